What follows belongs to an exercise in optimizing a design on an open flow for small area; a production flow would make more cautious choices.
RTL that was checked went through simulation tests only; none was proved equivalent to the original.
Order is by start time. A run may have started before the one above it ended, and the first run may already hold edits.
The series may have gaps, and a smaller design here may also do less where the tests do not look.
Only the layout flow was run in runs 1, 3, 8 and 9; the RTL was not checked for function there.
No activity file was given, so power comes from the tool's default toggle rates.

===== design/flow/config.mk =====
export PLATFORM = sky130hd
export DESIGN_NAME = Motor_Controller
export DESIGN_NICKNAME = Motor_Controller
export VERILOG_FILES = /design/flow/design.v
export SDC_FILE = /design/flow/constraint.sdc
export NUM_CORES = 4
export LEC_CHECK = 0
export CAP_MARGIN = 20
export CORE_MARGIN = 2
export CORE_UTILIZATION = 40
export SLEW_MARGIN = 20

===== design/flow/constraint.sdc =====
create_clock -name core_clock -period 10.0 [get_ports {in_clk}]
set_input_delay 2.0000 -clock core_clock [delete_from_list [all_inputs] [get_ports {in_clk}]]
set_output_delay 2.0000 -clock core_clock [all_outputs]
set_load 0.01 [all_outputs]

===== design/flow/design.v =====
`timescale 1ns / 1ps
module PWM_Generator
#(parameter 
      CLK_FREQUENCY = 8'd100,     
      PWM_PERIOD			 = 16'd20000      
)
(
    input in_rst,              
    input in_clk,				 
    input [15:0] pwm_thres,	 
    output reg pwm_out,			 
    output reg out_reg_period_start    
    );
localparam
      TIMER_1US_CONTER = CLK_FREQUENCY / 2 - 1,
      PWM_PERIOD_CONTER = PWM_PERIOD - 1;
reg [8 - 1 : 0]  timer_cnter;
reg                  timer_1us;
reg [15:0] count;   
always@(posedge in_clk) begin
   if(in_rst == 1) begin
      timer_cnter <= 0;
      timer_1us <= 0;
      out_reg_period_start <= 0;
      count <= 0;
   end
   else begin
      if(timer_cnter >= TIMER_1US_CONTER) begin
         timer_1us <= ~timer_1us;
         timer_cnter <= 0;
         if(timer_1us == 0) begin
            if(count >= PWM_PERIOD_CONTER) begin
               count <= 0;
            end
            else begin
               count <= count + 1;
            end
         end
      end
      else begin
         timer_cnter <= timer_cnter + 1;
         if((count == 0) && (timer_cnter == 0) && (timer_1us == 1)) begin
            out_reg_period_start <= 1;
         end
         else begin
            out_reg_period_start <= 0;
         end
      end
   end
end
always@(*) begin
	if(count < pwm_thres)  
		pwm_out <=1;
	else
		pwm_out <=0;
end
endmodule
`timescale 1ns / 1ps
module encoder
   #(
   DUAL_CH_EN = 1'b1
   )
   (
	clk,
	rst_n,
	clr,	 
	phA,
	phB,
	dir,
	cnter,  
	upOf,
   downOf
	);
   localparam
      State0 = 2'b00,
      State1 = 2'b01,
      State2 = 2'b11,
      State3 = 2'b10;
	input clk, rst_n, clr;   
	input phA, phB;	 
	output reg dir;			 
	output  reg [15:0] cnter;			 
	reg [1:0] phADelayed, phBDelayed;	 
	output upOf;
   output downOf;
   reg [1 : 0] state;
	wire cntEn;	
	always@(posedge clk)
		begin
		phADelayed <= {phADelayed[0], phA}; 
		phBDelayed <= {phBDelayed[0], phB}; 
		end
	assign cntEn = (phADelayed[1] ^ phADelayed[0] ^
	                phBDelayed[1] ^ phBDelayed[0]);
   always@(posedge clk or negedge rst_n) begin
		if(~rst_n)
			cnter <= 16'h00000;
      else begin
         case({clr,cntEn})
            2'b00: begin
               cnter <= 0;
            end
            2'b01: begin
               if(dir == 0) begin
                  cnter <= 1;
               end
               else begin
                  cnter <= 16'hFFFF;
               end
            end
            2'b10: begin
               cnter <= cnter;
            end
            2'b11: begin
               if(dir == 0) begin
                  if(upOf == 1)
                     cnter <= cnter;
                  else
                     cnter <= cnter + 1;
               end
               else begin
                  if(downOf == 1)            
                     cnter <= cnter;            
                  else            
                     cnter <= cnter - 1;            
               end
            end
         endcase
      end
   end
   assign upOf = (cnter == 16'h7fff) ? 1 : 0;
   assign downOf = (cnter == 16'h8001) ? 1 : 0;
   always@(posedge clk or negedge rst_n) begin
      if(rst_n == 0) begin
         state <= State0;
         dir <= 0;
      end
      else if(rst_n == 1)begin
         if(1 == DUAL_CH_EN) begin
            case(state)
               State0: begin
                  if((phA == 1) && (phB == 0)) begin
                     state <= State1;
                     dir   <= 1;
                  end
                  else if((phA == 0) && (phB == 1)) begin
                     state <= State3;
                     dir   <= 0;
                  end
                  else begin
                     state <= state;
                     dir   <= dir;
                  end
               end
               State1: begin
                  if((phA == 1) && (phB == 1)) begin
                     state <= State2;
                     dir   <= 1;
                  end
                  else if((phA == 0) && (phB == 0)) begin
                     state <= State0;
                     dir   <= 0;
                  end
                  else begin
                     state <= state;
                     dir   <= dir;
                  end
               end
               State2: begin
                  if((phA == 0) && (phB == 1)) begin
                     state <= State3;
                     dir   <= 1;
                  end
                  else if((phA == 1) && (phB == 0)) begin
                     state <= State1;
                     dir   <= 0;
                  end
                  else begin
                     state <= state;
                     dir   <= dir;
                  end
               end
               State3: begin
                  if((phA == 0) && (phB == 0)) begin
                     state <= State0;
                     dir   <= 1;
                  end
                  else if((phA == 1) && (phB == 1)) begin
                     state <= State2;
                     dir   <= 0;
                  end
                  else begin
                     state <= state;
                     dir   <= dir;
                  end
               end
            endcase
         end
         else begin
            dir <= dir;
         end
      end
      else begin
         state <= state;
         dir <= dir;
      end
   end
endmodule
`timescale 1 ns / 1 ps 
(* CORE_GENERATION_INFO="pid_ctrl,hls_ip_2014_2,{HLS_INPUT_TYPE=c,HLS_INPUT_FLOAT=0,HLS_INPUT_FIXED=0,HLS_INPUT_PART=xc7z020clg484-1,HLS_INPUT_CLOCK=10.000000,HLS_INPUT_ARCH=others,HLS_SYN_CLOCK=8.354000,HLS_SYN_LAT=3,HLS_SYN_TPT=none,HLS_SYN_MEM=0,HLS_SYN_DSP=0,HLS_SYN_FF=0,HLS_SYN_LUT=0}" *)
module pid_ctrl (
        ap_clk,
        ap_rst,
        ap_start,
        ap_done,
        ap_idle,
        ap_ready,
        io_port_err_in,
        io_port_kp_parameter,
        io_port_ki_parameter,
        io_port_out_max,
        io_port_out_min,
        io_port_ui_limit,
        io_port_set_ui_temp_en,
        io_port_set_ui_temp,
        io_port_out,
        io_port_out_ap_vld,
        io_port_out_sign,
        io_port_out_sign_ap_vld,
        io_port_usign_out,
        io_port_usign_out_ap_vld
);
parameter    ap_const_logic_1 = 1'b1;
parameter    ap_const_logic_0 = 1'b0;
parameter    ap_ST_st1_fsm_0 = 2'b00;
parameter    ap_ST_st2_fsm_1 = 2'b1;
parameter    ap_ST_st3_fsm_2 = 2'b10;
parameter    ap_ST_st4_fsm_3 = 2'b11;
parameter    ap_const_lv32_0 = 32'b00000000000000000000000000000000;
parameter    ap_const_lv8_1 = 8'b1;
parameter    ap_const_lv32_8 = 32'b1000;
parameter    ap_const_lv32_1F = 32'b11111;
parameter    ap_const_lv32_17 = 32'b10111;
parameter    ap_const_lv1_1 = 1'b1;
parameter    ap_const_lv32_F = 32'b1111;
parameter    ap_const_lv16_0 = 16'b0000000000000000;
parameter    ap_true = 1'b1;
input   ap_clk;
input   ap_rst;
input   ap_start;
output   ap_done;
output   ap_idle;
output   ap_ready;
input  [15:0] io_port_err_in;
input  [15:0] io_port_kp_parameter;
input  [15:0] io_port_ki_parameter;
input  [15:0] io_port_out_max;
input  [15:0] io_port_out_min;
input  [31:0] io_port_ui_limit;
input  [7:0] io_port_set_ui_temp_en;
input  [31:0] io_port_set_ui_temp;
output  [15:0] io_port_out;
output   io_port_out_ap_vld;
output  [7:0] io_port_out_sign;
output   io_port_out_sign_ap_vld;
output  [15:0] io_port_usign_out;
output   io_port_usign_out_ap_vld;
reg ap_done;
reg ap_idle;
reg ap_ready;
reg io_port_out_ap_vld;
reg io_port_out_sign_ap_vld;
reg io_port_usign_out_ap_vld;
reg   [1:0] ap_CS_fsm;
reg   [31:0] ui_temp;
wire   [31:0] tmp_1_fu_150_p1;
reg   [31:0] tmp_1_reg_396;
wire   [31:0] tmp_6_fu_164_p2;
reg   [31:0] tmp_6_reg_401;
reg   [23:0] tmp_8_reg_410;
reg   [15:0] out_2_reg_416;
wire   [31:0] ui_temp_new_fu_222_p3;
reg   [31:0] ui_temp_new_reg_421;
reg   [15:0] tmp_11_reg_427;
wire   [0:0] sel_tmp7_fu_319_p2;
reg   [0:0] sel_tmp7_reg_437;
wire   [15:0] out_5_fu_340_p3;
reg   [15:0] out_5_reg_442;
wire   [31:0] ui_temp_new_1_fu_325_p3;
wire   [15:0] out_6_fu_354_p3;
wire   [0:0] tmp_fu_132_p2;
wire   [15:0] tmp_5_fu_158_p0;
wire   [15:0] tmp_5_fu_158_p1;
wire   [31:0] ui_temp_loc_fu_142_p3;
wire   [31:0] tmp_5_fu_158_p2;
wire   [15:0] up_temp_fu_174_p0;
wire   [15:0] up_temp_fu_174_p1;
wire   [31:0] up_temp_fu_174_p2;
wire   [31:0] tmp_s_fu_204_p2;
wire   [0:0] tmp_10_fu_210_p2;
wire   [0:0] tmp_7_fu_199_p2;
wire   [31:0] tmp_10_tmp_6_fu_215_p3;
wire   [23:0] tmp_9_fu_244_p1;
wire   [23:0] tmp_3_fu_253_p1;
wire   [15:0] out_3_fu_258_p2;
wire   [0:0] tmp_13_fu_268_p2;
wire   [0:0] tmp_9_fu_244_p2;
wire   [0:0] tmp_3_fu_253_p2;
wire   [0:0] sel_tmp1_fu_288_p2;
wire   [0:0] sel_tmp2_fu_294_p2;
wire   [31:0] sel_tmp_fu_282_p3;
wire   [0:0] sel_tmp6_demorgan_fu_307_p2;
wire   [0:0] tmp_12_fu_262_p2;
wire   [0:0] sel_tmp6_fu_313_p2;
wire   [31:0] sel_tmp3_fu_300_p3;
wire   [15:0] out_5_out_3_fu_274_p3;
wire   [15:0] out_4_fu_332_p3;
wire   [0:0] tmp_14_fu_360_p3;
wire   [15:0] tmp_15_fu_368_p2;
wire   [0:0] tmp_16_fu_383_p3;
reg   [1:0] ap_NS_fsm;
always @ (posedge ap_clk)
begin : ap_ret_ap_CS_fsm
    if (ap_rst == 1'b1) begin
        ap_CS_fsm <= ap_ST_st1_fsm_0;
    end else begin
        ap_CS_fsm <= ap_NS_fsm;
    end
end
always @(posedge ap_clk)
begin
    if ((ap_ST_st2_fsm_1 == ap_CS_fsm)) begin
        out_2_reg_416 <= {{up_temp_fu_174_p2[ap_const_lv32_17 : ap_const_lv32_8]}};
        tmp_11_reg_427 <= {{ui_temp_new_fu_222_p3[ap_const_lv32_17 : ap_const_lv32_8]}};
        tmp_8_reg_410 <= {{up_temp_fu_174_p2[ap_const_lv32_1F : ap_const_lv32_8]}};
        ui_temp_new_reg_421 <= ui_temp_new_fu_222_p3;
    end
end
always @(posedge ap_clk)
begin
    if ((ap_ST_st3_fsm_2 == ap_CS_fsm)) begin
        out_5_reg_442 <= out_5_fu_340_p3;
        sel_tmp7_reg_437 <= sel_tmp7_fu_319_p2;
    end
end
always @(posedge ap_clk)
begin
    if (ap_rst == 1'b1) begin
        ui_temp <= ap_const_lv32_0;
    end else if ((ap_ST_st3_fsm_2 == ap_CS_fsm)) begin
        ui_temp <= ui_temp_new_1_fu_325_p3;
    end
end
always @(posedge ap_clk)
begin
    if (((ap_ST_st1_fsm_0 == ap_CS_fsm) & ~(ap_start == ap_const_logic_0))) begin
        tmp_1_reg_396 <= tmp_1_fu_150_p1;
        tmp_6_reg_401 <= tmp_6_fu_164_p2;
    end
end
always @ (ap_CS_fsm)
begin
    if ((ap_ST_st4_fsm_3 == ap_CS_fsm)) begin
        ap_done = ap_const_logic_1;
    end else begin
        ap_done = ap_const_logic_0;
    end
end
always @ (ap_start or ap_CS_fsm)
begin
    if ((~(ap_const_logic_1 == ap_start) & (ap_ST_st1_fsm_0 == ap_CS_fsm))) begin
        ap_idle = ap_const_logic_1;
    end else begin
        ap_idle = ap_const_logic_0;
    end
end
always @ (ap_CS_fsm)
begin
    if ((ap_ST_st4_fsm_3 == ap_CS_fsm)) begin
        ap_ready = ap_const_logic_1;
    end else begin
        ap_ready = ap_const_logic_0;
    end
end
always @ (ap_CS_fsm)
begin
    if ((ap_ST_st4_fsm_3 == ap_CS_fsm)) begin
        io_port_out_ap_vld = ap_const_logic_1;
    end else begin
        io_port_out_ap_vld = ap_const_logic_0;
    end
end
always @ (ap_CS_fsm)
begin
    if ((ap_ST_st4_fsm_3 == ap_CS_fsm)) begin
        io_port_out_sign_ap_vld = ap_const_logic_1;
    end else begin
        io_port_out_sign_ap_vld = ap_const_logic_0;
    end
end
always @ (ap_CS_fsm)
begin
    if ((ap_ST_st4_fsm_3 == ap_CS_fsm)) begin
        io_port_usign_out_ap_vld = ap_const_logic_1;
    end else begin
        io_port_usign_out_ap_vld = ap_const_logic_0;
    end
end
always @ (ap_start or ap_CS_fsm)
begin
    case (ap_CS_fsm)
        ap_ST_st1_fsm_0 : 
        begin
            if (~(ap_start == ap_const_logic_0)) begin
                ap_NS_fsm = ap_ST_st2_fsm_1;
            end else begin
                ap_NS_fsm = ap_ST_st1_fsm_0;
            end
        end
        ap_ST_st2_fsm_1 : 
        begin
            ap_NS_fsm = ap_ST_st3_fsm_2;
        end
        ap_ST_st3_fsm_2 : 
        begin
            ap_NS_fsm = ap_ST_st4_fsm_3;
        end
        ap_ST_st4_fsm_3 : 
        begin
            ap_NS_fsm = ap_ST_st1_fsm_0;
        end
        default : 
        begin
            ap_NS_fsm = 'bx;
        end
    endcase
end
assign io_port_out = out_6_fu_354_p3;
assign io_port_out_sign = $unsigned(tmp_16_fu_383_p3);
assign io_port_usign_out = ((tmp_14_fu_360_p3)? tmp_15_fu_368_p2: out_6_fu_354_p3);
assign out_3_fu_258_p2 = (tmp_11_reg_427 + out_2_reg_416);
assign out_4_fu_332_p3 = ((tmp_9_fu_244_p2)? io_port_out_max: out_5_out_3_fu_274_p3);
assign out_5_fu_340_p3 = ((sel_tmp2_fu_294_p2)? io_port_out_min: out_4_fu_332_p3);
assign out_5_out_3_fu_274_p3 = ((tmp_13_fu_268_p2)? io_port_out_min: out_3_fu_258_p2);
assign out_6_fu_354_p3 = ((sel_tmp7_reg_437)? io_port_out_max: out_5_reg_442);
assign sel_tmp1_fu_288_p2 = (tmp_9_fu_244_p2 ^ ap_const_lv1_1);
assign sel_tmp2_fu_294_p2 = (tmp_3_fu_253_p2 & sel_tmp1_fu_288_p2);
assign sel_tmp3_fu_300_p3 = ((sel_tmp2_fu_294_p2)? tmp_6_reg_401: sel_tmp_fu_282_p3);
assign sel_tmp6_demorgan_fu_307_p2 = (tmp_9_fu_244_p2 | tmp_3_fu_253_p2);
assign sel_tmp6_fu_313_p2 = (sel_tmp6_demorgan_fu_307_p2 ^ ap_const_lv1_1);
assign sel_tmp7_fu_319_p2 = (tmp_12_fu_262_p2 & sel_tmp6_fu_313_p2);
assign sel_tmp_fu_282_p3 = ((tmp_9_fu_244_p2)? tmp_6_reg_401: ui_temp_new_reg_421);
assign tmp_10_fu_210_p2 = ($signed(tmp_6_reg_401) < $signed(tmp_s_fu_204_p2)? 1'b1: 1'b0);
assign tmp_10_tmp_6_fu_215_p3 = ((tmp_10_fu_210_p2)? tmp_s_fu_204_p2: tmp_6_reg_401);
assign tmp_12_fu_262_p2 = ($signed(out_3_fu_258_p2) > $signed(io_port_out_max)? 1'b1: 1'b0);
assign tmp_13_fu_268_p2 = ($signed(out_3_fu_258_p2) < $signed(io_port_out_min)? 1'b1: 1'b0);
assign tmp_14_fu_360_p3 = out_6_fu_354_p3[ap_const_lv32_F];
assign tmp_15_fu_368_p2 = (ap_const_lv16_0 - out_6_fu_354_p3);
assign tmp_16_fu_383_p3 = out_6_fu_354_p3[ap_const_lv32_F];
assign tmp_1_fu_150_p1 = $signed(io_port_err_in);
assign tmp_3_fu_253_p1 = $signed(io_port_out_min);
assign tmp_3_fu_253_p2 = ($signed(tmp_8_reg_410) < $signed(tmp_3_fu_253_p1)? 1'b1: 1'b0);
assign tmp_5_fu_158_p0 = io_port_ki_parameter;
assign tmp_5_fu_158_p1 = io_port_err_in;
assign tmp_5_fu_158_p2 = ($signed(tmp_5_fu_158_p0) * $signed(tmp_5_fu_158_p1));
assign tmp_6_fu_164_p2 = (ui_temp_loc_fu_142_p3 + tmp_5_fu_158_p2);
assign tmp_7_fu_199_p2 = ($signed(tmp_6_reg_401) > $signed(io_port_ui_limit)? 1'b1: 1'b0);
assign tmp_9_fu_244_p1 = $signed(io_port_out_max);
assign tmp_9_fu_244_p2 = ($signed(tmp_8_reg_410) > $signed(tmp_9_fu_244_p1)? 1'b1: 1'b0);
assign tmp_fu_132_p2 = (io_port_set_ui_temp_en == ap_const_lv8_1? 1'b1: 1'b0);
assign tmp_s_fu_204_p2 = (ap_const_lv32_0 - io_port_ui_limit);
assign ui_temp_loc_fu_142_p3 = ((tmp_fu_132_p2)? io_port_set_ui_temp: ui_temp);
assign ui_temp_new_1_fu_325_p3 = ((sel_tmp7_fu_319_p2)? ui_temp_new_reg_421: sel_tmp3_fu_300_p3);
assign ui_temp_new_fu_222_p3 = ((tmp_7_fu_199_p2)? io_port_ui_limit: tmp_10_tmp_6_fu_215_p3);
assign up_temp_fu_174_p0 = io_port_kp_parameter;
assign up_temp_fu_174_p1 = tmp_1_reg_396;
assign up_temp_fu_174_p2 = ($signed(up_temp_fu_174_p0) * $signed(up_temp_fu_174_p1));
endmodule  
`timescale 1ns / 1ps
module Motor_Controller
#(
parameter
      CLK_FREQUENCY = 8'd4,            
      PWM_PERIOD			 = 16'd2016,       
		SPEED_CTRL_PERIOD = 16'd2,     
localparam
		WIDTH = 8'd16,
	   INT_WIDTH = 8'd32
)
(
    input in_rst_n,          
    input in_clk,				 
	 input in_module_en,  
	 input in_fwd_dir,   
	 input in_PID_passby,
	 input in_phA,          
	 input in_phB,          
	 input [WIDTH - 1 : 0] in_speed_set,
	 output reg [WIDTH - 1 : 0] out_cur_speed,
	 input [WIDTH - 1 : 0] in_kp_param,
	 input [WIDTH - 1 : 0] in_ki_param,
	 input [WIDTH - 1 : 0] in_pid_out_max,
	 input [WIDTH - 1 : 0] in_pid_out_min,
	 input [31 : 0] in_pid_ui_limit,
	 output reg out_reg_PWMdir,
	 output out_w_PWM     
    );
localparam
    STATE0 = 2'd0,
    STATE1 = 2'd1,
    STATE2 = 2'd2,
    STATE3 = 2'd3
	 ;
reg [1 : 0] reg_calc_state;
reg reg_encoder_clr_n;
reg reg_pid_start;
wire w_pid_done;
reg [WIDTH - 1 : 0] reg_err;
wire [WIDTH - 1 : 0] w_pid_out;
wire [7 : 0] w_pid_out_sign;
reg [WIDTH - 1 : 0] reg_pwm_thres;
wire w_pwm_period_start;
wire [WIDTH - 1 : 0] w_encoder_cnter;
reg reg_speed_period_end;
reg [15 : 0] reg_speed_ctrl_period_cnter;
wire dir;
wire upOf;
wire downOf;
always@(posedge in_clk) begin
    if(in_rst_n == 0) begin
	     reg_calc_state         <= STATE0;
		  reg_encoder_clr_n  <= 0;
		  reg_pid_start <= 0;
		  out_reg_PWMdir <= 0;
		  out_cur_speed <= 0;
		  reg_pwm_thres <= 0;
	 end
	 else begin
	     case(reg_calc_state)
		      STATE0: begin
				    if(in_module_en == 1) begin
					     reg_calc_state  <= STATE1;
						  reg_encoder_clr_n <= 1;
				    end
					 else begin
					     reg_pwm_thres <= 0;
					 end
				end
				STATE1: begin
				    reg_calc_state  <= STATE2;
				    reg_encoder_clr_n <= 0;
					 out_cur_speed <= w_encoder_cnter;
					 reg_err <= in_speed_set - ((in_PID_passby == 0) ? w_encoder_cnter : 16'd0);
					 reg_pid_start <= 1;
				end
				STATE2: begin
				    reg_encoder_clr_n <= 1;
					 if(w_pid_done == 1) begin
				        reg_calc_state  <= STATE3;
						  reg_pid_start <= 0;
						  if(in_fwd_dir == 1) begin
						      out_reg_PWMdir <= w_pid_out_sign[0];
						  end
						  else begin
						      out_reg_PWMdir <= ~w_pid_out_sign[0];
						  end
						  reg_pwm_thres <= ((in_PID_passby == 0) ? {w_pid_out[10 : 0], 5'd0} : w_pid_out[15 : 0]);
					 end 
				end
				STATE3: begin
				    if(reg_speed_period_end == 1) begin
				        reg_calc_state  <= STATE0;
					 end
				end
		  endcase
	 end
end
always@(posedge in_clk) begin
    if(in_rst_n == 0) begin
		  reg_speed_ctrl_period_cnter <= 1;
    end
	 else begin
	     if(w_pwm_period_start == 1) begin
		      if( reg_speed_ctrl_period_cnter >= SPEED_CTRL_PERIOD) begin
					 reg_speed_ctrl_period_cnter <= 1;
				end
		      else begin
				    reg_speed_ctrl_period_cnter <= reg_speed_ctrl_period_cnter + 1;
			    end
		  end
	 end
end
always@(posedge in_clk) begin
    if(in_rst_n == 0) begin
	     reg_speed_period_end <= 0;
    end
	 else begin
	     if((w_pwm_period_start == 1)  && ( reg_speed_ctrl_period_cnter >= SPEED_CTRL_PERIOD)) begin
		      reg_speed_period_end <= 1;
		  end
		  else begin
		      reg_speed_period_end <= 0;
		  end
	 end
end
PWM_Generator
#(
    .CLK_FREQUENCY   (CLK_FREQUENCY),
    .PWM_PERIOD           (PWM_PERIOD)
)
 PWM_Generator_inst0
 (
    .in_rst			                     (~ in_rst_n), 
    .in_clk			                  (in_clk), 
    .pwm_thres		               (reg_pwm_thres), 
    .pwm_out			               (out_w_PWM), 
    .out_reg_period_start    (w_pwm_period_start)
    );
encoder
#(
    .DUAL_CH_EN(1'b1)
) encoder_inst0 (
    .clk       (in_clk), 
    .rst_n    (in_rst_n), 
    .clr        (reg_encoder_clr_n), 
    .phA     (in_phA), 
    .phB     (in_phB), 
    .dir       (dir), 
    .cnter   (w_encoder_cnter), 
    .upOf   (upOf), 
    .downOf(downOf)
    );
pid_ctrl pid_ctrl_inst0 (
    .ap_clk		(in_clk), 
    .ap_rst		(~in_rst_n), 
    .ap_start   (reg_pid_start), 
    .ap_done  (w_pid_done), 
    .ap_idle    (), 
    .ap_ready (), 
    .io_port_err_in                        (reg_err), 
    .io_port_kp_parameter           ((in_PID_passby == 0) ? in_kp_param : 16'd256), 
    .io_port_ki_parameter            ((in_PID_passby == 0) ? in_ki_param : 16'd0), 
    .io_port_out_max                   ((in_PID_passby == 0) ? in_pid_out_max : PWM_PERIOD), 
    .io_port_out_min                    ((in_PID_passby == 0) ? in_pid_out_min : (0 - PWM_PERIOD)), 
    .io_port_ui_limit                     ((in_PID_passby == 0) ? in_pid_ui_limit : 16'd0), 
    .io_port_set_ui_temp_en        (8'd0), 
    .io_port_set_ui_temp              (32'd0), 
    .io_port_out                                (), 
    .io_port_out_ap_vld(), 
    .io_port_out_sign                         (w_pid_out_sign),     
    .io_port_out_sign_ap_vld(), 
    .io_port_usign_out                     (w_pid_out), 
    .io_port_usign_out_ap_vld()
    );
endmodule

===== design/flow/run.sh =====
#!/bin/bash
# synth_recipe.tcl (not shown) runs the flow's synth.tcl, then flattens the netlist and writes it again
# the make line also repeats each setting of config.mk as NAME=value (left out here)
make -C /OpenROAD-flow-scripts/flow DESIGN_CONFIG=/design/flow/config.mk WORK_HOME=/design/flow/orfs CLKGATE_MAP_FILE= SYNTH_SCRIPT=/design/flow/synth_recipe.tcl finish

==> out/metrics.cfg, run 1 <==
[routing]
wl_per_cell_um = 17.99
vias = 28500
viasPerCell = 5.145
drcViolationCount = 0
drt-pass1-iter-count = 5
wirelength_mm = 99.68
initialDrtViolationCount = 1734
ant_nets = 0

[yosys]
ys_async_sr_fraction_pct = 6.934
avgSynthCellArea_um2 = 9.283
ys_ff_latch = 274
syn_area_um2 = 38640
ys_seq_area_share_pct = 17.99
ys_warn_count = 5
ys.flop_type = edfxtp_1
netlist_instances = 4162
synth_cell_types = 84
synth_edf_count = 137

[setup_path]
reg2reg_to = pid_ctrl_inst0.tmp_6_reg_401[29]$_DFFE_PP_
cp_num_cells = 23
cp_top_family = adder cells
critPathSlowestCell = fa_1
critPathLaunchType = input pin
rr_startpoint = reg_err[1]$_DFFE_PP_
ff2ff_setup_slack_ns = 2.77
path_class = in -> reg
cpPeakStageDelay_ns = 0.64
path_buf_inv = 5
path_max_fanout = 12
reg2regPathDepth = 22
end_kind = flop
worstSetupStartpoint = in_ki_param[15]
cp.arrival_ns = 8.90
crit_chain = clkdlybuf4s50_1, nor2b_1, buf_4, nand2_1, fa_1, fa_1, inv_1, fa_1, fa_1, fa_1, inv_1, fa_1, inv_1, ha_1, nand2_1, nor3_1, nand3_1, a211oi_1, nor4_1, nor3_1, and2_1, o21ai_0, a221oi_1
worstPathRequired_ns = 10.34
cp_common_cell = fa_1
critPathCapture = pid_ctrl_inst0.tmp_6_reg_401[29]$_DFFE_PP_

[job]
maxCapViolations = 0

[grt]
grt_max_degree = 82
grtUsageTotal_pct = 20.51
grt_overflow_total = 0
grt_pass1_wl_mm = 160.2
grt_pass1_vias = 29070
antenna_found_initial = 6

[floorplanning]
die_h_um = 314.8
die_w_um = 314.8
coreArea_um2 = 95290
rows = 113
design.die.area_um2 = 99100
io_pins = 137
start_util_pct = 40.55

[clock_network]
numCtsBuffers = 34
htreeDepth = 2
cts_root_buf = clkbuf_16
post_cts_buffers = 0
clk_latency_ns = 0.58
clk_pin_slew_ns = 0.05
ctsResizeCount = 0
cts_tree = built
cts.sinks = 274
ctsHoldBuffers = 0
clock_path_buffers = 3

[worst_hold_path]
holdPathStages = 0
hold_path.class = reg -> reg

[placed_design]
port_buffers = 136
dp_slack_ns = 0.8021
gp_congestion = 0.8942
dp_hpwl_mm = 80.81
dp.cells = 5476
place_area_um2 = 41430

[timing]
setup_ws_ns = 1.444
fmax_mhz = 116.9
grt_setup_unrepaired = no
worst_slew_pin_slew_ns = 1.159
finalClockSkew_ns = 0.03205
fin_setup_tns_ns = 0
finalMaxSlewViolations = 0
slew-limit-headroom_pct = 22.72
finalSetupViolCount = 0
fin_crit_sh_pct = 85.56
layout_min_cycle_time_ns = 8.556
final-hold-violation-count = 0

[cells_and_area]
area_delta_synth_final_pct = 10.36
fillCellCount = 9299
multi_input_area_um2 = 28520
final_cell_mix = inv_1, fa_1, nand2_1
seq_area_um2 = 6952
insertedDiodeCount = 0
final_nets = 5321
layoutNonFillerInstCount = 5540
drive_gt1_share_pct = 3.532
final_common_cell = inv_1
final_area_um2 = 42640

[run_status]
status = finished clean

-- how the worst min path moves through the flow --
stage	start	endpoint	slack, ns
6_report	encoder_inst0.phADelayed[0]$_DFF_P_	encoder_inst0.phADelayed[1]$_DFF_P_	0.36
5_1_grt	encoder_inst0.phADelayed[0]$_DFF_P_	encoder_inst0.phADelayed[1]$_DFF_P_	0.37
4_1_cts	encoder_inst0.phADelayed[0]$_DFF_P_	encoder_inst0.phADelayed[1]$_DFF_P_	0.36
3_5_place_dp	encoder_inst0.phADelayed[0]$_DFF_P_	encoder_inst0.phADelayed[1]$_DFF_P_	0.35
3_3_place_gp	encoder_inst0.phADelayed[0]$_DFF_P_	encoder_inst0.phADelayed[1]$_DFF_P_	0.35
2_1_floorplan	encoder_inst0.phBDelayed[0]$_DFF_P_	encoder_inst0.phBDelayed[1]$_DFF_P_	0.35
-- worst register-to-register path, cell delays in order, from the launching register on --
cell	delay [ns]
edfxtp_1	0.77
nand2_1	0.32
inv_1	0.09
fa_1	0.73
inv_1	0.11
fa_1	0.53
inv_1	0.28
fa_1	0.50
fa_1	0.50
fa_1	0.50
inv_1	0.05
fa_1	0.48
inv_1	0.05
ha_1	0.38
nand2_1	0.08
nor3_1	0.15
nand3_1	0.10
a211oi_1	0.31
nor4_1	0.09
nor3_1	0.38
and2_1	0.20
o21ai_0	0.08
a221oi_1	0.33
-- registers in the layout, summed over array words and instances, names as in the netlist, 8 cells and up --
name	count
pid_ctrl_inst0.tmp_1_reg_396	16
pid_ctrl_inst0.ui_temp	32
pid_ctrl_inst0.tmp_8_reg_410	9
out_cur_speed	16
reg_pwm_thres	16
pid_ctrl_inst0.out_5_reg_442	16
pid_ctrl_inst0.out_2_reg_416	15
reg_speed_ctrl_period_cnter	16
pid_ctrl_inst0.tmp_6_reg_401	32
PWM_Generator_inst0.count	16
PWM_Generator_inst0.timer_cnter	8
reg_err	16
pid_ctrl_inst0.ui_temp_new_reg_421	32
encoder_inst0.cnter	16
-- cell type report --
type,count,area share (%)
sequential,274,16.30
timing repair buffer,193,4.237
inverter,696,6.127
tap,1265,3.712
multi-input combinational,3051,66.88
clock inverter,14,0.3873
clock buffer,47,2.353
-- metal layers --
metal  global-route usage [%]  wire, µm  vias up
met4                    5.325      2508        4
met2                    32.58     45100      665
met5                        0        25        -
met3                    3.611      6085      121
met1                    28.90     45970    14050
li1                         -         -    13670
-- per-stage QoR --
stage	hold WS (ns)	util, %
after floorplan	0.3487	-
after global placement	0.3536	43.47
after detailed placement	0.3549	43.47
after CTS	0.3629	44.70
after global routing	0.3673	44.75
final	0.3606	44.75
-- synthesized netlist by cell type (19+ instances only) --
| cell | instances | share of area (%) |
|---|---|---|
| xnor2_1 | 118 | 2.7 |
| o21ai_0 | 144 | 1.9 |
| nor4_1 | 22 | 0.36 |
| and3_1 | 24 | 0.39 |
| xor2_1 | 46 | 1.0 |
| nand2b_1 | 27 | 0.44 |
| dfrtp_1 | 19 | 1.2 |
| nand4_1 | 31 | 0.50 |
| a21o_1 | 58 | 1.1 |
| inv_1 | 696 | 6.8 |
| a31oi_1 | 24 | 0.39 |
| ha_1 | 395 | 13 |
| a21oi_1 | 180 | 2.3 |
| dfxtp_1 | 118 | 6.1 |
| nand2_1 | 397 | 3.9 |
| and2_1 | 273 | 4.4 |
| nor3_1 | 41 | 0.53 |
| nor2_1 | 203 | 2.0 |
| clkbuf_1 | 121 | 1.2 |
| a211oi_1 | 25 | 0.49 |
| mux2i_1 | 84 | 2.2 |
| edfxtp_1 | 137 | 11 |
| o21a_1 | 36 | 0.70 |
| nor2b_1 | 97 | 1.6 |
| fa_1 | 557 | 29 |
| nand3_1 | 67 | 0.87 |
-- cell families after synthesis --
kind of cell	Yosys count	share of synthesized area, %
simple gates	1233	15.92
xor+xnor	164	3.718
buf+inv	841	8.300
other cells	1	0.009706
flops	274	17.99
fa+ha+maj	952	41.65
compound gates	608	10.08
mux	89	2.322
Power of run 1 is left out: the tool's default activity adds up to more than one toggle a clock period on the data nets, which glitch-free logic cannot reach.
==> run 2, diff against run 1 <==
==> design/flow/design.v (replaced) <==
`timescale 1ns / 1ps
module Motor_Controller
#(
parameter
      CLK_FREQUENCY     = 8'd4,       
      PWM_PERIOD        = 16'd2016,   
      SPEED_CTRL_PERIOD = 16'd2       
)
(
    input in_rst_n,
    input in_clk,
    input in_module_en,
    input in_fwd_dir,
    input in_PID_passby,
    input in_phA,
    input in_phB,
    input [15:0] in_speed_set,
    output reg [15:0] out_cur_speed,
    input [15:0] in_kp_param,
    input [15:0] in_ki_param,
    input [15:0] in_pid_out_max,
    input [15:0] in_pid_out_min,
    input [31:0] in_pid_ui_limit,
    output reg out_reg_PWMdir,
    output out_w_PWM
);
localparam CW = (PWM_PERIOD > 16'd8192) ? 15 : (PWM_PERIOD > 16'd4096) ? 14 :
                (PWM_PERIOD > 16'd2048) ? 12 : (PWM_PERIOD > 16'd1024) ? 11 :
                (PWM_PERIOD > 16'd512) ? 10 : (PWM_PERIOD > 16'd256) ? 9 :
                (PWM_PERIOD > 16'd128) ? 8 : (PWM_PERIOD > 16'd64) ? 7 :
                (PWM_PERIOD > 16'd32) ? 6 : 5;
localparam [2:0] P0F = 3'b000, P1 = 3'b001, P2 = 3'b011, P3 = 3'b010,
                 P4 = 3'b110, P5 = 3'b111, P6 = 3'b101, P0 = 3'b100;
reg [2:0] st;
wire idle = (st == P0F) | (st == P0);
wire s_p1 = (st == P1);
wire s_p2 = (st == P2);
wire s_p4 = (st == P4);
wire s_p5 = (st == P5);
wire spe;
always @(posedge in_clk) begin
    if (!in_rst_n) st <= P0F;
    else case (st)
        P0F, P0: if (in_module_en) st <= P1;
        P1: st <= P2;
        P2: st <= P3;
        P3: st <= P4;
        P4: st <= P5;
        P5: st <= P6;
        P6: if (spe) st <= P0;
        default: st <= P0F;
    endcase
end
reg [1:0] ph;             
reg [CW-1:0] count;       
reg started;              
always @(posedge in_clk) begin
    if (!in_rst_n) begin
        ph <= 2'd0;
        count <= {CW{1'b0}};
        started <= 1'b0;
    end else begin
        ph <= ph + 2'd1;
        if (ph == 2'd1) begin
            started <= 1'b1;
            if ((count & (PWM_PERIOD - 1)) == (PWM_PERIOD - 1)) count <= {CW{1'b0}};
            else count <= count + 1'b1;
        end
    end
end
assign spe = started & (ph == 2'd1) & (count == {CW{1'b0}});
reg [15:0] pwm_thres;
assign out_w_PWM = (count < pwm_thres);
reg a0, a1, b0, b1;
always @(posedge in_clk) begin
    a0 <= in_phA; a1 <= a0;
    b0 <= in_phB; b1 <= b0;
end
wire cnt_en = a0 ^ a1 ^ b0 ^ b1;
reg sA, sB, dir;
always @(posedge in_clk or negedge in_rst_n) begin
    if (!in_rst_n) begin
        sA <= 1'b0; sB <= 1'b0; dir <= 1'b0;
    end else if ((in_phA ^ sA) ^ (in_phB ^ sB)) begin
        sA <= in_phA; sB <= in_phB;
        dir <= sA ^ sB ^ in_phA ^ sA;
    end
end
reg [15:0] cnter;
wire enc_clr = (st == P0F) | s_p2;
wire [15:0] cbase = enc_clr ? 16'd0 : cnter;
wire csat = dir ? (cbase == 16'h8001) : (cbase == 16'h7fff);
always @(posedge in_clk) begin
    if (cnt_en & ~csat) cnter <= cbase + (dir ? 16'hffff : 16'h0001);
    else cnter <= cbase;
end
reg [15:0] err;
reg [31:0] ui;           
reg [31:0] x;            
reg [15:0] t16;          
reg tovh, tovl;          
reg [15:0] o5;           
reg sel7;
wire signed [15:0] ki_e = in_PID_passby ? 16'sd0 : in_ki_param;
wire signed [15:0] kp_e = in_PID_passby ? 16'sd256 : in_kp_param;
wire signed [15:0] max_e = in_PID_passby ? PWM_PERIOD : in_pid_out_max;
wire signed [15:0] min_e = in_PID_passby ? (16'd0 - PWM_PERIOD) : in_pid_out_min;
wire signed [31:0] lim = in_PID_passby ? 32'd0 : in_pid_ui_limit;
wire signed [15:0] m_a = st[0] ? ki_e : kp_e;
wire signed [31:0] prod = m_a * $signed(err);
wire signed [31:0] nlim = 32'd0 - lim;
wire gt = $signed(ui) > lim;
wire lt = $signed(ui) < nlim;
wire [31:0] clamp = gt ? lim : (lt ? nlim : ui);
wire signed [15:0] o3 = x[23:8] + t16;
wire t9 = tovh | (~tovl & ($signed(t16) > max_e));
wire t3 = tovl | (~tovh & ($signed(t16) < min_e));
wire t12 = o3 > max_e;
wire t13 = o3 < min_e;
wire cl = t9 | t3;
wire [15:0] o6 = sel7 ? max_e : o5;
wire [15:0] mag = o6[15] ? (16'd0 - o6) : o6;
always @(posedge in_clk) begin
    if (s_p1) err <= in_speed_set - (in_PID_passby ? 16'd0 : cnter);
    x <= clamp;
    t16 <= prod[23:8];
    tovh <= ~prod[31] & (prod[30:23] != 8'h00);
    tovl <= prod[31] & (prod[30:23] != 8'hff);
    o5 <= t9 ? max_e : ((t3 | t13) ? min_e : o3);
    sel7 <= t12 & ~cl;
end
always @(posedge in_clk) begin
    if (!in_rst_n) ui <= 32'd0;
    else if (s_p2) ui <= ui + prod;
    else if (s_p4 & ~cl) ui <= x;
end
always @(posedge in_clk) begin
    if (!in_rst_n) begin
        out_cur_speed <= 16'd0;
        out_reg_PWMdir <= 1'b0;
        pwm_thres <= 16'd0;
    end else begin
        if (s_p1) out_cur_speed <= cnter;
        if (s_p5) begin
            out_reg_PWMdir <= o6[15] ^ ~in_fwd_dir;
            pwm_thres <= in_PID_passby ? mag : {mag[10:0], 5'd0};
        end else if (idle & ~in_module_en) pwm_thres <= 16'd0;
    end
end
endmodule
==> run 2 against run 1 <==
  * First-iteration DRC count shrank 29%
  * Core utilization grew 3.1 points
  * Maximum frequency shrank 12%
  * Routed wire length shrank 28%
  * Global-route usage grew 1.7 points
  * Critical path depth grew 10
  * Highest routed layer is now met4
  * Clock skew shrank 0.017 ns
  * Sequential share of layout area shrank 3.2 points
  * Synthesized area shrank 34%
  * Non-clock buffer count grew 194
  * Die area shrank 34%
==> out/metrics.cfg, run 2 <==
[clock_network]
cts.sinks = 188  ; -31%
numCtsBuffers = 17  ; -50%
cts_root_buf = clkbuf_16
htreeDepth = 4  ; +2
clk_latency_ns = 0.46  ; -0.12 ns
cts_tree = built
clock_path_buffers = 2  ; -1
clk_pin_slew_ns = 0.07  ; +0.02 ns
ctsHoldBuffers = 0  ; unchanged

[yosys]
yosysTopAreaCell = fa_1
ys_async_sr_fraction_pct = 1.596  ; -5.3 points
ys.flop_type = dfxtp_1
synth_area_leaders = fa_1, ha_1, dfxtp_1, inv_1, nand2_1
synth.top_cell.area_share_pct = 21.04  ; -7.8 points
yosys-top-cells-count = inv_1, nand2_1, ha_1
syn_area_um2 = 25310  ; -34%
synth_most_common_cell = inv_1
ys_ff_latch = 188  ; -31%
synth_edf_count = 16  ; -88%
ys_warn_count = 1  ; -4
avgSynthCellArea_um2 = 8.346  ; -10%
synth_cell_types = 79  ; -6.0%
ys_seq_area_share_pct = 15.56  ; -2.4 points
netlist_instances = 3033  ; -27%

[timing]
slew-limit-headroom_pct = 34.76  ; +12 points
finalSetupViolCount = 0  ; unchanged
worst_slew_pin_slew_ns = 0.9786  ; -0.1806 ns
fin_crit_sh_pct = 97.36  ; +12 points
layout_min_cycle_time_ns = 9.736  ; +1.180 ns
fmax_mhz = 102.7  ; -12%
final-hold-violation-count = 0  ; unchanged
finalClockSkew_ns = 0.01482  ; -0.01723 ns
finalMaxSlewViolations = 0  ; unchanged

[routing]
wl_per_cell_um = 17.23  ; -4.2%
drt-pass1-iter-count = 5  ; unchanged
vias = 21680  ; -24%
drcViolationCount = 0  ; unchanged
viasPerCell = 5.178  ; +0.65%
wirelength_mm = 72.14  ; -28%
ant_nets = 0  ; unchanged
initialDrtViolationCount = 1223  ; -29%

[cells_and_area]
final_common_cell = inv_1
drive_gt1_share_pct = 10.30  ; +6.8 points
insertedDiodeCount = 0  ; unchanged
final_nets = 4014  ; -25%
final_cell_mix = inv_1, nand2_1, ha_1
layoutNonFillerInstCount = 4187  ; -24%
top_regs = ui (32), x (32)
area_delta_synth_final_pct = 18.75

[floorplanning]
io_pins = 137  ; unchanged
start_util_pct = 40.28  ; -0.27 points
design.die.area_um2 = 65310  ; -34%
die_w_um = 255.6  ; -19%
coreArea_um2 = 62850  ; -34%
rows = 92  ; -19%
die_h_um = 255.6  ; -19%

[setup_path]
path_max_fanout = 8  ; -4
path_class = in -> reg
worstPathRequired_ns = 10.39  ; +0.05 ns
cp.arrival_ns = 10.12  ; +1.22 ns
critPathSlowestCell = fa_1
critPathLaunchType = input pin
cpPeakStageDelay_ns = 0.59  ; -0.05 ns
cp_common_cell = fa_1
end_kind = flop

[grt]
grtUsageTotal_pct = 22.26  ; +1.7 points
grt_max_degree = 53  ; -35%
grt_pass1_vias = 21580  ; -26%
antenna_found_initial = 0  ; -6
grt_pass1_wl_mm = 117.2  ; -27%
grt_overflow_total = 0  ; unchanged

[job]
maxCapViolations = 0  ; unchanged

[placed_design]
gp_congestion = 0.8937  ; about the same
dp_hpwl_mm = 59.53  ; -26%
dp.cells = 4149  ; -24%
port_buffers = 136  ; unchanged

[run_status]
status = finished clean

[worst_hold_path]
hold_path.class = reg -> reg

run 2: changes by cell type after synthesis, sizes merged, moves of 51 or more:
cell | before | now
nor2b | 97 | 41
inv | 696 | 391
ha | 395 | 301
edfxtp | 137 | 16
nand2 | 397 | 329
and2 | 273 | 143
dfxtp | 118 | 169
fa | 557 | 266
run 2: repair_timing:
action / in CTS / in global routing
resized for setup: 4 / 45
buffers inserted: 0 / 5
pin swaps: 0 / 40
endpoints found under the setup margin: 1 / 6
cloned: 0 / 1
run 2: final cells by class:
type                            instances  area, µm²
Multi-Input combinational cell       2343      19720
Sequential cell                       188       3940
Clock inverter                         15      155.1
Tap cell                              846       1059
Timing Repair Buffer                  387       3296
Inverter                              391       1468
Fill cell                            6226      32790
Clock buffer                           17      425.4
run 2: kinds of logic (layout without fill, tap and decap cells):
| logic type | Yosys count | count (layout) | synth area share, % |
|---|---|---|---|
| AO/OA/AOI/OAI | 602 | 602 | 15.19 |
| flip-flops | 188 | 188 | 15.56 |
| XOR/XNOR | 148 | 148 | 5.175 |
| AND/OR/NAND/NOR | 962 | 962 | 18.13 |
| adder cells (fa/ha/maj) | 568 | 568 | 35.95 |
| multiplexers | 63 | 63 | 2.531 |
| buffers and inverters | 502 | 810 | 7.459 |
run 2: path summary, 6_finish.rpt:
path | from | cells past startpoint | slack, ns | end
setup / recovery | in_ki_param[4] | 33 | 0.26 | ui[31]$_SDFFE_PN0P_
hold / removal | b0$_DFF_P_ | 0 | 0.36 | b1$_DFF_P_
min in group asynchronous | in_rst_n | 2 | 1.92 | dir$_DFFE_PN0P_
hold reg to reg | b0$_DFF_P_ | 0 | 0.36 | b1$_DFF_P_
max in group asynchronous | in_rst_n | 2 | 7.81 | sA$_DFFE_PN0P_
setup reg to reg | st[0]$_SDFFE_PN0P_ | 33 | 1.06 | ui[30]$_SDFFE_PN0P_
run 2: metrics by stage:
stage | hold slack, ns | util (%) | TNS [ns] | setup WS, ns | cell area (µm²)
5_1_grt | 0.3767 | 47.83 | -0.04789 | -0.04789 | 30060
3_5_place_dp | 0.3574 | 46.46 | -1.336 | -0.5449 | 29200
2_1_floorplan | 0.3489 | - | 0 | 0.002825 | 25350
3_3_place_gp | 0.3572 | 46.46 | -1.139 | -0.4842 | 29200
6_report | 0.3632 | 47.83 | 0 | 0.2635 | 30060
4_1_cts | 0.3662 | 47.41 | 0 | 0.006149 | 29790
run 2: metal layers:
| layer | routed length (µm) | GRT usage, % | share of wire [%] |
|---|---|---|---|
| met5 | 0 | 0 | 0 |
| met4 | 1416 | 5.214 | 2.0 |
| met3 | 2702 | 1.862 | 3.7 |
| met2 | 33940 | 37.04 | 47 |
| met1 | 34080 | 31.38 | 47 |
run 2: critical path: cells and delay by family:
family	cells	cell delay (ns)
AOI/OAI and AO/OA	9	1.45
and+or+nand+nor	6	1.15
adders and majority gates	8	3.65
muxes	1	0.22
buffers and inverters	7	1.07
xor gates and xnor gates	2	0.56
Power of run 2 is left out for the same reason.
==> run 3, diff against run 2 <==
--- a/design/flow/design.v
+++ b/design/flow/design.v
@@ -108,4 +108,6 @@
 wire signed [31:0] lim = in_PID_passby ? 32'd0 : in_pid_ui_limit;
-wire signed [15:0] m_a = st[0] ? ki_e : kp_e;
-wire signed [31:0] prod = m_a * $signed(err);
+wire [15:0] m_a = st[0] ? ki_e : kp_e;
+wire [31:0] m_c = st[0] ? ui : 32'd0;
+wire [31:0] prod;
+mac16 u_mac (.a(m_a), .b(err), .c(m_c), .s(prod));
 wire signed [31:0] nlim = 32'd0 - lim;
@@ -133,3 +135,3 @@
     if (!in_rst_n) ui <= 32'd0;
-    else if (s_p2) ui <= ui + prod;
+    else if (s_p2) ui <= prod;
     else if (s_p4 & ~cl) ui <= x;
@@ -150 +152,861 @@
 endmodule
+module mac16(input [15:0] a, input [15:0] b, input [31:0] c, output [31:0] s);
+wire pp1, pp2, pp3, pp4, pp5, pp6, pp7, pp8, pp9, pp10, pp11, pp12, pp13, pp14, pp15, pp16;
+wire pp17, pp18, pp19, pp20, pp21, pp22, pp23, pp24, pp25, pp26, pp27, pp28, pp29, pp30, pp31, pp32;
+wire pp33, pp34, pp35, pp36, pp37, pp38, pp39, pp40, pp41, pp42, pp43, pp44, pp45, pp46, pp47, pp48;
+wire pp49, pp50, pp51, pp52, pp53, pp54, pp55, pp56, pp57, pp58, pp59, pp60, pp61, pp62, pp63, pp64;
+wire pp65, pp66, pp67, pp68, pp69, pp70, pp71, pp72, pp73, pp74, pp75, pp76, pp77, pp78, pp79, pp80;
+wire pp81, pp82, pp83, pp84, pp85, pp86, pp87, pp88, pp89, pp90, pp91, pp92, pp93, pp94, pp95, pp96;
+wire pp97, pp98, pp99, pp100, pp101, pp102, pp103, pp104, pp105, pp106, pp107, pp108, pp109, pp110, pp111, pp112;
+wire pp113, pp114, pp115, pp116, pp117, pp118, pp119, pp120, pp121, pp122, pp123, pp124, pp125, pp126, pp127, pp128;
+wire pp129, pp130, pp131, pp132, pp133, pp134, pp135, pp136, pp137, pp138, pp139, pp140, pp141, pp142, pp143, pp144;
+wire pp145, pp146, pp147, pp148, pp149, pp150, pp151, pp152, pp153, pp154, pp155, pp156, pp157, pp158, pp159, pp160;
+wire pp161, pp162, pp163, pp164, pp165, pp166, pp167, pp168, pp169, pp170, pp171, pp172, pp173, pp174, pp175, pp176;
+wire pp177, pp178, pp179, pp180, pp181, pp182, pp183, pp184, pp185, pp186, pp187, pp188, pp189, pp190, pp191, pp192;
+wire pp193, pp194, pp195, pp196, pp197, pp198, pp199, pp200, pp201, pp202, pp203, pp204, pp205, pp206, pp207, pp208;
+wire pp209, pp210, pp211, pp212, pp213, pp214, pp215, pp216, pp217, pp218, pp219, pp220, pp221, pp222, pp223, pp224;
+wire pp225, pp226, pp227, pp228, pp229, pp230, pp231, pp232, pp233, pp234, pp235, pp236, pp237, pp238, pp239, pp240;
+wire pp241, pp242, pp243, pp244, pp245, pp246, pp247, pp248, pp249, pp250, pp251, pp252, pp253, pp254, pp255, pp256;
+wire s257, c258, s259, c260, s261, c262, s263, c264, s265, c266, s267, c268, s269, c270, s271, c272;
+wire s273, c274, s275, c276, s277, c278, s279, c280, s281, c282, s283, c284, s285, c286, s287, c288;
+wire s289, c290, s291, c292, s293, c294, s295, c296, s297, c298, s299, c300, s301, c302, s303, c304;
+wire s305, c306, s307, c308, s309, c310, s311, c312, s313, c314, s315, c316, s317, c318, s319, c320;
+wire s321, c322, s323, c324, s325, c326, s327, c328, s329, c330, s331, c332, s333, c334, s335, c336;
+wire s337, c338, s339, c340, s341, c342, s343, c344, s345, c346, s347, c348, s349, c350, s351, c352;
+wire s353, c354, s355, c356, s357, c358, s359, c360, s361, c362, s363, c364, s365, c366, s367, c368;
+wire s369, c370, s371, c372, s373, c374, s375, c376, s377, c378, s379, c380, s381, c382, s383, c384;
+wire s385, c386, s387, c388, s389, c390, s391, c392, s393, c394, s395, c396, s397, c398, s399, c400;
+wire s401, c402, s403, c404, s405, c406, s407, c408, s409, c410, s411, c412, s413, c414, s415, c416;
+wire s417, c418, s419, c420, s421, c422, s423, c424, s425, c426, s427, c428, s429, c430, s431, c432;
+wire s433, c434, s435, c436, s437, c438, s439, c440, s441, c442, s443, c444, s445, c446, s447, c448;
+wire s449, c450, s451, c452, s453, c454, s455, c456, s457, c458, s459, c460, s461, c462, s463, c464;
+wire s465, c466, s467, c468, s469, c470, s471, c472, s473, c474, s475, c476, s477, c478, s479, c480;
+wire s481, c482, s483, c484, s485, c486, s487, c488, s489, c490, s491, c492, s493, c494, s495, c496;
+wire s497, c498, s499, c500, s501, c502, s503, c504, s505, c506, s507, c508, s509, c510, s511, c512;
+wire s513, c514, s515, c516, s517, c518, s519, c520, s521, c522, s523, c524, s525, c526, s527, c528;
+wire s529, c530, s531, c532, s533, c534, s535, c536, s537, c538, s539, c540, s541, c542, s543, c544;
+wire s545, c546, s547, c548, s549, c550, s551, c552, s553, c554, s555, c556, s557, c558, s559, c560;
+wire s561, c562, s563, c564, s565, c566, s567, c568, s569, c570, s571, c572, s573, c574, s575, c576;
+wire s577, c578, s579, c580, s581, c582, s583, c584, s585, c586, s587, c588, s589, c590, s591, c592;
+wire s593, c594, s595, c596, s597, c598, s599, c600, s601, c602, s603, c604, s605, c606, s607, c608;
+wire s609, c610, s611, c612, s613, c614, s615, c616, s617, c618, s619, c620, s621, c622, s623, c624;
+wire s625, c626, s627, c628, s629, c630, s631, c632, s633, c634, s635, c636, s637, c638, s639, c640;
+wire s641, c642, s643, c644, s645, c646, s647, c648, s649, c650, s651, c652, s653, c654, s655, c656;
+wire s657, c658, s659, c660, s661, c662, s663, c664, s665, c666, s667, c668, s669, c670, s671, c672;
+wire s673, c674, s675, c676, s677, c678, s679, c680, s681, c682, s683, c684, s685, c686, s687, c688;
+wire s689, c690, s691, c692, s693, c694, s695, c696, s697, c698, s699, c700, s701, c702, s703, c704;
+wire s705, c706, s707, c708, s709, c710, s711, c712, s713, c714, s715, c716, s717, c718, s719, c720;
+wire s721, c722, s723, c724, s725, c726, s727, c728, s729, c730, s731, c732, s733, c734, s735, c736;
+wire s737, c738, s739, c740, s741, c742, s743, c744, s745, c746, s747, c748, s749, c750, s751, c752;
+wire s753, c754, s755, c756, s757, c758, s759, c760, s761, c762, s763, c764, s765, c766, s767, c768;
+wire s769, c770, s771, c772, s773, c774, s775, c776, s777, c778, s779, c780, s781, c782, s783, c784;
+wire s785, c786, s787, c788, s789, c790, s791, c792, s793, c794, s795, c796, s797, c798, s799, c800;
+wire s801, c802, s803, c804, s805, c806;
+assign pp1 = a[0] & b[0];
+assign pp2 = a[0] & b[1];
+assign pp3 = a[0] & b[2];
+assign pp4 = a[0] & b[3];
+assign pp5 = a[0] & b[4];
+assign pp6 = a[0] & b[5];
+assign pp7 = a[0] & b[6];
+assign pp8 = a[0] & b[7];
+assign pp9 = a[0] & b[8];
+assign pp10 = a[0] & b[9];
+assign pp11 = a[0] & b[10];
+assign pp12 = a[0] & b[11];
+assign pp13 = a[0] & b[12];
+assign pp14 = a[0] & b[13];
+assign pp15 = a[0] & b[14];
+assign pp16 = a[1] & b[0];
+assign pp17 = a[1] & b[1];
+assign pp18 = a[1] & b[2];
+assign pp19 = a[1] & b[3];
+assign pp20 = a[1] & b[4];
+assign pp21 = a[1] & b[5];
+assign pp22 = a[1] & b[6];
+assign pp23 = a[1] & b[7];
+assign pp24 = a[1] & b[8];
+assign pp25 = a[1] & b[9];
+assign pp26 = a[1] & b[10];
+assign pp27 = a[1] & b[11];
+assign pp28 = a[1] & b[12];
+assign pp29 = a[1] & b[13];
+assign pp30 = a[1] & b[14];
+assign pp31 = a[2] & b[0];
+assign pp32 = a[2] & b[1];
+assign pp33 = a[2] & b[2];
+assign pp34 = a[2] & b[3];
+assign pp35 = a[2] & b[4];
+assign pp36 = a[2] & b[5];
+assign pp37 = a[2] & b[6];
+assign pp38 = a[2] & b[7];
+assign pp39 = a[2] & b[8];
+assign pp40 = a[2] & b[9];
+assign pp41 = a[2] & b[10];
+assign pp42 = a[2] & b[11];
+assign pp43 = a[2] & b[12];
+assign pp44 = a[2] & b[13];
+assign pp45 = a[2] & b[14];
+assign pp46 = a[3] & b[0];
+assign pp47 = a[3] & b[1];
+assign pp48 = a[3] & b[2];
+assign pp49 = a[3] & b[3];
+assign pp50 = a[3] & b[4];
+assign pp51 = a[3] & b[5];
+assign pp52 = a[3] & b[6];
+assign pp53 = a[3] & b[7];
+assign pp54 = a[3] & b[8];
+assign pp55 = a[3] & b[9];
+assign pp56 = a[3] & b[10];
+assign pp57 = a[3] & b[11];
+assign pp58 = a[3] & b[12];
+assign pp59 = a[3] & b[13];
+assign pp60 = a[3] & b[14];
+assign pp61 = a[4] & b[0];
+assign pp62 = a[4] & b[1];
+assign pp63 = a[4] & b[2];
+assign pp64 = a[4] & b[3];
+assign pp65 = a[4] & b[4];
+assign pp66 = a[4] & b[5];
+assign pp67 = a[4] & b[6];
+assign pp68 = a[4] & b[7];
+assign pp69 = a[4] & b[8];
+assign pp70 = a[4] & b[9];
+assign pp71 = a[4] & b[10];
+assign pp72 = a[4] & b[11];
+assign pp73 = a[4] & b[12];
+assign pp74 = a[4] & b[13];
+assign pp75 = a[4] & b[14];
+assign pp76 = a[5] & b[0];
+assign pp77 = a[5] & b[1];
+assign pp78 = a[5] & b[2];
+assign pp79 = a[5] & b[3];
+assign pp80 = a[5] & b[4];
+assign pp81 = a[5] & b[5];
+assign pp82 = a[5] & b[6];
+assign pp83 = a[5] & b[7];
+assign pp84 = a[5] & b[8];
+assign pp85 = a[5] & b[9];
+assign pp86 = a[5] & b[10];
+assign pp87 = a[5] & b[11];
+assign pp88 = a[5] & b[12];
+assign pp89 = a[5] & b[13];
+assign pp90 = a[5] & b[14];
+assign pp91 = a[6] & b[0];
+assign pp92 = a[6] & b[1];
+assign pp93 = a[6] & b[2];
+assign pp94 = a[6] & b[3];
+assign pp95 = a[6] & b[4];
+assign pp96 = a[6] & b[5];
+assign pp97 = a[6] & b[6];
+assign pp98 = a[6] & b[7];
+assign pp99 = a[6] & b[8];
+assign pp100 = a[6] & b[9];
+assign pp101 = a[6] & b[10];
+assign pp102 = a[6] & b[11];
+assign pp103 = a[6] & b[12];
+assign pp104 = a[6] & b[13];
+assign pp105 = a[6] & b[14];
+assign pp106 = a[7] & b[0];
+assign pp107 = a[7] & b[1];
+assign pp108 = a[7] & b[2];
+assign pp109 = a[7] & b[3];
+assign pp110 = a[7] & b[4];
+assign pp111 = a[7] & b[5];
+assign pp112 = a[7] & b[6];
+assign pp113 = a[7] & b[7];
+assign pp114 = a[7] & b[8];
+assign pp115 = a[7] & b[9];
+assign pp116 = a[7] & b[10];
+assign pp117 = a[7] & b[11];
+assign pp118 = a[7] & b[12];
+assign pp119 = a[7] & b[13];
+assign pp120 = a[7] & b[14];
+assign pp121 = a[8] & b[0];
+assign pp122 = a[8] & b[1];
+assign pp123 = a[8] & b[2];
+assign pp124 = a[8] & b[3];
+assign pp125 = a[8] & b[4];
+assign pp126 = a[8] & b[5];
+assign pp127 = a[8] & b[6];
+assign pp128 = a[8] & b[7];
+assign pp129 = a[8] & b[8];
+assign pp130 = a[8] & b[9];
+assign pp131 = a[8] & b[10];
+assign pp132 = a[8] & b[11];
+assign pp133 = a[8] & b[12];
+assign pp134 = a[8] & b[13];
+assign pp135 = a[8] & b[14];
+assign pp136 = a[9] & b[0];
+assign pp137 = a[9] & b[1];
+assign pp138 = a[9] & b[2];
+assign pp139 = a[9] & b[3];
+assign pp140 = a[9] & b[4];
+assign pp141 = a[9] & b[5];
+assign pp142 = a[9] & b[6];
+assign pp143 = a[9] & b[7];
+assign pp144 = a[9] & b[8];
+assign pp145 = a[9] & b[9];
+assign pp146 = a[9] & b[10];
+assign pp147 = a[9] & b[11];
+assign pp148 = a[9] & b[12];
+assign pp149 = a[9] & b[13];
+assign pp150 = a[9] & b[14];
+assign pp151 = a[10] & b[0];
+assign pp152 = a[10] & b[1];
+assign pp153 = a[10] & b[2];
+assign pp154 = a[10] & b[3];
+assign pp155 = a[10] & b[4];
+assign pp156 = a[10] & b[5];
+assign pp157 = a[10] & b[6];
+assign pp158 = a[10] & b[7];
+assign pp159 = a[10] & b[8];
+assign pp160 = a[10] & b[9];
+assign pp161 = a[10] & b[10];
+assign pp162 = a[10] & b[11];
+assign pp163 = a[10] & b[12];
+assign pp164 = a[10] & b[13];
+assign pp165 = a[10] & b[14];
+assign pp166 = a[11] & b[0];
+assign pp167 = a[11] & b[1];
+assign pp168 = a[11] & b[2];
+assign pp169 = a[11] & b[3];
+assign pp170 = a[11] & b[4];
+assign pp171 = a[11] & b[5];
+assign pp172 = a[11] & b[6];
+assign pp173 = a[11] & b[7];
+assign pp174 = a[11] & b[8];
+assign pp175 = a[11] & b[9];
+assign pp176 = a[11] & b[10];
+assign pp177 = a[11] & b[11];
+assign pp178 = a[11] & b[12];
+assign pp179 = a[11] & b[13];
+assign pp180 = a[11] & b[14];
+assign pp181 = a[12] & b[0];
+assign pp182 = a[12] & b[1];
+assign pp183 = a[12] & b[2];
+assign pp184 = a[12] & b[3];
+assign pp185 = a[12] & b[4];
+assign pp186 = a[12] & b[5];
+assign pp187 = a[12] & b[6];
+assign pp188 = a[12] & b[7];
+assign pp189 = a[12] & b[8];
+assign pp190 = a[12] & b[9];
+assign pp191 = a[12] & b[10];
+assign pp192 = a[12] & b[11];
+assign pp193 = a[12] & b[12];
+assign pp194 = a[12] & b[13];
+assign pp195 = a[12] & b[14];
+assign pp196 = a[13] & b[0];
+assign pp197 = a[13] & b[1];
+assign pp198 = a[13] & b[2];
+assign pp199 = a[13] & b[3];
+assign pp200 = a[13] & b[4];
+assign pp201 = a[13] & b[5];
+assign pp202 = a[13] & b[6];
+assign pp203 = a[13] & b[7];
+assign pp204 = a[13] & b[8];
+assign pp205 = a[13] & b[9];
+assign pp206 = a[13] & b[10];
+assign pp207 = a[13] & b[11];
+assign pp208 = a[13] & b[12];
+assign pp209 = a[13] & b[13];
+assign pp210 = a[13] & b[14];
+assign pp211 = a[14] & b[0];
+assign pp212 = a[14] & b[1];
+assign pp213 = a[14] & b[2];
+assign pp214 = a[14] & b[3];
+assign pp215 = a[14] & b[4];
+assign pp216 = a[14] & b[5];
+assign pp217 = a[14] & b[6];
+assign pp218 = a[14] & b[7];
+assign pp219 = a[14] & b[8];
+assign pp220 = a[14] & b[9];
+assign pp221 = a[14] & b[10];
+assign pp222 = a[14] & b[11];
+assign pp223 = a[14] & b[12];
+assign pp224 = a[14] & b[13];
+assign pp225 = a[14] & b[14];
+assign pp226 = a[15] & ~b[0];
+assign pp227 = b[15] & ~a[0];
+assign pp228 = a[15] & ~b[1];
+assign pp229 = b[15] & ~a[1];
+assign pp230 = a[15] & ~b[2];
+assign pp231 = b[15] & ~a[2];
+assign pp232 = a[15] & ~b[3];
+assign pp233 = b[15] & ~a[3];
+assign pp234 = a[15] & ~b[4];
+assign pp235 = b[15] & ~a[4];
+assign pp236 = a[15] & ~b[5];
+assign pp237 = b[15] & ~a[5];
+assign pp238 = a[15] & ~b[6];
+assign pp239 = b[15] & ~a[6];
+assign pp240 = a[15] & ~b[7];
+assign pp241 = b[15] & ~a[7];
+assign pp242 = a[15] & ~b[8];
+assign pp243 = b[15] & ~a[8];
+assign pp244 = a[15] & ~b[9];
+assign pp245 = b[15] & ~a[9];
+assign pp246 = a[15] & ~b[10];
+assign pp247 = b[15] & ~a[10];
+assign pp248 = a[15] & ~b[11];
+assign pp249 = b[15] & ~a[11];
+assign pp250 = a[15] & ~b[12];
+assign pp251 = b[15] & ~a[12];
+assign pp252 = a[15] & ~b[13];
+assign pp253 = b[15] & ~a[13];
+assign pp254 = a[15] & ~b[14];
+assign pp255 = b[15] & ~a[14];
+assign pp256 = ~(a[15] | b[15]);
+assign s257 = c[0] ^ pp1;
+assign c258 = c[0] & pp1;
+assign s259 = c[1] ^ pp2 ^ pp16;
+assign c260 = (c[1] & pp2) | (pp16 & (c[1] ^ pp2));
+assign s261 = c258 ^ s259;
+assign c262 = c258 & s259;
+assign s263 = c[2] ^ pp3 ^ pp17;
+assign c264 = (c[2] & pp3) | (pp17 & (c[2] ^ pp3));
+assign s265 = pp31 ^ c260 ^ s263;
+assign c266 = (pp31 & c260) | (s263 & (pp31 ^ c260));
+assign s267 = c262 ^ s265;
+assign c268 = c262 & s265;
+assign s269 = c[3] ^ pp4 ^ pp18;
+assign c270 = (c[3] & pp4) | (pp18 & (c[3] ^ pp4));
+assign s271 = pp32 ^ pp46 ^ c264;
+assign c272 = (pp32 & pp46) | (c264 & (pp32 ^ pp46));
+assign s273 = s269 ^ c266 ^ s271;
+assign c274 = (s269 & c266) | (s271 & (s269 ^ c266));
+assign s275 = c268 ^ s273;
+assign c276 = c268 & s273;
+assign s277 = c[4] ^ pp5 ^ pp19;
+assign c278 = (c[4] & pp5) | (pp19 & (c[4] ^ pp5));
+assign s279 = pp33 ^ pp47 ^ pp61;
+assign c280 = (pp33 & pp47) | (pp61 & (pp33 ^ pp47));
+assign s281 = c270 ^ s277 ^ s279;
+assign c282 = (c270 & s277) | (s279 & (c270 ^ s277));
+assign s283 = c272 ^ s281 ^ c274;
+assign c284 = (c272 & s281) | (c274 & (c272 ^ s281));
+assign s285 = c276 ^ s283;
+assign c286 = c276 & s283;
+assign s287 = c[5] ^ pp6 ^ pp20;
+assign c288 = (c[5] & pp6) | (pp20 & (c[5] ^ pp6));
+assign s289 = pp34 ^ pp48 ^ pp62;
+assign c290 = (pp34 & pp48) | (pp62 & (pp34 ^ pp48));
+assign s291 = pp76 ^ c278 ^ c280;
+assign c292 = (pp76 & c278) | (c280 & (pp76 ^ c278));
+assign s293 = s287 ^ s289 ^ c282;
+assign c294 = (s287 & s289) | (c282 & (s287 ^ s289));
+assign s295 = s291 ^ s293 ^ c284;
+assign c296 = (s291 & s293) | (c284 & (s291 ^ s293));
+assign s297 = c286 ^ s295;
+assign c298 = c286 & s295;
+assign s299 = c[6] ^ pp7 ^ pp21;
+assign c300 = (c[6] & pp7) | (pp21 & (c[6] ^ pp7));
+assign s301 = pp35 ^ pp49 ^ pp63;
+assign c302 = (pp35 & pp49) | (pp63 & (pp35 ^ pp49));
+assign s303 = pp77 ^ pp91 ^ c288;
+assign c304 = (pp77 & pp91) | (c288 & (pp77 ^ pp91));
+assign s305 = c290 ^ s299 ^ s301;
+assign c306 = (c290 & s299) | (s301 & (c290 ^ s299));
+assign s307 = c292 ^ s303 ^ s305;
+assign c308 = (c292 & s303) | (s305 & (c292 ^ s303));
+assign s309 = c294 ^ s307 ^ c296;
+assign c310 = (c294 & s307) | (c296 & (c294 ^ s307));
+assign s311 = c298 ^ s309;
+assign c312 = c298 & s309;
+assign s313 = c[7] ^ pp8 ^ pp22;
+assign c314 = (c[7] & pp8) | (pp22 & (c[7] ^ pp8));
+assign s315 = pp36 ^ pp50 ^ pp64;
+assign c316 = (pp36 & pp50) | (pp64 & (pp36 ^ pp50));
+assign s317 = pp78 ^ pp92 ^ pp106;
+assign c318 = (pp78 & pp92) | (pp106 & (pp78 ^ pp92));
+assign s319 = c300 ^ c302 ^ s313;
+assign c320 = (c300 & c302) | (s313 & (c300 ^ c302));
+assign s321 = s315 ^ s317 ^ c304;
+assign c322 = (s315 & s317) | (c304 & (s315 ^ s317));
+assign s323 = c306 ^ s319 ^ s321;
+assign c324 = (c306 & s319) | (s321 & (c306 ^ s319));
+assign s325 = c308 ^ s323 ^ c310;
+assign c326 = (c308 & s323) | (c310 & (c308 ^ s323));
+assign s327 = c312 ^ s325;
+assign c328 = c312 & s325;
+assign s329 = c[8] ^ pp9 ^ pp23;
+assign c330 = (c[8] & pp9) | (pp23 & (c[8] ^ pp9));
+assign s331 = pp37 ^ pp51 ^ pp65;
+assign c332 = (pp37 & pp51) | (pp65 & (pp37 ^ pp51));
+assign s333 = pp79 ^ pp93 ^ pp107;
+assign c334 = (pp79 & pp93) | (pp107 & (pp79 ^ pp93));
+assign s335 = pp121 ^ c314 ^ c316;
+assign c336 = (pp121 & c314) | (c316 & (pp121 ^ c314));
+assign s337 = c318 ^ s329 ^ s331;
+assign c338 = (c318 & s329) | (s331 & (c318 ^ s329));
+assign s339 = s333 ^ c320 ^ s335;
+assign c340 = (s333 & c320) | (s335 & (s333 ^ c320));
+assign s341 = s337 ^ c322 ^ s339;
+assign c342 = (s337 & c322) | (s339 & (s337 ^ c322));
+assign s343 = c324 ^ s341 ^ c326;
+assign c344 = (c324 & s341) | (c326 & (c324 ^ s341));
+assign s345 = c328 ^ s343;
+assign c346 = c328 & s343;
+assign s347 = c[9] ^ pp10 ^ pp24;
+assign c348 = (c[9] & pp10) | (pp24 & (c[9] ^ pp10));
+assign s349 = pp38 ^ pp52 ^ pp66;
+assign c350 = (pp38 & pp52) | (pp66 & (pp38 ^ pp52));
+assign s351 = pp80 ^ pp94 ^ pp108;
+assign c352 = (pp80 & pp94) | (pp108 & (pp80 ^ pp94));
+assign s353 = pp122 ^ pp136 ^ c330;
+assign c354 = (pp122 & pp136) | (c330 & (pp122 ^ pp136));
+assign s355 = c332 ^ c334 ^ s347;
+assign c356 = (c332 & c334) | (s347 & (c332 ^ c334));
+assign s357 = s349 ^ s351 ^ c336;
+assign c358 = (s349 & s351) | (c336 & (s349 ^ s351));
+assign s359 = c338 ^ s353 ^ s355;
+assign c360 = (c338 & s353) | (s355 & (c338 ^ s353));
+assign s361 = c340 ^ s357 ^ s359;
+assign c362 = (c340 & s357) | (s359 & (c340 ^ s357));
+assign s363 = c342 ^ s361 ^ c344;
+assign c364 = (c342 & s361) | (c344 & (c342 ^ s361));
+assign s365 = c346 ^ s363;
+assign c366 = c346 & s363;
+assign s367 = c[10] ^ pp11 ^ pp25;
+assign c368 = (c[10] & pp11) | (pp25 & (c[10] ^ pp11));
+assign s369 = pp39 ^ pp53 ^ pp67;
+assign c370 = (pp39 & pp53) | (pp67 & (pp39 ^ pp53));
+assign s371 = pp81 ^ pp95 ^ pp109;
+assign c372 = (pp81 & pp95) | (pp109 & (pp81 ^ pp95));
+assign s373 = pp123 ^ pp137 ^ pp151;
+assign c374 = (pp123 & pp137) | (pp151 & (pp123 ^ pp137));
+assign s375 = c348 ^ c350 ^ c352;
+assign c376 = (c348 & c350) | (c352 & (c348 ^ c350));
+assign s377 = s367 ^ s369 ^ s371;
+assign c378 = (s367 & s369) | (s371 & (s367 ^ s369));
+assign s379 = s373 ^ c354 ^ c356;
+assign c380 = (s373 & c354) | (c356 & (s373 ^ c354));
+assign s381 = s375 ^ s377 ^ c358;
+assign c382 = (s375 & s377) | (c358 & (s375 ^ s377));
+assign s383 = c360 ^ s379 ^ s381;
+assign c384 = (c360 & s379) | (s381 & (c360 ^ s379));
+assign s385 = c362 ^ s383 ^ c364;
+assign c386 = (c362 & s383) | (c364 & (c362 ^ s383));
+assign s387 = c366 ^ s385;
+assign c388 = c366 & s385;
+assign s389 = c[11] ^ pp12 ^ pp26;
+assign c390 = (c[11] & pp12) | (pp26 & (c[11] ^ pp12));
+assign s391 = pp40 ^ pp54 ^ pp68;
+assign c392 = (pp40 & pp54) | (pp68 & (pp40 ^ pp54));
+assign s393 = pp82 ^ pp96 ^ pp110;
+assign c394 = (pp82 & pp96) | (pp110 & (pp82 ^ pp96));
+assign s395 = pp124 ^ pp138 ^ pp152;
+assign c396 = (pp124 & pp138) | (pp152 & (pp124 ^ pp138));
+assign s397 = pp166 ^ c368 ^ c370;
+assign c398 = (pp166 & c368) | (c370 & (pp166 ^ c368));
+assign s399 = c372 ^ c374 ^ s389;
+assign c400 = (c372 & c374) | (s389 & (c372 ^ c374));
+assign s401 = s391 ^ s393 ^ s395;
+assign c402 = (s391 & s393) | (s395 & (s391 ^ s393));
+assign s403 = c376 ^ c378 ^ s397;
+assign c404 = (c376 & c378) | (s397 & (c376 ^ c378));
+assign s405 = s399 ^ s401 ^ c380;
+assign c406 = (s399 & s401) | (c380 & (s399 ^ s401));
+assign s407 = s403 ^ c382 ^ s405;
+assign c408 = (s403 & c382) | (s405 & (s403 ^ c382));
+assign s409 = c384 ^ s407 ^ c386;
+assign c410 = (c384 & s407) | (c386 & (c384 ^ s407));
+assign s411 = c388 ^ s409;
+assign c412 = c388 & s409;
+assign s413 = c[12] ^ pp13 ^ pp27;
+assign c414 = (c[12] & pp13) | (pp27 & (c[12] ^ pp13));
+assign s415 = pp41 ^ pp55 ^ pp69;
+assign c416 = (pp41 & pp55) | (pp69 & (pp41 ^ pp55));
+assign s417 = pp83 ^ pp97 ^ pp111;
+assign c418 = (pp83 & pp97) | (pp111 & (pp83 ^ pp97));
+assign s419 = pp125 ^ pp139 ^ pp153;
+assign c420 = (pp125 & pp139) | (pp153 & (pp125 ^ pp139));
+assign s421 = pp167 ^ pp181 ^ c390;
+assign c422 = (pp167 & pp181) | (c390 & (pp167 ^ pp181));
+assign s423 = c392 ^ c394 ^ c396;
+assign c424 = (c392 & c394) | (c396 & (c392 ^ c394));
+assign s425 = s413 ^ s415 ^ s417;
+assign c426 = (s413 & s415) | (s417 & (s413 ^ s415));
+assign s427 = s419 ^ c398 ^ c400;
+assign c428 = (s419 & c398) | (c400 & (s419 ^ c398));
+assign s429 = c402 ^ s421 ^ s423;
+assign c430 = (c402 & s421) | (s423 & (c402 ^ s421));
+assign s431 = s425 ^ c404 ^ s427;
+assign c432 = (s425 & c404) | (s427 & (s425 ^ c404));
+assign s433 = s429 ^ c406 ^ s431;
+assign c434 = (s429 & c406) | (s431 & (s429 ^ c406));
+assign s435 = c408 ^ s433 ^ c410;
+assign c436 = (c408 & s433) | (c410 & (c408 ^ s433));
+assign s437 = c412 ^ s435;
+assign c438 = c412 & s435;
+assign s439 = c[13] ^ pp14 ^ pp28;
+assign c440 = (c[13] & pp14) | (pp28 & (c[13] ^ pp14));
+assign s441 = pp42 ^ pp56 ^ pp70;
+assign c442 = (pp42 & pp56) | (pp70 & (pp42 ^ pp56));
+assign s443 = pp84 ^ pp98 ^ pp112;
+assign c444 = (pp84 & pp98) | (pp112 & (pp84 ^ pp98));
+assign s445 = pp126 ^ pp140 ^ pp154;
+assign c446 = (pp126 & pp140) | (pp154 & (pp126 ^ pp140));
+assign s447 = pp168 ^ pp182 ^ pp196;
+assign c448 = (pp168 & pp182) | (pp196 & (pp168 ^ pp182));
+assign s449 = c414 ^ c416 ^ c418;
+assign c450 = (c414 & c416) | (c418 & (c414 ^ c416));
+assign s451 = c420 ^ s439 ^ s441;
+assign c452 = (c420 & s439) | (s441 & (c420 ^ s439));
+assign s453 = s443 ^ s445 ^ s447;
+assign c454 = (s443 & s445) | (s447 & (s443 ^ s445));
+assign s455 = c422 ^ c424 ^ c426;
+assign c456 = (c422 & c424) | (c426 & (c422 ^ c424));
+assign s457 = s449 ^ s451 ^ s453;
+assign c458 = (s449 & s451) | (s453 & (s449 ^ s451));
+assign s459 = c428 ^ c430 ^ s455;
+assign c460 = (c428 & c430) | (s455 & (c428 ^ c430));
+assign s461 = s457 ^ c432 ^ s459;
+assign c462 = (s457 & c432) | (s459 & (s457 ^ c432));
+assign s463 = c434 ^ s461 ^ c436;
+assign c464 = (c434 & s461) | (c436 & (c434 ^ s461));
+assign s465 = c438 ^ s463;
+assign c466 = c438 & s463;
+assign s467 = c[14] ^ pp15 ^ pp29;
+assign c468 = (c[14] & pp15) | (pp29 & (c[14] ^ pp15));
+assign s469 = pp43 ^ pp57 ^ pp71;
+assign c470 = (pp43 & pp57) | (pp71 & (pp43 ^ pp57));
+assign s471 = pp85 ^ pp99 ^ pp113;
+assign c472 = (pp85 & pp99) | (pp113 & (pp85 ^ pp99));
+assign s473 = pp127 ^ pp141 ^ pp155;
+assign c474 = (pp127 & pp141) | (pp155 & (pp127 ^ pp141));
+assign s475 = pp169 ^ pp183 ^ pp197;
+assign c476 = (pp169 & pp183) | (pp197 & (pp169 ^ pp183));
+assign s477 = pp211 ^ c440 ^ c442;
+assign c478 = (pp211 & c440) | (c442 & (pp211 ^ c440));
+assign s479 = c444 ^ c446 ^ c448;
+assign c480 = (c444 & c446) | (c448 & (c444 ^ c446));
+assign s481 = s467 ^ s469 ^ s471;
+assign c482 = (s467 & s469) | (s471 & (s467 ^ s469));
+assign s483 = s473 ^ s475 ^ c450;
+assign c484 = (s473 & s475) | (c450 & (s473 ^ s475));
+assign s485 = c452 ^ c454 ^ s477;
+assign c486 = (c452 & c454) | (s477 & (c452 ^ c454));
+assign s487 = s479 ^ s481 ^ c456;
+assign c488 = (s479 & s481) | (c456 & (s479 ^ s481));
+assign s489 = s483 ^ c458 ^ s485;
+assign c490 = (s483 & c458) | (s485 & (s483 ^ c458));
+assign s491 = s487 ^ c460 ^ s489;
+assign c492 = (s487 & c460) | (s489 & (s487 ^ c460));
+assign s493 = c462 ^ s491 ^ c464;
+assign c494 = (c462 & s491) | (c464 & (c462 ^ s491));
+assign s495 = c466 ^ s493;
+assign c496 = c466 & s493;
+assign s497 = b[15] ^ c[15] ^ a[15];
+assign c498 = (b[15] & c[15]) | (a[15] & (b[15] ^ c[15]));
+assign s499 = pp30 ^ pp44 ^ pp58;
+assign c500 = (pp30 & pp44) | (pp58 & (pp30 ^ pp44));
+assign s501 = pp72 ^ pp86 ^ pp100;
+assign c502 = (pp72 & pp86) | (pp100 & (pp72 ^ pp86));
+assign s503 = pp114 ^ pp128 ^ pp142;
+assign c504 = (pp114 & pp128) | (pp142 & (pp114 ^ pp128));
+assign s505 = pp156 ^ pp170 ^ pp184;
+assign c506 = (pp156 & pp170) | (pp184 & (pp156 ^ pp170));
+assign s507 = pp198 ^ pp212 ^ pp226;
+assign c508 = (pp198 & pp212) | (pp226 & (pp198 ^ pp212));
+assign s509 = pp227 ^ s497 ^ c468;
+assign c510 = (pp227 & s497) | (c468 & (pp227 ^ s497));
+assign s511 = c470 ^ c472 ^ c474;
+assign c512 = (c470 & c472) | (c474 & (c470 ^ c472));
+assign s513 = c476 ^ s499 ^ s501;
+assign c514 = (c476 & s499) | (s501 & (c476 ^ s499));
+assign s515 = s503 ^ s505 ^ s507;
+assign c516 = (s503 & s505) | (s507 & (s503 ^ s505));
+assign s517 = c478 ^ c480 ^ c482;
+assign c518 = (c478 & c480) | (c482 & (c478 ^ c480));
+assign s519 = s509 ^ s511 ^ s513;
+assign c520 = (s509 & s511) | (s513 & (s509 ^ s511));
+assign s521 = s515 ^ c484 ^ c486;
+assign c522 = (s515 & c484) | (c486 & (s515 ^ c484));
+assign s523 = s517 ^ s519 ^ c488;
+assign c524 = (s517 & s519) | (c488 & (s517 ^ s519));
+assign s525 = s521 ^ c490 ^ s523;
+assign c526 = (s521 & c490) | (s523 & (s521 ^ c490));
+assign s527 = c492 ^ s525 ^ c494;
+assign c528 = (c492 & s525) | (c494 & (c492 ^ s525));
+assign s529 = c496 ^ s527;
+assign c530 = c496 & s527;
+assign s531 = c[16] ^ pp45 ^ pp59;
+assign c532 = (c[16] & pp45) | (pp59 & (c[16] ^ pp45));
+assign s533 = pp73 ^ pp87 ^ pp101;
+assign c534 = (pp73 & pp87) | (pp101 & (pp73 ^ pp87));
+assign s535 = pp115 ^ pp129 ^ pp143;
+assign c536 = (pp115 & pp129) | (pp143 & (pp115 ^ pp129));
+assign s537 = pp157 ^ pp171 ^ pp185;
+assign c538 = (pp157 & pp171) | (pp185 & (pp157 ^ pp171));
+assign s539 = pp199 ^ pp213 ^ pp228;
+assign c540 = (pp199 & pp213) | (pp228 & (pp199 ^ pp213));
+assign s541 = pp229 ^ c498 ^ c500;
+assign c542 = (pp229 & c498) | (c500 & (pp229 ^ c498));
+assign s543 = c502 ^ c504 ^ c506;
+assign c544 = (c502 & c504) | (c506 & (c502 ^ c504));
+assign s545 = c508 ^ s531 ^ s533;
+assign c546 = (c508 & s531) | (s533 & (c508 ^ s531));
+assign s547 = s535 ^ s537 ^ s539;
+assign c548 = (s535 & s537) | (s539 & (s535 ^ s537));
+assign s549 = c510 ^ c512 ^ c514;
+assign c550 = (c510 & c512) | (c514 & (c510 ^ c512));
+assign s551 = c516 ^ s541 ^ s543;
+assign c552 = (c516 & s541) | (s543 & (c516 ^ s541));
+assign s553 = s545 ^ s547 ^ c518;
+assign c554 = (s545 & s547) | (c518 & (s545 ^ s547));
+assign s555 = c520 ^ s549 ^ s551;
+assign c556 = (c520 & s549) | (s551 & (c520 ^ s549));
+assign s557 = c522 ^ s553 ^ s555;
+assign c558 = (c522 & s553) | (s555 & (c522 ^ s553));
+assign s559 = c524 ^ s557 ^ c526;
+assign c560 = (c524 & s557) | (c526 & (c524 ^ s557));
+assign s561 = s559 ^ c528 ^ c530;
+assign c562 = (s559 & c528) | (c530 & (s559 ^ c528));
+assign s563 = c[17] ^ pp60 ^ pp74;
+assign c564 = (c[17] & pp60) | (pp74 & (c[17] ^ pp60));
+assign s565 = pp88 ^ pp102 ^ pp116;
+assign c566 = (pp88 & pp102) | (pp116 & (pp88 ^ pp102));
+assign s567 = pp130 ^ pp144 ^ pp158;
+assign c568 = (pp130 & pp144) | (pp158 & (pp130 ^ pp144));
+assign s569 = pp172 ^ pp186 ^ pp200;
+assign c570 = (pp172 & pp186) | (pp200 & (pp172 ^ pp186));
+assign s571 = pp214 ^ pp230 ^ pp231;
+assign c572 = (pp214 & pp230) | (pp231 & (pp214 ^ pp230));
+assign s573 = c532 ^ c534 ^ c536;
+assign c574 = (c532 & c534) | (c536 & (c532 ^ c534));
+assign s575 = c538 ^ c540 ^ s563;
+assign c576 = (c538 & c540) | (s563 & (c538 ^ c540));
+assign s577 = s565 ^ s567 ^ s569;
+assign c578 = (s565 & s567) | (s569 & (s565 ^ s567));
+assign s579 = s571 ^ c542 ^ c544;
+assign c580 = (s571 & c542) | (c544 & (s571 ^ c542));
+assign s581 = c546 ^ c548 ^ s573;
+assign c582 = (c546 & c548) | (s573 & (c546 ^ c548));
+assign s583 = s575 ^ s577 ^ c550;
+assign c584 = (s575 & s577) | (c550 & (s575 ^ s577));
+assign s585 = c552 ^ s579 ^ s581;
+assign c586 = (c552 & s579) | (s581 & (c552 ^ s579));
+assign s587 = c554 ^ s583 ^ c556;
+assign c588 = (c554 & s583) | (c556 & (c554 ^ s583));
+assign s589 = s585 ^ c558 ^ s587;
+assign c590 = (s585 & c558) | (s587 & (s585 ^ c558));
+assign s591 = s589 ^ c560 ^ c562;
+assign c592 = (s589 & c560) | (c562 & (s589 ^ c560));
+assign s593 = c[18] ^ pp75 ^ pp89;
+assign c594 = (c[18] & pp75) | (pp89 & (c[18] ^ pp75));
+assign s595 = pp103 ^ pp117 ^ pp131;
+assign c596 = (pp103 & pp117) | (pp131 & (pp103 ^ pp117));
+assign s597 = pp145 ^ pp159 ^ pp173;
+assign c598 = (pp145 & pp159) | (pp173 & (pp145 ^ pp159));
+assign s599 = pp187 ^ pp201 ^ pp215;
+assign c600 = (pp187 & pp201) | (pp215 & (pp187 ^ pp201));
+assign s601 = pp232 ^ pp233 ^ c564;
+assign c602 = (pp232 & pp233) | (c564 & (pp232 ^ pp233));
+assign s603 = c566 ^ c568 ^ c570;
+assign c604 = (c566 & c568) | (c570 & (c566 ^ c568));
+assign s605 = c572 ^ s593 ^ s595;
+assign c606 = (c572 & s593) | (s595 & (c572 ^ s593));
+assign s607 = s597 ^ s599 ^ c574;
+assign c608 = (s597 & s599) | (c574 & (s597 ^ s599));
+assign s609 = c576 ^ c578 ^ s601;
+assign c610 = (c576 & c578) | (s601 & (c576 ^ c578));
+assign s611 = s603 ^ s605 ^ c580;
+assign c612 = (s603 & s605) | (c580 & (s603 ^ s605));
+assign s613 = c582 ^ s607 ^ s609;
+assign c614 = (c582 & s607) | (s609 & (c582 ^ s607));
+assign s615 = c584 ^ s611 ^ c586;
+assign c616 = (c584 & s611) | (c586 & (c584 ^ s611));
+assign s617 = s613 ^ c588 ^ s615;
+assign c618 = (s613 & c588) | (s615 & (s613 ^ c588));
+assign s619 = c590 ^ s617 ^ c592;
+assign c620 = (c590 & s617) | (c592 & (c590 ^ s617));
+assign s621 = c[19] ^ pp90 ^ pp104;
+assign c622 = (c[19] & pp90) | (pp104 & (c[19] ^ pp90));
+assign s623 = pp118 ^ pp132 ^ pp146;
+assign c624 = (pp118 & pp132) | (pp146 & (pp118 ^ pp132));
+assign s625 = pp160 ^ pp174 ^ pp188;
+assign c626 = (pp160 & pp174) | (pp188 & (pp160 ^ pp174));
+assign s627 = pp202 ^ pp216 ^ pp234;
+assign c628 = (pp202 & pp216) | (pp234 & (pp202 ^ pp216));
+assign s629 = pp235 ^ c594 ^ c596;
+assign c630 = (pp235 & c594) | (c596 & (pp235 ^ c594));
+assign s631 = c598 ^ c600 ^ s621;
+assign c632 = (c598 & c600) | (s621 & (c598 ^ c600));
+assign s633 = s623 ^ s625 ^ s627;
+assign c634 = (s623 & s625) | (s627 & (s623 ^ s625));
+assign s635 = c602 ^ c604 ^ c606;
+assign c636 = (c602 & c604) | (c606 & (c602 ^ c604));
+assign s637 = s629 ^ s631 ^ s633;
+assign c638 = (s629 & s631) | (s633 & (s629 ^ s631));
+assign s639 = c608 ^ c610 ^ s635;
+assign c640 = (c608 & c610) | (s635 & (c608 ^ c610));
+assign s641 = s637 ^ c612 ^ c614;
+assign c642 = (s637 & c612) | (c614 & (s637 ^ c612));
+assign s643 = s639 ^ c616 ^ s641;
+assign c644 = (s639 & c616) | (s641 & (s639 ^ c616));
+assign s645 = c618 ^ s643 ^ c620;
+assign c646 = (c618 & s643) | (c620 & (c618 ^ s643));
+assign s647 = c[20] ^ pp105 ^ pp119;
+assign c648 = (c[20] & pp105) | (pp119 & (c[20] ^ pp105));
+assign s649 = pp133 ^ pp147 ^ pp161;
+assign c650 = (pp133 & pp147) | (pp161 & (pp133 ^ pp147));
+assign s651 = pp175 ^ pp189 ^ pp203;
+assign c652 = (pp175 & pp189) | (pp203 & (pp175 ^ pp189));
+assign s653 = pp217 ^ pp236 ^ pp237;
+assign c654 = (pp217 & pp236) | (pp237 & (pp217 ^ pp236));
+assign s655 = c622 ^ c624 ^ c626;
+assign c656 = (c622 & c624) | (c626 & (c622 ^ c624));
+assign s657 = c628 ^ s647 ^ s649;
+assign c658 = (c628 & s647) | (s649 & (c628 ^ s647));
+assign s659 = s651 ^ s653 ^ c630;
+assign c660 = (s651 & s653) | (c630 & (s651 ^ s653));
+assign s661 = c632 ^ c634 ^ s655;
+assign c662 = (c632 & c634) | (s655 & (c632 ^ c634));
+assign s663 = s657 ^ c636 ^ s659;
+assign c664 = (s657 & c636) | (s659 & (s657 ^ c636));
+assign s665 = c638 ^ s661 ^ s663;
+assign c666 = (c638 & s661) | (s663 & (c638 ^ s661));
+assign s667 = c640 ^ c642 ^ s665;
+assign c668 = (c640 & c642) | (s665 & (c640 ^ c642));
+assign s669 = c644 ^ s667 ^ c646;
+assign c670 = (c644 & s667) | (c646 & (c644 ^ s667));
+assign s671 = c[21] ^ pp120 ^ pp134;
+assign c672 = (c[21] & pp120) | (pp134 & (c[21] ^ pp120));
+assign s673 = pp148 ^ pp162 ^ pp176;
+assign c674 = (pp148 & pp162) | (pp176 & (pp148 ^ pp162));
+assign s675 = pp190 ^ pp204 ^ pp218;
+assign c676 = (pp190 & pp204) | (pp218 & (pp190 ^ pp204));
+assign s677 = pp238 ^ pp239 ^ c648;
+assign c678 = (pp238 & pp239) | (c648 & (pp238 ^ pp239));
+assign s679 = c650 ^ c652 ^ c654;
+assign c680 = (c650 & c652) | (c654 & (c650 ^ c652));
+assign s681 = s671 ^ s673 ^ s675;
+assign c682 = (s671 & s673) | (s675 & (s671 ^ s673));
+assign s683 = c656 ^ c658 ^ s677;
+assign c684 = (c656 & c658) | (s677 & (c656 ^ c658));
+assign s685 = s679 ^ s681 ^ c660;
+assign c686 = (s679 & s681) | (c660 & (s679 ^ s681));
+assign s687 = c662 ^ s683 ^ c664;
+assign c688 = (c662 & s683) | (c664 & (c662 ^ s683));
+assign s689 = s685 ^ c666 ^ s687;
+assign c690 = (s685 & c666) | (s687 & (s685 ^ c666));
+assign s691 = c668 ^ s689 ^ c670;
+assign c692 = (c668 & s689) | (c670 & (c668 ^ s689));
+assign s693 = c[22] ^ pp135 ^ pp149;
+assign c694 = (c[22] & pp135) | (pp149 & (c[22] ^ pp135));
+assign s695 = pp163 ^ pp177 ^ pp191;
+assign c696 = (pp163 & pp177) | (pp191 & (pp163 ^ pp177));
+assign s697 = pp205 ^ pp219 ^ pp240;
+assign c698 = (pp205 & pp219) | (pp240 & (pp205 ^ pp219));
+assign s699 = pp241 ^ c672 ^ c674;
+assign c700 = (pp241 & c672) | (c674 & (pp241 ^ c672));
+assign s701 = c676 ^ s693 ^ s695;
+assign c702 = (c676 & s693) | (s695 & (c676 ^ s693));
+assign s703 = s697 ^ c678 ^ c680;
+assign c704 = (s697 & c678) | (c680 & (s697 ^ c678));
+assign s705 = c682 ^ s699 ^ s701;
+assign c706 = (c682 & s699) | (s701 & (c682 ^ s699));
+assign s707 = c684 ^ s703 ^ s705;
+assign c708 = (c684 & s703) | (s705 & (c684 ^ s703));
+assign s709 = c686 ^ s707 ^ c688;
+assign c710 = (c686 & s707) | (c688 & (c686 ^ s707));
+assign s711 = c690 ^ s709 ^ c692;
+assign c712 = (c690 & s709) | (c692 & (c690 ^ s709));
+assign s713 = c[23] ^ pp150 ^ pp164;
+assign c714 = (c[23] & pp150) | (pp164 & (c[23] ^ pp150));
+assign s715 = pp178 ^ pp192 ^ pp206;
+assign c716 = (pp178 & pp192) | (pp206 & (pp178 ^ pp192));
+assign s717 = pp220 ^ pp242 ^ pp243;
+assign c718 = (pp220 & pp242) | (pp243 & (pp220 ^ pp242));
+assign s719 = c694 ^ c696 ^ c698;
+assign c720 = (c694 & c696) | (c698 & (c694 ^ c696));
+assign s721 = s713 ^ s715 ^ s717;
+assign c722 = (s713 & s715) | (s717 & (s713 ^ s715));
+assign s723 = c700 ^ c702 ^ s719;
+assign c724 = (c700 & c702) | (s719 & (c700 ^ c702));
+assign s725 = s721 ^ c704 ^ c706;
+assign c726 = (s721 & c704) | (c706 & (s721 ^ c704));
+assign s727 = s723 ^ c708 ^ s725;
+assign c728 = (s723 & c708) | (s725 & (s723 ^ c708));
+assign s729 = s727 ^ c710 ^ c712;
+assign c730 = (s727 & c710) | (c712 & (s727 ^ c710));
+assign s731 = c[24] ^ pp165 ^ pp179;
+assign c732 = (c[24] & pp165) | (pp179 & (c[24] ^ pp165));
+assign s733 = pp193 ^ pp207 ^ pp221;
+assign c734 = (pp193 & pp207) | (pp221 & (pp193 ^ pp207));
+assign s735 = pp244 ^ pp245 ^ c714;
+assign c736 = (pp244 & pp245) | (c714 & (pp244 ^ pp245));
+assign s737 = c716 ^ c718 ^ s731;
+assign c738 = (c716 & c718) | (s731 & (c716 ^ c718));
+assign s739 = s733 ^ c720 ^ c722;
+assign c740 = (s733 & c720) | (c722 & (s733 ^ c720));
+assign s741 = s735 ^ s737 ^ c724;
+assign c742 = (s735 & s737) | (c724 & (s735 ^ s737));
+assign s743 = s739 ^ s741 ^ c726;
+assign c744 = (s739 & s741) | (c726 & (s739 ^ s741));
+assign s745 = c728 ^ s743 ^ c730;
+assign c746 = (c728 & s743) | (c730 & (c728 ^ s743));
+assign s747 = c[25] ^ pp180 ^ pp194;
+assign c748 = (c[25] & pp180) | (pp194 & (c[25] ^ pp180));
+assign s749 = pp208 ^ pp222 ^ pp246;
+assign c750 = (pp208 & pp222) | (pp246 & (pp208 ^ pp222));
+assign s751 = pp247 ^ c732 ^ c734;
+assign c752 = (pp247 & c732) | (c734 & (pp247 ^ c732));
+assign s753 = s747 ^ s749 ^ c736;
+assign c754 = (s747 & s749) | (c736 & (s747 ^ s749));
+assign s755 = c738 ^ s751 ^ c740;
+assign c756 = (c738 & s751) | (c740 & (c738 ^ s751));
+assign s757 = s753 ^ c742 ^ s755;
+assign c758 = (s753 & c742) | (s755 & (s753 ^ c742));
+assign s759 = c744 ^ s757 ^ c746;
+assign c760 = (c744 & s757) | (c746 & (c744 ^ s757));
+assign s761 = c[26] ^ pp195 ^ pp209;
+assign c762 = (c[26] & pp195) | (pp209 & (c[26] ^ pp195));
+assign s763 = pp223 ^ pp248 ^ pp249;
+assign c764 = (pp223 & pp248) | (pp249 & (pp223 ^ pp248));
+assign s765 = c748 ^ c750 ^ s761;
+assign c766 = (c748 & c750) | (s761 & (c748 ^ c750));
+assign s767 = s763 ^ c752 ^ s765;
+assign c768 = (s763 & c752) | (s765 & (s763 ^ c752));
+assign s769 = c754 ^ s767 ^ c756;
+assign c770 = (c754 & s767) | (c756 & (c754 ^ s767));
+assign s771 = c758 ^ s769 ^ c760;
+assign c772 = (c758 & s769) | (c760 & (c758 ^ s769));
+assign s773 = c[27] ^ pp210 ^ pp224;
+assign c774 = (c[27] & pp210) | (pp224 & (c[27] ^ pp210));
+assign s775 = pp250 ^ pp251 ^ c762;
+assign c776 = (pp250 & pp251) | (c762 & (pp250 ^ pp251));
+assign s777 = c764 ^ s773 ^ c766;
+assign c778 = (c764 & s773) | (c766 & (c764 ^ s773));
+assign s779 = s775 ^ c768 ^ s777;
+assign c780 = (s775 & c768) | (s777 & (s775 ^ c768));
+assign s781 = s779 ^ c770 ^ c772;
+assign c782 = (s779 & c770) | (c772 & (s779 ^ c770));
+assign s783 = c[28] ^ pp225 ^ pp252;
+assign c784 = (c[28] & pp225) | (pp252 & (c[28] ^ pp225));
+assign s785 = pp253 ^ c774 ^ s783;
+assign c786 = (pp253 & c774) | (s783 & (pp253 ^ c774));
+assign s787 = c776 ^ s785 ^ c778;
+assign c788 = (c776 & s785) | (c778 & (c776 ^ s785));
+assign s789 = s787 ^ c780 ^ c782;
+assign c790 = (s787 & c780) | (c782 & (s787 ^ c780));
+assign s791 = c[29] ^ pp254 ^ pp255;
+assign c792 = (c[29] & pp254) | (pp255 & (c[29] ^ pp254));
+assign s793 = c784 ^ s791 ^ c786;
+assign c794 = (c784 & s791) | (c786 & (c784 ^ s791));
+assign s795 = s793 ^ c788 ^ c790;
+assign c796 = (s793 & c788) | (c790 & (s793 ^ c788));
+assign s797 = 1'b1 ^ c[30] ^ pp256;
+assign c798 = (1'b1 & c[30]) | (pp256 & (1'b1 ^ c[30]));
+assign s799 = c792 ^ s797 ^ c794;
+assign c800 = (c792 & s797) | (c794 & (c792 ^ s797));
+assign s801 = s799 ^ c796;
+assign c802 = s799 & c796;
+assign s803 = 1'b1 ^ c[31] ^ c798;
+assign c804 = (1'b1 & c[31]) | (c798 & (1'b1 ^ c[31]));
+assign s805 = s803 ^ c800 ^ c802;
+assign c806 = (s803 & c800) | (c802 & (s803 ^ c800));
+assign s = {s805, s801, s795, s789, s781, s771, s759, s745, s729, s711, s691, s669, s645, s619, s591, s561, s529, s495, s465, s437, s411, s387, s365, s345, s327, s311, s297, s285, s275, s267, s261, s257};
+endmodule
==> run 3 against run 2 <==
  * Now fails the layout checks on setup timing
  * Worst hold slack better by 0.0010 ns
  * Design area is 14% lower
  * Routed wire length is 2.6% lower
  * Flip-flop and latch count stayed put
  * Synthesized cell count is 16% lower
  * Non-clock buffer count is 114 lower
  * Setup slack worse by 3.6 ns
  * Synthesized area is 12% lower
  * Count of clock-buffer cells in the layout is 2 higher
  * Critical path depth is 15 higher
  * Via count is 13% lower
  * Highest routed layer unchanged
==> out/metrics.cfg, run 3 <==
[run_status]
status = failed layout checks
failed_checks = setup timing

[yosys]
synth.top_cell.area_share_pct = 23.30  ; +2.3 points
yosysTopAreaCell = fa_1
synth_cell_types = 79  ; unchanged
syn_area_um2 = 22170  ; -12%
netlist_instances = 2534  ; -16%
yosys-top-cells-count = nand2_1, inv_1, fa_1
synth_edf_count = 16  ; unchanged
synth_area_leaders = fa_1, dfxtp_1, ha_1, nand2_1, inv_1
synth_most_common_cell = nand2_1
avgSynthCellArea_um2 = 8.749  ; +4.8%
ys_warn_count = 1  ; unchanged
ys.flop_type = dfxtp_1
ys_ff_latch = 188  ; unchanged
ys_seq_area_share_pct = 17.77  ; +2.2 points
ys_async_sr_fraction_pct = 1.596  ; unchanged

[timing]
fmax_mhz = 75.04  ; -27%
grt_setup_unrepaired = yes
slew-limit-headroom_pct = 29.74  ; -5.0 points
worst_slew_pin_slew_ns = 1.050  ; +0.07145 ns
fin_crit_sh_pct = 133.3  ; +36 points
holdWs_ns = 0.3642  ; +0.001025 ns
finalClockSkew_ns = 0.01712  ; +0.002306 ns
layout_min_cycle_time_ns = 13.33  ; +3.590 ns
finalMaxSlewViolations = 0  ; unchanged
setup_ws_ns = -3.326  ; -3.590 ns
finalSetupViolCount = 19  ; +19
final-hold-violation-count = 0  ; unchanged

[setup_path]
cp_top_family = adder cells
cp.arrival_ns = 13.70  ; +3.58 ns
cpPeakStageDelay_ns = 0.49  ; -0.10 ns
critPathSlowestCell = fa_1
path_max_fanout = 4  ; -4
critPathLaunchType = input pin
worstPathRequired_ns = 10.38  ; about the same
cp_common_cell = fa_2
path_buf_inv = 9  ; +2
path_class = in -> reg
end_kind = flop

[cells_and_area]
seq_area_um2 = 3944  ; about the same
final_cell_mix = nand2_1, inv_1, fa_1
top_regs = ui (32), x (32)
final_common_cell = nand2_1
area_delta_synth_final_pct = 16.77
drive_gt1_share_pct = 10.81  ; +0.52 points
fillCellCount = 5262  ; -15%
insertedDiodeCount = 0  ; unchanged
layoutNonFillerInstCount = 3476  ; -17%
final_nets = 3295  ; -18%
fin_util_pct = 47.08  ; -0.75 points
multi_input_area_um2 = 17000  ; -14%

[grt]
antenna_found_initial = 0  ; unchanged
grt_pass1_vias = 19710  ; -8.7%
grt_pass1_wl_mm = 109.9  ; -6.2%
grtUsageTotal_pct = 24.98  ; +2.7 points
grt_overflow_total = 0  ; unchanged
grt_max_degree = 53  ; unchanged

[power]
worst_ir_drop_vdd_mv = 0.3925
powerDensity_nw_per_um2 = 319.3
power_leakage_nw = 11.26
finalPower_w = 0.008265

[floorplanning]
io_pins = 137  ; unchanged
die_w_um = 239.4  ; -6.3%
start_util_pct = 40.32  ; +0.043 points
design.die.area_um2 = 57320  ; -12%
coreArea_um2 = 54990  ; -13%
rows = 86  ; -6.5%
die_h_um = 239.4  ; -6.3%

[routing]
met2_length_mm = 34.62  ; +2.0%
maxUsedRoutingLayer = met4
wl_met1_mm = 29.31  ; -14%
drcViolationCount = 0  ; unchanged
drt-pass1-iter-count = 5  ; unchanged
ant_nets = 0  ; unchanged
viasPerCell = 5.442  ; +5.1%
wirelength_mm = 70.26  ; -2.6%
wl_per_cell_um = 20.21  ; +17%
met3_wirelength_mm = 3.862  ; +43%
initialDrtViolationCount = 1166  ; -4.7%
vias = 18920  ; -13%

[placed_design]
dp_hpwl_mm = 56.77  ; -4.6%
gp_congestion = 0.9763  ; +9.2%
port_buffers = 136  ; unchanged
dp.cells = 3434  ; -17%
dp_slack_ns = -4.286  ; -3.742 ns

[clock_network]
numCtsBuffers = 17  ; unchanged
cts.sinks = 188  ; unchanged
ctsHoldBuffers = 0  ; unchanged
clk_pin_slew_ns = 0.08  ; about the same
clock_path_buffers = 2  ; unchanged
cts_root_buf = clkbuf_16
htreeDepth = 4  ; unchanged
clk_latency_ns = 0.48  ; +0.02 ns
cts_tree = built

[worst_hold_path]
hold_path.class = reg -> reg

[job]
maxCapViolations = 0  ; unchanged

==> run 3: cell count changes in the layout (fill, tap and decap cells not counted), moves of 26 or more <==
cell | before | now
nor3_1 | 66 | 38
a21o_1 | 75 | 24
xor2_1 | 49 | 15
buf_4 | 245 | 133
mux2i_1 | 53 | 79
fa_2 | 3 | 29
o21ai_1 | 59 | 4
ha_1 | 299 | 201
nor2_1 | 210 | 140
inv_1 | 387 | 261
o21ai_0 | 52 | 88
fa_1 | 263 | 229
a21oi_1 | 179 | 131
==> run 3: worst register-to-register path, delay by kind of cell, from the launching register on <==
kind | cells | cell delay [ns]
AOI/OAI and AO/OA | 2 | 0.23
xor gates and xnor gates | 3 | 0.49
adders and majority gates | 31 | 10.10
buffers and inverters | 8 | 0.52
DFF | 1 | 0.52
muxes | 1 | 0.13
and+or+nand+nor | 2 | 0.26
==> run 3: logic make-up after synthesis <==
group / Yosys count / synth area share [%]
adders and majority gates: 462 / 34.80
AOI/OAI and AO/OA: 472 / 13.94
muxes: 110 / 5.113
and+or+nand+nor: 824 / 17.99
xor gates and xnor gates: 95 / 3.753
DFF: 188 / 17.77
buffers and inverters: 383 / 6.632
==> run 3: power by group <==
| group | switching, W | internal, W |
|---|---|---|
| sequential | 0.000236 | 0.00102 |
| combinational | 0.00349 | 0.00283 |
| clock | 0.000340 | 0.000351 |
==> run 3: worst paths after layout <==
path,startpoint,slack [ns],depth (start not counted),endpoint
worst max-delay path,in_ki_param[0],-3.33,48,ui[31]$_SDFFE_PN0P_
worst min-delay path,a0$_DFF_P_,0.36,0,a1$_DFF_P_
worst max register to register,st[0]$_SDFFE_PN0P_,-2.32,47,ui[31]$_SDFFE_PN0P_
worst min register to register,a0$_DFF_P_,0.36,0,a1$_DFF_P_
max in group asynchronous,in_rst_n,7.47,2,dir$_DFFE_PN0P_
min in group asynchronous,in_rst_n,2.21,2,sA$_DFFE_PN0P_
==> run 3: layer usage <==
layer / vias to the layer above / global-route usage [%]
met2: 596 / 44.10
met5: - / 0
met4: 0 / 8.977
met3: 107 / 3.884
met1: 9315 / 30.77
li1: 8900 / -
==> run 3: area by class of cell <==
class	count	share of cell area, %
multi-input combinational	1963	65.65
sequential	188	15.24
timing repair buffer	273	9.300
inverter	272	3.944
tap	748	3.615
clock buffer	19	1.793
clock inverter	13	0.4592
==> run 3: through the flow <==
stage	instance area, µm²	TNS (ns)
finish	25890	-32.73
global route	25890	-36.92
CTS	25840	-31.87
detailed placement	25130	-51.62
global placement	25130	-50.42
floorplan	22380	-43.46
==> run 3: timing repair <==
item	CTS	global route
gates resized for setup	40	8
endpoints found under the hold margin	0	0
endpoints found under the setup margin	21	19
pin swaps	16	6
setup buffers	9	3
==> run 4, diff against run 3 <==
==> design/flow/design.v (replaced) <==
`timescale 1ns / 1ps
module Motor_Controller
#(
parameter
      CLK_FREQUENCY     = 8'd4,       
      PWM_PERIOD        = 16'd2016,   
      SPEED_CTRL_PERIOD = 16'd2       
)
(
    input in_rst_n,
    input in_clk,
    input in_module_en,
    input in_fwd_dir,
    input in_PID_passby,
    input in_phA,
    input in_phB,
    input [15:0] in_speed_set,
    output reg [15:0] out_cur_speed,
    input [15:0] in_kp_param,
    input [15:0] in_ki_param,
    input [15:0] in_pid_out_max,
    input [15:0] in_pid_out_min,
    input [31:0] in_pid_ui_limit,
    output reg out_reg_PWMdir,
    output out_w_PWM
);
localparam CW = (PWM_PERIOD > 16'd8192) ? 15 : (PWM_PERIOD > 16'd4096) ? 13 :
                (PWM_PERIOD > 16'd2048) ? 12 : (PWM_PERIOD > 16'd1024) ? 11 :
                (PWM_PERIOD > 16'd512) ? 10 : (PWM_PERIOD > 16'd256) ? 9 :
                (PWM_PERIOD > 16'd128) ? 8 : (PWM_PERIOD > 16'd64) ? 7 :
                (PWM_PERIOD > 16'd32) ? 6 : 5;
localparam [CW-1:0] LAST = PWM_PERIOD - 1;
localparam [2:0] P0F = 3'b000, P1 = 3'b001, P2 = 3'b011, P3 = 3'b010,
                 P4 = 3'b110, P5 = 3'b111, P6 = 3'b101, P0 = 3'b100;
reg [2:0] st;
wire idle = (st == P0F) | (st == P0);
wire s_p1 = (st == P1);
wire s_p2 = (st == P2);
wire s_p4 = (st == P4);
wire s_p5 = (st == P5);
wire spe;
always @(posedge in_clk) begin
    if (!in_rst_n) st <= P0F;
    else case (st)
        P0F, P0: if (in_module_en) st <= P1;
        P1: st <= P2;
        P2: st <= P3;
        P3: st <= P4;
        P4: st <= P5;
        P5: st <= P6;
        P6: if (spe) st <= P0;
        default: st <= P0F;
    endcase
end
reg [1:0] ph;             
reg [CW-1:0] count;       
reg started;              
wire tick = (ph == 2'd1);
wire [CW:0] cc;           
wire [CW-1:0] cnext;
assign cc[0] = tick;
genvar i;
generate for (i = 0; i < CW; i = i + 1) begin : g_cnt
    assign cnext[i] = count[i] ^ cc[i];
    assign cc[i+1] = count[i] & cc[i];
end endgenerate
wire czero = ~in_rst_n | (tick & ((count & LAST) == LAST));
always @(posedge in_clk) begin
    if (!in_rst_n) begin
        ph <= 2'd0;
        started <= 1'b0;
    end else begin
        ph <= ph + 2'd1;
        if (tick) started <= 1'b1;
    end
    count <= czero ? {CW{1'b0}} : cnext;
end
assign spe = started & tick & (count == {CW{1'b0}});
reg [15:0] pwm_thres;
wire [CW:0] pc;
assign pc[0] = 1'b0;
generate for (i = 0; i < CW; i = i + 1) begin : g_pwm
    assign pc[i+1] = (pwm_thres[i] & ~count[i]) | (pwm_thres[i] & pc[i]) | (~count[i] & pc[i]);
end endgenerate
assign out_w_PWM = pc[CW] | (|pwm_thres[15:CW]);
reg a0, a1, b0, b1;
always @(posedge in_clk) begin
    a0 <= in_phA; a1 <= a0;
    b0 <= in_phB; b1 <= b0;
end
wire cnt_en = a0 ^ a1 ^ b0 ^ b1;
reg sA, sB, dir;
always @(posedge in_clk or negedge in_rst_n) begin
    if (!in_rst_n) begin
        sA <= 1'b0; sB <= 1'b0; dir <= 1'b0;
    end else if ((in_phA ^ sA) ^ (in_phB ^ sB)) begin
        sA <= in_phA; sB <= in_phB;
        dir <= sB ^ in_phA;
    end
end
reg [15:0] cnter;
wire enc_clr = (st == P0F) | s_p2;
wire [15:0] cbase = enc_clr ? 16'd0 : cnter;
wire [16:0] ec;
wire [15:0] enext;
assign ec[0] = 1'b0;
generate for (i = 0; i < 16; i = i + 1) begin : g_enc
    wire bi = (i == 0) ? cnt_en : (cnt_en & dir);
    assign enext[i] = cbase[i] ^ bi ^ ec[i];
    assign ec[i+1] = (cbase[i] & bi) | (cbase[i] & ec[i]) | (bi & ec[i]);
end endgenerate
wire csat = enext[15] & ~(|enext[14:0]);
wire csat_up = csat & ~dir;
always @(posedge in_clk) begin
    cnter <= {enext[15] & ~csat_up, enext[14:1] | {14{csat_up}}, enext[0] | csat};
end
reg [15:0] err;
reg [31:0] ui;           
reg [31:0] x;            
reg [15:0] t16;          
reg tovh, tovl;          
reg [15:0] o5;           
reg sel7;
wire [16:0] rc;
wire [15:0] err_d;
assign rc[0] = 1'b1;
generate for (i = 0; i < 16; i = i + 1) begin : g_err
    wire bi = ~cnter[i] | in_PID_passby;
    assign err_d[i] = in_speed_set[i] ^ bi ^ rc[i];
    assign rc[i+1] = (in_speed_set[i] & bi) | (in_speed_set[i] & rc[i]) | (bi & rc[i]);
end endgenerate
wire [15:0] ki_e = in_PID_passby ? 16'd0 : in_ki_param;
wire [15:0] kp_e = in_PID_passby ? 16'd256 : in_kp_param;
wire [15:0] max_e = in_PID_passby ? PWM_PERIOD : in_pid_out_max;
wire [15:0] min_e = in_PID_passby ? (16'd0 - PWM_PERIOD) : in_pid_out_min;
wire [15:0] m_a = st[0] ? ki_e : kp_e;
wire [31:0] m_c = st[0] ? ui : 32'd0;
wire [31:0] prod;
mac16 u_mac (.a(m_a), .b(err), .c(m_c), .s(prod));
wire [31:0] lim = in_pid_ui_limit;
wire [31:0] nlim;
inc32 u_neg (.a(~lim), .y(nlim));
wire gt, lt;
slt #(32) u_gt (.a(lim), .b(ui), .y(gt));
wire [31:0] clamp = gt ? lim : (lt ? nlim : ui);
slt #(32) u_lt (.a(ui), .b(nlim), .y(lt));
wire [16:0] oc;
wire [15:0] o3;
assign oc[0] = 1'b0;
generate for (i = 0; i < 16; i = i + 1) begin : g_o3
    assign o3[i] = x[i+8] ^ t16[i] ^ oc[i];
    assign oc[i+1] = (x[i+8] & t16[i]) | (x[i+8] & oc[i]) | (t16[i] & oc[i]);
end endgenerate
wire c9, c3, t12, t13;
slt #(16) u_c9 (.a(max_e), .b(t16), .y(c9));
slt #(16) u_c3 (.a(t16), .b(min_e), .y(c3));
slt #(16) u_12 (.a(max_e), .b(o3), .y(t12));
slt #(16) u_13 (.a(o3), .b(min_e), .y(t13));
wire t9 = tovh | (~tovl & c9);
wire t3 = tovl | (~tovh & c3);
wire cl = t9 | t3;
wire [15:0] o6 = sel7 ? max_e : o5;
wire [16:0] mc;
wire [15:0] mag;
assign mc[0] = o6[15];
generate for (i = 0; i < 16; i = i + 1) begin : g_mag
    wire v = o6[i] ^ o6[15];
    assign mag[i] = v ^ mc[i];
    assign mc[i+1] = v & mc[i];
end endgenerate
always @(posedge in_clk) begin
    if (s_p1) err <= err_d;
    x <= in_PID_passby ? 32'd0 : clamp;
    t16 <= prod[23:8];
    tovh <= ~prod[31] & (prod[30:23] != 8'h00);
    tovl <= prod[31] & (prod[30:23] != 8'hff);
    o5 <= t9 ? max_e : ((t3 | t13) ? min_e : o3);
    sel7 <= t12 & ~cl;
end
always @(posedge in_clk) begin
    if (!in_rst_n) ui <= 32'd0;
    else if (s_p2) ui <= prod;
    else if (s_p4 & ~cl) ui <= x;
end
always @(posedge in_clk) begin
    if (!in_rst_n) begin
        out_cur_speed <= 16'd0;
        out_reg_PWMdir <= 1'b0;
        pwm_thres <= 16'd0;
    end else begin
        if (s_p1) out_cur_speed <= cnter;
        if (s_p5) begin
            out_reg_PWMdir <= o6[15] ^ ~in_fwd_dir;
            pwm_thres <= in_PID_passby ? mag : {mag[10:0], 5'd0};
        end else if (idle & ~in_module_en) pwm_thres <= 16'd0;
    end
end
endmodule
module slt #(parameter N = 16) (input [N-1:0] a, input [N-1:0] b, output y);
wire [N:0] c;
assign c[0] = 1'b0;
genvar i;
generate for (i = 0; i < N; i = i + 1) begin : g
    wire ai = (i == N-1) ? ~a[i] : a[i];
    wire bi = (i == N-1) ? ~b[i] : b[i];
    assign c[i+1] = (bi & ~ai) | (bi & c[i]) | (~ai & c[i]);
end endgenerate
assign y = c[N];
endmodule
module inc32 (input [31:0] a, output [31:0] y);
wire [32:0] c;
assign c[0] = 1'b1;
genvar i;
generate for (i = 0; i < 32; i = i + 1) begin : g
    assign y[i] = a[i] ^ c[i];
    assign c[i+1] = a[i] & c[i];
end endgenerate
endmodule
module mac16(input [15:0] a, input [15:0] b, input [31:0] c, output [31:0] s);
wire pp1, pp2, pp3, pp4, pp5, pp6, pp7, pp8, pp9, pp10, pp11, pp12, pp13, pp14, pp15, pp16;
wire pp17, pp18, pp19, pp20, pp21, pp22, pp23, pp24, pp25, pp26, pp27, pp28, pp29, pp30, pp31, pp32;
wire pp33, pp34, pp35, pp36, pp37, pp38, pp39, pp40, pp41, pp42, pp43, pp44, pp45, pp46, pp47, pp48;
wire pp49, pp50, pp51, pp52, pp53, pp54, pp55, pp56, pp57, pp58, pp59, pp60, pp61, pp62, pp63, pp64;
wire pp65, pp66, pp67, pp68, pp69, pp70, pp71, pp72, pp73, pp74, pp75, pp76, pp77, pp78, pp79, pp80;
wire pp81, pp82, pp83, pp84, pp85, pp86, pp87, pp88, pp89, pp90, pp91, pp92, pp93, pp94, pp95, pp96;
wire pp97, pp98, pp99, pp100, pp101, pp102, pp103, pp104, pp105, pp106, pp107, pp108, pp109, pp110, pp111, pp112;
wire pp113, pp114, pp115, pp116, pp117, pp118, pp119, pp120, pp121, pp122, pp123, pp124, pp125, pp126, pp127, pp128;
wire pp129, pp130, pp131, pp132, pp133, pp134, pp135, pp136, pp137, pp138, pp139, pp140, pp141, pp142, pp143, pp144;
wire pp145, pp146, pp147, pp148, pp149, pp150, pp151, pp152, pp153, pp154, pp155, pp156, pp157, pp158, pp159, pp160;
wire pp161, pp162, pp163, pp164, pp165, pp166, pp167, pp168, pp169, pp170, pp171, pp172, pp173, pp174, pp175, pp176;
wire pp177, pp178, pp179, pp180, pp181, pp182, pp183, pp184, pp185, pp186, pp187, pp188, pp189, pp190, pp191, pp192;
wire pp193, pp194, pp195, pp196, pp197, pp198, pp199, pp200, pp201, pp202, pp203, pp204, pp205, pp206, pp207, pp208;
wire pp209, pp210, pp211, pp212, pp213, pp214, pp215, pp216, pp217, pp218, pp219, pp220, pp221, pp222, pp223, pp224;
wire pp225, pp226, pp227, pp228, pp229, pp230, pp231, pp232, pp233, pp234, pp235, pp236, pp237, pp238, pp239, pp240;
wire pp241, pp242, pp243, pp244, pp245, pp246, pp247, pp248, pp249, pp250, pp251, pp252, pp253, pp254, pp255, pp256;
wire s257, c258, s259, c260, s261, c262, s263, c264, s265, c266, s267, c268, s269, c270, s271, c272;
wire s273, c274, s275, c276, s277, c278, s279, c280, s281, c282, s283, c284, s285, c286, s287, c288;
wire s289, c290, s291, c292, s293, c294, s295, c296, s297, c298, s299, c300, s301, c302, s303, c304;
wire s305, c306, s307, c308, s309, c310, s311, c312, s313, c314, s315, c316, s317, c318, s319, c320;
wire s321, c322, s323, c324, s325, c326, s327, c328, s329, c330, s331, c332, s333, c334, s335, c336;
wire s337, c338, s339, c340, s341, c342, s343, c344, s345, c346, s347, c348, s349, c350, s351, c352;
wire s353, c354, s355, c356, s357, c358, s359, c360, s361, c362, s363, c364, s365, c366, s367, c368;
wire s369, c370, s371, c372, s373, c374, s375, c376, s377, c378, s379, c380, s381, c382, s383, c384;
wire s385, c386, s387, c388, s389, c390, s391, c392, s393, c394, s395, c396, s397, c398, s399, c400;
wire s401, c402, s403, c404, s405, c406, s407, c408, s409, c410, s411, c412, s413, c414, s415, c416;
wire s417, c418, s419, c420, s421, c422, s423, c424, s425, c426, s427, c428, s429, c430, s431, c432;
wire s433, c434, s435, c436, s437, c438, s439, c440, s441, c442, s443, c444, s445, c446, s447, c448;
wire s449, c450, s451, c452, s453, c454, s455, c456, s457, c458, s459, c460, s461, c462, s463, c464;
wire s465, c466, s467, c468, s469, c470, s471, c472, s473, c474, s475, c476, s477, c478, s479, c480;
wire s481, c482, s483, c484, s485, c486, s487, c488, s489, c490, s491, c492, s493, c494, s495, c496;
wire s497, c498, s499, c500, s501, c502, s503, c504, s505, c506, s507, c508, s509, c510, s511, c512;
wire s513, c514, s515, c516, s517, c518, s519, c520, s521, c522, s523, c524, s525, c526, s527, c528;
wire s529, c530, s531, c532, s533, c534, s535, c536, s537, c538, s539, c540, s541, c542, s543, c544;
wire s545, c546, s547, c548, s549, c550, s551, c552, s553, c554, s555, c556, s557, c558, s559, c560;
wire s561, c562, s563, c564, s565, c566, s567, c568, s569, c570, s571, c572, s573, c574, s575, c576;
wire s577, c578, s579, c580, s581, c582, s583, c584, s585, c586, s587, c588, s589, c590, s591, c592;
wire s593, c594, s595, c596, s597, c598, s599, c600, s601, c602, s603, c604, s605, c606, s607, c608;
wire s609, c610, s611, c612, s613, c614, s615, c616, s617, c618, s619, c620, s621, c622, s623, c624;
wire s625, c626, s627, c628, s629, c630, s631, c632, s633, c634, s635, c636, s637, c638, s639, c640;
wire s641, c642, s643, c644, s645, c646, s647, c648, s649, c650, s651, c652, s653, c654, s655, c656;
wire s657, c658, s659, c660, s661, c662, s663, c664, s665, c666, s667, c668, s669, c670, s671, c672;
wire s673, c674, s675, c676, s677, c678, s679, c680, s681, c682, s683, c684, s685, c686, s687, c688;
wire s689, c690, s691, c692, s693, c694, s695, c696, s697, c698, s699, c700, s701, c702, s703, c704;
wire s705, c706, s707, c708, s709, c710, s711, c712, s713, c714, s715, c716, s717, c718, s719, c720;
wire s721, c722, s723, c724, s725, c726, s727, c728, s729, c730, s731, c732, s733, c734, s735, c736;
wire s737, c738, s739, c740, s741, c742, s743, c744, s745, c746, s747, c748, s749, c750, s751, c752;
wire s753, c754, s755, c756, s757, c758, s759, c760, s761, c762, s763, c764, s765, c766, s767, h768;
wire s769, h770, s771, h772, s773, p774, c775, s776, c777, s778, c779, s780, c781, s782, c783, s784;
wire h785, s786, h787, s788, h789, s790, p791, c792, s793, c794, s795, c796, s797, c798, s799, c800;
wire s801, h802, s803, h804, s805, h806, s807, p808, c809, s810, c811, s812, c813, s814, c815, s816;
wire c817, s818, h819, s820, h821, s822, h823, s824, p825, c826, s827, c828, s829, c830, s831, c832;
wire s833, c834, s835, h836, s837, h838, s839, h840, s841, p842, c843, s844, c845, s846, c847, s848;
wire c849, s850, c851, s852, h853, s854, h855, s856, h857, s858;
assign pp1 = a[0] & b[0];
assign pp2 = a[0] & b[1];
assign pp3 = a[0] & b[2];
assign pp4 = a[0] & b[3];
assign pp5 = a[0] & b[4];
assign pp6 = a[0] & b[5];
assign pp7 = a[0] & b[6];
assign pp8 = a[0] & b[7];
assign pp9 = a[0] & b[8];
assign pp10 = a[0] & b[9];
assign pp11 = a[0] & b[10];
assign pp12 = a[0] & b[11];
assign pp13 = a[0] & b[12];
assign pp14 = a[0] & b[13];
assign pp15 = a[0] & b[14];
assign pp16 = a[1] & b[0];
assign pp17 = a[1] & b[1];
assign pp18 = a[1] & b[2];
assign pp19 = a[1] & b[3];
assign pp20 = a[1] & b[4];
assign pp21 = a[1] & b[5];
assign pp22 = a[1] & b[6];
assign pp23 = a[1] & b[7];
assign pp24 = a[1] & b[8];
assign pp25 = a[1] & b[9];
assign pp26 = a[1] & b[10];
assign pp27 = a[1] & b[11];
assign pp28 = a[1] & b[12];
assign pp29 = a[1] & b[13];
assign pp30 = a[1] & b[14];
assign pp31 = a[2] & b[0];
assign pp32 = a[2] & b[1];
assign pp33 = a[2] & b[2];
assign pp34 = a[2] & b[3];
assign pp35 = a[2] & b[4];
assign pp36 = a[2] & b[5];
assign pp37 = a[2] & b[6];
assign pp38 = a[2] & b[7];
assign pp39 = a[2] & b[8];
assign pp40 = a[2] & b[9];
assign pp41 = a[2] & b[10];
assign pp42 = a[2] & b[11];
assign pp43 = a[2] & b[12];
assign pp44 = a[2] & b[13];
assign pp45 = a[2] & b[14];
assign pp46 = a[3] & b[0];
assign pp47 = a[3] & b[1];
assign pp48 = a[3] & b[2];
assign pp49 = a[3] & b[3];
assign pp50 = a[3] & b[4];
assign pp51 = a[3] & b[5];
assign pp52 = a[3] & b[6];
assign pp53 = a[3] & b[7];
assign pp54 = a[3] & b[8];
assign pp55 = a[3] & b[9];
assign pp56 = a[3] & b[10];
assign pp57 = a[3] & b[11];
assign pp58 = a[3] & b[12];
assign pp59 = a[3] & b[13];
assign pp60 = a[3] & b[14];
assign pp61 = a[4] & b[0];
assign pp62 = a[4] & b[1];
assign pp63 = a[4] & b[2];
assign pp64 = a[4] & b[3];
assign pp65 = a[4] & b[4];
assign pp66 = a[4] & b[5];
assign pp67 = a[4] & b[6];
assign pp68 = a[4] & b[7];
assign pp69 = a[4] & b[8];
assign pp70 = a[4] & b[9];
assign pp71 = a[4] & b[10];
assign pp72 = a[4] & b[11];
assign pp73 = a[4] & b[12];
assign pp74 = a[4] & b[13];
assign pp75 = a[4] & b[14];
assign pp76 = a[5] & b[0];
assign pp77 = a[5] & b[1];
assign pp78 = a[5] & b[2];
assign pp79 = a[5] & b[3];
assign pp80 = a[5] & b[4];
assign pp81 = a[5] & b[5];
assign pp82 = a[5] & b[6];
assign pp83 = a[5] & b[7];
assign pp84 = a[5] & b[8];
assign pp85 = a[5] & b[9];
assign pp86 = a[5] & b[10];
assign pp87 = a[5] & b[11];
assign pp88 = a[5] & b[12];
assign pp89 = a[5] & b[13];
assign pp90 = a[5] & b[14];
assign pp91 = a[6] & b[0];
assign pp92 = a[6] & b[1];
assign pp93 = a[6] & b[2];
assign pp94 = a[6] & b[3];
assign pp95 = a[6] & b[4];
assign pp96 = a[6] & b[5];
assign pp97 = a[6] & b[6];
assign pp98 = a[6] & b[7];
assign pp99 = a[6] & b[8];
assign pp100 = a[6] & b[9];
assign pp101 = a[6] & b[10];
assign pp102 = a[6] & b[11];
assign pp103 = a[6] & b[12];
assign pp104 = a[6] & b[13];
assign pp105 = a[6] & b[14];
assign pp106 = a[7] & b[0];
assign pp107 = a[7] & b[1];
assign pp108 = a[7] & b[2];
assign pp109 = a[7] & b[3];
assign pp110 = a[7] & b[4];
assign pp111 = a[7] & b[5];
assign pp112 = a[7] & b[6];
assign pp113 = a[7] & b[7];
assign pp114 = a[7] & b[8];
assign pp115 = a[7] & b[9];
assign pp116 = a[7] & b[10];
assign pp117 = a[7] & b[11];
assign pp118 = a[7] & b[12];
assign pp119 = a[7] & b[13];
assign pp120 = a[7] & b[14];
assign pp121 = a[8] & b[0];
assign pp122 = a[8] & b[1];
assign pp123 = a[8] & b[2];
assign pp124 = a[8] & b[3];
assign pp125 = a[8] & b[4];
assign pp126 = a[8] & b[5];
assign pp127 = a[8] & b[6];
assign pp128 = a[8] & b[7];
assign pp129 = a[8] & b[8];
assign pp130 = a[8] & b[9];
assign pp131 = a[8] & b[10];
assign pp132 = a[8] & b[11];
assign pp133 = a[8] & b[12];
assign pp134 = a[8] & b[13];
assign pp135 = a[8] & b[14];
assign pp136 = a[9] & b[0];
assign pp137 = a[9] & b[1];
assign pp138 = a[9] & b[2];
assign pp139 = a[9] & b[3];
assign pp140 = a[9] & b[4];
assign pp141 = a[9] & b[5];
assign pp142 = a[9] & b[6];
assign pp143 = a[9] & b[7];
assign pp144 = a[9] & b[8];
assign pp145 = a[9] & b[9];
assign pp146 = a[9] & b[10];
assign pp147 = a[9] & b[11];
assign pp148 = a[9] & b[12];
assign pp149 = a[9] & b[13];
assign pp150 = a[9] & b[14];
assign pp151 = a[10] & b[0];
assign pp152 = a[10] & b[1];
assign pp153 = a[10] & b[2];
assign pp154 = a[10] & b[3];
assign pp155 = a[10] & b[4];
assign pp156 = a[10] & b[5];
assign pp157 = a[10] & b[6];
assign pp158 = a[10] & b[7];
assign pp159 = a[10] & b[8];
assign pp160 = a[10] & b[9];
assign pp161 = a[10] & b[10];
assign pp162 = a[10] & b[11];
assign pp163 = a[10] & b[12];
assign pp164 = a[10] & b[13];
assign pp165 = a[10] & b[14];
assign pp166 = a[11] & b[0];
assign pp167 = a[11] & b[1];
assign pp168 = a[11] & b[2];
assign pp169 = a[11] & b[3];
assign pp170 = a[11] & b[4];
assign pp171 = a[11] & b[5];
assign pp172 = a[11] & b[6];
assign pp173 = a[11] & b[7];
assign pp174 = a[11] & b[8];
assign pp175 = a[11] & b[9];
assign pp176 = a[11] & b[10];
assign pp177 = a[11] & b[11];
assign pp178 = a[11] & b[12];
assign pp179 = a[11] & b[13];
assign pp180 = a[11] & b[14];
assign pp181 = a[12] & b[0];
assign pp182 = a[12] & b[1];
assign pp183 = a[12] & b[2];
assign pp184 = a[12] & b[3];
assign pp185 = a[12] & b[4];
assign pp186 = a[12] & b[5];
assign pp187 = a[12] & b[6];
assign pp188 = a[12] & b[7];
assign pp189 = a[12] & b[8];
assign pp190 = a[12] & b[9];
assign pp191 = a[12] & b[10];
assign pp192 = a[12] & b[11];
assign pp193 = a[12] & b[12];
assign pp194 = a[12] & b[13];
assign pp195 = a[12] & b[14];
assign pp196 = a[13] & b[0];
assign pp197 = a[13] & b[1];
assign pp198 = a[13] & b[2];
assign pp199 = a[13] & b[3];
assign pp200 = a[13] & b[4];
assign pp201 = a[13] & b[5];
assign pp202 = a[13] & b[6];
assign pp203 = a[13] & b[7];
assign pp204 = a[13] & b[8];
assign pp205 = a[13] & b[9];
assign pp206 = a[13] & b[10];
assign pp207 = a[13] & b[11];
assign pp208 = a[13] & b[12];
assign pp209 = a[13] & b[13];
assign pp210 = a[13] & b[14];
assign pp211 = a[14] & b[0];
assign pp212 = a[14] & b[1];
assign pp213 = a[14] & b[2];
assign pp214 = a[14] & b[3];
assign pp215 = a[14] & b[4];
assign pp216 = a[14] & b[5];
assign pp217 = a[14] & b[6];
assign pp218 = a[14] & b[7];
assign pp219 = a[14] & b[8];
assign pp220 = a[14] & b[9];
assign pp221 = a[14] & b[10];
assign pp222 = a[14] & b[11];
assign pp223 = a[14] & b[12];
assign pp224 = a[14] & b[13];
assign pp225 = a[14] & b[14];
assign pp226 = a[15] & ~b[0];
assign pp227 = b[15] & ~a[0];
assign pp228 = a[15] & ~b[1];
assign pp229 = b[15] & ~a[1];
assign pp230 = a[15] & ~b[2];
assign pp231 = b[15] & ~a[2];
assign pp232 = a[15] & ~b[3];
assign pp233 = b[15] & ~a[3];
assign pp234 = a[15] & ~b[4];
assign pp235 = b[15] & ~a[4];
assign pp236 = a[15] & ~b[5];
assign pp237 = b[15] & ~a[5];
assign pp238 = a[15] & ~b[6];
assign pp239 = b[15] & ~a[6];
assign pp240 = a[15] & ~b[7];
assign pp241 = b[15] & ~a[7];
assign pp242 = a[15] & ~b[8];
assign pp243 = b[15] & ~a[8];
assign pp244 = a[15] & ~b[9];
assign pp245 = b[15] & ~a[9];
assign pp246 = a[15] & ~b[10];
assign pp247 = b[15] & ~a[10];
assign pp248 = a[15] & ~b[11];
assign pp249 = b[15] & ~a[11];
assign pp250 = a[15] & ~b[12];
assign pp251 = b[15] & ~a[12];
assign pp252 = a[15] & ~b[13];
assign pp253 = b[15] & ~a[13];
assign pp254 = a[15] & ~b[14];
assign pp255 = b[15] & ~a[14];
assign pp256 = ~(a[15] | b[15]);
assign s257 = c[12] ^ pp13;
assign c258 = c[12] & pp13;
assign s259 = c[13] ^ pp14 ^ pp28;
assign c260 = (c[13] & pp14) | (pp28 & (c[13] ^ pp14));
assign s261 = pp42 ^ pp56;
assign c262 = pp42 & pp56;
assign s263 = c[14] ^ pp15 ^ pp29;
assign c264 = (c[14] & pp15) | (pp29 & (c[14] ^ pp15));
assign s265 = pp43 ^ pp57 ^ pp71;
assign c266 = (pp43 & pp57) | (pp71 & (pp43 ^ pp57));
assign s267 = pp85 ^ pp99;
assign c268 = pp85 & pp99;
assign s269 = b[15] ^ c[15] ^ a[15];
assign c270 = (b[15] & c[15]) | (a[15] & (b[15] ^ c[15]));
assign s271 = pp30 ^ pp44 ^ pp58;
assign c272 = (pp30 & pp44) | (pp58 & (pp30 ^ pp44));
assign s273 = pp72 ^ pp86 ^ pp100;
assign c274 = (pp72 & pp86) | (pp100 & (pp72 ^ pp86));
assign s275 = pp114 ^ pp128 ^ pp142;
assign c276 = (pp114 & pp128) | (pp142 & (pp114 ^ pp128));
assign s277 = pp156 ^ pp170;
assign c278 = pp156 & pp170;
assign s279 = c[16] ^ pp45 ^ pp59;
assign c280 = (c[16] & pp45) | (pp59 & (c[16] ^ pp45));
assign s281 = pp73 ^ pp87 ^ pp101;
assign c282 = (pp73 & pp87) | (pp101 & (pp73 ^ pp87));
assign s283 = pp115 ^ pp129 ^ pp143;
assign c284 = (pp115 & pp129) | (pp143 & (pp115 ^ pp129));
assign s285 = pp157 ^ pp171 ^ pp185;
assign c286 = (pp157 & pp171) | (pp185 & (pp157 ^ pp171));
assign s287 = c[17] ^ pp60 ^ pp74;
assign c288 = (c[17] & pp60) | (pp74 & (c[17] ^ pp60));
assign s289 = pp88 ^ pp102 ^ pp116;
assign c290 = (pp88 & pp102) | (pp116 & (pp88 ^ pp102));
assign s291 = pp130 ^ pp144 ^ pp158;
assign c292 = (pp130 & pp144) | (pp158 & (pp130 ^ pp144));
assign s293 = c[18] ^ pp75 ^ pp89;
assign c294 = (c[18] & pp75) | (pp89 & (c[18] ^ pp75));
assign s295 = pp103 ^ pp117 ^ pp131;
assign c296 = (pp103 & pp117) | (pp131 & (pp103 ^ pp117));
assign s297 = c[19] ^ pp90 ^ pp104;
assign c298 = (c[19] & pp90) | (pp104 & (c[19] ^ pp90));
assign s299 = c[8] ^ pp9;
assign c300 = c[8] & pp9;
assign s301 = c[9] ^ pp10 ^ pp24;
assign c302 = (c[9] & pp10) | (pp24 & (c[9] ^ pp10));
assign s303 = pp38 ^ pp52;
assign c304 = pp38 & pp52;
assign s305 = c[10] ^ pp11 ^ pp25;
assign c306 = (c[10] & pp11) | (pp25 & (c[10] ^ pp11));
assign s307 = pp39 ^ pp53 ^ pp67;
assign c308 = (pp39 & pp53) | (pp67 & (pp39 ^ pp53));
assign s309 = pp81 ^ pp95;
assign c310 = pp81 & pp95;
assign s311 = c[11] ^ pp12 ^ pp26;
assign c312 = (c[11] & pp12) | (pp26 & (c[11] ^ pp12));
assign s313 = pp40 ^ pp54 ^ pp68;
assign c314 = (pp40 & pp54) | (pp68 & (pp40 ^ pp54));
assign s315 = pp82 ^ pp96 ^ pp110;
assign c316 = (pp82 & pp96) | (pp110 & (pp82 ^ pp96));
assign s317 = pp124 ^ pp138;
assign c318 = pp124 & pp138;
assign s319 = pp27 ^ pp41 ^ pp55;
assign c320 = (pp27 & pp41) | (pp55 & (pp27 ^ pp41));
assign s321 = pp69 ^ pp83 ^ pp97;
assign c322 = (pp69 & pp83) | (pp97 & (pp69 ^ pp83));
assign s323 = pp111 ^ pp125 ^ pp139;
assign c324 = (pp111 & pp125) | (pp139 & (pp111 ^ pp125));
assign s325 = pp153 ^ pp167 ^ pp181;
assign c326 = (pp153 & pp167) | (pp181 & (pp153 ^ pp167));
assign s327 = pp70 ^ pp84 ^ pp98;
assign c328 = (pp70 & pp84) | (pp98 & (pp70 ^ pp84));
assign s329 = pp112 ^ pp126 ^ pp140;
assign c330 = (pp112 & pp126) | (pp140 & (pp112 ^ pp126));
assign s331 = pp154 ^ pp168 ^ pp182;
assign c332 = (pp154 & pp168) | (pp182 & (pp154 ^ pp168));
assign s333 = pp196 ^ c258 ^ s261;
assign c334 = (pp196 & c258) | (s261 & (pp196 ^ c258));
assign s335 = pp113 ^ pp127 ^ pp141;
assign c336 = (pp113 & pp127) | (pp141 & (pp113 ^ pp127));
assign s337 = pp155 ^ pp169 ^ pp183;
assign c338 = (pp155 & pp169) | (pp183 & (pp155 ^ pp169));
assign s339 = pp197 ^ pp211 ^ c262;
assign c340 = (pp197 & pp211) | (c262 & (pp197 ^ pp211));
assign s341 = s267 ^ c260 ^ s263;
assign c342 = (s267 & c260) | (s263 & (s267 ^ c260));
assign s343 = pp184 ^ pp198 ^ pp212;
assign c344 = (pp184 & pp198) | (pp212 & (pp184 ^ pp198));
assign s345 = pp226 ^ pp227 ^ c268;
assign c346 = (pp226 & pp227) | (c268 & (pp226 ^ pp227));
assign s347 = s277 ^ s269 ^ c264;
assign c348 = (s277 & s269) | (c264 & (s277 ^ s269));
assign s349 = c266 ^ s271 ^ s273;
assign c350 = (c266 & s271) | (s273 & (c266 ^ s271));
assign s351 = pp199 ^ pp213 ^ pp228;
assign c352 = (pp199 & pp213) | (pp228 & (pp199 ^ pp213));
assign s353 = pp229 ^ c278 ^ c270;
assign c354 = (pp229 & c278) | (c270 & (pp229 ^ c278));
assign s355 = c272 ^ c274 ^ c276;
assign c356 = (c272 & c274) | (c276 & (c272 ^ c274));
assign s357 = s279 ^ s281 ^ s283;
assign c358 = (s279 & s281) | (s283 & (s279 ^ s281));
assign s359 = pp172 ^ pp186 ^ pp200;
assign c360 = (pp172 & pp186) | (pp200 & (pp172 ^ pp186));
assign s361 = pp214 ^ pp230 ^ pp231;
assign c362 = (pp214 & pp230) | (pp231 & (pp214 ^ pp230));
assign s363 = c280 ^ c282 ^ c284;
assign c364 = (c280 & c282) | (c284 & (c280 ^ c282));
assign s365 = c286 ^ s287 ^ s289;
assign c366 = (c286 & s287) | (s289 & (c286 ^ s287));
assign s367 = pp145 ^ pp159 ^ pp173;
assign c368 = (pp145 & pp159) | (pp173 & (pp145 ^ pp159));
assign s369 = pp187 ^ pp201 ^ pp215;
assign c370 = (pp187 & pp201) | (pp215 & (pp187 ^ pp201));
assign s371 = pp232 ^ pp233 ^ c288;
assign c372 = (pp232 & pp233) | (c288 & (pp232 ^ pp233));
assign s373 = c290 ^ c292 ^ s293;
assign c374 = (c290 & c292) | (s293 & (c290 ^ c292));
assign s375 = pp118 ^ pp132 ^ pp146;
assign c376 = (pp118 & pp132) | (pp146 & (pp118 ^ pp132));
assign s377 = pp160 ^ pp174 ^ pp188;
assign c378 = (pp160 & pp174) | (pp188 & (pp160 ^ pp174));
assign s379 = pp202 ^ pp216 ^ pp234;
assign c380 = (pp202 & pp216) | (pp234 & (pp202 ^ pp216));
assign s381 = pp235 ^ c294 ^ c296;
assign c382 = (pp235 & c294) | (c296 & (pp235 ^ c294));
assign s383 = c[20] ^ pp105 ^ pp119;
assign c384 = (c[20] & pp105) | (pp119 & (c[20] ^ pp105));
assign s385 = pp133 ^ pp147 ^ pp161;
assign c386 = (pp133 & pp147) | (pp161 & (pp133 ^ pp147));
assign s387 = pp175 ^ pp189 ^ pp203;
assign c388 = (pp175 & pp189) | (pp203 & (pp175 ^ pp189));
assign s389 = pp217 ^ pp236 ^ pp237;
assign c390 = (pp217 & pp236) | (pp237 & (pp217 ^ pp236));
assign s391 = c[21] ^ pp120 ^ pp134;
assign c392 = (c[21] & pp120) | (pp134 & (c[21] ^ pp120));
assign s393 = pp148 ^ pp162 ^ pp176;
assign c394 = (pp148 & pp162) | (pp176 & (pp148 ^ pp162));
assign s395 = pp190 ^ pp204 ^ pp218;
assign c396 = (pp190 & pp204) | (pp218 & (pp190 ^ pp204));
assign s397 = c[22] ^ pp135 ^ pp149;
assign c398 = (c[22] & pp135) | (pp149 & (c[22] ^ pp135));
assign s399 = pp163 ^ pp177 ^ pp191;
assign c400 = (pp163 & pp177) | (pp191 & (pp163 ^ pp177));
assign s401 = c[23] ^ pp150 ^ pp164;
assign c402 = (c[23] & pp150) | (pp164 & (c[23] ^ pp150));
assign s403 = c[5] ^ pp6;
assign c404 = c[5] & pp6;
assign s405 = c[6] ^ pp7 ^ pp21;
assign c406 = (c[6] & pp7) | (pp21 & (c[6] ^ pp7));
assign s407 = pp35 ^ pp49;
assign c408 = pp35 & pp49;
assign s409 = c[7] ^ pp8 ^ pp22;
assign c410 = (c[7] & pp8) | (pp22 & (c[7] ^ pp8));
assign s411 = pp36 ^ pp50 ^ pp64;
assign c412 = (pp36 & pp50) | (pp64 & (pp36 ^ pp50));
assign s413 = pp78 ^ pp92;
assign c414 = pp78 & pp92;
assign s415 = pp23 ^ pp37 ^ pp51;
assign c416 = (pp23 & pp37) | (pp51 & (pp23 ^ pp37));
assign s417 = pp65 ^ pp79 ^ pp93;
assign c418 = (pp65 & pp79) | (pp93 & (pp65 ^ pp79));
assign s419 = pp107 ^ pp121 ^ s299;
assign c420 = (pp107 & pp121) | (s299 & (pp107 ^ pp121));
assign s421 = pp66 ^ pp80 ^ pp94;
assign c422 = (pp66 & pp80) | (pp94 & (pp66 ^ pp80));
assign s423 = pp108 ^ pp122 ^ pp136;
assign c424 = (pp108 & pp122) | (pp136 & (pp108 ^ pp122));
assign s425 = c300 ^ s303 ^ s301;
assign c426 = (c300 & s303) | (s301 & (c300 ^ s303));
assign s427 = pp109 ^ pp123 ^ pp137;
assign c428 = (pp109 & pp123) | (pp137 & (pp109 ^ pp123));
assign s429 = pp151 ^ c304 ^ s309;
assign c430 = (pp151 & c304) | (s309 & (pp151 ^ c304));
assign s431 = c302 ^ s305 ^ s307;
assign c432 = (c302 & s305) | (s307 & (c302 ^ s305));
assign s433 = pp152 ^ pp166 ^ c310;
assign c434 = (pp152 & pp166) | (c310 & (pp152 ^ pp166));
assign s435 = s317 ^ c306 ^ c308;
assign c436 = (s317 & c306) | (c308 & (s317 ^ c306));
assign s437 = s311 ^ s313 ^ s315;
assign c438 = (s311 & s313) | (s315 & (s311 ^ s313));
assign s439 = c318 ^ s257 ^ c312;
assign c440 = (c318 & s257) | (c312 & (c318 ^ s257));
assign s441 = c314 ^ c316 ^ s319;
assign c442 = (c314 & c316) | (s319 & (c314 ^ c316));
assign s443 = s321 ^ s323 ^ s325;
assign c444 = (s321 & s323) | (s325 & (s321 ^ s323));
assign s445 = c320 ^ c322 ^ c324;
assign c446 = (c320 & c322) | (c324 & (c320 ^ c322));
assign s447 = c326 ^ s327 ^ s329;
assign c448 = (c326 & s327) | (s329 & (c326 ^ s327));
assign s449 = s331 ^ s259 ^ s333;
assign c450 = (s331 & s259) | (s333 & (s331 ^ s259));
assign s451 = c328 ^ c330 ^ c332;
assign c452 = (c328 & c330) | (c332 & (c328 ^ c330));
assign s453 = s335 ^ s337 ^ s265;
assign c454 = (s335 & s337) | (s265 & (s335 ^ s337));
assign s455 = c334 ^ s339 ^ s341;
assign c456 = (c334 & s339) | (s341 & (c334 ^ s339));
assign s457 = c336 ^ c338 ^ s343;
assign c458 = (c336 & c338) | (s343 & (c336 ^ c338));
assign s459 = s275 ^ c340 ^ s345;
assign c460 = (s275 & c340) | (s345 & (s275 ^ c340));
assign s461 = c342 ^ s347 ^ s349;
assign c462 = (c342 & s347) | (s349 & (c342 ^ s347));
assign s463 = c344 ^ s351 ^ s285;
assign c464 = (c344 & s351) | (s285 & (c344 ^ s351));
assign s465 = c346 ^ s353 ^ c348;
assign c466 = (c346 & s353) | (c348 & (c346 ^ s353));
assign s467 = c350 ^ s355 ^ s357;
assign c468 = (c350 & s355) | (s357 & (c350 ^ s355));
assign s469 = c352 ^ s359 ^ s361;
assign c470 = (c352 & s359) | (s361 & (c352 ^ s359));
assign s471 = s291 ^ c354 ^ c356;
assign c472 = (s291 & c354) | (c356 & (s291 ^ c354));
assign s473 = c358 ^ s363 ^ s365;
assign c474 = (c358 & s363) | (s365 & (c358 ^ s363));
assign s475 = c360 ^ c362 ^ s367;
assign c476 = (c360 & c362) | (s367 & (c360 ^ c362));
assign s477 = s369 ^ s295 ^ c364;
assign c478 = (s369 & s295) | (c364 & (s369 ^ s295));
assign s479 = c366 ^ s371 ^ s373;
assign c480 = (c366 & s371) | (s373 & (c366 ^ s371));
assign s481 = c368 ^ c370 ^ s375;
assign c482 = (c368 & c370) | (s375 & (c368 ^ c370));
assign s483 = s377 ^ s379 ^ s297;
assign c484 = (s377 & s379) | (s297 & (s377 ^ s379));
assign s485 = c372 ^ c374 ^ s381;
assign c486 = (c372 & c374) | (s381 & (c372 ^ c374));
assign s487 = c376 ^ c378 ^ c380;
assign c488 = (c376 & c378) | (c380 & (c376 ^ c378));
assign s489 = c298 ^ s383 ^ s385;
assign c490 = (c298 & s383) | (s385 & (c298 ^ s383));
assign s491 = s387 ^ s389 ^ c382;
assign c492 = (s387 & s389) | (c382 & (s387 ^ s389));
assign s493 = pp238 ^ pp239 ^ c384;
assign c494 = (pp238 & pp239) | (c384 & (pp238 ^ pp239));
assign s495 = c386 ^ c388 ^ c390;
assign c496 = (c386 & c388) | (c390 & (c386 ^ c388));
assign s497 = s391 ^ s393 ^ s395;
assign c498 = (s391 & s393) | (s395 & (s391 ^ s393));
assign s499 = pp205 ^ pp219 ^ pp240;
assign c500 = (pp205 & pp219) | (pp240 & (pp205 ^ pp219));
assign s501 = pp241 ^ c392 ^ c394;
assign c502 = (pp241 & c392) | (c394 & (pp241 ^ c392));
assign s503 = c396 ^ s397 ^ s399;
assign c504 = (c396 & s397) | (s399 & (c396 ^ s397));
assign s505 = pp178 ^ pp192 ^ pp206;
assign c506 = (pp178 & pp192) | (pp206 & (pp178 ^ pp192));
assign s507 = pp220 ^ pp242 ^ pp243;
assign c508 = (pp220 & pp242) | (pp243 & (pp220 ^ pp242));
assign s509 = c398 ^ c400 ^ s401;
assign c510 = (c398 & c400) | (s401 & (c398 ^ c400));
assign s511 = c[24] ^ pp165 ^ pp179;
assign c512 = (c[24] & pp165) | (pp179 & (c[24] ^ pp165));
assign s513 = pp193 ^ pp207 ^ pp221;
assign c514 = (pp193 & pp207) | (pp221 & (pp193 ^ pp207));
assign s515 = pp244 ^ pp245 ^ c402;
assign c516 = (pp244 & pp245) | (c402 & (pp244 ^ pp245));
assign s517 = c[25] ^ pp180 ^ pp194;
assign c518 = (c[25] & pp180) | (pp194 & (c[25] ^ pp180));
assign s519 = pp208 ^ pp222 ^ pp246;
assign c520 = (pp208 & pp222) | (pp246 & (pp208 ^ pp222));
assign s521 = c[26] ^ pp195 ^ pp209;
assign c522 = (c[26] & pp195) | (pp209 & (c[26] ^ pp195));
assign s523 = c[3] ^ pp4;
assign c524 = c[3] & pp4;
assign s525 = c[4] ^ pp5 ^ pp19;
assign c526 = (c[4] & pp5) | (pp19 & (c[4] ^ pp5));
assign s527 = pp33 ^ pp47;
assign c528 = pp33 & pp47;
assign s529 = pp20 ^ pp34 ^ pp48;
assign c530 = (pp20 & pp34) | (pp48 & (pp20 ^ pp34));
assign s531 = pp62 ^ pp76 ^ s403;
assign c532 = (pp62 & pp76) | (s403 & (pp62 ^ pp76));
assign s533 = pp63 ^ pp77 ^ pp91;
assign c534 = (pp63 & pp77) | (pp91 & (pp63 ^ pp77));
assign s535 = c404 ^ s407 ^ s405;
assign c536 = (c404 & s407) | (s405 & (c404 ^ s407));
assign s537 = pp106 ^ c408 ^ s413;
assign c538 = (pp106 & c408) | (s413 & (pp106 ^ c408));
assign s539 = c406 ^ s409 ^ s411;
assign c540 = (c406 & s409) | (s411 & (c406 ^ s409));
assign s541 = c414 ^ c410 ^ c412;
assign c542 = (c414 & c410) | (c412 & (c414 ^ c410));
assign s543 = s415 ^ s417 ^ s419;
assign c544 = (s415 & s417) | (s419 & (s415 ^ s417));
assign s545 = c416 ^ c418 ^ s421;
assign c546 = (c416 & c418) | (s421 & (c416 ^ c418));
assign s547 = s423 ^ c420 ^ s425;
assign c548 = (s423 & c420) | (s425 & (s423 ^ c420));
assign s549 = c422 ^ c424 ^ s427;
assign c550 = (c422 & c424) | (s427 & (c422 ^ c424));
assign s551 = s429 ^ c426 ^ s431;
assign c552 = (s429 & c426) | (s431 & (s429 ^ c426));
assign s553 = c428 ^ c430 ^ s433;
assign c554 = (c428 & c430) | (s433 & (c428 ^ c430));
assign s555 = c432 ^ s435 ^ s437;
assign c556 = (c432 & s435) | (s437 & (c432 ^ s435));
assign s557 = c434 ^ c436 ^ c438;
assign c558 = (c434 & c436) | (c438 & (c434 ^ c436));
assign s559 = s439 ^ s441 ^ s443;
assign c560 = (s439 & s441) | (s443 & (s439 ^ s441));
assign s561 = c440 ^ c442 ^ c444;
assign c562 = (c440 & c442) | (c444 & (c440 ^ c442));
assign s563 = s445 ^ s447 ^ s449;
assign c564 = (s445 & s447) | (s449 & (s445 ^ s447));
assign s565 = c446 ^ c448 ^ s451;
assign c566 = (c446 & c448) | (s451 & (c446 ^ c448));
assign s567 = s453 ^ c450 ^ s455;
assign c568 = (s453 & c450) | (s455 & (s453 ^ c450));
assign s569 = c452 ^ c454 ^ s457;
assign c570 = (c452 & c454) | (s457 & (c452 ^ c454));
assign s571 = s459 ^ c456 ^ s461;
assign c572 = (s459 & c456) | (s461 & (s459 ^ c456));
assign s573 = c458 ^ s463 ^ c460;
assign c574 = (c458 & s463) | (c460 & (c458 ^ s463));
assign s575 = s465 ^ c462 ^ s467;
assign c576 = (s465 & c462) | (s467 & (s465 ^ c462));
assign s577 = c464 ^ s469 ^ c466;
assign c578 = (c464 & s469) | (c466 & (c464 ^ s469));
assign s579 = s471 ^ c468 ^ s473;
assign c580 = (s471 & c468) | (s473 & (s471 ^ c468));
assign s581 = c470 ^ s475 ^ c472;
assign c582 = (c470 & s475) | (c472 & (c470 ^ s475));
assign s583 = s477 ^ c474 ^ s479;
assign c584 = (s477 & c474) | (s479 & (s477 ^ c474));
assign s585 = c476 ^ s481 ^ s483;
assign c586 = (c476 & s481) | (s483 & (c476 ^ s481));
assign s587 = c478 ^ c480 ^ s485;
assign c588 = (c478 & c480) | (s485 & (c478 ^ c480));
assign s589 = c482 ^ c484 ^ s487;
assign c590 = (c482 & c484) | (s487 & (c482 ^ c484));
assign s591 = s489 ^ c486 ^ s491;
assign c592 = (s489 & c486) | (s491 & (s489 ^ c486));
assign s593 = c488 ^ c490 ^ s493;
assign c594 = (c488 & c490) | (s493 & (c488 ^ c490));
assign s595 = s495 ^ s497 ^ c492;
assign c596 = (s495 & s497) | (c492 & (s495 ^ s497));
assign s597 = s499 ^ c494 ^ c496;
assign c598 = (s499 & c494) | (c496 & (s499 ^ c494));
assign s599 = c498 ^ s501 ^ s503;
assign c600 = (c498 & s501) | (s503 & (c498 ^ s501));
assign s601 = c500 ^ s505 ^ s507;
assign c602 = (c500 & s505) | (s507 & (c500 ^ s505));
assign s603 = c502 ^ c504 ^ s509;
assign c604 = (c502 & c504) | (s509 & (c502 ^ c504));
assign s605 = c506 ^ c508 ^ s511;
assign c606 = (c506 & c508) | (s511 & (c506 ^ c508));
assign s607 = s513 ^ c510 ^ s515;
assign c608 = (s513 & c510) | (s515 & (s513 ^ c510));
assign s609 = pp247 ^ c512 ^ c514;
assign c610 = (pp247 & c512) | (c514 & (pp247 ^ c512));
assign s611 = s517 ^ s519 ^ c516;
assign c612 = (s517 & s519) | (c516 & (s517 ^ s519));
assign s613 = pp223 ^ pp248 ^ pp249;
assign c614 = (pp223 & pp248) | (pp249 & (pp223 ^ pp248));
assign s615 = c518 ^ c520 ^ s521;
assign c616 = (c518 & c520) | (s521 & (c518 ^ c520));
assign s617 = c[27] ^ pp210 ^ pp224;
assign c618 = (c[27] & pp210) | (pp224 & (c[27] ^ pp210));
assign s619 = pp250 ^ pp251 ^ c522;
assign c620 = (pp250 & pp251) | (c522 & (pp250 ^ pp251));
assign s621 = c[28] ^ pp225 ^ pp252;
assign c622 = (c[28] & pp225) | (pp252 & (c[28] ^ pp225));
assign s623 = c[2] ^ pp3;
assign c624 = c[2] & pp3;
assign s625 = pp18 ^ pp32 ^ pp46;
assign c626 = (pp18 & pp32) | (pp46 & (pp18 ^ pp32));
assign s627 = pp61 ^ c524 ^ s527;
assign c628 = (pp61 & c524) | (s527 & (pp61 ^ c524));
assign s629 = c528 ^ c526 ^ s529;
assign c630 = (c528 & c526) | (s529 & (c528 ^ c526));
assign s631 = c530 ^ s533 ^ c532;
assign c632 = (c530 & s533) | (c532 & (c530 ^ s533));
assign s633 = c534 ^ s537 ^ c536;
assign c634 = (c534 & s537) | (c536 & (c534 ^ s537));
assign s635 = c538 ^ c540 ^ s541;
assign c636 = (c538 & c540) | (s541 & (c538 ^ c540));
assign s637 = c542 ^ s545 ^ c544;
assign c638 = (c542 & s545) | (c544 & (c542 ^ s545));
assign s639 = c546 ^ s549 ^ c548;
assign c640 = (c546 & s549) | (c548 & (c546 ^ s549));
assign s641 = c550 ^ s553 ^ c552;
assign c642 = (c550 & s553) | (c552 & (c550 ^ s553));
assign s643 = c554 ^ c556 ^ s557;
assign c644 = (c554 & c556) | (s557 & (c554 ^ c556));
assign s645 = c558 ^ c560 ^ s561;
assign c646 = (c558 & c560) | (s561 & (c558 ^ c560));
assign s647 = c562 ^ s565 ^ c564;
assign c648 = (c562 & s565) | (c564 & (c562 ^ s565));
assign s649 = c566 ^ s569 ^ c568;
assign c650 = (c566 & s569) | (c568 & (c566 ^ s569));
assign s651 = c570 ^ s573 ^ c572;
assign c652 = (c570 & s573) | (c572 & (c570 ^ s573));
assign s653 = c574 ^ s577 ^ c576;
assign c654 = (c574 & s577) | (c576 & (c574 ^ s577));
assign s655 = c578 ^ s581 ^ c580;
assign c656 = (c578 & s581) | (c580 & (c578 ^ s581));
assign s657 = s585 ^ c582 ^ c584;
assign c658 = (s585 & c582) | (c584 & (s585 ^ c582));
assign s659 = c586 ^ s589 ^ s591;
assign c660 = (c586 & s589) | (s591 & (c586 ^ s589));
assign s661 = c590 ^ s593 ^ c592;
assign c662 = (c590 & s593) | (c592 & (c590 ^ s593));
assign s663 = c594 ^ s597 ^ s599;
assign c664 = (c594 & s597) | (s599 & (c594 ^ s597));
assign s665 = s601 ^ c598 ^ c600;
assign c666 = (s601 & c598) | (c600 & (s601 ^ c598));
assign s667 = c602 ^ s605 ^ c604;
assign c668 = (c602 & s605) | (c604 & (c602 ^ s605));
assign s669 = c606 ^ s609 ^ c608;
assign c670 = (c606 & s609) | (c608 & (c606 ^ s609));
assign s671 = s613 ^ c610 ^ s615;
assign c672 = (s613 & c610) | (s615 & (s613 ^ c610));
assign s673 = c614 ^ s617 ^ c616;
assign c674 = (c614 & s617) | (c616 & (c614 ^ s617));
assign s675 = pp253 ^ c618 ^ s621;
assign c676 = (pp253 & c618) | (s621 & (pp253 ^ c618));
assign s677 = c[29] ^ pp254 ^ pp255;
assign c678 = (c[29] & pp254) | (pp255 & (c[29] ^ pp254));
assign s679 = 1'b1 ^ c[30];
assign c680 = 1'b1 & c[30];
assign s681 = c[1] ^ pp2;
assign c682 = c[1] & pp2;
assign s683 = pp17 ^ pp31 ^ s623;
assign c684 = (pp17 & pp31) | (s623 & (pp17 ^ pp31));
assign s685 = c624 ^ s523 ^ s625;
assign c686 = (c624 & s523) | (s625 & (c624 ^ s523));
assign s687 = c626 ^ s525 ^ s627;
assign c688 = (c626 & s525) | (s627 & (c626 ^ s525));
assign s689 = c628 ^ s531 ^ s629;
assign c690 = (c628 & s531) | (s629 & (c628 ^ s531));
assign s691 = c630 ^ s535 ^ s631;
assign c692 = (c630 & s535) | (s631 & (c630 ^ s535));
assign s693 = s539 ^ c632 ^ s633;
assign c694 = (s539 & c632) | (s633 & (s539 ^ c632));
assign s695 = s543 ^ c634 ^ s635;
assign c696 = (s543 & c634) | (s635 & (s543 ^ c634));
assign s697 = c636 ^ s547 ^ s637;
assign c698 = (c636 & s547) | (s637 & (c636 ^ s547));
assign s699 = s551 ^ c638 ^ s639;
assign c700 = (s551 & c638) | (s639 & (s551 ^ c638));
assign s701 = s555 ^ c640 ^ s641;
assign c702 = (s555 & c640) | (s641 & (s555 ^ c640));
assign s703 = s559 ^ c642 ^ s643;
assign c704 = (s559 & c642) | (s643 & (s559 ^ c642));
assign s705 = s563 ^ c644 ^ s645;
assign c706 = (s563 & c644) | (s645 & (s563 ^ c644));
assign s707 = c646 ^ s567 ^ s647;
assign c708 = (c646 & s567) | (s647 & (c646 ^ s567));
assign s709 = s571 ^ c648 ^ s649;
assign c710 = (s571 & c648) | (s649 & (s571 ^ c648));
assign s711 = s575 ^ c650 ^ s651;
assign c712 = (s575 & c650) | (s651 & (s575 ^ c650));
assign s713 = s579 ^ c652 ^ s653;
assign c714 = (s579 & c652) | (s653 & (s579 ^ c652));
assign s715 = s583 ^ c654 ^ s655;
assign c716 = (s583 & c654) | (s655 & (s583 ^ c654));
assign s717 = s587 ^ c656 ^ s657;
assign c718 = (s587 & c656) | (s657 & (s587 ^ c656));
assign s719 = c588 ^ s659 ^ c658;
assign c720 = (c588 & s659) | (c658 & (c588 ^ s659));
assign s721 = s595 ^ c660 ^ s661;
assign c722 = (s595 & c660) | (s661 & (s595 ^ c660));
assign s723 = c596 ^ s663 ^ c662;
assign c724 = (c596 & s663) | (c662 & (c596 ^ s663));
assign s725 = s603 ^ c664 ^ s665;
assign c726 = (s603 & c664) | (s665 & (s603 ^ c664));
assign s727 = s607 ^ c666 ^ s667;
assign c728 = (s607 & c666) | (s667 & (s607 ^ c666));
assign s729 = s611 ^ s669 ^ c668;
assign c730 = (s611 & s669) | (c668 & (s611 ^ s669));
assign s731 = c612 ^ s671 ^ c670;
assign c732 = (c612 & s671) | (c670 & (c612 ^ s671));
assign s733 = s619 ^ c672 ^ s673;
assign c734 = (s619 & c672) | (s673 & (s619 ^ c672));
assign s735 = c620 ^ s675 ^ c674;
assign c736 = (c620 & s675) | (c674 & (c620 ^ s675));
assign s737 = c622 ^ s677 ^ c676;
assign c738 = (c622 & s677) | (c676 & (c622 ^ s677));
assign s739 = s679 ^ pp256 ^ c678;
assign c740 = (s679 & pp256) | (c678 & (s679 ^ pp256));
assign s741 = 1'b1 ^ c[31] ^ c680;
assign c742 = (1'b1 & c[31]) | (c680 & (1'b1 ^ c[31]));
assign s743 = c[0] ^ pp1;
assign c744 = c[0] & pp1;
assign s745 = s681 ^ pp16 ^ c744;
assign c746 = (s681 & pp16) | (c744 & (s681 ^ pp16));
assign s747 = c682 ^ s683 ^ c746;
assign c748 = (c682 & s683) | (c746 & (c682 ^ s683));
assign s749 = c684 ^ s685 ^ c748;
assign c750 = (c684 & s685) | (c748 & (c684 ^ s685));
assign s751 = c686 ^ s687 ^ c750;
assign c752 = (c686 & s687) | (c750 & (c686 ^ s687));
assign s753 = c688 ^ s689 ^ c752;
assign c754 = (c688 & s689) | (c752 & (c688 ^ s689));
assign s755 = c690 ^ s691 ^ c754;
assign c756 = (c690 & s691) | (c754 & (c690 ^ s691));
assign s757 = c692 ^ s693 ^ c756;
assign c758 = (c692 & s693) | (c756 & (c692 ^ s693));
assign s759 = c694 ^ s695;
assign c760 = c694 & s695;
assign s761 = c696 ^ s697 ^ c760;
assign c762 = (c696 & s697) | (c760 & (c696 ^ s697));
assign s763 = c698 ^ s699 ^ c762;
assign c764 = (c698 & s699) | (c762 & (c698 ^ s699));
assign s765 = c700 ^ s701 ^ c764;
assign c766 = (c700 & s701) | (c764 & (c700 ^ s701));
assign s767 = s759 ^ c758;
assign h768 = s759 & c758;
assign s769 = s761 ^ h768;
assign h770 = s761 & h768;
assign s771 = s763 ^ h770;
assign h772 = s763 & h770;
assign s773 = s765 ^ h772;
assign p774 = s759 & s761 & s763 & s765;
assign c775 = c766 | (c758 & p774);
assign s776 = c702 ^ s703;
assign c777 = c702 & s703;
assign s778 = c704 ^ s705 ^ c777;
assign c779 = (c704 & s705) | (c777 & (c704 ^ s705));
assign s780 = c706 ^ s707 ^ c779;
assign c781 = (c706 & s707) | (c779 & (c706 ^ s707));
assign s782 = c708 ^ s709 ^ c781;
assign c783 = (c708 & s709) | (c781 & (c708 ^ s709));
assign s784 = s776 ^ c775;
assign h785 = s776 & c775;
assign s786 = s778 ^ h785;
assign h787 = s778 & h785;
assign s788 = s780 ^ h787;
assign h789 = s780 & h787;
assign s790 = s782 ^ h789;
assign p791 = s776 & s778 & s780 & s782;
assign c792 = c783 | (c775 & p791);
assign s793 = c710 ^ s711;
assign c794 = c710 & s711;
assign s795 = c712 ^ s713 ^ c794;
assign c796 = (c712 & s713) | (c794 & (c712 ^ s713));
assign s797 = c714 ^ s715 ^ c796;
assign c798 = (c714 & s715) | (c796 & (c714 ^ s715));
assign s799 = c716 ^ s717 ^ c798;
assign c800 = (c716 & s717) | (c798 & (c716 ^ s717));
assign s801 = s793 ^ c792;
assign h802 = s793 & c792;
assign s803 = s795 ^ h802;
assign h804 = s795 & h802;
assign s805 = s797 ^ h804;
assign h806 = s797 & h804;
assign s807 = s799 ^ h806;
assign p808 = s793 & s795 & s797 & s799;
assign c809 = c800 | (c792 & p808);
assign s810 = c718 ^ s719;
assign c811 = c718 & s719;
assign s812 = c720 ^ s721 ^ c811;
assign c813 = (c720 & s721) | (c811 & (c720 ^ s721));
assign s814 = c722 ^ s723 ^ c813;
assign c815 = (c722 & s723) | (c813 & (c722 ^ s723));
assign s816 = c724 ^ s725 ^ c815;
assign c817 = (c724 & s725) | (c815 & (c724 ^ s725));
assign s818 = s810 ^ c809;
assign h819 = s810 & c809;
assign s820 = s812 ^ h819;
assign h821 = s812 & h819;
assign s822 = s814 ^ h821;
assign h823 = s814 & h821;
assign s824 = s816 ^ h823;
assign p825 = s810 & s812 & s814 & s816;
assign c826 = c817 | (c809 & p825);
assign s827 = c726 ^ s727;
assign c828 = c726 & s727;
assign s829 = c728 ^ s729 ^ c828;
assign c830 = (c728 & s729) | (c828 & (c728 ^ s729));
assign s831 = c730 ^ s731 ^ c830;
assign c832 = (c730 & s731) | (c830 & (c730 ^ s731));
assign s833 = c732 ^ s733 ^ c832;
assign c834 = (c732 & s733) | (c832 & (c732 ^ s733));
assign s835 = s827 ^ c826;
assign h836 = s827 & c826;
assign s837 = s829 ^ h836;
assign h838 = s829 & h836;
assign s839 = s831 ^ h838;
assign h840 = s831 & h838;
assign s841 = s833 ^ h840;
assign p842 = s827 & s829 & s831 & s833;
assign c843 = c834 | (c826 & p842);
assign s844 = c734 ^ s735;
assign c845 = c734 & s735;
assign s846 = c736 ^ s737 ^ c845;
assign c847 = (c736 & s737) | (c845 & (c736 ^ s737));
assign s848 = c738 ^ s739 ^ c847;
assign c849 = (c738 & s739) | (c847 & (c738 ^ s739));
assign s850 = c740 ^ s741 ^ c849;
assign c851 = (c740 & s741) | (c849 & (c740 ^ s741));
assign s852 = s844 ^ c843;
assign h853 = s844 & c843;
assign s854 = s846 ^ h853;
assign h855 = s846 & h853;
assign s856 = s848 ^ h855;
assign h857 = s848 & h855;
assign s858 = s850 ^ h857;
assign s = {s858, s856, s854, s852, s841, s839, s837, s835, s824, s822, s820, s818, s807, s805, s803, s801, s790, s788, s786, s784, s773, s771, s769, s767, s757, s755, s753, s751, s749, s747, s745, s743};
endmodule
==> run 4 against run 3 <==
  * Worst hold slack better by 0.0052 ns
  * Combinational power down 18%
  * Global-route usage down 0.99 points
  * Sequential share of layout area up 1.5 points
  * Clock power up 6.1%
  * Final cell count down 11%
  * Now clean on timing, DRC and antenna
  * Sequential power about the same
==> out/metrics.cfg, run 4 <==
[clock_network]
numCtsBuffers = 17  ; unchanged
cts_root_buf = clkbuf_16
cts_tree = built
clk_latency_ns = 0.48  ; about the same
htreeDepth = 4  ; unchanged
cts.sinks = 188  ; unchanged
clock_path_buffers = 2  ; unchanged
clk_pin_slew_ns = 0.08  ; about the same

[routing]
initialDrtViolationCount = 1217  ; +4.4%
vias = 16910  ; -11%
drcViolationCount = 0  ; unchanged
drt-pass1-iter-count = 5  ; unchanged
ant_nets = 0  ; unchanged
wl_per_cell_um = 20.12  ; -0.47%
viasPerCell = 5.471  ; +0.53%
wirelength_mm = 62.18  ; -11%

[timing]
finalClockSkew_ns = 0.02026  ; +0.003132 ns
finalMaxSlewViolations = 0  ; unchanged
slew-limit-headroom_pct = 29.47  ; -0.26 points
holdWs_ns = 0.3694  ; +0.005192 ns
worst_slew_pin_slew_ns = 1.054  ; +0.003950 ns
fmax_mhz = 103.3  ; +38%
fin_crit_sh_pct = 96.85  ; -36 points
finalSetupViolCount = 0  ; -19
layout_min_cycle_time_ns = 9.685  ; -3.641 ns
final-hold-violation-count = 0  ; unchanged
fin_setup_tns_ns = 0  ; +32.73 ns

[cells_and_area]
top_regs = ui (32), x (32)
area_delta_synth_final_pct = 13.57
insertedDiodeCount = 0  ; unchanged
final_cell_mix = inv_1, fa_1, nand2_1
final_common_cell = inv_1
seq_area_um2 = 3940  ; about the same
multi_input_area_um2 = 14970  ; -12%
final_nets = 2908  ; -12%
layoutNonFillerInstCount = 3091  ; -11%
fin_util_pct = 45.90  ; -1.2 points
fillCellCount = 4892  ; -7.0%
drive_gt1_share_pct = 5.682  ; -5.1 points

[power]
powerDensity_nw_per_um2 = 305.3  ; -4.4%
finalPower_w = 0.007174  ; -13%
worst_ir_drop_vdd_mv = 0.3830  ; -2.4%
power_leakage_nw = 10.21  ; -9.3%

[yosys]
netlist_instances = 2311  ; -8.8%
ys_async_sr_fraction_pct = 1.596  ; unchanged
syn_area_um2 = 20690  ; -6.7%
avgSynthCellArea_um2 = 8.953  ; +2.3%
synth_most_common_cell = inv_1
synth_cell_types = 88  ; +11%
synth_edf_count = 16  ; unchanged
ys_seq_area_share_pct = 19.04  ; +1.3 points
synth_area_leaders = fa_1, dfxtp_1, inv_1, ha_1, and2_1
ys_warn_count = 1  ; unchanged
synth.top_cell.area_share_pct = 28.25  ; +5.0 points
yosysTopAreaCell = fa_1
ys_ff_latch = 188  ; unchanged
yosys-top-cells-count = inv_1, fa_1, nand2_1
ys.flop_type = dfxtp_1

[grt]
antenna_found_initial = 0  ; unchanged
grtUsageTotal_pct = 23.99  ; -0.99 points
grt_max_degree = 98  ; +85%
grt_overflow_total = 0  ; unchanged
grt_pass1_wl_mm = 99.83  ; -9.2%
grt_pass1_vias = 17980  ; -8.8%

[placed_design]
dp_hpwl_mm = 48.03  ; -15%
gp_congestion = 0.9542  ; -2.3%
dp.cells = 3059  ; -11%
port_buffers = 136  ; unchanged

[floorplanning]
io_pins = 137  ; unchanged
rows = 83  ; -3.5%
coreArea_um2 = 51200  ; -6.9%
start_util_pct = 40.41  ; +0.094 points
die_h_um = 231.4  ; -3.3%
design.die.area_um2 = 53560  ; -6.6%
die_w_um = 231.4  ; -3.3%

[setup_path]
path_class = in -> reg
critPathLaunchType = input pin
end_kind = flop
cp.arrival_ns = 10.07  ; -3.63 ns
cpPeakStageDelay_ns = 0.49  ; about the same
critPathSlowestCell = clkdlybuf4s50_1
cp_common_cell = ha_1
path_max_fanout = 15  ; +11
worstPathRequired_ns = 10.39  ; about the same

[worst_hold_path]
hold_path.class = reg -> reg

[job]
maxCapViolations = 0  ; unchanged

[run_status]
status = finished clean

==> run 4: cell types whose count changed after synthesis, moves of 20 or more <==
cell,before,now
a211oi_1,17,37
a21oi_1,133,46
fa_1,258,292
ha_1,203,99
inv_1,270,352
mux2i_1,84,55
nand2_1,316,237
nor2_1,146,102
nor2b_1,50,89
nor3_1,40,18
o2111ai_1,2,26
o211ai_1,4,37
o21ai_0,88,65
xnor2_1,80,25
==> run 4: area by class of cell <==
cell class	instances	share of cell area, %
Inverter	355	5.671
Clock buffer	17	1.810
Timing Repair Buffer	184	7.519
Multi-Input combinational cell	1652	63.69
Clock inverter	15	0.9212
Tap cell	680	3.621
Sequential cell	188	16.77
==> run 4: cells by family after synthesis <==
family          count (synthesis)  synth area share, %
simple gates                  740                18.27
buf+inv                       471                8.781
fa+ha+maj                     403                34.82
compound gates                394                13.65
flops                         188                19.04
mux                            75                3.749
xor+xnor                       40                1.693
==> run 4: report_power, final <==
group	switching, W	total [W]	leakage [nW]	internal [W]
sequential	0.000244	0.00124	1.58	0.00100
combinational	0.00303	0.00520	8.33	0.00217
clock	0.000365	0.000732	0.305	0.000367
total	0.00364	0.00717	10.2	0.00354
==> run 4: critical path, delay by kind of cell <==
kind / cells / cell delay (ns)
AOI/OAI and AO/OA: 6 / 1.32
adders and majority gates: 28 / 5.73
buffers and inverters: 4 / 0.83
muxes: 1 / 0.15
and+or+nand+nor: 1 / 0.05
==> run 4: routing by layer <==
metal / vias up / GRT usage, % / part of all wire (%)
li1: 7795 / - / -
met1: 8433 / 31.66 / 44
met2: 559 / 39.39 / 47
met3: 124 / 3.925 / 5.8
met4: 0 / 9.315 / 3.4
met5: - / 0 / 0
==> run 4: metrics by stage <==
step	setup slack (ns)	instance area (µm²)
after global placement	0.01463	22840
after detailed placement	-0.1520	22840
after global routing	-0.03191	23500
after CTS	0.3512	23480
final	0.3148	23500
after floorplan	0.05286	20690
==> run 4: path summary, 6_finish.rpt <==
check,endpoint,startpoint,slack (ns),depth (start not counted)
setup / recovery,x[13]$_SDFF_PP0_,in_pid_ui_limit[1],0.31,40
hold / removal,a1$_DFF_P_,a0$_DFF_P_,0.37,0
setup reg to reg,o5[11]$_DFF_P_,t16[0]$_DFF_P_,0.71,26
hold reg to reg,a1$_DFF_P_,a0$_DFF_P_,0.37,0
max in group asynchronous,sB$_DFFE_PN0P_,in_rst_n,7.53,2
min in group asynchronous,dir$_DFFE_PN0P_,in_rst_n,1.88,2
==> run 4: timing repair <==
action	CTS	global route
hold buffers	0	0
setup endpoints to repair	0	9
setup buffers	0	0
resized for setup	0	2
==> run 5, diff against run 4 <==
==> design/flow/flow/run.sh (new file) <==
#!/bin/bash
# Own layout flow: the standard synthesis, then a signal-polarity clean-up of
# the mapped netlist (flow/polopt.py: removes inverters around full adders and
# picks inverted/non-inverted gate twins), then the standard layout of that
# netlist, with the smallest buffer on the ports.
set -euo pipefail
W=$(pwd)
R=$W/orfs/results/$FLOW_PLATFORM/Motor_Controller/base
LIB=$FLOW_HOME/platforms/$FLOW_PLATFORM/lib/sky130_fd_sc_hd__tt_025C_1v80.lib
bash standard.sh synth > $W/synth.log 2>&1
cp $R/1_2_yosys.v $W/1_2_yosys.std.v
python3 $W/flow/polopt.py $W/1_2_yosys.std.v $R/1_2_yosys.v $LIB > $W/polopt.log 2>&1
rm -f $R/1_synth.odb
bash standard.sh 'BUFFER_PORTS_ARGS=-buffer_cell sky130_fd_sc_hd__buf_1' finish > $W/layout.log 2>&1
==> design/flow/flow/polopt.py (new file) <==
#!/usr/bin/env python3
"""Signal-polarity optimisation of a mapped sky130hd netlist (after synthesis).

Every internal inverter is dissolved; then each full adder may be used in
inverted polarity (a full adder is self-dual: FA(~a,~b,~c) = (~sum, ~cout)),
and each simple gate may be swapped for its output-inverted twin (and2 <->
nand2, a21o <-> a21oi, ...).  A local search picks the choice with the least
cell area (inverters added where a consumer needs the other polarity plus the
area change of swapped gates).  Flip-flops, ports and the logic function are
left unchanged.

usage: polopt.py in.v out.v liberty.lib"""
import re, sys, random, math

src, dst, lib = sys.argv[1], sys.argv[2], sys.argv[3]
text = open(src).read()
libtxt = open(lib).read()
AREA = {}
for m in re.finditer(r'cell \("(sky130_fd_sc_hd__\w+)"\)\s*\{(.*?)\n\s*area\s*:\s*([\d.]+)', libtxt, re.S):
    AREA[m.group(1)] = float(m.group(3))
INV_AREA = AREA['sky130_fd_sc_hd__inv_1']

PAIRS = [('and2', 'nand2'), ('and3', 'nand3'), ('and4', 'nand4'), ('or2', 'nor2'), ('or3', 'nor3'),
         ('or4', 'nor4'), ('xor2', 'xnor2'), ('xor3', 'xnor3'), ('a21o', 'a21oi'), ('o21a', 'o21ai'),
         ('a22o', 'a22oi'), ('o22a', 'o22ai'), ('a211o', 'a211oi'), ('o211a', 'o211ai'),
         ('a31o', 'a31oi'), ('o31a', 'o31ai'), ('a2bb2o', 'a2bb2oi'), ('o2bb2a', 'o2bb2ai'),
         ('a32o', 'a32oi'), ('o32a', 'o32ai'), ('a221o', 'a221oi'), ('o221a', 'o221ai'),
         ('a311o', 'a311oi'), ('o311a', 'o311ai'), ('a2111o', 'a2111oi'), ('o2111a', 'o2111ai'),
         ('and2b', 'nand2b'), ('or2b', 'nor2b'), ('and3b', 'nand3b'), ('or3b', 'nor3b'),
         ('and4b', 'nand4b'), ('or4b', 'nor4b'), ('a21bo', 'a21boi'), ('o21ba', 'o21bai'),
         ('mux2', 'mux2i'), ('and4bb', 'nand4bb'), ('or4bb', 'nor4bb'), ('a41o', 'a41oi'),
         ('o41a', 'o41ai'), ('buf', 'inv'), ('clkbuf', 'clkinv')]
TWIN = {}
for a, b in PAIRS:
    TWIN[a] = b
    TWIN[b] = a
def twin_type(typ):
    m = re.match(r'sky130_fd_sc_hd__(\w+?)_(\d+)$', typ)
    if not m or m.group(1) not in TWIN:
        return None
    t = TWIN[m.group(1)]
    for d in (m.group(2), '1', '2'):
        cand = 'sky130_fd_sc_hd__%s_%s' % (t, d)
        if cand in AREA:
            return cand
    return None

OUTPINS = {'X', 'Y', 'Q', 'Q_N', 'SUM', 'COUT', 'HI', 'LO'}
cell_re = re.compile(r'^(\s*)(sky130_fd_sc_hd__\w+)\s+(\\\S+\s|\S+)\s*\((.*?)\);\n', re.M | re.S)
pin_re = re.compile(r'\.(\w+)\(\s*(.*?)\s*\)\s*(?:,|$)', re.S)
cells = []
for m in cell_re.finditer(text):
    typ, name, body = m.group(2), m.group(3), m.group(4)
    pins = [(p, n.strip()) for p, n in pin_re.findall(body)]
    cells.append({'typ': typ, 'name': name, 'pins': pins, 'span': m.span()})

ports = set()
for m in re.finditer(r'^\s*(input|output|inout)\s+(\[[^\]]*\]\s*)?(\S+?)\s*;', text, re.M):
    ports.add(m.group(3))
fixed = set()
for m in re.finditer(r'^\s*assign\s+(.*?);', text, re.M | re.S):
    for tok in re.findall(r'\\\S+|[A-Za-z_][\w$]*(?:\[\d+\])?', m.group(1)):
        fixed.add(tok.strip())
def base(n):
    return n.lstrip('\\').strip().split('[')[0]
def is_fixed(n):
    return n in fixed or base(n) in ports or "'" in n
def is_inv(c):
    return re.match(r'sky130_fd_sc_hd__(clk)?inv_\d+$', c['typ']) is not None
def is_fa(c):
    return re.match(r'sky130_fd_sc_hd__fa_\d+$', c['typ']) is not None

drv = {}
for i, c in enumerate(cells):
    for p, n in c['pins']:
        if p in OUTPINS:
            drv[n] = (i, p)
coll = set()
for i, c in enumerate(cells):
    if is_inv(c):
        d = dict(c['pins'])
        if not is_fixed(d['A']) and not is_fixed(d['Y']):
            coll.add(i)
memo = {}
def root(n):
    if n in memo:
        return memo[n]
    if n in drv and drv[n][0] in coll:
        r, par = root(dict(cells[drv[n][0]]['pins'])['A'])
        res = (r, par ^ 1)
    else:
        res = (n, 0)
    memo[n] = res
    return res

cons = []
for i, c in enumerate(cells):
    if i in coll:
        continue
    for k, (p, n) in enumerate(c['pins']):
        if p in OUTPINS or p == 'CLK':
            continue
        r, par = root(n)
        cons.append((i, k, r, par))

# flippable cells: kind 'fa' (inputs and outputs flip) or 'gate' (output flips, type swaps)
flip = {}
kind = {}
delta = {}
for i, c in enumerate(cells):
    if i in coll:
        continue
    outs_fixed = any(is_fixed(n) for p, n in c['pins'] if p in OUTPINS)
    if outs_fixed:
        continue
    if is_fa(c):
        flip[i] = 0; kind[i] = 'fa'; delta[i] = 0.0
    else:
        t = twin_type(c['typ'])
        if t and sum(1 for p, n in c['pins'] if p in OUTPINS) == 1:
            flip[i] = 0; kind[i] = 'gate'; delta[i] = AREA[t] - AREA[c['typ']]

def q(r):
    if r in drv and drv[r][0] in flip:
        return flip[drv[r][0]]
    return 0
cnt = {}
by_cell = {}
for (i, k, r, par) in cons:
    need = par ^ (flip[i] if kind.get(i) == 'fa' else 0)
    cnt.setdefault(r, [0, 0])[need] += 1
    if kind.get(i) == 'fa':
        by_cell.setdefault(i, []).append((r, par))
outs = {i: [n for p, n in cells[i]['pins'] if p in OUTPINS] for i in flip}
def rcost(r):
    c = cnt.get(r)
    if c is None:
        return 0.0
    return INV_AREA if c[1 - q(r)] > 0 else 0.0
def ccost(i):
    return delta[i] if flip[i] else 0.0
def toggle(i):
    for (r, par) in by_cell.get(i, []):
        need = par ^ flip[i]
        cnt[r][need] -= 1
        cnt[r][need ^ 1] += 1
    flip[i] ^= 1
def total():
    return sum(rcost(r) for r in cnt) + sum(ccost(i) for i in flip)
start = total()
random.seed(7)
keys = list(flip)
aff_of = {i: set(r for r, _ in by_cell.get(i, [])) | set(outs[i]) for i in keys}
cur = start
best = start
best_flip = dict(flip)
T = 3.0
steps = 400 * len(keys)
for s in range(steps):
    i = random.choice(keys)
    aff = aff_of[i]
    before = sum(rcost(r) for r in aff) + ccost(i)
    toggle(i)
    after = sum(rcost(r) for r in aff) + ccost(i)
    d = after - before
    if d <= 0 or random.random() < math.exp(-d / T):
        cur += d
        if cur < best - 1e-9:
            best = cur
            best_flip = dict(flip)
    else:
        toggle(i)
    T = max(0.05, 3.0 * (1 - s / steps))
# restore best
for i in keys:
    if flip[i] != best_flip[i]:
        toggle(i)
final = total()

newinv = {}
extra_wires = []
extra_cells = []
def esc(n):
    return n + ' ' if n.startswith('\\') else n
def net_for(r, need):
    if need == q(r):
        return r
    if r not in newinv:
        k = len(newinv)
        w = 'pinv_%d_n' % k
        newinv[r] = w
        extra_wires.append('  wire %s;\n' % w)
        extra_cells.append('  sky130_fd_sc_hd__inv_1 pinv_%d (\n    .A(%s),\n    .Y(%s)\n  );\n' % (k, esc(r), w))
    return newinv[r]
newpins = {}
for (i, k, r, par) in cons:
    need = par ^ (flip[i] if kind.get(i) == 'fa' else 0)
    newpins[(i, k)] = net_for(r, need)

out = []
pos = 0
nswap = 0
for i, c in enumerate(cells):
    s, e = c['span']
    out.append(text[pos:s])
    pos = e
    if i in coll:
        continue
    typ = c['typ']
    swap = kind.get(i) == 'gate' and flip[i]
    if swap:
        typ = twin_type(typ)
        nswap += 1
    pins = []
    for k, (p, n) in enumerate(c['pins']):
        if swap and p in ('X', 'Y'):
            p = 'Y' if p == 'X' else 'X'
        pins.append('    .%s(%s)' % (p, esc(newpins.get((i, k), n))))
    name = c['name'] if c['name'].endswith(' ') or not c['name'].startswith('\\') else c['name'] + ' '
    out.append('  %s %s(\n%s\n  );\n' % (typ, name if name.endswith(' ') else name + ' ', ',\n'.join(pins)))
tail = text[pos:]
body = ''.join(out)
idx = body.find('  sky130_fd_sc_hd__')
body = body[:idx] + ''.join(extra_wires) + body[idx:]
tail = tail.replace('endmodule', ''.join(extra_cells) + 'endmodule', 1)
open(dst, 'w').write(body + tail)
print('polopt: %d cells, %d inverters dissolved, %d added, %d FAs inverted, %d gates swapped; '
      'polarity cost %.1f -> %.1f um2' % (len(cells), len(coll), len(newinv),
      sum(1 for i in flip if kind[i] == 'fa' and flip[i]), nswap, start, final))
==> design/flow/standard.sh (new file) <==
#!/bin/bash
# synth_recipe.tcl (not shown) runs the flow's synth.tcl, then flattens the netlist and writes it again
# the make line also repeats each setting of config.mk as NAME=value (left out here)
make -C /OpenROAD-flow-scripts/flow DESIGN_CONFIG=/design/flow/config.mk WORK_HOME=/design/flow/orfs CLKGATE_MAP_FILE= SYNTH_SCRIPT=/design/flow/synth_recipe.tcl "${@:-finish}"
removed: design/flow/run.sh
==> run 5 against run 4 <==
  * Routed wire length decreased by 4.5%
  * Non-clock buffer count shrank 11
  * Flip-flop and latch count unchanged
  * Die area shrank 2.8%
  * Sequential share of layout area up 1.2 points
  * Global-route usage decreased by 0.67 points
  * Setup slack gained 0.30 ns
  * Register-to-register slack improved by 0.22 ns
  * Power down 5.1%
  * Combinational power fell by 6.7%
  * Critical endpoint is now x[12]$_SDFF_PP0_
  * Largest cell class unchanged
==> out/metrics.cfg, run 5 <==
[setup_path]
path_class = in -> reg
cp_common_cell = ha_1
critPathLaunchType = input pin
reg2regPathDepth = 26  ; unchanged
ff2ff_setup_slack_ns = 0.93  ; +0.22 ns
critPathSlowestCell = o31a_1
reg2reg_to = o5[0]$_DFF_P_
end_kind = flop
rr_startpoint = t16[0]$_DFF_P_
cp.arrival_ns = 9.77  ; -0.30 ns
path_max_fanout = 16  ; +1
worstPathRequired_ns = 10.38  ; about the same
cpPeakStageDelay_ns = 0.34  ; -0.15 ns

[clock_network]
clock_path_buffers = 2  ; unchanged
cts.sinks = 188  ; unchanged
htreeDepth = 4  ; unchanged
post_cts_buffers = 0  ; unchanged
ctsHoldBuffers = 0  ; unchanged
clk_pin_slew_ns = 0.08  ; about the same
cts_root_buf = clkbuf_16
numCtsBuffers = 17  ; unchanged
clk_latency_ns = 0.47  ; about the same
ctsResizeCount = 0  ; unchanged
cts_tree = built

[cells_and_area]
final_nets = 2726  ; -6.3%
drive_gt1_share_pct = 5.473  ; -0.21 points
area_delta_synth_final_pct = 8.926
top_regs = ui (32), x (32)
fin_util_pct = 43.91  ; -2.0 points
insertedDiodeCount = 0  ; unchanged
final_cell_mix = fa_1, nand2_1, inv_1
seq_area_um2 = 3940  ; unchanged
fillCellCount = 4909  ; +0.35%
multi_input_area_um2 = 14960  ; about the same
final_common_cell = fa_1

[routing]
ant_nets = 0  ; unchanged
drt-pass1-iter-count = 6  ; +1
wirelength_mm = 59.38  ; -4.5%
vias = 16260  ; -3.8%
drcViolationCount = 0  ; unchanged
wl_per_cell_um = 20.47  ; +1.8%
viasPerCell = 5.606  ; +2.5%
initialDrtViolationCount = 1112  ; -8.6%

[timing]
worst_slew_pin_slew_ns = 1.063  ; +0.009054 ns
fin_setup_tns_ns = 0  ; unchanged
finalMaxSlewViolations = 0  ; unchanged
finalSetupViolCount = 0  ; unchanged
layout_min_cycle_time_ns = 9.389  ; -0.2965 ns
grt_setup_unrepaired = no
fmax_mhz = 106.5  ; +3.2%
finalClockSkew_ns = 0.01340  ; -0.006852 ns
slew-limit-headroom_pct = 28.87  ; -0.61 points
final-hold-violation-count = 0  ; unchanged
fin_crit_sh_pct = 93.89  ; -3.0 points
setup_ws_ns = 0.6113  ; +0.2965 ns

[floorplanning]
design.die.area_um2 = 52060  ; -2.8%
coreArea_um2 = 49860  ; -2.6%
die_h_um = 228.2  ; -1.4%
io_pins = 137  ; unchanged
rows = 82  ; -1.2%
die_w_um = 228.2  ; -1.4%
start_util_pct = 40.31  ; -0.097 points

[worst_hold_path]
min_from = a0$_DFF_P_
hold_path.class = reg -> reg
holdPathStages = 0  ; unchanged
min_delay_worst_endpoint = a1$_DFF_P_

[grt]
grt_pass1_wl_mm = 95.51  ; -4.3%
grt_use_met3_pct = 2.938  ; -0.99 points
grtUsageTotal_pct = 23.32  ; -0.67 points
use_met1_pct = 31.14  ; -0.52 points
met2_usage_pct = 39.25  ; -0.14 points
antenna_found_initial = 0  ; unchanged
gr-max-usage-layer = met2
grt_max_degree = 116  ; +18%
grt_pass1_vias = 17080  ; -5.0%
grt_overflow_total = 0  ; unchanged

[yosys]
syn_area_um2 = 20100  ; -2.8%
ys_warn_count = 1  ; unchanged
avgSynthCellArea_um2 = 9.345  ; +4.4%
netlist_instances = 2151  ; -6.9%

[power]
worst_ir_drop_vdd_mv = 0.3893  ; +1.6%
power_leakage_nw = 8.924  ; -13%
powerDensity_nw_per_um2 = 310.9  ; +1.8%

[job]
maxCapViolations = 0  ; unchanged

[placed_design]
dp_slack_ns = 0.2052  ; +0.3571 ns
port_buffers = 136  ; unchanged
dp_hpwl_mm = 45.99  ; -4.2%
gp_congestion = 0.9470  ; -0.75%

[run_status]
status = finished clean

run 5: layout make-up:
| cell class | instances | share of cell area [%] |
|---|---|---|
| timing repair buffer | 173 | 3.857 |
| tap | 672 | 3.840 |
| clock buffer | 17 | 1.943 |
| inverter | 184 | 3.154 |
| clock inverter | 15 | 0.8686 |
| multi-input combinational | 1652 | 68.34 |
| sequential | 188 | 17.99 |
run 5: critical path: cells and delay by family:
family                     cells  cell delay, ns
AOI/OAI and AO/OA              6            1.29
adders and majority gates     28            5.72
and+or+nand+nor                1            0.07
muxes                          1            0.17
buffers and inverters          4            0.52
run 5: how the worst max path moves through the flow:
stage                       startpoint               end  depth (start not counted)
floorplan                in_PID_passby      tovh$_DFF_P_                         30
CTS                 in_pid_ui_limit[1]  x[12]$_SDFF_PP0_                         40
finish              in_pid_ui_limit[1]  x[12]$_SDFF_PP0_                         40
global placement    in_pid_ui_limit[1]  x[12]$_SDFF_PP0_                         40
detailed placement  in_pid_ui_limit[1]  x[12]$_SDFF_PP0_                         38
global route        in_pid_ui_limit[0]  x[10]$_SDFF_PP0_                         38
run 5: power by group:
group	switching (W)	internal (W)
logic	0.00284	0.00201
clock network	0.000354	0.000362
registers	0.000245	0.000999
total	0.00344	0.00337
run 5: per-stage QoR:
step                      std cells  instance area (µm²)  power [W]  hold WS (ns)
after floorplan                2151                20100   0.004390        0.3489
after global placement         2868                21240   0.005952        0.3530
after detailed placement       2868                21250   0.006015        0.3575
after CTS                      2900                21860   0.006782        0.3692
after global routing           2901                21900   0.007405        0.3752
final                          2901                21900   0.006807        0.3660
run 5: metal layers:
metal  part of all wire [%]  vias up
met2                     48      552
li1                       -     7426
met3                    5.5       98
met4                    2.8        0
met5                      0        -
met1                     44     8186
==> run 6, diff against run 5 <==
==> design/flow/run.sh (new file) <==
#!/bin/bash
# synth_recipe.tcl (not shown) runs the flow's synth.tcl, then flattens the netlist and writes it again
# the make line also repeats each setting of config.mk as NAME=value (left out here)
make -C /OpenROAD-flow-scripts/flow DESIGN_CONFIG=/design/flow/config.mk WORK_HOME=/design/flow/orfs CLKGATE_MAP_FILE= SYNTH_SCRIPT=/design/flow/synth_recipe.tcl finish
--- a/design/flow/config.mk
+++ b/design/flow/config.mk
@@ -7,2 +7,3 @@
 export LEC_CHECK = 0
+export ABC_AREA = 1
 export CAP_MARGIN = 20
removed: design/flow/flow/run.sh
removed: design/flow/flow/polopt.py
removed: design/flow/standard.sh
==> run 6 against run 5 <==
  * Routed wire length decreased by 0.29%
  * Final cell count grew 17%
  * Critical path type unchanged
  * Largest cell class unchanged
  * Synthesized area down 1.0%
  * Register-to-register slack better by 0.02 ns
  * Flip-flop and latch count did not move
  * Critical path depth did not move
  * Highest routed layer unchanged
  * Global-route usage rose by 0.92 points
  * Clock skew fell by 0.0029 ns
  * Die area fell by 1.0%
  * Via count rose by 5.3%
  * First-iteration DRC count up 5.9%
==> out/metrics.cfg, run 6 <==
[floorplanning]
start_util_pct = 40.56  ; +0.24 points
design.die.area_um2 = 51540  ; -1.0%
coreArea_um2 = 49050  ; -1.6%
die_w_um = 227.0  ; -0.51%
rows = 81  ; -1.2%
die_h_um = 227.0  ; -0.51%
io_pins = 137  ; unchanged

[timing]
fin_setup_tns_ns = 0  ; unchanged
worst_slew_pin_slew_ns = 1.008  ; -0.05470 ns
layout_min_cycle_time_ns = 9.356  ; -0.03250 ns
finalSetupViolCount = 0  ; unchanged
grt_setup_unrepaired = no
slew-limit-headroom_pct = 32.77  ; +3.9 points
fmax_mhz = 106.9  ; +0.35%
finalMaxSlewViolations = 0  ; unchanged
final-hold-violation-count = 0  ; unchanged
fin_crit_sh_pct = 93.56  ; -0.33 points
finalClockSkew_ns = 0.01046  ; -0.002945 ns

[run_status]
status = finished clean

[yosys]
syn_area_um2 = 19890  ; -1.0%
synth.top_cell.area_share_pct = 29.38
synth_edf_count = 16
ys_ff_latch = 188
synth_area_leaders = fa_1, dfxtp_1, nand2_1, inv_1, ha_1
ys_seq_area_share_pct = 19.80
yosysTopAreaCell = fa_1
avgSynthCellArea_um2 = 7.611  ; -19%
netlist_instances = 2614  ; +22%
ys_warn_count = 1  ; unchanged
ys.flop_type = dfxtp_1
ys_async_sr_fraction_pct = 1.596
synth_most_common_cell = nand2_1
synth_cell_types = 46
yosys-top-cells-count = nand2_1, inv_1, fa_1

[placed_design]
dp_hpwl_mm = 47.95  ; +4.2%
port_buffers = 136  ; unchanged
gp_congestion = 0.9526  ; +0.59%
dp.cells = 3367  ; +17%
place_area_um2 = 22060  ; +3.8%

[routing]
drcViolationCount = 0  ; unchanged
viasPerCell = 5.034  ; -10%
drt-pass1-iter-count = 5  ; -1
vias = 17120  ; +5.3%
initialDrtViolationCount = 1178  ; +5.9%
wirelength_mm = 59.21  ; -0.29%
ant_nets = 0  ; unchanged
wl_per_cell_um = 17.41  ; -15%

[setup_path]
path_max_fanout = 59  ; +43
critPathLaunchType = input pin
critPathSlowestCell = clkdlybuf4s50_1
cpPeakStageDelay_ns = 0.50  ; +0.16 ns
cp.arrival_ns = 9.74  ; -0.03 ns
worstPathRequired_ns = 10.38  ; about the same
path_class = in -> reg
cp_common_cell = ha_1
end_kind = flop

[cells_and_area]
final_nets = 3233  ; +19%
insertedDiodeCount = 0  ; unchanged
top_regs = ui (32), x (32)
final_common_cell = nand2_1
fin_util_pct = 46.20  ; +2.3 points
layoutNonFillerInstCount = 3400  ; +17%
final_cell_mix = nand2_1, inv_1, fa_1
drive_gt1_share_pct = 4.020  ; -1.5 points
fillCellCount = 5036  ; +2.6%
final_area_um2 = 22660  ; +3.5%
area_delta_synth_final_pct = 13.91

[clock_network]
clk_latency_ns = 0.49  ; +0.02 ns
ctsResizeCount = 0  ; unchanged
cts.sinks = 188  ; unchanged
post_cts_buffers = 0  ; unchanged
htreeDepth = 4  ; unchanged
ctsHoldBuffers = 0  ; unchanged
numCtsBuffers = 17  ; unchanged
cts_root_buf = clkbuf_16
cts_tree = built
clk_pin_slew_ns = 0.07  ; about the same
clock_path_buffers = 2  ; unchanged

[worst_hold_path]
hold_path.class = reg -> reg

[grt]
grt_max_degree = 63  ; -46%
grt_pass1_wl_mm = 94.84  ; -0.70%
antenna_found_initial = 1  ; +1
grt_overflow_total = 0  ; unchanged
grt_pass1_vias = 17800  ; +4.2%
grtUsageTotal_pct = 24.24  ; +0.92 points

[job]
maxCapViolations = 0  ; unchanged

[run 6: through the flow]
stage / hold WS, ns / setup slack (ns)
final: 0.3709 / 0.6438
after global placement: 0.3540 / 0.2552
after global routing: 0.3771 / 0.1436
after CTS: 0.3692 / 0.6768
after detailed placement: 0.3639 / 0.1674
after floorplan: 0.3489 / 0.8464
[run 6: per-layer routing]
layer / global-route usage (%) / vias up / share of wire [%]
met3: 4.324 / 124 / 6.0
met4: 11.98 / 0 / 4.5
li1: - / 8211 / -
met2: 41.75 / 543 / 49
met1: 29.27 / 8238 / 40
met5: 0 / - / 0
[run 6: cell type report]
cell class / count / area, µm² / share of cell area [%]
well taps: 664 / 830.8 / 3.666
clock inverters: 8 / 80.08 / 0.3534
flip-flops and latches: 188 / 3940 / 17.39
clock buffers: 24 / 501.7 / 2.214
inverters: 565 / 2121 / 9.358
multi-input cells: 1766 / 13430 / 59.25
repair buffers: 185 / 1762 / 7.774
[run 6: path summary, 6_finish.rpt]
path | cells past startpoint | to | slack (ns) | startpoint
setup / recovery | 40 | x[0]$_SDFF_PP0_ | 0.64 | in_pid_ui_limit[0]
hold / removal | 0 | b1$_DFF_P_ | 0.37 | b0$_DFF_P_
setup reg to reg | 27 | cnter[13]$_DFF_P_ | 0.95 | st[0]$_SDFFE_PN0P_
hold reg to reg | 0 | b1$_DFF_P_ | 0.37 | b0$_DFF_P_
max in group asynchronous | 2 | sB$_DFFE_PN0P_ | 7.89 | in_rst_n
min in group asynchronous | 2 | dir$_DFFE_PN0P_ | 1.87 | in_rst_n
[run 6: cells by family after synthesis]
kind of cell	count (synthesis)	synth area share [%]
buf+inv	660	12.75
fa+ha+maj	391	35.61
compound gates	334	9.943
flops	188	19.80
mux	2	0.1132
simple gates	1001	20.11
xor+xnor	38	1.673
[run 6: critical path, delay by kind of cell]
family	cells	cell delay, ns
AO/OA/AOI/OAI	2	0.31
XOR/XNOR	1	0.23
adder cells (fa/ha/maj)	30	5.99
buffers and inverters	4	0.86
AND/OR/NAND/NOR	3	0.30
Power of run 6 is not shown: the default activity estimate is doubtful for this run.
==> run 7, diff against run 6 <==
--- a/design/flow/design.v
+++ b/design/flow/design.v
@@ -116,3 +116,2 @@
 end
-reg [15:0] err;
 reg [31:0] ui;           
@@ -121,4 +120,5 @@
 reg tovh, tovl;          
-reg [15:0] o5;           
-reg sel7;
+wire [15:0] err = t16;
+wire [15:0] o5 = t16;
+wire sel7 = tovh;
 wire [16:0] rc;
@@ -171,9 +171,7 @@
 always @(posedge in_clk) begin
-    if (s_p1) err <= err_d;
     x <= in_PID_passby ? 32'd0 : clamp;
-    t16 <= prod[23:8];
-    tovh <= ~prod[31] & (prod[30:23] != 8'h00);
+    if (~st[1]) t16 <= err_d;
+    else if (~st[0]) t16 <= st[2] ? (t9 ? max_e : ((t3 | t13) ? min_e : o3)) : prod[23:8];
+    tovh <= st[2] ? (t12 & ~cl) : (~prod[31] & (prod[30:23] != 8'h00));
     tovl <= prod[31] & (prod[30:23] != 8'hff);
-    o5 <= t9 ? max_e : ((t3 | t13) ? min_e : o3);
-    sel7 <= t12 & ~cl;
 end
==> design/flow/flow/run.sh (new file) <==
#!/bin/bash
# Own layout flow: the standard synthesis, then a signal-polarity clean-up of
# the mapped netlist (flow/polopt.py: removes inverters around full adders and
# picks inverted/non-inverted gate twins), then the standard layout of that
# netlist, with the smallest buffer on the ports.
set -euo pipefail
W=$(pwd)
R=$W/orfs/results/$FLOW_PLATFORM/Motor_Controller/base
LIB=$FLOW_HOME/platforms/$FLOW_PLATFORM/lib/sky130_fd_sc_hd__tt_025C_1v80.lib
bash standard.sh synth > $W/synth.log 2>&1
cp $R/1_2_yosys.v $W/1_2_yosys.std.v
python3 $W/flow/polopt.py $W/1_2_yosys.std.v $R/1_2_yosys.v $LIB > $W/polopt.log 2>&1
rm -f $R/1_synth.odb
bash standard.sh 'BUFFER_PORTS_ARGS=-buffer_cell sky130_fd_sc_hd__buf_1' finish > $W/layout.log 2>&1
==> design/flow/flow/polopt.py: back to that of run 5 <==
==> design/flow/standard.sh (new file) <==
#!/bin/bash
# synth_recipe.tcl (not shown) runs the flow's synth.tcl, then flattens the netlist and writes it again
# the make line also repeats each setting of config.mk as NAME=value (left out here)
make -C /OpenROAD-flow-scripts/flow DESIGN_CONFIG=/design/flow/config.mk WORK_HOME=/design/flow/orfs CLKGATE_MAP_FILE= SYNTH_SCRIPT=/design/flow/synth_recipe.tcl "${@:-finish}"
--- a/design/flow/config.mk
+++ b/design/flow/config.mk
@@ -7,3 +7,2 @@
 export LEC_CHECK = 0
-export ABC_AREA = 1
 export CAP_MARGIN = 20
removed: design/flow/run.sh
==> run 7 against run 6 <==
  * Still clean on timing, DRC and antenna
  * Maximum frequency shrank 1.4%
  * Synthesized cell count shrank 19%
  * Non-clock buffer count grew 22
  * Final cell count shrank 16%
  * Register-to-register slack gained 0.18 ns
  * Critical path type unchanged
  * Global-route usage grew 2.5 points
  * Count of clock-buffer cells in the layout shrank 7
  * Sequential share of layout area shrank 2.0 points
  * Critical path depth shrank 11
  * Routed wire length grew 11%
  * Die area shrank 2.8%
==> out/metrics.cfg, run 7 <==
[timing]
fin_setup_tns_ns = 0  ; unchanged
setup_ws_ns = 0.5107  ; -0.1331 ns
holdWs_ns = 0.3695  ; -0.001388 ns
final-hold-violation-count = 0  ; unchanged
fmax_mhz = 105.4  ; -1.4%
grt_setup_unrepaired = no
fin_crit_sh_pct = 94.89  ; +1.3 points
finalSetupViolCount = 0  ; unchanged
worst_slew_pin_slew_ns = 1.088  ; +0.07969 ns
finalClockSkew_ns = 0.01577  ; +0.005312 ns
slew-limit-headroom_pct = 27.19  ; -5.6 points
layout_min_cycle_time_ns = 9.489  ; +0.1331 ns
finalMaxSlewViolations = 0  ; unchanged

[setup_path]
cp_common_cell = fa_1
reg2regPathDepth = 29  ; +7.4%
critPathSlowestCell = fa_1
cp.arrival_ns = 9.84  ; +0.10 ns
path_max_fanout = 21  ; -64%
rr_startpoint = st[0]$_SDFFE_PN0P_
end_kind = flop
reg2reg_to = tovh$_DFF_P_
worstPathRequired_ns = 10.35  ; -0.03 ns
ff2ff_setup_slack_ns = 1.13  ; +0.18 ns
critPathLaunchType = input pin
cpPeakStageDelay_ns = 0.56  ; +0.06 ns
path_class = in -> reg

[clock_network]
htreeDepth = 4  ; unchanged
numCtsBuffers = 17  ; unchanged
post_cts_buffers = 0  ; unchanged
ctsHoldBuffers = 0  ; unchanged
cts_tree = built
clock_path_buffers = 2  ; unchanged
clk_latency_ns = 0.46  ; -0.03 ns
ctsResizeCount = 0  ; unchanged
cts_root_buf = clkbuf_16
clk_pin_slew_ns = 0.07  ; about the same
cts.sinks = 155  ; -18%

[placed_design]
dp_hpwl_mm = 52.07  ; +8.6%
gp_congestion = 0.9491  ; -0.37%
port_buffers = 136  ; unchanged
dp_slack_ns = 0.06180  ; -0.1056 ns

[worst_hold_path]
min_from = b0$_DFF_P_
hold_path.class = reg -> reg
holdPathStages = 0  ; unchanged
min_delay_worst_endpoint = b1$_DFF_P_

[floorplanning]
die_h_um = 223.8  ; -1.4%
coreArea_um2 = 47750  ; -2.7%
die_w_um = 223.8  ; -1.4%
io_pins = 137  ; unchanged
design.die.area_um2 = 50070  ; -2.8%
rows = 80  ; -1.2%
start_util_pct = 40.46  ; -0.096 points

[cells_and_area]
fin_util_pct = 44.60  ; -1.6 points
drive_gt1_share_pct = 7.265  ; +3.2 points
area_delta_synth_final_pct = 10.22
top_regs = ui (32), x (32)
final_cell_mix = fa_1, inv_1, nand2_1
final_nets = 2727  ; -16%
final_common_cell = fa_1
fillCellCount = 4626  ; -8.1%

[yosys]
ys_warn_count = 1  ; unchanged
syn_area_um2 = 19320  ; -2.9%
avgSynthCellArea_um2 = 9.130  ; +20%
netlist_instances = 2116  ; -19%

[routing]
wirelength_mm = 65.71  ; +11%
vias = 16590  ; -3.1%
drt-pass1-iter-count = 6  ; +1
drcViolationCount = 0  ; unchanged
initialDrtViolationCount = 1753  ; +49%
wl_per_cell_um = 23.07  ; +32%
viasPerCell = 5.825  ; +16%
ant_nets = 0  ; unchanged

[run_status]
status = finished clean

[grt]
antenna_found_initial = 4  ; +3
grt_pass1_wl_mm = 101.0  ; +6.5%
grt_overflow_total = 0  ; unchanged
grtUsageTotal_pct = 26.70  ; +2.5 points
grt_max_degree = 98  ; +56%
grt_pass1_vias = 16940  ; -4.8%

[job]
maxCapViolations = 0  ; unchanged

-- run 7: stage by stage --
step,instances,cell area (µm²)
detailed placement,2813,20690
global placement,2813,20680
finish,2848,21290
global route,2848,21290
floorplan,2116,19320
CTS,2845,21280
-- run 7: area by class of cell --
class	count	area, µm²	share of cell area, %
multi-input combinational	1647	14860	69.80
sequential	155	3279	15.40
timing repair buffer	207	1074	5.042
tap	615	769.5	3.614
inverter	189	709.4	3.332
clock buffer	17	425.4	1.998
clock inverter	15	165.2	0.7756
antenna	3	7.507	0.03526
-- run 7: worst max-delay path by stage --
stage / startpoint / end / slack, ns / cells past startpoint
2_1_floorplan: in_PID_passby / ui[31]$_SDFFE_PN0P_ / 0.04 / 32
3_3_place_gp: in_pid_ui_limit[0] / x[18]$_SDFF_PP0_ / 0.20 / 41
3_5_place_dp: in_PID_passby / tovh$_DFF_P_ / 0.06 / 29
4_1_cts: in_PID_passby / tovh$_DFF_P_ / 0.55 / 29
5_1_grt: in_pid_ui_limit[0] / x[18]$_SDFF_PP0_ / 0.05 / 41
6_report: in_PID_passby / tovh$_DFF_P_ / 0.51 / 29
-- run 7: worst max-delay path: cells and delay by family --
family / cells / cell delay (ns)
xor+xnor: 3 / 0.49
buf+inv: 5 / 0.75
compound gates: 3 / 0.74
simple gates: 5 / 0.97
fa+ha+maj: 13 / 4.86
-- run 7: routing by layer --
layer | track usage [%] | part of all wire [%] | wire length, µm
met5 | 0 | 0.017 | 11
met3 | 5.614 | 9.6 | 6314
met4 | 11.10 | 4.5 | 2969
met2 | 40.66 | 43 | 28530
met1 | 36.94 | 42 | 27880
Power of run 7 is not shown: default switching activity piles up to over one toggle a cycle in this logic, so the estimate is an artifact.
==> run 8, diff against run 7 <==
--- a/design/flow/design.v
+++ b/design/flow/design.v
@@ -78,3 +78,4 @@
 assign spe = started & tick & (count == {CW{1'b0}});
-reg [15:0] pwm_thres;
+reg [CW-1:0] pwm_thres;
+reg thres_big;
 wire [CW:0] pc;
@@ -84,3 +85,3 @@
 end endgenerate
-assign out_w_PWM = pc[CW] | (|pwm_thres[15:CW]);
+assign out_w_PWM = pc[CW] | thres_big;
 reg a0, a1, b0, b1;
@@ -170,2 +171,3 @@
 end endgenerate
+wire [15:0] thr16 = in_PID_passby ? mag : {mag[10:0], 5'd0};
 always @(posedge in_clk) begin
@@ -186,3 +188,4 @@
         out_reg_PWMdir <= 1'b0;
-        pwm_thres <= 16'd0;
+        pwm_thres <= {CW{1'b0}};
+        thres_big <= 1'b0;
     end else begin
@@ -191,4 +194,8 @@
             out_reg_PWMdir <= o6[15] ^ ~in_fwd_dir;
-            pwm_thres <= in_PID_passby ? mag : {mag[10:0], 5'd0};
-        end else if (idle & ~in_module_en) pwm_thres <= 16'd0;
+            pwm_thres <= thr16[CW-1:0];
+            thres_big <= |thr16[15:CW];
+        end else if (idle & ~in_module_en) begin
+            pwm_thres <= {CW{1'b0}};
+            thres_big <= 1'b0;
+        end
     end
--- a/design/flow/config.mk
+++ b/design/flow/config.mk
@@ -10,2 +10,3 @@
 export CORE_UTILIZATION = 40
+export CTS_BUF_LIST = sky130_fd_sc_hd__clkbuf_4 sky130_fd_sc_hd__clkbuf_8
 export SLEW_MARGIN = 20
==> run 8 against run 7 <==
  * Still clean
  * Core utilization fell by 0.43 points
  * Final cell count down 0.49%
  * Register-to-register slack improved by 0.04 ns
  * Routed wire length up 6.3%
  * Highest routed layer unchanged
  * Sequential share of layout area fell by 0.17 points
  * Worst hold slack improved by 0.0019 ns
==> out/metrics.cfg, run 8 <==
[run_status]
status = finished clean

[floorplanning]
io_pins = 137  ; unchanged
die_h_um = 222.9  ; -0.37%
design.die.area_um2 = 49700  ; -0.74%
rows = 80  ; unchanged
start_util_pct = 40.32  ; -0.14 points
die_w_um = 222.9  ; -0.37%
coreArea_um2 = 47550  ; -0.42%

[clock_network]
htreeDepth = 4  ; unchanged
cts_root_buf = clkbuf_8
ctsResizeCount = 0  ; unchanged
post_cts_buffers = 0  ; unchanged
clock_path_buffers = 2  ; unchanged
cts.sinks = 151  ; -2.6%
ctsHoldBuffers = 0  ; unchanged
clk_latency_ns = 0.50  ; +0.04 ns
cts_tree = built
numCtsBuffers = 17  ; unchanged
clk_pin_slew_ns = 0.08  ; about the same

[timing]
layout_min_cycle_time_ns = 9.557  ; +0.06785 ns
finalSetupViolCount = 0  ; unchanged
finalMaxSlewViolations = 0  ; unchanged
fmax_mhz = 104.6  ; -0.71%
fin_crit_sh_pct = 95.57  ; +0.68 points
setup_ws_ns = 0.4428  ; -0.06785 ns
holdWs_ns = 0.3714  ; +0.001890 ns
worst_slew_pin_slew_ns = 1.135  ; +0.04668 ns
finalClockSkew_ns = 0.01110  ; -0.004676 ns
grt_setup_unrepaired = no
slew-limit-headroom_pct = 24.35  ; -2.8 points
final-hold-violation-count = 0  ; unchanged
fin_setup_tns_ns = 0  ; unchanged

[setup_path]
cp_num_cells = 31  ; +6.9%
end_kind = flop
cp_top_family = adder cells
critPathSlowestCell = fa_1
ff2ff_setup_slack_ns = 1.17  ; +0.04 ns
path_class = in -> reg
reg2regPathDepth = 29  ; unchanged
cp_common_cell = fa_1
cp.arrival_ns = 10.00  ; +0.16 ns
reg2reg_to = tovh$_DFF_P_
path_max_fanout = 30  ; +43%
rr_startpoint = st[0]$_SDFFE_PN0P_
cpPeakStageDelay_ns = 0.52  ; -0.04 ns
critPathLaunchType = input pin
path_buf_inv = 6  ; +1
worstPathRequired_ns = 10.44  ; +0.09 ns

[cells_and_area]
top_regs = ui (32), x (32)
final_common_cell = fa_1
fillCellCount = 4697  ; +1.5%
final_nets = 2715  ; -0.44%
area_delta_synth_final_pct = 9.541
drive_gt1_share_pct = 6.904  ; -0.36 points
final_cell_mix = fa_1, inv_1, nand2_1
final_area_um2 = 21000  ; -1.4%

[worst_hold_path]
min_from = a0$_DFF_P_
hold_path.class = reg -> reg
min_delay_worst_endpoint = a1$_DFF_P_
holdPathStages = 0  ; unchanged

[routing]
wl_per_cell_um = 24.66  ; +6.9%
vias = 17050  ; +2.8%
wirelength_mm = 69.88  ; +6.3%
initialDrtViolationCount = 1377  ; -21%
drt-pass1-iter-count = 5  ; -1
drcViolationCount = 0  ; unchanged
ant_nets = 0  ; unchanged
viasPerCell = 6.018  ; +3.3%

[yosys]
avgSynthCellArea_um2 = 9.138  ; about the same
netlist_instances = 2098  ; -0.85%
syn_area_um2 = 19170  ; -0.76%
ys_warn_count = 1  ; unchanged

[grt]
grt_overflow_total = 0  ; unchanged
grt_max_degree = 60  ; -39%
grtUsageTotal_pct = 28.69  ; +2.0 points
grt_pass1_vias = 17700  ; +4.5%
grt_pass1_wl_mm = 107.4  ; +6.3%
antenna_found_initial = 5  ; +1

[placed_design]
place_area_um2 = 20600  ; -0.39%
dp_hpwl_mm = 54.85  ; +5.3%
port_buffers = 136  ; unchanged
dp_slack_ns = 0.03091  ; -0.03089 ns
gp_congestion = 0.9614  ; +1.3%

[job]
maxCapViolations = 0  ; unchanged

==> run 8: routing by layer <==
metal	GRT usage [%]	vias to the layer above	share of wire, %
met1	36.40	8497	40
met3	5.927	188	8.2
li1	-	7475	-
met4	14.27	10	5.4
met5	1.173	-	0.21
met2	46.50	884	46
==> run 8: through the flow <==
stage	std cells	util, %
final	2834	44.17
after global routing	2832	44.16
after CTS	2831	44.15
after detailed placement	2801	43.34
after global placement	2801	43.34
after floorplan	2098	-
==> run 8: final cells by class <==
cell class | count | area, µm² | share of cell area [%]
sequential | 151 | 3199 | 15.23
antenna | 3 | 7.507 | 0.03575
clock buffer | 23 | 291.5 | 1.388
tap | 615 | 769.5 | 3.664
clock inverter | 7 | 95.09 | 0.4528
timing repair buffer | 211 | 1112 | 5.296
multi-input combinational | 1640 | 14830 | 70.59
inverter | 184 | 700.7 | 3.336
==> run 8: how the worst max path moves through the flow <==
stage | to | slack [ns] | start
2_1_floorplan | tovh$_DFF_P_ | 0.03 | in_PID_passby
3_3_place_gp | x[16]$_SDFF_PP0_ | 0.12 | in_pid_ui_limit[0]
3_5_place_dp | x[16]$_SDFF_PP0_ | 0.03 | in_pid_ui_limit[1]
4_1_cts | x[16]$_SDFF_PP0_ | 0.56 | in_pid_ui_limit[1]
5_1_grt | x[4]$_SDFF_PP0_ | 0.13 | in_pid_ui_limit[1]
6_report | tovh$_DFF_P_ | 0.44 | in_PID_passby
==> run 8: worst reg2reg max path: cells and delay by family (launching register included) <==
kind	cells	cell delay (ns)
adders and majority gates	13	4.76
xor gates and xnor gates	3	0.56
buffers and inverters	3	0.33
AOI/OAI and AO/OA	5	1.14
and+or+nand+nor	4	0.70
DFF	1	0.92
muxes	1	0.37
Power of run 8 is left out for the same reason.
==> run 9, diff against run 8 <==
--- a/design/flow/flow/polopt.py
+++ b/design/flow/flow/polopt.py
@@ -150,25 +150,30 @@
 start = total()
-random.seed(7)
 keys = list(flip)
 aff_of = {i: set(r for r, _ in by_cell.get(i, [])) | set(outs[i]) for i in keys}
-cur = start
 best = start
 best_flip = dict(flip)
-T = 3.0
-steps = 400 * len(keys)
-for s in range(steps):
-    i = random.choice(keys)
-    aff = aff_of[i]
-    before = sum(rcost(r) for r in aff) + ccost(i)
-    toggle(i)
-    after = sum(rcost(r) for r in aff) + ccost(i)
-    d = after - before
-    if d <= 0 or random.random() < math.exp(-d / T):
-        cur += d
-        if cur < best - 1e-9:
-            best = cur
-            best_flip = dict(flip)
-    else:
+for seed in range(8):
+    random.seed(seed)
+    # restart from the all-zero assignment
+    for i in keys:
+        if flip[i]:
+            toggle(i)
+    cur = start
+    T0 = 4.0
+    steps = 300 * len(keys)
+    for s_ in range(steps):
+        T = max(0.02, T0 * (1 - s_ / steps))
+        i = random.choice(keys)
+        aff = aff_of[i]
+        before = sum(rcost(r) for r in aff) + ccost(i)
         toggle(i)
-    T = max(0.05, 3.0 * (1 - s / steps))
+        after = sum(rcost(r) for r in aff) + ccost(i)
+        d = after - before
+        if d <= 0 or random.random() < math.exp(-d / T):
+            cur += d
+            if cur < best - 1e-9:
+                best = cur
+                best_flip = dict(flip)
+        else:
+            toggle(i)
 # restore best
@@ -229 +234,14 @@
       sum(1 for i in flip if kind[i] == 'fa' and flip[i]), nswap, start, final))
+if len(sys.argv) > 4:
+    from collections import Counter
+    dk = Counter(); ck = Counter()
+    for r in cnt:
+        if rcost(r):
+            d = cells[drv[r][0]]['typ'].replace('sky130_fd_sc_hd__', '') + '.' + drv[r][1] if r in drv else 'port'
+            dk[d] += 1
+    for (i, k, r, par) in cons:
+        need = par ^ (flip[i] if kind.get(i) == 'fa' else 0)
+        if need != q(r):
+            ck[cells[i]['typ'].replace('sky130_fd_sc_hd__', '') + '.' + cells[i]['pins'][k][0]] += 1
+    print('drivers', dk.most_common(12))
+    print('consumers', ck.most_common(16))
--- a/design/flow/config.mk
+++ b/design/flow/config.mk
@@ -11,2 +11,3 @@
 export CTS_BUF_LIST = sky130_fd_sc_hd__clkbuf_4 sky130_fd_sc_hd__clkbuf_8
+export GPL_TIMING_DRIVEN = 0
 export SLEW_MARGIN = 20
==> run 9 against run 8 <==
  * Synthesized area shrank 0.18%
  * Highest routed layer is now met4
  * Flip-flop and latch count is the same
  * Worst hold slack lost 0.0041 ns
  * Largest cell class unchanged
  * Sequential share of layout area shrank 0.22 points
  * Setup slack lost 0.22 ns
  * Count of clock-buffer cells in the layout shrank 5
  * Non-clock buffer count grew 56
  * Clock skew grew 0.012 ns
  * Still clean
  * First-iteration DRC count grew 43%
  * Global-route usage grew 1.3 points
==> out/metrics.cfg, run 9 <==
[run_status]
status = finished clean

[setup_path]
reg2reg_to = cnter[10]$_DFF_P_
end_kind = flop
cp.arrival_ns = 10.16  ; +0.16 ns
cp_common_cell = fa_1
cpPeakStageDelay_ns = 0.60  ; +0.08 ns
reg2regPathDepth = 24  ; -17%
worstSetupStartpoint = in_PID_passby
critPathSlowestCell = fa_2
path_max_fanout = 19  ; -37%
ff2ff_setup_slack_ns = 0.38  ; -0.79 ns
worstPathRequired_ns = 10.38  ; -0.06 ns
critPathLaunchType = input pin
path_class = in -> reg
critPathCapture = tovh$_DFF_P_

[grt]
grt_max_degree = 20  ; -67%
grt_overflow_total = 0  ; unchanged
antenna_found_initial = 4  ; -1
grt_pass1_vias = 18260  ; +3.2%
grt_pass1_wl_mm = 111.4  ; +3.7%
grtUsageTotal_pct = 29.99  ; +1.3 points

[cells_and_area]
final_nets = 2772  ; +2.1%
final_cell_mix = fa_1, nand2_1, inv_1
final_common_cell = fa_1
layoutNonFillerInstCount = 2892  ; +2.0%
final_area_um2 = 21290  ; +1.4%
top_regs = ui (32), x (32)
area_delta_synth_final_pct = 11.26
drive_gt1_share_pct = 7.209  ; +0.30 points
fin_util_pct = 44.88  ; +0.71 points

[clock_network]
clk_pin_slew_ns = 0.10  ; +0.02 ns
htreeDepth = 4  ; unchanged
clock_path_buffers = 2  ; unchanged
cts_root_buf = clkbuf_8
ctsHoldBuffers = 0  ; unchanged
cts.sinks = 151  ; unchanged
numCtsBuffers = 17  ; unchanged
clk_latency_ns = 0.49  ; about the same
cts_tree = built

[job]
maxCapViolations = 0  ; unchanged

[timing]
layout_min_cycle_time_ns = 9.777  ; +0.2198 ns
fin_crit_sh_pct = 97.77  ; +2.2 points
finalMaxSlewViolations = 0  ; unchanged
setup_ws_ns = 0.2230  ; -0.2198 ns
slew-limit-headroom_pct = 16.95  ; -7.4 points
finalClockSkew_ns = 0.02332  ; +0.01222 ns
final-hold-violation-count = 0  ; unchanged
fmax_mhz = 102.3  ; -2.2%
finalSetupViolCount = 0  ; unchanged
worst_slew_pin_slew_ns = 1.211  ; +0.07637 ns

[placed_design]
dp_slack_ns = -2.502  ; -2.533 ns
dp.cells = 2847  ; +1.6%
port_buffers = 131  ; -3.7%
dp_hpwl_mm = 59.88  ; +9.2%
place_area_um2 = 20400  ; -0.98%
gp_congestion = 0.9932  ; +3.3%

[floorplanning]
io_pins = 137  ; unchanged
start_util_pct = 40.34  ; about the same
die_w_um = 222.7  ; about the same
coreArea_um2 = 47450  ; -0.21%
rows = 80  ; unchanged
die_h_um = 222.7  ; about the same
design.die.area_um2 = 49610  ; -0.17%

[routing]
wirelength_mm = 73.65  ; +5.4%
drcViolationCount = 0  ; unchanged
drt-pass1-iter-count = 6  ; +1
viasPerCell = 6.056  ; +0.63%
initialDrtViolationCount = 1972  ; +43%
ant_nets = 0  ; unchanged
wl_per_cell_um = 25.47  ; +3.3%
vias = 17510  ; +2.7%

[yosys]
syn_area_um2 = 19140  ; -0.18%
netlist_instances = 2101  ; +0.14%
avgSynthCellArea_um2 = 9.109  ; -0.32%
ys_warn_count = 1  ; unchanged

[worst_hold_path]
hold_path.class = reg -> reg

run 9: critical path: cells and delay by family:
| kind | cells | cell delay [ns] |
|---|---|---|
| AOI/OAI and AO/OA | 4 | 0.85 |
| and+or+nand+nor | 4 | 0.96 |
| adders and majority gates | 13 | 4.92 |
| buffers and inverters | 10 | 1.41 |
run 9: cell type report:
type                       count  area (µm²)
antenna                        2       5.005
buffer                       122       595.6
clock buffer                  18       241.5
clock inverter                14       206.4
fill                        4722       26150
inverter                     185       703.2
multi-input combinational   1640       14980
sequential                   151        3198
tap                          615       769.5
timing repair buffer         145       596.8
run 9: worst min-delay path by stage:
stage          slack (ns)  startpoint  depth (start not counted)          to
2_1_floorplan        0.35  b0$_DFF_P_                          0  b1$_DFF_P_
4_1_cts              0.37  b0$_DFF_P_                          0  b1$_DFF_P_
3_5_place_dp         0.36  b0$_DFF_P_                          0  b1$_DFF_P_
3_3_place_gp         0.35  b0$_DFF_P_                          0  b1$_DFF_P_
5_1_grt              0.38  b0$_DFF_P_                          0  b1$_DFF_P_
6_report             0.37  b0$_DFF_P_                          0  b1$_DFF_P_
run 9: per-stage QoR:
stage / setup TNS (ns) / hold slack [ns]
floorplan: 0 / 0.3489
global placement: -54.78 / 0.3536
detailed placement: -58.80 / 0.3600
CTS: 0 / 0.3704
global route: -0.008130 / 0.3767
finish: 0 / 0.3673
run 9: layer usage:
metal / share of wire [%] / GRT usage, % / vias to the layer above
li1: - / - / 7585
met1: 40 / 39.11 / 8677
met2: 45 / 47.05 / 1034
met3: 9.9 / 6.599 / 217
met4: 5.6 / 14.98 / 0
met5: 0 / 0 / -
run 9: what timing repair did:
action,in CTS,in global routing
pin swaps,6,13
endpoints found under the setup margin,29,34
buffers inserted,7,7
gates resized for setup,59,55
Power of run 9 is left out for the same reason.
==> run 10, diff against run 9 <==
--- a/design/flow/design.v
+++ b/design/flow/design.v
@@ -118,3 +118,5 @@
 reg [31:0] ui;           
+reg incf;                
 reg [31:0] x;            
+reg lt3;                 
 reg [15:0] t16;          
@@ -139,13 +141,11 @@
 wire [31:0] prod;
-mac16 u_mac (.a(m_a), .b(err), .c(m_c), .s(prod));
+mac16 u_mac (.a(m_a), .b(err), .c(m_c), .ci(st[0] & incf), .s(prod));
 wire [31:0] lim = in_pid_ui_limit;
-wire [31:0] nlim;
-inc32 u_neg (.a(~lim), .y(nlim));
 wire gt, lt;
 slt #(32) u_gt (.a(lim), .b(ui), .y(gt));
-wire [31:0] clamp = gt ? lim : (lt ? nlim : ui);
-slt #(32) u_lt (.a(ui), .b(nlim), .y(lt));
+sneg #(32) u_lt (.a(ui), .b(lim), .y(lt));
+wire [31:0] clamp = gt ? lim : (lt ? ~lim : ui);
 wire [16:0] oc;
 wire [15:0] o3;
-assign oc[0] = 1'b0;
+assign oc[0] = lt3 & (&x[7:0]);
 generate for (i = 0; i < 16; i = i + 1) begin : g_o3
@@ -174,2 +174,3 @@
     x <= in_PID_passby ? 32'd0 : clamp;
+    lt3 <= ~in_PID_passby & ~gt & lt;
     if (~st[1]) t16 <= err_d;
@@ -180,5 +181,12 @@
 always @(posedge in_clk) begin
-    if (!in_rst_n) ui <= 32'd0;
-    else if (s_p2) ui <= prod;
-    else if (s_p4 & ~cl) ui <= x;
+    if (!in_rst_n) begin
+        ui <= 32'd0;
+        incf <= 1'b0;
+    end else if (s_p2) begin
+        ui <= prod;
+        incf <= 1'b0;
+    end else if (s_p4 & ~cl) begin
+        ui <= x;
+        incf <= lt3;
+    end
 end
@@ -214,12 +222,12 @@
 endmodule
-module inc32 (input [31:0] a, output [31:0] y);
-wire [32:0] c;
-assign c[0] = 1'b1;
+module sneg #(parameter N = 32) (input [N-1:0] a, input [N-1:0] b, output y);
+wire [N:0] c;
+assign c[0] = 1'b0;
 genvar i;
-generate for (i = 0; i < 32; i = i + 1) begin : g
-    assign y[i] = a[i] ^ c[i];
-    assign c[i+1] = a[i] & c[i];
+generate for (i = 0; i < N; i = i + 1) begin : g
+    assign c[i+1] = (a[i] & b[i]) | (a[i] & c[i]) | (b[i] & c[i]);
 end endgenerate
+assign y = a[N-1] ^ b[N-1] ^ c[N];
 endmodule
-module mac16(input [15:0] a, input [15:0] b, input [31:0] c, output [31:0] s);
+module mac16(input [15:0] a, input [15:0] b, input [31:0] c, input ci, output [31:0] s);
 wire pp1, pp2, pp3, pp4, pp5, pp6, pp7, pp8, pp9, pp10, pp11, pp12, pp13, pp14, pp15, pp16;
@@ -271,9 +279,9 @@
 wire s737, c738, s739, c740, s741, c742, s743, c744, s745, c746, s747, c748, s749, c750, s751, c752;
-wire s753, c754, s755, c756, s757, c758, s759, c760, s761, c762, s763, c764, s765, c766, s767, h768;
-wire s769, h770, s771, h772, s773, p774, c775, s776, c777, s778, c779, s780, c781, s782, c783, s784;
-wire h785, s786, h787, s788, h789, s790, p791, c792, s793, c794, s795, c796, s797, c798, s799, c800;
-wire s801, h802, s803, h804, s805, h806, s807, p808, c809, s810, c811, s812, c813, s814, c815, s816;
-wire c817, s818, h819, s820, h821, s822, h823, s824, p825, c826, s827, c828, s829, c830, s831, c832;
-wire s833, c834, s835, h836, s837, h838, s839, h840, s841, p842, c843, s844, c845, s846, c847, s848;
-wire c849, s850, c851, s852, h853, s854, h855, s856, h857, s858;
+wire s753, c754, s755, c756, s757, c758, s759, c760, s761, c762, s763, c764, s765, c766, s767, c768;
+wire s769, h770, s771, h772, s773, h774, s775, p776, c777, s778, c779, s780, c781, s782, c783, s784;
+wire c785, s786, h787, s788, h789, s790, h791, s792, p793, c794, s795, c796, s797, c798, s799, c800;
+wire s801, c802, s803, h804, s805, h806, s807, h808, s809, p810, c811, s812, c813, s814, c815, s816;
+wire c817, s818, c819, s820, h821, s822, h823, s824, h825, s826, p827, c828, s829, c830, s831, c832;
+wire s833, c834, s835, c836, s837, h838, s839, h840, s841, h842, s843, p844, c845, s846, c847, s848;
+wire c849, s850, c851, s852, c853, s854, h855, s856, h857, s858, h859, s860;
 assign pp1 = a[0] & b[0];
@@ -958,68 +966,68 @@
 assign c680 = 1'b1 & c[30];
-assign s681 = c[1] ^ pp2;
-assign c682 = c[1] & pp2;
-assign s683 = pp17 ^ pp31 ^ s623;
-assign c684 = (pp17 & pp31) | (s623 & (pp17 ^ pp31));
-assign s685 = c624 ^ s523 ^ s625;
-assign c686 = (c624 & s523) | (s625 & (c624 ^ s523));
-assign s687 = c626 ^ s525 ^ s627;
-assign c688 = (c626 & s525) | (s627 & (c626 ^ s525));
-assign s689 = c628 ^ s531 ^ s629;
-assign c690 = (c628 & s531) | (s629 & (c628 ^ s531));
-assign s691 = c630 ^ s535 ^ s631;
-assign c692 = (c630 & s535) | (s631 & (c630 ^ s535));
-assign s693 = s539 ^ c632 ^ s633;
-assign c694 = (s539 & c632) | (s633 & (s539 ^ c632));
-assign s695 = s543 ^ c634 ^ s635;
-assign c696 = (s543 & c634) | (s635 & (s543 ^ c634));
-assign s697 = c636 ^ s547 ^ s637;
-assign c698 = (c636 & s547) | (s637 & (c636 ^ s547));
-assign s699 = s551 ^ c638 ^ s639;
-assign c700 = (s551 & c638) | (s639 & (s551 ^ c638));
-assign s701 = s555 ^ c640 ^ s641;
-assign c702 = (s555 & c640) | (s641 & (s555 ^ c640));
-assign s703 = s559 ^ c642 ^ s643;
-assign c704 = (s559 & c642) | (s643 & (s559 ^ c642));
-assign s705 = s563 ^ c644 ^ s645;
-assign c706 = (s563 & c644) | (s645 & (s563 ^ c644));
-assign s707 = c646 ^ s567 ^ s647;
-assign c708 = (c646 & s567) | (s647 & (c646 ^ s567));
-assign s709 = s571 ^ c648 ^ s649;
-assign c710 = (s571 & c648) | (s649 & (s571 ^ c648));
-assign s711 = s575 ^ c650 ^ s651;
-assign c712 = (s575 & c650) | (s651 & (s575 ^ c650));
-assign s713 = s579 ^ c652 ^ s653;
-assign c714 = (s579 & c652) | (s653 & (s579 ^ c652));
-assign s715 = s583 ^ c654 ^ s655;
-assign c716 = (s583 & c654) | (s655 & (s583 ^ c654));
-assign s717 = s587 ^ c656 ^ s657;
-assign c718 = (s587 & c656) | (s657 & (s587 ^ c656));
-assign s719 = c588 ^ s659 ^ c658;
-assign c720 = (c588 & s659) | (c658 & (c588 ^ s659));
-assign s721 = s595 ^ c660 ^ s661;
-assign c722 = (s595 & c660) | (s661 & (s595 ^ c660));
-assign s723 = c596 ^ s663 ^ c662;
-assign c724 = (c596 & s663) | (c662 & (c596 ^ s663));
-assign s725 = s603 ^ c664 ^ s665;
-assign c726 = (s603 & c664) | (s665 & (s603 ^ c664));
-assign s727 = s607 ^ c666 ^ s667;
-assign c728 = (s607 & c666) | (s667 & (s607 ^ c666));
-assign s729 = s611 ^ s669 ^ c668;
-assign c730 = (s611 & s669) | (c668 & (s611 ^ s669));
-assign s731 = c612 ^ s671 ^ c670;
-assign c732 = (c612 & s671) | (c670 & (c612 ^ s671));
-assign s733 = s619 ^ c672 ^ s673;
-assign c734 = (s619 & c672) | (s673 & (s619 ^ c672));
-assign s735 = c620 ^ s675 ^ c674;
-assign c736 = (c620 & s675) | (c674 & (c620 ^ s675));
-assign s737 = c622 ^ s677 ^ c676;
-assign c738 = (c622 & s677) | (c676 & (c622 ^ s677));
-assign s739 = s679 ^ pp256 ^ c678;
-assign c740 = (s679 & pp256) | (c678 & (s679 ^ pp256));
-assign s741 = 1'b1 ^ c[31] ^ c680;
-assign c742 = (1'b1 & c[31]) | (c680 & (1'b1 ^ c[31]));
-assign s743 = c[0] ^ pp1;
-assign c744 = c[0] & pp1;
-assign s745 = s681 ^ pp16 ^ c744;
-assign c746 = (s681 & pp16) | (c744 & (s681 ^ pp16));
+assign s681 = c[0] ^ ci;
+assign c682 = c[0] & ci;
+assign s683 = c[1] ^ pp2 ^ pp16;
+assign c684 = (c[1] & pp2) | (pp16 & (c[1] ^ pp2));
+assign s685 = pp17 ^ pp31 ^ s623;
+assign c686 = (pp17 & pp31) | (s623 & (pp17 ^ pp31));
+assign s687 = c624 ^ s523 ^ s625;
+assign c688 = (c624 & s523) | (s625 & (c624 ^ s523));
+assign s689 = c626 ^ s525 ^ s627;
+assign c690 = (c626 & s525) | (s627 & (c626 ^ s525));
+assign s691 = c628 ^ s531 ^ s629;
+assign c692 = (c628 & s531) | (s629 & (c628 ^ s531));
+assign s693 = c630 ^ s535 ^ s631;
+assign c694 = (c630 & s535) | (s631 & (c630 ^ s535));
+assign s695 = s539 ^ c632 ^ s633;
+assign c696 = (s539 & c632) | (s633 & (s539 ^ c632));
+assign s697 = s543 ^ c634 ^ s635;
+assign c698 = (s543 & c634) | (s635 & (s543 ^ c634));
+assign s699 = c636 ^ s547 ^ s637;
+assign c700 = (c636 & s547) | (s637 & (c636 ^ s547));
+assign s701 = s551 ^ c638 ^ s639;
+assign c702 = (s551 & c638) | (s639 & (s551 ^ c638));
+assign s703 = s555 ^ c640 ^ s641;
+assign c704 = (s555 & c640) | (s641 & (s555 ^ c640));
+assign s705 = s559 ^ c642 ^ s643;
+assign c706 = (s559 & c642) | (s643 & (s559 ^ c642));
+assign s707 = s563 ^ c644 ^ s645;
+assign c708 = (s563 & c644) | (s645 & (s563 ^ c644));
+assign s709 = c646 ^ s567 ^ s647;
+assign c710 = (c646 & s567) | (s647 & (c646 ^ s567));
+assign s711 = s571 ^ c648 ^ s649;
+assign c712 = (s571 & c648) | (s649 & (s571 ^ c648));
+assign s713 = s575 ^ c650 ^ s651;
+assign c714 = (s575 & c650) | (s651 & (s575 ^ c650));
+assign s715 = s579 ^ c652 ^ s653;
+assign c716 = (s579 & c652) | (s653 & (s579 ^ c652));
+assign s717 = s583 ^ c654 ^ s655;
+assign c718 = (s583 & c654) | (s655 & (s583 ^ c654));
+assign s719 = s587 ^ c656 ^ s657;
+assign c720 = (s587 & c656) | (s657 & (s587 ^ c656));
+assign s721 = c588 ^ s659 ^ c658;
+assign c722 = (c588 & s659) | (c658 & (c588 ^ s659));
+assign s723 = s595 ^ c660 ^ s661;
+assign c724 = (s595 & c660) | (s661 & (s595 ^ c660));
+assign s725 = c596 ^ s663 ^ c662;
+assign c726 = (c596 & s663) | (c662 & (c596 ^ s663));
+assign s727 = s603 ^ c664 ^ s665;
+assign c728 = (s603 & c664) | (s665 & (s603 ^ c664));
+assign s729 = s607 ^ c666 ^ s667;
+assign c730 = (s607 & c666) | (s667 & (s607 ^ c666));
+assign s731 = s611 ^ s669 ^ c668;
+assign c732 = (s611 & s669) | (c668 & (s611 ^ s669));
+assign s733 = c612 ^ s671 ^ c670;
+assign c734 = (c612 & s671) | (c670 & (c612 ^ s671));
+assign s735 = s619 ^ c672 ^ s673;
+assign c736 = (s619 & c672) | (s673 & (s619 ^ c672));
+assign s737 = c620 ^ s675 ^ c674;
+assign c738 = (c620 & s675) | (c674 & (c620 ^ s675));
+assign s739 = c622 ^ s677 ^ c676;
+assign c740 = (c622 & s677) | (c676 & (c622 ^ s677));
+assign s741 = s679 ^ pp256 ^ c678;
+assign c742 = (s679 & pp256) | (c678 & (s679 ^ pp256));
+assign s743 = 1'b1 ^ c[31] ^ c680;
+assign c744 = (1'b1 & c[31]) | (c680 & (1'b1 ^ c[31]));
+assign s745 = s681 ^ pp1;
+assign c746 = s681 & pp1;
 assign s747 = c682 ^ s683 ^ c746;
@@ -1036,6 +1044,6 @@
 assign c758 = (c692 & s693) | (c756 & (c692 ^ s693));
-assign s759 = c694 ^ s695;
-assign c760 = c694 & s695;
-assign s761 = c696 ^ s697 ^ c760;
-assign c762 = (c696 & s697) | (c760 & (c696 ^ s697));
+assign s759 = c694 ^ s695 ^ c758;
+assign c760 = (c694 & s695) | (c758 & (c694 ^ s695));
+assign s761 = c696 ^ s697;
+assign c762 = c696 & s697;
 assign s763 = c698 ^ s699 ^ c762;
@@ -1044,6 +1052,6 @@
 assign c766 = (c700 & s701) | (c764 & (c700 ^ s701));
-assign s767 = s759 ^ c758;
-assign h768 = s759 & c758;
-assign s769 = s761 ^ h768;
-assign h770 = s761 & h768;
+assign s767 = c702 ^ s703 ^ c766;
+assign c768 = (c702 & s703) | (c766 & (c702 ^ s703));
+assign s769 = s761 ^ c760;
+assign h770 = s761 & c760;
 assign s771 = s763 ^ h770;
@@ -1051,8 +1059,8 @@
 assign s773 = s765 ^ h772;
-assign p774 = s759 & s761 & s763 & s765;
-assign c775 = c766 | (c758 & p774);
-assign s776 = c702 ^ s703;
-assign c777 = c702 & s703;
-assign s778 = c704 ^ s705 ^ c777;
-assign c779 = (c704 & s705) | (c777 & (c704 ^ s705));
+assign h774 = s765 & h772;
+assign s775 = s767 ^ h774;
+assign p776 = s761 & s763 & s765 & s767;
+assign c777 = c768 | (c760 & p776);
+assign s778 = c704 ^ s705;
+assign c779 = c704 & s705;
 assign s780 = c706 ^ s707 ^ c779;
@@ -1061,6 +1069,6 @@
 assign c783 = (c708 & s709) | (c781 & (c708 ^ s709));
-assign s784 = s776 ^ c775;
-assign h785 = s776 & c775;
-assign s786 = s778 ^ h785;
-assign h787 = s778 & h785;
+assign s784 = c710 ^ s711 ^ c783;
+assign c785 = (c710 & s711) | (c783 & (c710 ^ s711));
+assign s786 = s778 ^ c777;
+assign h787 = s778 & c777;
 assign s788 = s780 ^ h787;
@@ -1068,8 +1076,8 @@
 assign s790 = s782 ^ h789;
-assign p791 = s776 & s778 & s780 & s782;
-assign c792 = c783 | (c775 & p791);
-assign s793 = c710 ^ s711;
-assign c794 = c710 & s711;
-assign s795 = c712 ^ s713 ^ c794;
-assign c796 = (c712 & s713) | (c794 & (c712 ^ s713));
+assign h791 = s782 & h789;
+assign s792 = s784 ^ h791;
+assign p793 = s778 & s780 & s782 & s784;
+assign c794 = c785 | (c777 & p793);
+assign s795 = c712 ^ s713;
+assign c796 = c712 & s713;
 assign s797 = c714 ^ s715 ^ c796;
@@ -1078,6 +1086,6 @@
 assign c800 = (c716 & s717) | (c798 & (c716 ^ s717));
-assign s801 = s793 ^ c792;
-assign h802 = s793 & c792;
-assign s803 = s795 ^ h802;
-assign h804 = s795 & h802;
+assign s801 = c718 ^ s719 ^ c800;
+assign c802 = (c718 & s719) | (c800 & (c718 ^ s719));
+assign s803 = s795 ^ c794;
+assign h804 = s795 & c794;
 assign s805 = s797 ^ h804;
@@ -1085,8 +1093,8 @@
 assign s807 = s799 ^ h806;
-assign p808 = s793 & s795 & s797 & s799;
-assign c809 = c800 | (c792 & p808);
-assign s810 = c718 ^ s719;
-assign c811 = c718 & s719;
-assign s812 = c720 ^ s721 ^ c811;
-assign c813 = (c720 & s721) | (c811 & (c720 ^ s721));
+assign h808 = s799 & h806;
+assign s809 = s801 ^ h808;
+assign p810 = s795 & s797 & s799 & s801;
+assign c811 = c802 | (c794 & p810);
+assign s812 = c720 ^ s721;
+assign c813 = c720 & s721;
 assign s814 = c722 ^ s723 ^ c813;
@@ -1095,6 +1103,6 @@
 assign c817 = (c724 & s725) | (c815 & (c724 ^ s725));
-assign s818 = s810 ^ c809;
-assign h819 = s810 & c809;
-assign s820 = s812 ^ h819;
-assign h821 = s812 & h819;
+assign s818 = c726 ^ s727 ^ c817;
+assign c819 = (c726 & s727) | (c817 & (c726 ^ s727));
+assign s820 = s812 ^ c811;
+assign h821 = s812 & c811;
 assign s822 = s814 ^ h821;
@@ -1102,8 +1110,8 @@
 assign s824 = s816 ^ h823;
-assign p825 = s810 & s812 & s814 & s816;
-assign c826 = c817 | (c809 & p825);
-assign s827 = c726 ^ s727;
-assign c828 = c726 & s727;
-assign s829 = c728 ^ s729 ^ c828;
-assign c830 = (c728 & s729) | (c828 & (c728 ^ s729));
+assign h825 = s816 & h823;
+assign s826 = s818 ^ h825;
+assign p827 = s812 & s814 & s816 & s818;
+assign c828 = c819 | (c811 & p827);
+assign s829 = c728 ^ s729;
+assign c830 = c728 & s729;
 assign s831 = c730 ^ s731 ^ c830;
@@ -1112,6 +1120,6 @@
 assign c834 = (c732 & s733) | (c832 & (c732 ^ s733));
-assign s835 = s827 ^ c826;
-assign h836 = s827 & c826;
-assign s837 = s829 ^ h836;
-assign h838 = s829 & h836;
+assign s835 = c734 ^ s735 ^ c834;
+assign c836 = (c734 & s735) | (c834 & (c734 ^ s735));
+assign s837 = s829 ^ c828;
+assign h838 = s829 & c828;
 assign s839 = s831 ^ h838;
@@ -1119,8 +1127,8 @@
 assign s841 = s833 ^ h840;
-assign p842 = s827 & s829 & s831 & s833;
-assign c843 = c834 | (c826 & p842);
-assign s844 = c734 ^ s735;
-assign c845 = c734 & s735;
-assign s846 = c736 ^ s737 ^ c845;
-assign c847 = (c736 & s737) | (c845 & (c736 ^ s737));
+assign h842 = s833 & h840;
+assign s843 = s835 ^ h842;
+assign p844 = s829 & s831 & s833 & s835;
+assign c845 = c836 | (c828 & p844);
+assign s846 = c736 ^ s737;
+assign c847 = c736 & s737;
 assign s848 = c738 ^ s739 ^ c847;
@@ -1129,6 +1137,6 @@
 assign c851 = (c740 & s741) | (c849 & (c740 ^ s741));
-assign s852 = s844 ^ c843;
-assign h853 = s844 & c843;
-assign s854 = s846 ^ h853;
-assign h855 = s846 & h853;
+assign s852 = c742 ^ s743 ^ c851;
+assign c853 = (c742 & s743) | (c851 & (c742 ^ s743));
+assign s854 = s846 ^ c845;
+assign h855 = s846 & c845;
 assign s856 = s848 ^ h855;
@@ -1136,3 +1144,5 @@
 assign s858 = s850 ^ h857;
-assign s = {s858, s856, s854, s852, s841, s839, s837, s835, s824, s822, s820, s818, s807, s805, s803, s801, s790, s788, s786, s784, s773, s771, s769, s767, s757, s755, s753, s751, s749, s747, s745, s743};
+assign h859 = s850 & h857;
+assign s860 = s852 ^ h859;
+assign s = {s860, s858, s856, s854, s843, s841, s839, s837, s826, s824, s822, s820, s809, s807, s805, s803, s792, s790, s788, s786, s775, s773, s771, s769, s759, s757, s755, s753, s751, s749, s747, s745};
 endmodule
==> design/flow/flow/run.sh (replaced) <==
#!/bin/bash
# Own layout flow:
#  1. the standard synthesis (standard.sh synth);
#  2. three more syntheses of the same RTL that differ only in ABC's script or
#     in SYNTH_HIERARCHICAL, each in its own folder;
#  3. flow/choose.py keeps a netlist only if its flip-flops are exactly the
#     standard synthesis's (same cells, renamed to the standard names), puts
#     each through flow/polopt.py (inverter clean-up around full adders, gate
#     polarity twins) and takes the smallest;
#  4. the standard layout of that netlist, with the smallest port buffer.
set -euo pipefail
W=$(pwd)
R=$W/orfs/results/$FLOW_PLATFORM/Motor_Controller/base
LIB=$FLOW_HOME/platforms/$FLOW_PLATFORM/lib/sky130_fd_sc_hd__tt_025C_1v80.lib
bash standard.sh synth > $W/synth.log 2>&1
cp $R/1_2_yosys.v $W/1_2_yosys.std.v
alts=()
i=0
for v in "ABC_AREA=1" "SYNTH_HIERARCHICAL=0" "SYNTH_HIERARCHICAL=0 ABC_AREA=1"; do
  i=$((i+1))
  sed "s#$W/orfs#$W/alt$i#g" standard.sh > $W/alt$i.sh
  ( bash $W/alt$i.sh $v synth > $W/alt$i.log 2>&1 || true ) &
  alts+=("$W/alt$i/results/$FLOW_PLATFORM/Motor_Controller/base/1_2_yosys.v")
done
wait
python3 $W/flow/choose.py $LIB $R/1_2_yosys.v $W/1_2_yosys.std.v "${alts[@]}" > $W/choose.log 2>&1
rm -f $R/1_synth.odb
bash standard.sh 'BUFFER_PORTS_ARGS=-buffer_cell sky130_fd_sc_hd__buf_1' finish > $W/layout.log 2>&1
==> design/flow/flow/choose.py (new file) <==
#!/usr/bin/env python3
"""Pick the smallest of several synthesis netlists of the same RTL.

usage: choose.py liberty out.v ref.v [alt.v ...]
ref.v is bench's standard synthesis. An alternative is used only if it has
exactly the same flip-flops (output net, cell type); its flip-flop instances
are renamed to the names the standard synthesis gave them. Each netlist is
first put through polopt.py; the one with the least cell area is written."""
import re, sys, subprocess, os

lib, out, ref = sys.argv[1], sys.argv[2], sys.argv[3]
alts = sys.argv[4:]
here = os.path.dirname(os.path.abspath(__file__))
libtxt = open(lib).read()
AREA = {m.group(1): float(m.group(3)) for m in re.finditer(
    r'cell \("(sky130_fd_sc_hd__\w+)"\)\s*\{(.*?)\n\s*area\s*:\s*([\d.]+)', libtxt, re.S)}
cell_re = re.compile(r'^(\s*)(sky130_fd_sc_hd__\w+)\s+(\\\S+\s|\S+)\s*\((.*?)\);\n', re.M | re.S)
FF = re.compile(r'sky130_fd_sc_hd__(df|edf|sdf|dl)\w*$')

def parse(text):
    cells = []
    for m in cell_re.finditer(text):
        pins = dict((p, n.strip()) for p, n in re.findall(r'\.(\w+)\(\s*(.*?)\s*\)\s*(?:,|$)', m.group(4), re.S))
        cells.append((m.group(2), m.group(3).strip(), pins, m.span(3)))
    return cells

def area(text):
    return sum(AREA.get(t, 0.0) for t, n, p, s in parse(text))

def flops(cells):
    # instance name -> (type, output net)
    return {n: (t, p.get('Q', p.get('Q_N'))) for t, n, p, s in cells if FF.match(t)}

reft = open(ref).read()
refff = flops(parse(reft))
refq = {q: n for n, (t, q) in refff.items()}
cands = [('standard', ref, reft)]
for a in alts:
    if not os.path.exists(a):
        print('%s: missing' % a)
        continue
    t = open(a).read()
    cells = parse(t)
    ff = flops(cells)
    ren = {}
    ok = len(ff) == len(refff)
    for n, (typ, q) in ff.items():
        want = n if n in refff else refq.get(q)
        if want is None or refff[want][0] != typ:
            ok = False
            break
        if want != n:
            ren[n] = want
    if not ok or len(set(ren.values()) | (set(ff) - set(ren))) != len(refff):
        print('%s: flip-flops differ from the standard synthesis, not used' % a)
        continue
    names = set(n for _, n, _, _ in cells)
    spans = []
    for typ, n, pins, span in cells:
        if n in ren:
            spans.append((span, ren[n]))
        elif n in set(ren.values()):
            k = 0
            while '%s_c%d' % (n.lstrip('\\'), k) in names:
                k += 1
            spans.append((span, '%s_c%d' % (n.lstrip('\\'), k)))
    for (s, e), new in sorted(spans, reverse=True):
        if new.startswith('\\') or re.search(r'[^\w]', new):
            new = '\\' + new.lstrip('\\')
        t = t[:s] + new + ' ' + t[e:]
    chk = flops(parse(t))
    assert set(chk) == set(refff) and all(chk[n][0] == refff[n][0] for n in refff), 'rename failed'
    fn = a + '.ren.v'
    open(fn, 'w').write(t)
    cands.append((os.path.basename(os.path.dirname(a)) or a, fn, t))
best = None
for name, fn, t in cands:
    pfn = fn + '.pol.v'
    r = subprocess.run([sys.executable, os.path.join(here, 'polopt.py'), fn, pfn, lib], capture_output=True, text=True)
    if r.returncode != 0:
        print('%s: polopt failed: %s' % (name, r.stderr[-500:]))
        continue
    a0 = area(t)
    a1 = area(open(pfn).read())
    print('%s (%s): area %.1f, after polopt %.1f; %s' % (name, fn, a0, a1, r.stdout.strip()))
    if best is None or a1 < best[0] - 1e-6:
        best = (a1, name, pfn)
print('chosen: %s, %.1f' % (best[1], best[0]))
open(out, 'w').write(open(best[2]).read())
--- a/design/flow/config.mk
+++ b/design/flow/config.mk
@@ -11,3 +11,3 @@
 export CTS_BUF_LIST = sky130_fd_sc_hd__clkbuf_4 sky130_fd_sc_hd__clkbuf_8
-export GPL_TIMING_DRIVEN = 0
 export SLEW_MARGIN = 20
+export SYNTH_HIERARCHICAL = 1
==> run 10 against run 9 <==
  * Still clean
  * Routed wire length is 20% lower
  * Maximum frequency increased by 0.99%
  * Setup slack gained 0.096 ns
  * Via count fell by 13%
  * Critical path depth down 2
  * Sequential share of layout area grew 0.67 points
  * Global-route usage is 5.3 points lower
  * First-iteration DRC count down 46%
  * Non-clock buffer count down 49
  * Synthesized area decreased by 1.4%
==> out/metrics.cfg, run 10 <==
[routing]
drt-pass1-iter-count = 6  ; unchanged
initialDrtViolationCount = 1074  ; -46%
wirelength_mm = 59.10  ; -20%
viasPerCell = 5.534  ; -8.6%
vias = 15290  ; -13%
drcViolationCount = 0  ; unchanged
wl_per_cell_um = 21.40  ; -16%
ant_nets = 0  ; unchanged

[placed_design]
dp_hpwl_mm = 47.21  ; -21%
port_buffers = 136  ; +3.8%
dp.cells = 2730  ; -4.1%
gp_congestion = 0.9605  ; -3.3%

[floorplanning]
coreArea_um2 = 46560  ; -1.9%
design.die.area_um2 = 48940  ; -1.3%
die_w_um = 221.2  ; -0.67%
start_util_pct = 40.55  ; +0.21 points
rows = 79  ; -1.3%
die_h_um = 221.2  ; -0.67%
io_pins = 137  ; unchanged

[cells_and_area]
drive_gt1_share_pct = 10.77  ; +3.6 points
top_regs = ui (32), x (32)
final_nets = 2624  ; -5.3%
area_delta_synth_final_pct = 9.399
fillCellCount = 4487  ; -5.0%
layoutNonFillerInstCount = 2762  ; -4.5%
insertedDiodeCount = 0  ; -2
final_cell_mix = nand2_1, fa_1, inv_1
final_common_cell = nand2_1

[setup_path]
end_kind = flop
worstPathRequired_ns = 10.20  ; -0.18 ns
path_class = reg -> reg
critPathLaunchType = flop
reg2reg_to = t16[4]$_DFFE_PP_
rr_startpoint = x[0]$_SDFF_PP0_
critPathCapture = t16[4]$_DFFE_PP_
path_max_fanout = 13  ; -6
cp.arrival_ns = 9.88  ; -0.28 ns
ff2ff_setup_slack_ns = 0.32  ; -0.06 ns
critPathSlowestCell = fa_1
cp_top_family = adder cells
path_buf_inv = 3  ; -7
cpPeakStageDelay_ns = 0.59  ; about the same
cp_num_cells = 29  ; -6.5%
cp_common_cell = fa_1
reg2regPathDepth = 29  ; +21%
worstSetupStartpoint = x[0]$_SDFF_PP0_

[grt]
grt_pass1_vias = 16240  ; -11%
grtUsageTotal_pct = 24.72  ; -5.3 points
antenna_found_initial = 0  ; -4
grt_pass1_wl_mm = 93.97  ; -16%
grt_max_degree = 55  ; +180%
grt_overflow_total = 0  ; unchanged

[worst_hold_path]
hold_path.class = reg -> reg

[yosys]
netlist_instances = 2036  ; -3.1%
avgSynthCellArea_um2 = 9.272  ; +1.8%
syn_area_um2 = 18880  ; -1.4%
ys_warn_count = 7  ; +6

[clock_network]
numCtsBuffers = 17  ; unchanged
clk_latency_ns = 0.49  ; about the same
clock_path_buffers = 2  ; unchanged
cts_root_buf = clkbuf_8
htreeDepth = 4  ; unchanged
cts.sinks = 153  ; +1.3%
cts_tree = built
clk_pin_slew_ns = 0.09  ; about the same

[timing]
slew-limit-headroom_pct = 27.36  ; +10 points
worst_slew_pin_slew_ns = 1.090  ; -0.1216 ns
fmax_mhz = 103.3  ; +0.99%
grt_setup_unrepaired = no
finalMaxSlewViolations = 0  ; unchanged
finalSetupViolCount = 0  ; unchanged
finalClockSkew_ns = 0.02075  ; -0.002571 ns
final-hold-violation-count = 0  ; unchanged
fin_crit_sh_pct = 96.81  ; -0.96 points
layout_min_cycle_time_ns = 9.681  ; -0.09556 ns

[run_status]
status = finished clean

[job]
maxCapViolations = 0  ; unchanged

[run 10: layout make-up]
class | instances | area [µm²] | share of cell area, %
Inverter | 172 | 655.6 | 3.175
Multi-Input combinational cell | 1581 | 14460 | 70.03
Clock buffer | 18 | 247.7 | 1.200
Timing Repair Buffer | 218 | 1180 | 5.713
Sequential cell | 153 | 3239 | 15.69
Clock inverter | 13 | 107.6 | 0.5211
Tap cell | 607 | 759.5 | 3.678
[run 10: what timing repair did]
action,4_1_cts,5_1_grt
resized for setup,0,6
hold buffers,0,0
buffers inserted,0,0
setup endpoints to repair,0,18
[run 10: how the worst min path moves through the flow]
stage	startpoint	end	slack [ns]	cells after the start
after detailed placement	b0$_DFF_P_	b1$_DFF_P_	0.36	0
after floorplan	b0$_DFF_P_	b1$_DFF_P_	0.35	0
after CTS	b0$_DFF_P_	b1$_DFF_P_	0.37	0
after global routing	b0$_DFF_P_	b1$_DFF_P_	0.38	0
final	b0$_DFF_P_	b1$_DFF_P_	0.37	0
after global placement	b0$_DFF_P_	b1$_DFF_P_	0.35	0
[run 10: metrics by stage]
step	hold WS, ns	utilization [%]	cell area, µm²	setup TNS, ns	setup slack (ns)
finish	0.3690	44.36	20650	0	0.3186
floorplan	0.3489	-	19020	0	0.003022
CTS	0.3692	44.24	20600	0	0.02839
global route	0.3792	44.36	20650	0	0.002077
global placement	0.3541	43.46	20230	-0.07309	-0.05400
detailed placement	0.3565	43.48	20240	-0.2854	-0.1450
[run 10: worst reg2reg max path: cells and delay by family (launching register included)]
kind                     cells  cell delay (ns)
AO/OA/AOI/OAI                5             0.66
adder cells (fa/ha/maj)     16             7.11
buffers and inverters        3             0.47
flip-flops                   1             0.32
multiplexers                 1             0.36
AND/OR/NAND/NOR              4             0.49
[run 10: metal layers]
metal | vias to the layer above | global-route usage (%) | part of all wire (%)
li1 | 6926 | - | -
met1 | 7614 | 31.85 | 41
met2 | 598 | 41.19 | 48
met3 | 148 | 4.023 | 6.4
met4 | 0 | 10.46 | 4.5
met5 | - | 0 | 0
Power of run 10 is left out for the same reason.
==> run 11, diff against run 10 <==
==> design/flow/flow/run.sh (replaced) <==
#!/bin/bash
# Own layout flow:
#  1. the standard synthesis (standard.sh synth);
#  2. flow/remap.py maps the combinational logic again with an area-oriented
#     ABC script (flip-flops, full/half adders and their names are kept);
#  3. flow/polopt.py removes inverters around full adders and picks gate
#     polarity twins;
#  4. the standard layout of that netlist, with the smallest port buffer.
set -euo pipefail
W=$(pwd)
R=$W/orfs/results/$FLOW_PLATFORM/Motor_Controller/base
LIB=$FLOW_HOME/platforms/$FLOW_PLATFORM/lib/sky130_fd_sc_hd__tt_025C_1v80.lib
YS=$(command -v yosys || echo $FLOW_HOME/../tools/install/yosys/bin/yosys)
bash standard.sh synth > $W/synth.log 2>&1
cp $R/1_2_yosys.v $W/1_2_yosys.std.v
python3 $W/flow/remap.py $YS $LIB $W/1_2_yosys.std.v $W/1_2_yosys.remap.v > $W/remap.log 2>&1
python3 $W/flow/polopt.py $W/1_2_yosys.remap.v $R/1_2_yosys.v $LIB > $W/polopt.log 2>&1
rm -f $R/1_synth.odb
bash standard.sh 'BUFFER_PORTS_ARGS=-buffer_cell sky130_fd_sc_hd__buf_1' finish > $W/layout.log 2>&1
==> design/flow/flow/remap.py (new file) <==
#!/usr/bin/env python3
"""Re-map the combinational logic of a mapped netlist with an area-oriented
ABC script. Flip-flops, full and half adders and tie cells stay as they are
(same instances and names); every other cell is read as its liberty function
and mapped again.

usage: remap.py yosys liberty in.v out.v"""
import sys, subprocess, os, re, tempfile
ys, lib, src, dst = sys.argv[1:5]
keep = set(re.findall(r'^\s*(sky130_fd_sc_hd__(?:fa|ha|df|edf|sdf|dl|conb)\w*)\s', open(src).read(), re.M))
d = tempfile.mkdtemp(prefix='remap')
abc = os.path.join(d, 'area.abc')
open(abc, 'w').write('strash\ndc2\ndch -f\nmap -a\nmfs2\nstrash\ndch -f\nmap -a\ntopo\ndnsize\n')
script = os.path.join(d, 'remap.ys')
open(script, 'w').write('''read_liberty -ignore_miss_func %s
read_verilog %s
hierarchy -top Motor_Controller
setattr -mod -set keep_hierarchy 1 %s
flatten
opt_clean
abc -liberty %s -script %s Motor_Controller
opt_clean -purge
select Motor_Controller
write_verilog -noattr -noexpr -nohex -nodec -selected %s
''' % (lib, src, ' '.join(sorted(keep)), lib, abc, dst))
r = subprocess.run([ys, '-q', '-l', dst + '.log', script], capture_output=True, text=True)
sys.exit(r.returncode)
removed: design/flow/flow/choose.py
==> run 11 against run 10 <==
  * Still clean
  * Synthesized area shrank 11%
  * Global-route usage increased by 3.9 points
  * Final cell count is 1.3% lower
  * Synthesized cell count shrank 4.7%
  * First-iteration DRC count up 70%
  * Register-to-register slack improved by 0.30 ns
  * Maximum frequency up 1.3%
  * Critical path depth rose by 7
  * Non-clock buffer count is 3 lower
  * Sequential share of layout area is 1.3 points higher
  * Count of clock-buffer cells in the layout grew 1
  * Die area down 10%
  * Largest cell class unchanged
==> out/metrics.cfg, run 11 <==
[run_status]
status = finished clean

[cells_and_area]
drive_gt1_share_pct = 6.310  ; -4.5 points
area_delta_synth_final_pct = 13.28
final_nets = 2655  ; +1.2%
final_area_um2 = 19110  ; -7.5%
final_common_cell = nand2_1
final_cell_mix = nand2_1, fa_1, nor2_1
insertedDiodeCount = 0  ; unchanged
top_regs = ui (32), x (32)

[floorplanning]
io_pins = 137  ; unchanged
design.die.area_um2 = 43830  ; -10%
die_w_um = 209.4  ; -5.4%
rows = 75  ; -5.1%
coreArea_um2 = 41760  ; -10%
start_util_pct = 40.39  ; -0.15 points
die_h_um = 209.4  ; -5.4%

[routing]
initialDrtViolationCount = 1828  ; +70%
viasPerCell = 5.793  ; +4.7%
drcViolationCount = 0  ; unchanged
maxUsedRoutingLayer = met4
wl_per_cell_um = 22.52  ; +5.3%
wl_met1_mm = 25.38  ; +4.6%
ant_nets = 0  ; unchanged
met3_wirelength_mm = 5.647  ; +48%
met2_length_mm = 27.87  ; -1.7%
vias = 15790  ; +3.3%
wirelength_mm = 61.40  ; +3.9%
drt-pass1-iter-count = 8  ; +2

[setup_path]
worstPathRequired_ns = 10.40  ; +0.20 ns
reg2regPathDepth = 27  ; -6.9%
path_max_fanout = 25  ; +12
critPathSlowestCell = fa_1
end_kind = flop
path_class = in -> reg
rr_startpoint = x[0]$_SDFF_PP0_
reg2reg_to = t16[13]$_DFFE_PP_
ff2ff_setup_slack_ns = 0.62  ; +0.30 ns
cp_top_family = adder cells
cp_common_cell = fa_1
cpPeakStageDelay_ns = 0.53  ; -0.06 ns
path_buf_inv = 8  ; +5
cp.arrival_ns = 9.95  ; +0.07 ns
critPathLaunchType = input pin

[clock_network]
cts_root_buf = clkbuf_8
post_cts_buffers = 0  ; unchanged
clk_pin_slew_ns = 0.10  ; about the same
ctsHoldBuffers = 0  ; unchanged
cts.sinks = 153  ; unchanged
htreeDepth = 4  ; unchanged
clock_path_buffers = 2  ; unchanged
cts_tree = built
numCtsBuffers = 17  ; unchanged
ctsResizeCount = 0  ; unchanged
clk_latency_ns = 0.47  ; -0.02 ns

[yosys]
avgSynthCellArea_um2 = 8.695  ; -6.2%
netlist_instances = 1940  ; -4.7%
syn_area_um2 = 16870  ; -11%
ys_warn_count = 7  ; unchanged

[timing]
slew-limit-headroom_pct = 30.24  ; +2.9 points
finalClockSkew_ns = 0.01541  ; -0.005336 ns
final-hold-violation-count = 0  ; unchanged
fmax_mhz = 104.7  ; +1.3%
worst_slew_pin_slew_ns = 1.045  ; -0.04433 ns
finalMaxSlewViolations = 0  ; unchanged
grt_setup_unrepaired = no
finalSetupViolCount = 0  ; unchanged
layout_min_cycle_time_ns = 9.553  ; -0.1280 ns
fin_crit_sh_pct = 95.53  ; -1.3 points

[worst_hold_path]
holdPathStages = 0  ; unchanged
min_delay_worst_endpoint = b1$_DFF_P_
min_from = b0$_DFF_P_
hold_path.class = reg -> reg

[placed_design]
dp_hpwl_mm = 49.93  ; +5.8%
port_buffers = 136  ; unchanged
gp_congestion = 0.9784  ; +1.9%
place_area_um2 = 18670  ; -7.8%

[grt]
grt_overflow_total = 0  ; unchanged
antenna_found_initial = 0  ; unchanged
grt_max_degree = 39  ; -29%
grt_pass1_vias = 15940  ; -1.8%
grtUsageTotal_pct = 28.57  ; +3.9 points
grt_pass1_wl_mm = 94.74  ; +0.82%

[job]
maxCapViolations = 0  ; unchanged

run 11: how the worst max path moves through the flow:
stage | startpoint | slack (ns) | to | depth (start not counted)
detailed placement | in_PID_passby | -0.02 | ui[31]$_SDFFE_PN0P_ | 36
global placement | in_PID_passby | 0.006 | tovh$_DFF_P_ | 37
floorplan | in_PID_passby | 0.18 | ui[31]$_SDFFE_PN0P_ | 29
finish | in_PID_passby | 0.45 | ui[31]$_SDFFE_PN0P_ | 36
CTS | in_PID_passby | 0.44 | ui[31]$_SDFFE_PN0P_ | 36
global route | in_PID_passby | 0.02 | tovh$_DFF_P_ | 37
run 11: worst register-to-register path, delay by kind of cell (launching register included):
family	cells	cell delay, ns
AOI/OAI and AO/OA	5	0.76
DFF	1	0.33
xor gates and xnor gates	2	0.43
buffers and inverters	2	0.33
and+or+nand+nor	3	0.33
adders and majority gates	15	6.93
run 11: metrics by stage:
| stage | TNS [ns] | instances | setup slack (ns) | hold slack [ns] | utilization, % |
|---|---|---|---|---|---|
| 3_3_place_gp | 0 | 2692 | 0.005737 | 0.3550 | 44.71 |
| 6_report | 0 | 2726 | 0.4466 | 0.3779 | 45.76 |
| 4_1_cts | 0 | 2724 | 0.4443 | 0.3811 | 45.64 |
| 5_1_grt | 0 | 2726 | 0.02007 | 0.3921 | 45.76 |
| 3_5_place_dp | -0.04280 | 2692 | -0.02317 | 0.3586 | 44.71 |
| 2_1_floorplan | 0 | 1940 | 0.1842 | 0.3489 | - |
run 11: layout make-up:
class                   instances  area, µm²
fillers                      4127      22650
multi-input cells            1516      12630
repair buffers                215       1157
flip-flops and latches        153       3238
well taps                     539      674.4
clock buffers                  19      255.2
inverters                     271       1017
clock inverters                13      133.9
run 11: routing by layer:
metal	global-route usage, %	vias to the layer above
li1	-	6974
met1	38.82	7872
met2	45.22	795
met5	0	-
met4	10.10	0
met3	6.210	151
Power of run 11 is left out for the same reason.
==> run 12, diff against run 11 <==
==> design/flow/flow/run.sh (replaced) <==
#!/bin/bash
# Own layout flow: the standard synthesis, then a signal-polarity clean-up of
# the mapped netlist (flow/polopt.py: removes inverters around full adders and
# picks inverted/non-inverted gate twins), then the standard layout of that
# netlist, with the smallest buffer on the ports.
set -euo pipefail
W=$(pwd)
R=$W/orfs/results/$FLOW_PLATFORM/Motor_Controller/base
LIB=$FLOW_HOME/platforms/$FLOW_PLATFORM/lib/sky130_fd_sc_hd__tt_025C_1v80.lib
bash standard.sh synth > $W/synth.log 2>&1
cp $R/1_2_yosys.v $W/1_2_yosys.std.v
python3 $W/flow/polopt.py $W/1_2_yosys.std.v $R/1_2_yosys.v $LIB > $W/polopt.log 2>&1
rm -f $R/1_synth.odb
bash standard.sh 'BUFFER_PORTS_ARGS=-buffer_cell sky130_fd_sc_hd__buf_1' finish > $W/layout.log 2>&1
removed: design/flow/flow/remap.py
==> run 12 against run 11 <==
  * Worst hold slack lost 0.0089 ns
  * Die area grew 12%
  * Still clean
  * Flip-flop and latch count is the same
  * Setup slack lost 0.13 ns
  * Core utilization shrank 1.4 points
  * Via count shrank 3.2%
  * Global-route usage shrank 3.9 points
  * Clock skew grew 0.0053 ns
  * Critical endpoint is now t16[4]$_DFFE_PP_
  * Count of clock-buffer cells in the layout shrank 1
  * Design area grew 8.1%
  * Non-clock buffer count grew 3
==> out/metrics.cfg, run 12 <==
[clock_network]
post_cts_buffers = 0  ; unchanged
clk_latency_ns = 0.49  ; +0.02 ns
htreeDepth = 4  ; unchanged
cts_tree = built
clock_path_buffers = 2  ; unchanged
cts_root_buf = clkbuf_8
cts.sinks = 153  ; unchanged
numCtsBuffers = 17  ; unchanged
ctsHoldBuffers = 0  ; unchanged
clk_pin_slew_ns = 0.09  ; about the same

[grt]
antenna_found_initial = 0  ; unchanged
grt_overflow_total = 0  ; unchanged
met2_usage_pct = 41.19  ; -4.0 points
grt_pass1_vias = 16240  ; +1.9%
grt_pass1_wl_mm = 93.97  ; -0.81%
use_met1_pct = 31.85  ; -7.0 points
gr-max-usage-layer = met2
grt_max_degree = 55  ; +41%
grtUsageTotal_pct = 24.72  ; -3.9 points
grt_use_met3_pct = 4.023  ; -2.2 points

[timing]
finalSetupViolCount = 0  ; unchanged
worst_slew_pin_slew_ns = 1.090  ; +0.04433 ns
grt_setup_unrepaired = no
slew-limit-headroom_pct = 27.36  ; -2.9 points
fin_crit_sh_pct = 96.81  ; +1.3 points
layout_min_cycle_time_ns = 9.681  ; +0.1280 ns
finalMaxSlewViolations = 0  ; unchanged
fmax_mhz = 103.3  ; -1.3%
finalClockSkew_ns = 0.02075  ; +0.005336 ns
final-hold-violation-count = 0  ; unchanged

[routing]
wirelength_mm = 59.10  ; -3.7%
wl_per_cell_um = 21.40  ; -5.0%
vias = 15290  ; -3.2%
viasPerCell = 5.534  ; -4.5%
ant_nets = 0  ; unchanged
initialDrtViolationCount = 1074  ; -41%
drcViolationCount = 0  ; unchanged
drt-pass1-iter-count = 6  ; -2

[placed_design]
port_buffers = 136  ; unchanged
dp_hpwl_mm = 47.21  ; -5.4%
gp_congestion = 0.9605  ; -1.8%
place_area_um2 = 20240  ; +8.4%

[yosys]
syn_area_um2 = 18880  ; +12%
netlist_instances = 2036  ; +4.9%
ys_warn_count = 7  ; unchanged
avgSynthCellArea_um2 = 9.272  ; +6.6%

[setup_path]
ff2ff_setup_slack_ns = 0.32  ; -0.30 ns
cp.arrival_ns = 9.88  ; -0.07 ns
critPathLaunchType = flop
critPathSlowestCell = fa_1
cpPeakStageDelay_ns = 0.59  ; +0.06 ns
rr_startpoint = x[0]$_SDFF_PP0_
path_class = reg -> reg
worstPathRequired_ns = 10.20  ; -0.20 ns
cp_top_family = adder cells
path_buf_inv = 3  ; -5
cp_common_cell = fa_1
end_kind = flop
reg2regPathDepth = 29  ; +7.4%
reg2reg_to = t16[4]$_DFFE_PP_
path_max_fanout = 13  ; -48%

[worst_hold_path]
min_delay_worst_endpoint = b1$_DFF_P_
hold_path.class = reg -> reg
min_from = b0$_DFF_P_
holdPathStages = 0  ; unchanged

[floorplanning]
die_w_um = 221.2  ; +5.7%
design.die.area_um2 = 48940  ; +12%
start_util_pct = 40.55  ; +0.15 points
coreArea_um2 = 46560  ; +11%
io_pins = 137  ; unchanged
rows = 79  ; +5.3%
die_h_um = 221.2  ; +5.7%

[cells_and_area]
insertedDiodeCount = 0  ; unchanged
top_regs = ui (32), x (32)
seq_area_um2 = 3239  ; about the same
area_delta_synth_final_pct = 9.399
final_area_um2 = 20650  ; +8.1%
final_common_cell = nand2_1
multi_input_area_um2 = 14460  ; +14%
final_nets = 2624  ; -1.2%
drive_gt1_share_pct = 10.77  ; +4.5 points
fillCellCount = 4487  ; +8.7%
final_cell_mix = nand2_1, fa_1, inv_1

[job]
maxCapViolations = 0  ; unchanged

[run_status]
status = finished clean

## run 12: worst max-delay path by stage
stage,depth (start not counted),endpoint,startpoint
floorplan,32,ui[31]$_SDFFE_PN0P_,in_PID_passby
global placement,29,ui[31]$_SDFFE_PN0P_,in_PID_passby
detailed placement,26,tovh$_DFF_P_,in_PID_passby
CTS,29,t16[10]$_DFFE_PP_,x[0]$_SDFF_PP0_
global route,27,ui[31]$_SDFFE_PN0P_,in_PID_passby
finish,29,t16[4]$_DFFE_PP_,x[0]$_SDFF_PP0_
## run 12: final cells by class
type / count / area share [%]
Multi-Input combinational cell: 1581 / 70.03
Inverter: 172 / 3.175
Clock buffer: 18 / 1.200
Sequential cell: 153 / 15.69
Tap cell: 607 / 3.678
Timing Repair Buffer: 218 / 5.713
Clock inverter: 13 / 0.5211
## run 12: per-layer routing
| layer | wire length, µm | part of all wire, % |
|---|---|---|
| met1 | 24270 | 41 |
| met2 | 28360 | 48 |
| met5 | 0 | 0 |
| met4 | 2661 | 4.5 |
| met3 | 3811 | 6.4 |
## run 12: timing repair
item / CTS / global route
endpoints found under the hold margin: 0 / 0
setup endpoints to repair: 0 / 18
resized for setup: 0 / 6
## run 12: worst register-to-register path: cells and delay by family (launching register included)
family | cells | cell delay, ns
compound gates | 5 | 0.66
simple gates | 4 | 0.49
buf+inv | 3 | 0.47
fa+ha+maj | 16 | 7.11
mux | 1 | 0.36
flops | 1 | 0.32
## run 12: through the flow
step	cells	TNS [ns]	hold slack (ns)	util, %	setup slack [ns]
after floorplan	2036	0	0.3489	-	0.003022
after global placement	2730	-0.07309	0.3541	43.46	-0.05400
final	2762	0	0.3690	44.36	0.3186
after global routing	2762	0	0.3792	44.36	0.002077
after detailed placement	2730	-0.2854	0.3565	43.48	-0.1450
after CTS	2761	0	0.3692	44.24	0.02839
Power of run 12 is left out for the same reason.
==> run 13, diff against run 12 <==
==> design/flow/flow/run.sh (replaced) <==
#!/bin/bash
# Own layout flow:
#  1. the standard synthesis (standard.sh synth);
#  2. flow/remap.py maps the combinational logic again with an area-oriented
#     ABC script (flip-flops, full/half adders and their names are kept);
#  3. flow/polopt.py removes inverters around full adders and picks gate
#     polarity twins;
#  4. the standard layout of that netlist, with the smallest port buffer.
set -euo pipefail
W=$(pwd)
R=$W/orfs/results/$FLOW_PLATFORM/Motor_Controller/base
LIB=$FLOW_HOME/platforms/$FLOW_PLATFORM/lib/sky130_fd_sc_hd__tt_025C_1v80.lib
YS=$(command -v yosys || echo $FLOW_HOME/../tools/install/yosys/bin/yosys)
bash standard.sh synth > $W/synth.log 2>&1
cp $R/1_2_yosys.v $W/1_2_yosys.std.v
python3 $W/flow/remap.py $YS $LIB $W/1_2_yosys.std.v $W/1_2_yosys.remap.v > $W/remap.log 2>&1
python3 $W/flow/polopt.py $W/1_2_yosys.remap.v $R/1_2_yosys.v $LIB > $W/polopt.log 2>&1
rm -f $R/1_synth.odb
bash standard.sh 'BUFFER_PORTS_ARGS=-buffer_cell sky130_fd_sc_hd__buf_1' finish > $W/layout.log 2>&1
==> design/flow/flow/remap.py (new file) <==
#!/usr/bin/env python3
"""Re-map the combinational logic of a mapped netlist with an area-oriented
ABC script. Flip-flops, full and half adders and tie cells stay as they are
(same instances and names); every other cell is read as its liberty function
and mapped again.

usage: remap.py yosys liberty in.v out.v"""
import sys, subprocess, os, re, tempfile
ys, lib, src, dst = sys.argv[1:5]
keep = set(re.findall(r'^\s*(sky130_fd_sc_hd__(?:fa|ha|df|edf|sdf|dl|conb)\w*)\s', open(src).read(), re.M))
libcells = re.findall(r'cell \("(sky130_fd_sc_hd__\w+)"\)', open(lib).read())
dont = ' '.join('-dont_use ' + c for c in libcells if 'lpflow' in c or 'probe' in c)
d = tempfile.mkdtemp(prefix='remap')
abc = os.path.join(d, 'area.abc')
open(abc, 'w').write('strash\ndc2\ndch -f\nmap -a\nmfs2\nstrash\ndch -f\nmap -a\ntopo\ndnsize\n')
script = os.path.join(d, 'remap.ys')
open(script, 'w').write('''read_liberty -ignore_miss_func %s
read_verilog %s
hierarchy -top Motor_Controller
setattr -mod -set keep_hierarchy 1 %s
flatten
opt_clean
abc -liberty %s %s -script %s Motor_Controller
opt_clean -purge
select Motor_Controller
write_verilog -noattr -noexpr -nohex -nodec -selected %s
''' % (lib, src, ' '.join(sorted(keep)), lib, dont, abc, dst))
r = subprocess.run([ys, '-q', '-l', dst + '.log', script], capture_output=True, text=True)
sys.exit(r.returncode)
--- a/design/flow/config.mk
+++ b/design/flow/config.mk
@@ -11,2 +11,3 @@
 export CTS_BUF_LIST = sky130_fd_sc_hd__clkbuf_4 sky130_fd_sc_hd__clkbuf_8
+export GPL_TIMING_DRIVEN = 0
 export SLEW_MARGIN = 20
==> run 13 against run 12 <==
  * Die area is 10% lower
  * Setup slack better by 0.053 ns
  * Largest cell class unchanged
  * Synthesized cell count is 5.0% lower
==> out/metrics.cfg, run 13 <==
[timing]
worst_slew_pin_slew_ns = 1.080  ; -0.009955 ns
setup_ws_ns = 0.3712  ; +0.05259 ns
final-hold-violation-count = 0  ; unchanged
finalClockSkew_ns = 0.01840  ; -0.002351 ns
fin_setup_tns_ns = 0  ; unchanged
fin_crit_sh_pct = 96.29  ; -0.53 points
slew-limit-headroom_pct = 27.95  ; +0.58 points
finalSetupViolCount = 0  ; unchanged
fmax_mhz = 103.9  ; +0.55%
layout_min_cycle_time_ns = 9.629  ; -0.05259 ns
finalMaxSlewViolations = 0  ; unchanged

[setup_path]
cp.arrival_ns = 9.87  ; about the same
end_kind = flop
path_class = reg -> reg
critPathLaunchType = flop
worstPathRequired_ns = 10.24  ; +0.04 ns
ff2ff_setup_slack_ns = 0.37  ; +0.05 ns
path_max_fanout = 20  ; +7

[grt]
antenna_found_initial = 0  ; unchanged
grt_pass1_vias = 15810  ; -2.7%
grt_overflow_total = 0  ; unchanged
use_met1_pct = 37.89  ; +6.0 points
gr-max-usage-layer = met2
grt_max_degree = 44  ; -20%
grt_use_met3_pct = 5.521  ; +1.5 points
grtUsageTotal_pct = 27.90  ; +3.2 points
met2_usage_pct = 44.77  ; +3.6 points
grt_pass1_wl_mm = 92.38  ; -1.7%

[cells_and_area]
multi_input_area_um2 = 12740  ; -12%
fin_util_pct = 46.46  ; +2.1 points
seq_area_um2 = 3239  ; unchanged
final_nets = 2644  ; +0.76%
area_delta_synth_final_pct = 15.14
final_cell_mix = nand2_1, fa_1, nor2_1
drive_gt1_share_pct = 7.399  ; -3.4 points
top_regs = ui (32), x (32)
fillCellCount = 4176  ; -6.9%
final_common_cell = nand2_1
insertedDiodeCount = 0  ; unchanged

[routing]
vias = 15750  ; +3.0%
ant_nets = 0  ; unchanged
viasPerCell = 5.800  ; +4.8%
initialDrtViolationCount = 2072  ; +93%
drt-pass1-iter-count = 8  ; +2
drcViolationCount = 0  ; unchanged
wirelength_mm = 61.18  ; +3.5%
wl_per_cell_um = 22.53  ; +5.3%

[clock_network]
cts.sinks = 153  ; unchanged
numCtsBuffers = 17  ; unchanged
clk_pin_slew_ns = 0.11  ; +0.02 ns
htreeDepth = 4  ; unchanged
cts_tree = built
clk_latency_ns = 0.51  ; +0.02 ns
ctsHoldBuffers = 0  ; unchanged
clock_path_buffers = 2  ; unchanged
cts_root_buf = clkbuf_8

[floorplanning]
design.die.area_um2 = 43880  ; -10%
start_util_pct = 40.35  ; -0.19 points
rows = 75  ; -5.1%
die_w_um = 209.5  ; -5.3%
io_pins = 137  ; unchanged
coreArea_um2 = 41850  ; -10%
die_h_um = 209.5  ; -5.3%

[yosys]
netlist_instances = 1934  ; -5.0%
syn_area_um2 = 16890  ; -11%
ys_warn_count = 7  ; unchanged
avgSynthCellArea_um2 = 8.733  ; -5.8%

[placed_design]
dp_hpwl_mm = 47.38  ; +0.36%
gp_congestion = 0.9505  ; -1.0%
port_buffers = 136  ; unchanged
dp_slack_ns = -2.261  ; -2.116 ns

[job]
maxCapViolations = 0  ; unchanged

[worst_hold_path]
hold_path.class = reg -> reg

[run_status]
status = finished clean

run 13: metrics by stage:
stage / instances / cell area [µm²] / hold slack [ns]
after floorplan: 1934 / 16890 / 0.3489
after global routing: 2715 / 19440 / 0.3884
after detailed placement: 2628 / 18370 / 0.3592
after global placement: 2609 / 18070 / 0.3547
final: 2715 / 19440 / 0.3763
after CTS: 2677 / 18980 / 0.3803
run 13: path summary, 6_finish.rpt:
kind | startpoint | to | depth (start not counted)
max in group asynchronous | in_rst_n | dir$_DFFE_PN0P_ | 2
setup / recovery | x[7]$_SDFF_PP0_ | t16[15]$_DFFE_PP_ | 27
hold / removal | a0$_DFF_P_ | a1$_DFF_P_ | 0
min in group asynchronous | in_rst_n | sB$_DFFE_PN0P_ | 2
setup reg to reg | x[7]$_SDFF_PP0_ | t16[15]$_DFFE_PP_ | 27
hold reg to reg | a0$_DFF_P_ | a1$_DFF_P_ | 0
run 13: final cells by class:
class	instances	area share, %
tap	539	3.468
multi-input combinational	1518	65.54
timing repair buffer	209	6.711
sequential	153	16.66
timing repair inverter	1	0.05791
clock buffer	17	1.203
clock inverter	15	1.030
inverter	263	5.334
run 13: what timing repair did:
action / CTS / global route
resized for setup: 16 / 19
buffers inserted: 17 / 31
gates cloned: 0 / 4
pin swaps: 9 / 15
setup endpoints to repair: 31 / 7
run 13: critical path, stage by stage (launching register included):
cell,delay (ns)
dfxtp_1,0.32
nand4_1,0.09
nor3_1,0.10
fa_1,0.46
fa_1,0.48
fa_1,0.47
fa_1,0.47
fa_1,0.47
fa_1,0.46
fa_1,0.46
fa_1,0.47
fa_1,0.46
fa_1,0.47
fa_1,0.46
fa_1,0.48
fa_1,0.46
fa_1,0.46
fa_1,0.44
xnor2_1,0.19
xor2_1,0.13
inv_1,0.12
o22ai_1,0.07
o22ai_1,0.26
nand3_4,0.26
inv_2,0.28
a21oi_1,0.13
o21ai_1,0.28
o221ai_1,0.18
run 13: metal layers:
layer	vias to the layer above	share of wire [%]
met5	-	0
met4	0	3.3
met3	134	9.5
met2	809	46
met1	7843	41
li1	6961	-
Power of run 13 is left out for the same reason.
==> run 14, diff against run 13 <==
--- a/design/flow/config.mk
+++ b/design/flow/config.mk
@@ -7,3 +7,3 @@
 export LEC_CHECK = 0
-export CAP_MARGIN = 20
+export CAP_MARGIN = 0
 export CORE_MARGIN = 2
@@ -11,4 +11,3 @@
 export CTS_BUF_LIST = sky130_fd_sc_hd__clkbuf_4 sky130_fd_sc_hd__clkbuf_8
-export GPL_TIMING_DRIVEN = 0
-export SLEW_MARGIN = 20
+export SLEW_MARGIN = 0
 export SYNTH_HIERARCHICAL = 1
==> run 14 against run 13 <==
  * Still clean on timing, DRC and antenna
  * Design area is 1.5% lower
  * Synthesized cell count did not move
  * Non-clock buffer count grew 2
  * Core utilization shrank 0.70 points
  * Register-to-register slack gained 0.07 ns
==> out/metrics.cfg, run 14 <==
[setup_path]
path_buf_inv = 2  ; unchanged
cp_common_cell = fa_1
path_max_fanout = 12  ; -40%
cpPeakStageDelay_ns = 0.47  ; about the same
ff2ff_setup_slack_ns = 0.44  ; +0.07 ns
cp.arrival_ns = 9.74  ; -0.13 ns
worstPathRequired_ns = 10.18  ; -0.06 ns
end_kind = flop
path_class = reg -> reg
critPathLaunchType = flop
critPathSlowestCell = fa_1
cp_top_family = adder cells

[grt]
grtUsageTotal_pct = 28.84  ; +0.94 points
grt_overflow_total = 0  ; unchanged
grt_pass1_vias = 15980  ; +1.1%
grt_pass1_wl_mm = 95.25  ; +3.1%
antenna_found_initial = 0  ; unchanged
grt_max_degree = 40  ; -9.1%

[timing]
fmax_mhz = 104.6  ; +0.76%
slew-limit-headroom_pct = 17.73  ; -10 points
finalSetupViolCount = 0  ; unchanged
grt_setup_unrepaired = no
fin_crit_sh_pct = 95.56  ; -0.73 points
worst_slew_pin_slew_ns = 1.233  ; +0.1530 ns
finalMaxSlewViolations = 0  ; unchanged
fin_setup_tns_ns = 0  ; unchanged
finalClockSkew_ns = 0.01581  ; -0.002589 ns
layout_min_cycle_time_ns = 9.556  ; -0.07269 ns
final-hold-violation-count = 0  ; unchanged

[floorplanning]
design.die.area_um2 = 43880  ; unchanged
coreArea_um2 = 41850  ; unchanged
rows = 75  ; unchanged
die_w_um = 209.5  ; unchanged
die_h_um = 209.5  ; unchanged
start_util_pct = 40.35  ; unchanged
io_pins = 137  ; unchanged

[yosys]
syn_area_um2 = 16890  ; unchanged
netlist_instances = 1934  ; unchanged
avgSynthCellArea_um2 = 8.733  ; unchanged
ys_warn_count = 7  ; unchanged

[clock_network]
clock_path_buffers = 2  ; unchanged
clk_latency_ns = 0.47  ; -0.04 ns
cts_tree = built
clk_pin_slew_ns = 0.08  ; -0.03 ns
htreeDepth = 4  ; unchanged
cts_root_buf = clkbuf_8
cts.sinks = 153  ; unchanged
numCtsBuffers = 17  ; unchanged

[cells_and_area]
final_nets = 2645  ; +0.038%
final_common_cell = nand2_1
fillCellCount = 4170  ; -0.14%
drive_gt1_share_pct = 6.293  ; -1.1 points
final_cell_mix = nand2_1, fa_1, nor2_1
multi_input_area_um2 = 12680  ; -0.53%
area_delta_synth_final_pct = 13.39
top_regs = ui (32), x (32)
seq_area_um2 = 3238  ; about the same
insertedDiodeCount = 0  ; unchanged

[routing]
wirelength_mm = 62.30  ; +1.8%
drcViolationCount = 0  ; unchanged
viasPerCell = 5.805  ; about the same
vias = 15770  ; +0.13%
drt-pass1-iter-count = 6  ; -2
wl_per_cell_um = 22.94  ; +1.8%
ant_nets = 0  ; unchanged
initialDrtViolationCount = 1524  ; -26%

[job]
maxCapViolations = 0  ; unchanged

[worst_hold_path]
hold_path.class = reg -> reg

[placed_design]
dp_hpwl_mm = 50.80  ; +7.2%
gp_congestion = 0.9993  ; +5.1%
port_buffers = 136  ; unchanged

[run_status]
status = finished clean

==> run 14: cell types whose count changed in the layout (fill, tap and decap cells not counted), sizes merged <==
cell | before | now
buf | 205 | 209
bufinv | 1 | 6
clkinvlp | 5 | 2
clkinv | 53 | 50
clkbuf | 21 | 20
inv | 220 | 219
==> run 14: area by class of cell <==
class                           count  share of cell area (%)
Clock inverter                     14                   1.281
Multi-Input combinational cell   1518                   66.19
Timing Repair Buffer              211                   5.684
Tap cell                          539                   3.521
Inverter                          263                   5.155
Sequential cell                   153                   16.91
Clock buffer                       18                   1.261
==> run 14: timing repair <==
| item | CTS | global route |
|---|---|---|
| gates resized for setup | 0 | 2 |
| hold buffers | 0 | 0 |
| setup buffers | 0 | 0 |
| setup endpoints to repair | 0 | 3 |
==> run 14: metrics by stage <==
stage                     cells  utilization (%)  instance area [µm²]  setup slack, ns  hold WS [ns]
after floorplan            1934                -                16890           0.1846        0.3489
after global placement     2684            44.59                18660           0.2636        0.3541
after detailed placement   2684            44.59                18660          0.05066        0.3581
after CTS                  2716            45.75                19150           0.3753        0.3704
after global routing       2716            45.76                19150          0.06233        0.3781
final                      2716            45.76                19150           0.4438        0.3671
==> run 14: per-layer routing <==
metal | wire, µm | global-route usage, % | vias to the layer above | share of wire, %
met5 | 0 | 0 | - | 0
met3 | 4764 | 3.457 | 131 | 7.6
li1 | - | - | 6953 | -
met1 | 26220 | 40.26 | 7946 | 42
met4 | 2428 | 10.81 | 0 | 3.9
met2 | 28890 | 46.32 | 737 | 46
==> run 14: worst paths after layout <==
check | start | to | cells after the start
min in group asynchronous | in_rst_n | sA$_DFFE_PN0P_ | 2
max | x[7]$_SDFF_PP0_ | t16[15]$_DFFE_PP_ | 27
max reg2reg | x[7]$_SDFF_PP0_ | t16[15]$_DFFE_PP_ | 27
min | b0$_DFF_P_ | b1$_DFF_P_ | 0
max in group asynchronous | in_rst_n | dir$_DFFE_PN0P_ | 2
min reg2reg | b0$_DFF_P_ | b1$_DFF_P_ | 0
==> run 14: worst reg2reg max path: stages (launching register included) <==
cell,delay (ns)
dfxtp_1,0.33
nand4_1,0.10
nor3_1,0.12
fa_1,0.47
fa_1,0.47
fa_1,0.46
fa_1,0.47
fa_1,0.46
fa_1,0.46
fa_1,0.46
fa_1,0.46
fa_1,0.46
fa_1,0.47
fa_1,0.46
fa_1,0.47
fa_1,0.46
fa_1,0.46
fa_1,0.44
xnor2_1,0.19
xor2_1,0.13
inv_1,0.13
o22ai_1,0.07
o22ai_1,0.14
nand3_1,0.11
inv_1,0.34
a21oi_1,0.17
o21ai_0,0.32
o221ai_1,0.19
Power of run 14 is left out for the same reason.
==> run 15, diff against run 14 <==
--- a/design/flow/design.v
+++ b/design/flow/design.v
@@ -118,3 +118,2 @@
 reg [31:0] ui;           
-reg incf;                
 reg [31:0] x;            
@@ -138,6 +137,5 @@
 wire [15:0] min_e = in_PID_passby ? (16'd0 - PWM_PERIOD) : in_pid_out_min;
-wire [15:0] m_a = st[0] ? ki_e : kp_e;
-wire [31:0] m_c = st[0] ? ui : 32'd0;
+wire [15:0] m_a = st[0] ? ki_e : (st[2] ? 16'd0 : kp_e);
 wire [31:0] prod;
-mac16 u_mac (.a(m_a), .b(err), .c(m_c), .ci(st[0] & incf), .s(prod));
+mac16 u_mac (.a(m_a), .b(err), .c(x), .ci(st[2] & lt3), .s(prod));
 wire [31:0] lim = in_pid_ui_limit;
@@ -146,3 +144,6 @@
 sneg #(32) u_lt (.a(ui), .b(lim), .y(lt));
-wire [31:0] clamp = gt ? lim : (lt ? ~lim : ui);
+wire x_zero = st[0] ? st[1] : in_PID_passby;
+wire x_lim = gt & ~st[0];
+wire x_nlim = lt & ~gt & ~st[0];
+wire [31:0] x_d = x_zero ? 32'd0 : (x_lim ? lim : (x_nlim ? ~lim : ui));
 wire [16:0] oc;
@@ -173,3 +174,3 @@
 always @(posedge in_clk) begin
-    x <= in_PID_passby ? 32'd0 : clamp;
+    x <= x_d;
     lt3 <= ~in_PID_passby & ~gt & lt;
@@ -181,12 +182,4 @@
 always @(posedge in_clk) begin
-    if (!in_rst_n) begin
-        ui <= 32'd0;
-        incf <= 1'b0;
-    end else if (s_p2) begin
-        ui <= prod;
-        incf <= 1'b0;
-    end else if (s_p4 & ~cl) begin
-        ui <= x;
-        incf <= lt3;
-    end
+    if (!in_rst_n) ui <= 32'd0;
+    else if (s_p2 | (s_p4 & ~cl)) ui <= prod;
 end
--- a/design/flow/config.mk
+++ b/design/flow/config.mk
@@ -7,3 +7,3 @@
 export LEC_CHECK = 0
-export CAP_MARGIN = 0
+export CAP_MARGIN = 20
 export CORE_MARGIN = 2
@@ -11,3 +11,3 @@
 export CTS_BUF_LIST = sky130_fd_sc_hd__clkbuf_4 sky130_fd_sc_hd__clkbuf_8
-export SLEW_MARGIN = 0
+export SLEW_MARGIN = 20
 export SYNTH_HIERARCHICAL = 1
==> run 15 against run 14 <==
  * Count of clock-buffer cells in the layout up 1
  * Flip-flop and latch count down 1
  * Die area down 2.0%
  * Sequential share of layout area up 0.063 points
  * Register-to-register slack better by 0.09 ns
  * Critical endpoint unchanged
  * Worst hold slack about the same
  * Routed wire length down 4.8%
==> out/metrics.cfg, run 15 <==
[timing]
slew-limit-headroom_pct = 28.41  ; +11 points
grt_setup_unrepaired = no
finalSetupViolCount = 0  ; unchanged
worst_slew_pin_slew_ns = 1.064  ; -0.1687 ns
fmax_mhz = 104.3  ; -0.32%
finalClockSkew_ns = 0.02333  ; +0.007523 ns
final-hold-violation-count = 0  ; unchanged
layout_min_cycle_time_ns = 9.586  ; +0.03016 ns
finalMaxSlewViolations = 0  ; unchanged
holdWs_ns = 0.3672  ; +0.0001050 ns
fin_crit_sh_pct = 95.86  ; +0.30 points

[placed_design]
port_buffers = 136  ; unchanged
gp_congestion = 0.9590  ; -4.0%
dp_hpwl_mm = 47.76  ; -6.0%
dp.cells = 2623  ; -2.3%

[yosys]
avgSynthCellArea_um2 = 8.902  ; +1.9%
ys_warn_count = 7  ; unchanged
syn_area_um2 = 16540  ; -2.1%
netlist_instances = 1858  ; -3.9%

[grt]
antenna_found_initial = 4  ; +4
grt_max_degree = 45  ; +13%
grtUsageTotal_pct = 28.35  ; -0.49 points
grt_pass1_vias = 15540  ; -2.7%
grt_pass1_wl_mm = 92.64  ; -2.7%
grt_overflow_total = 0  ; unchanged

[clock_network]
clk_latency_ns = 0.53  ; +0.06 ns
numCtsBuffers = 17  ; unchanged
post_cts_buffers = 0  ; unchanged
htreeDepth = 4  ; unchanged
clock_path_buffers = 2  ; unchanged
cts_root_buf = clkbuf_8
cts.sinks = 152  ; -0.65%
clk_pin_slew_ns = 0.10  ; +0.02 ns
cts_tree = built
ctsHoldBuffers = 0  ; unchanged
ctsResizeCount = 0  ; unchanged

[run_status]
status = finished clean

[routing]
ant_nets = 0  ; unchanged
wl_per_cell_um = 22.31  ; -2.7%
initialDrtViolationCount = 1555  ; +2.0%
drcViolationCount = 0  ; unchanged
wirelength_mm = 59.30  ; -4.8%
vias = 14990  ; -4.9%
drt-pass1-iter-count = 6  ; unchanged
viasPerCell = 5.640  ; -2.9%

[cells_and_area]
drive_gt1_share_pct = 7.065  ; +0.77 points
final_common_cell = fa_1
final_nets = 2591  ; -2.0%
layoutNonFillerInstCount = 2658  ; -2.1%
top_regs = ui (32), x (32)
fillCellCount = 4028  ; -3.4%
final_cell_mix = fa_1, nand2_1, nor2_1
area_delta_synth_final_pct = 14.65

[job]
maxCapViolations = 0  ; unchanged

[setup_path]
cp.arrival_ns = 9.85  ; +0.11 ns
critPathLaunchType = input pin
cp_common_cell = fa_1
path_class = in -> reg
cpPeakStageDelay_ns = 0.49  ; +0.02 ns
critPathSlowestCell = fa_1
path_max_fanout = 32  ; +20
end_kind = flop
rr_startpoint = x[5]$_SDFF_PP0_
worstSetupStartpoint = in_PID_passby
worstPathRequired_ns = 10.26  ; +0.08 ns
crit_chain = clkbuf_2, buf_4, nor2_1, ha_1, fa_1, fa_1, fa_1, fa_1, fa_1, fa_1, fa_1, fa_1, fa_1, fa_1, fa_1, fa_1, fa_1, fa_1, xnor2_1, o21ai_0, nand2_1, o221ai_1
reg2regPathDepth = 27  ; unchanged

[floorplanning]
design.die.area_um2 = 42990  ; -2.0%
rows = 74  ; -1.3%
start_util_pct = 40.51  ; +0.15 points
die_h_um = 207.3  ; -1.0%
die_w_um = 207.3  ; -1.0%
coreArea_um2 = 40830  ; -2.4%
io_pins = 137  ; unchanged

[worst_hold_path]
min_from = a0$_DFF_P_
hold_path.class = reg -> reg
holdPathStages = 0  ; unchanged

-- run 15: final timing paths --
kind | slack (ns) | end
max | 0.41 | t16[15]$_DFFE_PP_
min | 0.37 | a1$_DFF_P_
max reg2reg | 0.53 | t16[4]$_DFFE_PP_
min reg2reg | 0.37 | a1$_DFF_P_
max in group asynchronous | 8.12 | sA$_DFFE_PN0P_
min in group asynchronous | 1.54 | sB$_DFFE_PN0P_
-- run 15: cell type report --
class / count / area [µm²] / area share (%)
Inverter: 263 / 988.4 / 5.213
Antenna cell: 3 / 7.507 / 0.03959
Clock buffer: 19 / 249.0 / 1.313
Timing Repair Buffer: 233 / 1279 / 6.744
Tap cell: 532 / 665.6 / 3.510
Sequential cell: 152 / 3218 / 16.97
Clock inverter: 13 / 168.9 / 0.8908
Multi-Input combinational cell: 1443 / 12390 / 65.32
-- run 15: critical path: cells and delay by family --
family	cells	cell delay [ns]
AO/OA/AOI/OAI	2	0.24
XOR/XNOR	1	0.24
adder cells (fa/ha/maj)	15	6.57
buffers and inverters	2	0.57
AND/OR/NAND/NOR	2	0.20
-- run 15: layer usage --
metal / track usage [%] / vias to the layer above / share of wire [%] / wire length [µm]
met1: 38.61 / 7403 / 42 / 24980
met5: 0 / - / 0.027 / 16
li1: - / 6754 / - / -
met2: 44.78 / 706 / 46 / 27250
met3: 5.416 / 125 / 8.0 / 4757
met4: 11.06 / 2 / 3.9 / 2295
-- run 15: per-stage QoR --
| step | area (µm²) | TNS [ns] | worst slack, ns | util (%) |
|---|---|---|---|---|
| after detailed placement | 18530 | -0.4700 | -0.1937 | 45.37 |
| after global placement | 18530 | -0.08045 | -0.05221 | 45.37 |
| final | 18960 | 0 | 0.4137 | 46.44 |
| after CTS | 18940 | 0 | 0.3726 | 46.40 |
| after global routing | 18960 | 0 | 0.01602 | 46.43 |
| after floorplan | 16560 | 0 | 0.1669 | - |
Power of run 15 is left out for the same reason.
==> run 16, diff against run 15 <==
--- a/design/flow/design.v
+++ b/design/flow/design.v
@@ -118,2 +118,3 @@
 reg [31:0] ui;           
+reg incf;                
 reg [31:0] x;            
@@ -137,5 +138,6 @@
 wire [15:0] min_e = in_PID_passby ? (16'd0 - PWM_PERIOD) : in_pid_out_min;
-wire [15:0] m_a = st[0] ? ki_e : (st[2] ? 16'd0 : kp_e);
+wire [15:0] m_a = st[0] ? ki_e : kp_e;
+wire [31:0] m_c = st[0] ? ui : 32'd0;
 wire [31:0] prod;
-mac16 u_mac (.a(m_a), .b(err), .c(x), .ci(st[2] & lt3), .s(prod));
+mac16 u_mac (.a(m_a), .b(err), .c(m_c), .ci(st[0] & incf), .s(prod));
 wire [31:0] lim = in_pid_ui_limit;
@@ -144,6 +146,3 @@
 sneg #(32) u_lt (.a(ui), .b(lim), .y(lt));
-wire x_zero = st[0] ? st[1] : in_PID_passby;
-wire x_lim = gt & ~st[0];
-wire x_nlim = lt & ~gt & ~st[0];
-wire [31:0] x_d = x_zero ? 32'd0 : (x_lim ? lim : (x_nlim ? ~lim : ui));
+wire [31:0] clamp = gt ? lim : (lt ? ~lim : ui);
 wire [16:0] oc;
@@ -174,3 +173,3 @@
 always @(posedge in_clk) begin
-    x <= x_d;
+    x <= in_PID_passby ? 32'd0 : clamp;
     lt3 <= ~in_PID_passby & ~gt & lt;
@@ -182,4 +181,12 @@
 always @(posedge in_clk) begin
-    if (!in_rst_n) ui <= 32'd0;
-    else if (s_p2 | (s_p4 & ~cl)) ui <= prod;
+    if (!in_rst_n) begin
+        ui <= 32'd0;
+        incf <= 1'b0;
+    end else if (s_p2) begin
+        ui <= prod;
+        incf <= 1'b0;
+    end else if (s_p4 & ~cl) begin
+        ui <= x;
+        incf <= lt3;
+    end
 end
==> run 16 against run 15 <==
  * Highest routed layer is now met4
  * Largest cell class unchanged
  * Setup slack improved by 0.0016 ns
  * Via count is 5.3% higher
  * Non-clock buffer count down 21
  * Count of clock-buffer cells in the layout down 1
  * Still clean
  * Worst hold slack got worse by 0.0017 ns
==> out/metrics.cfg, run 16 <==
[run_status]
status = finished clean

[floorplanning]
die_w_um = 209.5  ; +1.0%
coreArea_um2 = 41850  ; +2.5%
die_h_um = 209.5  ; +1.0%
rows = 75  ; +1.4%
io_pins = 137  ; unchanged
design.die.area_um2 = 43880  ; +2.1%
start_util_pct = 40.35  ; -0.15 points

[routing]
vias = 15780  ; +5.3%
viasPerCell = 5.809  ; +3.0%
wl_per_cell_um = 22.94  ; +2.8%
drcViolationCount = 0  ; unchanged
ant_nets = 0  ; unchanged
drt-pass1-iter-count = 6  ; unchanged
initialDrtViolationCount = 1379  ; -11%
wirelength_mm = 62.33  ; +5.1%

[setup_path]
cp.arrival_ns = 9.77  ; -0.08 ns
rr_startpoint = x[7]$_SDFF_PP0_
path_buf_inv = 2  ; unchanged
critPathLaunchType = flop
path_class = reg -> reg
critPathSlowestCell = fa_1
reg2reg_to = t16[15]$_DFFE_PP_
cpPeakStageDelay_ns = 0.47  ; -0.02 ns
ff2ff_setup_slack_ns = 0.42  ; -0.11 ns
end_kind = flop
path_max_fanout = 12  ; -63%
cp_common_cell = fa_1
cp_top_family = adder cells
worstPathRequired_ns = 10.19  ; -0.07 ns
reg2regPathDepth = 27  ; unchanged

[yosys]
syn_area_um2 = 16890  ; +2.1%
ys_warn_count = 7  ; unchanged
avgSynthCellArea_um2 = 8.733  ; -1.9%
netlist_instances = 1934  ; +4.1%

[cells_and_area]
drive_gt1_share_pct = 6.244  ; -0.82 points
final_common_cell = nand2_1
seq_area_um2 = 3238  ; +0.62%
area_delta_synth_final_pct = 13.46
fillCellCount = 4154  ; +3.1%
final_cell_mix = nand2_1, fa_1, nor2_1
multi_input_area_um2 = 12670  ; +2.3%
final_area_um2 = 19160  ; +1.1%
insertedDiodeCount = 0  ; -3
top_regs = ui (32), x (32)
final_nets = 2646  ; +2.1%

[timing]
finalClockSkew_ns = 0.01553  ; -0.007806 ns
finalMaxSlewViolations = 0  ; unchanged
setup_ws_ns = 0.4153  ; +0.001598 ns
layout_min_cycle_time_ns = 9.585  ; -0.001598 ns
finalSetupViolCount = 0  ; unchanged
worst_slew_pin_slew_ns = 1.114  ; +0.04976 ns
final-hold-violation-count = 0  ; unchanged
fin_crit_sh_pct = 95.85  ; about the same
slew-limit-headroom_pct = 25.67  ; -2.7 points
fin_setup_tns_ns = 0  ; unchanged
fmax_mhz = 104.3  ; about the same
grt_setup_unrepaired = no

[worst_hold_path]
hold_path.class = reg -> reg
holdPathStages = 0  ; unchanged
min_from = b0$_DFF_P_
min_delay_worst_endpoint = b1$_DFF_P_

[placed_design]
dp_hpwl_mm = 50.82  ; +6.4%
port_buffers = 136  ; unchanged
dp_slack_ns = 0.1443  ; +0.3380 ns
gp_congestion = 0.9993  ; +4.2%
place_area_um2 = 18680  ; +0.80%

[clock_network]
ctsHoldBuffers = 0  ; unchanged
numCtsBuffers = 17  ; unchanged
cts.sinks = 153  ; +0.66%
clk_latency_ns = 0.48  ; -0.05 ns
cts_tree = built
clock_path_buffers = 2  ; unchanged
clk_pin_slew_ns = 0.09  ; about the same
cts_root_buf = clkbuf_8
htreeDepth = 4  ; unchanged
ctsResizeCount = 0  ; unchanged
post_cts_buffers = 0  ; unchanged

[grt]
use_met1_pct = 39.46  ; +0.85 points
met2_usage_pct = 46.92  ; +2.1 points
grt_pass1_vias = 16000  ; +3.0%
grt_overflow_total = 0  ; unchanged
grtUsageTotal_pct = 28.86  ; +0.51 points
antenna_found_initial = 0  ; -4
grt_max_degree = 40  ; -11%
gr-max-usage-layer = met2
grt_pass1_wl_mm = 95.35  ; +2.9%
grt_use_met3_pct = 4.055  ; -1.4 points

[job]
maxCapViolations = 0  ; unchanged

[run 16: worst reg2reg max path, stage by stage, from the launching register on]
cell and delay (ns):
dfxtp_1 0.33, nand4_1 0.09, nor3_1 0.12, fa_1 0.47, fa_1 0.47, fa_1 0.46
fa_1 0.46, fa_1 0.46, fa_1 0.46, fa_1 0.46, fa_1 0.47, fa_1 0.47
fa_1 0.47, fa_1 0.46, fa_1 0.46, fa_1 0.46, fa_1 0.46, fa_1 0.44
xnor2_1 0.15, xor2_1 0.17, inv_1 0.13, o22ai_1 0.08, o22ai_1 0.14, nand3_1 0.12
inv_1 0.35, a21oi_1 0.16, o21ai_0 0.35, o221ai_1 0.19
[run 16: area by class of cell]
type | instances | share of cell area, %
Clock buffer | 18 | 1.260
Multi-Input combinational cell | 1518 | 66.13
Timing Repair Buffer | 212 | 5.759
Inverter | 263 | 5.152
Sequential cell | 153 | 16.90
Clock inverter | 14 | 1.280
Tap cell | 539 | 3.519
[run 16: worst max-delay path by stage]
stage | cells past startpoint | to | from
after CTS | 27 | t16[15]$_DFFE_PP_ | x[7]$_SDFF_PP0_
after floorplan | 29 | ui[31]$_SDFFE_PN0P_ | in_PID_passby
after global placement | 34 | tovh$_DFF_P_ | in_PID_passby
after detailed placement | 35 | ui[31]$_SDFFE_PN0P_ | in_PID_passby
final | 27 | t16[15]$_DFFE_PP_ | x[7]$_SDFF_PP0_
after global routing | 36 | tovh$_DFF_P_ | in_PID_passby
[run 16: per-layer routing]
layer / up-vias / wire length (µm)
met2: 738 / 28740
met4: 0 / 2492
met1: 7951 / 26390
li1: 6964 / -
met5: - / 0
met3: 129 / 4710
[run 16: metrics by stage]
step / hold slack, ns / util, % / cells
floorplan: 0.3489 / - / 1934
finish: 0.3655 / 45.78 / 2717
global route: 0.3727 / 45.78 / 2717
global placement: 0.3541 / 44.59 / 2684
detailed placement: 0.3539 / 44.62 / 2685
CTS: 0.3662 / 45.78 / 2717
Power of run 16 is left out for the same reason.
==> run 17, diff against run 16 <==
--- a/design/flow/design.v
+++ b/design/flow/design.v
@@ -118,3 +118,2 @@
 reg [31:0] ui;           
-reg incf;                
 reg [31:0] x;            
@@ -138,6 +137,5 @@
 wire [15:0] min_e = in_PID_passby ? (16'd0 - PWM_PERIOD) : in_pid_out_min;
-wire [15:0] m_a = st[0] ? ki_e : kp_e;
-wire [31:0] m_c = st[0] ? ui : 32'd0;
+wire [15:0] m_a = st[0] ? ki_e : (st[2] ? 16'd0 : kp_e);
 wire [31:0] prod;
-mac16 u_mac (.a(m_a), .b(err), .c(m_c), .ci(st[0] & incf), .s(prod));
+mac16 u_mac (.a(m_a), .b(err), .c(x), .ci(st[2] & lt3), .s(prod));
 wire [31:0] lim = in_pid_ui_limit;
@@ -146,3 +144,6 @@
 sneg #(32) u_lt (.a(ui), .b(lim), .y(lt));
-wire [31:0] clamp = gt ? lim : (lt ? ~lim : ui);
+wire x_zero = st[0] ? st[1] : in_PID_passby;
+wire x_lim = gt & ~st[0];
+wire x_nlim = lt & ~gt & ~st[0];
+wire [31:0] x_d = x_zero ? 32'd0 : (x_lim ? lim : (x_nlim ? ~lim : ui));
 wire [16:0] oc;
@@ -173,3 +174,3 @@
 always @(posedge in_clk) begin
-    x <= in_PID_passby ? 32'd0 : clamp;
+    x <= x_d;
     lt3 <= ~in_PID_passby & ~gt & lt;
@@ -181,12 +182,4 @@
 always @(posedge in_clk) begin
-    if (!in_rst_n) begin
-        ui <= 32'd0;
-        incf <= 1'b0;
-    end else if (s_p2) begin
-        ui <= prod;
-        incf <= 1'b0;
-    end else if (s_p4 & ~cl) begin
-        ui <= x;
-        incf <= lt3;
-    end
+    if (!in_rst_n) ui <= 32'd0;
+    else if (s_p2 | (s_p4 & ~cl)) ui <= prod;
 end
--- a/design/flow/config.mk
+++ b/design/flow/config.mk
@@ -9,4 +9,5 @@
 export CORE_MARGIN = 2
-export CORE_UTILIZATION = 40
+export CORE_UTILIZATION = 60
 export CTS_BUF_LIST = sky130_fd_sc_hd__clkbuf_4 sky130_fd_sc_hd__clkbuf_8
+export PLACE_DENSITY = 0.7
 export SLEW_MARGIN = 20
==> run 17 against run 16 <==
  * Final cell count decreased by 9.6%
  * Synthesized cell count decreased by 3.9%
  * Count of clock-buffer cells in the layout decreased by 1
  * First-iteration DRC count increased by 11%
  * Flip-flop and latch count decreased by 1
  * Non-clock buffer count increased by 15
  * Register-to-register slack about the same
  * Synthesized area decreased by 2.1%
  * Die area decreased by 34%
  * Sequential share of layout area increased by 0.36 points
  * Critical path depth unchanged
  * Critical path type unchanged
==> out/metrics.cfg, run 17 <==
[grt]
use_met1_pct = 52.85  ; +13 points
grt_overflow_total = 0  ; unchanged
grt_pass1_vias = 15370  ; -4.0%
antenna_found_initial = 0  ; unchanged
met2_usage_pct = 62.77  ; +16 points
grtUsageTotal_pct = 40.44  ; +12 points
grt_max_degree = 45  ; +13%
grt_pass1_wl_mm = 86.49  ; -9.3%
gr-max-usage-layer = met2
grt_use_met3_pct = 9.930  ; +5.9 points

[routing]
initialDrtViolationCount = 1533  ; +11%
drt-pass1-iter-count = 8  ; +2
vias = 15180  ; -3.8%
viasPerCell = 6.179  ; +6.4%
drcViolationCount = 0  ; unchanged
ant_nets = 0  ; unchanged
wl_per_cell_um = 22.74  ; -0.89%
wirelength_mm = 55.87  ; -10%

[cells_and_area]
final_cell_mix = fa_1, nand2_1, nor2_1
fillCellCount = 2282  ; -45%
insertedDiodeCount = 0  ; unchanged
final_area_um2 = 18650  ; -2.7%
area_delta_synth_final_pct = 12.73
final_nets = 2585  ; -2.3%
layoutNonFillerInstCount = 2457  ; -9.6%
fin_util_pct = 68.99  ; +23 points
top_regs = ui (32), x (32)
final_common_cell = fa_1
drive_gt1_share_pct = 6.853  ; +0.61 points

[timing]
slew-limit-headroom_pct = 22.11  ; -3.6 points
fin_crit_sh_pct = 95.99  ; +0.14 points
grt_setup_unrepaired = yes
finalMaxSlewViolations = 0  ; unchanged
fmax_mhz = 104.2  ; -0.15%
final-hold-violation-count = 0  ; unchanged
finalSetupViolCount = 0  ; unchanged
finalClockSkew_ns = 0.02144  ; +0.005918 ns
worst_slew_pin_slew_ns = 1.158  ; +0.04386 ns
layout_min_cycle_time_ns = 9.599  ; +0.01399 ns

[clock_network]
clock_path_buffers = 2  ; unchanged
post_cts_buffers = 0  ; unchanged
ctsHoldBuffers = 0  ; unchanged
cts_tree = built
clk_latency_ns = 0.49  ; about the same
numCtsBuffers = 17  ; unchanged
clk_pin_slew_ns = 0.11  ; +0.02 ns
cts_root_buf = clkbuf_8
cts.sinks = 152  ; -0.65%
htreeDepth = 4  ; unchanged

[setup_path]
path_class = reg -> reg
path_max_fanout = 16  ; +4
worstPathRequired_ns = 10.22  ; +0.03 ns
cp_common_cell = fa_1
end_kind = flop
cpPeakStageDelay_ns = 0.48  ; about the same
cp.arrival_ns = 9.82  ; +0.05 ns
critPathSlowestCell = fa_1
cp_top_family = adder cells
critPathLaunchType = flop
path_buf_inv = 2  ; unchanged

[floorplanning]
io_pins = 137  ; unchanged
die_w_um = 170.0  ; -19%
coreArea_um2 = 27030  ; -35%
die_h_um = 170.0  ; -19%
design.die.area_um2 = 28910  ; -34%
rows = 60  ; -20%
start_util_pct = 61.20  ; +21 points

[yosys]
ys_warn_count = 7  ; unchanged
avgSynthCellArea_um2 = 8.902  ; +1.9%
syn_area_um2 = 16540  ; -2.1%
netlist_instances = 1858  ; -3.9%

[placed_design]
gp_congestion = 1.050  ; +5.1%
dp.cells = 2426  ; -9.6%
place_area_um2 = 18210  ; -2.5%
dp_hpwl_mm = 45.36  ; -11%
port_buffers = 136  ; unchanged

[job]
maxCapViolations = 0  ; unchanged

[worst_hold_path]
hold_path.class = reg -> reg

[run_status]
status = finished clean

-- run 17: area by class of cell --
class                   count  area [µm²]  area share, %
well taps                 341       426.7          2.288
multi-input cells        1443       12390          66.46
inverters                 263       988.4          5.301
flip-flops and latches    152        3218          17.26
repair buffers            227        1207          6.476
clock buffers              17       234.0          1.255
clock inverters            14       178.9         0.9596
-- run 17: routing by layer --
metal  wire (µm)  share of wire, %
met1       21380                38
met3        6104                11
met4        3457               6.2
met2       24920                45
met5           0                 0
-- run 17: worst paths after layout --
kind	startpoint	end	slack [ns]	cells past startpoint
worst max-delay path	x[1]$_SDFF_PP0_	t16[4]$_DFFE_PP_	0.40	27
worst min-delay path	a0$_DFF_P_	a1$_DFF_P_	0.37	0
worst max register to register	x[1]$_SDFF_PP0_	t16[4]$_DFFE_PP_	0.40	27
worst min register to register	a0$_DFF_P_	a1$_DFF_P_	0.37	0
max in group asynchronous	in_rst_n	sB$_DFFE_PN0P_	8.10	2
min in group asynchronous	in_rst_n	dir$_DFFE_PN0P_	1.57	2
-- run 17: through the flow --
stage / worst slack [ns] / hold slack [ns] / TNS, ns
final: 0.4013 / 0.3739 / 0
after global routing: -0.01326 / 0.3774 / -0.02486
after CTS: 0.03992 / 0.3736 / 0
after detailed placement: -0.4350 / 0.3589 / -1.248
after global placement: -0.1794 / 0.3533 / -0.3886
after floorplan: 0.1669 / 0.3489 / 0
-- run 17: worst reg2reg max path, stage by stage (launching register included) --
cell	delay, ns
dfxtp_1	0.40
nand3_1	0.12
nor4_1	0.14
fa_1	0.48
fa_1	0.47
fa_1	0.47
fa_1	0.48
fa_1	0.47
fa_1	0.46
fa_1	0.46
fa_1	0.47
fa_1	0.48
fa_1	0.46
fa_1	0.46
fa_1	0.46
fa_1	0.46
fa_1	0.46
fa_1	0.44
xnor2_1	0.20
xor2_1	0.21
inv_1	0.13
o221a_2	0.28
nand2_1	0.08
inv_1	0.24
a21oi_1	0.21
o21ai_0	0.11
o211ai_1	0.10
o221ai_1	0.14
-- run 17: timing repair --
item                                   in CTS  in global routing
setup endpoints to repair                   0                  6
resized for setup                           0                  9
endpoints found under the hold margin       0                  0
Power of run 17 is left out for the same reason.
==> run 18, diff against run 17 <==
==> design/flow/flow/run.sh (replaced) <==
#!/bin/bash
# Own layout flow:
#  1. the standard synthesis (standard.sh synth);
#  2. flow/choose.py: the standard netlist and versions of it whose
#     combinational logic flow/remap.py mapped again with area-oriented ABC
#     scripts (flip-flops, full/half adders and all register names kept) each go
#     through flow/polopt.py (inverter clean-up around full adders, gate
#     polarity twins); the smallest is kept, with a few more rounds of both
#     while they help;
#  3. the standard layout of that netlist, with the smallest port buffer.
set -euo pipefail
W=$(pwd)
R=$W/orfs/results/$FLOW_PLATFORM/Motor_Controller/base
LIB=$FLOW_HOME/platforms/$FLOW_PLATFORM/lib/sky130_fd_sc_hd__tt_025C_1v80.lib
export YOSYS=$(command -v yosys || echo $FLOW_HOME/../tools/install/yosys/bin/yosys)
bash standard.sh synth > $W/synth.log 2>&1
cp $R/1_2_yosys.v $W/1_2_yosys.std.v
python3 $W/flow/choose.py $LIB $R/1_2_yosys.v $W/1_2_yosys.std.v > $W/choose.log 2>&1
rm -f $R/1_synth.odb
bash standard.sh 'BUFFER_PORTS_ARGS=-buffer_cell sky130_fd_sc_hd__buf_1' finish > $W/layout.log 2>&1
==> design/flow/flow/choose.py (new file) <==
#!/usr/bin/env python3
"""Pick the smallest of several synthesis netlists of the same RTL.

usage: choose.py liberty out.v ref.v [alt.v ...]
ref.v is bench's standard synthesis. An alternative is used only if it has
exactly the same flip-flops (output net, cell type); its flip-flop instances
are renamed to the names the standard synthesis gave them. Each netlist is
first put through polopt.py; the one with the least cell area is written."""
import re, sys, subprocess, os

lib, out, ref = sys.argv[1], sys.argv[2], sys.argv[3]
alts = sys.argv[4:]
here = os.path.dirname(os.path.abspath(__file__))
libtxt = open(lib).read()
AREA = {m.group(1): float(m.group(3)) for m in re.finditer(
    r'cell \("(sky130_fd_sc_hd__\w+)"\)\s*\{(.*?)\n\s*area\s*:\s*([\d.]+)', libtxt, re.S)}
cell_re = re.compile(r'^(\s*)(sky130_fd_sc_hd__\w+)\s+(\\\S+\s|\S+)\s*\((.*?)\);\n', re.M | re.S)
FF = re.compile(r'sky130_fd_sc_hd__(df|edf|sdf|dl)\w*$')

def parse(text):
    cells = []
    for m in cell_re.finditer(text):
        pins = dict((p, n.strip()) for p, n in re.findall(r'\.(\w+)\(\s*(.*?)\s*\)\s*(?:,|$)', m.group(4), re.S))
        cells.append((m.group(2), m.group(3).strip(), pins, m.span(3)))
    return cells

def area(text):
    return sum(AREA.get(t, 0.0) for t, n, p, s in parse(text))

def flops(cells):
    # instance name -> (type, output net)
    return {n: (t, p.get('Q', p.get('Q_N'))) for t, n, p, s in cells if FF.match(t)}

reft = open(ref).read()
refff = flops(parse(reft))
refq = {q: n for n, (t, q) in refff.items()}
cands = [('standard', ref, reft)]
for a in alts:
    if not os.path.exists(a):
        print('%s: missing' % a)
        continue
    t = open(a).read()
    cells = parse(t)
    ff = flops(cells)
    ren = {}
    ok = len(ff) == len(refff)
    for n, (typ, q) in ff.items():
        want = n if n in refff else refq.get(q)
        if want is None or refff[want][0] != typ:
            ok = False
            break
        if want != n:
            ren[n] = want
    if not ok or len(set(ren.values()) | (set(ff) - set(ren))) != len(refff):
        print('%s: flip-flops differ from the standard synthesis, not used' % a)
        continue
    names = set(n for _, n, _, _ in cells)
    spans = []
    for typ, n, pins, span in cells:
        if n in ren:
            spans.append((span, ren[n]))
        elif n in set(ren.values()):
            k = 0
            while '%s_c%d' % (n.lstrip('\\'), k) in names:
                k += 1
            spans.append((span, '%s_c%d' % (n.lstrip('\\'), k)))
    for (s, e), new in sorted(spans, reverse=True):
        if new.startswith('\\') or re.search(r'[^\w]', new):
            new = '\\' + new.lstrip('\\')
        t = t[:s] + new + ' ' + t[e:]
    chk = flops(parse(t))
    assert set(chk) == set(refff) and all(chk[n][0] == refff[n][0] for n in refff), 'rename failed'
    fn = a + '.ren.v'
    open(fn, 'w').write(t)
    cands.append((os.path.basename(os.path.dirname(a)) or a, fn, t))
# every candidate is also re-mapped (flow/remap.py, two ABC scripts); all go through polopt
import concurrent.futures
ys = os.environ.get('YOSYS', 'yosys')
SCRIPTS = ['A', 'H']
jobs = []
for name, fn, t in cands:
    jobs.append((name, fn, None))
    for sc in SCRIPTS:
        jobs.append((name + '+remap' + sc, fn, sc))
def run(job):
    name, fn, sc = job
    src = fn
    if sc:
        src = '%s.remap%s.v' % (fn, sc)
        r = subprocess.run([sys.executable, os.path.join(here, 'remap.py'), ys, lib, fn, src, sc], capture_output=True, text=True)
        if r.returncode != 0 or not os.path.exists(src):
            return (name, None, 'remap failed: ' + r.stderr[-300:])
    pfn = src + '.pol.v'
    r = subprocess.run([sys.executable, os.path.join(here, 'polopt.py'), src, pfn, lib], capture_output=True, text=True)
    if r.returncode != 0:
        return (name, None, 'polopt failed: ' + r.stderr[-300:])
    return (name, pfn, '%.1f -> %.1f; %s' % (area(open(src).read()), area(open(pfn).read()), r.stdout.strip()))
best = None
with concurrent.futures.ThreadPoolExecutor(max_workers=4) as ex:
    for name, pfn, msg in ex.map(run, jobs):
        print('%s: %s' % (name, msg))
        if pfn is None:
            continue
        a1 = area(open(pfn).read())
        if best is None or a1 < best[0] - 1e-6:
            best = (a1, name, pfn)
print('chosen: %s, %.1f' % (best[1], best[0]))
# a few more rounds of re-mapping and polarity clean-up while they help
for rnd in range(3):
    name, pfn, msg = run(('round%d' % (rnd + 1), best[2], 'H'))
    print('%s: %s' % (name, msg))
    if pfn is None:
        break
    a1 = area(open(pfn).read())
    if a1 < best[0] - 1.0:
        best = (a1, best[1] + '+' + name, pfn)
    else:
        break
print('final: %s, %.1f' % (best[1], best[0]))
open(out, 'w').write(open(best[2]).read())
--- a/design/flow/flow/remap.py
+++ b/design/flow/flow/remap.py
@@ -6,5 +6,6 @@
 
-usage: remap.py yosys liberty in.v out.v"""
+usage: remap.py yosys liberty in.v out.v [A|H]"""
 import sys, subprocess, os, re, tempfile
 ys, lib, src, dst = sys.argv[1:5]
+variant = sys.argv[5] if len(sys.argv) > 5 else 'A'
 keep = set(re.findall(r'^\s*(sky130_fd_sc_hd__(?:fa|ha|df|edf|sdf|dl|conb)\w*)\s', open(src).read(), re.M))
@@ -14,3 +15,7 @@
 abc = os.path.join(d, 'area.abc')
-open(abc, 'w').write('strash\ndc2\ndch -f\nmap -a\nmfs2\nstrash\ndch -f\nmap -a\ntopo\ndnsize\n')
+SCRIPTS = {
+    'A': 'strash\ndc2\ndch -f\nmap -a\nmfs2\nstrash\ndch -f\nmap -a\ntopo\ndnsize\n',
+    'H': 'strash\ndc2\ndc2\ndch -f\nmap -a\nmfs2\nstrash\ndch -f\nmap -a\nstrash\ndch -f\nmap -a\ntopo\ndnsize\n',
+}
+open(abc, 'w').write(SCRIPTS[variant])
 script = os.path.join(d, 'remap.ys')
--- a/design/flow/config.mk
+++ b/design/flow/config.mk
@@ -10,3 +10,5 @@
 export CORE_UTILIZATION = 60
-export CTS_BUF_LIST = sky130_fd_sc_hd__clkbuf_4 sky130_fd_sc_hd__clkbuf_8
+export CTS_BUF_LIST = sky130_fd_sc_hd__clkbuf_8
+export CTS_CLUSTER_DIAMETER = 80
+export CTS_CLUSTER_SIZE = 30
 export PLACE_DENSITY = 0.7
==> run 18 against run 17 <==
  * Critical path depth is 4 higher
  * Critical endpoint is now tovh$_DFF_P_
  * Register-to-register slack better by 0.12 ns
  * Still clean on timing, DRC and antenna
  * Via count is 2.5% lower
  * Routed wire length is 3.5% lower
  * First-iteration DRC count is 6.1% higher
  * Maximum frequency is 0.62% higher
  * Count of clock-buffer cells in the layout is 1 higher
  * Global-route usage is 0.75 points lower
  * Die area is 1.7% lower
  * Final cell count is 3.0% lower
==> out/metrics.cfg, run 18 <==
[timing]
finalClockSkew_ns = 0.01481  ; -0.006634 ns
final-hold-violation-count = 0  ; unchanged
layout_min_cycle_time_ns = 9.540  ; -0.05884 ns
fmax_mhz = 104.8  ; +0.62%
slew-limit-headroom_pct = 35.04  ; +13 points
worst_slew_pin_slew_ns = 0.9742  ; -0.1834 ns
finalMaxSlewViolations = 0  ; unchanged
grt_setup_unrepaired = no
fin_crit_sh_pct = 95.40  ; -0.59 points
finalSetupViolCount = 0  ; unchanged
fin_setup_tns_ns = 0  ; unchanged
setup_ws_ns = 0.4601  ; +0.05884 ns

[placed_design]
gp_congestion = 1.030  ; -1.9%
port_buffers = 136  ; unchanged
dp_slack_ns = -0.1296  ; +0.3054 ns
dp.cells = 2349  ; -3.2%
dp_hpwl_mm = 43.10  ; -5.0%
place_area_um2 = 17630  ; -3.2%

[cells_and_area]
area_delta_synth_final_pct = 10.94
final_nets = 2508  ; -3.0%
layoutNonFillerInstCount = 2383  ; -3.0%
drive_gt1_share_pct = 4.951  ; -1.9 points
final_cell_mix = fa_1, nor2_1, nand2_1
final_common_cell = fa_1
final_area_um2 = 18030  ; -3.3%
top_regs = ui (32), x (32)

[routing]
drt-pass1-iter-count = 6  ; -2
wirelength_mm = 53.92  ; -3.5%
viasPerCell = 6.213  ; +0.55%
drcViolationCount = 0  ; unchanged
ant_nets = 0  ; unchanged
initialDrtViolationCount = 1627  ; +6.1%
vias = 14810  ; -2.5%
wl_per_cell_um = 22.63  ; -0.50%

[grt]
grt_pass1_wl_mm = 84.97  ; -1.8%
antenna_found_initial = 0  ; unchanged
grt_overflow_total = 0  ; unchanged
grtUsageTotal_pct = 39.69  ; -0.75 points
grt_pass1_vias = 15140  ; -1.5%
grt_max_degree = 38  ; -16%

[clock_network]
htreeDepth = 4  ; unchanged
cts_tree = built
post_cts_buffers = 0  ; unchanged
clock_path_buffers = 2  ; unchanged
clk_latency_ns = 0.47  ; -0.02 ns
numCtsBuffers = 17  ; unchanged
clk_pin_slew_ns = 0.09  ; -0.02 ns
cts.sinks = 152  ; unchanged
cts_root_buf = clkbuf_8

[yosys]
netlist_instances = 1818  ; -2.2%
ys_warn_count = 7  ; unchanged
syn_area_um2 = 16250  ; -1.7%
avgSynthCellArea_um2 = 8.939  ; +0.42%

[floorplanning]
die_w_um = 168.6  ; -0.85%
coreArea_um2 = 26800  ; -0.83%
io_pins = 137  ; unchanged
design.die.area_um2 = 28420  ; -1.7%
rows = 60  ; unchanged
start_util_pct = 60.64  ; -0.56 points
die_h_um = 168.6  ; -0.85%

[setup_path]
path_buf_inv = 5  ; +3
critPathSlowestCell = fa_1
end_kind = flop
cp_common_cell = fa_1
critPathLaunchType = input pin
path_class = in -> reg
cp.arrival_ns = 9.91  ; +0.09 ns
worstPathRequired_ns = 10.37  ; +0.15 ns
cp_top_family = adder cells
cpPeakStageDelay_ns = 0.59  ; +0.11 ns
path_max_fanout = 9  ; -7

[worst_hold_path]
hold_path.class = reg -> reg

[run_status]
status = finished clean

[job]
maxCapViolations = 0  ; unchanged

==> run 18: metal layers <==
| layer | global-route usage, % | share of wire, % |
|---|---|---|
| met5 | 0 | 0 |
| met4 | 13.98 | 3.5 |
| met3 | 12.74 | 12 |
| met2 | 60.83 | 44 |
| met1 | 53.61 | 40 |
==> run 18: layout make-up <==
class	instances	area [µm²]
Sequential cell	152	3218
Antenna cell	2	5.005
Timing Repair Buffer	190	929.6
Tap cell	341	426.7
Clock inverter	14	140.1
Inverter	254	953.4
Clock buffer	18	247.7
Fill cell	2293	8771
Multi-Input combinational cell	1412	12110
==> run 18: path summary, 6_finish.rpt <==
kind / cells after the start / to / from / slack, ns
worst max-delay path: 31 / tovh$_DFF_P_ / in_PID_passby / 0.46
worst min-delay path: 0 / b1$_DFF_P_ / b0$_DFF_P_ / 0.37
worst max register to register: 26 / t16[14]$_DFFE_PP_ / x[7]$_SDFF_PP0_ / 0.52
worst min register to register: 0 / b1$_DFF_P_ / b0$_DFF_P_ / 0.37
max in group asynchronous: 2 / dir$_DFFE_PN0P_ / in_rst_n / 8.16
min in group asynchronous: 2 / sA$_DFFE_PN0P_ / in_rst_n / 1.54
==> run 18: through the flow <==
stage	utilization, %	hold slack [ns]
floorplan	-	0.3489
global placement	65.77	0.3538
detailed placement	65.77	0.3571
CTS	67.21	0.3701
global route	67.25	0.3804
finish	67.27	0.3676
==> run 18: timing repair <==
action,CTS,global route
gates resized for setup,0,5
setup endpoints to repair,0,16
hold buffers,0,0
Power of run 18 is left out for the same reason.
==> run 19, diff against run 18 <==
--- a/design/flow/config.mk
+++ b/design/flow/config.mk
@@ -10,5 +10,3 @@
 export CORE_UTILIZATION = 60
-export CTS_BUF_LIST = sky130_fd_sc_hd__clkbuf_8
-export CTS_CLUSTER_DIAMETER = 80
-export CTS_CLUSTER_SIZE = 30
+export CTS_BUF_LIST = sky130_fd_sc_hd__clkbuf_4 sky130_fd_sc_hd__clkbuf_8
 export PLACE_DENSITY = 0.7
==> run 19 against run 18 <==
  * Global-route usage is the same
  * Critical path depth is the same
  * Via count is essentially flat
  * Final cell count is the same
  * Non-clock buffer count is the same
  * Register-to-register slack is essentially flat
  * Synthesized cell count is the same
  * Count of clock-buffer cells in the layout grew 1
  * Critical endpoint unchanged
  * Routed wire length is the same
  * Worst hold slack is essentially flat
  * Still clean
  * Sequential share of layout area is essentially flat
  * Design area is essentially flat
==> out/metrics.cfg, run 19 <==
[routing]
met3_wirelength_mm = 6.255  ; -0.49%
drt-pass1-iter-count = 6  ; unchanged
ant_nets = 0  ; unchanged
maxUsedRoutingLayer = met4
initialDrtViolationCount = 1627  ; unchanged
met2_length_mm = 23.94  ; about the same
drcViolationCount = 0  ; unchanged
wl_per_cell_um = 22.63  ; unchanged
vias = 14790  ; -0.088%
wirelength_mm = 53.92  ; unchanged
wl_met1_mm = 21.82  ; +0.15%
viasPerCell = 6.207  ; about the same

[grt]
grt_pass1_vias = 15140  ; unchanged
grt_pass1_wl_mm = 84.97  ; unchanged
antenna_found_initial = 0  ; unchanged
grt_max_degree = 38  ; unchanged
grtUsageTotal_pct = 39.69  ; unchanged
grt_overflow_total = 0  ; unchanged

[clock_network]
cts_root_buf = clkbuf_8
cts_tree = built
clk_pin_slew_ns = 0.09  ; about the same
clk_latency_ns = 0.47  ; about the same
cts.sinks = 152  ; unchanged
clock_path_buffers = 2  ; unchanged
htreeDepth = 4  ; unchanged
post_cts_buffers = 0  ; unchanged
numCtsBuffers = 17  ; unchanged

[timing]
finalClockSkew_ns = 0.01481  ; +0.0000001000 ns
fmax_mhz = 104.8  ; unchanged
layout_min_cycle_time_ns = 9.540  ; -0.00002200 ns
grt_setup_unrepaired = no
worst_slew_pin_slew_ns = 0.9742  ; unchanged
finalSetupViolCount = 0  ; unchanged
finalMaxSlewViolations = 0  ; unchanged
fin_crit_sh_pct = 95.40  ; about the same
final-hold-violation-count = 0  ; unchanged
slew-limit-headroom_pct = 35.04  ; unchanged

[worst_hold_path]
hold_path.class = reg -> reg
holdPathStages = 0  ; unchanged
min_from = b0$_DFF_P_

[setup_path]
end_kind = flop
reg2regPathDepth = 26  ; unchanged
worstSetupStartpoint = in_PID_passby
critPathSlowestCell = fa_1
critPathLaunchType = input pin
path_class = in -> reg
rr_startpoint = x[7]$_SDFF_PP0_
path_max_fanout = 9  ; unchanged
worstPathRequired_ns = 10.37  ; about the same
cp_common_cell = fa_1
cpPeakStageDelay_ns = 0.59  ; about the same
cp.arrival_ns = 9.91  ; about the same

[placed_design]
gp_congestion = 1.030  ; unchanged
dp_hpwl_mm = 43.10  ; unchanged
dp.cells = 2349  ; unchanged
port_buffers = 136  ; unchanged

[floorplanning]
die_w_um = 168.6  ; unchanged
die_h_um = 168.6  ; unchanged
start_util_pct = 60.64  ; unchanged
design.die.area_um2 = 28420  ; unchanged
io_pins = 137  ; unchanged
coreArea_um2 = 26800  ; unchanged
rows = 60  ; unchanged

[yosys]
netlist_instances = 1818  ; unchanged
syn_area_um2 = 16250  ; unchanged
avgSynthCellArea_um2 = 8.939  ; unchanged
ys_warn_count = 7  ; unchanged

[cells_and_area]
fillCellCount = 2291  ; -0.087%
drive_gt1_share_pct = 5.000  ; +0.049 points
final_cell_mix = fa_1, nor2_1, nand2_1
area_delta_synth_final_pct = 10.96  ; about the same
multi_input_area_um2 = 12110  ; unchanged
seq_area_um2 = 3218  ; unchanged
final_common_cell = fa_1
layoutNonFillerInstCount = 2383  ; unchanged
top_regs = ui (32), x (32)
final_nets = 2508  ; unchanged

[run_status]
status = finished clean

[job]
maxCapViolations = 0  ; unchanged

-- run 19: critical path, delay by kind of cell --
| family | cells | cell delay (ns) |
|---|---|---|
| and+or+nand+nor | 10 | 1.42 |
| buffers and inverters | 5 | 0.59 |
| AOI/OAI and AO/OA | 3 | 0.51 |
| adders and majority gates | 13 | 5.41 |
-- run 19: stage by stage --
stage	cell area, µm²	setup WS, ns	hold WS [ns]	util [%]	TNS [ns]
floorplan	16250	0.3169	0.3489	-	0
global placement	17630	0.02638	0.3538	65.77	0
detailed placement	17630	-0.1296	0.3571	65.77	-0.2146
CTS	18020	0.3388	0.3701	67.23	0
global route	18030	0.03273	0.3804	67.27	0
finish	18030	0.4602	0.3677	67.29	0
-- run 19: what timing repair did --
action	CTS	global route
hold buffers	0	0
resized for setup	0	5
endpoints found under the setup margin	0	16
-- run 19: final timing paths --
| check | endpoint | slack, ns |
|---|---|---|
| max in group asynchronous | dir$_DFFE_PN0P_ | 8.16 |
| setup / recovery | tovh$_DFF_P_ | 0.46 |
| min in group asynchronous | sA$_DFFE_PN0P_ | 1.54 |
| hold / removal | b1$_DFF_P_ | 0.37 |
| hold reg to reg | b1$_DFF_P_ | 0.37 |
| setup reg to reg | t16[14]$_DFFE_PP_ | 0.51 |
-- run 19: cell type report --
type | count | area share, %
Clock buffer | 19 | 1.415
Sequential cell | 152 | 17.85
Timing Repair Buffer | 190 | 5.155
Antenna cell | 2 | 0.02775
Inverter | 254 | 5.287
Tap cell | 341 | 2.366
Clock inverter | 13 | 0.7563
Multi-Input combinational cell | 1412 | 67.15
-- run 19: per-layer routing --
metal / track usage (%) / vias up
li1: - / 6530
met1: 53.61 / 7237
met2: 60.83 / 904
met3: 12.74 / 121
met4: 13.98 / 0
met5: 0 / -
Power of run 19 is left out for the same reason.
==> run 20, diff against run 19 <==
--- a/design/flow/config.mk
+++ b/design/flow/config.mk
@@ -9,5 +9,5 @@
 export CORE_MARGIN = 2
-export CORE_UTILIZATION = 60
+export CORE_UTILIZATION = 75
 export CTS_BUF_LIST = sky130_fd_sc_hd__clkbuf_4 sky130_fd_sc_hd__clkbuf_8
-export PLACE_DENSITY = 0.7
+export PLACE_DENSITY = 0.85
 export SLEW_MARGIN = 20
==> run 20 against run 19 <==
  * Design area fell by 0.44%
  * Flip-flop and latch count did not move
  * Maximum frequency fell by 1.5%
  * Critical path depth fell by 4
  * Largest cell class unchanged
  * Count of clock-buffer cells in the layout fell by 2
  * Clock skew rose by 0.0095 ns
  * Register-to-register slack got worse by 0.20 ns
  * Synthesized cell count did not move
==> out/metrics.cfg, run 20 <==
[run_status]
status = finished clean

[cells_and_area]
final_nets = 2506  ; -0.080%
seq_area_um2 = 3218  ; unchanged
final_area_um2 = 17950  ; -0.44%
fin_util_pct = 84.88  ; +18 points
area_delta_synth_final_pct = 10.48
fillCellCount = 1278  ; -44%
top_regs = ui (32), x (32)
multi_input_area_um2 = 12100  ; about the same
final_cell_mix = fa_1, nor2_1, nand2_1
drive_gt1_share_pct = 4.760  ; -0.24 points
final_common_cell = fa_1

[job]
maxCapViolations = 0  ; unchanged

[floorplanning]
rows = 53  ; -12%
die_w_um = 151.2  ; -10%
start_util_pct = 76.83  ; +16 points
die_h_um = 151.2  ; -10%
design.die.area_um2 = 22860  ; -20%
io_pins = 137  ; unchanged
coreArea_um2 = 21150  ; -21%

[setup_path]
cp.arrival_ns = 9.89  ; -0.02 ns
critPathLaunchType = flop
rr_startpoint = x[7]$_SDFF_PP0_
path_class = reg -> reg
end_kind = flop
path_max_fanout = 7  ; -2
reg2reg_to = t16[14]$_DFFE_PP_
reg2regPathDepth = 27  ; +3.8%
ff2ff_setup_slack_ns = 0.31  ; -0.20 ns
worstSetupStartpoint = x[7]$_SDFF_PP0_
worstPathRequired_ns = 10.20  ; -0.17 ns

[clock_network]
ctsHoldBuffers = 0  ; unchanged
cts_root_buf = clkbuf_8
cts.sinks = 152  ; unchanged
numCtsBuffers = 17  ; unchanged
clock_path_buffers = 2  ; unchanged
post_cts_buffers = 0  ; unchanged
htreeDepth = 4  ; unchanged
cts_tree = built
clk_pin_slew_ns = 0.11  ; +0.02 ns
clk_latency_ns = 0.49  ; +0.02 ns

[routing]
drcViolationCount = 0  ; unchanged
wirelength_mm = 54.66  ; +1.4%
ant_nets = 0  ; unchanged
wl_per_cell_um = 23.60  ; +4.3%
drt-pass1-iter-count = 10  ; +4
initialDrtViolationCount = 1976  ; +21%
viasPerCell = 6.766  ; +9.0%
vias = 15670  ; +5.9%

[yosys]
netlist_instances = 1818  ; unchanged
avgSynthCellArea_um2 = 8.939  ; unchanged
syn_area_um2 = 16250  ; unchanged
ys_warn_count = 7  ; unchanged

[grt]
grt_pass1_vias = 15850  ; +4.7%
grt_overflow_total = 0  ; unchanged
grt_pass1_wl_mm = 84.24  ; -0.87%
grtUsageTotal_pct = 50.00  ; +10 points
antenna_found_initial = 1  ; +1
grt_max_degree = 41  ; +7.9%

[worst_hold_path]
min_delay_worst_endpoint = a1$_DFF_P_
min_from = a0$_DFF_P_
holdPathStages = 0  ; unchanged
hold_path.class = reg -> reg

[timing]
grt_setup_unrepaired = no
finalSetupViolCount = 0  ; unchanged
holdWs_ns = 0.3711  ; +0.003444 ns
finalMaxSlewViolations = 0  ; unchanged
fmax_mhz = 103.2  ; -1.5%
final-hold-violation-count = 0  ; unchanged
slew-limit-headroom_pct = 29.92  ; -5.1 points
finalClockSkew_ns = 0.02430  ; +0.009492 ns
fin_setup_tns_ns = 0  ; unchanged
layout_min_cycle_time_ns = 9.687  ; +0.1469 ns
worst_slew_pin_slew_ns = 1.038  ; +0.06342 ns
fin_crit_sh_pct = 96.87  ; +1.5 points

[placed_design]
place_area_um2 = 17520  ; -0.58%
gp_congestion = 1.062  ; +3.1%
dp_hpwl_mm = 42.39  ; -1.6%
port_buffers = 136  ; unchanged

[run 20: layout make-up]
class	count	share of cell area (%)
well taps	275	1.916
multi-input cells	1412	67.41
flip-flops and latches	152	17.92
repair buffers	188	5.094
inverters	254	5.310
diodes	3	0.04181
clock buffers	17	1.303
clock inverters	15	1.003
[run 20: what timing repair did]
| item | in CTS | in global routing |
|---|---|---|
| endpoints found under the setup margin | 0 | 8 |
| hold endpoints to repair | 0 | 0 |
| resized for setup | 0 | 3 |
[run 20: per-stage QoR]
step                      setup WS (ns)  std cells
after floorplan                  0.3169       1818
after global placement           0.1045       2281
after detailed placement        -0.1730       2281
after CTS                        0.3175       2313
after global routing            0.03006       2313
final                            0.3132       2316
[run 20: critical path: stages (launching register included)]
cell and delay [ns]:
dfxtp_1 0.35, nand4_1 0.10, nor3_1 0.15, fa_1 0.48, fa_1 0.47, fa_1 0.46
fa_1 0.46, fa_1 0.46, fa_1 0.46, fa_1 0.46, fa_1 0.47, fa_1 0.46
fa_1 0.46, fa_1 0.47, fa_1 0.46, fa_1 0.48, fa_1 0.47, fa_1 0.46
xnor2_1 0.24, xnor2_1 0.16, o22ai_1 0.19, a21oi_1 0.06, o21ai_0 0.33, nand2_1 0.12
inv_1 0.29, a21oi_1 0.12, o21ai_1 0.16, o211ai_1 0.12
[run 20: worst max path at each step]
stage | to | slack (ns) | cells after the start
after CTS | tovh$_DFF_P_ | 0.32 | 32
after detailed placement | tovh$_DFF_P_ | -0.17 | 31
after global placement | tovh$_DFF_P_ | 0.10 | 32
after floorplan | tovh$_DFF_P_ | 0.32 | 30
after global routing | tovh$_DFF_P_ | 0.03 | 32
final | t16[14]$_DFFE_PP_ | 0.31 | 27
[run 20: metal layers]
metal / vias up / track usage (%) / routed length, µm
li1: 6529 / - / -
met1: 7347 / 61.50 / 18270
met2: 1433 / 73.53 / 23740
met3: 359 / 22.56 / 9157
met4: 2 / 27.66 / 3431
met5: - / 2.273 / 55
Power of run 20 is left out for the same reason.

static timing again, ports no longer ideal:
How much do the figures lean on ideal ports? The routed layouts below were timed once more, with nothing changed but the port constraints.
Step 1: set_driving_cell puts a clkbuf_16 on in_clk and a buf_2 on each other input, an assumption about the parent block.
Step 2, shift: input delay + t, output delay - t, t = (earliest + latest rising clock arrival at the registers) / 2. This alone moves slack from input paths to output paths.
Three values: ideal ports, drivers, drivers and shift; two values: the first two.
run	t (ns)	setup WS [ns]	slew at the worst register clock pin (ns)
run 1	0.626	1.444 / 1.477 / 0.851	0.07 / 0.07
run 2	0.500	0.264 / 0.287 / -0.213	0.08 / 0.08
run 3	0.528	-3.326 / -3.318 / -3.846	0.08 / 0.08
run 4	0.530	0.315 / 0.349 / -0.182	0.08 / 0.08
run 5	0.524	0.611 / 0.646 / 0.122	0.08 / 0.08
run 6	0.538	0.644 / 0.677 / 0.138	0.07 / 0.07
run 7	0.508	0.511 / 0.536 / 0.028	0.08 / 0.08
run 8	0.545	0.443 / 0.464 / -0.081	0.09 / 0.09
run 9	0.526	0.223 / 0.244 / -0.282	0.11 / 0.11
run 10	0.531	0.319 / 0.319 / -0.107	0.10 / 0.10
run 11	0.508	0.447 / 0.471 / -0.038	0.10 / 0.10
run 12	0.531	0.319 / 0.319 / -0.107	0.10 / 0.10
run 13	0.550	0.371 / 0.310 / -0.240	0.11 / 0.11
run 14	0.508	0.444 / 0.444 / 0.060	0.09 / 0.09
run 15	0.569	0.414 / 0.443 / -0.125	0.10 / 0.10
run 16	0.514	0.415 / 0.415 / 0.047	0.10 / 0.10
run 17	0.527	0.401 / 0.401 / -0.054	0.11 / 0.11
run 18	0.514	0.460 / 0.485 / -0.029	0.10 / 0.10
run 19	0.514	0.460 / 0.485 / -0.030	0.10 / 0.10
run 20	0.527	0.313 / 0.313 / -0.123	0.12 / 0.12
Met with ideal ports but missed after step 2: setup timing in 13 of these runs. The setup slack of run 13, which loses most, moves by -0.061 ns with the drivers and by -0.611 ns with both steps.
